Source: an optimization exercise on an open RTL-to-GDS flow (aim: small area and a short achievable clock period). Production flows keep margins and buffers that such runs may drop.
RTL that was checked went through simulation tests only; none was proved equivalent to the original.
Order is by start time. A run may have started before the one above it ended, and the first run may already hold edits.
Not every run is shown, and edits may drop behaviour that the tests do not exercise.
The RTL of runs 2 to 9, 12, 13, 15, 18 to 20 and 28 was laid out without a check of its function.
Power is estimated from default activity; no workload was simulated.

File: design.v
module s_sat_13_12 #(
    parameter   WIN  = 13,
    parameter   WOUT = 12
)(
    input  signed     [WIN-1:0]  din,
    output reg signed [WOUT-1:0] dout
);
always  @(*) begin
    if ((din[WIN-1] == 1'b1) && (din[WIN-2:WOUT-1] != { {WIN-WOUT}{1'b1} })) begin
        dout = {1'b1,{{WOUT-1}{1'b0}}};
    end
    else if ((din[WIN-1] == 1'b0) && (din[WIN-2:WOUT-1] != { {WIN-WOUT}{1'b0} })) begin
        dout = {1'b0,{{WOUT-1}{1'b1}}};
    end
    else begin
        dout = din[WOUT-1:0];
    end
end
endmodule
module s_sat_22_12 #(
    parameter   WIN  = 22,
    parameter   WOUT = 12
)(
    input  signed     [WIN-1:0]  din,
    output reg signed [WOUT-1:0] dout
);
always  @(*) begin
    if ((din[WIN-1] == 1'b1) && (din[WIN-2:WIN-3] != { 2{1'b1} })) begin
        dout = {1'b1,{{WOUT-1}{1'b0}}};
    end
    else if ((din[WIN-1] == 1'b0) && (din[WIN-2:WIN-3] != { 2{1'b0} })) begin
        dout = {1'b0,{{WOUT-1}{1'b1}}};
    end
    else begin
        dout = din[19:8];
    end
end
endmodule
module butterfly #(
    parameter WD = 12
)(
    input  signed [WD-1:0] din_a_re,
    input  signed [WD-1:0] din_a_im,
    input  signed [WD-1:0] din_b_re,
    input  signed [WD-1:0] din_b_im,
    output signed [WD-1:0] dout_a_re,
    output signed [WD-1:0] dout_a_im,
    output signed [WD-1:0] dout_b_re,
    output signed [WD-1:0] dout_b_im
);
    wire signed [WD:0] add_re, add_im, sub_re, sub_im;
    assign add_re = din_a_re + din_b_re;
    assign add_im = din_a_im + din_b_im;
    assign sub_re = din_a_re - din_b_re;
    assign sub_im = din_a_im - din_b_im;
    s_sat_13_12 sa0 (
        .din(add_re),
        .dout(dout_a_re)
    );
    s_sat_13_12 sa1 (
        .din(add_im),
        .dout(dout_a_im)
    );
    s_sat_13_12 sa2 (
        .din(sub_re),
        .dout(dout_b_re)
    );
    s_sat_13_12 sa3 (
        .din(sub_im),
        .dout(dout_b_im)
    );
endmodule
module tf_multi #(
    parameter WD   = 12,
    parameter WNRD = 9
)(
    input  signed [WD-1:0]   din_re,
    input  signed [WD-1:0]   din_im,
    input  signed [WNRD-1:0] wnr_re,
    input  signed [WNRD-1:0] wnr_im,
    output signed [WD-1:0]   dout_re,
    output signed [WD-1:0]   dout_im
);
    wire signed [WD+WNRD-1:0] m0, m1, m2, m3;
    assign m0 = din_re * wnr_re;
    assign m1 = din_im * wnr_im;
    assign m2 = din_re * wnr_im;
    assign m3 = din_im * wnr_re;
    wire signed [WD+WNRD:0] s0, s1;
    assign s0 = m0 - m1;     
    assign s1 = m2 + m3;     
    s_sat_22_12 sat0
    (
        .din(s0),
        .dout(dout_re)
    );
    s_sat_22_12 sat1
    (
        .din(s1),
        .dout(dout_im)
    );
endmodule
module fft_16 #(
    parameter WD = 12,
    parameter WNRD = 9
)(
    input                  clk,
    input                  rst_n,
    input                  en,
    input  signed [WD-1:0] sin_re,
    input  signed [WD-1:0] sin_im,
    output signed [WD-1:0] sout_re,
    output signed [WD-1:0] sout_im
);
    localparam W16_1_RE = 9'b011101100;
    localparam W16_1_IM = 9'b110011110;
    localparam W16_2_RE = 9'b010110101;
    localparam W16_2_IM = 9'b101001010;
    localparam W16_3_RE = 9'b001100001;
    localparam W16_3_IM = 9'b100010011;
    localparam W16_4_RE = 9'b000000000;
    localparam W16_4_IM = 9'b100000000;
    localparam W16_5_RE = 9'b110011110;
    localparam W16_5_IM = 9'b100010011;
    localparam W16_6_RE = 9'b101001010;
    localparam W16_6_IM = 9'b101001010;
    localparam W16_7_RE = 9'b100010011;
    localparam W16_7_IM = 9'b110011110;
    reg [3:0] count;
    reg  signed [WNRD-1:0] w1_re, w1_im, w2_re, w2_im;
    wire signed [WNRD-1:0] w3_re, w3_im;
    reg  signed [WD-1:0] d1_re [0:7];
    reg  signed [WD-1:0] d1_im [0:7];
    wire signed [WD-1:0] bf1_a_re;
    wire signed [WD-1:0] bf1_a_im;
    wire signed [WD-1:0] bf1_b_re;
    wire signed [WD-1:0] bf1_b_im;
    wire signed [WD-1:0] mux1_a_re;
    wire signed [WD-1:0] mux1_a_im;
    wire signed [WD-1:0] mux1_b_re;
    wire signed [WD-1:0] mux1_b_im;
    wire signed [WD-1:0] tf1_re;
    wire signed [WD-1:0] tf1_im;
    wire signed [WD-1:0] mux1_out_re;
    wire signed [WD-1:0] mux1_out_im;
    reg signed  [WD-1:0] stage1_out_re;
    reg signed  [WD-1:0] stage1_out_im;
    reg  signed [WD-1:0] d2_re [0:3];
    reg  signed [WD-1:0] d2_im [0:3];
    wire signed [WD-1:0] bf2_a_re;
    wire signed [WD-1:0] bf2_a_im;
    wire signed [WD-1:0] bf2_b_re;
    wire signed [WD-1:0] bf2_b_im;
    wire signed [WD-1:0] mux2_a_re;
    wire signed [WD-1:0] mux2_a_im;
    wire signed [WD-1:0] mux2_b_re;
    wire signed [WD-1:0] mux2_b_im;
    wire signed [WD-1:0] tf2_re;
    wire signed [WD-1:0] tf2_im;
    wire signed [WD-1:0] mux2_out_re;
    wire signed [WD-1:0] mux2_out_im;
    reg signed  [WD-1:0] stage2_out_re;
    reg signed  [WD-1:0] stage2_out_im;
    reg  signed [WD-1:0] d3_re [0:1];
    reg  signed [WD-1:0] d3_im [0:1];
    wire signed [WD-1:0] bf3_a_re;
    wire signed [WD-1:0] bf3_a_im;
    wire signed [WD-1:0] bf3_b_re;
    wire signed [WD-1:0] bf3_b_im;
    wire signed [WD-1:0] mux3_a_re;
    wire signed [WD-1:0] mux3_a_im;
    wire signed [WD-1:0] mux3_b_re;
    wire signed [WD-1:0] mux3_b_im;
    wire signed [WD-1:0] tf3_re;
    wire signed [WD-1:0] tf3_im;
    wire signed [WD-1:0] mux3_out_re;
    wire signed [WD-1:0] mux3_out_im;
    reg signed  [WD-1:0] stage3_out_re;
    reg signed  [WD-1:0] stage3_out_im;
    reg  signed [WD-1:0] d4_re;
    reg  signed [WD-1:0] d4_im;
    wire signed [WD-1:0] bf4_a_re;
    wire signed [WD-1:0] bf4_a_im;
    wire signed [WD-1:0] bf4_b_re;
    wire signed [WD-1:0] bf4_b_im;
    wire signed [WD-1:0] mux4_a_re;
    wire signed [WD-1:0] mux4_a_im;
    wire signed [WD-1:0] mux4_b_re;
    wire signed [WD-1:0] mux4_b_im;
    reg signed  [WD-1:0] stage4_out_re;
    reg signed  [WD-1:0] stage4_out_im;
    always @(posedge clk) begin
        if (!rst_n)
            count <= 4'd0;
        else if (en)
            count <= count + 1'b1;
        else
            count <= 4'd0;
    end
    assign mux1_a_re = (count[3])? bf1_a_re : d1_re[7];
    assign mux1_a_im = (count[3])? bf1_a_im : d1_im[7];
    assign mux1_b_re = (count[3])? bf1_b_re : sin_re;
    assign mux1_b_im = (count[3])? bf1_b_im : sin_im;
    assign mux1_out_re = ((count > 4'd0) & (count < 4'd8))? tf1_re : mux1_a_re;      
    assign mux1_out_im = ((count > 4'd0) & (count < 4'd8))? tf1_im : mux1_a_im;
    always @(*) begin
        w1_re <= W16_1_RE;
        w1_im <= W16_1_IM;
        case(count)
            4'd2: begin
                w1_re <= W16_2_RE;
                w1_im <= W16_2_IM;
            end
            4'd3: begin
                w1_re <= W16_3_RE;
                w1_im <= W16_3_IM;
            end
            4'd4: begin
                w1_re <= W16_4_RE;
                w1_im <= W16_4_IM;
            end
            4'd5: begin
                w1_re <= W16_5_RE;
                w1_im <= W16_5_IM;
            end
            4'd6: begin
                w1_re <= W16_6_RE;
                w1_im <= W16_6_IM;
            end
            4'd7: begin
                w1_re <= W16_7_RE;
                w1_im <= W16_7_IM;
            end
            default: begin
                w1_re <= W16_1_RE;
                w1_im <= W16_1_IM;
            end
        endcase
    end
    assign mux2_a_re = ((count == 0) | (count > 12) | (count > 4 & count < 9))? bf2_a_re : d2_re[3];
    assign mux2_a_im = ((count == 0) | (count > 12) | (count > 4 & count < 9))? bf2_a_im : d2_im[3];
    assign mux2_b_re = ((count == 0) | (count > 12) | (count > 4 & count < 9))? bf2_b_re : stage1_out_re;
    assign mux2_b_im = ((count == 0) | (count > 12) | (count > 4 & count < 9))? bf2_b_im : stage1_out_im;
    assign mux2_out_re = ((count > 1 & count < 5) | (count > 9 & count < 13))? tf2_re : mux2_a_re;
    assign mux2_out_im = ((count > 1 & count < 5) | (count > 9 & count < 13))? tf2_im : mux2_a_im;
    always @(*) begin
        w2_re <= W16_2_RE;
        w2_im <= W16_2_IM;
        case(count)
            4'd3: begin
                w2_re <= W16_4_RE;
                w2_im <= W16_4_IM;
            end
            4'd4: begin
                w2_re <= W16_6_RE;
                w2_im <= W16_6_IM;
            end
            4'd11: begin
                w2_re <= W16_4_RE;
                w2_im <= W16_4_IM;
            end
            4'd12: begin
                w2_re <= W16_6_RE;
                w2_im <= W16_6_IM;
            end
            default: begin
                w2_re <= W16_2_RE;
                w2_im <= W16_2_IM;
            end
        endcase
    end
    assign mux3_a_re = (~count[1])?
                        bf3_a_re : d3_re[1];
    assign mux3_a_im = (~count[1])?
                        bf3_a_im : d3_im[1];
    assign mux3_b_re = (~count[1])?
                        bf3_b_re : stage2_out_re;
    assign mux3_b_im = (~count[1])?
                        bf3_b_im : stage2_out_im;
    assign mux3_out_re = ((count==3) | (count==7) | (count==11) | (count==15))? tf3_re : mux3_a_re;
    assign mux3_out_im = ((count==3) | (count==7) | (count==11) | (count==15))? tf3_im : mux3_a_im;
    assign w3_re = W16_4_RE;
    assign w3_im = W16_4_IM;
    assign mux4_a_re = (~count[0])? bf4_a_re : d4_re;
    assign mux4_a_im = (~count[0])? bf4_a_im : d4_im;
    assign mux4_b_re = (~count[0])? bf4_b_re : stage3_out_re;
    assign mux4_b_im = (~count[0])? bf4_b_im : stage3_out_im;
    always @(posedge clk) begin
        if (!rst_n) begin
            d1_re[0] <= 12'd0;
            d1_im[0] <= 12'd0;
            d1_re[1] <= 12'd0;
            d1_im[1] <= 12'd0;
            d1_re[2] <= 12'd0;
            d1_im[2] <= 12'd0;
            d1_re[3] <= 12'd0;
            d1_im[3] <= 12'd0;
            d1_re[4] <= 12'd0;
            d1_im[4] <= 12'd0;
            d1_re[5] <= 12'd0;
            d1_im[5] <= 12'd0;
            d1_re[6] <= 12'd0;
            d1_im[6] <= 12'd0;
            d1_re[7] <= 12'd0;
            d1_im[7] <= 12'd0;
        end
        else begin
            d1_re[0] <= mux1_b_re;
            d1_im[0] <= mux1_b_im;
            d1_re[1] <= d1_re[0];
            d1_im[1] <= d1_im[0];
            d1_re[2] <= d1_re[1];
            d1_im[2] <= d1_im[1];
            d1_re[3] <= d1_re[2];
            d1_im[3] <= d1_im[2];
            d1_re[4] <= d1_re[3];
            d1_im[4] <= d1_im[3];
            d1_re[5] <= d1_re[4];
            d1_im[5] <= d1_im[4];
            d1_re[6] <= d1_re[5];
            d1_im[6] <= d1_im[5];
            d1_re[7] <= d1_re[6];
            d1_im[7] <= d1_im[6];
        end
    end
    butterfly bf1
    (
    .din_a_re   (d1_re[7]),
    .din_a_im   (d1_im[7]),
    .din_b_re   (sin_re),
    .din_b_im   (sin_im),
    .dout_a_re  (bf1_a_re),
    .dout_a_im  (bf1_a_im),
    .dout_b_re  (bf1_b_re),
    .dout_b_im  (bf1_b_im)
    );
    tf_multi tf1
    (
    .din_re     (mux1_a_re),
    .din_im     (mux1_a_im),
    .wnr_re     (w1_re),
    .wnr_im     (w1_im),
    .dout_re    (tf1_re),
    .dout_im    (tf1_im)
    );
    always @(posedge clk) begin
        if (!rst_n) begin
            stage1_out_re <= 12'd0;
            stage1_out_im <= 12'd0;
        end
        else begin
            stage1_out_re <= mux1_out_re;
            stage1_out_im <= mux1_out_im;
        end
    end
    always @(posedge clk) begin
        if (!rst_n) begin
            d2_re[0] <= 12'd0;
            d2_im[0] <= 12'd0;
            d2_re[1] <= 12'd0;
            d2_im[1] <= 12'd0;
            d2_re[2] <= 12'd0;
            d2_im[2] <= 12'd0;
            d2_re[3] <= 12'd0;
            d2_im[3] <= 12'd0;
        end
        else begin
            d2_re[0] <= mux2_b_re;
            d2_im[0] <= mux2_b_im;
            d2_re[1] <= d2_re[0];
            d2_im[1] <= d2_im[0];
            d2_re[2] <= d2_re[1];
            d2_im[2] <= d2_im[1];
            d2_re[3] <= d2_re[2];
            d2_im[3] <= d2_im[2];
        end
    end
    butterfly bf2
    (
    .din_a_re   (d2_re[3]),
    .din_a_im   (d2_im[3]),
    .din_b_re   (stage1_out_re),
    .din_b_im   (stage1_out_im),
    .dout_a_re  (bf2_a_re),
    .dout_a_im  (bf2_a_im),
    .dout_b_re  (bf2_b_re),
    .dout_b_im  (bf2_b_im)
    );
    tf_multi tf2
    (
    .din_re     (mux2_a_re),
    .din_im     (mux2_a_im),
    .wnr_re     (w2_re),
    .wnr_im     (w2_im),
    .dout_re    (tf2_re),
    .dout_im    (tf2_im)
    );
    always @(posedge clk) begin
        if (!rst_n) begin
            stage2_out_re <= 12'd0;
            stage2_out_im <= 12'd0;
        end
        else begin
            stage2_out_re <= mux2_out_re;
            stage2_out_im <= mux2_out_im;
        end
    end
    always @(posedge clk) begin
        if (!rst_n) begin
            d3_re[0] <= 12'd0;
            d3_im[0] <= 12'd0;
            d3_re[1] <= 12'd0;
            d3_im[1] <= 12'd0;
        end
        else begin
            d3_re[0] <= mux3_b_re;
            d3_im[0] <= mux3_b_im;
            d3_re[1] <= d3_re[0];
            d3_im[1] <= d3_im[0];
        end
    end
    butterfly bf3
    (
    .din_a_re   (d3_re[1]),
    .din_a_im   (d3_im[1]),
    .din_b_re   (stage2_out_re),
    .din_b_im   (stage2_out_im),
    .dout_a_re  (bf3_a_re),
    .dout_a_im  (bf3_a_im),
    .dout_b_re  (bf3_b_re),
    .dout_b_im  (bf3_b_im)
    );
    tf_multi tf3
    (
    .din_re     (mux3_a_re),
    .din_im     (mux3_a_im),
    .wnr_re     (w3_re),
    .wnr_im     (w3_im),
    .dout_re    (tf3_re),
    .dout_im    (tf3_im)
    );
    always @(posedge clk) begin
        if (!rst_n) begin
            stage3_out_re <= 12'd0;
            stage3_out_im <= 12'd0;
        end
        else begin
            stage3_out_re <= mux3_out_re;
            stage3_out_im <= mux3_out_im;
        end
    end
    always @(posedge clk) begin
        if (!rst_n) begin
            d4_re <= 12'd0;
            d4_im <= 12'd0;
        end
        else begin
            d4_re <= mux4_b_re;
            d4_im <= mux4_b_im;
        end
    end
    butterfly bf4
    (
    .din_a_re   (d4_re),
    .din_a_im   (d4_im),
    .din_b_re   (stage3_out_re),
    .din_b_im   (stage3_out_im),
    .dout_a_re  (bf4_a_re),
    .dout_a_im  (bf4_a_im),
    .dout_b_re  (bf4_b_re),
    .dout_b_im  (bf4_b_im)
    );
    always @(posedge clk) begin
        if (!rst_n) begin
            stage4_out_re <= 12'd0;
            stage4_out_im <= 12'd0;
        end
        else begin
            stage4_out_re <= mux4_a_re;
            stage4_out_im <= mux4_a_im;
        end
    end
    assign sout_re = stage4_out_re;
    assign sout_im = stage4_out_im;
endmodule
File: run.sh
#!/bin/bash
# synth_recipe.tcl (not shown) runs the flow's synth.tcl, then flattens the netlist and writes it again
# the make line also repeats each setting of config.mk as NAME=value (left out here)
make -C /OpenROAD-flow-scripts/flow DESIGN_CONFIG=/design/flow/config.mk WORK_HOME=/design/flow/orfs CLKGATE_MAP_FILE= SYNTH_SCRIPT=/design/flow/synth_recipe.tcl finish
File: config.mk
export PLATFORM = sky130hd
export DESIGN_NAME = fft_16
export DESIGN_NICKNAME = fft_16
export VERILOG_FILES = /design/flow/design.v
export SDC_FILE = /design/flow/constraint.sdc
export NUM_CORES = 4
export LEC_CHECK = 0
export CAP_MARGIN = 20
export CORE_MARGIN = 2
export CORE_UTILIZATION = 40
export SLEW_MARGIN = 20
File: constraint.sdc
create_clock -name core_clock -period 11.0 [get_ports {clk}]
set_input_delay 2.2000 -clock core_clock [delete_from_list [all_inputs] [get_ports {clk}]]
set_output_delay 2.2000 -clock core_clock [all_outputs]
set_load 0.01 [all_outputs]
==> results.rst, run 1 <==
.. list-table::
   :header-rows: 1

   * - Metric
     - Value
   * - Total of warnings raised by yosys
     - 15
   * - Critical-path maximum fanout
     - 5
   * - Total Routing Usage GR
     - around 22%
   * - Layout overhead on the synthesized area
     - 14.3%
   * - Achievable frequency
     - about 0.093 GHz
   * - Least-Margin Pin Slew
     - between 1 and 1.5 ns
   * - Number of clock sinks
     - between 400 and 500
   * - Global placer's final weighted congestion
     - between 0.9 and 1
   * - Yosys top cell area share
     - between 20 and 30%
   * - Max capacitance violation total
     - 0
   * - Height of the chip
     - ~360 µm
   * - Stage delay of the slowest cell on the critical path
     - approximately 0.54 ns
   * - Share of the cycle needed by the critical path after routing
     - ~98%
   * - Global-route wire length before repair
     - approximately 230 mm
   * - Antenna violations before repair
     - 1
   * - Pin count of the biggest net entering global routing
     - between 90 and 100
   * - Worst max-slew margin expressed relative to the limit
     - about a quarter
   * - Critical Path AT
     - around 11 ns
   * - Initial standard-cell utilization of the core
     - 40.2%
   * - Synth area leader
     - sky130_fd_sc_hd__fa_1
   * - Fraction of final layout cells sized beyond drive strength 1
     - 11.5%
   * - Core Footprint
     - between 0.1 and 0.15 mm²
   * - Total Routed Length
     - around 140 mm
   * - Net count of the mapped netlist
     - about 7,100
   * - R2r worst-path depth
     - 36
   * - Worst reg-to-reg setup slack
     - roughly 0.56 ns
   * - CTS H-tree depth
     - 2
   * - Gr ovfl total
     - 0
   * - Netlist Area Pre-Place
     - about 0.052 mm²
   * - Total number of nets in the final design
     - 7,359
   * - Via count of the first global-routing pass
     - 41,100
   * - Most common cell after layout, fill and taps aside
     - sky130_fd_sc_hd__inv_1
   * - Final Hold Fails
     - 0
   * - Cell seen most often among critical-path stages
     - sky130_fd_sc_hd__fa_1
   * - Number of storage elements in the synthesis netlist
     - 460
   * - Number of vias in the routed layout
     - 39,500
   * - Period minus WS final
     - between 10 and 15 ns
   * - Cts bufs inserted
     - 55
   * - Post-synth EDFFs
     - 0
   * - DR DRC count
     - 0
   * - Post-Synthesis Cells
     - around 5,800
   * - Async set-or-reset flop fraction in the synthesized netlist
     - 0%
   * - Critical path depth in cells
     - 36
   * - Number of standard cells in the final layout excluding fillers
     - 7,830
   * - Critical Path End
     - stage1_out_re[5]
   * - Timing startpoint of the critical path
     - sin_re[5]
   * - Number of buffer and inverter instances along the worst setup path
     - 9
   * - Most frequently used flop master after synthesis
     - sky130_fd_sc_hd__dfxtp_1
   * - Average cell area after synthesis
     - around 9.0 µm²
   * - Total die area
     - 0.133 mm²
   * - Number of buffer cells added on primary ports
     - 50
   * - Setup crit end kind
     - flip-flop
   * - Delay-heaviest family, CP
     - adder cells
   * - Worst hold slack
     - about 0.42 ns
   * - CTS root buffer
     - sky130_fd_sc_hd__clkbuf_16
   * - Critical path startpoint category
     - primary input
   * - Routed via count divided by cell count
     - 5.05
   * - Iter 0 DRT Violations
     - 2,591
   * - CTS Hold Buffers Added
     - 0
   * - Total placed cells including tap cells
     - between 7,000 and 8,000
   * - Outcome
     - finished clean
   * - Site row count
     - 132
   * - Final-report setup violation count
     - 0
   * - Top post-synthesis cells by area
     - sky130_fd_sc_hd__fa_1 (28%), sky130_fd_sc_hd__dfxtp_1 (18%), sky130_fd_sc_hd__ha_1 (14%), sky130_fd_sc_hd__inv_1 (7.7%), sky130_fd_sc_hd__a21oi_1 (3.6%)
   * - Crit Path Category
     - primary input to flip-flop
   * - Die width
     - ~360 µm
   * - Distinct cell type count of the synthesized netlist
     - 110
   * - Maximum root-to-sink buffer count
     - 3
   * - Count of final max-slew check failures
     - 0
   * - Clock tree from TritonCTS
     - yes
   * - Most frequent cells in the layout
     - sky130_fd_sc_hd__inv_1 (1,055), sky130_fd_sc_hd__fa_1 (711), sky130_fd_sc_hd__ha_1 (563)
   * - Required time at the endpoint of the critical path
     - ~12 ns
   * - Reg clk slew, reported paths
     - about 0.06 ns
   * - Hold WC Path Type
     - flip-flop to flip-flop
   * - Sequential area share after synthesis
     - roughly 18%
   * - Detail Placement HPWL
     - 116 mm
   * - Highest-delay cell along the critical path
     - sky130_fd_sc_hd__fa_1
   * - Final routed wire length divided by cell count
     - around 18 µm
   * - Number of antenna-violating nets in the routed design
     - 0
   * - Latest clock arrival within the worst-skew pair
     - a little under 0.7 ns
   * - Top Ports
     - 51
   * - Detailed Routing Iterations Pass 1
     - 5
   * - Critical register-to-register path endpoint
     - stage2_out_re[5]
   * - Worst clock skew
     - between 0.05 and 0.06 ns
   * - Reg-to-Reg Start
     - d2_re[3][4]
## worst register-to-register path: cells and delay by family, from the launching register on
family,cells,cell delay [ns]
adder cells (fa/ha/maj),9,4.22
buffers and inverters,8,0.93
AND/OR/NAND/NOR,5,1.24
XOR/XNOR,1,0.22
flip-flops,1,0.50
AO/OA/AOI/OAI,13,3.25
## layer usage
layer	wire length [µm]	global-route usage [%]	share of wire, %
met5	8	0	0.0056
met4	3430	5.39	2.4
met3	7180	2.72	5.0
met2	66100	36.3	46
met1	66500	30.6	46
## kinds of logic after synthesis
kind of cell,share of synthesized area (%)
DFF,17.7
adders and majority gates,42.8
AOI/OAI and AO/OA,12.6
and+or+nand+nor,12.4
xor gates and xnor gates,4.27
muxes,0.640
buffers and inverters,9.54
## cell usage after synthesis, drive strengths merged, types with 38 or more instances
master and n:
xor2 71, nor3 48, fa 718, nand2b 86, nand3 38, dfxtp 460, nor2 390, and2 283
a21o 42, ha 575, nor2b 41, a21oi 377, a221oi 45, inv 1071, o21ai 281, maj3 69
nand2 295, clkbuf 216, xnor2 178, o21bai 46
## timing repair
| action | in CTS | in global routing |
|---|---|---|
| endpoints found under the setup margin | 24 | 35 |
| cloned | 1 | 2 |
| setup buffers | 9 | 15 |
| gates resized for setup | 38 | 102 |
| pin swaps | 27 | 66 |
## stage by stage
step	cell area, µm²	setup TNS (ns)	setup WS (ns)	util [%]
floorplan	52100	-0.221	-0.0368	-
global placement	56800	-20.67	-0.985	43.9
detailed placement	56800	-25.04	-1.15	43.9
CTS	58900	0	0.0112	45.6
global route	59500	-0.314	-0.0474	46.0
finish	59500	0	0.230	46.0
## flip-flops by register name, summed over array words and instances (netlist names)
signal	count
d1_re	96
stage4_out_im	12
d1_im	96
d2_re	48
d4_im	12
stage4_out_re	12
stage2_out_re	12
stage3_out_re	12
stage2_out_im	12
d3_re	24
d2_im	48
d4_re	12
count	4
stage3_out_im	12
stage1_out_im	12
stage1_out_re	12
d3_im	24
## layout make-up
| class | instances | area, µm² |
|---|---|---|
| antenna | 2 | 5.00 |
| inverter | 1079 | 4060 |
| timing repair buffer | 445 | 3540 |
| clock inverter | 38 | 475 |
| clock buffer | 66 | 1480 |
| sequential | 460 | 9220 |
| tap | 1742 | 2180 |
| fill | 12500 | 69900 |
| multi-input combinational | 3998 | 38500 |
## worst min path at each step
| stage | depth (start not counted) | to | startpoint | slack, ns |
|---|---|---|---|---|
| after floorplan | 1 | d1_im[1][0] | d1_im[0][0] | 0.41 |
| after global placement | 1 | d2_re[3][10] | d2_re[2][10] | 0.41 |
| after detailed placement | 1 | d2_re[1][0] | d2_re[0][0] | 0.42 |
| after CTS | 1 | d1_re[5][3] | d1_re[4][3] | 0.43 |
| after global routing | 1 | d1_re[7][7] | d1_re[6][7] | 0.43 |
| final | 1 | d1_re[5][3] | d1_re[4][3] | 0.42 |
Power of run 1 is left out: the tool's default activity adds up to more than one toggle a clock period on the data nets, which glitch-free logic cannot reach.
==> inputs of run 2 (changes only) <==
==> design.v (replaced) <==
module s_sat_13_12 (
    input  signed [12:0] din,
    output signed [11:0] dout
);
    assign dout = (din[12] ^ din[11]) ? {din[12], {11{~din[12]}}} : din[11:0];
endmodule
module s_sat_22_12 (
    input  signed [21:0] din,
    output signed [11:0] dout
);
    wire ovf = (din[21] != din[20]) || (din[21] != din[19]);
    assign dout = ovf ? {din[21], {11{~din[21]}}} : din[19:8];
endmodule
module butterfly (
    input  signed [11:0] din_a_re,
    input  signed [11:0] din_a_im,
    input  signed [11:0] din_b_re,
    input  signed [11:0] din_b_im,
    output signed [11:0] dout_a_re,
    output signed [11:0] dout_a_im,
    output signed [11:0] dout_b_re,
    output signed [11:0] dout_b_im
);
    wire signed [12:0] add_re = din_a_re + din_b_re;
    wire signed [12:0] add_im = din_a_im + din_b_im;
    wire signed [12:0] sub_re = din_a_re - din_b_re;
    wire signed [12:0] sub_im = din_a_im - din_b_im;
    s_sat_13_12 sa0 (.din(add_re), .dout(dout_a_re));
    s_sat_13_12 sa1 (.din(add_im), .dout(dout_a_im));
    s_sat_13_12 sa2 (.din(sub_re), .dout(dout_b_re));
    s_sat_13_12 sa3 (.din(sub_im), .dout(dout_b_im));
endmodule
module tf_multi (
    input  signed [11:0] din_re,
    input  signed [11:0] din_im,
    input         [2:0]  k,
    output signed [11:0] dout_re,
    output signed [11:0] dout_im
);
    wire signed [11:0] a = din_re;
    wire signed [11:0] b = din_im;
    wire signed [20:0] a5   = (a <<< 2) + a;
    wire signed [20:0] a3   = (a <<< 1) + a;
    wire signed [20:0] a97  = (a3 <<< 5) + a;
    wire signed [20:0] a236 = (a <<< 8) - (a5 <<< 2);
    wire signed [20:0] a181 = (a5 <<< 5) + (a5 <<< 2) + a;
    wire signed [20:0] a256 = a <<< 8;
    wire signed [20:0] b5   = (b <<< 2) + b;
    wire signed [20:0] b3   = (b <<< 1) + b;
    wire signed [20:0] b97  = (b3 <<< 5) + b;
    wire signed [20:0] b236 = (b <<< 8) - (b5 <<< 2);
    wire signed [20:0] b181 = (b5 <<< 5) + (b5 <<< 2) + b;
    wire signed [20:0] b256 = b <<< 8;
    reg signed [20:0] re_a, re_b, im_a, im_b;
    reg ra_n, ea_re, eb_re, ia_n, ib_n, ea_im, eb_im;
    always @(*) begin
        re_a = 21'sd0; re_b = 21'sd0; im_a = 21'sd0; im_b = 21'sd0;
        ra_n = 1'b0; ea_re = 1'b0; eb_re = 1'b0;
        ia_n = 1'b0; ib_n = 1'b0; ea_im = 1'b0; eb_im = 1'b0;
        case (k)
            3'd1: begin re_a = a236; re_b = b97;  eb_re = 1'b1;
                        im_a = a97;  im_b = b236; ia_n = 1'b1; ea_im = 1'b1; end
            3'd2: begin re_a = a181; re_b = b181; eb_re = 1'b1;
                        im_a = a181; im_b = b181; ia_n = 1'b1; ea_im = 1'b1; end
            3'd3: begin re_a = a97;  re_b = b236; eb_re = 1'b1;
                        im_a = a236; im_b = b97;  ia_n = 1'b1; ea_im = 1'b1; end
            3'd4: begin re_a = 21'sd0; re_b = b256;
                        im_a = a256; im_b = 21'sd0; ia_n = 1'b1; end
            3'd5: begin re_a = a97;  re_b = b236; ra_n = 1'b1; ea_re = 1'b1; eb_re = 1'b1;
                        im_a = a236; im_b = b97;  ia_n = 1'b1; ib_n = 1'b1; ea_im = 1'b1; eb_im = 1'b1; end
            3'd6: begin re_a = a181; re_b = b181; ra_n = 1'b1; ea_re = 1'b1; eb_re = 1'b1;
                        im_a = a181; im_b = b181; ia_n = 1'b1; ib_n = 1'b1; ea_im = 1'b1; eb_im = 1'b1; end
            default: begin re_a = a236; re_b = b97; ra_n = 1'b1; ea_re = 1'b1; eb_re = 1'b1;
                        im_a = a97;  im_b = b236; ia_n = 1'b1; ib_n = 1'b1; ea_im = 1'b1; eb_im = 1'b1; end
        endcase
    end
    wire signed [20:0] ea = {{9{a[11]}}, a};
    wire signed [20:0] eb = {{9{b[11]}}, b};
    wire signed [21:0] s_re = (ra_n ? -re_a : re_a) + re_b
                            + (ea_re ? -ea : 21'sd0) + (eb_re ? eb : 21'sd0);
    wire signed [21:0] s_im = -im_a + (ib_n ? -im_b : im_b)
                            + (ea_im ? -ea : 21'sd0) + (eb_im ? -eb : 21'sd0);
    s_sat_22_12 sat0 (.din(s_re), .dout(dout_re));
    s_sat_22_12 sat1 (.din(s_im), .dout(dout_im));
endmodule
module tf_multi2 (
    input  signed [11:0] din_re,
    input  signed [11:0] din_im,
    input         [1:0]  k,        
    output signed [11:0] dout_re,
    output signed [11:0] dout_im
);
    wire signed [11:0] a = din_re;
    wire signed [11:0] b = din_im;
    wire signed [12:0] u = a + b;
    wire signed [12:0] v = b - a;
    wire signed [21:0] u5 = (u <<< 2) + u;
    wire signed [21:0] v5 = (v <<< 2) + v;
    wire signed [21:0] u181 = (u5 <<< 5) + (u5 <<< 2) + u;
    wire signed [21:0] v181 = (v5 <<< 5) + (v5 <<< 2) + v;
    wire signed [21:0] a256 = a <<< 8;
    wire signed [21:0] b256 = b <<< 8;
    reg signed [21:0] s_re, s_im;
    always @(*) begin
        case (k)
            2'd2:    begin s_re = b256;      s_im = -a256; end
            2'd3:    begin s_re = v181 + v;  s_im = -(u181 + u); end
            default: begin s_re = u181 + b;  s_im = v181 - a; end
        endcase
    end
    s_sat_22_12 sat0 (.din(s_re), .dout(dout_re));
    s_sat_22_12 sat1 (.din(s_im), .dout(dout_im));
endmodule
module fft_16 (
    input                clk,
    input                rst_n,
    input                en,
    input  signed [11:0] sin_re,
    input  signed [11:0] sin_im,
    output signed [11:0] sout_re,
    output signed [11:0] sout_im
);
    reg [3:0] count;
    always @(posedge clk) begin
        if (!rst_n || !en) count <= 4'd0;
        else               count <= count + 4'd1;
    end
    reg signed [11:0] d1_re [0:7];
    reg signed [11:0] d1_im [0:7];
    reg signed [11:0] s1_re, s1_im;
    reg signed [11:0] m1_re, m1_im;
    wire signed [11:0] bf1_a_re, bf1_a_im, bf1_b_re, bf1_b_im;
    wire signed [11:0] tf1_re, tf1_im;
    butterfly bf1 (.din_a_re(d1_re[7]), .din_a_im(d1_im[7]),
                   .din_b_re(sin_re),   .din_b_im(sin_im),
                   .dout_a_re(bf1_a_re), .dout_a_im(bf1_a_im),
                   .dout_b_re(bf1_b_re), .dout_b_im(bf1_b_im));
    tf_multi tf1 (.din_re(d1_re[6]), .din_im(d1_im[6]), .k(count[2:0] + 3'd1),
                  .dout_re(tf1_re), .dout_im(tf1_im));
    integer i;
    always @(posedge clk) begin
        m1_re <= tf1_re;
        m1_im <= tf1_im;
        if (!rst_n) begin
            for (i = 0; i < 8; i = i + 1) begin
                d1_re[i] <= 12'd0;
                d1_im[i] <= 12'd0;
            end
            s1_re <= 12'd0;
            s1_im <= 12'd0;
        end else begin
            d1_re[0] <= count[3] ? bf1_b_re : sin_re;
            d1_im[0] <= count[3] ? bf1_b_im : sin_im;
            for (i = 1; i < 8; i = i + 1) begin
                d1_re[i] <= d1_re[i-1];
                d1_im[i] <= d1_im[i-1];
            end
            s1_re <= count[3] ? bf1_a_re : (count[2:0] == 3'd0) ? d1_re[7] : m1_re;
            s1_im <= count[3] ? bf1_a_im : (count[2:0] == 3'd0) ? d1_im[7] : m1_im;
        end
    end
    wire bfly2 = (count[2:0] == 3'd0) | (count[2] & (count[1] | count[0]));
    reg signed [11:0] d2_re [0:3];
    reg signed [11:0] d2_im [0:3];
    reg signed [11:0] s2_re, s2_im;
    reg signed [11:0] m2_re, m2_im;
    wire signed [11:0] bf2_a_re, bf2_a_im, bf2_b_re, bf2_b_im;
    wire signed [11:0] tf2_re, tf2_im;
    butterfly bf2 (.din_a_re(d2_re[3]), .din_a_im(d2_im[3]),
                   .din_b_re(s1_re),    .din_b_im(s1_im),
                   .dout_a_re(bf2_a_re), .dout_a_im(bf2_a_im),
                   .dout_b_re(bf2_b_re), .dout_b_im(bf2_b_im));
    tf_multi2 tf2 (.din_re(d2_re[2]), .din_im(d2_im[2]), .k(count[1:0]),
                   .dout_re(tf2_re), .dout_im(tf2_im));
    always @(posedge clk) begin
        m2_re <= tf2_re;
        m2_im <= tf2_im;
        if (!rst_n) begin
            for (i = 0; i < 4; i = i + 1) begin
                d2_re[i] <= 12'd0;
                d2_im[i] <= 12'd0;
            end
            s2_re <= 12'd0;
            s2_im <= 12'd0;
        end else begin
            d2_re[0] <= bfly2 ? bf2_b_re : s1_re;
            d2_im[0] <= bfly2 ? bf2_b_im : s1_im;
            for (i = 1; i < 4; i = i + 1) begin
                d2_re[i] <= d2_re[i-1];
                d2_im[i] <= d2_im[i-1];
            end
            s2_re <= bfly2 ? bf2_a_re : (count[1:0] == 2'd1) ? d2_re[3] : m2_re;
            s2_im <= bfly2 ? bf2_a_im : (count[1:0] == 2'd1) ? d2_im[3] : m2_im;
        end
    end
    reg signed [11:0] d3_re [0:1];
    reg signed [11:0] d3_im [0:1];
    reg signed [11:0] s3_re, s3_im;
    wire signed [11:0] bf3_a_re, bf3_a_im, bf3_b_re, bf3_b_im;
    wire signed [11:0] neg3_re = (d3_re[1] == 12'h800) ? 12'sd2047 : -d3_re[1];
    butterfly bf3 (.din_a_re(d3_re[1]), .din_a_im(d3_im[1]),
                   .din_b_re(s2_re),    .din_b_im(s2_im),
                   .dout_a_re(bf3_a_re), .dout_a_im(bf3_a_im),
                   .dout_b_re(bf3_b_re), .dout_b_im(bf3_b_im));
    always @(posedge clk) begin
        if (!rst_n) begin
            d3_re[0] <= 12'd0; d3_im[0] <= 12'd0;
            d3_re[1] <= 12'd0; d3_im[1] <= 12'd0;
            s3_re <= 12'd0;    s3_im <= 12'd0;
        end else begin
            d3_re[0] <= count[1] ? s2_re : bf3_b_re;
            d3_im[0] <= count[1] ? s2_im : bf3_b_im;
            d3_re[1] <= d3_re[0];
            d3_im[1] <= d3_im[0];
            s3_re <= ~count[1] ? bf3_a_re : count[0] ? d3_im[1] : d3_re[1];
            s3_im <= ~count[1] ? bf3_a_im : count[0] ? neg3_re  : d3_im[1];
        end
    end
    reg signed [11:0] d4_re, d4_im;
    reg signed [11:0] s4_re, s4_im;
    wire signed [11:0] bf4_a_re, bf4_a_im, bf4_b_re, bf4_b_im;
    butterfly bf4 (.din_a_re(d4_re), .din_a_im(d4_im),
                   .din_b_re(s3_re), .din_b_im(s3_im),
                   .dout_a_re(bf4_a_re), .dout_a_im(bf4_a_im),
                   .dout_b_re(bf4_b_re), .dout_b_im(bf4_b_im));
    always @(posedge clk) begin
        if (!rst_n) begin
            d4_re <= 12'd0; d4_im <= 12'd0;
            s4_re <= 12'd0; s4_im <= 12'd0;
        end else begin
            d4_re <= count[0] ? s3_re : bf4_b_re;
            d4_im <= count[0] ? s3_im : bf4_b_im;
            s4_re <= count[0] ? d4_re : bf4_a_re;
            s4_im <= count[0] ? d4_im : bf4_a_im;
        end
    end
    assign sout_re = s4_re;
    assign sout_im = s4_im;
endmodule
==> run 2 against run 1 <==
  * Still clean on timing, DRC and antenna
  * Sequential share of layout area is 5.0 points higher
  * Synthesized cell count down 4.1%
  * Register-to-register slack better by 0.83 ns
  * Design area shrank 16%
  * First-iteration DRC count up 10%
  * Area after synthesis shrank 12%
  * Via count down 3.2%
  * Critical endpoint is now m1_re[2]
  * Largest cell class unchanged
==> results.rst, run 2 <==
.. list-table::
   :header-rows: 1

   * - Metric
     - Value
   * - Final Hold Fails
     - 0 (unchanged)
   * - Average cell area after synthesis
     - 8.25 µm² (-8.6%)
   * - Least-Margin Pin Slew
     - 1.16 ns (+0.0242 ns)
   * - Top post-synthesis cells by area
     - sky130_fd_sc_hd__dfxtp_1 (22%), sky130_fd_sc_hd__ha_1 (16%), sky130_fd_sc_hd__fa_1 (6.9%), sky130_fd_sc_hd__xnor2_1 (6.2%), sky130_fd_sc_hd__a21oi_1 (5.9%)
   * - Worst max-slew margin expressed relative to the limit
     - 20.5% (-3.1 points)
   * - Most numerous cell types in the synthesized netlist
     - sky130_fd_sc_hd__inv_1 (593), sky130_fd_sc_hd__ha_1 (576), sky130_fd_sc_hd__a21oi_1 (542)
   * - Pin count of the biggest net entering global routing
     - 106 (+13%)
   * - Total number of nets in the final design
     - 6,254 (-15%)
   * - Crit Path Category
     - flip-flop to flip-flop
   * - Unrepaired setup endpoints after global routing
     - no
   * - Number of instances on the worst hold path
     - 1 (unchanged)
   * - Total Routing Usage GR
     - 22.5% (+0.51 points)
   * - Number of clock sinks
     - 508 (+10%)
   * - Worst Hold Path EP
     - d1_re[3][7]
   * - Number of standard cells in the final layout excluding fillers
     - 7,043 (-10%)
   * - Most common cell in the synthesized netlist
     - sky130_fd_sc_hd__inv_1
   * - Number of vias in the routed layout
     - 38,300 (-3.2%)
   * - Height of the chip
     - 342 µm (-6.3%)
   * - Share of the cycle needed by the critical path after routing
     - 87.3% (-11 points)
   * - Initial standard-cell utilization of the core
     - 40.4% (+0.20 points)
   * - Core Footprint
     - 0.113 mm² (-13%)
   * - Critical Path AT
     - 10.10 ns (-1.19 ns)
   * - Critical register-to-register path endpoint
     - m1_re[2]
   * - Global Route met3 Usage
     - 2.97% (+0.25 points)
   * - Filler cell count in the final layout
     - 11,200 (-11%)
   * - CTS Hold Buffers Added
     - 0 (unchanged)
   * - Registers with the most flip-flops
     - d1_im: 96 flops, d1_re: 96 flops
   * - Final-report setup violation count
     - 0 (unchanged)
   * - Number of cells upsized or downsized after cts
     - 0 (-100%)
   * - Setup_tns
     - 0 ns (unchanged)
   * - Fraction of final layout cells sized beyond drive strength 1
     - 4.88% (-6.6 points)
   * - Maximum root-to-sink buffer count
     - 3 (unchanged)
   * - Max capacitance violation total
     - 0 (unchanged)
   * - Yosys top cell area share
     - 22.3% (-5.3 points)
   * - Iter 0 DRT Violations
     - 2,854 (+10%)
   * - Required time at the endpoint of the critical path
     - 11.49 ns (-0.03 ns)
   * - Post-Synthesis Cells
     - 5,530 (-4.1%)
   * - Most common cell after layout, fill and taps aside
     - sky130_fd_sc_hd__inv_1
   * - Number of storage elements in the synthesis netlist
     - 508 (+10%)
   * - Clock tree from TritonCTS
     - yes
   * - Stage delay of the slowest cell on the critical path
     - 0.81 ns (+0.27 ns)
   * - Top Ports
     - 51 (unchanged)
   * - Most frequent cells in the layout
     - sky130_fd_sc_hd__inv_1 (593), sky130_fd_sc_hd__ha_1 (575), sky130_fd_sc_hd__a21oi_1 (542)
   * - Reg clk slew, reported paths
     - 0.06 ns (about the same)
   * - Net count of the mapped netlist
     - 6,290 (-11%)
   * - CTS root buffer
     - sky130_fd_sc_hd__clkbuf_16
   * - Distinct cell type count of the synthesized netlist
     - 96 (-13%)
   * - Hold WC Path Type
     - flip-flop to flip-flop
   * - DR DRC count
     - 0 (unchanged)
   * - Layout overhead on the synthesized area
     - 8.91%
   * - Gr ovfl total
     - 0 (unchanged)
   * - Count of final max-slew check failures
     - 0 (unchanged)
   * - Total of warnings raised by yosys
     - 15 (unchanged)
   * - Die width
     - 342 µm (-6.3%)
   * - Detail Placement HPWL
     - 105 mm (-10%)
   * - Number of antenna-violating nets in the routed design
     - 0 (unchanged)
   * - Synth area leader
     - sky130_fd_sc_hd__dfxtp_1
   * - Global-route wire length before repair
     - 209 mm (-9.0%)
   * - Critical-path maximum fanout
     - 18 (+13)
   * - Most frequently used flop master after synthesis
     - sky130_fd_sc_hd__dfxtp_1
   * - Antenna violations before repair
     - 6 (+5)
   * - Final routed wire length divided by cell count
     - 18.9 µm (+3.4%)
   * - Number of buffers inserted by post-CTS setup repair
     - 0 (-9)
   * - Critical path startpoint category
     - flip-flop
   * - Total placed cells including tap cells
     - 6,936 (-9.9%)
   * - Reg-to-Reg Start
     - d1_re[6][1]
   * - Setup crit end kind
     - flip-flop
   * - Most used routing layer
     - met2
   * - Period minus WS final
     - 9.61 ns (-1.16 ns)
   * - Highest-delay cell along the critical path
     - sky130_fd_sc_hd__dfxtp_1
   * - Achievable frequency
     - 0.104 GHz (+12%)
   * - Global placer's final weighted congestion
     - 0.952 (+3.8%)
   * - Worst clock skew
     - 0.0455 ns (-0.00915 ns)
   * - Latest clock arrival within the worst-skew pair
     - 0.69 ns (about the same)
   * - Met1 routing resource usage after global routing
     - 31.2% (+0.58 points)
   * - Total Routed Length
     - 133 mm (-7.0%)
   * - Routed via count divided by cell count
     - 5.43 (+7.6%)
   * - Post-synth EDFFs
     - 0 (unchanged)
   * - Outcome
     - finished clean
   * - Cts bufs inserted
     - 56 (+1.8%)
   * - Sequential area share after synthesis
     - 22.3% (+4.6 points)
   * - HP Start
     - d1_re[2][7]
   * - Via count of the first global-routing pass
     - 36,700 (-11%)
   * - Global-route track usage on met2
     - 36.7% (+0.41 points)
   * - CTS H-tree depth
     - 2 (unchanged)
   * - Detailed Routing Iterations Pass 1
     - 6 (+1)
   * - Worst reg-to-reg setup slack
     - 1.39 ns (+0.83 ns)
   * - Total die area
     - 0.117 mm² (-12%)
   * - Netlist Area Pre-Place
     - 0.0456 mm² (-12%)
   * - Async set-or-reset flop fraction in the synthesized netlist
     - 0% (unchanged)
   * - Number of buffer cells added on primary ports
     - 50 (unchanged)
   * - Site row count
     - 123 (-6.8%)
   * - R2r worst-path depth
     - 34 (-5.6%)
[run 2: area by class of cell]
class                           instances  area, µm²  share of cell area (%)
Multi-Input combinational cell       4224      32500                    65.4
Sequential cell                       508      10200                    20.5
Inverter                              597       2240                    4.51
Tap cell                             1500       1880                    3.78
Clock buffer                           68       1520                    3.05
Timing Repair Buffer                  107        933                    1.88
Clock inverter                         33        413                   0.831
Antenna cell                            6       15.0                  0.0302
[run 2: metal layers]
| metal | part of all wire, % | wire [µm] |
|---|---|---|
| met4 | 2.7 | 3590 |
| met1 | 46 | 61600 |
| met3 | 5.9 | 7920 |
| met5 | 0.0098 | 13 |
| met2 | 45 | 60200 |
[run 2: through the flow]
stage	util, %	setup slack, ns	hold WS [ns]	area (µm²)
global placement	42.3	1.66	0.412	47700
detailed placement	42.3	1.50	0.417	47700
CTS	44.0	1.45	0.396	49700
global route	44.0	0.618	0.412	49700
floorplan	-	2.64	0.412	45600
finish	44.0	1.39	0.407	49700
[run 2: worst max path at each step]
stage,start,to,slack [ns],cells after the start
floorplan,d1_re[6][11],m1_re[10],2.64,33
global placement,d1_re[6][1],m1_re[7],1.66,33
detailed placement,d1_re[6][1],m1_re[10],1.50,33
CTS,d1_re[6][1],m1_re[2],1.45,33
global route,d1_re[6][1],m1_re[2],0.62,34
finish,d1_re[6][1],m1_re[2],1.39,34
[run 2: kinds of logic after synthesis]
kind of cell / after synthesis / share of synthesized area, %
fa+ha+maj: 786 / 23.9
simple gates: 1312 / 14.8
buf+inv: 798 / 6.59
compound gates: 1613 / 22.2
mux: 78 / 1.82
flops: 508 / 22.3
xor+xnor: 435 / 8.45
[run 2: worst max-delay path, delay by kind of cell (launching register included)]
kind                       cells  cell delay [ns]
AOI/OAI and AO/OA             13             3.35
xor gates and xnor gates       3             0.79
adders and majority gates      6             2.55
buffers and inverters          3             0.18
DFF                            1             0.81
and+or+nand+nor                9             1.76
Power of run 2 is left out for the same reason.
==> inputs of run 3 (changes only) <==
--- a/config.mk
+++ b/config.mk
@@ -6,6 +6,8 @@
 export NUM_CORES = 4
 export LEC_CHECK = 0
+export ABC_CLOCK_PERIOD_IN_PS = 3000
 export CAP_MARGIN = 20
 export CORE_MARGIN = 2
 export CORE_UTILIZATION = 40
+export SETUP_SLACK_MARGIN = 5
 export SLEW_MARGIN = 20
==> run 3 against run 2 <==
  * Die area stayed put
  * Synthesized cell count unchanged
  * Still clean
  * Via count rose by 4.4%
==> results.rst, run 3 <==
.. list-table::
   :header-rows: 1

   * - Metric
     - Value
   * - Initial standard-cell utilization of the core
     - 40.4% (unchanged)
   * - Latest clock arrival within the worst-skew pair
     - 0.63 ns (-0.06 ns)
   * - Iter 0 DRT Violations
     - 3,370 (+18%)
   * - Total Routed Length
     - 140 mm (+5.2%)
   * - Net count of the mapped netlist
     - 6,290 (unchanged)
   * - CTS Hold Buffers Added
     - 0 (unchanged)
   * - Least-Margin Pin Slew
     - 1.06 ns (-0.102 ns)
   * - Final Hold Fails
     - 0 (unchanged)
   * - Worst Hold Path EP
     - d2_im[2][7]
   * - Number of buffer cells added on primary ports
     - 50 (unchanged)
   * - HP Start
     - d2_im[1][7]
   * - Total of warnings raised by yosys
     - 15 (unchanged)
   * - Async set-or-reset flop fraction in the synthesized netlist
     - 0% (unchanged)
   * - Fraction of final layout cells sized beyond drive strength 1
     - 17.8% (+13 points)
   * - Highest-delay cell along the critical path
     - sky130_fd_sc_hd__fa_1
   * - Achievable frequency
     - 0.122 GHz (+18%)
   * - Height of the chip
     - 342 µm (unchanged)
   * - Yosys top cell area share
     - 22.3% (unchanged)
   * - Distinct cell type count of the synthesized netlist
     - 96 (unchanged)
   * - Critical Path AT
     - 8.66 ns (-1.44 ns)
   * - Unrepaired setup endpoints after global routing
     - yes
   * - Stage delay of the slowest cell on the critical path
     - 0.56 ns (-0.25 ns)
   * - DR DRC count
     - 0 (unchanged)
   * - Filler cell count in the final layout
     - 10,500 (-6.0%)
   * - Layout overhead on the synthesized area
     - 22.1%
   * - Met2 layer wire length in the routed design
     - 64.4 mm (+7.0%)
   * - Worst reg-to-reg setup slack
     - 2.83 ns (+1.44 ns)
   * - Detail Route met3 WL
     - 7.36 mm (-7.1%)
   * - R2r worst-path depth
     - 35 (+2.9%)
   * - Synth area leader
     - sky130_fd_sc_hd__dfxtp_1
   * - Total Routing Usage GR
     - 23.1% (+0.59 points)
   * - Global-route wire length before repair
     - 217 mm (+3.4%)
   * - Via count of the first global-routing pass
     - 38,300 (+4.2%)
   * - Number of antenna-violating nets in the routed design
     - 0 (unchanged)
   * - Top post-synthesis cells by area
     - sky130_fd_sc_hd__dfxtp_1 (22%), sky130_fd_sc_hd__ha_1 (16%), sky130_fd_sc_hd__fa_1 (6.9%), sky130_fd_sc_hd__xnor2_1 (6.2%), sky130_fd_sc_hd__a21oi_1 (5.9%)
   * - Outcome
     - finished clean
   * - Most frequently used flop master after synthesis
     - sky130_fd_sc_hd__dfxtp_1
   * - Number of clock sinks
     - 508 (unchanged)
   * - Most common cell after layout, fill and taps aside
     - sky130_fd_sc_hd__inv_1
   * - Critical-path maximum fanout
     - 4 (-14)
   * - Critical register-to-register path endpoint
     - m1_re[4]
   * - Final-report setup violation count
     - 0 (unchanged)
   * - Cts bufs inserted
     - 51 (-8.9%)
   * - Antenna violations before repair
     - 2 (-4)
   * - Gr ovfl total
     - 0 (unchanged)
   * - Share of the cycle needed by the critical path after routing
     - 74.3% (-13 points)
   * - Netlist Area Pre-Place
     - 0.0456 mm² (unchanged)
   * - Worst clock skew
     - 0.0337 ns (-0.0118 ns)
   * - Crit Path Category
     - flip-flop to flip-flop
   * - Hold WC Path Type
     - flip-flop to flip-flop
   * - Most frequent cells in the layout
     - sky130_fd_sc_hd__inv_1 (561), sky130_fd_sc_hd__ha_1 (487), sky130_fd_sc_hd__dfxtp_1 (477)
   * - Total number of nets in the final design
     - 6,512 (+4.1%)
   * - Detail Placement HPWL
     - 101 mm (-3.1%)
   * - Post-Synthesis Cells
     - 5,530 (unchanged)
   * - Critical path startpoint category
     - flip-flop
   * - Required time at the endpoint of the critical path
     - 11.49 ns (about the same)
   * - Core Footprint
     - 0.113 mm² (unchanged)
   * - Max capacitance violation total
     - 0 (unchanged)
   * - CTS root buffer
     - sky130_fd_sc_hd__clkbuf_16
   * - Worst max-slew margin expressed relative to the limit
     - 28.8% (+8.3 points)
   * - Number of vias in the routed layout
     - 40,000 (+4.4%)
   * - Total die area
     - 0.117 mm² (unchanged)
   * - Reg-to-Reg Start
     - d1_re[6][3]
   * - Maximum root-to-sink buffer count
     - 3 (unchanged)
   * - Clock tree from TritonCTS
     - yes
   * - Site row count
     - 123 (unchanged)
   * - Pin count of the biggest net entering global routing
     - 128 (+21%)
   * - Most numerous cell types in the synthesized netlist
     - sky130_fd_sc_hd__inv_1 (593), sky130_fd_sc_hd__ha_1 (576), sky130_fd_sc_hd__a21oi_1 (542)
   * - Routed via count divided by cell count
     - 5.48 (+0.84%)
   * - Registers with the most flip-flops
     - d1_im: 96 flops, d1_re: 96 flops
   * - Final routed wire length divided by cell count
     - 19.2 µm (+1.5%)
   * - M1 wire length
     - 65.0 mm (+5.5%)
   * - Detailed Routing Iterations Pass 1
     - 7 (+1)
   * - Most common cell in the synthesized netlist
     - sky130_fd_sc_hd__inv_1
   * - Average cell area after synthesis
     - 8.25 µm² (unchanged)
   * - Sequential area share after synthesis
     - 22.3% (unchanged)
   * - Top Ports
     - 51 (unchanged)
   * - Setup_tns
     - 0 ns (unchanged)
   * - Number of storage elements in the synthesis netlist
     - 508 (unchanged)
   * - Setup crit end kind
     - flip-flop
   * - Die width
     - 342 µm (unchanged)
   * - CTS H-tree depth
     - 2 (unchanged)
   * - Reg clk slew, reported paths
     - 0.07 ns (about the same)
   * - Max layer used
     - met4
   * - Count of final max-slew check failures
     - 0 (unchanged)
   * - Number of instances on the worst hold path
     - 1 (unchanged)
   * - Post-synth EDFFs
     - 0 (unchanged)
   * - Period minus WS final
     - 8.17 ns (-1.44 ns)
   * - Global placer's final weighted congestion
     - 0.944 (-0.84%)
-- run 3: layer usage --
layer  up-vias  track usage (%)
met1     19100             32.5
met4         0             5.21
met2      1058             38.1
li1      19600                -
met3       207             2.33
met5         -                0
-- run 3: how the worst max path moves through the flow --
stage / startpoint / endpoint / cells after the start
2_1_floorplan: d1_re[6][3] / m1_re[2] / 34
3_3_place_gp: d1_re[6][6] / m1_re[6] / 27
3_5_place_dp: d1_re[6][6] / m1_re[4] / 27
4_1_cts: d1_re[6][3] / m1_re[9] / 37
5_1_grt: d1_re[6][8] / m1_re[4] / 34
6_report: d1_re[6][3] / m1_re[4] / 35
-- run 3: cells by family (layout without fill, tap and decap cells) --
family / Yosys count / in the layout / synth area share [%]
and+or+nand+nor: 1312 / 1312 / 14.8
other: 0 / 1 / 0
AOI/OAI and AO/OA: 1613 / 1618 / 22.2
buffers and inverters: 798 / 1057 / 6.59
adders and majority gates: 786 / 786 / 23.9
DFF: 508 / 508 / 22.3
muxes: 78 / 78 / 1.82
xor gates and xnor gates: 435 / 435 / 8.45
-- run 3: area by class of cell --
cell class | count | area, µm² | area share [%]
Multi-Input combinational cell | 4229 | 36200 | 65.1
Sequential cell | 508 | 10300 | 18.4
Timing Repair Buffer | 365 | 3270 | 5.87
Inverter | 597 | 2270 | 4.08
Tap cell | 1500 | 1880 | 3.37
Clock buffer | 73 | 1520 | 2.73
Clock inverter | 22 | 239 | 0.429
Antenna cell | 1 | 2.50 | 0.00449
-- run 3: worst max-delay path: cells and delay by family (launching register included) --
family / cells / cell delay, ns
compound gates: 12 / 2.83
xor+xnor: 3 / 0.56
fa+ha+maj: 6 / 2.34
buf+inv: 7 / 0.61
flops: 1 / 0.38
simple gates: 7 / 1.30
-- run 3: what timing repair did --
| item | 4_1_cts | 5_1_grt |
|---|---|---|
| resized for setup | 383 | 165 |
| setup endpoints to repair | 48 | 66 |
| setup buffers | 215 | 48 |
| endpoints found under the hold margin | 0 | 0 |
| pin swaps | 237 | 173 |
| gates cloned | 9 | 2 |
-- run 3: per-stage QoR --
step	util, %	hold slack (ns)	cell area, µm²	instances	worst slack, ns
5_1_grt	49.4	0.427	55700	7294	2.56
4_1_cts	48.2	0.398	54400	7243	3.19
3_3_place_gp	43.1	0.413	48700	6924	2.25
3_5_place_dp	43.2	0.417	48700	6924	2.12
6_report	49.4	0.406	55700	7295	2.83
2_1_floorplan	-	0.411	46700	5530	3.74
Power of run 3 is left out for the same reason.
==> inputs of run 4 (changes only) <==
==> design.v (replaced) <==
module tf_multi (
    input  signed [11:0] a,
    input  signed [11:0] b,
    input  signed [13:0] a3,       
    input  signed [13:0] b3,       
    input         [2:0]  k,
    output        [21:0] re_s,
    output        [21:0] re_c,
    output        [21:0] im_s,
    output        [21:0] im_c
);
    function [11:0] cdig(input [2:0] kk);
        case (kk)
            3'd1: cdig = {4'sd4, -4'sd2, -4'sd4};
            3'd2: cdig = {4'sd3, -4'sd1, -4'sd3};
            3'd3: cdig = {4'sd1,  4'sd4,  4'sd1};
            3'd5: cdig = {-4'sd1, -4'sd4, -4'sd2};
            3'd6: cdig = {-4'sd3, 4'sd1,  4'sd2};
            3'd7: cdig = {-4'sd4, 4'sd2,  4'sd3};
            default: cdig = 12'd0;
        endcase
    endfunction
    function [11:0] sdig(input [2:0] kk);
        case (kk)
            3'd1, 3'd7: sdig = {4'sd1, 4'sd4, 4'sd2};
            3'd2, 3'd6: sdig = {4'sd3, -4'sd1, -4'sd2};
            3'd3, 3'd5: sdig = {4'sd4, -4'sd2, -4'sd3};
            3'd4:       sdig = {4'sd4, 4'sd0, 4'sd0};
            default:    sdig = 12'd0;
        endcase
    endfunction
    function [11:0] negdig(input [11:0] d);
        negdig = {-d[11:8], -d[7:4], -d[3:0]};
    endfunction
    function [21:0] row(input signed [11:0] x, input signed [13:0] x3,
                        input [3:0] d, input integer p);
        reg [3:0] m;
        reg signed [21:0] mv;
        begin
            m = d[3] ? -d : d;
            case (m)
                4'd1: mv = x;
                4'd2: mv = x <<< 1;
                4'd3: mv = x3;
                4'd4: mv = x <<< 2;
                default: mv = 22'sd0;
            endcase
            row = d[3] ? (~mv) << p : mv << p;
        end
    endfunction
    function [21:0] corr(input [11:0] da, input [11:0] db);
        corr = (da[11] ? 22'd64 : 22'd0) + (da[7] ? 22'd8 : 22'd0) + (da[3] ? 22'd1 : 22'd0)
             + (db[11] ? 22'd64 : 22'd0) + (db[7] ? 22'd8 : 22'd0) + (db[3] ? 22'd1 : 22'd0);
    endfunction
    function [43:0] csa(input [21:0] x, input [21:0] y, input [21:0] z);
        csa = {x ^ y ^ z, ((x & y) | (x & z) | (y & z)) << 1};
    endfunction
    function [43:0] tree(input [21:0] r0, input [21:0] r1, input [21:0] r2,
                         input [21:0] r3, input [21:0] r4, input [21:0] r5,
                         input [21:0] kc);
        reg [43:0] l1a, l1b, l2, l3;
        begin
            l1a = csa(r0, r1, r2);
            l1b = csa(r3, r4, r5);
            l2  = csa(l1a[43:22], l1a[21:0], l1b[43:22]);
            l3  = csa(l2[43:22], l2[21:0], l1b[21:0]);
            tree = csa(l3[43:22], l3[21:0], kc);
        end
    endfunction
    wire [11:0] c_d  = cdig(k);
    wire [11:0] s_d  = sdig(k);
    wire [11:0] ns_d = negdig(s_d);
    wire [43:0] re_v = tree(row(a, a3, c_d[11:8], 6), row(a, a3, c_d[7:4], 3), row(a, a3, c_d[3:0], 0),
                            row(b, b3, s_d[11:8], 6), row(b, b3, s_d[7:4], 3), row(b, b3, s_d[3:0], 0),
                            corr(c_d, s_d));
    wire [43:0] im_v = tree(row(a, a3, ns_d[11:8], 6), row(a, a3, ns_d[7:4], 3), row(a, a3, ns_d[3:0], 0),
                            row(b, b3, c_d[11:8], 6), row(b, b3, c_d[7:4], 3), row(b, b3, c_d[3:0], 0),
                            corr(ns_d, c_d));
    assign re_s = re_v[43:22];
    assign re_c = re_v[21:0];
    assign im_s = im_v[43:22];
    assign im_c = im_v[21:0];
endmodule
module tf_multi2 (
    input  signed [11:0] a,
    input  signed [11:0] b,
    input  signed [12:0] u,
    input  signed [12:0] v,
    input         [1:0]  k,        
    output        [21:0] re_s,
    output        [21:0] re_c,
    output        [21:0] im_s,
    output        [21:0] im_c
);
    function [43:0] csa(input [21:0] x, input [21:0] y, input [21:0] z);
        csa = {x ^ y ^ z, ((x & y) | (x & z) | (y & z)) << 1};
    endfunction
    function [43:0] tree6(input [21:0] r0, input [21:0] r1, input [21:0] r2,
                          input [21:0] r3, input [21:0] r4, input [21:0] r5);
        reg [43:0] l1a, l1b, l2;
        begin
            l1a = csa(r0, r1, r2);
            l1b = csa(r3, r4, r5);
            l2  = csa(l1a[43:22], l1a[21:0], l1b[43:22]);
            tree6 = csa(l2[43:22], l2[21:0], l1b[21:0]);
        end
    endfunction
    wire w2 = (k == 2'd1);
    wire w4 = (k == 2'd2);
    wire w6 = (k == 2'd3);
    wire signed [21:0] xr = w6 ? v : w2 ? u : 22'sd0;
    wire signed [21:0] xi = w6 ? ~u : w2 ? v : 22'sd0;
    wire signed [21:0] nu = ~u;
    wire signed [21:0] na = ~a;
    wire signed [21:0] su = u;
    wire signed [21:0] sv = v;
    wire signed [21:0] sb = b;
    wire signed [21:0] re_r0 = w2 ? su : w6 ? (sv <<< 1) : 22'sd0;
    wire signed [21:0] re_r5 = w2 ? sb : w4 ? (sb <<< 8) : 22'sd0;
    wire signed [21:0] im_r0 = w2 ? sv : w6 ? (nu <<< 1) : 22'sd256;
    wire signed [21:0] im_r5 = w2 ? na : w4 ? (na <<< 8) : 22'sd182;
    wire [21:0] im_r2 = (xi <<< 2) | {21'd0, w2};
    wire [43:0] re_v = tree6(xr <<< 7, xr <<< 5, xr <<< 4, xr <<< 2, re_r0, re_r5);
    wire [43:0] im_v = tree6(xi <<< 7, xi <<< 5, xi <<< 4, im_r2, im_r0, im_r5);
    assign re_s = re_v[43:22];
    assign re_c = re_v[21:0];
    assign im_s = im_v[43:22];
    assign im_c = im_v[21:0];
endmodule
module fft_16 (
    input                clk,
    input                rst_n,
    input                en,
    input  signed [11:0] sin_re,
    input  signed [11:0] sin_im,
    output signed [11:0] sout_re,
    output signed [11:0] sout_im
);
    function signed [11:0] sat13(input signed [12:0] x);
        sat13 = (x[12] ^ x[11]) ? {x[12], {11{~x[12]}}} : x[11:0];
    endfunction
    function signed [11:0] sat14(input signed [13:0] x);
        sat14 = (x[13:11] == 3'b000 || x[13:11] == 3'b111) ? x[11:0]
                                                         : {x[13], {11{~x[13]}}};
    endfunction
    reg [3:0] count;
    always @(posedge clk) begin
        if (!rst_n || !en) count <= 4'd0;
        else               count <= count + 4'd1;
    end
    integer i;
    reg signed [12:0] d1r0_re, d1r0_im;           
    reg signed [11:0] d1_re [1:7];
    reg signed [11:0] d1_im [1:7];
    reg signed [13:0] s1_re, s1_im;               
    reg signed [13:0] p3_re, p3_im;               
    reg        [21:0] v1rs, v1rc, v1is, v1ic;      
    wire signed [11:0] a1_re = d1_re[7];
    wire signed [11:0] a1_im = d1_im[7];
    wire signed [12:0] add1_re = a1_re + sin_re;
    wire signed [12:0] add1_im = a1_im + sin_im;
    wire signed [12:0] sub1_re = a1_re - sin_re;
    wire signed [12:0] sub1_im = a1_im - sin_im;
    wire [21:0] t1rs, t1rc, t1is, t1ic;
    tf_multi tf1 (.a(d1_re[6]), .b(d1_im[6]), .a3(p3_re), .b3(p3_im),
                  .k(count[2:0] + 3'd1),
                  .re_s(t1rs), .re_c(t1rc), .im_s(t1is), .im_c(t1ic));
    wire [21:0] m1_re_full = v1rs + v1rc;
    wire [21:0] m1_im_full = v1is + v1ic;
    wire signed [13:0] m1_re = m1_re_full[21:8];
    wire signed [13:0] m1_im = m1_im_full[21:8];
    always @(posedge clk) begin
        v1rs <= t1rs; v1rc <= t1rc; v1is <= t1is; v1ic <= t1ic;
        if (!rst_n) begin
            d1r0_re <= 13'd0; d1r0_im <= 13'd0;
            for (i = 1; i < 8; i = i + 1) begin
                d1_re[i] <= 12'd0;
                d1_im[i] <= 12'd0;
            end
            s1_re <= 14'd0; s1_im <= 14'd0;
            p3_re <= 14'd0; p3_im <= 14'd0;
        end else begin
            d1r0_re <= count[3] ? sub1_re : {sin_re[11], sin_re};
            d1r0_im <= count[3] ? sub1_im : {sin_im[11], sin_im};
            d1_re[1] <= sat13(d1r0_re);
            d1_im[1] <= sat13(d1r0_im);
            for (i = 2; i < 8; i = i + 1) begin
                d1_re[i] <= d1_re[i-1];
                d1_im[i] <= d1_im[i-1];
            end
            p3_re <= (d1_re[5] <<< 1) + d1_re[5];
            p3_im <= (d1_im[5] <<< 1) + d1_im[5];
            s1_re <= count[3] ? add1_re : (count[2:0] == 3'd0) ? a1_re : m1_re;
            s1_im <= count[3] ? add1_im : (count[2:0] == 3'd0) ? a1_im : m1_im;
        end
    end
    wire bfly2 = (count[2:0] == 3'd0) | (count[2] & (count[1] | count[0]));
    wire signed [11:0] y1_re = sat14(s1_re);
    wire signed [11:0] y1_im = sat14(s1_im);
    reg signed [12:0] d2r0_re, d2r0_im;
    reg signed [11:0] d2_re [1:3];
    reg signed [11:0] d2_im [1:3];
    reg signed [13:0] s2_re, s2_im;
    reg signed [12:0] u2, v2;                     
    reg        [21:0] v2rs, v2rc, v2is, v2ic;
    wire signed [12:0] add2_re = d2_re[3] + y1_re;
    wire signed [12:0] add2_im = d2_im[3] + y1_im;
    wire signed [12:0] sub2_re = d2_re[3] - y1_re;
    wire signed [12:0] sub2_im = d2_im[3] - y1_im;
    wire [21:0] t2rs, t2rc, t2is, t2ic;
    tf_multi2 tf2 (.a(d2_re[2]), .b(d2_im[2]), .u(u2), .v(v2), .k(count[1:0]),
                   .re_s(t2rs), .re_c(t2rc), .im_s(t2is), .im_c(t2ic));
    wire [21:0] m2_re_full = v2rs + v2rc;
    wire [21:0] m2_im_full = v2is + v2ic;
    wire signed [13:0] m2_re = m2_re_full[21:8];
    wire signed [13:0] m2_im = m2_im_full[21:8];
    always @(posedge clk) begin
        v2rs <= t2rs; v2rc <= t2rc; v2is <= t2is; v2ic <= t2ic;
        if (!rst_n) begin
            d2r0_re <= 13'd0; d2r0_im <= 13'd0;
            for (i = 1; i < 4; i = i + 1) begin
                d2_re[i] <= 12'd0;
                d2_im[i] <= 12'd0;
            end
            s2_re <= 14'd0; s2_im <= 14'd0;
            u2 <= 13'd0; v2 <= 13'd0;
        end else begin
            d2r0_re <= bfly2 ? sub2_re : {y1_re[11], y1_re};
            d2r0_im <= bfly2 ? sub2_im : {y1_im[11], y1_im};
            d2_re[1] <= sat13(d2r0_re);
            d2_im[1] <= sat13(d2r0_im);
            d2_re[2] <= d2_re[1]; d2_im[2] <= d2_im[1];
            d2_re[3] <= d2_re[2]; d2_im[3] <= d2_im[2];
            u2 <= d2_re[1] + d2_im[1];
            v2 <= d2_im[1] - d2_re[1];
            s2_re <= bfly2 ? add2_re : (count[1:0] == 2'd1) ? d2_re[3] : m2_re;
            s2_im <= bfly2 ? add2_im : (count[1:0] == 2'd1) ? d2_im[3] : m2_im;
        end
    end
    wire signed [11:0] y2_re = sat14(s2_re);
    wire signed [11:0] y2_im = sat14(s2_im);
    reg signed [12:0] d3r0_re, d3r0_im;
    reg signed [11:0] d3_re, d3_im;
    reg signed [12:0] s3_re, s3_im;
    wire signed [12:0] add3_re = d3_re + y2_re;
    wire signed [12:0] add3_im = d3_im + y2_im;
    wire signed [12:0] sub3_re = d3_re - y2_re;
    wire signed [12:0] sub3_im = d3_im - y2_im;
    wire signed [12:0] neg3_re = -d3_re;
    always @(posedge clk) begin
        if (!rst_n) begin
            d3r0_re <= 13'd0; d3r0_im <= 13'd0;
            d3_re <= 12'd0;   d3_im <= 12'd0;
            s3_re <= 13'd0;   s3_im <= 13'd0;
        end else begin
            d3r0_re <= count[1] ? {y2_re[11], y2_re} : sub3_re;
            d3r0_im <= count[1] ? {y2_im[11], y2_im} : sub3_im;
            d3_re <= sat13(d3r0_re);
            d3_im <= sat13(d3r0_im);
            s3_re <= ~count[1] ? add3_re : count[0] ? {d3_im[11], d3_im} : {d3_re[11], d3_re};
            s3_im <= ~count[1] ? add3_im : count[0] ? neg3_re : {d3_im[11], d3_im};
        end
    end
    wire signed [11:0] y3_re = sat13(s3_re);
    wire signed [11:0] y3_im = sat13(s3_im);
    reg signed [12:0] d4r_re, d4r_im;
    reg signed [11:0] s4_re, s4_im;
    wire signed [11:0] a4_re = sat13(d4r_re);
    wire signed [11:0] a4_im = sat13(d4r_im);
    wire signed [12:0] add4_re = a4_re + y3_re;
    wire signed [12:0] add4_im = a4_im + y3_im;
    wire signed [12:0] sub4_re = a4_re - y3_re;
    wire signed [12:0] sub4_im = a4_im - y3_im;
    always @(posedge clk) begin
        if (!rst_n) begin
            d4r_re <= 13'd0; d4r_im <= 13'd0;
            s4_re <= 12'd0;  s4_im <= 12'd0;
        end else begin
            d4r_re <= count[0] ? {y3_re[11], y3_re} : sub4_re;
            d4r_im <= count[0] ? {y3_im[11], y3_im} : sub4_im;
            s4_re <= count[0] ? a4_re : sat13(add4_re);
            s4_im <= count[0] ? a4_im : sat13(add4_im);
        end
    end
    assign sout_re = s4_re;
    assign sout_im = s4_im;
endmodule
--- a/config.mk
+++ b/config.mk
@@ -6,5 +6,5 @@
 export NUM_CORES = 4
 export LEC_CHECK = 0
-export ABC_CLOCK_PERIOD_IN_PS = 3000
+export ABC_CLOCK_PERIOD_IN_PS = 2500
 export CAP_MARGIN = 20
 export CORE_MARGIN = 2
==> run 4 against run 3 <==
  * Still clean on timing, DRC and antenna
  * Sequential share of layout area grew 8.3 points
  * Critical path depth decreased by 14
  * Register-to-register slack better by 2.3 ns
  * Final cell count shrank 4.1%
  * Critical path type unchanged
  * Critical endpoint is now v1is[6]
==> results.rst, run 4 <==
.. list-table::
   :header-rows: 1

   * - Metric
     - Value
   * - Outcome
     - finished clean
   * - Worst Hold Path EP
     - d1_im[5][4]
   * - Final core occ
     - 44.5% (-4.9 points)
   * - Final-report setup violation count
     - 0 (unchanged)
   * - Total number of nets in the final design
     - 6,123 (-6.0%)
   * - HP Start
     - d1_im[4][4]
   * - Routed via count divided by cell count
     - 5.42 (-0.98%)
   * - Worst max-slew margin expressed relative to the limit
     - 22.7% (-6.1 points)
   * - Yosys top cell area share
     - 29.5% (+7.2 points)
   * - Detail Placement HPWL
     - 99.4 mm (-2.0%)
   * - Netlist Area Pre-Place
     - 0.0468 mm² (+2.6%)
   * - Most common cell after layout, fill and taps aside
     - sky130_fd_sc_hd__dfxtp_1
   * - Cells along the critical path
     - buf_12 -> ha_2 -> ha_4 -> nand2b_1 -> nand2_1 -> buf_6 -> nor2_4 -> buf_12 -> clkinvlp_4 -> ha_4 -> clkinvlp_4 -> a2111oi_4 -> buf_4 -> a222oi_1 -> nor2_1 -> xnor2_1 -> fa_1 -> fa_1 -> inv_1 -> fa_1 -> fa_1
   * - Latest clock arrival within the worst-skew pair
     - 0.68 ns (+0.05 ns)
   * - Number of buffer cells added on primary ports
     - 50 (unchanged)
   * - Total Routed Length
     - 137 mm (-2.3%)
   * - Final Power
     - approximately 13 mW
   * - R2r worst-path depth
     - 21 (-40%)
   * - Portion of netlist area occupied by mux cells
     - 1.12% (-0.69 points)
   * - Critical path startpoint category
     - flip-flop
   * - Sequential area share after synthesis
     - 29.5% (+7.2 points)
   * - Async set-or-reset flop fraction in the synthesized netlist
     - 0% (unchanged)
   * - Highest-delay cell along the critical path
     - sky130_fd_sc_hd__fa_1
   * - Most numerous cell types in the synthesized netlist
     - sky130_fd_sc_hd__dfxtp_1 (689), sky130_fd_sc_hd__a21oi_1 (544), sky130_fd_sc_hd__nor2_1 (529)
   * - Most frequently used flop master after synthesis
     - sky130_fd_sc_hd__dfxtp_1
   * - Required time at the endpoint of the critical path
     - 11.53 ns (+0.04 ns)
   * - Number of instances on the worst hold path
     - 1 (unchanged)
   * - Distinct cell type count of the synthesized netlist
     - 80 (-17%)
   * - Via count of the first global-routing pass
     - 36,300 (-5.1%)
   * - Net count of the mapped netlist
     - 6,279 (-0.17%)
   * - Global-route wire length before repair
     - 212 mm (-2.3%)
   * - Average cell area after synthesis
     - 8.41 µm² (+2.0%)
   * - DR DRC count
     - 0 (unchanged)
   * - Reg-to-Reg Start
     - count[1]
   * - CTS Hold Buffers Added
     - 0 (unchanged)
   * - Clock tree from TritonCTS
     - yes
   * - Number of antenna-violating nets in the routed design
     - 0 (unchanged)
   * - Most common cell in the synthesized netlist
     - sky130_fd_sc_hd__dfxtp_1
   * - Layout overhead on the synthesized area
     - 10.2%
   * - Count of final max-slew check failures
     - 0 (unchanged)
   * - Total die area
     - 0.120 mm² (+2.6%)
   * - Global placer's final weighted congestion
     - 0.923 (-2.2%)
   * - Registers with the most flip-flops
     - d1_im: 82 flops, d1_re: 82 flops
   * - Total of warnings raised by yosys
     - 11 (-4)
   * - Cell seen most often among critical-path stages
     - sky130_fd_sc_hd__fa_1
   * - Die width
     - 346 µm (+1.3%)
   * - Final routed wire length divided by cell count
     - 19.6 µm (+1.9%)
   * - Top post-synthesis cells by area
     - sky130_fd_sc_hd__dfxtp_1 (29%), sky130_fd_sc_hd__ha_1 (11%), sky130_fd_sc_hd__fa_1 (11%), sky130_fd_sc_hd__a21oi_1 (5.8%), sky130_fd_sc_hd__xnor2_1 (5.1%)
   * - Post-Synthesis Cells
     - 5,565 (+0.63%)
   * - Largest family of logic cells by synthesized area
     - adder cells
   * - Least-Margin Pin Slew
     - 1.15 ns (+0.0946 ns)
   * - Iter 0 DRT Violations
     - 3,782 (+12%)
   * - Setup_tns
     - 0 ns (unchanged)
   * - Synth area leader
     - sky130_fd_sc_hd__dfxtp_1
   * - Critical-path maximum fanout
     - 39 (+35)
   * - CTS root buffer
     - sky130_fd_sc_hd__clkbuf_16
   * - Period minus WS final
     - 5.83 ns (-2.34 ns)
   * - Detailed Routing Iterations Pass 1
     - 10 (+3)
   * - Height of the chip
     - 346 µm (+1.3%)
   * - Initial standard-cell utilization of the core
     - 40.3% (-0.10 points)
   * - Max capacitance violation total
     - 0 (unchanged)
   * - Hold WC Path Type
     - flip-flop to flip-flop
   * - Crit Path Category
     - flip-flop to flip-flop
   * - Most frequent cells in the layout
     - sky130_fd_sc_hd__dfxtp_1 (686), sky130_fd_sc_hd__a21oi_1 (543), sky130_fd_sc_hd__nor2_1 (526)
   * - Final Hold Fails
     - 0 (unchanged)
   * - Unrepaired setup endpoints after global routing
     - no
   * - Leakage power
     - 22.5 nW
   * - Post-synth EDFFs
     - 0 (unchanged)
   * - XOR/XNOR share of the synthesized area
     - 6.23% (-2.2 points)
   * - Area fraction in and, or, nand and nor cells after synthesis
     - 15.7% (+0.86 points)
   * - Area fraction in compound gates after synthesis
     - 17.9% (-4.3 points)
   * - Worst vdd rail ir drop
     - 0.141 mV
   * - Fraction of final layout cells sized beyond drive strength 1
     - 5.26% (-13 points)
   * - Share of the cycle needed by the critical path after routing
     - 53.0% (-21 points)
   * - CTS H-tree depth
     - 3 (+1)
   * - Pin count of the biggest net entering global routing
     - 125 (-2.3%)
   * - Number of buffer and inverter instances along the worst setup path
     - 7 (unchanged)
   * - Maximum root-to-sink buffer count
     - 3 (unchanged)
   * - Worst reg-to-reg setup slack
     - 5.17 ns (+2.34 ns)
   * - Achievable frequency
     - 0.172 GHz (+40%)
   * - Setup crit end kind
     - flip-flop
   * - Cell area power density
     - 258 mW/mm²
   * - Worst clock skew
     - 0.0316 ns (-0.00216 ns)
   * - Reg clk slew, reported paths
     - 0.06 ns (about the same)
   * - Gr ovfl total
     - 0 (unchanged)
   * - Core Footprint
     - 0.116 mm² (+2.9%)
   * - Critical register-to-register path endpoint
     - v1is[6]
   * - Stage delay of the slowest cell on the critical path
     - 0.49 ns (-0.07 ns)
   * - Number of clock sinks
     - 689 (+36%)
   * - Top Ports
     - 51 (unchanged)
   * - Critical Path AT
     - 6.36 ns (-2.30 ns)
   * - Antenna violations before repair
     - 12 (+10)
   * - Delay-heaviest family, CP
     - adder cells
   * - Total Routing Usage GR
     - 22.3% (-0.78 points)
   * - Site row count
     - 125 (+1.6%)
   * - Cts bufs inserted
     - 81 (+59%)
   * - Number of storage elements in the synthesis netlist
     - 689 (+36%)
   * - Number of vias in the routed layout
     - 38,000 (-5.0%)
   * - Adder-cell share of the synthesized area
     - 22.6% (-1.3 points)
## run 4: cells by family (layout without fill, tap and decap cells)
group / count (synthesis) / count (layout)
xor+xnor: 333 / 333
buf+inv: 868 / 775
fa+ha+maj: 689 / 689
simple gates: 1604 / 1604
mux: 51 / 51
compound gates: 1331 / 1332
flops: 689 / 689
other cells: 0 / 1
## run 4: worst max-delay path by stage
stage / startpoint / endpoint / slack, ns / cells after the start
floorplan: count[0] / v1is[16] / 5.07 / 25
global placement: count[1] / v1is[16] / 2.60 / 21
detailed placement: count[1] / v1is[16] / 2.54 / 21
CTS: count[1] / v1rs[20] / 4.97 / 18
global route: count[1] / v1is[6] / 4.97 / 18
finish: count[1] / v1is[6] / 5.17 / 21
## run 4: worst register-to-register path, cell delays in order, from the launching register on
cell	delay (ns)
sky130_fd_sc_hd__dfxtp_2	0.38
sky130_fd_sc_hd__buf_12	0.19
sky130_fd_sc_hd__ha_2	0.21
sky130_fd_sc_hd__ha_4	0.36
sky130_fd_sc_hd__nand2b_1	0.14
sky130_fd_sc_hd__nand2_1	0.08
sky130_fd_sc_hd__buf_6	0.21
sky130_fd_sc_hd__nor2_4	0.20
sky130_fd_sc_hd__buf_12	0.19
sky130_fd_sc_hd__clkinvlp_4	0.19
sky130_fd_sc_hd__ha_4	0.35
sky130_fd_sc_hd__clkinvlp_4	0.13
sky130_fd_sc_hd__a2111oi_4	0.43
sky130_fd_sc_hd__buf_4	0.22
sky130_fd_sc_hd__a222oi_1	0.10
sky130_fd_sc_hd__nor2_1	0.19
sky130_fd_sc_hd__xnor2_1	0.18
sky130_fd_sc_hd__fa_1	0.48
sky130_fd_sc_hd__fa_1	0.49
sky130_fd_sc_hd__inv_1	0.05
sky130_fd_sc_hd__fa_1	0.49
sky130_fd_sc_hd__fa_1	0.41
## run 4: report_power, final
group	internal (mW)	leakage (nW)	switching (mW)
combinational	2.87	15.5	4.04
clock	1.62	1.33	1.15
sequential	3.17	5.67	0.485
total	7.66	22.5	5.67
## run 4: cell type report
class | count | area (µm²)
Antenna cell | 1 | 2.50
Clock buffer | 106 | 2230
Clock inverter | 41 | 522
Fill cell | 11300 | 64400
Inverter | 510 | 1940
Multi-Input combinational cell | 4009 | 30000
Sequential cell | 689 | 13800
Tap cell | 1524 | 1910
Timing Repair Buffer | 118 | 1190
## run 4: what timing repair did
| action | CTS | global route |
|---|---|---|
| setup buffers | 10 | 7 |
| endpoints found under the setup margin | 76 | 55 |
| pin swaps | 5 | 6 |
| cloned | 0 | 4 |
| resized for setup | 34 | 26 |
## run 4: stage by stage
| stage | cells | setup slack (ns) | instance area [µm²] | hold WS (ns) |
|---|---|---|---|---|
| floorplan | 5565 | 5.07 | 46800 | 0.412 |
| CTS | 6986 | 4.97 | 51300 | 0.428 |
| global placement | 6829 | 2.60 | 48300 | 0.414 |
| global route | 6997 | 4.97 | 51600 | 0.436 |
| finish | 6998 | 5.17 | 51600 | 0.427 |
| detailed placement | 6829 | 2.54 | 48300 | 0.417 |
## run 4: metal layers
layer	share of wire (%)	track usage, %	wire length, µm
met1	45	30.6	61100
met2	45	35.6	61100
met3	7.3	3.52	9970
met4	3.6	7.98	4880
met5	0	0	0
==> inputs of run 5 (changes only) <==
--- a/config.mk
+++ b/config.mk
@@ -6,8 +6,6 @@
 export NUM_CORES = 4
 export LEC_CHECK = 0
-export ABC_CLOCK_PERIOD_IN_PS = 2500
 export CAP_MARGIN = 20
 export CORE_MARGIN = 2
 export CORE_UTILIZATION = 40
-export SETUP_SLACK_MARGIN = 5
 export SLEW_MARGIN = 20
==> run 5 against run 4 <==
  * Still clean
  * Area after synthesis unchanged
  * Synthesized cell count unchanged
  * Sequential power about the same
  * Die area unchanged
  * Total power increased by 0.62%
  * Sequential share of layout area is 0.18 points higher
  * First-iteration DRC count fell by 13%
  * Utilization shrank 0.30 points
  * Critical path type unchanged
==> results.rst, run 5 <==
.. list-table::
   :header-rows: 1

   * - Metric
     - Value
   * - Detailed Routing Iterations Pass 1
     - 13 (+3)
   * - HP Start
     - d1_im[4][2]
   * - Met2 layer wire length in the routed design
     - 60.7 mm (-0.72%)
   * - Height of the chip
     - 346 µm (unchanged)
   * - Number of instances on the worst hold path
     - 1 (unchanged)
   * - R2r worst-path depth
     - 20 (-4.8%)
   * - Net count of the mapped netlist
     - 6,279 (unchanged)
   * - Via count of the first global-routing pass
     - 36,200 (-0.36%)
   * - Fraction of final layout cells sized beyond drive strength 1
     - 4.66% (-0.60 points)
   * - M1 wire length
     - 60.3 mm (-1.3%)
   * - Stage delay of the slowest cell on the critical path
     - 1.06 ns (+0.57 ns)
   * - Total Routed Length
     - 135 mm (-1.8%)
   * - Most frequently used flop master after synthesis
     - sky130_fd_sc_hd__dfxtp_1
   * - Async set-or-reset flop fraction in the synthesized netlist
     - 0% (unchanged)
   * - Achievable frequency
     - 0.120 GHz (-30%)
   * - Outcome
     - finished clean
   * - Reg clk slew, reported paths
     - 0.07 ns (about the same)
   * - Iter 0 DRT Violations
     - 3,297 (-13%)
   * - Antenna violations before repair
     - 14 (+2)
   * - Worst max-slew margin expressed relative to the limit
     - 26.7% (+4.0 points)
   * - Maximum root-to-sink buffer count
     - 3 (unchanged)
   * - Reg-to-Reg Start
     - count[0]
   * - Number of cells upsized or downsized after cts
     - 0 (-100%)
   * - Yosys top cell area share
     - 29.5% (unchanged)
   * - Count of final max-slew check failures
     - 0 (unchanged)
   * - Die width
     - 346 µm (unchanged)
   * - Period minus WS final
     - 8.30 ns (+2.48 ns)
   * - Setup crit end kind
     - flip-flop
   * - CTS root buffer
     - sky130_fd_sc_hd__clkbuf_16
   * - Detail Placement HPWL
     - 100 mm (+0.99%)
   * - Total die area
     - 0.120 mm² (unchanged)
   * - Detail Route met3 WL
     - 9.25 mm (-7.3%)
   * - Unrepaired setup endpoints after global routing
     - no
   * - Number of antenna-violating nets in the routed design
     - 0 (unchanged)
   * - Most common cell in the synthesized netlist
     - sky130_fd_sc_hd__dfxtp_1
   * - Critical-path maximum fanout
     - 39 (unchanged)
   * - DR DRC count
     - 0 (unchanged)
   * - Leakage power
     - 22.4 nW (-0.35%)
   * - Total Routing Usage GR
     - 22.2% (-0.11 points)
   * - Post-synth EDFFs
     - 0 (unchanged)
   * - Distinct cell type count of the synthesized netlist
     - 80 (unchanged)
   * - CTS Hold Buffers Added
     - 0 (unchanged)
   * - Core Footprint
     - 0.116 mm² (unchanged)
   * - Number of buffers inserted by post-CTS setup repair
     - 0 (-10)
   * - Most numerous cell types in the synthesized netlist
     - sky130_fd_sc_hd__dfxtp_1 (689), sky130_fd_sc_hd__a21oi_1 (544), sky130_fd_sc_hd__nor2_1 (529)
   * - Critical Path AT
     - 8.85 ns (+2.49 ns)
   * - Latest clock arrival within the worst-skew pair
     - 0.68 ns (about the same)
   * - Share of the cycle needed by the critical path after routing
     - 75.5% (+23 points)
   * - Top Ports
     - 51 (unchanged)
   * - Most frequent cells in the layout
     - sky130_fd_sc_hd__dfxtp_1 (686), sky130_fd_sc_hd__a21oi_1 (543), sky130_fd_sc_hd__nor2_1 (526)
   * - Setup_tns
     - 0 ns (unchanged)
   * - Post-Synthesis Cells
     - 5,565 (unchanged)
   * - Worst hold slack
     - 0.430 ns (+0.00299 ns)
   * - Cell seen most often among critical-path stages
     - sky130_fd_sc_hd__inv_1
   * - Pin count of the biggest net entering global routing
     - 100 (-20%)
   * - Critical register-to-register path endpoint
     - v1is[16]
   * - Hold WC Path Type
     - flip-flop to flip-flop
   * - Average cell area after synthesis
     - 8.41 µm² (unchanged)
   * - Worst reg-to-reg setup slack
     - 2.70 ns (-2.48 ns)
   * - Sequential power share
     - 27.3% (about the same)
   * - Number of vias in the routed layout
     - 37,600 (-0.90%)
   * - Max capacitance violation total
     - 0 (unchanged)
   * - Initial standard-cell utilization of the core
     - 40.3% (unchanged)
   * - Site row count
     - 125 (unchanged)
   * - Cells along the critical path
     - clkinv_1 -> ha_1 -> nand2_1 -> nand2_1 -> buf_4 -> nor2_2 -> buf_4 -> inv_1 -> ha_1 -> inv_1 -> a2111oi_4 -> o21ai_1 -> xnor2_1 -> inv_2 -> fa_1 -> inv_1 -> fa_1 -> inv_1 -> fa_1 -> ha_1
   * - Cell area power density
     - 262 mW/mm² (+1.3%)
   * - Gr ovfl total
     - 0 (unchanged)
   * - Netlist Area Pre-Place
     - 0.0468 mm² (unchanged)
   * - Global-route wire length before repair
     - 210 mm (-0.61%)
   * - Number of standard cells in the final layout excluding fillers
     - 6,975 (-0.33%)
   * - Proportion of power drawn by the clock network
     - 21.7% (+1.0 points)
   * - Final Hold Fails
     - 0 (unchanged)
   * - Filler cell count in the final layout
     - 11,400 (+0.66%)
   * - Number of storage elements in the synthesis netlist
     - 689 (unchanged)
   * - Synth area leader
     - sky130_fd_sc_hd__dfxtp_1
   * - Top post-synthesis cells by area
     - sky130_fd_sc_hd__dfxtp_1 (29%), sky130_fd_sc_hd__ha_1 (11%), sky130_fd_sc_hd__fa_1 (11%), sky130_fd_sc_hd__a21oi_1 (5.8%), sky130_fd_sc_hd__xnor2_1 (5.1%)
   * - Routed via count divided by cell count
     - 5.39 (-0.57%)
   * - Sequential area share after synthesis
     - 29.5% (unchanged)
   * - Worst Hold Path EP
     - d1_im[5][2]
   * - Number of clock sinks
     - 689 (unchanged)
   * - Cts bufs inserted
     - 80 (-1.2%)
   * - Global placer's final weighted congestion
     - 0.926 (+0.29%)
   * - Least-Margin Pin Slew
     - 1.10 ns (-0.0553 ns)
   * - Final-report setup violation count
     - 0 (unchanged)
   * - Net switching component of the power
     - 5.62 mW (-0.85%)
   * - Number of buffer cells added on primary ports
     - 50 (unchanged)
   * - Pint
     - 7.79 mW (+1.7%)
   * - Required time at the endpoint of the critical path
     - 11.55 ns (+0.02 ns)
   * - Critical path startpoint category
     - flip-flop
   * - Logic gate share of total power
     - 50.9% (-0.9 points)
   * - Total of warnings raised by yosys
     - 11 (unchanged)
   * - Final routed wire length divided by cell count
     - 19.3 µm (-1.5%)
   * - Max layer used
     - met5
   * - CTS H-tree depth
     - 3 (unchanged)
   * - Registers with the most flip-flops
     - d1_im: 82 flops, d1_re: 82 flops
   * - Worst vdd rail ir drop
     - 0.156 mV (+10%)
   * - Switching part of the total power
     - 41.9% (-0.62 points)
   * - Total placed cells including tap cells
     - 6,830 (+0.015%)
   * - Crit Path Category
     - flip-flop to flip-flop
   * - Most common cell after layout, fill and taps aside
     - sky130_fd_sc_hd__dfxtp_1
   * - Layout overhead on the synthesized area
     - 9.51%
   * - Worst clock skew
     - 0.0520 ns (+0.0204 ns)
   * - Highest-delay cell along the critical path
     - sky130_fd_sc_hd__ha_1
   * - Total number of nets in the final design
     - 6,102 (-0.34%)
   * - Clock tree from TritonCTS
     - yes
[run 5: critical path: cells and delay by family, from the launching register on]
kind | cells | cell delay (ns)
flops | 1 | 0.35
xor+xnor | 1 | 0.47
fa+ha+maj | 6 | 3.46
buf+inv | 8 | 2.48
simple gates | 3 | 0.30
compound gates | 2 | 1.06
[run 5: cell type report]
type	instances	area [µm²]	share of cell area [%]
multi-input cells	4008	29800	58.2
flip-flops and latches	689	13800	26.9
clock buffers	104	2260	4.41
inverters	510	1930	3.76
well taps	1524	1910	3.72
repair buffers	99	870	1.70
clock inverters	39	653	1.27
diodes	2	5.00	0.00976
[run 5: cells by family (layout without fill, tap and decap cells)]
logic type / Yosys count / after routing / synth area share (%)
xor+xnor: 333 / 333 / 6.23
fa+ha+maj: 689 / 689 / 22.6
flops: 689 / 689 / 29.5
buf+inv: 868 / 752 / 7.02
other cells: 0 / 2 / 0
mux: 51 / 51 / 1.12
compound gates: 1331 / 1331 / 17.9
simple gates: 1604 / 1604 / 15.7
[run 5: power groups by stage]
stage          Sequential, mW  Clock, mW  Combinational, mW
6_report                 3.67       2.92               6.83
5_1_grt                  3.74       3.08               7.76
3_5_place_dp             3.72          0               6.76
3_3_place_gp             3.71          0               6.66
2_1_floorplan            3.48          0               5.32
4_1_cts                  3.67       2.98               6.82
[run 5: through the flow]
step | total power [mW] | utilization [%] | worst slack (ns) | cell area (µm²)
floorplan | 8.80 | - | 4.90 | 46800
global placement | 10.4 | 41.6 | 2.69 | 48300
detailed placement | 10.5 | 41.6 | 2.49 | 48300
CTS | 13.5 | 44.1 | 2.50 | 51200
global route | 14.6 | 44.2 | 2.38 | 51300
finish | 13.4 | 44.2 | 2.70 | 51300
[run 5: how the worst max path moves through the flow]
stage,from,to
2_1_floorplan,count[0],v1is[16]
3_5_place_dp,count[0],v1is[16]
3_3_place_gp,count[0],v1is[16]
4_1_cts,count[0],v1is[16]
6_report,count[0],v1is[16]
5_1_grt,count[0],v1is[16]
[run 5: layer usage]
layer / track usage (%) / up-vias
met5: 0 / -
met3: 3.81 / 288
met1: 30.1 / 17800
met4: 7.34 / 2
met2: 35.8 / 1226
li1: - / 18300
==> inputs of run 6 (changes only) <==
--- a/design.v
+++ b/design.v
@@ -4,5 +4,5 @@
     input  signed [13:0] a3,       
     input  signed [13:0] b3,       
-    input         [2:0]  k,
+    input         [47:0] sel,      
     output        [21:0] re_s,
     output        [21:0] re_c,
@@ -10,87 +10,20 @@
     output        [21:0] im_c
 );
-    function [11:0] cdig(input [2:0] kk);
-        case (kk)
-            3'd1: cdig = {4'sd4, -4'sd2, -4'sd4};
-            3'd2: cdig = {4'sd3, -4'sd1, -4'sd3};
-            3'd3: cdig = {4'sd1,  4'sd4,  4'sd1};
-            3'd5: cdig = {-4'sd1, -4'sd4, -4'sd2};
-            3'd6: cdig = {-4'sd3, 4'sd1,  4'sd2};
-            3'd7: cdig = {-4'sd4, 4'sd2,  4'sd3};
-            default: cdig = 12'd0;
-        endcase
-    endfunction
-    function [11:0] sdig(input [2:0] kk);
-        case (kk)
-            3'd1, 3'd7: sdig = {4'sd1, 4'sd4, 4'sd2};
-            3'd2, 3'd6: sdig = {4'sd3, -4'sd1, -4'sd2};
-            3'd3, 3'd5: sdig = {4'sd4, -4'sd2, -4'sd3};
-            3'd4:       sdig = {4'sd4, 4'sd0, 4'sd0};
-            default:    sdig = 12'd0;
-        endcase
-    endfunction
-    function [11:0] negdig(input [11:0] d);
-        negdig = {-d[11:8], -d[7:4], -d[3:0]};
-    endfunction
+    wire [4:0] c6 = sel[47:43], c3 = sel[42:38], c0 = sel[37:33];
+    wire [4:0] s6 = sel[32:28], s3 = sel[27:23], s0 = sel[22:18];
+    wire [2:0] ns = sel[17:15];
+    wire [2:0] k_ra6 = sel[14:12], k_rb6 = sel[11:9], k_ib6 = sel[8:6],
+               k_ia3 = sel[5:3],   k_ib3 = sel[2:0];
     function [21:0] row(input signed [11:0] x, input signed [13:0] x3,
-                        input [3:0] d, input integer p);
-        reg [3:0] m;
-        reg signed [21:0] mv;
+                        input [3:0] m, input neg, input integer p, input [2:0] kc);
+        reg signed [21:0] mv, xs, x3s;
         begin
-            m = d[3] ? -d : d;
-            case (m)
-                4'd1: mv = x;
-                4'd2: mv = x <<< 1;
-                4'd3: mv = x3;
-                4'd4: mv = x <<< 2;
-                default: mv = 22'sd0;
-            endcase
-            row = d[3] ? (~mv) << p : mv << p;
-        end
-    endfunction
-    function [21:0] corr(input [11:0] da, input [11:0] db);
-        corr = (da[11] ? 22'd64 : 22'd0) + (da[7] ? 22'd8 : 22'd0) + (da[3] ? 22'd1 : 22'd0)
-             + (db[11] ? 22'd64 : 22'd0) + (db[7] ? 22'd8 : 22'd0) + (db[3] ? 22'd1 : 22'd0);
-    endfunction
-    function [43:0] csa(input [21:0] x, input [21:0] y, input [21:0] z);
-        csa = {x ^ y ^ z, ((x & y) | (x & z) | (y & z)) << 1};
-    endfunction
-    function [43:0] tree(input [21:0] r0, input [21:0] r1, input [21:0] r2,
-                         input [21:0] r3, input [21:0] r4, input [21:0] r5,
-                         input [21:0] kc);
-        reg [43:0] l1a, l1b, l2, l3;
-        begin
-            l1a = csa(r0, r1, r2);
-            l1b = csa(r3, r4, r5);
-            l2  = csa(l1a[43:22], l1a[21:0], l1b[43:22]);
-            l3  = csa(l2[43:22], l2[21:0], l1b[21:0]);
-            tree = csa(l3[43:22], l3[21:0], kc);
-        end
-    endfunction
-    wire [11:0] c_d  = cdig(k);
-    wire [11:0] s_d  = sdig(k);
-    wire [11:0] ns_d = negdig(s_d);
-    wire [43:0] re_v = tree(row(a, a3, c_d[11:8], 6), row(a, a3, c_d[7:4], 3), row(a, a3, c_d[3:0], 0),
-                            row(b, b3, s_d[11:8], 6), row(b, b3, s_d[7:4], 3), row(b, b3, s_d[3:0], 0),
-                            corr(c_d, s_d));
-    wire [43:0] im_v = tree(row(a, a3, ns_d[11:8], 6), row(a, a3, ns_d[7:4], 3), row(a, a3, ns_d[3:0], 0),
-                            row(b, b3, c_d[11:8], 6), row(b, b3, c_d[7:4], 3), row(b, b3, c_d[3:0], 0),
-                            corr(ns_d, c_d));
-    assign re_s = re_v[43:22];
-    assign re_c = re_v[21:0];
-    assign im_s = im_v[43:22];
-    assign im_c = im_v[21:0];
-endmodule
-module tf_multi2 (
-    input  signed [11:0] a,
-    input  signed [11:0] b,
-    input  signed [12:0] u,
-    input  signed [12:0] v,
-    input         [1:0]  k,        
-    output        [21:0] re_s,
-    output        [21:0] re_c,
-    output        [21:0] im_s,
-    output        [21:0] im_c
-);
+            xs = x;
+            x3s = x3;
+            mv = ({22{m[0]}} & xs) | ({22{m[1]}} & (xs << 1))
+               | ({22{m[2]}} & x3s) | ({22{m[3]}} & (xs << 2));
+            row = neg ? ~(mv << p) : ((mv << p) | kc);
+        end
+    endfunction
     function [43:0] csa(input [21:0] x, input [21:0] y, input [21:0] z);
         csa = {x ^ y ^ z, ((x & y) | (x & z) | (y & z)) << 1};
@@ -106,7 +39,70 @@
         end
     endfunction
-    wire w2 = (k == 2'd1);
-    wire w4 = (k == 2'd2);
-    wire w6 = (k == 2'd3);
+    wire [43:0] re_v = tree6(row(a, a3, c6[3:0], c6[4], 6, k_ra6),
+                             row(a, a3, c3[3:0], c3[4], 3, 3'd0),
+                             row(a, a3, c0[3:0], c0[4], 0, 3'd0),
+                             row(b, b3, s6[3:0], s6[4], 6, k_rb6),
+                             row(b, b3, s3[3:0], s3[4], 3, 3'd0),
+                             row(b, b3, s0[3:0], s0[4], 0, 3'd0));
+    wire [43:0] im_v = tree6(row(a, a3, s6[3:0], ns[2], 6, 3'd0),
+                             row(a, a3, s3[3:0], ns[1], 3, k_ia3),
+                             row(a, a3, s0[3:0], ns[0], 0, 3'd0),
+                             row(b, b3, c6[3:0], c6[4], 6, k_ib6),
+                             row(b, b3, c3[3:0], c3[4], 3, k_ib3),
+                             row(b, b3, c0[3:0], c0[4], 0, 3'd0));
+    assign re_s = re_v[43:22];
+    assign re_c = re_v[21:0];
+    assign im_s = im_v[43:22];
+    assign im_c = im_v[21:0];
+endmodule
+module tf_dec (
+    input  [2:0]  k,
+    output [47:0] sel
+);
+    function [4:0] dg(input integer d);
+        dg = {d < 0, (d == 4 || d == -4), (d == 3 || d == -3),
+              (d == 2 || d == -2), (d == 1 || d == -1)};
+    endfunction
+    reg [47:0] t;
+    always @(*) begin
+        case (k)
+            3'd1: t = {dg( 4), dg(-2), dg(-4), dg(1), dg( 4), dg( 2), 3'b111, 3'd2, 3'd0, 3'd5, 3'd0, 3'd0};
+            3'd2: t = {dg( 3), dg(-1), dg(-3), dg(3), dg(-1), dg(-2), 3'b100, 3'd4, 3'd0, 3'd3, 3'd0, 3'd0};
+            3'd3: t = {dg( 1), dg( 4), dg( 1), dg(4), dg(-2), dg(-3), 3'b100, 3'd2, 3'd0, 3'd1, 3'd0, 3'd0};
+            3'd4: t = {dg( 0), dg( 0), dg( 0), dg(4), dg( 0), dg( 0), 3'b100, 3'd0, 3'd0, 3'd1, 3'd0, 3'd0};
+            3'd5: t = {dg(-1), dg(-4), dg(-2), dg(4), dg(-2), dg(-3), 3'b100, 3'd0, 3'd5, 3'd0, 3'd4, 3'd0};
+            3'd6: t = {dg(-3), dg( 1), dg( 2), dg(3), dg(-1), dg(-2), 3'b100, 3'd0, 3'd3, 3'd0, 3'd2, 3'd0};
+            3'd7: t = {dg(-4), dg( 2), dg( 3), dg(1), dg( 4), dg( 2), 3'b111, 3'd0, 3'd1, 3'd0, 3'd0, 3'd4};
+            default: t = 48'd0;
+        endcase
+    end
+    assign sel = t;
+endmodule
+module tf_multi2 (
+    input  signed [11:0] a,
+    input  signed [11:0] b,
+    input  signed [12:0] u,
+    input  signed [12:0] v,
+    input                w2,       
+    input                w4,
+    input                w6,
+    output        [21:0] re_s,
+    output        [21:0] re_c,
+    output        [21:0] im_s,
+    output        [21:0] im_c
+);
+    function [43:0] csa(input [21:0] x, input [21:0] y, input [21:0] z);
+        csa = {x ^ y ^ z, ((x & y) | (x & z) | (y & z)) << 1};
+    endfunction
+    function [43:0] tree6(input [21:0] r0, input [21:0] r1, input [21:0] r2,
+                          input [21:0] r3, input [21:0] r4, input [21:0] r5);
+        reg [43:0] l1a, l1b, l2;
+        begin
+            l1a = csa(r0, r1, r2);
+            l1b = csa(r3, r4, r5);
+            l2  = csa(l1a[43:22], l1a[21:0], l1b[43:22]);
+            tree6 = csa(l2[43:22], l2[21:0], l1b[21:0]);
+        end
+    endfunction
     wire signed [21:0] xr = w6 ? v : w2 ? u : 22'sd0;
     wire signed [21:0] xi = w6 ? ~u : w2 ? v : 22'sd0;
@@ -145,7 +141,15 @@
     endfunction
     reg [3:0] count;
-    always @(posedge clk) begin
-        if (!rst_n || !en) count <= 4'd0;
-        else               count <= count + 4'd1;
+    wire [3:0] count_n = (!rst_n || !en) ? 4'd0 : count + 4'd1;
+    always @(posedge clk) count <= count_n;
+    wire [47:0] sel1_n;
+    tf_dec dec1 (.k(count_n[2:0] + 3'd1), .sel(sel1_n));
+    reg [47:0] sel1;
+    reg w2r, w4r, w6r;
+    always @(posedge clk) begin
+        sel1 <= sel1_n;
+        w2r <= (count_n[1:0] == 2'd1);
+        w4r <= (count_n[1:0] == 2'd2);
+        w6r <= (count_n[1:0] == 2'd3);
     end
     integer i;
@@ -164,5 +168,5 @@
     wire [21:0] t1rs, t1rc, t1is, t1ic;
     tf_multi tf1 (.a(d1_re[6]), .b(d1_im[6]), .a3(p3_re), .b3(p3_im),
-                  .k(count[2:0] + 3'd1),
+                  .sel(sel1),
                   .re_s(t1rs), .re_c(t1rc), .im_s(t1is), .im_c(t1ic));
     wire [21:0] m1_re_full = v1rs + v1rc;
@@ -209,5 +213,6 @@
     wire signed [12:0] sub2_im = d2_im[3] - y1_im;
     wire [21:0] t2rs, t2rc, t2is, t2ic;
-    tf_multi2 tf2 (.a(d2_re[2]), .b(d2_im[2]), .u(u2), .v(v2), .k(count[1:0]),
+    tf_multi2 tf2 (.a(d2_re[2]), .b(d2_im[2]), .u(u2), .v(v2),
+                   .w2(w2r), .w4(w4r), .w6(w6r),
                    .re_s(t2rs), .re_c(t2rc), .im_s(t2is), .im_c(t2ic));
     wire [21:0] m2_re_full = v2rs + v2rc;
--- a/config.mk
+++ b/config.mk
@@ -6,6 +6,8 @@
 export NUM_CORES = 4
 export LEC_CHECK = 0
+export ABC_CLOCK_PERIOD_IN_PS = 2500
 export CAP_MARGIN = 20
 export CORE_MARGIN = 2
 export CORE_UTILIZATION = 40
+export SETUP_SLACK_MARGIN = 5
 export SLEW_MARGIN = 20
==> run 6 against run 5 <==
  * Non-clock buffer count fell by 15
  * Setup slack improved by 3.7 ns
  * Critical path depth fell by 8
  * Area after synthesis fell by 5.0%
  * Largest power group unchanged
==> results.rst, run 6 <==
.. list-table::
   :header-rows: 1

   * - Metric
     - Value
   * - Outcome
     - finished clean
   * - Antenna violations before repair
     - 2 (-12)
   * - Critical path startpoint category
     - primary input
   * - Layout overhead on the synthesized area
     - 9.62%
   * - Via count of the first global-routing pass
     - 33,000 (-8.8%)
   * - Number of buffer cells added on primary ports
     - 50 (unchanged)
   * - Reg-to-Reg Start
     - s1_im[13]
   * - Netlist Area Pre-Place
     - 0.0445 mm² (-5.0%)
   * - Crit Path Category
     - primary input to flip-flop
   * - CTS Hold Buffers Added
     - 0 (unchanged)
   * - Area fraction in and, or, nand and nor cells after synthesis
     - 12.8% (-2.8 points)
   * - Maximum root-to-sink buffer count
     - 3 (unchanged)
   * - Adder-cell share of the synthesized area
     - 22.4% (-0.17 points)
   * - Total of warnings raised by yosys
     - 12 (+1)
   * - Worst clock skew
     - 0.0231 ns (-0.0288 ns)
   * - Final routed wire length divided by cell count
     - 18.7 µm (-2.9%)
   * - Total Routed Length
     - 120 mm (-11%)
   * - Area fraction in compound gates after synthesis
     - 17.8% (-0.13 points)
   * - Fraction of final layout cells sized beyond drive strength 1
     - 4.46% (-0.20 points)
   * - Portion of netlist area occupied by mux cells
     - 1.34% (+0.22 points)
   * - Most frequent cells in the layout
     - sky130_fd_sc_hd__dfxtp_1 (698), sky130_fd_sc_hd__inv_1 (513), sky130_fd_sc_hd__a21oi_1 (385)
   * - Period minus WS final
     - 4.61 ns (-3.70 ns)
   * - Number of vias in the routed layout
     - 33,900 (-10%)
   * - Count of final max-slew check failures
     - 0 (unchanged)
   * - Unrepaired setup endpoints after global routing
     - no
   * - Top Ports
     - 51 (unchanged)
   * - HP Start
     - d1_re[4][9]
   * - Number of cells upsized or downsized after cts
     - 0 (unchanged)
   * - Yosys top cell area share
     - 31.8% (+2.3 points)
   * - Share of the cycle needed by the critical path after routing
     - 41.9% (-34 points)
   * - CTS root buffer
     - sky130_fd_sc_hd__clkbuf_16
   * - Core Footprint
     - 0.111 mm² (-4.8%)
   * - Detail Placement HPWL
     - 87.7 mm (-13%)
   * - Pin count of the biggest net entering global routing
     - 145 (+45%)
   * - CTS H-tree depth
     - 3 (unchanged)
   * - Clock tree from TritonCTS
     - yes
   * - Global-route wire length before repair
     - 188 mm (-11%)
   * - Initial standard-cell utilization of the core
     - 40.2% (-0.087 points)
   * - Site row count
     - 122 (-2.4%)
   * - Most common cell in the synthesized netlist
     - sky130_fd_sc_hd__dfxtp_1
   * - Achievable frequency
     - 0.217 GHz (+80%)
   * - Synth area leader
     - sky130_fd_sc_hd__dfxtp_1
   * - Global placer's final weighted congestion
     - 0.928 (+0.27%)
   * - Final Hold Fails
     - 0 (unchanged)
   * - Most numerous cell types in the synthesized netlist
     - sky130_fd_sc_hd__dfxtp_1 (706), sky130_fd_sc_hd__inv_1 (514), sky130_fd_sc_hd__a21oi_1 (385)
   * - Critical Path AT
     - 5.19 ns (-3.66 ns)
   * - Most common cell after layout, fill and taps aside
     - sky130_fd_sc_hd__dfxtp_1
   * - Critical register-to-register path endpoint
     - s2_im[10]
   * - Number of storage elements in the synthesis netlist
     - 706 (+2.5%)
   * - Distinct cell type count of the synthesized netlist
     - 82 (+2.5%)
   * - Height of the chip
     - 337 µm (-2.5%)
   * - Number of antenna-violating nets in the routed design
     - 0 (unchanged)
   * - Most frequently used flop master after synthesis
     - sky130_fd_sc_hd__dfxtp_1
   * - Cts bufs inserted
     - 77 (-3.8%)
   * - Iter 0 DRT Violations
     - 2,731 (-17%)
   * - Number of buffers inserted by post-CTS setup repair
     - 0 (unchanged)
   * - Latest clock arrival within the worst-skew pair
     - 0.66 ns (-0.02 ns)
   * - Final-report setup violation count
     - 0 (unchanged)
   * - Cell area power density
     - 284 mW/mm² (+8.5%)
   * - Number of standard cells in the final layout excluding fillers
     - 6,397 (-8.3%)
   * - Total placed cells including tap cells
     - 6,257 (-8.4%)
   * - Number of clock sinks
     - 706 (+2.5%)
   * - Gr ovfl total
     - 0 (unchanged)
   * - Worst Hold Path EP
     - d1_re[5][9]
   * - R2r worst-path depth
     - 17 (-15%)
   * - Top post-synthesis cells by area
     - sky130_fd_sc_hd__dfxtp_1 (32%), sky130_fd_sc_hd__fa_1 (12%), sky130_fd_sc_hd__ha_1 (10%), sky130_fd_sc_hd__xnor2_1 (4.8%), sky130_fd_sc_hd__inv_1 (4.3%)
   * - Detailed Routing Iterations Pass 1
     - 11 (-2)
   * - Post-Synthesis Cells
     - 4,968 (-11%)
   * - Net count of the mapped netlist
     - 5,625 (-10%)
   * - Leakage power
     - 21.4 nW (-4.4%)
   * - Max capacitance violation total
     - 0 (unchanged)
   * - Critical-path maximum fanout
     - 6 (-85%)
   * - Reg clk slew, reported paths
     - 0.06 ns (about the same)
   * - Setup crit end kind
     - flip-flop
   * - Routed via count divided by cell count
     - 5.29 (-1.8%)
   * - Largest family of logic cells by synthesized area
     - adder cells
   * - Total die area
     - 0.114 mm² (-4.9%)
   * - Registers with the most flip-flops
     - d1_im: 82 flops, d1_re: 82 flops
   * - Total number of nets in the final design
     - 5,505 (-9.8%)
   * - Total Routing Usage GR
     - 21.0% (-1.3 points)
   * - Setup_tns
     - 0 ns (unchanged)
   * - DR DRC count
     - 0 (unchanged)
   * - Average cell area after synthesis
     - 8.95 µm² (+6.4%)
   * - Die width
     - 337 µm (-2.5%)
   * - XOR/XNOR share of the synthesized area
     - 7.09% (+0.86 points)
   * - Worst reg-to-reg setup slack
     - 6.42 ns (+3.72 ns)
   * - Hold WC Path Type
     - flip-flop to flip-flop
   * - Worst max-slew margin expressed relative to the limit
     - 31.3% (+4.6 points)
   * - Worst vdd rail ir drop
     - 0.229 mV (+47%)
   * - Async set-or-reset flop fraction in the synthesized netlist
     - 0% (unchanged)
   * - Post-synth EDFFs
     - 0 (unchanged)
   * - Required time at the endpoint of the critical path
     - 11.58 ns (+0.03 ns)
   * - Sequential area share after synthesis
     - 31.8% (+2.3 points)
   * - Number of instances on the worst hold path
     - 1 (unchanged)
   * - Least-Margin Pin Slew
     - 1.02 ns (-0.0757 ns)
run 6: per-stage QoR:
stage               area, µm²  utilization [%]  total power, mW  setup WS, ns  hold WS, ns
finish                  48800             44.1             13.8          6.39        0.419
detailed placement      46100             41.7             11.1          5.73        0.417
global route            48800             44.1             15.0          6.00        0.438
floorplan               44500                -             9.25          6.58        0.412
global placement        46100             41.7             11.0          5.68        0.413
CTS                     48700             44.1             13.9          6.42        0.426
run 6: worst max-delay path, cell delays in order:
cell,delay (ns)
sky130_fd_sc_hd__clkdlybuf4s50_1,0.52
sky130_fd_sc_hd__inv_1,0.06
sky130_fd_sc_hd__ha_1,0.37
sky130_fd_sc_hd__nor2b_1,0.18
sky130_fd_sc_hd__o21ai_0,0.22
sky130_fd_sc_hd__a21oi_1,0.12
sky130_fd_sc_hd__o21ai_0,0.22
sky130_fd_sc_hd__a21oi_1,0.15
sky130_fd_sc_hd__o21ai_0,0.26
sky130_fd_sc_hd__a21oi_1,0.12
sky130_fd_sc_hd__or4b_2,0.61
sky130_fd_sc_hd__a31oi_1,0.17
run 6: logic make-up (layout without fill, tap and decap cells):
group	after synthesis	count (layout)
DFF	706	706
buffers and inverters	801	741
xor gates and xnor gates	360	360
AOI/OAI and AO/OA	1201	1201
and+or+nand+nor	1204	1204
adders and majority gates	638	638
other	0	1
muxes	58	58
run 6: worst max-delay path by stage:
| stage | slack (ns) | to | startpoint |
|---|---|---|---|
| after floorplan | 6.58 | d1r0_re[12] | sin_re[2] |
| after global placement | 5.68 | d1r0_re[12] | sin_re[2] |
| after detailed placement | 5.73 | d1r0_re[12] | sin_re[2] |
| after CTS | 6.42 | d1r0_re[12] | sin_re[2] |
| after global routing | 6.00 | s2_im[10] | s1_im[13] |
| final | 6.39 | d1r0_re[12] | sin_re[2] |
run 6: layer usage:
layer  wire length, µm  track usage, %  vias up  part of all wire [%]
met5                 0               0        -                     0
met4              3880            6.87        0                   3.2
met3              6190            2.92      214                   5.2
met2             54900            34.4      858                    46
met1             54800            28.4    16300                    46
li1                  -               -    16500                     -
run 6: cell type report:
type                    count  area [µm²]
well taps                1488        1860
repair buffers             84         772
flip-flops and latches    706       14200
multi-input cells        3461       27300
fillers                 10800       61800
clock buffers             102        2110
clock inverters            37         568
diodes                      1        2.50
inverters                 518        1950
run 6: report_power, final:
part,internal [mW],total [mW],switching [mW]
sequential,3.22,3.69,0.465
combinational,3.07,7.38,4.31
clock,1.65,2.77,1.13
total,7.94,13.8,5.91
==> inputs of run 7 (changes only) <==
==> flow/run.sh (new file) <==
#!/bin/bash
set -euo pipefail
export SETUP_SLACK_MARGIN=7
bash standard.sh > make_standard.log 2>&1
==> standard.sh (new file) <==
#!/bin/bash
# synth_recipe.tcl (not shown) runs the flow's synth.tcl, then flattens the netlist and writes it again
# the make line also repeats each setting of config.mk as NAME=value (left out here)
make -C /OpenROAD-flow-scripts/flow DESIGN_CONFIG=/design/flow/config.mk WORK_HOME=/design/flow/orfs CLKGATE_MAP_FILE= SYNTH_SCRIPT=/design/flow/synth_recipe.tcl "${@:-finish}"
--- a/config.mk
+++ b/config.mk
@@ -10,4 +10,3 @@
 export CORE_MARGIN = 2
 export CORE_UTILIZATION = 40
-export SETUP_SLACK_MARGIN = 5
 export SLEW_MARGIN = 20
removed: run.sh
==> run 7 against run 6 <==
  * Still clean on timing, DRC and antenna
  * Flip-flop and latch count unchanged
  * Clock power is 4% lower
  * Non-clock buffer count rose by 18
  * Utilization up 0.46 points
  * Sequential power is essentially flat
  * Register-to-register slack better by 0.72 ns
  * Critical path type unchanged
==> results.rst, run 7 <==
.. list-table::
   :header-rows: 1

   * - Metric
     - Value
   * - CTS H-tree depth
     - 3 (unchanged)
   * - Most frequently used flop master after synthesis
     - sky130_fd_sc_hd__dfxtp_1
   * - Async set-or-reset flop fraction in the synthesized netlist
     - 0% (unchanged)
   * - Worst clock skew
     - 0.0353 ns (+0.0121 ns)
   * - Height of the chip
     - 337 µm (unchanged)
   * - Max capacitance violation total
     - 0 (unchanged)
   * - Cts bufs inserted
     - 77 (unchanged)
   * - Final routed wire length divided by cell count
     - 18.9 µm (+0.95%)
   * - Number of storage elements in the synthesis netlist
     - 706 (unchanged)
   * - Global-route track usage on met2
     - 34.3% (-0.13 points)
   * - XOR/XNOR share of the synthesized area
     - 7.09% (unchanged)
   * - Final Hold Fails
     - 0 (unchanged)
   * - Count of final max-slew check failures
     - 0 (unchanged)
   * - Filler cell count in the final layout
     - 10,900 (+0.10%)
   * - Number of clock sinks
     - 706 (unchanged)
   * - Least-Margin Pin Slew
     - 0.947 ns (-0.0762 ns)
   * - Critical-path maximum fanout
     - 6 (unchanged)
   * - Most common cell in the synthesized netlist
     - sky130_fd_sc_hd__dfxtp_1
   * - Setup crit end kind
     - flip-flop
   * - Pin count of the biggest net entering global routing
     - 104 (-28%)
   * - Yosys top cell area share
     - 31.8% (unchanged)
   * - Global Route met3 Usage
     - 2.96% (+0.040 points)
   * - Detail Placement HPWL
     - 87.8 mm (+0.12%)
   * - Fraction of final layout cells sized beyond drive strength 1
     - 6.45% (+2.0 points)
   * - Global placer's final weighted congestion
     - 0.889 (-4.2%)
   * - Outcome
     - finished clean
   * - Sequential power share
     - 26.6% (about the same)
   * - Maximum root-to-sink buffer count
     - 3 (unchanged)
   * - DR DRC count
     - 0 (unchanged)
   * - Worst max-slew margin expressed relative to the limit
     - 36.8% (+5.6 points)
   * - Largest family of logic cells by synthesized area
     - adder cells
   * - Number of vias in the routed layout
     - 34,100 (+0.68%)
   * - Final Power
     - 13.9 mW (+0.56%)
   * - Gr ovfl total
     - 0 (unchanged)
   * - Latest clock arrival within the worst-skew pair
     - 0.66 ns (about the same)
   * - Post-Synthesis Cells
     - 4,968 (unchanged)
   * - Die width
     - 337 µm (unchanged)
   * - Clock tree from TritonCTS
     - yes
   * - Most used routing layer
     - met2
   * - Net count of the mapped netlist
     - 5,625 (unchanged)
   * - Worst reg-to-reg setup slack
     - 7.14 ns (+0.72 ns)
   * - Final-report setup violation count
     - 0 (unchanged)
   * - Netlist Area Pre-Place
     - 0.0445 mm² (unchanged)
   * - Required time at the endpoint of the critical path
     - 11.58 ns (about the same)
   * - Period minus WS final
     - 3.93 ns (-0.677 ns)
   * - Total number of nets in the final design
     - 5,525 (+0.36%)
   * - Routed via count divided by cell count
     - 5.31 (+0.37%)
   * - Adder-cell share of the synthesized area
     - 22.4% (unchanged)
   * - Core Footprint
     - 0.111 mm² (unchanged)
   * - Hold WC Path Type
     - flip-flop to flip-flop
   * - Crit Path Category
     - primary input to flip-flop
   * - Reg clk slew, reported paths
     - 0.06 ns (about the same)
   * - Top post-synthesis cells by area
     - sky130_fd_sc_hd__dfxtp_1 (32%), sky130_fd_sc_hd__fa_1 (12%), sky130_fd_sc_hd__ha_1 (10%), sky130_fd_sc_hd__xnor2_1 (4.8%), sky130_fd_sc_hd__inv_1 (4.3%)
   * - Most common cell after layout, fill and taps aside
     - sky130_fd_sc_hd__dfxtp_1
   * - Portion of netlist area occupied by mux cells
     - 1.34% (unchanged)
   * - Worst vdd rail ir drop
     - 0.181 mV (-21%)
   * - Most frequent cells in the layout
     - sky130_fd_sc_hd__dfxtp_1 (692), sky130_fd_sc_hd__inv_1 (510), sky130_fd_sc_hd__a21oi_1 (370)
   * - Total Routed Length
     - 121 mm (+1.3%)
   * - Most numerous cell types in the synthesized netlist
     - sky130_fd_sc_hd__dfxtp_1 (706), sky130_fd_sc_hd__inv_1 (514), sky130_fd_sc_hd__a21oi_1 (385)
   * - Iter 0 DRT Violations
     - 2,588 (-5.2%)
   * - Achievable frequency
     - 0.254 GHz (+17%)
   * - Top Ports
     - 51 (unchanged)
   * - Area fraction in and, or, nand and nor cells after synthesis
     - 12.8% (unchanged)
   * - Leakage power
     - 21.6 nW (+0.71%)
   * - R2r worst-path depth
     - 17 (unchanged)
   * - Critical Path AT
     - 4.51 ns (-0.68 ns)
   * - Post-synth EDFFs
     - 0 (unchanged)
   * - Proportion of power drawn by the clock network
     - 19.0% (-1.0 points)
   * - Switching part of the total power
     - 43.0% (+0.36 points)
   * - CTS root buffer
     - sky130_fd_sc_hd__clkbuf_16
   * - Average cell area after synthesis
     - 8.95 µm² (unchanged)
   * - Initial standard-cell utilization of the core
     - 40.2% (unchanged)
   * - Layout overhead on the synthesized area
     - 10.8%
   * - Net switching component of the power
     - 5.99 mW (+1.4%)
   * - PnR worst setup slack
     - 7.07 ns (+0.677 ns)
   * - Distinct cell type count of the synthesized netlist
     - 82 (unchanged)
   * - Number of antenna diodes
     - 0 (-1)
   * - Cell area power density
     - 283 mW/mm² (-0.48%)
   * - Area fraction in compound gates after synthesis
     - 17.8% (unchanged)
   * - Pint
     - 7.94 mW (about the same)
   * - Sequential area share after synthesis
     - 31.8% (unchanged)
   * - Via count of the first global-routing pass
     - 33,600 (+1.7%)
   * - Number of buffer cells added on primary ports
     - 50 (unchanged)
   * - Number of instances on the worst hold path
     - 1 (unchanged)
   * - Registers with the most flip-flops
     - d1_im: 82 flops, d1_re: 82 flops
   * - Total die area
     - 0.114 mm² (unchanged)
   * - Number of antenna-violating nets in the routed design
     - 0 (unchanged)
   * - Total Routing Usage GR
     - 21.2% (+0.18 points)
   * - Global-route wire length before repair
     - 190 mm (+1.2%)
   * - Critical path startpoint category
     - primary input
   * - Share of the cycle needed by the critical path after routing
     - 35.7% (-6.2 points)
   * - Setup_tns
     - 0 ns (unchanged)
   * - Detailed Routing Iterations Pass 1
     - 9 (-2)
   * - Synth area leader
     - sky130_fd_sc_hd__dfxtp_1
   * - Logic gate share of total power
     - 54.4% (+1.1 points)
   * - Total of warnings raised by yosys
     - 12 (unchanged)
   * - Unrepaired setup endpoints after global routing
     - yes
   * - Antenna violations before repair
     - 3 (+1)
   * - Site row count
     - 122 (unchanged)
   * - Setup Slack @ Placement
     - 6.05 ns (+0.315 ns)
   * - Met1 routing resource usage after global routing
     - 28.6% (+0.19 points)
==> run 7: cell counts after synthesis <==
Identical to the previous run, type by type.
==> run 7: timing repair <==
item | 4_1_cts | 5_1_grt
hold endpoints to repair | 0 | 0
resized for setup | 35 | 71
hold buffers | 0 | 0
pin swaps | 8 | 17
setup buffers | 6 | 11
cloned | 1 | 1
endpoints found under the setup margin | 98 | 128
==> run 7: path summary, 6_finish.rpt <==
path	start	endpoint
setup / recovery	sin_re[3]	d1r0_re[12]
hold / removal	d1_im[4][9]	d1_im[5][9]
setup reg to reg	s1_im[13]	s2_im[10]
hold reg to reg	d1_im[4][9]	d1_im[5][9]
==> run 7: per-layer routing <==
layer	vias to the layer above	share of wire, %
met2	917	45
li1	16600	-
met1	16400	46
met3	241	5.5
met5	-	0
met4	0	3.7
==> run 7: cells by family after synthesis <==
family	count (synthesis)
adder cells (fa/ha/maj)	638
AND/OR/NAND/NOR	1204
AO/OA/AOI/OAI	1201
flip-flops	706
multiplexers	58
XOR/XNOR	360
buffers and inverters	801
==> run 7: per-stage QoR <==
stage | cell area, µm² | std cells | util (%) | hold slack (ns)
after detailed placement | 46200 | 6258 | 41.8 | 0.417
final | 49300 | 6417 | 44.6 | 0.428
after global routing | 49300 | 6417 | 44.6 | 0.438
after floorplan | 44600 | 4968 | - | 0.412
after global placement | 46200 | 6257 | 41.8 | 0.414
after CTS | 48900 | 6405 | 44.2 | 0.427
==> run 7: area by class of cell <==
| cell class | instances | area (µm²) | share of cell area, % |
|---|---|---|---|
| multi-input combinational | 3463 | 27800 | 56.4 |
| clock buffer | 109 | 2240 | 4.55 |
| timing repair buffer | 102 | 923 | 1.87 |
| clock inverter | 31 | 345 | 0.701 |
| inverter | 518 | 1960 | 3.97 |
| tap | 1488 | 1860 | 3.78 |
| sequential | 706 | 14200 | 28.7 |
==> run 7: power groups by stage <==
stage / Clock (mW) / Sequential [mW] / Combinational, mW
2_1_floorplan: 0 / 3.53 / 5.73
3_3_place_gp: 0 / 3.73 / 7.24
3_5_place_dp: 0 / 3.74 / 7.33
4_1_cts: 2.71 / 3.69 / 7.46
5_1_grt: 2.81 / 3.76 / 8.55
6_report: 2.65 / 3.70 / 7.57
==> run 7: worst max-delay path, stage by stage <==
cell and delay (ns):
sky130_fd_sc_hd__clkdlybuf4s50_1 0.51, sky130_fd_sc_hd__inv_1 0.09, sky130_fd_sc_hd__ha_4 0.27, sky130_fd_sc_hd__o21ai_2 0.07, sky130_fd_sc_hd__a21oi_1 0.10, sky130_fd_sc_hd__o21ai_1 0.21, sky130_fd_sc_hd__a21oi_2 0.10, sky130_fd_sc_hd__o21ai_1 0.17
sky130_fd_sc_hd__a21oi_1 0.12, sky130_fd_sc_hd__or4b_4 0.48, sky130_fd_sc_hd__a31oi_1 0.17
==> inputs of run 8 (changes only) <==
--- a/design.v
+++ b/design.v
@@ -154,4 +154,11 @@
     end
     integer i;
+    reg [2:0] age;
+    always @(posedge clk) begin
+        if (!rst_n)          age <= 3'd0;
+        else if (age != 3'd6) age <= age + 3'd1;
+    end
+    wire ok1 = (age == 3'd6);      
+    wire ok2 = (age >= 3'd2);      
     reg signed [12:0] d1r0_re, d1r0_im;           
     reg signed [11:0] d1_re [1:7];
@@ -160,6 +167,6 @@
     reg signed [13:0] p3_re, p3_im;               
     reg        [21:0] v1rs, v1rc, v1is, v1ic;      
-    wire signed [11:0] a1_re = d1_re[7];
-    wire signed [11:0] a1_im = d1_im[7];
+    wire signed [11:0] a1_re = ok1 ? d1_re[7] : 12'sd0;
+    wire signed [11:0] a1_im = ok1 ? d1_im[7] : 12'sd0;
     wire signed [12:0] add1_re = a1_re + sin_re;
     wire signed [12:0] add1_im = a1_im + sin_im;
@@ -176,12 +183,14 @@
     always @(posedge clk) begin
         v1rs <= t1rs; v1rc <= t1rc; v1is <= t1is; v1ic <= t1ic;
+        for (i = 2; i < 8; i = i + 1) begin
+            d1_re[i] <= d1_re[i-1];
+            d1_im[i] <= d1_im[i-1];
+        end
+        p3_re <= (d1_re[5] <<< 1) + d1_re[5];
+        p3_im <= (d1_im[5] <<< 1) + d1_im[5];
         if (!rst_n) begin
             d1r0_re <= 13'd0; d1r0_im <= 13'd0;
-            for (i = 1; i < 8; i = i + 1) begin
-                d1_re[i] <= 12'd0;
-                d1_im[i] <= 12'd0;
-            end
+            d1_re[1] <= 12'd0; d1_im[1] <= 12'd0;
             s1_re <= 14'd0; s1_im <= 14'd0;
-            p3_re <= 14'd0; p3_im <= 14'd0;
         end else begin
             d1r0_re <= count[3] ? sub1_re : {sin_re[11], sin_re};
@@ -189,12 +198,6 @@
             d1_re[1] <= sat13(d1r0_re);
             d1_im[1] <= sat13(d1r0_im);
-            for (i = 2; i < 8; i = i + 1) begin
-                d1_re[i] <= d1_re[i-1];
-                d1_im[i] <= d1_im[i-1];
-            end
-            p3_re <= (d1_re[5] <<< 1) + d1_re[5];
-            p3_im <= (d1_im[5] <<< 1) + d1_im[5];
-            s1_re <= count[3] ? add1_re : (count[2:0] == 3'd0) ? a1_re : m1_re;
-            s1_im <= count[3] ? add1_im : (count[2:0] == 3'd0) ? a1_im : m1_im;
+            s1_re <= count[3] ? add1_re : (count[2:0] == 3'd0) ? a1_re : ok1 ? m1_re : 14'sd0;
+            s1_im <= count[3] ? add1_im : (count[2:0] == 3'd0) ? a1_im : ok1 ? m1_im : 14'sd0;
         end
     end
@@ -208,8 +211,10 @@
     reg signed [12:0] u2, v2;                     
     reg        [21:0] v2rs, v2rc, v2is, v2ic;
-    wire signed [12:0] add2_re = d2_re[3] + y1_re;
-    wire signed [12:0] add2_im = d2_im[3] + y1_im;
-    wire signed [12:0] sub2_re = d2_re[3] - y1_re;
-    wire signed [12:0] sub2_im = d2_im[3] - y1_im;
+    wire signed [11:0] a2_re = ok2 ? d2_re[3] : 12'sd0;
+    wire signed [11:0] a2_im = ok2 ? d2_im[3] : 12'sd0;
+    wire signed [12:0] add2_re = a2_re + y1_re;
+    wire signed [12:0] add2_im = a2_im + y1_im;
+    wire signed [12:0] sub2_re = a2_re - y1_re;
+    wire signed [12:0] sub2_im = a2_im - y1_im;
     wire [21:0] t2rs, t2rc, t2is, t2ic;
     tf_multi2 tf2 (.a(d2_re[2]), .b(d2_im[2]), .u(u2), .v(v2),
@@ -222,12 +227,12 @@
     always @(posedge clk) begin
         v2rs <= t2rs; v2rc <= t2rc; v2is <= t2is; v2ic <= t2ic;
+        d2_re[2] <= d2_re[1]; d2_im[2] <= d2_im[1];
+        d2_re[3] <= d2_re[2]; d2_im[3] <= d2_im[2];
+        u2 <= d2_re[1] + d2_im[1];
+        v2 <= d2_im[1] - d2_re[1];
         if (!rst_n) begin
             d2r0_re <= 13'd0; d2r0_im <= 13'd0;
-            for (i = 1; i < 4; i = i + 1) begin
-                d2_re[i] <= 12'd0;
-                d2_im[i] <= 12'd0;
-            end
+            d2_re[1] <= 12'd0; d2_im[1] <= 12'd0;
             s2_re <= 14'd0; s2_im <= 14'd0;
-            u2 <= 13'd0; v2 <= 13'd0;
         end else begin
             d2r0_re <= bfly2 ? sub2_re : {y1_re[11], y1_re};
@@ -235,10 +240,6 @@
             d2_re[1] <= sat13(d2r0_re);
             d2_im[1] <= sat13(d2r0_im);
-            d2_re[2] <= d2_re[1]; d2_im[2] <= d2_im[1];
-            d2_re[3] <= d2_re[2]; d2_im[3] <= d2_im[2];
-            u2 <= d2_re[1] + d2_im[1];
-            v2 <= d2_im[1] - d2_re[1];
-            s2_re <= bfly2 ? add2_re : (count[1:0] == 2'd1) ? d2_re[3] : m2_re;
-            s2_im <= bfly2 ? add2_im : (count[1:0] == 2'd1) ? d2_im[3] : m2_im;
+            s2_re <= bfly2 ? add2_re : (count[1:0] == 2'd1) ? a2_re : ok2 ? m2_re : 14'sd0;
+            s2_im <= bfly2 ? add2_im : (count[1:0] == 2'd1) ? a2_im : ok2 ? m2_im : 14'sd0;
         end
     end
==> flow/run.sh (replaced) <==
#!/bin/bash
set -euo pipefail
export SETUP_SLACK_MARGIN=7.5
bash standard.sh > make_standard.log 2>&1
==> run 8 against run 7 <==
  * Highest routed layer is now met5
  * Flip-flop and latch count is 3 higher
  * Sequential share of layout area is 0.82 points lower
  * Register-to-register slack better by 0.19 ns
  * Count of clock-buffer cells in the layout stayed put
  * Wire length is 5.5% higher
  * Area after synthesis is 0.28% lower
  * Total power is 3.5% lower
  * Still clean on timing, DRC and antenna
  * Design area is 3.5% higher
  * Die area is 0.28% lower
  * Critical path type unchanged
==> results.rst, run 8 <==
.. list-table::
   :header-rows: 1

   * - Metric
     - Value
   * - Critical-path maximum fanout
     - 5 (-1)
   * - Setup_tns
     - 0 ns (unchanged)
   * - Hold WC Path Type
     - flip-flop to flip-flop
   * - Least-Margin Pin Slew
     - 1.07 ns (+0.127 ns)
   * - Number of buffer cells added on primary ports
     - 50 (unchanged)
   * - Total die area
     - 0.114 mm² (-0.28%)
   * - Total Routed Length
     - 128 mm (+5.5%)
   * - Portion of netlist area occupied by mux cells
     - 1.34% (-0.0046 points)
   * - Post-synth EDFFs
     - 0 (unchanged)
   * - Crit Path Category
     - primary input to flip-flop
   * - Die width
     - 337 µm (-0.14%)
   * - Via count of the first global-routing pass
     - 34,000 (+1.2%)
   * - Final Power
     - 13.4 mW (-3.5%)
   * - Reg clk slew, reported paths
     - 0.07 ns (about the same)
   * - Most common cell after layout, fill and taps aside
     - sky130_fd_sc_hd__dfxtp_1
   * - Cell area power density
     - 263 mW/mm² (-6.8%)
   * - Site row count
     - 122 (unchanged)
   * - Final Hold Fails
     - 0 (unchanged)
   * - Top post-synthesis cells by area
     - sky130_fd_sc_hd__dfxtp_1 (32%), sky130_fd_sc_hd__fa_1 (12%), sky130_fd_sc_hd__ha_1 (9.9%), sky130_fd_sc_hd__xnor2_1 (5.3%), sky130_fd_sc_hd__inv_1 (4.3%)
   * - Top Ports
     - 51 (unchanged)
   * - Latest clock arrival within the worst-skew pair
     - 0.68 ns (+0.02 ns)
   * - Critical Path AT
     - 4.48 ns (-0.03 ns)
   * - Registers with the most flip-flops
     - d1_im: 83 flops, d1_re: 83 flops
   * - CTS root buffer
     - sky130_fd_sc_hd__clkbuf_16
   * - Iter 0 DRT Violations
     - 3,019 (+17%)
   * - Net count of the mapped netlist
     - 5,572 (-0.94%)
   * - Required time at the endpoint of the critical path
     - 11.61 ns (+0.03 ns)
   * - Number of buffer and inverter instances along the worst setup path
     - 2 (unchanged)
   * - Number of clock sinks
     - 709 (+0.42%)
   * - Share of the cycle needed by the critical path after routing
     - 35.1% (-0.62 points)
   * - Core Footprint
     - 0.110 mm² (-0.14%)
   * - Initial standard-cell utilization of the core
     - 40.2% (-0.059 points)
   * - Delay-heaviest family, CP
     - compound AO/OA/AOI/OAI gates
   * - Synth area leader
     - sky130_fd_sc_hd__dfxtp_1
   * - Met1 routing resource usage after global routing
     - 29.9% (+1.3 points)
   * - Most used routing layer
     - met2
   * - Count of final max-slew check failures
     - 0 (unchanged)
   * - Final routed wire length divided by cell count
     - 19.8 µm (+4.6%)
   * - Total number of nets in the final design
     - 5,562 (+0.67%)
   * - Clock tree from TritonCTS
     - yes
   * - Period minus WS final
     - 3.86 ns (-0.0679 ns)
   * - Layout overhead on the synthesized area
     - 15.0%
   * - Number of antenna-violating nets in the routed design
     - 0 (unchanged)
   * - Final-report setup violation count
     - 0 (unchanged)
   * - Outcome
     - finished clean
   * - Leakage power
     - 22.2 nW (+2.7%)
   * - DR DRC count
     - 0 (unchanged)
   * - Routed via count divided by cell count
     - 5.39 (+1.4%)
   * - Filler cell count in the final layout
     - 10,500 (-3.1%)
   * - Detail Placement HPWL
     - 93.0 mm (+5.9%)
   * - Distinct cell type count of the synthesized netlist
     - 105 (+28%)
   * - Fraction of final layout cells sized beyond drive strength 1
     - 11.8% (+5.3 points)
   * - Largest family of logic cells by synthesized area
     - adder cells
   * - Setup crit end kind
     - flip-flop
   * - Pin count of the biggest net entering global routing
     - 98 (-5.8%)
   * - Highest-delay cell along the critical path
     - sky130_fd_sc_hd__or4_1
   * - Cts bufs inserted
     - 81 (+5.2%)
   * - Area fraction in compound gates after synthesis
     - 18.5% (+0.71 points)
   * - Most numerous cell types in the synthesized netlist
     - sky130_fd_sc_hd__dfxtp_1 (709), sky130_fd_sc_hd__inv_1 (509), sky130_fd_sc_hd__nor2_1 (379)
   * - Gr ovfl total
     - 0 (unchanged)
   * - Maximum root-to-sink buffer count
     - 3 (unchanged)
   * - Average cell area after synthesis
     - 9.00 µm² (+0.50%)
   * - Global Route met3 Usage
     - 3.12% (+0.16 points)
   * - Most frequent cells in the layout
     - sky130_fd_sc_hd__dfxtp_1 (689), sky130_fd_sc_hd__inv_1 (487), sky130_fd_sc_hd__nor2_1 (369)
   * - Detailed Routing Iterations Pass 1
     - 10 (+1)
   * - Most common cell in the synthesized netlist
     - sky130_fd_sc_hd__dfxtp_1
   * - Area fraction in and, or, nand and nor cells after synthesis
     - 11.5% (-1.3 points)
   * - Worst max-slew margin expressed relative to the limit
     - 27.6% (-9.2 points)
   * - Adder-cell share of the synthesized area
     - 22.2% (-0.16 points)
   * - XOR/XNOR share of the synthesized area
     - 7.60% (+0.51 points)
   * - Achievable frequency
     - 0.259 GHz (+1.8%)
   * - Global placer's final weighted congestion
     - 0.930 (+4.6%)
   * - Global-route wire length before repair
     - 197 mm (+3.6%)
   * - Stage delay of the slowest cell on the critical path
     - 0.40 ns (-0.11 ns)
   * - Netlist Area Pre-Place
     - 0.0444 mm² (-0.28%)
   * - Worst vdd rail ir drop
     - 0.169 mV (-6.7%)
   * - CTS H-tree depth
     - 3 (unchanged)
   * - Max capacitance violation total
     - 0 (unchanged)
   * - Worst clock skew
     - 0.0259 ns (-0.00931 ns)
   * - Unrepaired setup endpoints after global routing
     - yes
   * - Sequential area share after synthesis
     - 32.0% (+0.23 points)
   * - Yosys top cell area share
     - 32.0% (+0.23 points)
   * - Cells along the critical path
     - buf_8 -> ha_4 -> inv_2 -> fa_2 -> a31oi_1 -> o22ai_1 -> a32oi_1 -> maj3_2 -> o21ai_4 -> a211oi_2 -> nor2_1 -> or4_1 -> o21ai_1
   * - Global-route track usage on met2
     - 36.0% (+1.7 points)
   * - Height of the chip
     - 337 µm (-0.14%)
   * - Most frequently used flop master after synthesis
     - sky130_fd_sc_hd__dfxtp_1
   * - Total of warnings raised by yosys
     - 12 (unchanged)
   * - Async set-or-reset flop fraction in the synthesized netlist
     - 0% (unchanged)
   * - Total Routing Usage GR
     - 22.2% (+1.1 points)
   * - Critical path startpoint category
     - primary input
   * - Post-Synthesis Cells
     - 4,929 (-0.79%)
   * - Number of storage elements in the synthesis netlist
     - 709 (+0.42%)
   * - Number of vias in the routed layout
     - 34,900 (+2.3%)
   * - Antenna violations before repair
     - 4 (+1)
[run 8: per-layer routing]
| metal | share of wire (%) | wire length [µm] | vias up |
|---|---|---|---|
| met5 | 0.010 | 13 | - |
| met1 | 44 | 56900 | 16800 |
| met2 | 46 | 58400 | 1099 |
| li1 | - | - | 16700 |
| met4 | 4.0 | 5120 | 2 |
| met3 | 5.8 | 7460 | 247 |
[run 8: path summary, 6_finish.rpt]
path / slack (ns) / to / cells past startpoint / startpoint
max: 7.14 / d1r0_re[12] / 13 / sin_re[0]
min: 0.32 / d1_re[5][10] / 0 / d1_re[4][10]
max reg2reg: 7.33 / d1r0_im[10] / 18 / age[0]
min reg2reg: 0.32 / d1_re[5][10] / 0 / d1_re[4][10]
[run 8: area by class of cell]
class	instances	area, µm²	share of cell area [%]
flip-flops and latches	709	14200	27.9
diodes	3	7.51	0.0147
clock inverters	36	522	1.02
multi-input cells	3429	28300	55.5
repair buffers	185	1790	3.51
inverters	513	1970	3.86
clock buffers	109	2310	4.53
well taps	1488	1860	3.65
[run 8: report_power, final]
part           leakage [nW]  switching [mW]  internal, mW  total [mW]
combinational          14.9            3.85          2.89        6.74
sequential             5.86           0.578          3.28        3.86
clock                  1.38            1.17          1.66        2.83
[run 8: cells by family after synthesis]
kind of cell | Yosys count
flip-flops | 709
adder cells (fa/ha/maj) | 631
multiplexers | 58
XOR/XNOR | 384
AO/OA/AOI/OAI | 1223
buffers and inverters | 792
AND/OR/NAND/NOR | 1132
[run 8: repair_timing]
action | 4_1_cts | 5_1_grt
setup endpoints to repair | 329 | 218
gates cloned | 4 | 0
gates resized for setup | 201 | 176
pin swaps | 79 | 78
hold buffers | 0 | 0
buffers inserted | 57 | 36
[run 8: stage by stage]
| step | std cells | hold slack (ns) | instance area (µm²) | setup WS, ns | util, % |
|---|---|---|---|---|---|
| after floorplan | 4929 | 0.310 | 44600 | 6.68 | - |
| after global placement | 6227 | 0.310 | 46200 | 5.81 | 41.8 |
| after detailed placement | 6227 | 0.312 | 46200 | 5.80 | 41.8 |
| after CTS | 6433 | 0.319 | 50000 | 7.22 | 45.3 |
| after global routing | 6470 | 0.325 | 51000 | 7.01 | 46.2 |
| final | 6472 | 0.317 | 51000 | 7.14 | 46.2 |
==> inputs of run 9 (changes only) <==
==> flow/run.sh (replaced) <==
#!/bin/bash
set -euo pipefail
export SETUP_SLACK_MARGIN=8.0
bash standard.sh > make_standard.log 2>&1
==> run 9 against run 8 <==
  * Still clean on timing, DRC and antenna
  * Register-to-register slack lost 0.02 ns
  * Synthesized cell count is the same
  * Non-clock buffer count grew 222
  * Clock power grew 5%
  * Fmax grew 0.38%
  * Critical path depth is the same
  * First-iteration DRC count grew 3.9%
  * Critical endpoint unchanged
  * Largest power group unchanged
  * Highest routed layer is now met4
==> results.rst, run 9 <==
.. list-table::
   :header-rows: 1

   * - Metric
     - Value
   * - Achievable frequency
     - 0.260 GHz (+0.38%)
   * - Detailed Routing Iterations Pass 1
     - 9 (-1)
   * - Gr ovfl total
     - 0 (unchanged)
   * - Post-Synthesis Cells
     - 4,929 (unchanged)
   * - Worst vdd rail ir drop
     - 0.172 mV (+1.9%)
   * - Global placer's final weighted congestion
     - 0.925 (-0.54%)
   * - Leakage power
     - 24.1 nW (+8.5%)
   * - Core Footprint
     - 0.110 mm² (unchanged)
   * - Net switching component of the power
     - 6.25 mW (+12%)
   * - Top Ports
     - 51 (unchanged)
   * - Clock tree from TritonCTS
     - yes
   * - Unrepaired setup endpoints after global routing
     - yes
   * - Switching part of the total power
     - 41.9% (+0.19 points)
   * - Pin count of the biggest net entering global routing
     - 83 (-15%)
   * - Setup_tns
     - 0 ns (unchanged)
   * - Critical-path maximum fanout
     - 5 (unchanged)
   * - Average cell area after synthesis
     - 9.00 µm² (unchanged)
   * - Yosys top cell area share
     - 32.0% (unchanged)
   * - Proportion of power drawn by the clock network
     - 19.8% (-1.3 points)
   * - Most common cell in the synthesized netlist
     - sky130_fd_sc_hd__dfxtp_1
   * - Pint
     - 8.68 mW (+11%)
   * - Most common cell after layout, fill and taps aside
     - sky130_fd_sc_hd__dfxtp_1
   * - Detail Placement HPWL
     - 93.2 mm (+0.20%)
   * - Synth area leader
     - sky130_fd_sc_hd__dfxtp_1
   * - Max capacitance violation total
     - 0 (unchanged)
   * - CTS H-tree depth
     - 3 (unchanged)
   * - Total Routed Length
     - 140 mm (+9.6%)
   * - Placement-stage cell area
     - 0.0465 mm² (+0.77%)
   * - Sequential power share
     - 26.1% (-2.6 points)
   * - Required time at the endpoint of the critical path
     - 11.62 ns (about the same)
   * - Cell area power density
     - 265 mW/mm² (+0.59%)
   * - Timing startpoint of the critical path
     - sin_re[0]
   * - Sequential area share after synthesis
     - 32.0% (unchanged)
   * - Number of antenna-violating nets in the routed design
     - 0 (unchanged)
   * - Total Routing Usage GR
     - 23.6% (+1.3 points)
   * - Height of the chip
     - 337 µm (unchanged)
   * - Reg-to-Reg Start
     - age[0]
   * - Least-Margin Pin Slew
     - 0.890 ns (-0.185 ns)
   * - Number of instances on the worst hold path
     - 0 (unchanged)
   * - Reg clk slew, reported paths
     - 0.06 ns (about the same)
   * - Most frequently used flop master after synthesis
     - sky130_fd_sc_hd__dfxtp_1
   * - Global-route wire length before repair
     - 208 mm (+5.8%)
   * - Fraction of final layout cells sized beyond drive strength 1
     - 25.0% (+13 points)
   * - Antenna violations before repair
     - 3 (-1)
   * - Critical path startpoint category
     - primary input
   * - Initial standard-cell utilization of the core
     - 40.2% (unchanged)
   * - Period minus WS final
     - 3.85 ns (-0.0145 ns)
   * - XOR/XNOR share of the synthesized area
     - 7.60% (unchanged)
   * - Total of warnings raised by yosys
     - 12 (unchanged)
   * - Routed via count divided by cell count
     - 5.49 (+1.8%)
   * - Site row count
     - 122 (unchanged)
   * - Critical Path AT
     - 4.47 ns (about the same)
   * - Registers with the most flip-flops
     - d1_im: 83 flops, d1_re: 83 flops
   * - Number of buffer cells added on primary ports
     - 50 (unchanged)
   * - Crit Path Category
     - primary input to flip-flop
   * - Maximum root-to-sink buffer count
     - 3 (unchanged)
   * - Largest family of logic cells by synthesized area
     - adder cells
   * - Net count of the mapped netlist
     - 5,572 (unchanged)
   * - Distinct cell type count of the synthesized netlist
     - 105 (unchanged)
   * - Post-synth EDFFs
     - 0 (unchanged)
   * - Share of the cycle needed by the critical path after routing
     - 35.0% (-0.13 points)
   * - Logic gate share of total power
     - 54.0% (+3.8 points)
   * - Die width
     - 337 µm (unchanged)
   * - Final Hold Fails
     - 0 (unchanged)
   * - Area fraction in compound gates after synthesis
     - 18.5% (unchanged)
   * - Adder-cell share of the synthesized area
     - 22.2% (unchanged)
   * - Async set-or-reset flop fraction in the synthesized netlist
     - 0% (unchanged)
   * - Final instance area
     - 0.0563 mm² (+10%)
   * - Latest clock arrival within the worst-skew pair
     - 0.69 ns (about the same)
   * - Stage delay of the slowest cell on the critical path
     - 0.40 ns (about the same)
   * - R2r worst-path depth
     - 20 (+2)
   * - Total die area
     - 0.114 mm² (unchanged)
   * - Worst max-slew margin expressed relative to the limit
     - 40.5% (+13 points)
   * - Final core occ
     - 51.1% (+4.8 points)
   * - Area fraction in and, or, nand and nor cells after synthesis
     - 11.5% (unchanged)
   * - Setup crit end kind
     - flip-flop
   * - DR DRC count
     - 0 (unchanged)
   * - HP Start
     - d1_im[4][11]
   * - Count of final max-slew check failures
     - 0 (unchanged)
   * - Number of storage elements in the synthesis netlist
     - 709 (unchanged)
   * - Via count of the first global-routing pass
     - 35,400 (+4.2%)
   * - Portion of netlist area occupied by mux cells
     - 1.34% (unchanged)
   * - Cells along the critical path
     - buf_8 -> ha_4 -> inv_2 -> fa_2 -> a31oi_1 -> o22ai_1 -> a32oi_1 -> maj3_2 -> o21ai_4 -> a211oi_2 -> nor2_1 -> or4_1 -> o21ai_1
   * - Hold WC Path Type
     - flip-flop to flip-flop
   * - CTS root buffer
     - sky130_fd_sc_hd__clkbuf_16
   * - Worst clock skew
     - 0.0363 ns (+0.0103 ns)
   * - Number of clock sinks
     - 709 (unchanged)
   * - Outcome
     - finished clean
   * - Most frequent cells in the layout
     - sky130_fd_sc_hd__dfxtp_1 (653), sky130_fd_sc_hd__inv_1 (438), sky130_fd_sc_hd__nor2_1 (354)
   * - Top post-synthesis cells by area
     - sky130_fd_sc_hd__dfxtp_1 (32%), sky130_fd_sc_hd__fa_1 (12%), sky130_fd_sc_hd__ha_1 (9.9%), sky130_fd_sc_hd__xnor2_1 (5.3%), sky130_fd_sc_hd__inv_1 (4.3%)
   * - Total number of nets in the final design
     - 5,786 (+4.0%)
   * - Final-report setup violation count
     - 0 (unchanged)
   * - Layout overhead on the synthesized area
     - 27.0%
   * - Highest-delay cell along the critical path
     - sky130_fd_sc_hd__or4_1
   * - Netlist Area Pre-Place
     - 0.0444 mm² (unchanged)
   * - Iter 0 DRT Violations
     - 3,137 (+3.9%)
   * - Number of vias in the routed layout
     - 36,700 (+5.3%)
   * - Final routed wire length divided by cell count
     - 20.9 µm (+5.9%)
   * - Cts bufs inserted
     - 80 (-1.2%)
   * - CTS Hold Buffers Added
     - 0 (unchanged)
   * - Most numerous cell types in the synthesized netlist
     - sky130_fd_sc_hd__dfxtp_1 (709), sky130_fd_sc_hd__inv_1 (509), sky130_fd_sc_hd__nor2_1 (379)
## run 9: cell counts after synthesis
No cell type changed its count.
## run 9: power groups by stage
stage                     registers [mW]  logic (mW)  clock network [mW]
after detailed placement            3.90        6.34                   0
after CTS                           3.86        7.23                3.02
after global placement              3.90        6.26                   0
after global routing                3.95        8.90                3.11
final                               3.90        8.07                2.96
after floorplan                     3.61        4.96                   0
## run 9: final timing paths
kind	end	slack [ns]
setup / recovery	d1r0_re[12]	7.15
hold reg to reg	d1_im[5][11]	0.32
setup reg to reg	s1_im[8]	7.31
hold / removal	d1_im[5][11]	0.32
## run 9: cells by family after synthesis
group / after synthesis
AOI/OAI and AO/OA: 1223
adders and majority gates: 631
and+or+nand+nor: 1132
DFF: 709
xor gates and xnor gates: 384
buffers and inverters: 792
muxes: 58
## run 9: area by class of cell
type | count | area (µm²)
fill | 9872 | 54000
multi-input combinational | 3432 | 31100
sequential | 709 | 14300
timing repair buffer | 407 | 4170
clock buffer | 94 | 2120
inverter | 513 | 2000
tap | 1488 | 1860
clock inverter | 51 | 806
antenna | 1 | 2.50
## run 9: worst max-delay path, delay by kind of cell
| kind | cells | cell delay [ns] |
|---|---|---|
| compound gates | 6 | 0.92 |
| fa+ha+maj | 3 | 0.79 |
| buf+inv | 2 | 0.12 |
| simple gates | 2 | 0.46 |
## run 9: repair_timing
action                     CTS  global route
gates resized for setup    647           457
pin swaps                  247           335
buffers inserted           179           127
gates cloned                12            12
setup endpoints to repair  427           285
## run 9: metrics by stage
step	worst slack, ns	power, mW	hold slack, ns	instances
3_3_place_gp	5.82	10.2	0.310	6219
2_1_floorplan	6.68	8.57	0.310	4929
3_5_place_dp	5.82	10.2	0.312	6219
5_1_grt	7.07	16.0	0.326	6694
4_1_cts	7.23	14.1	0.323	6555
6_report	7.15	14.9	0.320	6695
## run 9: layer usage
| layer | vias up | track usage [%] | routed length (µm) |
|---|---|---|---|
| li1 | 17200 | - | - |
| met1 | 17900 | 31.1 | 59900 |
| met2 | 1317 | 39.5 | 65700 |
| met3 | 328 | 3.41 | 9090 |
| met4 | 0 | 7.83 | 5440 |
| met5 | - | 0 | 0 |
==> inputs of run 10 (changes only) <==
==> design.v (replaced) <==
module tf_multi (
    input  signed [11:0] a,
    input  signed [11:0] b,
    input  signed [13:0] a3,       
    input  signed [13:0] b3,       
    input         [47:0] sel,      
    output        [12:0] re_s,     
    output        [12:0] re_c,
    output               re_c8,    
    output        [12:0] im_s,
    output        [12:0] im_c,
    output               im_c8
);
    wire [4:0] c6 = sel[47:43], c3 = sel[42:38], c0 = sel[37:33];
    wire [4:0] s6 = sel[32:28], s3 = sel[27:23], s0 = sel[22:18];
    wire [2:0] ns = sel[17:15];
    wire [2:0] k_ra6 = sel[14:12], k_rb6 = sel[11:9], k_ib6 = sel[8:6],
               k_ia3 = sel[5:3],   k_ib3 = sel[2:0];
    function [21:0] row(input signed [11:0] x, input signed [13:0] x3,
                        input [3:0] m, input neg, input integer p, input [2:0] kc);
        reg signed [21:0] mv, xs, x3s;
        begin
            xs = x;
            x3s = x3;
            mv = ({22{m[0]}} & xs) | ({22{m[1]}} & (xs << 1))
               | ({22{m[2]}} & x3s) | ({22{m[3]}} & (xs << 2));
            row = neg ? ~(mv << p) : ((mv << p) | kc);
        end
    endfunction
    function [43:0] csa(input [21:0] x, input [21:0] y, input [21:0] z);
        csa = {x ^ y ^ z, ((x & y) | (x & z) | (y & z)) << 1};
    endfunction
    function [43:0] tree6(input [21:0] r0, input [21:0] r1, input [21:0] r2,
                          input [21:0] r3, input [21:0] r4, input [21:0] r5);
        reg [43:0] l1a, l1b, l2;
        begin
            l1a = csa(r0, r1, r2);
            l1b = csa(r3, r4, r5);
            l2  = csa(l1a[43:22], l1a[21:0], l1b[43:22]);
            tree6 = csa(l2[43:22], l2[21:0], l1b[21:0]);
        end
    endfunction
    wire [43:0] re_v = tree6(row(a, a3, c6[3:0], c6[4], 6, k_ra6),
                             row(a, a3, c3[3:0], c3[4], 3, 3'd0),
                             row(a, a3, c0[3:0], c0[4], 0, 3'd0),
                             row(b, b3, s6[3:0], s6[4], 6, k_rb6),
                             row(b, b3, s3[3:0], s3[4], 3, 3'd0),
                             row(b, b3, s0[3:0], s0[4], 0, 3'd0));
    wire [43:0] im_v = tree6(row(a, a3, s6[3:0], ns[2], 6, 3'd0),
                             row(a, a3, s3[3:0], ns[1], 3, k_ia3),
                             row(a, a3, s0[3:0], ns[0], 0, 3'd0),
                             row(b, b3, c6[3:0], c6[4], 6, k_ib6),
                             row(b, b3, c3[3:0], c3[4], 3, k_ib3),
                             row(b, b3, c0[3:0], c0[4], 0, 3'd0));
    wire [8:0] re_lo = re_v[29:22] + re_v[7:0];
    wire [8:0] im_lo = im_v[29:22] + im_v[7:0];
    assign re_s  = re_v[42:30];
    assign re_c  = re_v[20:8];
    assign re_c8 = re_lo[8];
    assign im_s  = im_v[42:30];
    assign im_c  = im_v[20:8];
    assign im_c8 = im_lo[8];
endmodule
module tf_dec (
    input  [2:0]  k,
    output [47:0] sel
);
    function [4:0] dg(input integer d);
        dg = {d < 0, (d == 4 || d == -4), (d == 3 || d == -3),
              (d == 2 || d == -2), (d == 1 || d == -1)};
    endfunction
    reg [47:0] t;
    always @(*) begin
        case (k)
            3'd1: t = {dg( 4), dg(-2), dg(-4), dg(1), dg( 4), dg( 2), 3'b111, 3'd2, 3'd0, 3'd5, 3'd0, 3'd0};
            3'd2: t = {dg( 3), dg(-1), dg(-3), dg(3), dg(-1), dg(-2), 3'b100, 3'd4, 3'd0, 3'd3, 3'd0, 3'd0};
            3'd3: t = {dg( 1), dg( 4), dg( 1), dg(4), dg(-2), dg(-3), 3'b100, 3'd2, 3'd0, 3'd1, 3'd0, 3'd0};
            3'd4: t = {dg( 0), dg( 0), dg( 0), dg(4), dg( 0), dg( 0), 3'b100, 3'd0, 3'd0, 3'd1, 3'd0, 3'd0};
            3'd5: t = {dg(-1), dg(-4), dg(-2), dg(4), dg(-2), dg(-3), 3'b100, 3'd0, 3'd5, 3'd0, 3'd4, 3'd0};
            3'd6: t = {dg(-3), dg( 1), dg( 2), dg(3), dg(-1), dg(-2), 3'b100, 3'd0, 3'd3, 3'd0, 3'd2, 3'd0};
            3'd7: t = {dg(-4), dg( 2), dg( 3), dg(1), dg( 4), dg( 2), 3'b111, 3'd0, 3'd1, 3'd0, 3'd0, 3'd4};
            default: t = 48'd0;
        endcase
    end
    assign sel = t;
endmodule
module tf_multi2 (
    input  signed [11:0] a,
    input  signed [11:0] b,
    input  signed [12:0] u,
    input  signed [12:0] v,
    input                w2,       
    input                w4,
    input                w6,
    output        [12:0] re_s,     
    output        [12:0] re_c,
    output               re_c8,    
    output        [12:0] im_s,
    output        [12:0] im_c,
    output               im_c8
);
    function [43:0] csa(input [21:0] x, input [21:0] y, input [21:0] z);
        csa = {x ^ y ^ z, ((x & y) | (x & z) | (y & z)) << 1};
    endfunction
    function [43:0] tree6(input [21:0] r0, input [21:0] r1, input [21:0] r2,
                          input [21:0] r3, input [21:0] r4, input [21:0] r5);
        reg [43:0] l1a, l1b, l2;
        begin
            l1a = csa(r0, r1, r2);
            l1b = csa(r3, r4, r5);
            l2  = csa(l1a[43:22], l1a[21:0], l1b[43:22]);
            tree6 = csa(l2[43:22], l2[21:0], l1b[21:0]);
        end
    endfunction
    wire signed [21:0] xr = w6 ? v : w2 ? u : 22'sd0;
    wire signed [21:0] xi = w6 ? ~u : w2 ? v : 22'sd0;
    wire signed [21:0] nu = ~u;
    wire signed [21:0] na = ~a;
    wire signed [21:0] su = u;
    wire signed [21:0] sv = v;
    wire signed [21:0] sb = b;
    wire signed [21:0] re_r0 = w2 ? su : w6 ? (sv <<< 1) : 22'sd0;
    wire signed [21:0] re_r5 = w2 ? sb : w4 ? (sb <<< 8) : 22'sd0;
    wire signed [21:0] im_r0 = w2 ? sv : w6 ? (nu <<< 1) : 22'sd256;
    wire signed [21:0] im_r5 = w2 ? na : w4 ? (na <<< 8) : 22'sd182;
    wire [21:0] im_r2 = (xi <<< 2) | {21'd0, w2};
    wire [43:0] re_v = tree6(xr <<< 7, xr <<< 5, xr <<< 4, xr <<< 2, re_r0, re_r5);
    wire [43:0] im_v = tree6(xi <<< 7, xi <<< 5, xi <<< 4, im_r2, im_r0, im_r5);
    wire [8:0] re_lo = re_v[29:22] + re_v[7:0];
    wire [8:0] im_lo = im_v[29:22] + im_v[7:0];
    assign re_s  = re_v[42:30];
    assign re_c  = re_v[20:8];
    assign re_c8 = re_lo[8];
    assign im_s  = im_v[42:30];
    assign im_c  = im_v[20:8];
    assign im_c8 = im_lo[8];
endmodule
module fft_16 (
    input                clk,
    input                rst_n,
    input                en,
    input  signed [11:0] sin_re,
    input  signed [11:0] sin_im,
    output signed [11:0] sout_re,
    output signed [11:0] sout_im
);
    function signed [11:0] sat13(input signed [12:0] x);
        sat13 = (x[12] ^ x[11]) ? {x[12], {11{~x[12]}}} : x[11:0];
    endfunction
    function signed [12:0] sx(input signed [11:0] x);
        sx = x;
    endfunction
    reg [3:0] count;
    wire [3:0] count_n = (!rst_n || !en) ? 4'd0 : count + 4'd1;
    always @(posedge clk) count <= count_n;
    reg z1;             
    reg bf2;            
    reg p2;             
    reg [47:0] sel1;    
    reg w2r, w4r, w6r;  
    wire [47:0] sel1_n;
    tf_dec dec1 (.k(count_n[2:0] + 3'd1), .sel(sel1_n));
    always @(posedge clk) begin
        z1  <= (count_n[2:0] == 3'd0);
        bf2 <= (count_n[2:0] == 3'd0) | (count_n[2] & (count_n[1] | count_n[0]));
        p2  <= (count_n[1:0] == 2'd1) & ~count_n[2];
        sel1 <= sel1_n;
        w2r <= (count_n[1:0] == 2'd1);
        w4r <= (count_n[1:0] == 2'd2);
        w6r <= (count_n[1:0] == 2'd3);
    end
    reg [7:0] age;
    always @(posedge clk) age <= rst_n ? {age[6:0], 1'b1} : 8'd0;
    wire ok1 = age[7];      
    wire ok2 = age[3];      
    wire ok3 = age[1];      
    integer i;
    reg signed [12:0] d1r0_re, d1r0_im;           
    reg signed [11:0] d1_re [1:7];
    reg signed [11:0] d1_im [1:7];
    reg signed [12:0] s1_re, s1_im;               
    reg signed [13:0] p3_re, p3_im;               
    reg        [12:0] v1rs, v1rc, v1is, v1ic;     
    reg               v1r8, v1i8;
    wire signed [11:0] a1_re = ok1 ? d1_re[7] : 12'sd0;
    wire signed [11:0] a1_im = ok1 ? d1_im[7] : 12'sd0;
    wire [12:0] t1rs, t1rc, t1is, t1ic;
    wire        t1r8, t1i8;
    tf_multi tf1 (.a(d1_re[6]), .b(d1_im[6]), .a3(p3_re), .b3(p3_im),
                  .sel(sel1),
                  .re_s(t1rs), .re_c(t1rc), .re_c8(t1r8),
                  .im_s(t1is), .im_c(t1ic), .im_c8(t1i8));
    wire tw1 = ~count[3] & ~z1 & ok1;
    wire signed [12:0] s1a_re = (count[3] | z1) ? sx(a1_re) : tw1 ? v1rs : 13'sd0;
    wire signed [12:0] s1a_im = (count[3] | z1) ? sx(a1_im) : tw1 ? v1is : 13'sd0;
    wire signed [12:0] s1b_re = count[3] ? sx(sin_re) : tw1 ? v1rc : 13'sd0;
    wire signed [12:0] s1b_im = count[3] ? sx(sin_im) : tw1 ? v1ic : 13'sd0;
    wire signed [12:0] s1n_re = s1a_re + s1b_re + (tw1 & v1r8);
    wire signed [12:0] s1n_im = s1a_im + s1b_im + (tw1 & v1i8);
    wire signed [12:0] d1a_re = count[3] ? sx(a1_re) : 13'sd0;
    wire signed [12:0] d1a_im = count[3] ? sx(a1_im) : 13'sd0;
    wire signed [12:0] d1b_re = sx(sin_re) ^ {13{count[3]}};
    wire signed [12:0] d1b_im = sx(sin_im) ^ {13{count[3]}};
    wire signed [12:0] d1n_re = d1a_re + d1b_re + count[3];
    wire signed [12:0] d1n_im = d1a_im + d1b_im + count[3];
    always @(posedge clk) begin
        v1rs <= t1rs; v1rc <= t1rc; v1is <= t1is; v1ic <= t1ic;
        v1r8 <= t1r8; v1i8 <= t1i8;
        d1r0_re <= d1n_re;
        d1r0_im <= d1n_im;
        d1_re[1] <= sat13(d1r0_re);
        d1_im[1] <= sat13(d1r0_im);
        for (i = 2; i < 8; i = i + 1) begin
            d1_re[i] <= d1_re[i-1];
            d1_im[i] <= d1_im[i-1];
        end
        p3_re <= (d1_re[5] <<< 1) + d1_re[5];
        p3_im <= (d1_im[5] <<< 1) + d1_im[5];
        if (!rst_n) begin
            s1_re <= 13'd0; s1_im <= 13'd0;
        end else begin
            s1_re <= s1n_re;
            s1_im <= s1n_im;
        end
    end
    wire signed [11:0] y1_re = sat13(s1_re);
    wire signed [11:0] y1_im = sat13(s1_im);
    reg signed [12:0] d2r0_re, d2r0_im;
    reg signed [11:0] d2_re [1:3];
    reg signed [11:0] d2_im [1:3];
    reg signed [12:0] s2_re, s2_im;
    reg signed [12:0] u2, v2;                     
    reg        [12:0] v2rs, v2rc, v2is, v2ic;
    reg               v2r8, v2i8;
    wire signed [11:0] a2_re = ok2 ? d2_re[3] : 12'sd0;
    wire signed [11:0] a2_im = ok2 ? d2_im[3] : 12'sd0;
    wire [12:0] t2rs, t2rc, t2is, t2ic;
    wire        t2r8, t2i8;
    tf_multi2 tf2 (.a(d2_re[2]), .b(d2_im[2]), .u(u2), .v(v2),
                   .w2(w2r), .w4(w4r), .w6(w6r),
                   .re_s(t2rs), .re_c(t2rc), .re_c8(t2r8),
                   .im_s(t2is), .im_c(t2ic), .im_c8(t2i8));
    wire tw2 = ~bf2 & ~p2 & ok2;
    wire signed [12:0] s2a_re = (bf2 | p2) ? sx(a2_re) : tw2 ? v2rs : 13'sd0;
    wire signed [12:0] s2a_im = (bf2 | p2) ? sx(a2_im) : tw2 ? v2is : 13'sd0;
    wire signed [12:0] s2b_re = bf2 ? sx(y1_re) : tw2 ? v2rc : 13'sd0;
    wire signed [12:0] s2b_im = bf2 ? sx(y1_im) : tw2 ? v2ic : 13'sd0;
    wire signed [12:0] s2n_re = s2a_re + s2b_re + (tw2 & v2r8);
    wire signed [12:0] s2n_im = s2a_im + s2b_im + (tw2 & v2i8);
    wire signed [12:0] d2a_re = bf2 ? sx(a2_re) : 13'sd0;
    wire signed [12:0] d2a_im = bf2 ? sx(a2_im) : 13'sd0;
    wire signed [12:0] d2b_re = sx(y1_re) ^ {13{bf2}};
    wire signed [12:0] d2b_im = sx(y1_im) ^ {13{bf2}};
    wire signed [12:0] d2n_re = d2a_re + d2b_re + bf2;
    wire signed [12:0] d2n_im = d2a_im + d2b_im + bf2;
    always @(posedge clk) begin
        v2rs <= t2rs; v2rc <= t2rc; v2is <= t2is; v2ic <= t2ic;
        v2r8 <= t2r8; v2i8 <= t2i8;
        d2r0_re <= d2n_re;
        d2r0_im <= d2n_im;
        d2_re[1] <= sat13(d2r0_re);
        d2_im[1] <= sat13(d2r0_im);
        d2_re[2] <= d2_re[1]; d2_im[2] <= d2_im[1];
        d2_re[3] <= d2_re[2]; d2_im[3] <= d2_im[2];
        u2 <= d2_re[1] + d2_im[1];
        v2 <= d2_im[1] - d2_re[1];
        if (!rst_n) begin
            s2_re <= 13'd0; s2_im <= 13'd0;
        end else begin
            s2_re <= s2n_re;
            s2_im <= s2n_im;
        end
    end
    wire signed [11:0] y2_re = sat13(s2_re);
    wire signed [11:0] y2_im = sat13(s2_im);
    reg signed [12:0] d3r0_re, d3r0_im;
    reg signed [11:0] d3_re, d3_im;
    reg signed [12:0] s3_re, s3_im;
    wire signed [11:0] a3_re = ok3 ? d3_re : 12'sd0;
    wire signed [11:0] a3_im = ok3 ? d3_im : 12'sd0;
    wire c1 = count[1], c0 = count[0];
    wire nc1 = ~count[1], nc0 = ~count[0];
    wire signed [12:0] s3a_re = (c1 & c0) ? sx(a3_im) : sx(a3_re);
    wire signed [12:0] s3a_im = (c1 & c0) ? ~sx(a3_re) : sx(a3_im);
    wire signed [12:0] s3n_re = s3a_re + (c1 ? 13'sd0 : sx(y2_re));
    wire signed [12:0] s3n_im = s3a_im + (c1 ? 13'sd0 : sx(y2_im)) + (c1 & c0);
    wire signed [12:0] d3n_re = (c1 ? 13'sd0 : sx(a3_re)) + (sx(y2_re) ^ {13{nc1}}) + nc1;
    wire signed [12:0] d3n_im = (c1 ? 13'sd0 : sx(a3_im)) + (sx(y2_im) ^ {13{nc1}}) + nc1;
    always @(posedge clk) begin
        d3r0_re <= d3n_re;
        d3r0_im <= d3n_im;
        d3_re <= sat13(d3r0_re);
        d3_im <= sat13(d3r0_im);
        if (!rst_n) begin
            s3_re <= 13'd0; s3_im <= 13'd0;
        end else begin
            s3_re <= s3n_re;
            s3_im <= s3n_im;
        end
    end
    wire signed [11:0] y3_re = sat13(s3_re);
    wire signed [11:0] y3_im = sat13(s3_im);
    reg signed [12:0] d4r_re, d4r_im;
    reg signed [11:0] s4_re, s4_im;
    wire signed [11:0] a4_re = sat13(d4r_re);
    wire signed [11:0] a4_im = sat13(d4r_im);
    wire signed [12:0] s4n_re = sx(a4_re) + (c0 ? 13'sd0 : sx(y3_re));
    wire signed [12:0] s4n_im = sx(a4_im) + (c0 ? 13'sd0 : sx(y3_im));
    wire signed [12:0] d4n_re = (c0 ? 13'sd0 : sx(a4_re)) + (sx(y3_re) ^ {13{nc0}}) + nc0;
    wire signed [12:0] d4n_im = (c0 ? 13'sd0 : sx(a4_im)) + (sx(y3_im) ^ {13{nc0}}) + nc0;
    always @(posedge clk) begin
        if (!rst_n) begin
            d4r_re <= 13'd0; d4r_im <= 13'd0;
            s4_re <= 12'd0;  s4_im <= 12'd0;
        end else begin
            d4r_re <= d4n_re;
            d4r_im <= d4n_im;
            s4_re <= sat13(s4n_re);
            s4_im <= sat13(s4n_im);
        end
    end
    assign sout_re = s4_re;
    assign sout_im = s4_im;
endmodule
==> run 10 against run 9 <==
  * Sequential power down 2%
  * Combinational power decreased by about 30%
  * Die area shrank 9.2%
  * Non-clock buffer count increased by 12
  * Flip-flop and latch count is 46 lower
  * Register-to-register slack better by 0.16 ns
  * Worst hold slack got worse by 0.0069 ns
  * Critical path type unchanged
  * Critical endpoint is now s1_re[3]
  * Largest power group unchanged
==> results.rst, run 10 <==
.. list-table::
   :header-rows: 1

   * - Metric
     - Value
   * - Outcome
     - finished clean
   * - Worst vdd rail ir drop
     - 0.158 mV (-8.0%)
   * - Switching part of the total power
     - 38.7% (-3.2 points)
   * - Gr ovfl total
     - 0 (unchanged)
   * - Sequential power share
     - 31.7% (+5.6 points)
   * - Registers with the most flip-flops
     - d1_im: 83 flops, d1_re: 83 flops
   * - Critical path startpoint category
     - primary input
   * - Total Routing Usage GR
     - 22.6% (-0.96 points)
   * - Most used routing layer
     - met2
   * - Required time at the endpoint of the critical path
     - 11.58 ns (-0.04 ns)
   * - Post-synth EDFFs
     - 0 (unchanged)
   * - Final instance area
     - 0.0519 mm² (-7.8%)
   * - Setup crit end kind
     - flip-flop
   * - Most common cell after layout, fill and taps aside
     - sky130_fd_sc_hd__dfxtp_1
   * - R2r worst-path depth
     - 13 (-35%)
   * - Number of standard cells in the final layout excluding fillers
     - 5,862 (-12%)
   * - Number of storage elements in the synthesis netlist
     - 663 (-6.5%)
   * - Detail Placement HPWL
     - 78.5 mm (-16%)
   * - Yosys top cell area share
     - 33.0% (+0.98 points)
   * - Height of the chip
     - 321 µm (-4.7%)
   * - Most numerous cell types in the synthesized netlist
     - sky130_fd_sc_hd__dfxtp_1 (663), sky130_fd_sc_hd__nand2_1 (359), sky130_fd_sc_hd__inv_1 (341)
   * - Total area of multi-input combinational cells
     - 0.0282 mm² (-9.3%)
   * - Routed via count divided by cell count
     - 5.42 (-1.2%)
   * - Critical path depth in cells
     - 15 (+2)
   * - Period minus WS final
     - 3.73 ns (-0.117 ns)
   * - Count of final max-slew check failures
     - 0 (unchanged)
   * - Total number of nets in the final design
     - 5,144 (-11%)
   * - Number of clock sinks
     - 663 (-6.5%)
   * - Delay-heaviest family, CP
     - buffers and inverters
   * - Top Ports
     - 51 (unchanged)
   * - Clock tree from TritonCTS
     - yes
   * - Global-route wire length before repair
     - 181 mm (-13%)
   * - Setup_tns
     - 0 ns (unchanged)
   * - Global placer's final weighted congestion
     - 0.912 (-1.4%)
   * - Pint
     - 7.44 mW (-14%)
   * - Max capacitance violation total
     - 0 (unchanged)
   * - Global Route met3 Usage
     - 4.07% (+0.66 points)
   * - Top post-synthesis cells by area
     - sky130_fd_sc_hd__dfxtp_1 (33%), sky130_fd_sc_hd__fa_1 (14%), sky130_fd_sc_hd__ha_1 (10%), sky130_fd_sc_hd__xnor2_1 (6.0%), sky130_fd_sc_hd__nand2_1 (3.3%)
   * - Detailed Routing Iterations Pass 1
     - 9 (unchanged)
   * - Achievable frequency
     - 0.268 GHz (+3.1%)
   * - Site row count
     - 116 (-4.9%)
   * - Filler cell count in the final layout
     - 8,739 (-11%)
   * - Unrepaired setup endpoints after global routing
     - yes
   * - Global-route track usage on met2
     - 36.9% (-2.5 points)
   * - Worst max-slew margin expressed relative to the limit
     - 34.6% (-5.8 points)
   * - Die width
     - 321 µm (-4.7%)
   * - Net switching component of the power
     - 4.70 mW (-25%)
   * - Worst clock skew
     - 0.0317 ns (-0.00456 ns)
   * - Cell area power density
     - 234 mW/mm² (-12%)
   * - Leakage power
     - 23.3 nW (-3.1%)
   * - Net count of the mapped netlist
     - 4,851 (-13%)
   * - Core Footprint
     - 0.0999 mm² (-9.5%)
   * - Latest clock arrival within the worst-skew pair
     - 0.66 ns (-0.03 ns)
   * - Initial standard-cell utilization of the core
     - 40.3% (+0.11 points)
   * - Met1 routing resource usage after global routing
     - 30.2% (-0.91 points)
   * - Post-Synthesis Cells
     - 4,211 (-15%)
   * - Distinct cell type count of the synthesized netlist
     - 80 (-24%)
   * - Cell seen most often among critical-path stages
     - sky130_fd_sc_hd__buf_4
   * - CTS H-tree depth
     - 3 (unchanged)
   * - Number of antenna-violating nets in the routed design
     - 0 (unchanged)
   * - Hold WC Path Type
     - flip-flop to flip-flop
   * - Most frequent cells in the layout
     - sky130_fd_sc_hd__dfxtp_1 (606), sky130_fd_sc_hd__nand2_1 (325), sky130_fd_sc_hd__ha_1 (283)
   * - Crit Path Category
     - primary input to flip-flop
   * - Footprint of the flip-flops and latches
     - 0.0134 mm² (-6.3%)
   * - DR DRC count
     - 0 (unchanged)
   * - CTS root buffer
     - sky130_fd_sc_hd__clkbuf_16
   * - Layout overhead on the synthesized area
     - 29.1%
   * - Critical-path maximum fanout
     - 2 (-3)
   * - Cells along the critical path
     - buf_4 -> a22o_1 -> ha_1 -> a21o_1 -> a21oi_2 -> buf_4 -> buf_4 -> buf_4 -> buf_4 -> buf_4 -> buf_4 -> buf_4 -> buf_4 -> xnor2_2 -> nor2_2
   * - Total of warnings raised by yosys
     - 12 (unchanged)
   * - Synth area leader
     - sky130_fd_sc_hd__dfxtp_1
   * - Netlist Area Pre-Place
     - 0.0402 mm² (-9.3%)
   * - Proportion of power drawn by the clock network
     - 22.1% (+2.3 points)
   * - Reg clk slew, reported paths
     - 0.06 ns (about the same)
   * - Cts bufs inserted
     - 75 (-6.3%)
   * - Sequential area share after synthesis
     - 33.0% (+0.98 points)
   * - Least-Margin Pin Slew
     - 0.970 ns (+0.0805 ns)
   * - Async set-or-reset flop fraction in the synthesized netlist
     - 0% (unchanged)
   * - Average cell area after synthesis
     - 9.56 µm² (+6.2%)
   * - Final Hold Fails
     - 0 (unchanged)
   * - Total die area
     - 0.103 mm² (-9.2%)
   * - Highest-delay cell along the critical path
     - sky130_fd_sc_hd__ha_1
   * - Antenna violations before repair
     - 3 (unchanged)
   * - Via count of the first global-routing pass
     - 31,200 (-12%)
   * - Most common cell in the synthesized netlist
     - sky130_fd_sc_hd__dfxtp_1
   * - Maximum root-to-sink buffer count
     - 3 (unchanged)
   * - Iter 0 DRT Violations
     - 2,843 (-9.4%)
   * - Number of instances on the worst hold path
     - 0 (unchanged)
   * - Stage delay of the slowest cell on the critical path
     - 0.28 ns (-0.12 ns)
   * - Pin count of the biggest net entering global routing
     - 56 (-33%)
   * - Number of buffer cells added on primary ports
     - 50 (unchanged)
   * - Critical Path AT
     - 4.31 ns (-0.16 ns)
   * - Fraction of final layout cells sized beyond drive strength 1
     - 26.6% (+1.5 points)
   * - Total placed cells including tap cells
     - 5,377 (-14%)
   * - Share of the cycle needed by the critical path after routing
     - 33.9% (-1.1 points)
   * - Setup Slack @ Placement
     - 6.13 ns (+0.308 ns)
   * - Logic gate share of total power
     - 46.3% (-7.7 points)
   * - Number of vias in the routed layout
     - 31,800 (-13%)
   * - Final-report setup violation count
     - 0 (unchanged)
   * - Placement-stage cell area
     - 0.0427 mm² (-8.2%)
   * - Final routed wire length divided by cell count
     - 20.6 µm (-1.8%)
   * - Total Routed Length
     - 121 mm (-14%)
   * - Most frequently used flop master after synthesis
     - sky130_fd_sc_hd__dfxtp_1
   * - PnR worst setup slack
     - 7.27 ns (+0.117 ns)
   * - Number of buffer and inverter instances along the worst setup path
     - 9 (+7)
==> run 10: cell count changes after synthesis, moves of 44 or more <==
cell	before	now
sky130_fd_sc_hd__inv_1	509	341
sky130_fd_sc_hd__nor2_1	379	220
sky130_fd_sc_hd__a21oi_1	370	225
sky130_fd_sc_hd__a21o_1	45	152
sky130_fd_sc_hd__a211oi_1	55	7
sky130_fd_sc_hd__dfxtp_1	709	663
sky130_fd_sc_hd__o21ai_0	227	183
==> run 10: cell type report <==
class / instances / area share (%)
Antenna cell: 1 / 0.00482
Clock buffer: 98 / 4.05
Clock inverter: 38 / 1.07
Inverter: 346 / 2.68
Multi-Input combinational cell: 2996 / 54.3
Sequential cell: 663 / 25.8
Tap cell: 1298 / 3.13
Timing Repair Buffer: 419 / 8.94
Timing Repair inverter: 3 / 0.0434
==> run 10: metal layers <==
| layer | vias up | wire [µm] |
|---|---|---|
| met5 | - | 0 |
| met4 | 0 | 4330 |
| met3 | 278 | 8970 |
| met2 | 1101 | 55400 |
| met1 | 15500 | 51800 |
| li1 | 14900 | - |
==> run 10: path summary, 6_finish.rpt <==
kind              slack (ns)     endpoint         from
hold reg to reg         0.31  d1_re[4][5]  d1_re[3][5]
setup reg to reg        7.47         v1r8     sel1[46]
hold / removal          0.31  d1_re[4][5]  d1_re[3][5]
setup / recovery        7.27     s1_re[3]    sin_re[1]
==> run 10: kinds of logic (layout without fill, tap and decap cells) <==
logic type	after synthesis	after routing	share of synthesized area, %
buf+inv	557	904	5.22
xor+xnor	372	372	8.10
flops	663	663	33.0
other cells	0	1	0
fa+ha+maj	634	634	24.7
compound gates	973	975	16.6
mux	38	38	0.958
simple gates	974	977	11.4
==> run 10: worst reg2reg max path, delay by kind of cell (launching register included) <==
family	cells	cell delay, ns
AOI/OAI and AO/OA	2	0.12
xor gates and xnor gates	1	0.15
adders and majority gates	4	1.71
buffers and inverters	3	0.37
DFF	1	0.38
and+or+nand+nor	3	0.68
==> run 10: power groups by stage <==
stage	clock, mW	combinational [mW]	sequential [mW]
finish	2.68	5.61	3.84
global route	2.84	6.30	3.89
CTS	2.73	5.26	3.79
detailed placement	0	4.83	3.81
global placement	0	4.78	3.81
floorplan	0	3.84	3.47
==> run 10: what timing repair did <==
item                       4_1_cts  5_1_grt
buffers inserted               193      116
setup endpoints to repair      315      228
hold buffers                     0        0
pin swaps                      230      326
gates resized for setup        602      404
cloned                          32        7
==> run 10: stage by stage <==
stage | utilization (%) | power [mW] | hold slack [ns]
detailed placement | 42.7 | 8.64 | 0.312
finish | 52.0 | 12.1 | 0.313
global placement | 42.7 | 8.59 | 0.310
floorplan | - | 7.30 | 0.310
CTS | 49.4 | 11.8 | 0.316
global route | 52.0 | 13.0 | 0.312
==> inputs of run 11 (changes only) <==
==> flow/run.sh (replaced) <==
#!/bin/bash
set -euo pipefail
export SETUP_SLACK_MARGIN=7.5
bash standard.sh > make_standard.log 2>&1
==> run 11 against run 10 <==
  * Total power fell by 8.5%
  * Final cell count fell by 3.8%
  * Register-to-register slack barely moved
  * Via count fell by 4.8%
  * Clock power fell by 7.8%
  * First-iteration DRC count fell by 16%
  * Largest power group unchanged
  * Flip-flop and latch count did not move
  * Highest routed layer unchanged
  * Fmax rose by 0.43%
==> results.rst, run 11 <==
.. list-table::
   :header-rows: 1

   * - Metric
     - Value
   * - Final Hold Fails
     - 0 (unchanged)
   * - Critical path startpoint category
     - primary input
   * - Reg clk slew, reported paths
     - 0.06 ns (about the same)
   * - Synth area leader
     - sky130_fd_sc_hd__dfxtp_1
   * - Final routed wire length divided by cell count
     - 19.5 µm (-5.2%)
   * - Sequential area share after synthesis
     - 33.0% (unchanged)
   * - Unrepaired setup endpoints after global routing
     - yes
   * - Filler cell count in the final layout
     - 9,266 (+6.0%)
   * - Initial standard-cell utilization of the core
     - 40.3% (unchanged)
   * - Leakage power
     - 21.5 nW (-7.7%)
   * - R2r worst-path depth
     - 10 (-3)
   * - Height of the chip
     - 321 µm (unchanged)
   * - Worst reg-to-reg setup slack
     - 7.48 ns (about the same)
   * - Number of buffer and inverter instances along the worst setup path
     - 1 (-8)
   * - HP Start
     - d1_re[3][5]
   * - Setup_tns
     - 0 ns (unchanged)
   * - Distinct cell type count of the synthesized netlist
     - 80 (unchanged)
   * - Number of instances on the worst hold path
     - 0 (unchanged)
   * - Registers with the most flip-flops
     - d1_im: 83 flops, d1_re: 83 flops
   * - Critical-path maximum fanout
     - 3 (+1)
   * - Final Power
     - 11.1 mW (-8.5%)
   * - Outcome
     - finished clean
   * - Number of antenna-violating nets in the routed design
     - 0 (unchanged)
   * - Max capacitance violation total
     - 0 (unchanged)
   * - Critical Path AT
     - 4.22 ns (-0.09 ns)
   * - Antenna violations before repair
     - 2 (-1)
   * - Cell area power density
     - 237 mW/mm² (+1.4%)
   * - Netlist Area Pre-Place
     - 0.0402 mm² (unchanged)
   * - Cells along the critical path
     - buf_8 -> a22o_1 -> fa_2 -> a21o_1 -> a21oi_2 -> o21ai_1 -> a2111o_1 -> a31oi_1 -> xor2_1 -> nor2_1
   * - Number of standard cells in the final layout excluding fillers
     - 5,640 (-3.8%)
   * - Routed via count divided by cell count
     - 5.36 (-1.1%)
   * - Post-Synthesis Cells
     - 4,211 (unchanged)
   * - Clock tree from TritonCTS
     - yes
   * - Worst Hold Path EP
     - d1_re[4][5]
   * - Most frequent cells in the layout
     - sky130_fd_sc_hd__dfxtp_1 (626), sky130_fd_sc_hd__nand2_1 (352), sky130_fd_sc_hd__inv_1 (330)
   * - Yosys top cell area share
     - 33.0% (unchanged)
   * - Period minus WS final
     - 3.72 ns (-0.0161 ns)
   * - Worst vdd rail ir drop
     - 0.126 mV (-20%)
   * - Final-report setup violation count
     - 0 (unchanged)
   * - Final instance area
     - 0.0469 mm² (-9.8%)
   * - Top post-synthesis cells by area
     - sky130_fd_sc_hd__dfxtp_1 (33%), sky130_fd_sc_hd__fa_1 (14%), sky130_fd_sc_hd__ha_1 (10%), sky130_fd_sc_hd__xnor2_1 (6.0%), sky130_fd_sc_hd__nand2_1 (3.3%)
   * - CTS H-tree depth
     - 3 (unchanged)
   * - Crit Path Category
     - primary input to flip-flop
   * - Count of final max-slew check failures
     - 0 (unchanged)
   * - Cts bufs inserted
     - 74 (-1.3%)
   * - Die width
     - 321 µm (unchanged)
   * - Gr ovfl total
     - 0 (unchanged)
   * - Core Footprint
     - 0.0999 mm² (unchanged)
   * - Layout overhead on the synthesized area
     - 16.5%
   * - Number of vias in the routed layout
     - 30,300 (-4.8%)
   * - Global placer's final weighted congestion
     - 0.902 (-1.1%)
   * - Total Routed Length
     - 110 mm (-8.8%)
   * - Average cell area after synthesis
     - 9.56 µm² (unchanged)
   * - Detail Placement HPWL
     - 77.3 mm (-1.4%)
   * - Stage delay of the slowest cell on the critical path
     - 0.44 ns (+0.16 ns)
   * - Worst clock skew
     - 0.0256 ns (-0.00616 ns)
   * - Setup crit end kind
     - flip-flop
   * - Share of the cycle needed by the critical path after routing
     - 33.8% (-0.15 points)
   * - Top Ports
     - 51 (unchanged)
   * - Most common cell after layout, fill and taps aside
     - sky130_fd_sc_hd__dfxtp_1
   * - Achievable frequency
     - 0.269 GHz (+0.43%)
   * - Most numerous cell types in the synthesized netlist
     - sky130_fd_sc_hd__dfxtp_1 (663), sky130_fd_sc_hd__nand2_1 (359), sky130_fd_sc_hd__inv_1 (341)
   * - Detailed Routing Iterations Pass 1
     - 8 (-1)
   * - Hold WC Path Type
     - flip-flop to flip-flop
   * - Iter 0 DRT Violations
     - 2,382 (-16%)
   * - Maximum root-to-sink buffer count
     - 3 (unchanged)
   * - CTS root buffer
     - sky130_fd_sc_hd__clkbuf_16
   * - Via count of the first global-routing pass
     - 29,800 (-4.7%)
   * - Post-synth EDFFs
     - 0 (unchanged)
   * - Total of warnings raised by yosys
     - 12 (unchanged)
   * - Async set-or-reset flop fraction in the synthesized netlist
     - 0% (unchanged)
   * - Required time at the endpoint of the critical path
     - 11.50 ns (-0.08 ns)
   * - Reg-to-Reg Start
     - sel1[27]
   * - Total Routing Usage GR
     - 21.1% (-1.5 points)
   * - Site row count
     - 116 (unchanged)
   * - Placement-stage cell area
     - 0.0420 mm² (-1.6%)
   * - Final core occ
     - 46.9% (-5.1 points)
   * - Most frequently used flop master after synthesis
     - sky130_fd_sc_hd__dfxtp_1
   * - Number of clock sinks
     - 663 (unchanged)
   * - DR DRC count
     - 0 (unchanged)
   * - Fraction of final layout cells sized beyond drive strength 1
     - 12.7% (-14 points)
   * - Number of buffer cells added on primary ports
     - 50 (unchanged)
   * - Delay-heaviest family, CP
     - compound AO/OA/AOI/OAI gates
   * - Most common cell in the synthesized netlist
     - sky130_fd_sc_hd__dfxtp_1
   * - Global-route wire length before repair
     - 170 mm (-6.0%)
   * - Number of storage elements in the synthesis netlist
     - 663 (unchanged)
   * - Net count of the mapped netlist
     - 4,851 (unchanged)
   * - Least-Margin Pin Slew
     - 1.06 ns (+0.0875 ns)
   * - Worst max-slew margin expressed relative to the limit
     - 29.4% (-5.2 points)
   * - Latest clock arrival within the worst-skew pair
     - 0.64 ns (-0.02 ns)
   * - Highest-delay cell along the critical path
     - sky130_fd_sc_hd__a2111o_1
   * - Total die area
     - 0.103 mm² (unchanged)
   * - Critical register-to-register path endpoint
     - v1r8
   * - Pin count of the biggest net entering global routing
     - 77 (+38%)
   * - Total placed cells including tap cells
     - 5,379 (+0.037%)
   * - Total number of nets in the final design
     - 4,922 (-4.3%)
run 11: report_power, final:
| group | total, mW | switching (mW) | internal [mW] |
|---|---|---|---|
| registers | 3.80 | 0.643 | 3.16 |
| logic | 4.83 | 2.60 | 2.23 |
| clock network | 2.47 | 1.07 | 1.40 |
run 11: worst max-delay path by stage:
| stage | from | end | slack (ns) | cells after the start |
|---|---|---|---|---|
| after floorplan | sin_im[0] | s1_im[11] | 6.89 | 9 |
| after global placement | sin_im[0] | s1_im[12] | 6.18 | 12 |
| after detailed placement | sin_re[0] | d1r0_re[10] | 6.13 | 11 |
| after CTS | sin_im[0] | s1_im[11] | 7.28 | 10 |
| after global routing | sin_im[0] | s1_im[12] | 7.19 | 13 |
| final | sin_re[0] | s1_re[11] | 7.28 | 10 |
run 11: cell families after synthesis:
kind of cell | synth area share, %
compound gates | 16.6
xor+xnor | 8.10
fa+ha+maj | 24.7
buf+inv | 5.22
flops | 33.0
mux | 0.958
simple gates | 11.4
run 11: per-stage QoR:
step | hold slack (ns) | worst slack (ns)
3_5_place_dp | 0.312 | 6.13
4_1_cts | 0.312 | 7.28
6_report | 0.311 | 7.28
5_1_grt | 0.319 | 7.19
3_3_place_gp | 0.310 | 6.18
2_1_floorplan | 0.310 | 6.89
run 11: metal layers:
metal	up-vias	global-route usage [%]	routed length (µm)
met5	-	0	0
met4	0	7.23	3550
met3	222	3.60	7150
met2	961	33.9	49900
met1	14600	28.6	49400
li1	14500	-	-
run 11: timing repair:
item,4_1_cts,5_1_grt
endpoints found under the hold margin,0,0
pin swaps,80,84
hold buffers,0,0
setup endpoints to repair,246,103
buffers inserted,64,43
resized for setup,238,125
cloned,15,3
run 11: worst reg2reg max path, delay by kind of cell (launching register included):
| family | cells | cell delay, ns |
|---|---|---|
| adder cells (fa/ha/maj) | 4 | 1.84 |
| flip-flops | 1 | 0.53 |
| AND/OR/NAND/NOR | 1 | 0.34 |
| buffers and inverters | 2 | 0.33 |
| XOR/XNOR | 1 | 0.25 |
| AO/OA/AOI/OAI | 2 | 0.13 |
run 11: cell type report:
type,count,area [µm²],area share (%)
clock buffer,94,2080,4.44
timing repair inverter,2,12.5,0.0267
inverter,346,1340,2.86
sequential,663,13400,28.5
clock inverter,41,349,0.745
tap,1298,1620,3.47
antenna,1,2.50,0.00534
multi-input combinational,2993,25900,55.3
timing repair buffer,202,2180,4.66
==> inputs of run 12 (changes only) <==
--- a/design.v
+++ b/design.v
@@ -151,4 +151,16 @@
         sx = x;
     endfunction
+    function [13:0] addsplit(input [12:0] a, input [12:0] b, input cin);
+        reg [7:0] lo;
+        reg [5:0] hi;
+        begin
+            lo = a[6:0] + b[6:0] + cin;
+            hi = a[12:7] + b[12:7];
+            addsplit = {hi, lo[7], lo[6:0]};
+        end
+    endfunction
+    function signed [12:0] addjoin(input [13:0] p);
+        addjoin = {p[13:8] + p[7], p[6:0]};
+    endfunction
     reg [3:0] count;
     wire [3:0] count_n = (!rst_n || !en) ? 4'd0 : count + 4'd1;
@@ -176,8 +188,8 @@
     wire ok3 = age[1];      
     integer i;
-    reg signed [12:0] d1r0_re, d1r0_im;           
+    reg        [13:0] d1r0_re, d1r0_im;           
     reg signed [11:0] d1_re [1:7];
     reg signed [11:0] d1_im [1:7];
-    reg signed [12:0] s1_re, s1_im;               
+    reg        [13:0] s1_re, s1_im;               
     reg signed [13:0] p3_re, p3_im;               
     reg        [12:0] v1rs, v1rc, v1is, v1ic;     
@@ -196,12 +208,12 @@
     wire signed [12:0] s1b_re = count[3] ? sx(sin_re) : tw1 ? v1rc : 13'sd0;
     wire signed [12:0] s1b_im = count[3] ? sx(sin_im) : tw1 ? v1ic : 13'sd0;
-    wire signed [12:0] s1n_re = s1a_re + s1b_re + (tw1 & v1r8);
-    wire signed [12:0] s1n_im = s1a_im + s1b_im + (tw1 & v1i8);
+    wire [13:0] s1n_re = addsplit(s1a_re, s1b_re, tw1 & v1r8);
+    wire [13:0] s1n_im = addsplit(s1a_im, s1b_im, tw1 & v1i8);
     wire signed [12:0] d1a_re = count[3] ? sx(a1_re) : 13'sd0;
     wire signed [12:0] d1a_im = count[3] ? sx(a1_im) : 13'sd0;
     wire signed [12:0] d1b_re = sx(sin_re) ^ {13{count[3]}};
     wire signed [12:0] d1b_im = sx(sin_im) ^ {13{count[3]}};
-    wire signed [12:0] d1n_re = d1a_re + d1b_re + count[3];
-    wire signed [12:0] d1n_im = d1a_im + d1b_im + count[3];
+    wire [13:0] d1n_re = addsplit(d1a_re, d1b_re, count[3]);
+    wire [13:0] d1n_im = addsplit(d1a_im, d1b_im, count[3]);
     always @(posedge clk) begin
         v1rs <= t1rs; v1rc <= t1rc; v1is <= t1is; v1ic <= t1ic;
@@ -209,6 +221,6 @@
         d1r0_re <= d1n_re;
         d1r0_im <= d1n_im;
-        d1_re[1] <= sat13(d1r0_re);
-        d1_im[1] <= sat13(d1r0_im);
+        d1_re[1] <= sat13(addjoin(d1r0_re));
+        d1_im[1] <= sat13(addjoin(d1r0_im));
         for (i = 2; i < 8; i = i + 1) begin
             d1_re[i] <= d1_re[i-1];
@@ -218,5 +230,5 @@
         p3_im <= (d1_im[5] <<< 1) + d1_im[5];
         if (!rst_n) begin
-            s1_re <= 13'd0; s1_im <= 13'd0;
+            s1_re <= 14'd0; s1_im <= 14'd0;
         end else begin
             s1_re <= s1n_re;
@@ -224,6 +236,6 @@
         end
     end
-    wire signed [11:0] y1_re = sat13(s1_re);
-    wire signed [11:0] y1_im = sat13(s1_im);
+    wire signed [11:0] y1_re = sat13(addjoin(s1_re));
+    wire signed [11:0] y1_im = sat13(addjoin(s1_im));
     reg signed [12:0] d2r0_re, d2r0_im;
     reg signed [11:0] d2_re [1:3];
==> flow/run.sh (replaced) <==
#!/bin/bash
set -euo pipefail
export SETUP_SLACK_MARGIN=7.7
bash standard.sh > make_standard.log 2>&1
==> run 12 against run 11 <==
  * Count of clock-buffer cells in the layout increased by 6
  * Via count increased by 1.5%
  * Sequential power decreased by 2%
  * First-iteration DRC count increased by 8.9%
  * Setup slack got worse by 0.53 ns
  * Utilization increased by 0.67 points
  * Clock skew increased by 0.017 ns
  * Final cell count increased by 2.8%
  * Die area increased by 1.9%
  * Still clean
  * Highest routed layer is now met5
  * Non-clock buffer count increased by 46
==> results.rst, run 12 <==
.. list-table::
   :header-rows: 1

   * - Metric
     - Value
   * - Layout overhead on the synthesized area
     - 18.1%
   * - Unrepaired setup endpoints after global routing
     - yes
   * - Total area of multi-input combinational cells
     - 0.0270 mm² (+4.2%)
   * - CTS Hold Buffers Added
     - 0 (unchanged)
   * - Maximum root-to-sink buffer count
     - 3 (unchanged)
   * - Critical register-to-register path endpoint
     - s2_re[4]
   * - Total of warnings raised by yosys
     - 12 (unchanged)
   * - Met1 routing resource usage after global routing
     - 27.4% (-1.2 points)
   * - Die width
     - 324 µm (+0.96%)
   * - Registers with the most flip-flops
     - d1_im: 83 flops, d1_re: 83 flops
   * - Critical path startpoint category
     - flip-flop
   * - Worst reg-to-reg setup slack
     - 6.75 ns (-0.73 ns)
   * - CTS H-tree depth
     - 3 (unchanged)
   * - Distinct cell type count of the synthesized netlist
     - 94 (+18%)
   * - Total die area
     - 0.105 mm² (+1.9%)
   * - Total placed cells including tap cells
     - 5,488 (+2.0%)
   * - Top post-synthesis cells by area
     - sky130_fd_sc_hd__dfxtp_1 (33%), sky130_fd_sc_hd__fa_1 (14%), sky130_fd_sc_hd__ha_1 (10%), sky130_fd_sc_hd__xnor2_1 (5.1%), sky130_fd_sc_hd__nand2_1 (3.3%)
   * - Reg-to-Reg Start
     - s1_re[8]
   * - Most frequently used flop master after synthesis
     - sky130_fd_sc_hd__dfxtp_1
   * - Setup crit end kind
     - flip-flop
   * - Portion of netlist area occupied by mux cells
     - 0.894% (-0.064 points)
   * - Number of antenna-violating nets in the routed design
     - 0 (unchanged)
   * - Sequential power share
     - 33.5% (-0.7 points)
   * - Site row count
     - 117 (+0.86%)
   * - Post-Synthesis Cells
     - 4,267 (+1.3%)
   * - Core Footprint
     - 0.102 mm² (+1.9%)
   * - Number of vias in the routed layout
     - 30,700 (+1.5%)
   * - Global-route track usage on met2
     - 34.1% (+0.25 points)
   * - Leakage power
     - 22.1 nW (+2.5%)
   * - Total number of nets in the final design
     - 5,021 (+2.0%)
   * - Via count of the first global-routing pass
     - 30,100 (+1.2%)
   * - Detailed Routing Iterations Pass 1
     - 10 (+2)
   * - Top Ports
     - 51 (unchanged)
   * - PnR worst setup slack
     - 6.75 ns (-0.532 ns)
   * - Achievable frequency
     - 0.235 GHz (-13%)
   * - CTS root buffer
     - sky130_fd_sc_hd__clkbuf_16
   * - Setup Slack @ Placement
     - 6.37 ns (+0.236 ns)
   * - Least-Margin Pin Slew
     - 0.988 ns (-0.0704 ns)
   * - Total Routing Usage GR
     - 21.1% (+0.045 points)
   * - Detail Placement HPWL
     - 79.6 mm (+2.9%)
   * - Crit Path Category
     - flip-flop to flip-flop
   * - Most used routing layer
     - met2
   * - Global placer's final weighted congestion
     - 0.910 (+0.91%)
   * - Period minus WS final
     - 4.25 ns (+0.532 ns)
   * - Number of instances on the worst hold path
     - 0 (unchanged)
   * - Synth area leader
     - sky130_fd_sc_hd__dfxtp_1
   * - Number of clock sinks
     - 667 (+0.60%)
   * - Post-synth EDFFs
     - 0 (unchanged)
   * - Critical Path AT
     - 4.77 ns (+0.55 ns)
   * - Outcome
     - finished clean
   * - Most common cell in the synthesized netlist
     - sky130_fd_sc_hd__dfxtp_1
   * - Count of final max-slew check failures
     - 0 (unchanged)
   * - Adder-cell share of the synthesized area
     - 24.6% (-0.14 points)
   * - Most numerous cell types in the synthesized netlist
     - sky130_fd_sc_hd__dfxtp_1 (667), sky130_fd_sc_hd__nand2_1 (357), sky130_fd_sc_hd__inv_1 (348)
   * - Net count of the mapped netlist
     - 4,913 (+1.3%)
   * - Logic gate share of total power
     - 43.6% (about the same)
   * - Average cell area after synthesis
     - 9.61 µm² (+0.61%)
   * - Cts bufs inserted
     - 75 (+1.4%)
   * - Required time at the endpoint of the critical path
     - 11.52 ns (+0.02 ns)
   * - Cell area power density
     - 229 mW/mm² (-3.3%)
   * - Worst clock skew
     - 0.0422 ns (+0.0166 ns)
   * - Pin count of the biggest net entering global routing
     - 79 (+2.6%)
   * - Number of storage elements in the synthesis netlist
     - 667 (+0.60%)
   * - Worst max-slew margin expressed relative to the limit
     - 33.6% (+4.2 points)
   * - Worst vdd rail ir drop
     - 0.148 mV (+18%)
   * - Final routed wire length divided by cell count
     - 19.4 µm (-0.58%)
   * - Proportion of power drawn by the clock network
     - 22.9% (+0.6 points)
   * - Global Route met3 Usage
     - 4.81% (+1.2 points)
   * - Pint
     - 6.85 mW (+0.94%)
   * - Sequential area share after synthesis
     - 32.5% (-0.44 points)
   * - HP Start
     - d1_re[2][0]
   * - Netlist Area Pre-Place
     - 0.0410 mm² (+2.0%)
   * - Worst Hold Path EP
     - d1_re[3][0]
   * - Total Routed Length
     - 112 mm (+2.2%)
   * - Share of the cycle needed by the critical path after routing
     - 38.6% (+4.8 points)
   * - DR DRC count
     - 0 (unchanged)
   * - Final-report setup violation count
     - 0 (unchanged)
   * - Number of standard cells in the final layout excluding fillers
     - 5,797 (+2.8%)
   * - Routed via count divided by cell count
     - 5.29 (-1.3%)
   * - Antenna violations before repair
     - 3 (+1)
   * - Critical-path maximum fanout
     - 6 (+3)
   * - Iter 0 DRT Violations
     - 2,593 (+8.9%)
   * - Largest family of logic cells by synthesized area
     - adder cells
   * - Filler cell count in the final layout
     - 9,442 (+1.9%)
   * - Latest clock arrival within the worst-skew pair
     - 0.66 ns (+0.02 ns)
   * - Net switching component of the power
     - 4.25 mW (-1.6%)
   * - Most frequent cells in the layout
     - sky130_fd_sc_hd__dfxtp_1 (613), sky130_fd_sc_hd__nand2_1 (347), sky130_fd_sc_hd__inv_1 (330)
   * - Final core occ
     - 47.6% (+0.67 points)
   * - Async set-or-reset flop fraction in the synthesized netlist
     - 0% (unchanged)
   * - Height of the chip
     - 324 µm (+0.96%)
   * - Most common cell after layout, fill and taps aside
     - sky130_fd_sc_hd__dfxtp_1
   * - Final Hold Fails
     - 0 (unchanged)
   * - Footprint of the flip-flops and latches
     - 0.0135 mm² (+0.83%)
   * - Reg clk slew, reported paths
     - 0.06 ns (about the same)
   * - Yosys top cell area share
     - 32.5% (-0.44 points)
   * - XOR/XNOR share of the synthesized area
     - 8.11% (+0.013 points)
   * - Setup_tns
     - 0 ns (unchanged)
   * - Hold WC Path Type
     - flip-flop to flip-flop
   * - Switching part of the total power
     - 38.3% (-0.62 points)
   * - Gr ovfl total
     - 0 (unchanged)
   * - Clock tree from TritonCTS
     - yes
   * - Number of buffer cells added on primary ports
     - 50 (unchanged)
   * - Area fraction in and, or, nand and nor cells after synthesis
     - 11.9% (+0.52 points)
   * - R2r worst-path depth
     - 24 (+14)
   * - Final Power
     - 11.1 mW (about the same)
   * - Max capacitance violation total
     - 0 (unchanged)
   * - Global-route wire length before repair
     - 171 mm (+0.37%)
   * - Fraction of final layout cells sized beyond drive strength 1
     - 16.1% (+3.4 points)
   * - Area fraction in compound gates after synthesis
     - 16.6% (about the same)
   * - Initial standard-cell utilization of the core
     - 40.3% (about the same)
[run 12: stage by stage]
step	hold slack, ns	instance area (µm²)
finish	0.315	48400
global route	0.328	48400
CTS	0.321	47100
detailed placement	0.312	43000
global placement	0.310	43000
floorplan	0.310	41600
[run 12: kinds of logic (layout without fill, tap and decap cells)]
| family | after synthesis | after routing |
|---|---|---|
| simple gates | 997 | 1001 |
| compound gates | 970 | 971 |
| flops | 667 | 667 |
| fa+ha+maj | 643 | 643 |
| buf+inv | 575 | 729 |
| xor+xnor | 379 | 380 |
| mux | 36 | 36 |
| other cells | 0 | 2 |
[run 12: power groups by stage]
| stage | registers (mW) | clock network (mW) | logic (mW) |
|---|---|---|---|
| finish | 3.71 | 2.55 | 4.84 |
| global route | 3.75 | 2.70 | 5.46 |
| CTS | 3.67 | 2.60 | 4.64 |
| detailed placement | 3.71 | 0 | 4.38 |
| global placement | 3.71 | 0 | 4.30 |
| floorplan | 3.41 | 0 | 3.35 |
[run 12: repair_timing]
action | CTS | global route
setup endpoints to repair | 269 | 145
gates resized for setup | 356 | 189
cloned | 8 | 3
setup buffers | 93 | 74
pin swaps | 75 | 159
[run 12: layout make-up]
type / count / share of cell area [%]
clock inverter: 29 / 0.767
timing repair inverter: 1 / 0.0103
inverter: 351 / 2.80
sequential: 667 / 27.8
antenna: 2 / 0.0103
multi-input combinational: 3031 / 55.8
timing repair buffer: 248 / 4.96
clock buffer: 100 / 4.34
tap: 1368 / 3.53
[run 12: worst max path at each step]
stage	startpoint	endpoint	slack (ns)	cells past startpoint
after floorplan	s1_re[8]	s2_re[12]	6.85	19
after global placement	sin_re[0]	s1_re[6]	6.46	12
after detailed placement	sel1[45]	v2i8	6.37	11
after CTS	s1_re[8]	s2_re[12]	6.77	18
after global routing	s1_re[7]	s2_re[10]	6.55	18
final	s1_re[8]	s2_re[4]	6.75	24
[run 12: per-layer routing]
layer,share of wire [%],vias to the layer above
li1,-,14700
met1,43,14800
met2,46,958
met3,7.4,235
met4,3.9,4
met5,0.016,-
[run 12: critical path, stage by stage, from the launching register on]
cell and delay (ns):
sky130_fd_sc_hd__dfxtp_2 0.33, sky130_fd_sc_hd__ha_4 0.16, sky130_fd_sc_hd__and3_4 0.16, sky130_fd_sc_hd__and3_4 0.20, sky130_fd_sc_hd__xor2_4 0.16, sky130_fd_sc_hd__ha_4 0.35
sky130_fd_sc_hd__clkinv_8 0.07, sky130_fd_sc_hd__a221oi_4 0.41, sky130_fd_sc_hd__o21ai_2 0.13, sky130_fd_sc_hd__fa_2 0.42, sky130_fd_sc_hd__fa_2 0.40, sky130_fd_sc_hd__a21o_1 0.18
sky130_fd_sc_hd__a21oi_2 0.15, sky130_fd_sc_hd__buf_4 0.13, sky130_fd_sc_hd__buf_6 0.08, sky130_fd_sc_hd__buf_6 0.08, sky130_fd_sc_hd__buf_6 0.08, sky130_fd_sc_hd__buf_6 0.08
sky130_fd_sc_hd__buf_6 0.08, sky130_fd_sc_hd__buf_6 0.08, sky130_fd_sc_hd__buf_6 0.08, sky130_fd_sc_hd__buf_6 0.08, sky130_fd_sc_hd__buf_6 0.08, sky130_fd_sc_hd__xnor2_2 0.04
sky130_fd_sc_hd__and2_1 0.15
==> inputs of run 13 (changes only) <==
--- a/design.v
+++ b/design.v
@@ -151,16 +151,11 @@
         sx = x;
     endfunction
-    function [13:0] addsplit(input [12:0] a, input [12:0] b, input cin);
-        reg [7:0] lo;
-        reg [5:0] hi;
+    function signed [12:0] addc(input [12:0] a, input [12:0] b, input ci);
+        reg [13:0] t;
         begin
-            lo = a[6:0] + b[6:0] + cin;
-            hi = a[12:7] + b[12:7];
-            addsplit = {hi, lo[7], lo[6:0]};
+            t = {a, 1'b1} + {b, ci};
+            addc = t[13:1];
         end
     endfunction
-    function signed [12:0] addjoin(input [13:0] p);
-        addjoin = {p[13:8] + p[7], p[6:0]};
-    endfunction
     reg [3:0] count;
     wire [3:0] count_n = (!rst_n || !en) ? 4'd0 : count + 4'd1;
@@ -188,8 +183,8 @@
     wire ok3 = age[1];      
     integer i;
-    reg        [13:0] d1r0_re, d1r0_im;           
+    reg signed [12:0] d1r0_re, d1r0_im;           
     reg signed [11:0] d1_re [1:7];
     reg signed [11:0] d1_im [1:7];
-    reg        [13:0] s1_re, s1_im;               
+    reg signed [12:0] s1_re, s1_im;               
     reg signed [13:0] p3_re, p3_im;               
     reg        [12:0] v1rs, v1rc, v1is, v1ic;     
@@ -208,12 +203,12 @@
     wire signed [12:0] s1b_re = count[3] ? sx(sin_re) : tw1 ? v1rc : 13'sd0;
     wire signed [12:0] s1b_im = count[3] ? sx(sin_im) : tw1 ? v1ic : 13'sd0;
-    wire [13:0] s1n_re = addsplit(s1a_re, s1b_re, tw1 & v1r8);
-    wire [13:0] s1n_im = addsplit(s1a_im, s1b_im, tw1 & v1i8);
+    wire signed [12:0] s1n_re = addc(s1a_re, s1b_re, tw1 & v1r8);
+    wire signed [12:0] s1n_im = addc(s1a_im, s1b_im, tw1 & v1i8);
     wire signed [12:0] d1a_re = count[3] ? sx(a1_re) : 13'sd0;
     wire signed [12:0] d1a_im = count[3] ? sx(a1_im) : 13'sd0;
     wire signed [12:0] d1b_re = sx(sin_re) ^ {13{count[3]}};
     wire signed [12:0] d1b_im = sx(sin_im) ^ {13{count[3]}};
-    wire [13:0] d1n_re = addsplit(d1a_re, d1b_re, count[3]);
-    wire [13:0] d1n_im = addsplit(d1a_im, d1b_im, count[3]);
+    wire signed [12:0] d1n_re = addc(d1a_re, d1b_re, count[3]);
+    wire signed [12:0] d1n_im = addc(d1a_im, d1b_im, count[3]);
     always @(posedge clk) begin
         v1rs <= t1rs; v1rc <= t1rc; v1is <= t1is; v1ic <= t1ic;
@@ -221,6 +216,6 @@
         d1r0_re <= d1n_re;
         d1r0_im <= d1n_im;
-        d1_re[1] <= sat13(addjoin(d1r0_re));
-        d1_im[1] <= sat13(addjoin(d1r0_im));
+        d1_re[1] <= sat13(d1r0_re);
+        d1_im[1] <= sat13(d1r0_im);
         for (i = 2; i < 8; i = i + 1) begin
             d1_re[i] <= d1_re[i-1];
@@ -230,5 +225,5 @@
         p3_im <= (d1_im[5] <<< 1) + d1_im[5];
         if (!rst_n) begin
-            s1_re <= 14'd0; s1_im <= 14'd0;
+            s1_re <= 13'd0; s1_im <= 13'd0;
         end else begin
             s1_re <= s1n_re;
@@ -236,6 +231,6 @@
         end
     end
-    wire signed [11:0] y1_re = sat13(addjoin(s1_re));
-    wire signed [11:0] y1_im = sat13(addjoin(s1_im));
+    wire signed [11:0] y1_re = sat13(s1_re);
+    wire signed [11:0] y1_im = sat13(s1_im);
     reg signed [12:0] d2r0_re, d2r0_im;
     reg signed [11:0] d2_re [1:3];
@@ -258,12 +253,12 @@
     wire signed [12:0] s2b_re = bf2 ? sx(y1_re) : tw2 ? v2rc : 13'sd0;
     wire signed [12:0] s2b_im = bf2 ? sx(y1_im) : tw2 ? v2ic : 13'sd0;
-    wire signed [12:0] s2n_re = s2a_re + s2b_re + (tw2 & v2r8);
-    wire signed [12:0] s2n_im = s2a_im + s2b_im + (tw2 & v2i8);
+    wire signed [12:0] s2n_re = addc(s2a_re, s2b_re, tw2 & v2r8);
+    wire signed [12:0] s2n_im = addc(s2a_im, s2b_im, tw2 & v2i8);
     wire signed [12:0] d2a_re = bf2 ? sx(a2_re) : 13'sd0;
     wire signed [12:0] d2a_im = bf2 ? sx(a2_im) : 13'sd0;
     wire signed [12:0] d2b_re = sx(y1_re) ^ {13{bf2}};
     wire signed [12:0] d2b_im = sx(y1_im) ^ {13{bf2}};
-    wire signed [12:0] d2n_re = d2a_re + d2b_re + bf2;
-    wire signed [12:0] d2n_im = d2a_im + d2b_im + bf2;
+    wire signed [12:0] d2n_re = addc(d2a_re, d2b_re, bf2);
+    wire signed [12:0] d2n_im = addc(d2a_im, d2b_im, bf2);
     always @(posedge clk) begin
         v2rs <= t2rs; v2rc <= t2rc; v2is <= t2is; v2ic <= t2ic;
@@ -296,7 +291,7 @@
     wire signed [12:0] s3a_im = (c1 & c0) ? ~sx(a3_re) : sx(a3_im);
     wire signed [12:0] s3n_re = s3a_re + (c1 ? 13'sd0 : sx(y2_re));
-    wire signed [12:0] s3n_im = s3a_im + (c1 ? 13'sd0 : sx(y2_im)) + (c1 & c0);
-    wire signed [12:0] d3n_re = (c1 ? 13'sd0 : sx(a3_re)) + (sx(y2_re) ^ {13{nc1}}) + nc1;
-    wire signed [12:0] d3n_im = (c1 ? 13'sd0 : sx(a3_im)) + (sx(y2_im) ^ {13{nc1}}) + nc1;
+    wire signed [12:0] s3n_im = addc(s3a_im, c1 ? 13'sd0 : sx(y2_im), c1 & c0);
+    wire signed [12:0] d3n_re = addc(c1 ? 13'sd0 : sx(a3_re), sx(y2_re) ^ {13{nc1}}, nc1);
+    wire signed [12:0] d3n_im = addc(c1 ? 13'sd0 : sx(a3_im), sx(y2_im) ^ {13{nc1}}, nc1);
     always @(posedge clk) begin
         d3r0_re <= d3n_re;
@@ -319,6 +314,6 @@
     wire signed [12:0] s4n_re = sx(a4_re) + (c0 ? 13'sd0 : sx(y3_re));
     wire signed [12:0] s4n_im = sx(a4_im) + (c0 ? 13'sd0 : sx(y3_im));
-    wire signed [12:0] d4n_re = (c0 ? 13'sd0 : sx(a4_re)) + (sx(y3_re) ^ {13{nc0}}) + nc0;
-    wire signed [12:0] d4n_im = (c0 ? 13'sd0 : sx(a4_im)) + (sx(y3_im) ^ {13{nc0}}) + nc0;
+    wire signed [12:0] d4n_re = addc(c0 ? 13'sd0 : sx(a4_re), sx(y3_re) ^ {13{nc0}}, nc0);
+    wire signed [12:0] d4n_im = addc(c0 ? 13'sd0 : sx(a4_im), sx(y3_im) ^ {13{nc0}}, nc0);
     always @(posedge clk) begin
         if (!rst_n) begin
==> flow/run.sh (replaced) <==
#!/bin/bash
set -euo pipefail
export SETUP_SLACK_MARGIN=7.5
export SETUP_MOVE_SEQUENCE=unbuffer,sizeup,swap,clone,split
bash standard.sh > make_standard.log 2>&1
==> run 13 against run 12 <==
  * Clock skew fell by 0.017 ns
  * Die area barely moved
  * Setup slack improved by 0.17 ns
  * Highest routed layer is now met4
  * Sequential power rose by 3%
  * Non-clock buffer count fell by 135
  * Fmax rose by 4.1%
  * Combinational power rose by 2%
  * Critical path depth fell by 8
  * First-iteration DRC count fell by 0.54%
  * Register-to-register slack improved by 0.17 ns
  * Design area fell by 1.7%
  * Still clean
==> results.rst, run 13 <==
.. list-table::
   :header-rows: 1

   * - Metric
     - Value
   * - Routed via count divided by cell count
     - 5.36 (+1.2%)
   * - Worst vdd rail ir drop
     - 0.141 mV (-4.6%)
   * - Global placer's final weighted congestion
     - 0.910 (about the same)
   * - Iter 0 DRT Violations
     - 2,579 (-0.54%)
   * - Post-Synthesis Cells
     - 4,331 (+1.5%)
   * - CTS root buffer
     - sky130_fd_sc_hd__clkbuf_16
   * - Required time at the endpoint of the critical path
     - 11.53 ns (about the same)
   * - Most common cell in the synthesized netlist
     - sky130_fd_sc_hd__dfxtp_1
   * - Total Routed Length
     - 114 mm (+1.6%)
   * - Most used routing layer
     - met2
   * - Unrepaired setup endpoints after global routing
     - yes
   * - Reg clk slew, reported paths
     - 0.06 ns (about the same)
   * - Registers with the most flip-flops
     - d1_im: 83 flops, d1_re: 83 flops
   * - Pin count of the biggest net entering global routing
     - 64 (-19%)
   * - Die width
     - 324 µm (about the same)
   * - Sequential area share after synthesis
     - 32.4% (-0.17 points)
   * - Critical Path AT
     - 4.61 ns (-0.16 ns)
   * - Fraction of final layout cells sized beyond drive strength 1
     - 11.4% (-4.7 points)
   * - Number of buffer cells added on primary ports
     - 50 (unchanged)
   * - Total number of nets in the final design
     - 4,962 (-1.2%)
   * - Global Route met3 Usage
     - 3.61% (-1.2 points)
   * - Worst max-slew margin expressed relative to the limit
     - 32.5% (-1.0 points)
   * - Final routed wire length divided by cell count
     - 19.9 µm (+2.4%)
   * - Leakage power
     - 21.6 nW (-2.3%)
   * - Post-synth EDFFs
     - 0 (unchanged)
   * - Critical path startpoint category
     - flip-flop
   * - Setup_tns
     - 0 ns (unchanged)
   * - Setup crit end kind
     - flip-flop
   * - Number of antenna-violating nets in the routed design
     - 0 (unchanged)
   * - Top Ports
     - 51 (unchanged)
   * - Distinct cell type count of the synthesized netlist
     - 95 (+1.1%)
   * - Async set-or-reset flop fraction in the synthesized netlist
     - 0% (unchanged)
   * - CTS H-tree depth
     - 3 (unchanged)
   * - Net count of the mapped netlist
     - 4,971 (+1.2%)
   * - Average cell area after synthesis
     - 9.46 µm² (-1.6%)
   * - Height of the chip
     - 324 µm (about the same)
   * - Count of final max-slew check failures
     - 0 (unchanged)
   * - Number of vias in the routed layout
     - 30,800 (+0.38%)
   * - Number of storage elements in the synthesis netlist
     - 663 (-0.60%)
   * - Synth area leader
     - sky130_fd_sc_hd__dfxtp_1
   * - Via count of the first global-routing pass
     - 30,100 (-0.080%)
   * - Clock tree from TritonCTS
     - yes
   * - Cell area power density
     - 242 mW/mm² (+5.6%)
   * - Antenna violations before repair
     - 3 (unchanged)
   * - Number of clock sinks
     - 663 (-0.60%)
   * - Detailed Routing Iterations Pass 1
     - 9 (-1)
   * - Most frequent cells in the layout
     - sky130_fd_sc_hd__dfxtp_1 (635), sky130_fd_sc_hd__nand2_1 (335), sky130_fd_sc_hd__inv_1 (334)
   * - Met1 routing resource usage after global routing
     - 29.8% (+2.4 points)
   * - Global-route track usage on met2
     - 33.8% (-0.27 points)
   * - Cts bufs inserted
     - 76 (+1.3%)
   * - Core Footprint
     - 0.102 mm² (unchanged)
   * - Max capacitance violation total
     - 0 (unchanged)
   * - Initial standard-cell utilization of the core
     - 40.3% (about the same)
   * - Global-route wire length before repair
     - 174 mm (+1.9%)
   * - DR DRC count
     - 0 (unchanged)
   * - Most numerous cell types in the synthesized netlist
     - sky130_fd_sc_hd__dfxtp_1 (663), sky130_fd_sc_hd__ha_1 (350), sky130_fd_sc_hd__inv_1 (345)
   * - Most frequently used flop master after synthesis
     - sky130_fd_sc_hd__dfxtp_1
   * - Hold WC Path Type
     - flip-flop to flip-flop
   * - Final Hold Fails
     - 0 (unchanged)
   * - Placement-stage cell area
     - 0.0429 mm² (-0.17%)
   * - Total die area
     - 0.105 mm² (about the same)
   * - Period minus WS final
     - 4.08 ns (-0.166 ns)
   * - Number of antenna diodes
     - 0 (-2)
   * - Layout overhead on the synthesized area
     - 16.2%
   * - Achievable frequency
     - 0.245 GHz (+4.1%)
   * - Least-Margin Pin Slew
     - 1.01 ns (+0.0228 ns)
   * - Final-report setup violation count
     - 0 (unchanged)
   * - Outcome
     - finished clean
   * - Total Routing Usage GR
     - 21.4% (+0.29 points)
   * - Share of the cycle needed by the critical path after routing
     - 37.1% (-1.5 points)
   * - Site row count
     - 117 (unchanged)
   * - Latest clock arrival within the worst-skew pair
     - 0.67 ns (about the same)
   * - Total of warnings raised by yosys
     - 12 (unchanged)
   * - Netlist Area Pre-Place
     - 0.0410 mm² (about the same)
   * - Maximum root-to-sink buffer count
     - 3 (unchanged)
   * - Worst clock skew
     - 0.0253 ns (-0.0169 ns)
   * - Detail Placement HPWL
     - 81.1 mm (+1.9%)
   * - Worst hold slack
     - 0.308 ns (-0.00673 ns)
   * - Most common cell after layout, fill and taps aside
     - sky130_fd_sc_hd__dfxtp_1
   * - Yosys top cell area share
     - 32.4% (-0.17 points)
   * - Gr ovfl total
     - 0 (unchanged)
   * - Final instance area
     - 0.0476 mm² (-1.7%)
   * - Top post-synthesis cells by area
     - sky130_fd_sc_hd__dfxtp_1 (32%), sky130_fd_sc_hd__fa_1 (13%), sky130_fd_sc_hd__ha_1 (11%), sky130_fd_sc_hd__xnor2_1 (5.7%), sky130_fd_sc_hd__inv_1 (3.2%)
   * - Critical-path maximum fanout
     - 27 (+21)
   * - Crit Path Category
     - flip-flop to flip-flop
run 13: cell count changes after synthesis, moves of 26 or more:
| cell | previous run | this run |
|---|---|---|
| sky130_fd_sc_hd__nor2_1 | 151 | 236 |
| sky130_fd_sc_hd__and2_1 | 137 | 68 |
| sky130_fd_sc_hd__a21oi_1 | 170 | 234 |
| sky130_fd_sc_hd__o21a_1 | 56 | 24 |
| sky130_fd_sc_hd__xor2_1 | 141 | 109 |
| sky130_fd_sc_hd__xnor2_1 | 237 | 267 |
| sky130_fd_sc_hd__a21o_1 | 119 | 145 |
run 13: final cells by class:
type	instances	area (µm²)
clock buffers	101	2170
clock inverters	36	634
fillers	9536	54100
inverters	350	1360
multi-input cells	3114	26900
flip-flops and latches	663	13300
well taps	1368	1710
repair buffers	113	1440
repair inverters	4	22.5
run 13: final timing paths:
path | from | end | slack (ns) | cells past startpoint
worst min-delay path | d1_im[4][3] | d1_im[5][3] | 0.31 | 0
worst min register to register | d1_im[4][3] | d1_im[5][3] | 0.31 | 0
worst max register to register | sel1[35] | v1i8 | 6.92 | 16
worst max-delay path | sel1[35] | v1i8 | 6.92 | 16
run 13: timing repair:
action / CTS / global route
gates cloned: 15 / 15
endpoints found under the setup margin: 213 / 127
setup buffers: 6 / 5
hold buffers: 0 / 0
endpoints found under the hold margin: 0 / 0
resized for setup: 185 / 199
pin swaps: 35 / 82
run 13: critical path: stages, from the launching register on:
cell and delay [ns]:
sky130_fd_sc_hd__dfxtp_1 0.33, sky130_fd_sc_hd__buf_12 0.17, sky130_fd_sc_hd__a22o_1 0.22, sky130_fd_sc_hd__a221oi_2 0.20, sky130_fd_sc_hd__xnor2_1 0.13, sky130_fd_sc_hd__fa_1 0.51, sky130_fd_sc_hd__inv_1 0.05, sky130_fd_sc_hd__fa_1 0.45
sky130_fd_sc_hd__fa_1 0.51, sky130_fd_sc_hd__inv_1 0.04, sky130_fd_sc_hd__ha_1 0.27, sky130_fd_sc_hd__nor2b_4 0.13, sky130_fd_sc_hd__o2111a_1 0.11, sky130_fd_sc_hd__a311o_1 0.28, sky130_fd_sc_hd__a21o_1 0.20, sky130_fd_sc_hd__a2111oi_4 0.28
sky130_fd_sc_hd__a21oi_1 0.07
run 13: kinds of logic (layout without fill, tap and decap cells):
group,Yosys count,in the layout,synth area share (%)
AO/OA/AOI/OAI,987,989,16.5
XOR/XNOR,376,376,8.03
adder cells (fa/ha/maj),653,653,24.5
buffers and inverters,562,604,5.25
flip-flops,663,663,32.4
multiplexers,37,38,0.928
AND/OR/NAND/NOR,1053,1058,12.4
run 13: layer usage:
metal | part of all wire (%) | wire length (µm)
met1 | 45 | 51600
met2 | 45 | 51800
met3 | 6.5 | 7460
met4 | 2.9 | 3300
met5 | 0 | 0
run 13: report_power, final:
| group | switching [mW] | total (mW) | internal (mW) |
|---|---|---|---|
| clock | 1.11 | 2.78 | 1.67 |
| combinational | 2.70 | 4.92 | 2.22 |
| sequential | 0.663 | 3.82 | 3.16 |
run 13: stage by stage:
stage | setup slack [ns] | total power [mW] | cells | util (%)
after floorplan | 7.11 | 7.06 | 4331 | -
after global placement | 5.99 | 8.41 | 5570 | 42.2
after detailed placement | 5.99 | 8.46 | 5570 | 42.2
after CTS | 6.93 | 11.3 | 5728 | 45.8
after global routing | 6.75 | 12.4 | 5749 | 46.8
final | 6.92 | 11.5 | 5749 | 46.8
==> inputs of run 14 (changes only) <==
==> design.v: back to that of run 10 <==
==> run 14 against run 13 <==
  * Clock skew is 0.00092 ns lower
  * Wire length is 3.0% lower
  * Non-clock buffer count is 1 higher
  * Critical endpoint is now s1_re[9]
  * Critical path depth is 6 lower
  * First-iteration DRC count is 3.4% lower
  * Still clean on timing, DRC and antenna
==> results.rst, run 14 <==
.. list-table::
   :header-rows: 1

   * - Metric
     - Value
   * - DR DRC count
     - 0 (unchanged)
   * - Number of antenna diodes
     - 0 (unchanged)
   * - Routed via count divided by cell count
     - 5.42 (+1.1%)
   * - Netlist Area Pre-Place
     - 0.0402 mm² (-1.8%)
   * - Via count of the first global-routing pass
     - 29,700 (-1.4%)
   * - Worst vdd rail ir drop
     - 0.125 mV (-12%)
   * - Cts bufs inserted
     - 74 (-2.6%)
   * - Final-report setup violation count
     - 0 (unchanged)
   * - Final routed wire length divided by cell count
     - 19.9 µm (+0.21%)
   * - Fraction of final layout cells sized beyond drive strength 1
     - 11.1% (-0.25 points)
   * - Reg clk slew, reported paths
     - 0.06 ns (about the same)
   * - Count of final max-slew check failures
     - 0 (unchanged)
   * - Final Hold Fails
     - 0 (unchanged)
   * - Height of the chip
     - 321 µm (-0.91%)
   * - Critical path startpoint category
     - primary input
   * - Net count of the mapped netlist
     - 4,851 (-2.4%)
   * - Sequential power share
     - 34.3% (+1.2 points)
   * - Footprint of the flip-flops and latches
     - 0.0134 mm² (+0.18%)
   * - Stage delay of the slowest cell on the critical path
     - 0.42 ns (-0.09 ns)
   * - Detail Placement HPWL
     - 77.3 mm (-4.7%)
   * - Pin count of the biggest net entering global routing
     - 77 (+20%)
   * - Global placer's final weighted congestion
     - 0.902 (-0.87%)
   * - Number of vias in the routed layout
     - 30,100 (-2.2%)
   * - Least-Margin Pin Slew
     - 1.04 ns (+0.0301 ns)
   * - Hold WC Path Type
     - flip-flop to flip-flop
   * - Filler cell count in the final layout
     - 9,338 (-2.1%)
   * - Initial standard-cell utilization of the core
     - 40.3% (about the same)
   * - Setup_tns
     - 0 ns (unchanged)
   * - Largest family of logic cells by synthesized area
     - adder cells
   * - XOR/XNOR share of the synthesized area
     - 8.10% (+0.063 points)
   * - Registers with the most flip-flops
     - d1_im: 83 flops, d1_re: 83 flops
   * - Reg-to-Reg Start
     - sel1[45]
   * - Adder-cell share of the synthesized area
     - 24.7% (+0.23 points)
   * - Most common cell in the synthesized netlist
     - sky130_fd_sc_hd__dfxtp_1
   * - Most numerous cell types in the synthesized netlist
     - sky130_fd_sc_hd__dfxtp_1 (663), sky130_fd_sc_hd__nand2_1 (359), sky130_fd_sc_hd__inv_1 (341)
   * - Highest-delay cell along the critical path
     - sky130_fd_sc_hd__a2111o_1
   * - Most frequent cells in the layout
     - sky130_fd_sc_hd__dfxtp_1 (626), sky130_fd_sc_hd__nand2_1 (354), sky130_fd_sc_hd__inv_1 (326)
   * - Average cell area after synthesis
     - 9.56 µm² (+0.97%)
   * - CTS root buffer
     - sky130_fd_sc_hd__clkbuf_16
   * - Cell area power density
     - 240 mW/mm² (-0.86%)
   * - Area fraction in compound gates after synthesis
     - 16.6% (+0.13 points)
   * - Top post-synthesis cells by area
     - sky130_fd_sc_hd__dfxtp_1 (33%), sky130_fd_sc_hd__fa_1 (14%), sky130_fd_sc_hd__ha_1 (10%), sky130_fd_sc_hd__xnor2_1 (6.0%), sky130_fd_sc_hd__nand2_1 (3.3%)
   * - Sequential area share after synthesis
     - 33.0% (+0.60 points)
   * - Proportion of power drawn by the clock network
     - 22.3% (-1.8 points)
   * - Max capacitance violation total
     - 0 (unchanged)
   * - Critical register-to-register path endpoint
     - v2i8
   * - Detailed Routing Iterations Pass 1
     - 13 (+4)
   * - Number of standard cells in the final layout excluding fillers
     - 5,562 (-3.3%)
   * - Total Routed Length
     - 111 mm (-3.0%)
   * - Total Routing Usage GR
     - 21.1% (-0.26 points)
   * - Share of the cycle needed by the critical path after routing
     - 34.0% (-3.1 points)
   * - Layout overhead on the synthesized area
     - 15.0%
   * - Unrepaired setup endpoints after global routing
     - yes
   * - Placement-stage cell area
     - 0.0420 mm² (-2.1%)
   * - Site row count
     - 116 (-0.85%)
   * - Post-Synthesis Cells
     - 4,211 (-2.8%)
   * - Iter 0 DRT Violations
     - 2,492 (-3.4%)
   * - Outcome
     - finished clean
   * - R2r worst-path depth
     - 12 (-4)
   * - Latest clock arrival within the worst-skew pair
     - 0.64 ns (-0.03 ns)
   * - Setup crit end kind
     - flip-flop
   * - Core Footprint
     - 0.0999 mm² (-1.9%)
   * - Maximum root-to-sink buffer count
     - 3 (unchanged)
   * - Async set-or-reset flop fraction in the synthesized netlist
     - 0% (unchanged)
   * - Timing startpoint of the critical path
     - sin_re[0]
   * - Worst reg-to-reg setup slack
     - 7.44 ns (+0.52 ns)
   * - Achievable frequency
     - 0.268 GHz (+9.2%)
   * - Cells along the critical path
     - buf_8 -> a22o_1 -> fa_2 -> a21o_1 -> a21oi_2 -> o21ai_2 -> a2111o_1 -> a41oi_2 -> xor2_1 -> nor2_1
   * - Gr ovfl total
     - 0 (unchanged)
   * - Post-synth EDFFs
     - 0 (unchanged)
   * - Critical Path AT
     - 4.23 ns (-0.38 ns)
   * - Number of antenna-violating nets in the routed design
     - 0 (unchanged)
   * - Portion of netlist area occupied by mux cells
     - 0.958% (+0.030 points)
   * - Total number of nets in the final design
     - 4,845 (-2.4%)
   * - Crit Path Category
     - primary input to flip-flop
   * - Pint
     - 6.77 mW (-3.9%)
   * - Yosys top cell area share
     - 33.0% (+0.60 points)
   * - Logic gate share of total power
     - 43.5% (+0.8 points)
   * - Number of instances on the worst hold path
     - 0 (unchanged)
   * - Worst Hold Path EP
     - d1_re[4][5]
   * - Most frequently used flop master after synthesis
     - sky130_fd_sc_hd__dfxtp_1
   * - Worst clock skew
     - 0.0244 ns (-0.000922 ns)
   * - HP Start
     - d1_re[3][5]
   * - Total of warnings raised by yosys
     - 12 (unchanged)
   * - Area fraction in and, or, nand and nor cells after synthesis
     - 11.4% (-1.0 points)
   * - Net switching component of the power
     - 4.33 mW (-3.1%)
   * - Period minus WS final
     - 3.74 ns (-0.344 ns)
   * - Most common cell after layout, fill and taps aside
     - sky130_fd_sc_hd__dfxtp_1
   * - Number of clock sinks
     - 663 (unchanged)
   * - Required time at the endpoint of the critical path
     - 11.50 ns (-0.03 ns)
   * - CTS H-tree depth
     - 3 (unchanged)
   * - Leakage power
     - 21.2 nW (-2.0%)
   * - Top Ports
     - 51 (unchanged)
   * - Number of storage elements in the synthesis netlist
     - 663 (unchanged)
   * - Clock tree from TritonCTS
     - yes
   * - Total placed cells including tap cells
     - 5,379 (-3.4%)
   * - Distinct cell type count of the synthesized netlist
     - 80 (-16%)
   * - Antenna violations before repair
     - 4 (+1)
   * - Critical-path maximum fanout
     - 4 (-85%)
   * - Die width
     - 321 µm (-0.91%)
   * - Synth area leader
     - sky130_fd_sc_hd__dfxtp_1
   * - Total area of multi-input combinational cells
     - 0.0259 mm² (-3.7%)
   * - Final instance area
     - 0.0463 mm² (-2.8%)
   * - Worst max-slew margin expressed relative to the limit
     - 30.5% (-2.0 points)
   * - Number of buffer cells added on primary ports
     - 50 (unchanged)
   * - Global-route wire length before repair
     - 170 mm (-2.2%)
   * - Total die area
     - 0.103 mm² (-1.8%)
   * - Switching part of the total power
     - 39.0% (+0.19 points)
[run 14: cell count changes after synthesis, moves of 10 or more]
cell / before / now
sky130_fd_sc_hd__nand3_1: 73 / 49
sky130_fd_sc_hd__maj3_1: 40 / 21
sky130_fd_sc_hd__nor2_1: 236 / 220
sky130_fd_sc_hd__o21ai_0: 167 / 183
sky130_fd_sc_hd__nand2_1: 344 / 359
sky130_fd_sc_hd__a31oi_1: 31 / 17
sky130_fd_sc_hd__fa_1: 263 / 276
sky130_fd_sc_hd__ha_1: 350 / 337
sky130_fd_sc_hd__xor2_1: 109 / 97
sky130_fd_sc_hd__a211oi_1: 18 / 7
sky130_fd_sc_hd__nand4_1: 17 / 6
sky130_fd_sc_hd__buf_2: 12 / 2
sky130_fd_sc_hd__clkbuf_1: 171 / 181
[run 14: cell families (layout without fill, tap and decap cells)]
kind of cell	count (synthesis)	count (layout)
AOI/OAI and AO/OA	973	973
adders and majority gates	634	634
muxes	38	38
xor gates and xnor gates	372	372
DFF	663	663
buffers and inverters	557	602
and+or+nand+nor	974	982
[run 14: area by class of cell]
cell class                 count  share of cell area [%]
sequential                   663                    28.9
timing repair inverter         7                  0.0919
tap                         1298                    3.51
clock buffer                  94                    4.49
inverter                     346                    2.91
clock inverter                41                   0.754
timing repair buffer         114                    3.35
multi-input combinational   2999                    56.0
[run 14: timing repair]
item | CTS | global route
setup endpoints to repair | 246 | 90
cloned | 23 | 10
hold buffers | 0 | 0
setup buffers | 9 | 6
pin swaps | 66 | 90
resized for setup | 255 | 116
[run 14: layer usage]
layer  vias to the layer above  part of all wire [%]  wire length, µm  track usage, %
li1                      14400                     -                -               -
met5                         -                     0                0               0
met3                       248                   6.7             7420            3.49
met4                         0                   3.5             3880            7.58
met1                     14500                    44            48800            28.7
met2                       993                    46            50600            33.9
[run 14: through the flow]
stage	hold WS [ns]	setup WS (ns)	utilization (%)	power (mW)
3_3_place_gp	0.310	6.18	42.1	8.35
6_report	0.310	7.26	46.4	11.1
5_1_grt	0.319	7.16	46.4	12.0
2_1_floorplan	0.310	6.89	-	7.09
3_5_place_dp	0.312	6.13	42.1	8.38
4_1_cts	0.312	7.25	45.8	11.0
[run 14: worst max path at each step]
| stage | to | slack [ns] | cells after the start |
|---|---|---|---|
| after floorplan | s1_im[11] | 6.89 | 9 |
| after detailed placement | d1r0_re[10] | 6.13 | 11 |
| after global routing | s1_im[11] | 7.16 | 10 |
| after CTS | s1_im[11] | 7.25 | 10 |
| after global placement | s1_im[12] | 6.18 | 12 |
| final | s1_re[9] | 7.26 | 10 |
[run 14: critical path: cells and delay by family]
| family | cells | cell delay [ns] |
|---|---|---|
| AND/OR/NAND/NOR | 1 | 0.07 |
| adder cells (fa/ha/maj) | 1 | 0.37 |
| buffers and inverters | 1 | 0.10 |
| XOR/XNOR | 1 | 0.17 |
| AO/OA/AOI/OAI | 6 | 1.32 |
[run 14: power by group through the flow]
stage | registers (mW) | clock network (mW) | logic (mW)
floorplan | 3.46 | 0 | 3.63
global placement | 3.82 | 0 | 4.53
detailed placement | 3.81 | 0 | 4.57
CTS | 3.77 | 2.52 | 4.73
global route | 3.85 | 2.62 | 5.49
finish | 3.81 | 2.47 | 4.82
==> inputs of run 15 (changes only) <==
==> design.v: back to that of run 12 <==
==> run 15 against run 14 <==
  * Clock power is 14% higher
  * Final cell count rose by 2.0%
  * Critical path depth up 8
  * Via count barely moved
  * First-iteration DRC count is 0.72% lower
  * Global-route usage rose by 0.066 points
  * Fmax fell by 15%
  * Setup slack worse by 0.68 ns
  * Utilization about the same
  * Die area up 1.9%
  * Critical path type is now flip-flop to flip-flop
==> results.rst, run 15 <==
.. list-table::
   :header-rows: 1

   * - Metric
     - Value
   * - Global placer's final weighted congestion
     - 0.936 (+3.7%)
   * - Max capacitance violation total
     - 0 (unchanged)
   * - Net count of the mapped netlist
     - 4,913 (+1.3%)
   * - Height of the chip
     - 324 µm (+0.96%)
   * - Most numerous cell types in the synthesized netlist
     - sky130_fd_sc_hd__dfxtp_1 (667), sky130_fd_sc_hd__nand2_1 (357), sky130_fd_sc_hd__inv_1 (348)
   * - Maximum root-to-sink buffer count
     - 3 (unchanged)
   * - Top post-synthesis cells by area
     - sky130_fd_sc_hd__dfxtp_1 (33%), sky130_fd_sc_hd__fa_1 (14%), sky130_fd_sc_hd__ha_1 (10%), sky130_fd_sc_hd__xnor2_1 (5.1%), sky130_fd_sc_hd__nand2_1 (3.3%)
   * - PnR worst setup slack
     - 6.58 ns (-0.684 ns)
   * - Async set-or-reset flop fraction in the synthesized netlist
     - 0% (unchanged)
   * - Hold WC Path Type
     - flip-flop to flip-flop
   * - Total number of nets in the final design
     - 4,885 (+0.83%)
   * - Number of clock sinks
     - 667 (+0.60%)
   * - Most common cell after layout, fill and taps aside
     - sky130_fd_sc_hd__dfxtp_1
   * - Final Hold Fails
     - 0 (unchanged)
   * - Total area of multi-input combinational cells
     - 0.0265 mm² (+2.3%)
   * - Stage delay of the slowest cell on the critical path
     - 0.41 ns (about the same)
   * - Pin count of the biggest net entering global routing
     - 79 (+2.6%)
   * - Top Ports
     - 51 (unchanged)
   * - Required time at the endpoint of the critical path
     - 11.54 ns (+0.04 ns)
   * - Largest family of logic cells by synthesized area
     - adder cells
   * - Detailed Routing Iterations Pass 1
     - 7 (-6)
   * - XOR/XNOR share of the synthesized area
     - 8.11% (+0.013 points)
   * - Registers with the most flip-flops
     - d1_im: 83 flops, d1_re: 83 flops
   * - Detail Placement HPWL
     - 80.8 mm (+4.4%)
   * - Post-synth EDFFs
     - 0 (unchanged)
   * - Worst vdd rail ir drop
     - 0.162 mV (+29%)
   * - Distinct cell type count of the synthesized netlist
     - 94 (+18%)
   * - Gr ovfl total
     - 0 (unchanged)
   * - Iter 0 DRT Violations
     - 2,474 (-0.72%)
   * - Final routed wire length divided by cell count
     - 19.6 µm (-1.3%)
   * - Clock tree from TritonCTS
     - yes
   * - Number of buffer and inverter instances along the worst setup path
     - 0 (-1)
   * - Detail Route met3 WL
     - 7.13 mm (-3.9%)
   * - Outcome
     - finished clean
   * - Achievable frequency
     - 0.226 GHz (-15%)
   * - Crit Path Category
     - flip-flop to flip-flop
   * - Critical path startpoint category
     - flip-flop
   * - Met2 layer wire length in the routed design
     - 51.7 mm (+2.1%)
   * - Site row count
     - 117 (+0.86%)
   * - Core Footprint
     - 0.102 mm² (+1.9%)
   * - Area fraction in compound gates after synthesis
     - 16.6% (about the same)
   * - Total Routed Length
     - 111 mm (+0.69%)
   * - CTS H-tree depth
     - 3 (unchanged)
   * - Critical-path maximum fanout
     - 6 (+2)
   * - Worst clock skew
     - 0.0239 ns (-0.000478 ns)
   * - Latest clock arrival within the worst-skew pair
     - 0.66 ns (+0.02 ns)
   * - Final Power
     - 11.1 mW (about the same)
   * - Number of buffer cells added on primary ports
     - 50 (unchanged)
   * - Area fraction in and, or, nand and nor cells after synthesis
     - 11.9% (+0.52 points)
   * - M1 wire length
     - 48.8 mm (about the same)
   * - Max layer used
     - met4
   * - Most frequent cells in the layout
     - sky130_fd_sc_hd__dfxtp_1 (633), sky130_fd_sc_hd__nand2_1 (352), sky130_fd_sc_hd__inv_1 (334)
   * - Routed via count divided by cell count
     - 5.31 (-2.0%)
   * - Die width
     - 324 µm (+0.96%)
   * - Period minus WS final
     - 4.42 ns (+0.684 ns)
   * - Share of the cycle needed by the critical path after routing
     - 40.2% (+6.2 points)
   * - Cell area power density
     - 236 mW/mm² (-1.7%)
   * - Setup Slack @ Placement
     - 6.38 ns (+0.248 ns)
   * - Number of antenna-violating nets in the routed design
     - 0 (unchanged)
   * - Fraction of final layout cells sized beyond drive strength 1
     - 10.9% (-0.21 points)
   * - CTS root buffer
     - sky130_fd_sc_hd__clkbuf_16
   * - Total Routing Usage GR
     - 21.2% (+0.066 points)
   * - Number of storage elements in the synthesis netlist
     - 667 (+0.60%)
   * - Filler cell count in the final layout
     - 9,603 (+2.8%)
   * - DR DRC count
     - 0 (unchanged)
   * - Delay-heaviest family, CP
     - compound AO/OA/AOI/OAI gates
   * - Average cell area after synthesis
     - 9.61 µm² (+0.61%)
   * - Highest-delay cell along the critical path
     - sky130_fd_sc_hd__fa_2
   * - Most frequently used flop master after synthesis
     - sky130_fd_sc_hd__dfxtp_1
   * - Leakage power
     - 21.4 nW (+1.4%)
   * - Reg clk slew, reported paths
     - 0.06 ns (about the same)
   * - Least-Margin Pin Slew
     - 1.03 ns (-0.00904 ns)
   * - Count of final max-slew check failures
     - 0 (unchanged)
   * - Global-route wire length before repair
     - 171 mm (+0.47%)
   * - Setup_tns
     - 0 ns (unchanged)
   * - CTS Hold Buffers Added
     - 0 (unchanged)
   * - Unrepaired setup endpoints after global routing
     - yes
   * - Antenna violations before repair
     - 0 (-4)
   * - Critical Path AT
     - 4.97 ns (+0.74 ns)
   * - Cts bufs inserted
     - 77 (+4.1%)
   * - Total of warnings raised by yosys
     - 12 (unchanged)
   * - Footprint of the flip-flops and latches
     - 0.0134 mm² (+0.46%)
   * - Worst hold slack
     - 0.318 ns (+0.00763 ns)
   * - Setup crit end kind
     - flip-flop
   * - Worst max-slew margin expressed relative to the limit
     - 31.0% (+0.44 points)
   * - Synth area leader
     - sky130_fd_sc_hd__dfxtp_1
   * - Portion of netlist area occupied by mux cells
     - 0.894% (-0.064 points)
   * - Most common cell in the synthesized netlist
     - sky130_fd_sc_hd__dfxtp_1
   * - Yosys top cell area share
     - 32.5% (-0.44 points)
   * - Layout overhead on the synthesized area
     - 14.9%
   * - Via count of the first global-routing pass
     - 29,700 (+0.22%)
   * - Sequential area share after synthesis
     - 32.5% (-0.44 points)
   * - Adder-cell share of the synthesized area
     - 24.6% (-0.14 points)
   * - Post-Synthesis Cells
     - 4,267 (+1.3%)
   * - Netlist Area Pre-Place
     - 0.0410 mm² (+2.0%)
   * - Initial standard-cell utilization of the core
     - 40.3% (about the same)
   * - Cells along the critical path
     - ha_4 -> and3_4 -> and3_4 -> xor2_4 -> ha_4 -> and2_4 -> a221oi_4 -> o21ai_2 -> fa_2 -> fa_2 -> a21o_1 -> a21oi_2 -> o21bai_1 -> a2111o_1 -> a41oi_2 -> o21ai_1 -> xor2_1 -> and2_1
   * - Number of vias in the routed layout
     - 30,100 (-0.046%)
   * - Total die area
     - 0.105 mm² (+1.9%)
   * - Final-report setup violation count
     - 0 (unchanged)
==> run 15: cell count changes after synthesis, sizes merged, moves of 11 or more <==
cell	before	now
and2	68	139
nor2	220	152
a21oi	227	177
xor2	97	141
xnor2	275	238
a21o	153	119
o21a	25	56
a21boi	57	83
nor2b	60	73
o31ai	16	4
buf	29	40
nand2b	28	39
o21ai	185	196
==> run 15: final cells by class <==
type	instances	area share, %
Timing Repair inverter	6	0.0637
Antenna cell	2	0.0106
Inverter	351	2.86
Tap cell	1368	3.63
Clock buffer	92	4.36
Clock inverter	50	1.57
Timing Repair Buffer	102	2.72
Sequential cell	667	28.5
Multi-Input combinational cell	3034	56.3
==> run 15: metal layers <==
metal	GRT usage [%]	up-vias
li1	-	14400
met1	28.1	14600
met2	34.8	915
met3	3.71	197
met4	7.39	0
met5	0	-
==> run 15: cells by family after synthesis <==
family	count (synthesis)
simple gates	997
compound gates	970
flops	667
fa+ha+maj	643
buf+inv	575
xor+xnor	379
mux	36
==> run 15: repair_timing <==
item / in CTS / in global routing
buffers inserted: 6 / 2
pin swaps: 52 / 80
setup endpoints to repair: 225 / 129
cloned: 18 / 7
resized for setup: 207 / 112
==> run 15: power by group <==
part / switching, mW / internal [mW]
logic: 2.55 / 2.05
registers: 0.581 / 3.12
clock network: 1.11 / 1.70
==> run 15: path summary, 6_finish.rpt <==
check                    from          end  slack (ns)  depth (start not counted)
setup reg to reg     s1_re[8]    s2_re[12]        6.58                         18
hold reg to reg   d1_im[4][6]  d1_im[5][6]        0.32                          0
setup / recovery     s1_re[8]    s2_re[12]        6.58                         18
hold / removal    d1_im[4][6]  d1_im[5][6]        0.32                          0
==> run 15: metrics by stage <==
stage / utilization (%) / instance area (µm²) / instances
3_3_place_gp: 42.1 / 42800 / 5495
6_report: 46.3 / 47100 / 5672
2_1_floorplan: - / 41300 / 4267
3_5_place_dp: 42.1 / 42800 / 5495
5_1_grt: 46.3 / 47100 / 5670
4_1_cts: 45.8 / 46600 / 5661
==> inputs of run 16 (changes only) <==
==> design.v: back to that of run 10 <==
==> flow/run.sh (replaced) <==
#!/bin/bash
set -euo pipefail
export SETUP_SLACK_MARGIN=7.25
export SETUP_MOVE_SEQUENCE=unbuffer,sizeup,swap,clone,split
bash standard.sh > make_standard.log 2>&1
--- a/config.mk
+++ b/config.mk
@@ -9,4 +9,5 @@
 export CAP_MARGIN = 20
 export CORE_MARGIN = 2
-export CORE_UTILIZATION = 40
+export CORE_UTILIZATION = 65
+export PLACE_DENSITY = 0.75
 export SLEW_MARGIN = 20
==> run 16 against run 15 <==
  * Still clean
  * Utilization up 26 points
  * Flip-flop and latch count shrank 4
  * Count of clock-buffer cells in the layout is 10 lower
  * Critical endpoint is now s1_im[11]
  * Largest power group unchanged
==> results.rst, run 16 <==
.. list-table::
   :header-rows: 1

   * - Metric
     - Value
   * - Worst hold slack
     - 0.323 ns (+0.00485 ns)
   * - Number of clock sinks
     - 663 (-0.60%)
   * - Height of the chip
     - 253 µm (-22%)
   * - Total of warnings raised by yosys
     - 12 (unchanged)
   * - Total die area
     - 0.0639 mm² (-39%)
   * - Clock tree from TritonCTS
     - yes
   * - Filler cell count in the final layout
     - 4,565 (-52%)
   * - Latest clock arrival within the worst-skew pair
     - 0.64 ns (-0.02 ns)
   * - Count of final max-slew check failures
     - 0 (unchanged)
   * - Netlist Area Pre-Place
     - 0.0402 mm² (-1.9%)
   * - Most frequent cells in the layout
     - sky130_fd_sc_hd__dfxtp_1 (646), sky130_fd_sc_hd__nand2_1 (359), sky130_fd_sc_hd__inv_1 (335)
   * - Hold WC Path Type
     - flip-flop to flip-flop
   * - Synth area leader
     - sky130_fd_sc_hd__dfxtp_1
   * - Final routed wire length divided by cell count
     - 20.9 µm (+6.2%)
   * - Layout overhead on the synthesized area
     - 11.1%
   * - Worst vdd rail ir drop
     - 0.168 mV (+3.6%)
   * - Number of storage elements in the synthesis netlist
     - 663 (-0.60%)
   * - Global-route track usage on met2
     - 50.8% (+16 points)
   * - Number of vias in the routed layout
     - 30,500 (+1.3%)
   * - Most numerous cell types in the synthesized netlist
     - sky130_fd_sc_hd__dfxtp_1 (663), sky130_fd_sc_hd__nand2_1 (359), sky130_fd_sc_hd__inv_1 (341)
   * - Setup_tns
     - 0 ns (unchanged)
   * - Site row count
     - 91 (-22%)
   * - Post-synth EDFFs
     - 0 (unchanged)
   * - Max capacitance violation total
     - 0 (unchanged)
   * - Final Hold Fails
     - 0 (unchanged)
   * - Number of standard cells in the final layout excluding fillers
     - 5,015 (-12%)
   * - Cell area power density
     - 246 mW/mm² (+4.5%)
   * - Total number of nets in the final design
     - 4,815 (-1.4%)
   * - Registers with the most flip-flops
     - d1_im: 83 flops, d1_re: 83 flops
   * - Total placed cells including tap cells
     - 4,871 (-11%)
   * - Number of buffer cells added on primary ports
     - 50 (unchanged)
   * - Top post-synthesis cells by area
     - sky130_fd_sc_hd__dfxtp_1 (33%), sky130_fd_sc_hd__fa_1 (14%), sky130_fd_sc_hd__ha_1 (10%), sky130_fd_sc_hd__xnor2_1 (6.0%), sky130_fd_sc_hd__nand2_1 (3.3%)
   * - Footprint of the flip-flops and latches
     - 0.0133 mm² (-0.87%)
   * - Cts bufs inserted
     - 71 (-7.8%)
   * - Post-Synthesis Cells
     - 4,211 (-1.3%)
   * - Net count of the mapped netlist
     - 4,851 (-1.3%)
   * - Async set-or-reset flop fraction in the synthesized netlist
     - 0% (unchanged)
   * - Global Route met3 Usage
     - 7.25% (+3.5 points)
   * - Leakage power
     - 20.7 nW (-3.5%)
   * - CTS H-tree depth
     - 3 (unchanged)
   * - Routed via count divided by cell count
     - 6.08 (+15%)
   * - Detail Placement HPWL
     - 75.1 mm (-7.0%)
   * - Pin count of the biggest net entering global routing
     - 92 (+16%)
   * - Fraction of final layout cells sized beyond drive strength 1
     - 8.33% (-2.6 points)
   * - Global-route wire length before repair
     - 161 mm (-6.1%)
   * - Critical-path maximum fanout
     - 4 (-2)
   * - Via count of the first global-routing pass
     - 29,500 (-0.80%)
   * - Antenna violations before repair
     - 2 (+2)
   * - Initial standard-cell utilization of the core
     - 65.4% (+25 points)
   * - Distinct cell type count of the synthesized netlist
     - 80 (-15%)
   * - Number of antenna diodes
     - 0 (-2)
   * - Die width
     - 253 µm (-22%)
   * - Detailed Routing Iterations Pass 1
     - 9 (+2)
   * - Period minus WS final
     - 3.79 ns (-0.636 ns)
   * - Critical path startpoint category
     - primary input
   * - Final-report setup violation count
     - 0 (unchanged)
   * - Required time at the endpoint of the critical path
     - 11.51 ns (-0.03 ns)
   * - Number of antenna-violating nets in the routed design
     - 0 (unchanged)
   * - Most used routing layer
     - met2
   * - Worst max-slew margin expressed relative to the limit
     - 31.5% (+0.49 points)
   * - Worst clock skew
     - 0.0265 ns (+0.00260 ns)
   * - DR DRC count
     - 0 (unchanged)
   * - Sequential area share after synthesis
     - 33.0% (+0.44 points)
   * - Reg clk slew, reported paths
     - 0.06 ns (about the same)
   * - Maximum root-to-sink buffer count
     - 3 (unchanged)
   * - Setup crit end kind
     - flip-flop
   * - Average cell area after synthesis
     - 9.56 µm² (-0.61%)
   * - Total Routing Usage GR
     - 32.4% (+11 points)
   * - Total area of multi-input combinational cells
     - 0.0256 mm² (-3.6%)
   * - CTS root buffer
     - sky130_fd_sc_hd__clkbuf_16
   * - Gr ovfl total
     - 0 (unchanged)
   * - Core Footprint
     - 0.0615 mm² (-40%)
   * - Global placer's final weighted congestion
     - 0.961 (+2.7%)
   * - Most frequently used flop master after synthesis
     - sky130_fd_sc_hd__dfxtp_1
   * - Share of the cycle needed by the critical path after routing
     - 34.4% (-5.8 points)
   * - Outcome
     - finished clean
   * - Least-Margin Pin Slew
     - 1.03 ns (-0.00495 ns)
   * - Most common cell after layout, fill and taps aside
     - sky130_fd_sc_hd__dfxtp_1
   * - Placement-stage cell area
     - 0.0413 mm² (-3.6%)
   * - Yosys top cell area share
     - 33.0% (+0.44 points)
   * - Critical Path AT
     - 4.30 ns (-0.67 ns)
   * - Final instance area
     - 0.0447 mm² (-5.1%)
   * - Top Ports
     - 51 (unchanged)
   * - Most common cell in the synthesized netlist
     - sky130_fd_sc_hd__dfxtp_1
   * - Unrepaired setup endpoints after global routing
     - yes
   * - Met1 routing resource usage after global routing
     - 43.8% (+16 points)
   * - Achievable frequency
     - 0.264 GHz (+17%)
   * - Iter 0 DRT Violations
     - 3,074 (+24%)
   * - Total Routed Length
     - 105 mm (-6.1%)
   * - Crit Path Category
     - primary input to flip-flop
[run 16: final timing paths]
kind                from           to  slack [ns]  cells after the start
max            sin_im[0]    s1_im[11]        7.21                     10
min          d1_re[2][6]  d1_re[3][6]        0.32                      0
max reg2reg     sel1[27]         v1r8        7.25                     10
min reg2reg  d1_re[2][6]  d1_re[3][6]        0.32                      0
[run 16: kinds of logic after synthesis]
family / synth area share (%)
muxes: 0.958
and+or+nand+nor: 11.4
AOI/OAI and AO/OA: 16.6
adders and majority gates: 24.7
DFF: 33.0
xor gates and xnor gates: 8.10
buffers and inverters: 5.22
[run 16: where the power goes]
group / internal, mW / total, mW / switching (mW) / leakage (nW)
clock: 1.46 / 2.50 / 1.04 / 1.19
combinational: 2.13 / 4.71 / 2.58 / 14.0
sequential: 3.15 / 3.80 / 0.644 / 5.54
total: 6.75 / 11.0 / 4.26 / 20.7
[run 16: critical path, stage by stage]
cell	delay (ns)
sky130_fd_sc_hd__buf_8	0.10
sky130_fd_sc_hd__a22o_4	0.24
sky130_fd_sc_hd__fa_2	0.40
sky130_fd_sc_hd__a21o_1	0.20
sky130_fd_sc_hd__a21oi_2	0.20
sky130_fd_sc_hd__o21ai_2	0.09
sky130_fd_sc_hd__a2111o_1	0.49
sky130_fd_sc_hd__a31oi_2	0.17
sky130_fd_sc_hd__xor2_1	0.16
sky130_fd_sc_hd__nor2_1	0.05
[run 16: area by class of cell]
cell class                      instances  share of cell area [%]
Clock inverter                         41                    1.31
Clock buffer                           82                    4.20
Tap cell                              790                    2.21
Inverter                              346                    2.96
Multi-Input combinational cell       2997                    57.2
Sequential cell                       663                    29.8
Timing Repair inverter                  3                  0.0336
Timing Repair Buffer                   93                    2.35
[run 16: per-layer routing]
layer  vias to the layer above  share of wire (%)
met5                         -                  0
met4                         0                3.6
met3                       237                9.2
met2                      1239                 45
met1                     14800                 42
li1                      14300                  -
[run 16: stage by stage]
| step | setup slack (ns) | total power [mW] | util (%) |
|---|---|---|---|
| final | 7.21 | 11.0 | 72.7 |
| after detailed placement | 6.10 | 8.37 | 67.1 |
| after CTS | 7.13 | 10.9 | 71.8 |
| after global placement | 6.16 | 8.24 | 67.1 |
| after floorplan | 6.89 | 7.06 | - |
| after global routing | 7.10 | 11.8 | 72.7 |
[run 16: repair_timing]
item                       CTS  global route
hold endpoints to repair     0             0
hold buffers                 0             0
setup buffers                4             4
setup endpoints to repair  168            99
gates resized for setup    114            97
gates cloned                 3            10
pin swaps                   19            40
==> inputs of run 17 (changes only) <==
--- a/config.mk
+++ b/config.mk
@@ -9,5 +9,4 @@
 export CAP_MARGIN = 20
 export CORE_MARGIN = 2
-export CORE_UTILIZATION = 65
-export PLACE_DENSITY = 0.75
+export CORE_UTILIZATION = 40
 export SLEW_MARGIN = 20
==> run 17 against run 16 <==
  * Still clean
  * Fmax grew 1.1%
  * Wire length grew 3.0%
  * Worst hold slack is essentially flat
  * Setup slack gained 0.040 ns
  * Register-to-register slack gained 0.08 ns
  * Via count shrank 2.6%
  * Final cell count grew 10%
  * Flip-flop and latch count is the same
  * Synthesized cell count is the same
  * Area after synthesis is the same
  * Utilization shrank 27 points
  * Critical path type unchanged
  * Critical endpoint unchanged
==> results.rst, run 17 <==
.. list-table::
   :header-rows: 1

   * - Metric
     - Value
   * - CTS root buffer
     - sky130_fd_sc_hd__clkbuf_16
   * - Worst reg-to-reg setup slack
     - 7.33 ns (+0.08 ns)
   * - Initial standard-cell utilization of the core
     - 40.3% (-25 points)
   * - Global placer's final weighted congestion
     - 0.948 (-1.3%)
   * - Area fraction in and, or, nand and nor cells after synthesis
     - 11.4% (unchanged)
   * - Top post-synthesis cells by area
     - sky130_fd_sc_hd__dfxtp_1 (33%), sky130_fd_sc_hd__fa_1 (14%), sky130_fd_sc_hd__ha_1 (10%), sky130_fd_sc_hd__xnor2_1 (6.0%), sky130_fd_sc_hd__nand2_1 (3.3%)
   * - Total number of nets in the final design
     - 4,818 (+0.062%)
   * - Antenna violations before repair
     - 5 (+3)
   * - Number of buffer cells added on primary ports
     - 50 (unchanged)
   * - Total Routing Usage GR
     - 20.9% (-12 points)
   * - Period minus WS final
     - 3.75 ns (-0.0400 ns)
   * - Latest clock arrival within the worst-skew pair
     - 0.68 ns (+0.04 ns)
   * - Final routed wire length divided by cell count
     - 19.5 µm (-6.7%)
   * - Net count of the mapped netlist
     - 4,851 (unchanged)
   * - Fraction of final layout cells sized beyond drive strength 1
     - 8.49% (+0.16 points)
   * - Count of final max-slew check failures
     - 0 (unchanged)
   * - Number of antenna-violating nets in the routed design
     - 0 (unchanged)
   * - Synth area leader
     - sky130_fd_sc_hd__dfxtp_1
   * - Critical path startpoint category
     - primary input
   * - Clock tree from TritonCTS
     - yes
   * - Most common cell in the synthesized netlist
     - sky130_fd_sc_hd__dfxtp_1
   * - CTS Hold Buffers Added
     - 0 (unchanged)
   * - Adder-cell share of the synthesized area
     - 24.7% (unchanged)
   * - Number of vias in the routed layout
     - 29,700 (-2.6%)
   * - Number of storage elements in the synthesis netlist
     - 663 (unchanged)
   * - Routed via count divided by cell count
     - 5.36 (-12%)
   * - Total of warnings raised by yosys
     - 12 (unchanged)
   * - Via count of the first global-routing pass
     - 29,200 (-0.98%)
   * - Worst Hold Path EP
     - d1_im[2][3]
   * - Core Footprint
     - 0.0999 mm² (+62%)
   * - Top Ports
     - 51 (unchanged)
   * - Most frequently used flop master after synthesis
     - sky130_fd_sc_hd__dfxtp_1
   * - Critical register-to-register path endpoint
     - s2_im[12]
   * - Total Routed Length
     - 108 mm (+3.0%)
   * - Global-route wire length before repair
     - 168 mm (+4.7%)
   * - Gr ovfl total
     - 0 (unchanged)
   * - R2r worst-path depth
     - 14 (+4)
   * - Post-Synthesis Cells
     - 4,211 (unchanged)
   * - Reg clk slew, reported paths
     - 0.06 ns (about the same)
   * - Unrepaired setup endpoints after global routing
     - yes
   * - Global Route met3 Usage
     - 3.40% (-3.8 points)
   * - Site row count
     - 116 (+27%)
   * - Area fraction in compound gates after synthesis
     - 16.6% (unchanged)
   * - Average cell area after synthesis
     - 9.56 µm² (unchanged)
   * - Die width
     - 321 µm (+27%)
   * - Filler cell count in the final layout
     - 9,549 (+110%)
   * - Achievable frequency
     - 0.267 GHz (+1.1%)
   * - Final Hold Fails
     - 0 (unchanged)
   * - XOR/XNOR share of the synthesized area
     - 8.10% (unchanged)
   * - Most common cell after layout, fill and taps aside
     - sky130_fd_sc_hd__dfxtp_1
   * - Iter 0 DRT Violations
     - 2,548 (-17%)
   * - Final-report setup violation count
     - 0 (unchanged)
   * - Detail Placement HPWL
     - 78.7 mm (+4.7%)
   * - Hold WC Path Type
     - flip-flop to flip-flop
   * - Largest family of logic cells by synthesized area
     - adder cells
   * - Distinct cell type count of the synthesized netlist
     - 80 (unchanged)
   * - Met1 routing resource usage after global routing
     - 28.9% (-15 points)
   * - Worst clock skew
     - 0.0555 ns (+0.0289 ns)
   * - CTS H-tree depth
     - 3 (unchanged)
   * - Share of the cycle needed by the critical path after routing
     - 34.0% (-0.36 points)
   * - Setup crit end kind
     - flip-flop
   * - Cts bufs inserted
     - 77 (+8.5%)
   * - Least-Margin Pin Slew
     - 1.04 ns (+0.0122 ns)
   * - Leakage power
     - 20.8 nW (+0.48%)
   * - Critical-path maximum fanout
     - 4 (unchanged)
   * - Reg-to-Reg Start
     - s1_im[11]
   * - Final Power
     - 11.2 mW (+1.5%)
   * - Worst max-slew margin expressed relative to the limit
     - 30.0% (-1.5 points)
   * - Post-synth EDFFs
     - 0 (unchanged)
   * - DR DRC count
     - 0 (unchanged)
   * - Cell area power density
     - 245 mW/mm² (-0.38%)
   * - HP Start
     - d1_im[1][3]
   * - Critical Path AT
     - 4.26 ns (-0.04 ns)
   * - Total die area
     - 0.103 mm² (+61%)
   * - Most used routing layer
     - met2
   * - Height of the chip
     - 321 µm (+27%)
   * - Required time at the endpoint of the critical path
     - 11.52 ns (about the same)
   * - Crit Path Category
     - primary input to flip-flop
   * - Outcome
     - finished clean
   * - Async set-or-reset flop fraction in the synthesized netlist
     - 0% (unchanged)
   * - Maximum root-to-sink buffer count
     - 3 (unchanged)
   * - Detailed Routing Iterations Pass 1
     - 10 (+1)
   * - Worst vdd rail ir drop
     - 0.166 mV (-0.92%)
   * - Setup_tns
     - 0 ns (unchanged)
   * - Portion of netlist area occupied by mux cells
     - 0.958% (unchanged)
   * - Pin count of the biggest net entering global routing
     - 88 (-4.3%)
   * - Netlist Area Pre-Place
     - 0.0402 mm² (unchanged)
   * - Most numerous cell types in the synthesized netlist
     - sky130_fd_sc_hd__dfxtp_1 (663), sky130_fd_sc_hd__nand2_1 (359), sky130_fd_sc_hd__inv_1 (341)
   * - Number of clock sinks
     - 663 (unchanged)
   * - Number of antenna diodes
     - 0 (unchanged)
   * - Most frequent cells in the layout
     - sky130_fd_sc_hd__dfxtp_1 (642), sky130_fd_sc_hd__nand2_1 (359), sky130_fd_sc_hd__inv_1 (337)
   * - Yosys top cell area share
     - 33.0% (unchanged)
   * - Layout overhead on the synthesized area
     - 13.2%
   * - Number of instances on the worst hold path
     - 0 (unchanged)
   * - Sequential area share after synthesis
     - 33.0% (unchanged)
   * - Global-route track usage on met2
     - 32.6% (-18 points)
   * - Registers with the most flip-flops
     - d1_im: 83 flops, d1_re: 83 flops
   * - Max capacitance violation total
     - 0 (unchanged)
[run 17: worst max path at each step]
stage	cells past startpoint	to	from	slack, ns
final	10	s1_im[11]	sin_im[0]	7.25
after global routing	12	s2_im[12]	bf2	7.14
after CTS	14	s2_im[12]	s1_im[11]	7.14
after detailed placement	12	s1_re[12]	sin_re[0]	6.15
after global placement	12	s1_re[12]	sin_re[0]	6.16
after floorplan	9	s1_im[11]	sin_im[0]	6.89
[run 17: stage by stage]
step                      setup WS (ns)  instance area, µm²  utilization, %  cells  hold WS (ns)
final                              7.25               45600            45.6   5537         0.323
after global routing               7.14               45600            45.6   5537         0.323
after CTS                          7.14               45100            45.2   5529         0.318
after detailed placement           6.15               41900            42.0   5378         0.312
after global placement             6.16               41900            42.0   5378         0.310
after floorplan                    6.89               40300               -   4211         0.310
[run 17: cells by family (layout without fill, tap and decap cells)]
kind of cell	count (synthesis)	after routing
AND/OR/NAND/NOR	974	978
AO/OA/AOI/OAI	973	973
flip-flops	663	663
adder cells (fa/ha/maj)	634	634
buffers and inverters	557	581
XOR/XNOR	372	372
multiplexers	38	38
[run 17: repair_timing]
action                                 4_1_cts  5_1_grt
buffers inserted                             4        3
cloned                                       7        5
resized for setup                          105       99
pin swaps                                   17       32
endpoints found under the hold margin        0        0
setup endpoints to repair                  149       79
[run 17: layout make-up]
cell class,instances,area (µm²),share of cell area (%)
multi-input combinational,2995,25500,56.0
sequential,663,13300,29.2
clock buffer,99,2140,4.70
tap,1298,1620,3.56
inverter,346,1330,2.91
timing repair buffer,92,1080,2.38
clock inverter,41,562,1.23
timing repair inverter,3,15.0,0.0330
[run 17: power breakdown]
part	switching (mW)	total, mW	internal (mW)
combinational	2.56	4.70	2.15
sequential	0.634	3.79	3.16
clock	1.12	2.69	1.57
total	4.31	11.2	6.87
[run 17: critical path, cell delays in order]
cell	delay, ns
sky130_fd_sc_hd__buf_8	0.10
sky130_fd_sc_hd__a22o_1	0.24
sky130_fd_sc_hd__fa_2	0.37
sky130_fd_sc_hd__a21o_1	0.17
sky130_fd_sc_hd__a21oi_2	0.20
sky130_fd_sc_hd__o21ai_2	0.10
sky130_fd_sc_hd__a2111o_1	0.43
sky130_fd_sc_hd__a31oi_1	0.24
sky130_fd_sc_hd__xor2_1	0.17
sky130_fd_sc_hd__nor2_1	0.05
[run 17: routing by layer]
| metal | vias to the layer above | wire length (µm) |
|---|---|---|
| met1 | 14300 | 49400 |
| met4 | 2 | 4200 |
| met2 | 940 | 47300 |
| li1 | 14300 | - |
| met3 | 187 | 6950 |
| met5 | - | 12 |
==> inputs of run 18 (changes only) <==
--- a/design.v
+++ b/design.v
@@ -192,16 +192,19 @@
                   .im_s(t1is), .im_c(t1ic), .im_c8(t1i8));
     wire tw1 = ~count[3] & ~z1 & ok1;
-    wire signed [12:0] s1a_re = (count[3] | z1) ? sx(a1_re) : tw1 ? v1rs : 13'sd0;
-    wire signed [12:0] s1a_im = (count[3] | z1) ? sx(a1_im) : tw1 ? v1is : 13'sd0;
-    wire signed [12:0] s1b_re = count[3] ? sx(sin_re) : tw1 ? v1rc : 13'sd0;
-    wire signed [12:0] s1b_im = count[3] ? sx(sin_im) : tw1 ? v1ic : 13'sd0;
-    wire signed [12:0] s1n_re = s1a_re + s1b_re + (tw1 & v1r8);
-    wire signed [12:0] s1n_im = s1a_im + s1b_im + (tw1 & v1i8);
-    wire signed [12:0] d1a_re = count[3] ? sx(a1_re) : 13'sd0;
-    wire signed [12:0] d1a_im = count[3] ? sx(a1_im) : 13'sd0;
-    wire signed [12:0] d1b_re = sx(sin_re) ^ {13{count[3]}};
-    wire signed [12:0] d1b_im = sx(sin_im) ^ {13{count[3]}};
-    wire signed [12:0] d1n_re = d1a_re + d1b_re + count[3];
-    wire signed [12:0] d1n_im = d1a_im + d1b_im + count[3];
+    wire signed [12:0] add1_re = sx(a1_re) + sx(sin_re);
+    wire signed [12:0] add1_im = sx(a1_im) + sx(sin_im);
+    wire signed [12:0] s1a_re = z1 ? sx(a1_re) : tw1 ? v1rs : 13'sd0;
+    wire signed [12:0] s1a_im = z1 ? sx(a1_im) : tw1 ? v1is : 13'sd0;
+    wire signed [12:0] s1b_re = tw1 ? v1rc : 13'sd0;
+    wire signed [12:0] s1b_im = tw1 ? v1ic : 13'sd0;
+    wire signed [12:0] m1_re = s1a_re + s1b_re + (tw1 & v1r8);
+    wire signed [12:0] m1_im = s1a_im + s1b_im + (tw1 & v1i8);
+    wire signed [12:0] s1n_re = count[3] ? add1_re : m1_re;
+    wire signed [12:0] s1n_im = count[3] ? add1_im : m1_im;
+    wire signed [12:0] d1a_re = count[3] ? ~sx(a1_re) : 13'sd0;
+    wire signed [12:0] d1a_im = count[3] ? ~sx(a1_im) : 13'sd0;
+    wire signed [12:0] d1n_re = d1a_re + sx(sin_re);
+    wire signed [12:0] d1n_im = d1a_im + sx(sin_im);
+    reg d1c;
     always @(posedge clk) begin
         v1rs <= t1rs; v1rc <= t1rc; v1is <= t1is; v1ic <= t1ic;
@@ -209,6 +212,7 @@
         d1r0_re <= d1n_re;
         d1r0_im <= d1n_im;
-        d1_re[1] <= sat13(d1r0_re);
-        d1_im[1] <= sat13(d1r0_im);
+        d1c <= count[3];
+        d1_re[1] <= sat13(d1r0_re ^ {13{d1c}});
+        d1_im[1] <= sat13(d1r0_im ^ {13{d1c}});
         for (i = 2; i < 8; i = i + 1) begin
             d1_re[i] <= d1_re[i-1];
==> run 18 against run 17 <==
  * Wire length up 6.8%
  * Sequential share of layout area is 0.76 points lower
  * Final cell count up 3.7%
  * Combinational power decreased by 4.3%
  * Sequential power is 3% lower
  * Count of clock-buffer cells in the layout decreased by 9
  * Setup slack gained 0.058 ns
  * Largest cell class unchanged
  * Largest power group unchanged
  * Highest routed layer unchanged
==> results.rst, run 18 <==
.. list-table::
   :header-rows: 1

   * - Metric
     - Value
   * - Total of warnings raised by yosys
     - 12 (unchanged)
   * - Most frequent cells in the layout
     - sky130_fd_sc_hd__dfxtp_1 (648), sky130_fd_sc_hd__inv_1 (343), sky130_fd_sc_hd__ha_1 (340)
   * - Share of the cycle needed by the critical path after routing
     - 33.5% (-0.53 points)
   * - Global placer's final weighted congestion
     - 0.893 (-5.8%)
   * - Critical Path AT
     - 1.49 ns (-2.77 ns)
   * - Number of clock sinks
     - 664 (+0.15%)
   * - Netlist Area Pre-Place
     - 0.0414 mm² (+2.8%)
   * - Number of antenna-violating nets in the routed design
     - 0 (unchanged)
   * - Final routed wire length divided by cell count
     - 20.1 µm (+3.0%)
   * - Via count of the first global-routing pass
     - 30,200 (+3.3%)
   * - Total die area
     - 0.106 mm² (+2.8%)
   * - Achievable frequency
     - 0.271 GHz (+1.6%)
   * - Setup_tns
     - 0 ns (unchanged)
   * - Required time at the endpoint of the critical path
     - 8.80 ns (-2.72 ns)
   * - Initial standard-cell utilization of the core
     - 40.5% (+0.20 points)
   * - Total Routed Length
     - 115 mm (+6.8%)
   * - Most frequently used flop master after synthesis
     - sky130_fd_sc_hd__dfxtp_1
   * - Post-synth EDFFs
     - 0 (unchanged)
   * - Yosys top cell area share
     - 32.1% (-0.86 points)
   * - Number of standard cells in the final layout excluding fillers
     - 5,740 (+3.7%)
   * - Gr ovfl total
     - 0 (unchanged)
   * - Critical-path maximum fanout
     - 1 (-3)
   * - Net count of the mapped netlist
     - 5,005 (+3.2%)
   * - Detailed Routing Iterations Pass 1
     - 13 (+3)
   * - Latest clock arrival within the worst-skew pair
     - 0.66 ns (-0.02 ns)
   * - Count of final max-slew check failures
     - 0 (unchanged)
   * - CTS Hold Buffers Added
     - 0 (unchanged)
   * - Iter 0 DRT Violations
     - 2,464 (-3.3%)
   * - Top Ports
     - 51 (unchanged)
   * - Unrepaired setup endpoints after global routing
     - no
   * - Leakage power
     - 21.1 nW (+1.3%)
   * - Distinct cell type count of the synthesized netlist
     - 80 (unchanged)
   * - Number of vias in the routed layout
     - 31,000 (+4.3%)
   * - Post-Synthesis Cells
     - 4,341 (+3.1%)
   * - Stage delay of the slowest cell on the critical path
     - 0.53 ns (+0.10 ns)
   * - Cells along the critical path
     - clkdlybuf4s50_1
   * - Delay-heaviest family, CP
     - buffers and inverters
   * - Core Footprint
     - 0.102 mm² (+2.3%)
   * - Detail Placement HPWL
     - 84.5 mm (+7.4%)
   * - Maximum root-to-sink buffer count
     - 3 (unchanged)
   * - Hold WC Path Type
     - flip-flop to flip-flop
   * - Average cell area after synthesis
     - 9.53 µm² (-0.24%)
   * - Cts bufs inserted
     - 72 (-6.5%)
   * - Pin count of the biggest net entering global routing
     - 89 (+1.1%)
   * - Period minus WS final
     - 3.69 ns (-0.0580 ns)
   * - Global Route met3 Usage
     - 2.82% (-0.58 points)
   * - Fraction of final layout cells sized beyond drive strength 1
     - 7.96% (-0.53 points)
   * - Met1 routing resource usage after global routing
     - 26.9% (-2.0 points)
   * - Total placed cells including tap cells
     - 5,583 (+3.8%)
   * - CTS H-tree depth
     - 3 (unchanged)
   * - Highest-delay cell along the critical path
     - sky130_fd_sc_hd__clkdlybuf4s50_1
   * - Most used routing layer
     - met2
   * - Most numerous cell types in the synthesized netlist
     - sky130_fd_sc_hd__dfxtp_1 (664), sky130_fd_sc_hd__ha_1 (359), sky130_fd_sc_hd__inv_1 (350)
   * - Least-Margin Pin Slew
     - 1.02 ns (-0.0147 ns)
   * - Total number of nets in the final design
     - 4,977 (+3.3%)
   * - Registers with the most flip-flops
     - d1_im: 83 flops, d1_re: 83 flops
   * - Routed via count divided by cell count
     - 5.39 (+0.58%)
   * - Final core occ
     - 45.8% (+0.20 points)
   * - Layout overhead on the synthesized area
     - 13.2% (about the same)
   * - Outcome
     - finished clean
   * - Clock tree from TritonCTS
     - yes
   * - Synth area leader
     - sky130_fd_sc_hd__dfxtp_1
   * - Final Hold Fails
     - 0 (unchanged)
   * - Setup crit end kind
     - output port
   * - Site row count
     - 117 (+0.86%)
   * - Sequential area share after synthesis
     - 32.1% (-0.86 points)
   * - Worst clock skew
     - 0.0388 ns (-0.0167 ns)
   * - CTS root buffer
     - sky130_fd_sc_hd__clkbuf_16
   * - Crit Path Category
     - flip-flop to output port
   * - Worst max-slew margin expressed relative to the limit
     - 31.6% (+1.6 points)
   * - Global-route track usage on met2
     - 35.5% (+2.9 points)
   * - Antenna violations before repair
     - 11 (+6)
   * - Top post-synthesis cells by area
     - sky130_fd_sc_hd__dfxtp_1 (32%), sky130_fd_sc_hd__fa_1 (13%), sky130_fd_sc_hd__ha_1 (11%), sky130_fd_sc_hd__xnor2_1 (5.9%), sky130_fd_sc_hd__inv_1 (3.2%)
   * - Number of buffer and inverter instances along the worst setup path
     - 1 (unchanged)
   * - Final-report setup violation count
     - 0 (unchanged)
   * - Most common cell after layout, fill and taps aside
     - sky130_fd_sc_hd__dfxtp_1
   * - Async set-or-reset flop fraction in the synthesized netlist
     - 0% (unchanged)
   * - Reg clk slew, reported paths
     - 0.06 ns (about the same)
   * - Most common cell in the synthesized netlist
     - sky130_fd_sc_hd__dfxtp_1
   * - Total Routing Usage GR
     - 20.9% (+0.053 points)
   * - Global-route wire length before repair
     - 174 mm (+3.2%)
   * - Number of storage elements in the synthesis netlist
     - 664 (+0.15%)
   * - Cell area power density
     - 229 mW/mm² (-6.5%)
   * - Worst vdd rail ir drop
     - 0.185 mV (+11%)
   * - Die width
     - 326 µm (+1.4%)
   * - DR DRC count
     - 0 (unchanged)
   * - Height of the chip
     - 326 µm (+1.4%)
   * - Max capacitance violation total
     - 0 (unchanged)
   * - Critical path startpoint category
     - flip-flop
   * - Number of buffer cells added on primary ports
     - 50 (unchanged)
## run 18: cell count changes in the layout (fill, tap and decap cells not counted), sizes merged, moves of 18 or more
cell,before,now
a21boi,57,38
ha,337,359
and3,65,44
nor2b,60,78
a21oi,227,209
and2,70,126
nand2,359,294
a21o,153,117
nor2,220,261
## run 18: timing repair
action | 4_1_cts | 5_1_grt
buffers inserted | 3 | 5
resized for setup | 64 | 117
pin swaps | 10 | 23
cloned | 4 | 12
setup endpoints to repair | 119 | 91
## run 18: where the power goes
group,leakage [nW],total [mW],internal [mW],switching (mW)
combinational,14.3,4.50,2.03,2.46
sequential,5.55,3.68,3.11,0.565
clock,1.22,2.57,1.47,1.10
total,21.1,10.7,6.62,4.12
## run 18: path summary, 6_finish.rpt
check	from	depth (start not counted)	slack (ns)	endpoint
hold / removal	d1_re[2][3]	0	0.33	d1_re[3][3]
setup / recovery	s4_re[6]	1	7.31	sout_re[6]
setup reg to reg	d1_re[6][4]	11	7.35	v1r8
hold reg to reg	d1_re[2][3]	0	0.33	d1_re[3][3]
## run 18: cell type report
class / count / area (µm²)
Clock inverter: 42 / 599
Antenna cell: 1 / 2.50
Timing Repair inverter: 3 / 15.0
Sequential cell: 664 / 13300
Tap cell: 1368 / 1710
Multi-Input combinational cell: 3114 / 26600
Clock buffer: 90 / 1930
Fill cell: 9861 / 55300
Timing Repair Buffer: 103 / 1250
Inverter: 355 / 1350
## run 18: routing by layer
metal	up-vias	wire, µm
li1	14800	-
met1	14900	48300
met2	1003	54700
met3	227	7280
met4	4	4800
met5	-	23
## run 18: cell families after synthesis
| logic type | after synthesis | synth area share [%] |
|---|---|---|
| compound gates | 982 | 16.4 |
| xor+xnor | 386 | 8.17 |
| fa+ha+maj | 671 | 25.1 |
| buf+inv | 567 | 5.16 |
| flops | 664 | 32.1 |
| mux | 42 | 1.03 |
| simple gates | 1029 | 12.0 |
## run 18: per-stage QoR
step	hold WS (ns)	cell area [µm²]	setup slack, ns	power, mW
global route	0.331	46800	7.24	11.6
finish	0.326	46800	7.31	10.7
floorplan	0.310	41500	7.14	6.75
CTS	0.327	46000	7.15	10.7
detailed placement	0.312	43200	6.32	8.11
global placement	0.310	43200	6.32	8.05
==> inputs of run 19 (changes only) <==
--- a/config.mk
+++ b/config.mk
@@ -10,3 +10,4 @@
 export CORE_MARGIN = 2
 export CORE_UTILIZATION = 40
+export CTS_BUF_LIST = sky130_fd_sc_hd__clkbuf_4 sky130_fd_sc_hd__clkbuf_8
 export SLEW_MARGIN = 20
==> run 19 against run 18 <==
  * Largest power group unchanged
  * First-iteration DRC count down 5.0%
  * Register-to-register slack better by 0.06 ns
  * Clock power about the same
  * Synthesized cell count unchanged
  * Final cell count up 1.3%
  * Clock skew up 0.024 ns
  * Critical endpoint is now s1_im[11]
  * Total power down 0.42%
  * Largest cell class unchanged
  * Fmax up 0.18%
==> results.rst, run 19 <==
.. list-table::
   :header-rows: 1

   * - Metric
     - Value
   * - Outcome
     - finished clean
   * - Max capacitance violation total
     - 0 (unchanged)
   * - Cells along the critical path
     - clkdlybuf4s50_1 -> ha_1 -> nand2_1 -> o211ai_1 -> a2111oi_4 -> o41ai_2 -> nor2_1 -> a21oi_1 -> o31ai_1
   * - Initial standard-cell utilization of the core
     - 40.5% (unchanged)
   * - Worst clock skew
     - 0.0627 ns (+0.0239 ns)
   * - Most numerous cell types in the synthesized netlist
     - sky130_fd_sc_hd__dfxtp_1 (664), sky130_fd_sc_hd__ha_1 (359), sky130_fd_sc_hd__inv_1 (350)
   * - Critical-path maximum fanout
     - 4 (+3)
   * - Filler cell count in the final layout
     - 9,932 (+0.72%)
   * - Number of standard cells in the final layout excluding fillers
     - 5,812 (+1.3%)
   * - Latest clock arrival within the worst-skew pair
     - 0.83 ns (+0.17 ns)
   * - Hold WC Path Type
     - flip-flop to flip-flop
   * - Critical path startpoint category
     - primary input
   * - Global-route wire length before repair
     - 175 mm (+0.81%)
   * - Core Footprint
     - 0.102 mm² (unchanged)
   * - Worst hold slack
     - 0.323 ns (-0.00294 ns)
   * - Synth area leader
     - sky130_fd_sc_hd__dfxtp_1
   * - Total Routed Length
     - 115 mm (about the same)
   * - Setup crit end kind
     - flip-flop
   * - Global Route met3 Usage
     - 3.67% (+0.85 points)
   * - Height of the chip
     - 326 µm (unchanged)
   * - Final Power
     - 10.7 mW (-0.42%)
   * - Number of buffer cells added on primary ports
     - 50 (unchanged)
   * - Top post-synthesis cells by area
     - sky130_fd_sc_hd__dfxtp_1 (32%), sky130_fd_sc_hd__fa_1 (13%), sky130_fd_sc_hd__ha_1 (11%), sky130_fd_sc_hd__xnor2_1 (5.9%), sky130_fd_sc_hd__inv_1 (3.2%)
   * - Least-Margin Pin Slew
     - 0.960 ns (-0.0646 ns)
   * - Unrepaired setup endpoints after global routing
     - yes
   * - Global-route track usage on met2
     - 35.6% (+0.11 points)
   * - Total area of multi-input combinational cells
     - 0.0266 mm² (-0.35%)
   * - CTS Hold Buffers Added
     - 0 (unchanged)
   * - Leakage power
     - 21.2 nW (+0.66%)
   * - Critical Path AT
     - 4.35 ns (+2.86 ns)
   * - Die width
     - 326 µm (unchanged)
   * - Total Routing Usage GR
     - 21.1% (+0.21 points)
   * - Number of clock sinks
     - 664 (unchanged)
   * - Registers with the most flip-flops
     - d1_im: 83 flops, d1_re: 83 flops
   * - Most common cell in the synthesized netlist
     - sky130_fd_sc_hd__dfxtp_1
   * - Worst max-slew margin expressed relative to the limit
     - 35.4% (+3.7 points)
   * - Layout overhead on the synthesized area
     - 12.9%
   * - Placement-stage cell area
     - 0.0432 mm² (unchanged)
   * - Post-synth EDFFs
     - 0 (unchanged)
   * - Average cell area after synthesis
     - 9.53 µm² (unchanged)
   * - Footprint of the flip-flops and latches
     - 0.0133 mm² (about the same)
   * - CTS H-tree depth
     - 3 (unchanged)
   * - Detail Placement HPWL
     - 84.5 mm (unchanged)
   * - Required time at the endpoint of the critical path
     - 11.67 ns (+2.87 ns)
   * - Cts bufs inserted
     - 111 (+54%)
   * - Highest-delay cell along the critical path
     - sky130_fd_sc_hd__clkdlybuf4s50_1
   * - Gr ovfl total
     - 0 (unchanged)
   * - Worst vdd rail ir drop
     - 0.164 mV (-12%)
   * - Setup_tns
     - 0 ns (unchanged)
   * - Pin count of the biggest net entering global routing
     - 89 (unchanged)
   * - Count of final max-slew check failures
     - 0 (unchanged)
   * - Share of the cycle needed by the critical path after routing
     - 33.5% (-0.061 points)
   * - Yosys top cell area share
     - 32.1% (unchanged)
   * - Netlist Area Pre-Place
     - 0.0414 mm² (unchanged)
   * - Site row count
     - 117 (unchanged)
   * - Delay-heaviest family, CP
     - compound AO/OA/AOI/OAI gates
   * - Number of storage elements in the synthesis netlist
     - 664 (unchanged)
   * - CTS root buffer
     - sky130_fd_sc_hd__clkbuf_8
   * - Number of vias in the routed layout
     - 31,000 (+0.31%)
   * - Number of buffer and inverter instances along the worst setup path
     - 1 (unchanged)
   * - Total number of nets in the final design
     - 5,012 (+0.70%)
   * - Cell area power density
     - 229 mW/mm² (-0.20%)
   * - Post-Synthesis Cells
     - 4,341 (unchanged)
   * - DR DRC count
     - 0 (unchanged)
   * - Async set-or-reset flop fraction in the synthesized netlist
     - 0% (unchanged)
   * - Final-report setup violation count
     - 0 (unchanged)
   * - Proportion of power drawn by the clock network
     - 23.9% (about the same)
   * - Crit Path Category
     - primary input to flip-flop
   * - Top Ports
     - 51 (unchanged)
   * - Total placed cells including tap cells
     - 5,583 (unchanged)
   * - Final Hold Fails
     - 0 (unchanged)
   * - Fraction of final layout cells sized beyond drive strength 1
     - 9.39% (+1.4 points)
   * - Met1 routing resource usage after global routing
     - 26.9% (-0.059 points)
   * - Total die area
     - 0.106 mm² (unchanged)
   * - Most used routing layer
     - met2
   * - Reg clk slew, reported paths
     - 0.06 ns (about the same)
   * - Iter 0 DRT Violations
     - 2,341 (-5.0%)
   * - HP Start
     - d1_im[2][9]
   * - Switching part of the total power
     - 38.6% (+0.24 points)
   * - Logic gate share of total power
     - 41.7% (-0.2 points)
   * - Detailed Routing Iterations Pass 1
     - 11 (-2)
   * - Number of antenna-violating nets in the routed design
     - 0 (unchanged)
   * - Clock tree from TritonCTS
     - yes
   * - Net switching component of the power
     - 4.13 mW (+0.21%)
   * - Antenna violations before repair
     - 11 (unchanged)
   * - Sequential area share after synthesis
     - 32.1% (unchanged)
   * - Most frequently used flop master after synthesis
     - sky130_fd_sc_hd__dfxtp_1
   * - Most frequent cells in the layout
     - sky130_fd_sc_hd__dfxtp_1 (648), sky130_fd_sc_hd__ha_1 (346), sky130_fd_sc_hd__inv_1 (343)
   * - Via count of the first global-routing pass
     - 30,600 (+1.3%)
   * - Achievable frequency
     - 0.272 GHz (+0.18%)
   * - Timing startpoint of the critical path
     - sin_im[2]
   * - Distinct cell type count of the synthesized netlist
     - 80 (unchanged)
   * - Sequential power share
     - 34.3% (about the same)
   * - Final instance area
     - 0.0467 mm² (-0.22%)
   * - Period minus WS final
     - 3.68 ns (-0.00675 ns)
   * - Most common cell after layout, fill and taps aside
     - sky130_fd_sc_hd__dfxtp_1
   * - Maximum root-to-sink buffer count
     - 3 (unchanged)
   * - Final core occ
     - 45.7% (-0.10 points)
   * - PnR worst setup slack
     - 7.32 ns (+0.00675 ns)
   * - Net count of the mapped netlist
     - 5,005 (unchanged)
   * - Setup Slack @ Placement
     - 6.32 ns (unchanged)
   * - Final routed wire length divided by cell count
     - 19.8 µm (-1.2%)
   * - Reg-to-Reg Start
     - s1_im[11]
   * - Stage delay of the slowest cell on the critical path
     - 0.49 ns (-0.04 ns)
   * - Routed via count divided by cell count
     - 5.34 (-0.93%)
   * - Total of warnings raised by yosys
     - 12 (unchanged)
   * - Global placer's final weighted congestion
     - 0.893 (unchanged)
   * - Pint
     - 6.57 mW (-0.82%)
==> run 19: timing repair <==
item / in CTS / in global routing
cloned: 5 / 7
resized for setup: 82 / 91
pin swaps: 6 / 11
setup buffers: 3 / 5
endpoints found under the setup margin: 127 / 79
==> run 19: area by class of cell <==
class / instances / area share, %
inverters: 355 / 2.88
diodes: 3 / 0.0161
multi-input cells: 3114 / 56.8
clock buffers: 162 / 4.50
clock inverters: 44 / 1.18
flip-flops and latches: 664 / 28.5
well taps: 1368 / 3.66
repair buffers: 99 / 2.39
repair inverters: 3 / 0.0321
==> run 19: cells by family (layout without fill, tap and decap cells) <==
group	after synthesis	in the layout	share of synthesized area, %
AND/OR/NAND/NOR	1029	1032	12.0
other	0	3	0
flip-flops	664	664	32.1
AO/OA/AOI/OAI	982	983	16.4
adder cells (fa/ha/maj)	671	671	25.1
XOR/XNOR	386	386	8.17
multiplexers	42	42	1.03
buffers and inverters	567	663	5.16
==> run 19: path summary, 6_finish.rpt <==
| path | to | slack [ns] | cells past startpoint |
|---|---|---|---|
| worst max-delay path | s1_im[11] | 7.32 | 9 |
| worst min-delay path | d1_im[3][9] | 0.32 | 0 |
| worst max register to register | s2_im[12] | 7.41 | 14 |
| worst min register to register | d1_im[3][9] | 0.32 | 0 |
==> run 19: metal layers <==
layer / share of wire (%) / vias to the layer above / routed length (µm)
li1: - / 14900 / -
met5: 0.011 / - / 13
met3: 6.1 / 240 / 6970
met4: 4.0 / 2 / 4650
met1: 42 / 14900 / 48900
met2: 47 / 946 / 54600
==> run 19: power by group through the flow <==
stage          Combinational (mW)  Sequential, mW  Clock (mW)
3_3_place_gp                 4.34            3.71           0
3_5_place_dp                 4.40            3.71           0
4_1_cts                      4.44            3.66        2.62
6_report                     4.47            3.67        2.56
5_1_grt                      5.09            3.72        2.73
2_1_floorplan                3.35            3.39           0
==> inputs of run 20 (changes only) <==
==> flow/run.sh (replaced) <==
#!/bin/bash
set -euo pipefail
export SETUP_SLACK_MARGIN=7.5
export SETUP_MOVE_SEQUENCE=unbuffer,sizeup,swap,clone,split
bash standard.sh > make_standard.log 2>&1
--- a/config.mk
+++ b/config.mk
@@ -10,4 +10,3 @@
 export CORE_MARGIN = 2
 export CORE_UTILIZATION = 40
-export CTS_BUF_LIST = sky130_fd_sc_hd__clkbuf_4 sky130_fd_sc_hd__clkbuf_8
 export SLEW_MARGIN = 20
==> run 20 against run 19 <==
  * Count of clock-buffer cells in the layout fell by 65
  * Clock power rose by 8.2%
  * Critical path type is now flip-flop to flip-flop
  * Still clean on timing, DRC and antenna
  * Total power rose by 3.4%
  * First-iteration DRC count rose by 13%
==> results.rst, run 20 <==
.. list-table::
   :header-rows: 1

   * - Metric
     - Value
   * - Outcome
     - finished clean
   * - Critical path startpoint category
     - flip-flop
   * - Largest family of logic cells by synthesized area
     - adder cells
   * - Total Routed Length
     - 114 mm (-1.1%)
   * - Worst reg-to-reg setup slack
     - 7.42 ns (about the same)
   * - Setup crit end kind
     - flip-flop
   * - Total area of multi-input combinational cells
     - 0.0274 mm² (+3.0%)
   * - Net count of the mapped netlist
     - 5,005 (unchanged)
   * - Final Hold Fails
     - 0 (unchanged)
   * - Unrepaired setup endpoints after global routing
     - yes
   * - Reg clk slew, reported paths
     - 0.06 ns (about the same)
   * - Critical-path maximum fanout
     - 7 (+3)
   * - Number of storage elements in the synthesis netlist
     - 664 (unchanged)
   * - Timing startpoint of the critical path
     - sel1[45]
   * - Period minus WS final
     - 3.58 ns (-0.0995 ns)
   * - Final-report setup violation count
     - 0 (unchanged)
   * - Yosys top cell area share
     - 32.1% (unchanged)
   * - Top Ports
     - 51 (unchanged)
   * - Filler cell count in the final layout
     - 9,708 (-2.3%)
   * - Area fraction in compound gates after synthesis
     - 16.4% (unchanged)
   * - Achievable frequency
     - 0.279 GHz (+2.8%)
   * - Footprint of the flip-flops and latches
     - 0.0133 mm² (+0.22%)
   * - CTS Hold Buffers Added
     - 0 (unchanged)
   * - Leakage power
     - 21.6 nW (+1.8%)
   * - Most frequent cells in the layout
     - sky130_fd_sc_hd__dfxtp_1 (637), sky130_fd_sc_hd__inv_1 (332), sky130_fd_sc_hd__ha_1 (316)
   * - Number of antenna-violating nets in the routed design
     - 0 (unchanged)
   * - Die width
     - 326 µm (unchanged)
   * - Iter 0 DRT Violations
     - 2,650 (+13%)
   * - Initial standard-cell utilization of the core
     - 40.5% (unchanged)
   * - Portion of netlist area occupied by mux cells
     - 1.03% (unchanged)
   * - Number of instances on the worst hold path
     - 0 (unchanged)
   * - Crit Path Category
     - flip-flop to flip-flop
   * - Total of warnings raised by yosys
     - 12 (unchanged)
   * - Total die area
     - 0.106 mm² (unchanged)
   * - Synth area leader
     - sky130_fd_sc_hd__dfxtp_1
   * - Number of buffer cells added on primary ports
     - 50 (unchanged)
   * - Most frequently used flop master after synthesis
     - sky130_fd_sc_hd__dfxtp_1
   * - Pin count of the biggest net entering global routing
     - 57 (-36%)
   * - Clock tree from TritonCTS
     - yes
   * - Layout overhead on the synthesized area
     - 16.6%
   * - DR DRC count
     - 0 (unchanged)
   * - Count of final max-slew check failures
     - 0 (unchanged)
   * - Required time at the endpoint of the critical path
     - 11.53 ns (-0.14 ns)
   * - Distinct cell type count of the synthesized netlist
     - 80 (unchanged)
   * - Via count of the first global-routing pass
     - 30,800 (+0.85%)
   * - Detailed Routing Iterations Pass 1
     - 12 (+1)
   * - Reg-to-Reg Start
     - sel1[45]
   * - Final instance area
     - 0.0482 mm² (+3.2%)
   * - Registers with the most flip-flops
     - d1_im: 83 flops, d1_re: 83 flops
   * - Share of the cycle needed by the critical path after routing
     - 32.6% (-0.90 points)
   * - Height of the chip
     - 326 µm (unchanged)
   * - PnR worst setup slack
     - 7.42 ns (+0.0995 ns)
   * - Global placer's final weighted congestion
     - 0.910 (+1.9%)
   * - Most common cell after layout, fill and taps aside
     - sky130_fd_sc_hd__dfxtp_1
   * - Routed via count divided by cell count
     - 5.38 (+0.79%)
   * - Detail Placement HPWL
     - 81.0 mm (-4.1%)
   * - CTS H-tree depth
     - 3 (unchanged)
   * - Worst vdd rail ir drop
     - 0.137 mV (-16%)
   * - Antenna violations before repair
     - 5 (-6)
   * - Cts bufs inserted
     - 77 (-31%)
   * - Site row count
     - 117 (unchanged)
   * - Core Footprint
     - 0.102 mm² (unchanged)
   * - Adder-cell share of the synthesized area
     - 25.1% (unchanged)
   * - XOR/XNOR share of the synthesized area
     - 8.17% (unchanged)
   * - Max capacitance violation total
     - 0 (unchanged)
   * - Sequential area share after synthesis
     - 32.1% (unchanged)
   * - Critical Path AT
     - 4.11 ns (-0.24 ns)
   * - Global-route wire length before repair
     - 175 mm (-0.13%)
   * - Setup Slack @ Placement
     - 6.28 ns (-0.0405 ns)
   * - Most numerous cell types in the synthesized netlist
     - sky130_fd_sc_hd__dfxtp_1 (664), sky130_fd_sc_hd__ha_1 (359), sky130_fd_sc_hd__inv_1 (350)
   * - Total number of nets in the final design
     - 5,009 (-0.060%)
   * - Setup_tns
     - 0 ns (unchanged)
   * - Post-synth EDFFs
     - 0 (unchanged)
   * - Area fraction in and, or, nand and nor cells after synthesis
     - 12.0% (unchanged)
   * - Final routed wire length divided by cell count
     - 19.7 µm (-0.45%)
   * - Most common cell in the synthesized netlist
     - sky130_fd_sc_hd__dfxtp_1
   * - Post-Synthesis Cells
     - 4,341 (unchanged)
   * - Worst clock skew
     - 0.0370 ns (-0.0257 ns)
   * - Total Routing Usage GR
     - 20.8% (-0.28 points)
   * - Gr ovfl total
     - 0 (unchanged)
   * - Worst max-slew margin expressed relative to the limit
     - 31.9% (-3.4 points)
   * - Top post-synthesis cells by area
     - sky130_fd_sc_hd__dfxtp_1 (32%), sky130_fd_sc_hd__fa_1 (13%), sky130_fd_sc_hd__ha_1 (11%), sky130_fd_sc_hd__xnor2_1 (5.9%), sky130_fd_sc_hd__inv_1 (3.2%)
   * - Maximum root-to-sink buffer count
     - 3 (unchanged)
   * - R2r worst-path depth
     - 13 (-1)
   * - Fraction of final layout cells sized beyond drive strength 1
     - 11.3% (+1.9 points)
   * - HP Start
     - d1_re[1][8]
   * - Placement-stage cell area
     - 0.0434 mm² (+0.37%)
   * - Number of vias in the routed layout
     - 31,100 (+0.17%)
   * - Async set-or-reset flop fraction in the synthesized netlist
     - 0% (unchanged)
   * - Number of clock sinks
     - 664 (unchanged)
   * - Netlist Area Pre-Place
     - 0.0414 mm² (unchanged)
   * - Average cell area after synthesis
     - 9.53 µm² (unchanged)
   * - Latest clock arrival within the worst-skew pair
     - 0.66 ns (-0.17 ns)
   * - CTS root buffer
     - sky130_fd_sc_hd__clkbuf_16
   * - Hold WC Path Type
     - flip-flop to flip-flop
   * - Least-Margin Pin Slew
     - 1.01 ns (+0.0512 ns)
   * - Cell area power density
     - 229 mW/mm² (+0.17%)
[run 20: cell count changes in the layout (fill, tap and decap cells not counted), sizes merged, moves of 6 or more]
cell,previous run,this run
clkinv,27,21
buf,45,60
clkinvlp,10,16
clkbuf,166,110
clkdlybuf4s50,21,7
bufbuf,1,12
[run 20: where the power goes]
group	switching, mW	internal (mW)
Clock	1.10	1.67
Sequential	0.538	3.11
Combinational	2.54	2.10
Total	4.18	6.88
[run 20: cell families after synthesis]
group,Yosys count
fa+ha+maj,671
simple gates,1029
compound gates,982
flops,664
buf+inv,567
mux,42
xor+xnor,386
[run 20: path summary, 6_finish.rpt]
path	endpoint
setup / recovery	v2i8
hold / removal	d1_re[2][8]
setup reg to reg	v2i8
hold reg to reg	d1_re[2][8]
[run 20: worst max-delay path, cell delays in order (launching register included)]
cell and delay, ns:
sky130_fd_sc_hd__dfxtp_4 0.51, sky130_fd_sc_hd__buf_12 0.19, sky130_fd_sc_hd__clkinvlp_4 0.18, sky130_fd_sc_hd__nor2_4 0.21, sky130_fd_sc_hd__buf_6 0.17, sky130_fd_sc_hd__nand2_4 0.06, sky130_fd_sc_hd__o21ai_4 0.10, sky130_fd_sc_hd__inv_2 0.08
sky130_fd_sc_hd__fa_1 0.53, sky130_fd_sc_hd__inv_1 0.05, sky130_fd_sc_hd__fa_1 0.49, sky130_fd_sc_hd__fa_1 0.42, sky130_fd_sc_hd__ha_1 0.30, sky130_fd_sc_hd__a21o_1 0.18
[run 20: final cells by class]
| cell class | instances | share of cell area (%) |
|---|---|---|
| Antenna cell | 3 | 0.0156 |
| Clock buffer | 97 | 4.40 |
| Clock inverter | 42 | 1.29 |
| Inverter | 355 | 2.85 |
| Multi-Input combinational cell | 3116 | 56.7 |
| Sequential cell | 664 | 27.7 |
| Tap cell | 1368 | 3.55 |
| Timing Repair Buffer | 125 | 3.45 |
| Timing Repair inverter | 6 | 0.0623 |
[run 20: through the flow]
| step | utilization (%) | cells | hold slack, ns | power (mW) |
|---|---|---|---|---|
| after global placement | 42.5 | 5584 | 0.310 | 8.00 |
| after CTS | 46.3 | 5754 | 0.310 | 11.0 |
| after floorplan | - | 4341 | 0.310 | 6.77 |
| final | 47.2 | 5776 | 0.312 | 11.1 |
| after detailed placement | 42.5 | 5584 | 0.312 | 8.05 |
| after global routing | 47.2 | 5773 | 0.320 | 11.9 |
[run 20: per-layer routing]
layer	up-vias	routed length [µm]	part of all wire, %	global-route usage (%)
met5	-	13	0.011	0
met4	2	4250	3.7	7.21
met3	225	8100	7.1	4.26
met2	966	53300	47	34.7
met1	15000	48300	42	26.8
li1	14900	-	-	-
[run 20: repair_timing]
action,4_1_cts,5_1_grt
pin swaps,35,105
resized for setup,215,181
setup buffers,11,5
cloned,20,14
endpoints found under the setup margin,215,102
hold endpoints to repair,0,0
==> inputs of run 21 (changes only) <==
--- a/design.v
+++ b/design.v
@@ -7,8 +7,8 @@
     output        [12:0] re_s,     
     output        [12:0] re_c,
-    output               re_c8,    
+    output        [8:0]  re_l,     
     output        [12:0] im_s,
     output        [12:0] im_c,
-    output               im_c8
+    output        [8:0]  im_l
 );
     wire [4:0] c6 = sel[47:43], c3 = sel[42:38], c0 = sel[37:33];
@@ -53,12 +53,12 @@
                              row(b, b3, c3[3:0], c3[4], 3, k_ib3),
                              row(b, b3, c0[3:0], c0[4], 0, 3'd0));
-    wire [8:0] re_lo = re_v[29:22] + re_v[7:0];
-    wire [8:0] im_lo = im_v[29:22] + im_v[7:0];
-    assign re_s  = re_v[42:30];
-    assign re_c  = re_v[20:8];
-    assign re_c8 = re_lo[8];
-    assign im_s  = im_v[42:30];
-    assign im_c  = im_v[20:8];
-    assign im_c8 = im_lo[8];
+    wire [4:0] re_lo = re_v[25:22] + re_v[3:0];
+    wire [4:0] im_lo = im_v[25:22] + im_v[3:0];
+    assign re_s = re_v[42:30];
+    assign re_c = re_v[20:8];
+    assign re_l = {re_v[29:26], re_v[7:4], re_lo[4]};
+    assign im_s = im_v[42:30];
+    assign im_c = im_v[20:8];
+    assign im_l = {im_v[29:26], im_v[7:4], im_lo[4]};
 endmodule
 module tf_dec (
@@ -95,8 +95,8 @@
     output        [12:0] re_s,     
     output        [12:0] re_c,
-    output               re_c8,    
+    output        [8:0]  re_l,     
     output        [12:0] im_s,
     output        [12:0] im_c,
-    output               im_c8
+    output        [8:0]  im_l
 );
     function [43:0] csa(input [21:0] x, input [21:0] y, input [21:0] z);
@@ -127,12 +127,12 @@
     wire [43:0] re_v = tree6(xr <<< 7, xr <<< 5, xr <<< 4, xr <<< 2, re_r0, re_r5);
     wire [43:0] im_v = tree6(xi <<< 7, xi <<< 5, xi <<< 4, im_r2, im_r0, im_r5);
-    wire [8:0] re_lo = re_v[29:22] + re_v[7:0];
-    wire [8:0] im_lo = im_v[29:22] + im_v[7:0];
-    assign re_s  = re_v[42:30];
-    assign re_c  = re_v[20:8];
-    assign re_c8 = re_lo[8];
-    assign im_s  = im_v[42:30];
-    assign im_c  = im_v[20:8];
-    assign im_c8 = im_lo[8];
+    wire [4:0] re_lo = re_v[25:22] + re_v[3:0];
+    wire [4:0] im_lo = im_v[25:22] + im_v[3:0];
+    assign re_s = re_v[42:30];
+    assign re_c = re_v[20:8];
+    assign re_l = {re_v[29:26], re_v[7:4], re_lo[4]};
+    assign im_s = im_v[42:30];
+    assign im_c = im_v[20:8];
+    assign im_l = {im_v[29:26], im_v[7:4], im_lo[4]};
 endmodule
 module fft_16 (
@@ -182,13 +182,16 @@
     reg signed [13:0] p3_re, p3_im;               
     reg        [12:0] v1rs, v1rc, v1is, v1ic;     
-    reg               v1r8, v1i8;
+    reg        [8:0]  v1rl, v1il;     
+    wire [4:0] c1r = v1rl[8:5] + v1rl[4:1] + v1rl[0];
+    wire [4:0] c1i = v1il[8:5] + v1il[4:1] + v1il[0];
+    wire v1r8 = c1r[4], v1i8 = c1i[4];
     wire signed [11:0] a1_re = ok1 ? d1_re[7] : 12'sd0;
     wire signed [11:0] a1_im = ok1 ? d1_im[7] : 12'sd0;
     wire [12:0] t1rs, t1rc, t1is, t1ic;
-    wire        t1r8, t1i8;
+    wire [8:0]  t1rl, t1il;
     tf_multi tf1 (.a(d1_re[6]), .b(d1_im[6]), .a3(p3_re), .b3(p3_im),
                   .sel(sel1),
-                  .re_s(t1rs), .re_c(t1rc), .re_c8(t1r8),
-                  .im_s(t1is), .im_c(t1ic), .im_c8(t1i8));
+                  .re_s(t1rs), .re_c(t1rc), .re_l(t1rl),
+                  .im_s(t1is), .im_c(t1ic), .im_l(t1il));
     wire tw1 = ~count[3] & ~z1 & ok1;
     wire signed [12:0] add1_re = sx(a1_re) + sx(sin_re);
@@ -209,5 +212,5 @@
     always @(posedge clk) begin
         v1rs <= t1rs; v1rc <= t1rc; v1is <= t1is; v1ic <= t1ic;
-        v1r8 <= t1r8; v1i8 <= t1i8;
+        v1rl <= t1rl; v1il <= t1il;
         d1r0_re <= d1n_re;
         d1r0_im <= d1n_im;
@@ -236,13 +239,16 @@
     reg signed [12:0] u2, v2;                     
     reg        [12:0] v2rs, v2rc, v2is, v2ic;
-    reg               v2r8, v2i8;
+    reg        [8:0]  v2rl, v2il;     
+    wire [4:0] c2r = v2rl[8:5] + v2rl[4:1] + v2rl[0];
+    wire [4:0] c2i = v2il[8:5] + v2il[4:1] + v2il[0];
+    wire v2r8 = c2r[4], v2i8 = c2i[4];
     wire signed [11:0] a2_re = ok2 ? d2_re[3] : 12'sd0;
     wire signed [11:0] a2_im = ok2 ? d2_im[3] : 12'sd0;
     wire [12:0] t2rs, t2rc, t2is, t2ic;
-    wire        t2r8, t2i8;
+    wire [8:0]  t2rl, t2il;
     tf_multi2 tf2 (.a(d2_re[2]), .b(d2_im[2]), .u(u2), .v(v2),
                    .w2(w2r), .w4(w4r), .w6(w6r),
-                   .re_s(t2rs), .re_c(t2rc), .re_c8(t2r8),
-                   .im_s(t2is), .im_c(t2ic), .im_c8(t2i8));
+                   .re_s(t2rs), .re_c(t2rc), .re_l(t2rl),
+                   .im_s(t2is), .im_c(t2ic), .im_l(t2il));
     wire tw2 = ~bf2 & ~p2 & ok2;
     wire signed [12:0] s2a_re = (bf2 | p2) ? sx(a2_re) : tw2 ? v2rs : 13'sd0;
@@ -260,5 +266,5 @@
     always @(posedge clk) begin
         v2rs <= t2rs; v2rc <= t2rc; v2is <= t2is; v2ic <= t2ic;
-        v2r8 <= t2r8; v2i8 <= t2i8;
+        v2rl <= t2rl; v2il <= t2il;
         d2r0_re <= d2n_re;
         d2r0_im <= d2n_im;
==> run 21 against run 20 <==
  * Worst hold slack improved by 0.0060 ns
  * Critical endpoint is now s1_re[10]
  * Largest power group unchanged
  * Clock skew down 0.0063 ns
  * Setup slack improved by 0.084 ns
  * Die area up 1.7%
  * Still clean on timing, DRC and antenna
  * Final cell count up 0.92%
  * Flip-flop and latch count up 32
  * Critical path type is now primary input to flip-flop
  * Register-to-register slack improved by 0.15 ns
  * Utilization shrank 0.68 points
==> results.rst, run 21 <==
.. list-table::
   :header-rows: 1

   * - Metric
     - Value
   * - Most frequent cells in the layout
     - sky130_fd_sc_hd__dfxtp_1 (671), sky130_fd_sc_hd__inv_1 (343), sky130_fd_sc_hd__ha_1 (325)
   * - Sequential area share after synthesis
     - 33.1% (+0.99 points)
   * - Pin count of the biggest net entering global routing
     - 86 (+51%)
   * - Maximum root-to-sink buffer count
     - 3 (unchanged)
   * - Unrepaired setup endpoints after global routing
     - yes
   * - Average cell area after synthesis
     - 9.57 µm² (+0.41%)
   * - Number of buffer cells added on primary ports
     - 50 (unchanged)
   * - Global placer's final weighted congestion
     - 0.891 (-2.1%)
   * - Die width
     - 328 µm (+0.83%)
   * - Reg-to-Reg Start
     - d4r_re[11]
   * - Initial standard-cell utilization of the core
     - 40.5% (about the same)
   * - DR DRC count
     - 0 (unchanged)
   * - Detail Placement HPWL
     - 82.7 mm (+2.0%)
   * - Post-synth EDFFs
     - 0 (unchanged)
   * - Share of the cycle needed by the critical path after routing
     - 31.8% (-0.76 points)
   * - Total of warnings raised by yosys
     - 12 (unchanged)
   * - Top post-synthesis cells by area
     - sky130_fd_sc_hd__dfxtp_1 (33%), sky130_fd_sc_hd__fa_1 (13%), sky130_fd_sc_hd__ha_1 (11%), sky130_fd_sc_hd__xnor2_1 (5.1%), sky130_fd_sc_hd__inv_1 (3.2%)
   * - Most numerous cell types in the synthesized netlist
     - sky130_fd_sc_hd__dfxtp_1 (696), sky130_fd_sc_hd__ha_1 (359), sky130_fd_sc_hd__inv_1 (358)
   * - Total number of nets in the final design
     - 5,043 (+0.68%)
   * - Leakage power
     - 21.4 nW (-0.93%)
   * - Least-Margin Pin Slew
     - 1.02 ns (+0.00963 ns)
   * - Core Footprint
     - 0.104 mm² (+1.7%)
   * - Final Hold Fails
     - 0 (unchanged)
   * - Filler cell count in the final layout
     - 9,843 (+1.4%)
   * - Net count of the mapped netlist
     - 5,060 (+1.1%)
   * - Setup crit end kind
     - flip-flop
   * - Period minus WS final
     - 3.50 ns (-0.0838 ns)
   * - Async set-or-reset flop fraction in the synthesized netlist
     - 0% (unchanged)
   * - Max capacitance violation total
     - 0 (unchanged)
   * - Critical Path AT
     - 4.04 ns (-0.07 ns)
   * - Clock tree from TritonCTS
     - yes
   * - Final routed wire length divided by cell count
     - 19.3 µm (-1.9%)
   * - Final instance area
     - 0.0484 mm² (+0.26%)
   * - Placement-stage cell area
     - 0.0442 mm² (+1.8%)
   * - Registers with the most flip-flops
     - d1_im: 83 flops, d1_re: 83 flops
   * - Yosys top cell area share
     - 33.1% (+0.99 points)
   * - Top Ports
     - 51 (unchanged)
   * - Achievable frequency
     - 0.286 GHz (+2.4%)
   * - Netlist Area Pre-Place
     - 0.0421 mm² (+1.7%)
   * - Number of clock sinks
     - 696 (+4.8%)
   * - Synth area leader
     - sky130_fd_sc_hd__dfxtp_1
   * - Number of standard cells in the final layout excluding fillers
     - 5,829 (+0.92%)
   * - Setup_tns
     - 0 ns (unchanged)
   * - Cts bufs inserted
     - 80 (+3.9%)
   * - Hold WC Path Type
     - flip-flop to flip-flop
   * - Count of final max-slew check failures
     - 0 (unchanged)
   * - Gr ovfl total
     - 0 (unchanged)
   * - Critical-path maximum fanout
     - 3 (-4)
   * - Site row count
     - 118 (+0.85%)
   * - Final Power
     - 11.2 mW (+1.3%)
   * - Total placed cells including tap cells
     - 5,651 (+1.2%)
   * - Height of the chip
     - 328 µm (+0.83%)
   * - Cell area power density
     - 232 mW/mm² (+1.0%)
   * - Switching part of the total power
     - 37.3% (-0.48 points)
   * - Most frequently used flop master after synthesis
     - sky130_fd_sc_hd__dfxtp_1
   * - Number of antenna-violating nets in the routed design
     - 0 (unchanged)
   * - HP Start
     - d1_re[3][4]
   * - Worst max-slew margin expressed relative to the limit
     - 31.9% (about the same)
   * - Fraction of final layout cells sized beyond drive strength 1
     - 10.6% (-0.67 points)
   * - Worst clock skew
     - 0.0307 ns (-0.00626 ns)
   * - Total die area
     - 0.108 mm² (+1.7%)
   * - Latest clock arrival within the worst-skew pair
     - 0.66 ns (about the same)
   * - Distinct cell type count of the synthesized netlist
     - 80 (unchanged)
   * - Final-report setup violation count
     - 0 (unchanged)
   * - Antenna violations before repair
     - 4 (-1)
   * - Critical path startpoint category
     - primary input
   * - Number of vias in the routed layout
     - 31,100 (+0.15%)
   * - Worst vdd rail ir drop
     - 0.128 mV (-6.7%)
   * - Most common cell in the synthesized netlist
     - sky130_fd_sc_hd__dfxtp_1
   * - Pint
     - 7.02 mW (+2.1%)
   * - Routed via count divided by cell count
     - 5.34 (-0.76%)
   * - Logic gate share of total power
     - 39.6% (-2.4 points)
   * - CTS H-tree depth
     - 3 (unchanged)
   * - Net switching component of the power
     - 4.18 mW (about the same)
   * - CTS root buffer
     - sky130_fd_sc_hd__clkbuf_16
   * - Via count of the first global-routing pass
     - 30,500 (-1.0%)
   * - Most common cell after layout, fill and taps aside
     - sky130_fd_sc_hd__dfxtp_1
   * - Timing startpoint of the critical path
     - sin_re[0]
   * - Number of storage elements in the synthesis netlist
     - 696 (+4.8%)
   * - Iter 0 DRT Violations
     - 2,578 (-2.7%)
   * - CTS Hold Buffers Added
     - 0 (unchanged)
   * - Required time at the endpoint of the critical path
     - 11.55 ns (+0.02 ns)
   * - Layout overhead on the synthesized area
     - 14.9%
   * - Sequential power share
     - 34.3% (+1.3 points)
   * - Crit Path Category
     - primary input to flip-flop
   * - Global-route wire length before repair
     - 173 mm (-1.1%)
   * - Total Routed Length
     - 113 mm (-1.0%)
   * - Reg clk slew, reported paths
     - 0.06 ns (about the same)
   * - Detailed Routing Iterations Pass 1
     - 10 (-2)
   * - Total Routing Usage GR
     - 20.6% (-0.26 points)
   * - Outcome
     - finished clean
   * - Post-Synthesis Cells
     - 4,396 (+1.3%)
   * - Proportion of power drawn by the clock network
     - 26.1% (+1.1 points)
==> run 21: final timing paths <==
path                                     to  slack [ns]  cells past startpoint
worst max-delay path              s1_re[10]        7.50                     11
worst min-delay path            d1_re[4][4]        0.32                      0
worst max register to register     s4_re[1]        7.57                     14
worst min register to register  d1_re[4][4]        0.32                      0
==> run 21: power groups by stage <==
stage	combinational, mW	clock, mW	sequential, mW
final	4.43	2.93	3.84
after detailed placement	4.25	0	3.87
after global routing	5.06	3.11	3.90
after CTS	4.33	3.00	3.83
after global placement	4.20	0	3.87
after floorplan	3.24	0	3.58
==> run 21: metal layers <==
metal | share of wire, % | vias to the layer above | global-route usage [%]
li1 | - | 15000 | -
met1 | 45 | 15000 | 28.0
met2 | 45 | 1000 | 32.7
met3 | 7.3 | 170 | 4.10
met4 | 2.8 | 4 | 6.92
met5 | 0.021 | - | 0
==> run 21: repair_timing <==
| item | in CTS | in global routing |
|---|---|---|
| hold endpoints to repair | 0 | 0 |
| resized for setup | 166 | 158 |
| gates cloned | 12 | 8 |
| buffers inserted | 3 | 3 |
| pin swaps | 22 | 67 |
| endpoints found under the setup margin | 215 | 144 |
==> run 21: layout make-up <==
type	instances	area [µm²]	share of cell area, %
multi-input cells	3136	27200	56.3
flip-flops and latches	696	14000	28.9
clock buffers	99	2180	4.51
well taps	1380	1730	3.57
inverters	361	1380	2.85
repair buffers	97	1060	2.19
clock inverters	50	772	1.60
repair inverters	7	40.0	0.0828
diodes	3	7.51	0.0155
==> run 21: logic make-up after synthesis <==
logic type,after synthesis,share of synthesized area [%]
and+or+nand+nor,1037,12.0
AOI/OAI and AO/OA,1000,16.2
DFF,696,33.1
adders and majority gates,657,24.4
buffers and inverters,575,5.16
xor gates and xnor gates,383,7.97
muxes,48,1.19
==> run 21: through the flow <==
step	hold WS [ns]	utilization, %	setup WS [ns]
after floorplan	0.310	-	7.20
after global placement	0.312	42.5	6.29
after detailed placement	0.312	42.5	6.30
after CTS	0.322	45.8	7.37
after global routing	0.327	46.5	7.42
final	0.318	46.5	7.50
==> run 21: worst max-delay path, stage by stage <==
cell	delay, ns
sky130_fd_sc_hd__buf_6	0.09
sky130_fd_sc_hd__ha_4	0.14
sky130_fd_sc_hd__inv_2	0.04
sky130_fd_sc_hd__fa_2	0.40
sky130_fd_sc_hd__nor2b_2	0.14
sky130_fd_sc_hd__o21ai_2	0.08
sky130_fd_sc_hd__a21oi_2	0.21
sky130_fd_sc_hd__o31a_1	0.27
sky130_fd_sc_hd__a31oi_4	0.12
sky130_fd_sc_hd__xnor2_1	0.15
sky130_fd_sc_hd__a31o_2	0.23
==> inputs of run 22 (changes only) <==
==> flow/run.sh (replaced) <==
#!/bin/bash
set -euo pipefail
export SETUP_SLACK_MARGIN=7.7
export SETUP_MOVE_SEQUENCE=unbuffer,sizeup,swap,clone,split
bash standard.sh > make_standard.log 2>&1
==> run 22 against run 21 <==
  * Still clean
  * Global-route usage rose by 0.89 points
  * Final cell count grew 0.14%
  * Via count grew 0.98%
  * Total power up 1.0%
  * Clock power is 2% lower
==> results.rst, run 22 <==
.. list-table::
   :header-rows: 1

   * - Metric
     - Value
   * - Number of storage elements in the synthesis netlist
     - 696 (unchanged)
   * - Number of buffer cells added on primary ports
     - 50 (unchanged)
   * - Gr ovfl total
     - 0 (unchanged)
   * - Synth area leader
     - sky130_fd_sc_hd__dfxtp_1
   * - Number of clock sinks
     - 696 (unchanged)
   * - Share of the cycle needed by the critical path after routing
     - 31.1% (-0.68 points)
   * - Cts bufs inserted
     - 78 (-2.5%)
   * - Reg clk slew, reported paths
     - 0.06 ns (about the same)
   * - Routed via count divided by cell count
     - 5.39 (+0.84%)
   * - Number of vias in the routed layout
     - 31,500 (+0.98%)
   * - Final Hold Fails
     - 0 (unchanged)
   * - Worst reg-to-reg setup slack
     - 7.58 ns (about the same)
   * - Required time at the endpoint of the critical path
     - 11.57 ns (+0.02 ns)
   * - CTS Hold Buffers Added
     - 0 (unchanged)
   * - Average cell area after synthesis
     - 9.57 µm² (unchanged)
   * - Final core occ
     - 47.4% (+0.91 points)
   * - Total Routing Usage GR
     - 21.5% (+0.89 points)
   * - Net count of the mapped netlist
     - 5,060 (unchanged)
   * - Height of the chip
     - 328 µm (unchanged)
   * - Netlist Area Pre-Place
     - 0.0421 mm² (unchanged)
   * - Yosys top cell area share
     - 33.1% (unchanged)
   * - Cell area power density
     - 230 mW/mm² (-0.91%)
   * - Most numerous cell types in the synthesized netlist
     - sky130_fd_sc_hd__dfxtp_1 (696), sky130_fd_sc_hd__ha_1 (359), sky130_fd_sc_hd__inv_1 (358)
   * - Registers with the most flip-flops
     - d1_im: 83 flops, d1_re: 83 flops
   * - Critical path startpoint category
     - flip-flop
   * - Iter 0 DRT Violations
     - 2,830 (+9.8%)
   * - Global-route wire length before repair
     - 180 mm (+3.8%)
   * - Max capacitance violation total
     - 0 (unchanged)
   * - CTS H-tree depth
     - 3 (unchanged)
   * - Count of final max-slew check failures
     - 0 (unchanged)
   * - Distinct cell type count of the synthesized netlist
     - 80 (unchanged)
   * - Final Power
     - 11.3 mW (+1.0%)
   * - Post-synth EDFFs
     - 0 (unchanged)
   * - Setup crit end kind
     - flip-flop
   * - Die width
     - 328 µm (unchanged)
   * - Final-report setup violation count
     - 0 (unchanged)
   * - Leakage power
     - 21.6 nW (+1.1%)
   * - Most common cell in the synthesized netlist
     - sky130_fd_sc_hd__dfxtp_1
   * - Hold WC Path Type
     - flip-flop to flip-flop
   * - Via count of the first global-routing pass
     - 31,000 (+1.6%)
   * - Total Routed Length
     - 118 mm (+5.1%)
   * - Site row count
     - 118 (unchanged)
   * - Fraction of final layout cells sized beyond drive strength 1
     - 13.2% (+2.6 points)
   * - Top post-synthesis cells by area
     - sky130_fd_sc_hd__dfxtp_1 (33%), sky130_fd_sc_hd__fa_1 (13%), sky130_fd_sc_hd__ha_1 (11%), sky130_fd_sc_hd__xnor2_1 (5.1%), sky130_fd_sc_hd__inv_1 (3.2%)
   * - Crit Path Category
     - flip-flop to flip-flop
   * - Final routed wire length divided by cell count
     - 20.3 µm (+4.9%)
   * - Unrepaired setup endpoints after global routing
     - yes
   * - Async set-or-reset flop fraction in the synthesized netlist
     - 0% (unchanged)
   * - Pin count of the biggest net entering global routing
     - 81 (-5.8%)
   * - Clock tree from TritonCTS
     - yes
   * - Total die area
     - 0.108 mm² (unchanged)
   * - Total number of nets in the final design
     - 5,058 (+0.30%)
   * - Least-Margin Pin Slew
     - 0.858 ns (-0.162 ns)
   * - Layout overhead on the synthesized area
     - 17.2%
   * - Detail Placement HPWL
     - 84.5 mm (+2.2%)
   * - Period minus WS final
     - 3.42 ns (-0.0750 ns)
   * - Critical Path AT
     - 3.99 ns (-0.05 ns)
   * - Setup_tns
     - 0 ns (unchanged)
   * - Most frequent cells in the layout
     - sky130_fd_sc_hd__dfxtp_1 (655), sky130_fd_sc_hd__inv_1 (334), sky130_fd_sc_hd__nand2_1 (316), sky130_fd_sc_hd__ha_1 (316), sky130_fd_sc_hd__fa_1 (263)
   * - Worst clock skew
     - 0.0483 ns (+0.0176 ns)
   * - Worst max-slew margin expressed relative to the limit
     - 42.6% (+11 points)
   * - Most common cell after layout, fill and taps aside
     - sky130_fd_sc_hd__dfxtp_1
   * - CTS root buffer
     - sky130_fd_sc_hd__clkbuf_16
   * - Outcome
     - finished clean
   * - Initial standard-cell utilization of the core
     - 40.5% (unchanged)
   * - Number of antenna-violating nets in the routed design
     - 0 (unchanged)
   * - Top Ports
     - 51 (unchanged)
   * - Core Footprint
     - 0.104 mm² (unchanged)
   * - Most frequently used flop master after synthesis
     - sky130_fd_sc_hd__dfxtp_1
   * - Detailed Routing Iterations Pass 1
     - 10 (unchanged)
   * - Antenna violations before repair
     - 6 (+2)
   * - Total of warnings raised by yosys
     - 12 (unchanged)
   * - Global placer's final weighted congestion
     - 0.891 (about the same)
   * - DR DRC count
     - 0 (unchanged)
   * - Post-Synthesis Cells
     - 4,396 (unchanged)
   * - Critical-path maximum fanout
     - 7 (+4)
   * - Achievable frequency
     - 0.292 GHz (+2.2%)
   * - Worst vdd rail ir drop
     - 0.214 mV (+67%)
   * - Sequential area share after synthesis
     - 33.1% (unchanged)
   * - Latest clock arrival within the worst-skew pair
     - 0.68 ns (+0.02 ns)
   * - Maximum root-to-sink buffer count
     - 3 (unchanged)
==> run 22: cell counts after synthesis <==
Identical to the previous run, type by type.
==> run 22: worst max-delay path, stage by stage (launching register included) <==
cell and delay, ns:
sky130_fd_sc_hd__dfxtp_4 0.40, sky130_fd_sc_hd__buf_12 0.14, sky130_fd_sc_hd__nor3b_4 0.42, sky130_fd_sc_hd__buf_12 0.17
sky130_fd_sc_hd__nor2b_4 0.14, sky130_fd_sc_hd__fa_2 0.25, sky130_fd_sc_hd__inv_2 0.05, sky130_fd_sc_hd__fa_2 0.42
sky130_fd_sc_hd__nor2b_4 0.13, sky130_fd_sc_hd__o21ai_2 0.08, sky130_fd_sc_hd__a21oi_2 0.26, sky130_fd_sc_hd__nor3_4 0.09
sky130_fd_sc_hd__o31ai_2 0.23, sky130_fd_sc_hd__mux2_4 0.33, sky130_fd_sc_hd__a31o_2 0.21
==> run 22: cell families (layout without fill, tap and decap cells) <==
group / count (synthesis) / in the layout / synth area share, %
and+or+nand+nor: 1037 / 1048 / 12.0
AOI/OAI and AO/OA: 1000 / 1001 / 16.2
DFF: 696 / 696 / 33.1
adders and majority gates: 657 / 657 / 24.4
buffers and inverters: 575 / 621 / 5.16
xor gates and xnor gates: 383 / 384 / 7.97
muxes: 48 / 48 / 1.19
other: 0 / 2 / 0
==> run 22: where the power goes <==
part / internal, mW / leakage [nW] / total [mW] / switching, mW
sequential: 3.28 / 5.82 / 3.88 / 0.595
combinational: 2.01 / 14.4 / 4.58 / 2.58
clock: 1.71 / 1.39 / 2.86 / 1.15
==> run 22: area by class of cell <==
type	count	area, µm²
tap	1380	1730
clock buffer	100	2200
fill	9715	54600
antenna	2	5.00
timing repair buffer	111	1530
timing repair inverter	8	47.5
inverter	361	1390
multi-input combinational	3138	27700
clock inverter	41	682
sequential	696	14000
==> run 22: per-stage QoR <==
stage                     cells  hold WS, ns  cell area (µm²)  worst slack, ns
final                      5837        0.308            49300             7.58
after global routing       5836        0.317            49300             7.48
after CTS                  5821        0.304            48400             7.46
after detailed placement   5643        0.312            44200             6.16
after global placement     5643        0.311            44200             6.27
after floorplan            4396        0.310            42600             7.20
==> run 22: routing by layer <==
layer,global-route usage (%),wire [µm],share of wire (%),up-vias
met4,7.44,4140,3.5,2
met3,4.18,7920,6.7,217
met1,29.0,52400,44,15300
li1,-,-,-,15000
met2,34.3,54000,46,937
met5,0,13,0.011,-
==> run 22: final timing paths <==
| kind | startpoint | endpoint | cells after the start |
|---|---|---|---|
| max reg2reg | age[7] | s1_re[10] | 14 |
| min reg2reg | d1_im[3][8] | d1_im[4][8] | 0 |
| max | age[7] | s1_re[10] | 14 |
| min | d1_im[3][8] | d1_im[4][8] | 0 |
==> run 22: repair_timing <==
action | 4_1_cts | 5_1_grt
setup endpoints to repair | 282 | 166
resized for setup | 368 | 170
setup buffers | 7 | 3
gates cloned | 30 | 11
pin swaps | 70 | 116
==> inputs of run 23 (changes only) <==
--- a/config.mk
+++ b/config.mk
@@ -10,3 +10,5 @@
 export CORE_MARGIN = 2
 export CORE_UTILIZATION = 40
+export CTS_CLUSTER_DIAMETER = 100
+export CTS_CLUSTER_SIZE = 30
 export SLEW_MARGIN = 20
==> run 23 against run 22 <==
  * Via count down 0.86%
  * Combinational power increased by 1%
  * Critical endpoint is now v1rl[0]
  * Flip-flop and latch count is the same
==> results.rst, run 23 <==
.. list-table::
   :header-rows: 1

   * - Metric
     - Value
   * - Sequential area share after synthesis
     - 33.1% (unchanged)
   * - Total Routed Length
     - 118 mm (-0.65%)
   * - Number of antenna diodes
     - 0 (-2)
   * - Net count of the mapped netlist
     - 5,060 (unchanged)
   * - R2r worst-path depth
     - 11 (-3)
   * - Total die area
     - 0.108 mm² (unchanged)
   * - Setup_tns
     - 0 ns (unchanged)
   * - Top post-synthesis cells by area
     - sky130_fd_sc_hd__dfxtp_1 (33%), sky130_fd_sc_hd__fa_1 (13%), sky130_fd_sc_hd__ha_1 (11%), sky130_fd_sc_hd__xnor2_1 (5.1%), sky130_fd_sc_hd__inv_1 (3.2%)
   * - Number of clock sinks
     - 696 (unchanged)
   * - Top Ports
     - 51 (unchanged)
   * - Reg clk slew, reported paths
     - 0.11 ns (+0.05 ns)
   * - Post-Synthesis Cells
     - 4,396 (unchanged)
   * - Critical path startpoint category
     - flip-flop
   * - Synth area leader
     - sky130_fd_sc_hd__dfxtp_1
   * - Count of final max-slew check failures
     - 0 (unchanged)
   * - Yosys top cell area share
     - 33.1% (unchanged)
   * - Most frequently used flop master after synthesis
     - sky130_fd_sc_hd__dfxtp_1
   * - Average cell area after synthesis
     - 9.57 µm² (unchanged)
   * - Maximum root-to-sink buffer count
     - 3 (unchanged)
   * - Routed via count divided by cell count
     - 5.42 (+0.64%)
   * - Number of storage elements in the synthesis netlist
     - 696 (unchanged)
   * - Most frequent cells in the layout
     - sky130_fd_sc_hd__dfxtp_1 (652), sky130_fd_sc_hd__inv_1 (327), sky130_fd_sc_hd__ha_1 (315)
   * - Detail Placement HPWL
     - 84.5 mm (unchanged)
   * - Latest clock arrival within the worst-skew pair
     - 0.71 ns (+0.03 ns)
   * - Fraction of final layout cells sized beyond drive strength 1
     - 12.3% (-0.84 points)
   * - Hold WC Path Type
     - flip-flop to flip-flop
   * - Achievable frequency
     - 0.292 GHz (about the same)
   * - Gr ovfl total
     - 0 (unchanged)
   * - Least-Margin Pin Slew
     - 0.893 ns (+0.0343 ns)
   * - Most common cell after layout, fill and taps aside
     - sky130_fd_sc_hd__dfxtp_1
   * - Period minus WS final
     - 3.42 ns (-0.00228 ns)
   * - Number of instances on the worst hold path
     - 0 (unchanged)
   * - HP Start
     - d1_re[2][5]
   * - Total of warnings raised by yosys
     - 12 (unchanged)
   * - Worst clock skew
     - 0.0560 ns (+0.00768 ns)
   * - Worst Hold Path EP
     - d1_re[3][5]
   * - Unrepaired setup endpoints after global routing
     - yes
   * - Antenna violations before repair
     - 4 (-2)
   * - Worst max-slew margin expressed relative to the limit
     - 40.3% (-2.3 points)
   * - Detailed Routing Iterations Pass 1
     - 11 (+1)
   * - Core Footprint
     - 0.104 mm² (unchanged)
   * - Global-route track usage on met2
     - 34.3% (about the same)
   * - Reg-to-Reg Start
     - sel1[36]
   * - Most common cell in the synthesized netlist
     - sky130_fd_sc_hd__dfxtp_1
   * - Final-report setup violation count
     - 0 (unchanged)
   * - Number of vias in the routed layout
     - 31,200 (-0.86%)
   * - Via count of the first global-routing pass
     - 30,300 (-2.2%)
   * - Clock tree from TritonCTS
     - yes
   * - DR DRC count
     - 0 (unchanged)
   * - Required time at the endpoint of the critical path
     - 11.56 ns (about the same)
   * - Cts bufs inserted
     - 31 (-60%)
   * - Netlist Area Pre-Place
     - 0.0421 mm² (unchanged)
   * - Number of buffer cells added on primary ports
     - 50 (unchanged)
   * - Critical register-to-register path endpoint
     - v1rl[0]
   * - Most numerous cell types in the synthesized netlist
     - sky130_fd_sc_hd__dfxtp_1 (696), sky130_fd_sc_hd__ha_1 (359), sky130_fd_sc_hd__inv_1 (358)
   * - Setup crit end kind
     - flip-flop
   * - Die width
     - 328 µm (unchanged)
   * - Share of the cycle needed by the critical path after routing
     - 31.1% (about the same)
   * - Layout overhead on the synthesized area
     - 13.4%
   * - Global placer's final weighted congestion
     - 0.891 (unchanged)
   * - Worst reg-to-reg setup slack
     - 7.58 ns (about the same)
   * - Worst vdd rail ir drop
     - 0.131 mV (-39%)
   * - Most used routing layer
     - met2
   * - Critical-path maximum fanout
     - 6 (-1)
   * - Critical Path AT
     - 3.98 ns (about the same)
   * - Cell area power density
     - 210 mW/mm² (-8.4%)
   * - Max capacitance violation total
     - 0 (unchanged)
   * - Global Route met3 Usage
     - 3.90% (-0.28 points)
   * - CTS root buffer
     - sky130_fd_sc_hd__clkbuf_16
   * - Leakage power
     - 20.8 nW (-3.9%)
   * - Post-synth EDFFs
     - 0 (unchanged)
   * - Async set-or-reset flop fraction in the synthesized netlist
     - 0% (unchanged)
   * - Total Routing Usage GR
     - 21.1% (-0.39 points)
   * - Pin count of the biggest net entering global routing
     - 81 (unchanged)
   * - Initial standard-cell utilization of the core
     - 40.5% (unchanged)
   * - Number of antenna-violating nets in the routed design
     - 0 (unchanged)
   * - Distinct cell type count of the synthesized netlist
     - 80 (unchanged)
   * - Global-route wire length before repair
     - 177 mm (-1.3%)
   * - Final routed wire length divided by cell count
     - 20.5 µm (+0.86%)
   * - Outcome
     - finished clean
   * - Crit Path Category
     - flip-flop to flip-flop
   * - Registers with the most flip-flops
     - d1_im: 83 flops, d1_re: 83 flops
   * - Final Hold Fails
     - 0 (unchanged)
   * - Site row count
     - 118 (unchanged)
   * - Final Power
     - 10.0 mW (-11%)
   * - Met1 routing resource usage after global routing
     - 28.5% (-0.42 points)
   * - Total number of nets in the final design
     - 5,018 (-0.79%)
   * - CTS H-tree depth
     - 1 (-2)
   * - Iter 0 DRT Violations
     - 2,895 (+2.3%)
   * - Height of the chip
     - 328 µm (unchanged)
run 23: timing repair:
| item | in CTS | in global routing |
|---|---|---|
| gates cloned | 28 | 20 |
| pin swaps | 62 | 123 |
| gates resized for setup | 350 | 229 |
| hold buffers | 0 | 0 |
| buffers inserted | 8 | 2 |
| setup endpoints to repair | 280 | 161 |
run 23: layer usage:
metal | share of wire, % | wire length [µm]
met5 | 0.027 | 32
met4 | 3.2 | 3720
met3 | 7.0 | 8260
met2 | 46 | 53900
met1 | 44 | 51700
run 23: cells by family after synthesis:
| group | count (synthesis) | share of synthesized area [%] |
|---|---|---|
| buffers and inverters | 575 | 5.16 |
| DFF | 696 | 33.1 |
| xor gates and xnor gates | 383 | 7.97 |
| AOI/OAI and AO/OA | 1000 | 16.2 |
| adders and majority gates | 657 | 24.4 |
| muxes | 48 | 1.19 |
| and+or+nand+nor | 1037 | 12.0 |
run 23: through the flow:
step                      instances  hold WS, ns  util [%]  setup slack (ns)  cell area [µm²]
after floorplan                4396        0.310         -              7.20            42600
after global placement         5643        0.311      42.5              6.27            44200
after detailed placement       5643        0.312      42.5              6.16            44200
after CTS                      5728        0.319      44.7              7.49            46500
after global routing           5750        0.321      45.9              7.47            47700
final                          5750        0.322      45.9              7.58            47700
run 23: cell type report:
class	count	area, µm²
tap	1380	1730
timing repair buffer	115	1570
clock buffer	34	787
timing repair inverter	9	52.6
sequential	696	14000
fill	9854	56200
clock inverter	15	270
multi-input combinational	3140	27900
inverter	361	1400
run 23: worst max-delay path, cell delays in order (launching register included):
cell and delay [ns]:
sky130_fd_sc_hd__dfxtp_4 0.40, sky130_fd_sc_hd__buf_12 0.15, sky130_fd_sc_hd__a22o_1 0.21, sky130_fd_sc_hd__a221oi_2 0.19
sky130_fd_sc_hd__xor2_1 0.22, sky130_fd_sc_hd__fa_1 0.47, sky130_fd_sc_hd__inv_2 0.07, sky130_fd_sc_hd__fa_1 0.45
sky130_fd_sc_hd__fa_1 0.57, sky130_fd_sc_hd__ha_4 0.21, sky130_fd_sc_hd__nor4b_4 0.12, sky130_fd_sc_hd__or2_4 0.23
run 23: how the worst max path moves through the flow:
| stage | from | to | slack (ns) | depth (start not counted) |
|---|---|---|---|---|
| 2_1_floorplan | sin_re[0] | d1r0_re[12] | 7.20 | 10 |
| 3_3_place_gp | bf2 | s2_re[12] | 6.27 | 13 |
| 3_5_place_dp | bf2 | s2_re[12] | 6.16 | 13 |
| 4_1_cts | s1_re[11] | s2_re[12] | 7.49 | 15 |
| 5_1_grt | sel1[36] | v1rl[0] | 7.47 | 11 |
| 6_report | sel1[36] | v1rl[0] | 7.58 | 11 |
run 23: report_power, final:
| group | total [mW] | switching (mW) | internal, mW |
|---|---|---|---|
| Clock | 1.51 | 0.888 | 0.619 |
| Combinational | 4.64 | 2.61 | 2.04 |
| Sequential | 3.88 | 0.604 | 3.27 |
==> inputs of run 24 (changes only) <==
--- a/config.mk
+++ b/config.mk
@@ -10,5 +10,5 @@
 export CORE_MARGIN = 2
 export CORE_UTILIZATION = 40
-export CTS_CLUSTER_DIAMETER = 100
-export CTS_CLUSTER_SIZE = 30
+export CTS_CLUSTER_DIAMETER = 80
+export CTS_CLUSTER_SIZE = 25
 export SLEW_MARGIN = 20
==> run 24 against run 23 <==
  * Wire length is 0.43% lower
  * Highest routed layer unchanged
  * Register-to-register slack better by 0.02 ns
  * Worst hold slack got worse by 0.0095 ns
  * Critical endpoint unchanged
  * Area after synthesis stayed put
  * Final cell count is 0.31% higher
==> results.rst, run 24 <==
.. list-table::
   :header-rows: 1

   * - Metric
     - Value
   * - Area fraction in compound gates after synthesis
     - 16.2% (unchanged)
   * - Outcome
     - finished clean
   * - Global-route wire length before repair
     - 178 mm (+0.47%)
   * - Fraction of final layout cells sized beyond drive strength 1
     - 12.6% (+0.31 points)
   * - Yosys top cell area share
     - 33.1% (unchanged)
   * - Final Power
     - 10.3 mW (+2.7%)
   * - Most common cell in the synthesized netlist
     - sky130_fd_sc_hd__dfxtp_1
   * - Die width
     - 328 µm (unchanged)
   * - Final-report setup violation count
     - 0 (unchanged)
   * - Sequential area share after synthesis
     - 33.1% (unchanged)
   * - Site row count
     - 118 (unchanged)
   * - Worst vdd rail ir drop
     - 0.152 mV (+16%)
   * - CTS root buffer
     - sky130_fd_sc_hd__clkbuf_16
   * - Cell area power density
     - 215 mW/mm² (+2.1%)
   * - Gr ovfl total
     - 0 (unchanged)
   * - Max capacitance violation total
     - 0 (unchanged)
   * - Portion of netlist area occupied by mux cells
     - 1.19% (unchanged)
   * - Layout overhead on the synthesized area
     - 14.1%
   * - Via count of the first global-routing pass
     - 30,600 (+0.85%)
   * - Total Routed Length
     - 117 mm (-0.43%)
   * - Post-synth EDFFs
     - 0 (unchanged)
   * - Distinct cell type count of the synthesized netlist
     - 80 (unchanged)
   * - DR DRC count
     - 0 (unchanged)
   * - Pin count of the biggest net entering global routing
     - 81 (unchanged)
   * - Synth area leader
     - sky130_fd_sc_hd__dfxtp_1
   * - Number of buffer and inverter instances along the worst setup path
     - 2 (unchanged)
   * - Average cell area after synthesis
     - 9.57 µm² (unchanged)
   * - Number of buffer cells added on primary ports
     - 50 (unchanged)
   * - Setup_tns
     - 0 ns (unchanged)
   * - Maximum root-to-sink buffer count
     - 3 (unchanged)
   * - Final instance area
     - 0.0480 mm² (+0.58%)
   * - Worst max-slew margin expressed relative to the limit
     - 42.1% (+1.8 points)
   * - Iter 0 DRT Violations
     - 2,779 (-4.0%)
   * - Least-Margin Pin Slew
     - 0.865 ns (-0.0276 ns)
   * - Number of vias in the routed layout
     - 31,200 (+0.14%)
   * - Number of standard cells in the final layout excluding fillers
     - 5,768 (+0.31%)
   * - Number of storage elements in the synthesis netlist
     - 696 (unchanged)
   * - Placement-stage cell area
     - 0.0442 mm² (unchanged)
   * - Height of the chip
     - 328 µm (unchanged)
   * - Top Ports
     - 51 (unchanged)
   * - Count of final max-slew check failures
     - 0 (unchanged)
   * - Most frequent cells in the layout
     - sky130_fd_sc_hd__dfxtp_1 (653), sky130_fd_sc_hd__inv_1 (329), sky130_fd_sc_hd__ha_1 (318)
   * - Total of warnings raised by yosys
     - 12 (unchanged)
   * - Routed via count divided by cell count
     - 5.41 (-0.17%)
   * - Net count of the mapped netlist
     - 5,060 (unchanged)
   * - Netlist Area Pre-Place
     - 0.0421 mm² (unchanged)
   * - Async set-or-reset flop fraction in the synthesized netlist
     - 0% (unchanged)
   * - Number of clock sinks
     - 696 (unchanged)
   * - Hold WC Path Type
     - flip-flop to flip-flop
   * - Most common cell after layout, fill and taps aside
     - sky130_fd_sc_hd__dfxtp_1
   * - Cell seen most often among critical-path stages
     - sky130_fd_sc_hd__fa_1
   * - Latest clock arrival within the worst-skew pair
     - 0.67 ns (-0.04 ns)
   * - Registers with the most flip-flops
     - d1_im: 83 flops, d1_re: 83 flops
   * - Most numerous cell types in the synthesized netlist
     - sky130_fd_sc_hd__dfxtp_1 (696), sky130_fd_sc_hd__ha_1 (359), sky130_fd_sc_hd__inv_1 (358)
   * - Total die area
     - 0.108 mm² (unchanged)
   * - Share of the cycle needed by the critical path after routing
     - 30.9% (-0.15 points)
   * - Core Footprint
     - 0.104 mm² (unchanged)
   * - Crit Path Category
     - flip-flop to flip-flop
   * - Delay-heaviest family, CP
     - adder cells
   * - Detailed Routing Iterations Pass 1
     - 10 (-1)
   * - Filler cell count in the final layout
     - 9,854 (unchanged)
   * - Detail Placement HPWL
     - 84.5 mm (unchanged)
   * - Critical-path maximum fanout
     - 6 (unchanged)
   * - Antenna violations before repair
     - 5 (+1)
   * - Area fraction in and, or, nand and nor cells after synthesis
     - 12.0% (unchanged)
   * - Setup crit end kind
     - flip-flop
   * - Largest family of logic cells by synthesized area
     - adder cells
   * - Worst clock skew
     - 0.0390 ns (-0.0170 ns)
   * - Number of antenna-violating nets in the routed design
     - 0 (unchanged)
   * - Cts bufs inserted
     - 42 (+35%)
   * - Final Hold Fails
     - 0 (unchanged)
   * - Number of antenna diodes
     - 0 (unchanged)
   * - Top post-synthesis cells by area
     - sky130_fd_sc_hd__dfxtp_1 (33%), sky130_fd_sc_hd__fa_1 (13%), sky130_fd_sc_hd__ha_1 (11%), sky130_fd_sc_hd__xnor2_1 (5.1%), sky130_fd_sc_hd__inv_1 (3.2%)
   * - Achievable frequency
     - 0.294 GHz (+0.49%)
   * - Required time at the endpoint of the critical path
     - 11.55 ns (about the same)
   * - Unrepaired setup endpoints after global routing
     - yes
   * - CTS Hold Buffers Added
     - 0 (unchanged)
   * - Stage delay of the slowest cell on the critical path
     - 0.57 ns (about the same)
   * - Most frequently used flop master after synthesis
     - sky130_fd_sc_hd__dfxtp_1
   * - Reg clk slew, reported paths
     - 0.10 ns (about the same)
   * - Post-Synthesis Cells
     - 4,396 (unchanged)
   * - Total Routing Usage GR
     - 21.3% (+0.20 points)
   * - Adder-cell share of the synthesized area
     - 24.4% (unchanged)
   * - Total number of nets in the final design
     - 5,023 (+0.10%)
   * - Period minus WS final
     - 3.40 ns (-0.0166 ns)
   * - Global placer's final weighted congestion
     - 0.891 (unchanged)
   * - Cells along the critical path
     - buf_12 -> a22o_1 -> a221oi_2 -> xor2_1 -> fa_1 -> inv_2 -> fa_1 -> fa_1 -> ha_4 -> nor4b_4 -> or2_4
   * - Initial standard-cell utilization of the core
     - 40.5% (unchanged)
   * - CTS H-tree depth
     - 2 (+1)
   * - Highest-delay cell along the critical path
     - sky130_fd_sc_hd__fa_1
   * - Critical Path AT
     - 3.95 ns (-0.03 ns)
   * - Critical path startpoint category
     - flip-flop
   * - Final routed wire length divided by cell count
     - 20.3 µm (-0.74%)
   * - Total placed cells including tap cells
     - 5,643 (unchanged)
   * - XOR/XNOR share of the synthesized area
     - 7.97% (unchanged)
   * - Leakage power
     - 20.9 nW (+0.75%)
   * - Clock tree from TritonCTS
     - yes
   * - Worst hold slack
     - 0.312 ns (-0.00952 ns)
-- run 24: worst paths after layout --
kind	start	endpoint	slack, ns	depth (start not counted)
max	sel1[36]	v1rl[0]	7.60	11
min	d1_im[3][2]	d1_im[4][2]	0.31	0
max reg2reg	sel1[36]	v1rl[0]	7.60	11
min reg2reg	d1_im[3][2]	d1_im[4][2]	0.31	0
-- run 24: where the power goes --
part	switching [mW]	internal [mW]
registers	0.601	3.27
logic	2.59	2.02
clock network	0.990	0.821
-- run 24: routing by layer --
metal | track usage, % | vias to the layer above | wire [µm] | share of wire (%)
li1 | - | 14900 | - | -
met1 | 28.7 | 15200 | 51500 | 44
met2 | 34.3 | 971 | 53500 | 46
met3 | 4.35 | 182 | 8380 | 7.2
met4 | 6.55 | 4 | 3770 | 3.2
met5 | 0 | - | 32 | 0.027
-- run 24: cells by family (layout without fill, tap and decap cells) --
family	Yosys count	after routing
AOI/OAI and AO/OA	1000	1001
xor gates and xnor gates	383	384
adders and majority gates	657	657
buffers and inverters	575	552
DFF	696	696
muxes	48	48
and+or+nand+nor	1037	1050
-- run 24: what timing repair did --
action	in CTS	in global routing
setup buffers	7	3
pin swaps	80	108
gates resized for setup	379	212
gates cloned	29	13
setup endpoints to repair	287	152
-- run 24: area by class of cell --
type                    count  area (µm²)  share of cell area (%)
clock inverters            25         368                   0.766
clock buffers              48        1100                    2.30
multi-input cells        3140       27800                    58.0
well taps                1380        1730                    3.60
flip-flops and latches    696       14000                    29.2
repair inverters            8        50.0                   0.104
repair buffers            110        1490                    3.11
inverters                 361        1390                    2.90
-- run 24: metrics by stage --
stage	utilization [%]	setup slack [ns]
final	46.2	7.60
after global routing	46.2	7.48
after CTS	45.2	7.52
after detailed placement	42.5	6.16
after global placement	42.5	6.27
after floorplan	-	7.20
==> inputs of run 25 (changes only) <==
==> flow/run.sh (replaced) <==
#!/bin/bash
set -euo pipefail
export SETUP_SLACK_MARGIN=7.5
export SETUP_MOVE_SEQUENCE=unbuffer,sizeup,swap,clone,split
bash standard.sh > make_standard.log 2>&1
==> run 25 against run 24 <==
  * Count of clock-buffer cells in the layout down 1
  * Largest power group unchanged
  * Critical path depth down 2
  * Highest routed layer unchanged
  * Final cell count down 0.31%
  * Synthesized cell count unchanged
  * Flip-flop and latch count unchanged
  * Utilization down 1.1 points
  * Sequential share of layout area up 0.63 points
  * Register-to-register slack worse by 0.06 ns
  * Via count down 1.3%
==> results.rst, run 25 <==
.. list-table::
   :header-rows: 1

   * - Metric
     - Value
   * - Most common cell in the synthesized netlist
     - sky130_fd_sc_hd__dfxtp_1
   * - Critical register-to-register path endpoint
     - s4_re[0]
   * - Unrepaired setup endpoints after global routing
     - yes
   * - Cell area power density
     - 215 mW/mm² (about the same)
   * - Gr ovfl total
     - 0 (unchanged)
   * - Post-synth EDFFs
     - 0 (unchanged)
   * - Initial standard-cell utilization of the core
     - 40.5% (unchanged)
   * - Netlist Area Pre-Place
     - 0.0421 mm² (unchanged)
   * - Share of the cycle needed by the critical path after routing
     - 32.0% (+1.0 points)
   * - Total die area
     - 0.108 mm² (unchanged)
   * - CTS root buffer
     - sky130_fd_sc_hd__clkbuf_16
   * - Final core occ
     - 45.0% (-1.1 points)
   * - Worst clock skew
     - 0.0449 ns (+0.00590 ns)
   * - Antenna violations before repair
     - 3 (-2)
   * - Via count of the first global-routing pass
     - 30,000 (-2.0%)
   * - Iter 0 DRT Violations
     - 2,823 (+1.6%)
   * - Sequential area share after synthesis
     - 33.1% (unchanged)
   * - Placement-stage cell area
     - 0.0442 mm² (about the same)
   * - Clock tree from TritonCTS
     - yes
   * - Period minus WS final
     - 3.52 ns (+0.112 ns)
   * - Maximum root-to-sink buffer count
     - 3 (unchanged)
   * - Number of clock sinks
     - 696 (unchanged)
   * - Worst reg-to-reg setup slack
     - 7.54 ns (-0.06 ns)
   * - Critical-path maximum fanout
     - 4 (-2)
   * - Latest clock arrival within the worst-skew pair
     - 0.66 ns (about the same)
   * - Achievable frequency
     - 0.284 GHz (-3.2%)
   * - Detail Placement HPWL
     - 82.7 mm (-2.1%)
   * - Average cell area after synthesis
     - 9.57 µm² (unchanged)
   * - Outcome
     - finished clean
   * - Setup crit end kind
     - flip-flop
   * - Top Ports
     - 51 (unchanged)
   * - Die width
     - 328 µm (unchanged)
   * - Setup_tns
     - 0 ns (unchanged)
   * - Post-Synthesis Cells
     - 4,396 (unchanged)
   * - Critical Path AT
     - 4.07 ns (+0.12 ns)
   * - Max capacitance violation total
     - 0 (unchanged)
   * - Critical path startpoint category
     - primary input
   * - Final routed wire length divided by cell count
     - 19.5 µm (-4.2%)
   * - Worst vdd rail ir drop
     - 0.122 mV (-20%)
   * - Crit Path Category
     - primary input to flip-flop
   * - Worst Hold Path EP
     - d1_re[4][4]
   * - Height of the chip
     - 328 µm (unchanged)
   * - Timing startpoint of the critical path
     - sin_re[2]
   * - Most numerous cell types in the synthesized netlist
     - sky130_fd_sc_hd__dfxtp_1 (696), sky130_fd_sc_hd__ha_1 (359), sky130_fd_sc_hd__inv_1 (358)
   * - Reg clk slew, reported paths
     - 0.09 ns (about the same)
   * - HP Start
     - d1_re[3][4]
   * - Cts bufs inserted
     - 42 (unchanged)
   * - Most common cell after layout, fill and taps aside
     - sky130_fd_sc_hd__dfxtp_1
   * - Yosys top cell area share
     - 33.1% (unchanged)
   * - Net switching component of the power
     - 4.01 mW (-4.1%)
   * - Met1 routing resource usage after global routing
     - 28.3% (-0.40 points)
   * - Worst max-slew margin expressed relative to the limit
     - 27.9% (-14 points)
   * - Total Routed Length
     - 112 mm (-4.5%)
   * - Least-Margin Pin Slew
     - 1.08 ns (+0.214 ns)
   * - Most used routing layer
     - met2
   * - Number of vias in the routed layout
     - 30,800 (-1.3%)
   * - Total Routing Usage GR
     - 20.3% (-1.0 points)
   * - Routed via count divided by cell count
     - 5.36 (-0.98%)
   * - Reg-to-Reg Start
     - d4r_re[11]
   * - Pin count of the biggest net entering global routing
     - 86 (+6.2%)
   * - Global-route wire length before repair
     - 171 mm (-3.7%)
   * - Top post-synthesis cells by area
     - sky130_fd_sc_hd__dfxtp_1 (33%), sky130_fd_sc_hd__fa_1 (13%), sky130_fd_sc_hd__ha_1 (11%), sky130_fd_sc_hd__xnor2_1 (5.1%), sky130_fd_sc_hd__inv_1 (3.2%)
   * - Layout overhead on the synthesized area
     - 11.3%
   * - Final Hold Fails
     - 0 (unchanged)
   * - Synth area leader
     - sky130_fd_sc_hd__dfxtp_1
   * - Global-route track usage on met2
     - 32.9% (-1.4 points)
   * - Switching part of the total power
     - 39.9% (-0.69 points)
   * - Number of antenna-violating nets in the routed design
     - 0 (unchanged)
   * - Fraction of final layout cells sized beyond drive strength 1
     - 8.95% (-3.7 points)
   * - Global placer's final weighted congestion
     - 0.891 (about the same)
   * - Hold WC Path Type
     - flip-flop to flip-flop
   * - R2r worst-path depth
     - 14 (+3)
   * - Site row count
     - 118 (unchanged)
   * - Proportion of power drawn by the clock network
     - 17.7% (about the same)
   * - Most frequent cells in the layout
     - sky130_fd_sc_hd__dfxtp_1 (673), sky130_fd_sc_hd__inv_1 (343), sky130_fd_sc_hd__ha_1 (325)
   * - Detailed Routing Iterations Pass 1
     - 10 (unchanged)
   * - CTS H-tree depth
     - 2 (unchanged)
   * - Number of buffer cells added on primary ports
     - 50 (unchanged)
   * - Distinct cell type count of the synthesized netlist
     - 80 (unchanged)
   * - Registers with the most flip-flops
     - d1_im: 83 flops, d1_re: 83 flops
   * - Net count of the mapped netlist
     - 5,060 (unchanged)
   * - Leakage power
     - 20.7 nW (-1.3%)
   * - Total of warnings raised by yosys
     - 12 (unchanged)
   * - Required time at the endpoint of the critical path
     - 11.55 ns (about the same)
   * - Number of storage elements in the synthesis netlist
     - 696 (unchanged)
   * - Most frequently used flop master after synthesis
     - sky130_fd_sc_hd__dfxtp_1
   * - Total number of nets in the final design
     - 5,005 (-0.36%)
   * - DR DRC count
     - 0 (unchanged)
   * - Core Footprint
     - 0.104 mm² (unchanged)
   * - Async set-or-reset flop fraction in the synthesized netlist
     - 0% (unchanged)
   * - Final instance area
     - 0.0468 mm² (-2.5%)
   * - Number of instances on the worst hold path
     - 0 (unchanged)
   * - Sequential power share
     - 38.2% (+0.6 points)
   * - Global Route met3 Usage
     - 3.06% (-1.3 points)
   * - Final-report setup violation count
     - 0 (unchanged)
   * - Pint
     - 6.04 mW (-1.3%)
   * - Count of final max-slew check failures
     - 0 (unchanged)
   * - Logic gate share of total power
     - 44.1% (-0.7 points)
## run 25: cell types whose count changed in the layout (fill, tap and decap cells not counted), sizes merged, moves of 4 or more
cell	previous run	this run
clkbuf	57	53
bufbuf	11	0
inv	361	370
clkinv	13	8
buf	77	47
dlymetal6s2s	1	7
clkdlybuf4s15	1	11
clkinvlp	18	13
dlygate4sd2	5	19
## run 25: metrics by stage
step | setup WS, ns | hold WS, ns | power [mW] | cells
after floorplan | 7.20 | 0.310 | 6.82 | 4396
after global placement | 6.29 | 0.312 | 8.07 | 5650
after detailed placement | 6.30 | 0.312 | 8.12 | 5651
after CTS | 7.33 | 0.301 | 10.0 | 5735
after global routing | 7.38 | 0.316 | 10.9 | 5749
final | 7.48 | 0.308 | 10.1 | 5750
## run 25: layer usage
| metal | wire (µm) | part of all wire [%] | up-vias |
|---|---|---|---|
| met5 | 15 | 0.013 | - |
| met4 | 2560 | 2.3 | 2 |
| met3 | 6960 | 6.2 | 149 |
| met2 | 51100 | 46 | 890 |
| met1 | 51300 | 46 | 14900 |
| li1 | - | - | 14900 |
## run 25: cell type report
type / instances / area [µm²]
Sequential cell: 696 / 14000
Antenna cell: 1 / 2.50
Timing Repair Buffer: 97 / 1050
Inverter: 361 / 1380
Fill cell: 9991 / 57100
Timing Repair inverter: 6 / 32.5
Tap cell: 1380 / 1730
Clock inverter: 25 / 329
Clock buffer: 47 / 1100
Multi-Input combinational cell: 3137 / 27200
## run 25: what timing repair did
action / 4_1_cts / 5_1_grt
gates resized for setup: 168 / 141
setup endpoints to repair: 213 / 145
hold buffers: 0 / 0
pin swaps: 20 / 56
gates cloned: 9 / 12
buffers inserted: 3 / 2
## run 25: kinds of logic after synthesis
group / Yosys count / synth area share, %
and+or+nand+nor: 1037 / 12.0
AOI/OAI and AO/OA: 1000 / 16.2
DFF: 696 / 33.1
adders and majority gates: 657 / 24.4
buffers and inverters: 575 / 5.16
xor gates and xnor gates: 383 / 7.97
muxes: 48 / 1.19
## run 25: how the worst max path moves through the flow
stage,endpoint,cells past startpoint,slack [ns]
global placement,s2_re[12],13,6.29
detailed placement,s2_re[12],13,6.30
CTS,s2_re[12],14,7.33
floorplan,d1r0_re[12],10,7.20
global route,s2_re[12],15,7.38
finish,s1_re[10],9,7.48
## run 25: power groups by stage
| stage | clock (mW) | sequential, mW | combinational [mW] |
|---|---|---|---|
| floorplan | 0 | 3.58 | 3.24 |
| global placement | 0 | 3.87 | 4.20 |
| detailed placement | 0 | 3.87 | 4.25 |
| finish | 1.78 | 3.84 | 4.44 |
| CTS | 1.84 | 3.82 | 4.34 |
| global route | 1.93 | 3.89 | 5.06 |
## run 25: critical path, cell delays in order
cell,delay [ns]
sky130_fd_sc_hd__clkdlybuf4s15_1,0.26
sky130_fd_sc_hd__ha_4,0.30
sky130_fd_sc_hd__nor2b_1,0.13
sky130_fd_sc_hd__o21ai_2,0.16
sky130_fd_sc_hd__a21oi_2,0.11
sky130_fd_sc_hd__o31a_1,0.34
sky130_fd_sc_hd__a31oi_2,0.24
sky130_fd_sc_hd__xnor2_1,0.11
sky130_fd_sc_hd__a31o_2,0.23
==> inputs of run 26 (changes only) <==
==> flow/run.sh (replaced) <==
#!/bin/bash
set -euo pipefail
export SETUP_SLACK_MARGIN=7.9
export SETUP_MOVE_SEQUENCE=unbuffer,sizeup,swap,clone,split
bash standard.sh > make_standard.log 2>&1
==> run 26 against run 25 <==
  * Combinational power rose by 7.4%
  * Global-route usage rose by 1.3 points
  * Synthesized cell count did not move
  * Wire length rose by 7.6%
  * Largest cell class unchanged
  * Via count rose by 2.1%
  * Sequential share of layout area fell by 1.2 points
  * First-iteration DRC count fell by 2.9%
  * Count of clock-buffer cells in the layout fell by 2
  * Die area did not move
  * Still clean
==> results.rst, run 26 <==
.. list-table::
   :header-rows: 1

   * - Metric
     - Value
   * - Share of the cycle needed by the critical path after routing
     - 31.2% (-0.76 points)
   * - Unrepaired setup endpoints after global routing
     - yes
   * - Worst max-slew margin expressed relative to the limit
     - 36.7% (+8.8 points)
   * - Netlist Area Pre-Place
     - 0.0421 mm² (unchanged)
   * - Total number of nets in the final design
     - 5,043 (+0.76%)
   * - CTS Hold Buffers Added
     - 0 (unchanged)
   * - Detail Placement HPWL
     - 83.6 mm (+1.1%)
   * - Reg clk slew, reported paths
     - 0.11 ns (+0.02 ns)
   * - Total die area
     - 0.108 mm² (unchanged)
   * - Least-Margin Pin Slew
     - 0.946 ns (-0.133 ns)
   * - Layout overhead on the synthesized area
     - 16.3%
   * - CTS H-tree depth
     - 2 (unchanged)
   * - Site row count
     - 118 (unchanged)
   * - Global placer's final weighted congestion
     - 0.904 (+1.5%)
   * - Total Routing Usage GR
     - 21.6% (+1.3 points)
   * - Net count of the mapped netlist
     - 5,060 (unchanged)
   * - Top Ports
     - 51 (unchanged)
   * - Sequential area share after synthesis
     - 33.1% (unchanged)
   * - Cts bufs inserted
     - 43 (+2.4%)
   * - Pin count of the biggest net entering global routing
     - 74 (-14%)
   * - Gr ovfl total
     - 0 (unchanged)
   * - Max capacitance violation total
     - 0 (unchanged)
   * - Maximum root-to-sink buffer count
     - 3 (unchanged)
   * - Setup crit end kind
     - flip-flop
   * - Yosys top cell area share
     - 33.1% (unchanged)
   * - Number of buffer cells added on primary ports
     - 50 (unchanged)
   * - Height of the chip
     - 328 µm (unchanged)
   * - Number of storage elements in the synthesis netlist
     - 696 (unchanged)
   * - Final Hold Fails
     - 0 (unchanged)
   * - Hold WC Path Type
     - flip-flop to flip-flop
   * - Number of clock sinks
     - 696 (unchanged)
   * - Required time at the endpoint of the critical path
     - 11.54 ns (about the same)
   * - Crit Path Category
     - flip-flop to flip-flop
   * - Cell area power density
     - 214 mW/mm² (-0.11%)
   * - Die width
     - 328 µm (unchanged)
   * - Core Footprint
     - 0.104 mm² (unchanged)
   * - Worst hold slack
     - 0.330 ns (+0.0224 ns)
   * - Synth area leader
     - sky130_fd_sc_hd__dfxtp_1
   * - Most numerous cell types in the synthesized netlist
     - sky130_fd_sc_hd__dfxtp_1 (696), sky130_fd_sc_hd__ha_1 (359), sky130_fd_sc_hd__inv_1 (358)
   * - Async set-or-reset flop fraction in the synthesized netlist
     - 0% (unchanged)
   * - Latest clock arrival within the worst-skew pair
     - 0.67 ns (about the same)
   * - Fraction of final layout cells sized beyond drive strength 1
     - 16.3% (+7.3 points)
   * - Most common cell after layout, fill and taps aside
     - sky130_fd_sc_hd__dfxtp_1
   * - Setup_tns
     - 0 ns (unchanged)
   * - Critical path startpoint category
     - flip-flop
   * - Average cell area after synthesis
     - 9.57 µm² (unchanged)
   * - PnR worst setup slack
     - 7.57 ns (+0.0832 ns)
   * - Most frequent cells in the layout
     - sky130_fd_sc_hd__dfxtp_1 (640), sky130_fd_sc_hd__inv_1 (312), sky130_fd_sc_hd__nand2_1 (308)
   * - Top post-synthesis cells by area
     - sky130_fd_sc_hd__dfxtp_1 (33%), sky130_fd_sc_hd__fa_1 (13%), sky130_fd_sc_hd__ha_1 (11%), sky130_fd_sc_hd__xnor2_1 (5.1%), sky130_fd_sc_hd__inv_1 (3.2%)
   * - Antenna violations before repair
     - 2 (-1)
   * - Critical Path AT
     - 3.98 ns (-0.09 ns)
   * - Final routed wire length divided by cell count
     - 20.8 µm (+6.9%)
   * - Final-report setup violation count
     - 0 (unchanged)
   * - Routed via count divided by cell count
     - 5.44 (+1.4%)
   * - Most frequently used flop master after synthesis
     - sky130_fd_sc_hd__dfxtp_1
   * - Critical-path maximum fanout
     - 8 (+4)
   * - Detailed Routing Iterations Pass 1
     - 10 (unchanged)
   * - Filler cell count in the final layout
     - 9,721 (-2.7%)
   * - DR DRC count
     - 0 (unchanged)
   * - Post-Synthesis Cells
     - 4,396 (unchanged)
   * - Number of antenna-violating nets in the routed design
     - 0 (unchanged)
   * - Worst clock skew
     - 0.0404 ns (-0.00451 ns)
   * - Initial standard-cell utilization of the core
     - 40.5% (unchanged)
   * - Clock tree from TritonCTS
     - yes
   * - Worst vdd rail ir drop
     - 0.165 mV (+35%)
   * - Distinct cell type count of the synthesized netlist
     - 80 (unchanged)
   * - Total Routed Length
     - 120 mm (+7.6%)
   * - Period minus WS final
     - 3.43 ns (-0.0832 ns)
   * - Global-route wire length before repair
     - 180 mm (+5.2%)
   * - Registers with the most flip-flops
     - d1_im: 83 flops, d1_re: 83 flops
   * - Outcome
     - finished clean
   * - Post-synth EDFFs
     - 0 (unchanged)
   * - Leakage power
     - 21.1 nW (+2.3%)
   * - Most common cell in the synthesized netlist
     - sky130_fd_sc_hd__dfxtp_1
   * - Count of final max-slew check failures
     - 0 (unchanged)
   * - Iter 0 DRT Violations
     - 2,740 (-2.9%)
   * - CTS root buffer
     - sky130_fd_sc_hd__clkbuf_16
   * - Achievable frequency
     - 0.291 GHz (+2.4%)
   * - Setup Slack @ Placement
     - 6.30 ns (+0.00648 ns)
   * - Total of warnings raised by yosys
     - 12 (unchanged)
   * - Via count of the first global-routing pass
     - 30,700 (+2.5%)
   * - Number of vias in the routed layout
     - 31,500 (+2.1%)
## run 26: cell count changes in the layout (fill, tap and decap cells not counted), sizes merged, moves of 2 or more
cell / change
buf: +42
bufbuf: +13
clkbuf: +4
clkdlybuf4s15: -10
clkinv: +5
clkinvlp: +3
dlygate4sd2: -17
dlymetal6s2s: -7
inv: -2
nor2: +2
or2: +4
## run 26: repair_timing
action | CTS | global route
endpoints found under the hold margin | 0 | 0
gates resized for setup | 474 | 265
setup buffers | 15 | 9
pin swaps | 146 | 152
setup endpoints to repair | 334 | 226
gates cloned | 40 | 11
## run 26: worst paths after layout
kind / startpoint / end / slack [ns] / cells after the start
worst max-delay path: sel1[45] / v2is[7] / 7.57 / 10
worst min register to register: d1_re[1][10] / d1_re[2][10] / 0.33 / 0
worst min-delay path: d1_re[1][10] / d1_re[2][10] / 0.33 / 0
worst max register to register: sel1[45] / v2is[7] / 7.57 / 10
## run 26: worst max-delay path: stages, from the launching register on
cell                         delay (ns)
sky130_fd_sc_hd__dfxtp_4           0.51
sky130_fd_sc_hd__clkinvlp_4        0.33
sky130_fd_sc_hd__nor2_4            0.40
sky130_fd_sc_hd__buf_8             0.20
sky130_fd_sc_hd__nand2_4           0.06
sky130_fd_sc_hd__o21ai_4           0.15
sky130_fd_sc_hd__inv_2             0.08
sky130_fd_sc_hd__fa_2              0.59
sky130_fd_sc_hd__inv_2             0.04
sky130_fd_sc_hd__fa_2              0.52
sky130_fd_sc_hd__fa_2              0.43
## run 26: cell type report
cell class,count,area [µm²],area share [%]
Antenna cell,1,2.50,0.00511
Clock buffer,45,1080,2.21
Timing Repair Buffer,124,1750,3.57
Timing Repair inverter,9,55.1,0.112
Multi-Input combinational cell,3144,28500,58.2
Tap cell,1380,1730,3.53
Inverter,361,1390,2.85
Sequential cell,696,14100,28.7
Clock inverter,29,397,0.810
## run 26: power by group
part,internal [mW],switching (mW)
sequential,3.28,0.613
combinational,2.12,2.65
clock,0.822,1.01
## run 26: through the flow
step | power [mW] | util, % | instance area (µm²) | instances
floorplan | 6.89 | - | 43000 | 4396
global placement | 8.20 | 42.8 | 44400 | 5639
detailed placement | 8.26 | 42.8 | 44400 | 5639
CTS | 10.3 | 45.9 | 47700 | 5768
global route | 11.3 | 47.1 | 48900 | 5788
finish | 10.5 | 47.1 | 48900 | 5789
## run 26: kinds of logic after synthesis
logic type	count (synthesis)	synth area share [%]
AND/OR/NAND/NOR	1037	12.0
AO/OA/AOI/OAI	1000	16.2
flip-flops	696	33.1
adder cells (fa/ha/maj)	657	24.4
buffers and inverters	575	5.16
XOR/XNOR	383	7.97
multiplexers	48	1.19
## run 26: metal layers
| metal | track usage [%] | wire length [µm] | vias to the layer above |
|---|---|---|---|
| met1 | 29.0 | 52600 | 15200 |
| met4 | 8.08 | 4550 | 4 |
| met2 | 33.8 | 53800 | 1084 |
| li1 | - | - | 15000 |
| met5 | 0.355 | 61 | - |
| met3 | 4.92 | 9410 | 228 |
==> inputs of run 27 (changes only) <==
==> flow/run.sh (replaced) <==
#!/bin/bash
set -euo pipefail
export SETUP_SLACK_MARGIN=7.7
export SETUP_MOVE_SEQUENCE=unbuffer,sizeup,swap,clone,split
bash standard.sh > make_standard.log 2>&1
--- a/config.mk
+++ b/config.mk
@@ -12,3 +12,4 @@
 export CTS_CLUSTER_DIAMETER = 80
 export CTS_CLUSTER_SIZE = 25
+export PLACE_DENSITY = 0.7
 export SLEW_MARGIN = 20
==> run 27 against run 26 <==
  * First-iteration DRC count rose by 25%
  * Highest routed layer unchanged
  * Die area stayed put
  * Still clean
  * Area after synthesis did not move
  * Register-to-register slack gained 0.04 ns
  * Clock power down 4%
==> results.rst, run 27 <==
.. list-table::
   :header-rows: 1

   * - Metric
     - Value
   * - Outcome
     - finished clean
   * - DR DRC count
     - 0 (unchanged)
   * - Total number of nets in the final design
     - 5,025 (-0.36%)
   * - Filler cell count in the final layout
     - 9,723 (+0.021%)
   * - R2r worst-path depth
     - 11 (+1)
   * - Netlist Area Pre-Place
     - 0.0421 mm² (unchanged)
   * - Share of the cycle needed by the critical path after routing
     - 30.9% (-0.33 points)
   * - Worst max-slew margin expressed relative to the limit
     - 32.1% (-4.6 points)
   * - Unrepaired setup endpoints after global routing
     - yes
   * - Clock tree from TritonCTS
     - yes
   * - Total Routed Length
     - 113 mm (-5.8%)
   * - XOR/XNOR share of the synthesized area
     - 7.97% (unchanged)
   * - Number of antenna-violating nets in the routed design
     - 0 (unchanged)
   * - Total of warnings raised by yosys
     - 12 (unchanged)
   * - Detail Placement HPWL
     - 80.7 mm (-3.5%)
   * - Top Ports
     - 51 (unchanged)
   * - Largest family of logic cells by synthesized area
     - adder cells
   * - Layout overhead on the synthesized area
     - 13.2%
   * - Post-synth EDFFs
     - 0 (unchanged)
   * - Cells along the critical path
     - buf_12 -> a22o_1 -> a221oi_2 -> xor2_1 -> fa_1 -> inv_2 -> fa_1 -> fa_1 -> ha_1 -> nor4b_4 -> or2_4
   * - Pin count of the biggest net entering global routing
     - 72 (-2.7%)
   * - Critical path startpoint category
     - flip-flop
   * - Height of the chip
     - 328 µm (unchanged)
   * - Proportion of power drawn by the clock network
     - 17.4% (about the same)
   * - Most frequent cells in the layout
     - sky130_fd_sc_hd__dfxtp_1 (648), sky130_fd_sc_hd__inv_1 (335), sky130_fd_sc_hd__ha_1 (319)
   * - Final instance area
     - 0.0476 mm² (-2.7%)
   * - Number of buffer cells added on primary ports
     - 50 (unchanged)
   * - Number of buffer and inverter instances along the worst setup path
     - 2 (-2)
   * - Max capacitance violation total
     - 0 (unchanged)
   * - Area fraction in and, or, nand and nor cells after synthesis
     - 12.0% (unchanged)
   * - Critical Path AT
     - 3.92 ns (-0.06 ns)
   * - Cell seen most often among critical-path stages
     - sky130_fd_sc_hd__fa_1
   * - Critical path depth in cells
     - 11 (+1)
   * - Worst vdd rail ir drop
     - 0.165 mV (about the same)
   * - Global placer's final weighted congestion
     - 0.926 (+2.5%)
   * - Detailed Routing Iterations Pass 1
     - 15 (+5)
   * - Site row count
     - 118 (unchanged)
   * - CTS root buffer
     - sky130_fd_sc_hd__clkbuf_16
   * - Yosys top cell area share
     - 33.1% (unchanged)
   * - Most numerous cell types in the synthesized netlist
     - sky130_fd_sc_hd__dfxtp_1 (696), sky130_fd_sc_hd__ha_1 (359), sky130_fd_sc_hd__inv_1 (358)
   * - Async set-or-reset flop fraction in the synthesized netlist
     - 0% (unchanged)
   * - Period minus WS final
     - 3.40 ns (-0.0362 ns)
   * - Iter 0 DRT Violations
     - 3,424 (+25%)
   * - Setup crit end kind
     - flip-flop
   * - Number of clock sinks
     - 696 (unchanged)
   * - Reg clk slew, reported paths
     - 0.09 ns (-0.02 ns)
   * - Stage delay of the slowest cell on the critical path
     - 0.47 ns (-0.12 ns)
   * - Average cell area after synthesis
     - 9.57 µm² (unchanged)
   * - Least-Margin Pin Slew
     - 1.01 ns (+0.0684 ns)
   * - Cell area power density
     - 213 mW/mm² (-0.58%)
   * - Sequential area share after synthesis
     - 33.1% (unchanged)
   * - Adder-cell share of the synthesized area
     - 24.4% (unchanged)
   * - Portion of netlist area occupied by mux cells
     - 1.19% (unchanged)
   * - Delay-heaviest family, CP
     - adder cells
   * - Synth area leader
     - sky130_fd_sc_hd__dfxtp_1
   * - Cts bufs inserted
     - 41 (-4.7%)
   * - Required time at the endpoint of the critical path
     - 11.52 ns (-0.02 ns)
   * - Final routed wire length divided by cell count
     - 19.7 µm (-5.5%)
   * - Number of vias in the routed layout
     - 31,700 (+0.90%)
   * - Maximum root-to-sink buffer count
     - 3 (unchanged)
   * - Highest-delay cell along the critical path
     - sky130_fd_sc_hd__fa_1
   * - Registers with the most flip-flops
     - d1_im: 83 flops, d1_re: 83 flops
   * - Area fraction in compound gates after synthesis
     - 16.2% (unchanged)
   * - Global-route wire length before repair
     - 173 mm (-3.8%)
   * - Sequential power share
     - 37.9% (+0.9 points)
   * - CTS Hold Buffers Added
     - 0 (unchanged)
   * - Placement-stage cell area
     - 0.0442 mm² (-0.64%)
   * - Fraction of final layout cells sized beyond drive strength 1
     - 11.9% (-4.4 points)
   * - Switching part of the total power
     - 40.1% (-0.68 points)
   * - Most frequently used flop master after synthesis
     - sky130_fd_sc_hd__dfxtp_1
   * - Net switching component of the power
     - 4.07 mW (-4.8%)
   * - Via count of the first global-routing pass
     - 31,100 (+1.3%)
   * - Logic gate share of total power
     - 44.7% (-0.8 points)
   * - Number of instances on the worst hold path
     - 0 (unchanged)
   * - Top post-synthesis cells by area
     - sky130_fd_sc_hd__dfxtp_1 (33%), sky130_fd_sc_hd__fa_1 (13%), sky130_fd_sc_hd__ha_1 (11%), sky130_fd_sc_hd__xnor2_1 (5.1%), sky130_fd_sc_hd__inv_1 (3.2%)
   * - Critical-path maximum fanout
     - 6 (-2)
   * - Routed via count divided by cell count
     - 5.50 (+1.3%)
   * - Most common cell in the synthesized netlist
     - sky130_fd_sc_hd__dfxtp_1
   * - Number of antenna diodes
     - 0 (-1)
   * - CTS H-tree depth
     - 2 (unchanged)
   * - Gr ovfl total
     - 0 (unchanged)
   * - Final-report setup violation count
     - 0 (unchanged)
   * - Most common cell after layout, fill and taps aside
     - sky130_fd_sc_hd__dfxtp_1
   * - Pint
     - 6.09 mW (-2.1%)
   * - Core Footprint
     - 0.104 mm² (unchanged)
   * - Hold WC Path Type
     - flip-flop to flip-flop
   * - Count of final max-slew check failures
     - 0 (unchanged)
   * - Number of storage elements in the synthesis netlist
     - 696 (unchanged)
   * - Distinct cell type count of the synthesized netlist
     - 80 (unchanged)
   * - Crit Path Category
     - flip-flop to flip-flop
   * - Total placed cells including tap cells
     - 5,639 (unchanged)
   * - Number of standard cells in the final layout excluding fillers
     - 5,767 (-0.38%)
   * - Final Hold Fails
     - 0 (unchanged)
   * - Net count of the mapped netlist
     - 5,060 (unchanged)
   * - Leakage power
     - 20.9 nW (-1.1%)
   * - Latest clock arrival within the worst-skew pair
     - 0.64 ns (-0.03 ns)
   * - Setup_tns
     - 0 ns (unchanged)
   * - Initial standard-cell utilization of the core
     - 40.5% (unchanged)
   * - Worst clock skew
     - 0.0537 ns (+0.0133 ns)
   * - Achievable frequency
     - 0.294 GHz (+1.1%)
   * - Total Routing Usage GR
     - 20.4% (-1.2 points)
   * - Post-Synthesis Cells
     - 4,396 (unchanged)
   * - Die width
     - 328 µm (unchanged)
   * - Antenna violations before repair
     - 2 (unchanged)
   * - Total die area
     - 0.108 mm² (unchanged)
==> run 27: cell families after synthesis <==
group                    count (synthesis)
XOR/XNOR                               383
AND/OR/NAND/NOR                       1037
flip-flops                             696
adder cells (fa/ha/maj)                657
multiplexers                            48
AO/OA/AOI/OAI                         1000
buffers and inverters                  575
==> run 27: path summary, 6_finish.rpt <==
path | end | startpoint | slack (ns)
setup / recovery | v1rl[0] | sel1[36] | 7.60
hold / removal | d1_im[4][1] | d1_im[3][1] | 0.30
setup reg to reg | v1rl[0] | sel1[36] | 7.60
hold reg to reg | d1_im[4][1] | d1_im[3][1] | 0.30
==> run 27: layer usage <==
layer	share of wire, %	track usage (%)	vias up
met5	0.0079	0	-
met4	4.4	8.52	2
met3	7.4	2.98	289
met2	46	33.6	1190
met1	42	26.7	15300
li1	-	-	14900
==> run 27: layout make-up <==
cell class / count / area [µm²] / area share [%]
Clock inverter: 23 / 312 / 0.654
Tap cell: 1380 / 1730 / 3.62
Sequential cell: 696 / 14000 / 29.5
Timing Repair inverter: 8 / 45.0 / 0.0945
Inverter: 361 / 1390 / 2.91
Timing Repair Buffer: 111 / 1440 / 3.03
Multi-Input combinational cell: 3142 / 27600 / 57.9
Clock buffer: 46 / 1100 / 2.30
==> run 27: what timing repair did <==
action                                 CTS  global route
setup endpoints to repair              293           150
pin swaps                               72           120
endpoints found under the hold margin    0             0
gates cloned                            26            15
setup buffers                           13             5
gates resized for setup                350           184
==> run 27: power groups by stage <==
| stage | Combinational [mW] | Clock (mW) | Sequential [mW] |
|---|---|---|---|
| floorplan | 3.26 | 0 | 3.58 |
| global placement | 4.16 | 0 | 3.86 |
| global route | 5.10 | 1.90 | 3.89 |
| CTS | 4.40 | 1.81 | 3.81 |
| detailed placement | 4.29 | 0 | 3.87 |
| finish | 4.54 | 1.77 | 3.85 |
==> run 27: per-stage QoR <==
stage | worst slack, ns | power, mW | util (%) | hold WS, ns
finish | 7.60 | 10.2 | 45.8 | 0.305
global route | 7.46 | 10.9 | 45.8 | 0.318
CTS | 7.49 | 10.0 | 45.0 | 0.306
detailed placement | 6.28 | 8.16 | 42.5 | 0.312
global placement | 6.34 | 8.02 | 42.5 | 0.311
floorplan | 7.20 | 6.84 | - | 0.310
==> inputs of run 28 (changes only) <==
--- a/design.v
+++ b/design.v
@@ -284,5 +284,5 @@
     wire signed [11:0] y2_re = sat13(s2_re);
     wire signed [11:0] y2_im = sat13(s2_im);
-    reg signed [12:0] d3r0_re, d3r0_im;
+    reg signed [11:0] d3r0_re, d3r0_im;
     reg signed [11:0] d3_re, d3_im;
     reg signed [12:0] s3_re, s3_im;
@@ -298,8 +298,8 @@
     wire signed [12:0] d3n_im = (c1 ? 13'sd0 : sx(a3_im)) + (sx(y2_im) ^ {13{nc1}}) + nc1;
     always @(posedge clk) begin
-        d3r0_re <= d3n_re;
-        d3r0_im <= d3n_im;
-        d3_re <= sat13(d3r0_re);
-        d3_im <= sat13(d3r0_im);
+        d3r0_re <= sat13(d3n_re);
+        d3r0_im <= sat13(d3n_im);
+        d3_re <= d3r0_re;
+        d3_im <= d3r0_im;
         if (!rst_n) begin
             s3_re <= 13'd0; s3_im <= 13'd0;
@@ -311,8 +311,8 @@
     wire signed [11:0] y3_re = sat13(s3_re);
     wire signed [11:0] y3_im = sat13(s3_im);
-    reg signed [12:0] d4r_re, d4r_im;
+    reg signed [11:0] d4r_re, d4r_im;
     reg signed [11:0] s4_re, s4_im;
-    wire signed [11:0] a4_re = sat13(d4r_re);
-    wire signed [11:0] a4_im = sat13(d4r_im);
+    wire signed [11:0] a4_re = d4r_re;
+    wire signed [11:0] a4_im = d4r_im;
     wire signed [12:0] s4n_re = sx(a4_re) + (c0 ? 13'sd0 : sx(y3_re));
     wire signed [12:0] s4n_im = sx(a4_im) + (c0 ? 13'sd0 : sx(y3_im));
@@ -321,9 +321,9 @@
     always @(posedge clk) begin
         if (!rst_n) begin
-            d4r_re <= 13'd0; d4r_im <= 13'd0;
+            d4r_re <= 12'd0; d4r_im <= 12'd0;
             s4_re <= 12'd0;  s4_im <= 12'd0;
         end else begin
-            d4r_re <= d4n_re;
-            d4r_im <= d4n_im;
+            d4r_re <= sat13(d4n_re);
+            d4r_im <= sat13(d4n_im);
             s4_re <= sat13(s4n_re);
             s4_im <= sat13(s4n_im);
==> run 28 against run 27 <==
  * Count of clock-buffer cells in the layout grew 2
  * Flip-flop and latch count shrank 4
  * Utilization grew 0.43 points
==> results.rst, run 28 <==
.. list-table::
   :header-rows: 1

   * - Metric
     - Value
   * - Sequential area share after synthesis
     - 32.9% (-0.20 points)
   * - Core Footprint
     - 0.104 mm² (unchanged)
   * - Reg-to-Reg Start
     - count[1]
   * - Distinct cell type count of the synthesized netlist
     - 90 (+13%)
   * - Critical-path maximum fanout
     - 57 (+51)
   * - Latest clock arrival within the worst-skew pair
     - 0.62 ns (-0.02 ns)
   * - R2r worst-path depth
     - 10 (-1)
   * - Registers with the most flip-flops
     - d1_im: 83 flops, d1_re: 83 flops
   * - Total placed cells including tap cells
     - 5,629 (-0.18%)
   * - Stage delay of the slowest cell on the critical path
     - 0.45 ns (-0.02 ns)
   * - Reg clk slew, reported paths
     - 0.09 ns (about the same)
   * - Height of the chip
     - 328 µm (about the same)
   * - Final-report setup violation count
     - 0 (unchanged)
   * - Total die area
     - 0.108 mm² (about the same)
   * - Most common cell in the synthesized netlist
     - sky130_fd_sc_hd__dfxtp_1
   * - Number of standard cells in the final layout excluding fillers
     - 5,758 (-0.16%)
   * - Layout overhead on the synthesized area
     - 14.3%
   * - Worst reg-to-reg setup slack
     - 7.65 ns (+0.05 ns)
   * - Final routed wire length divided by cell count
     - 19.7 µm (about the same)
   * - Pin count of the biggest net entering global routing
     - 59 (-18%)
   * - Max capacitance violation total
     - 0 (unchanged)
   * - Total Routing Usage GR
     - 20.2% (-0.16 points)
   * - Cell area power density
     - 208 mW/mm² (-2.5%)
   * - Share of the cycle needed by the critical path after routing
     - 31.1% (+0.21 points)
   * - Final Hold Fails
     - 0 (unchanged)
   * - Cells along the critical path
     - buf_2 -> buf_12 -> clkinv_8 -> buf_8 -> nor4b_1 -> nor2b_1 -> a221o_1
   * - Site row count
     - 118 (unchanged)
   * - Top Ports
     - 51 (unchanged)
   * - Least-Margin Pin Slew
     - 0.969 ns (-0.0459 ns)
   * - Highest-delay cell along the critical path
     - sky130_fd_sc_hd__nor4b_1
   * - Setup crit end kind
     - flip-flop
   * - Worst Hold Path EP
     - d1_re[5][9]
   * - Cts bufs inserted
     - 42 (+2.4%)
   * - Net count of the mapped netlist
     - 5,037 (-0.45%)
   * - Detailed Routing Iterations Pass 1
     - 12 (-3)
   * - Number of buffer cells added on primary ports
     - 50 (unchanged)
   * - Global-route wire length before repair
     - 173 mm (-0.25%)
   * - Yosys top cell area share
     - 32.9% (-0.20 points)
   * - Period minus WS final
     - 3.42 ns (+0.0235 ns)
   * - Most frequently used flop master after synthesis
     - sky130_fd_sc_hd__dfxtp_1
   * - Number of storage elements in the synthesis netlist
     - 692 (-0.57%)
   * - Die width
     - 328 µm (about the same)
   * - Top post-synthesis cells by area
     - sky130_fd_sc_hd__dfxtp_1 (33%), sky130_fd_sc_hd__fa_1 (13%), sky130_fd_sc_hd__ha_1 (10%), sky130_fd_sc_hd__xnor2_1 (4.9%), sky130_fd_sc_hd__inv_1 (3.1%)
   * - CTS root buffer
     - sky130_fd_sc_hd__clkbuf_16
   * - Number of clock sinks
     - 692 (-0.57%)
   * - Fraction of final layout cells sized beyond drive strength 1
     - 13.3% (+1.4 points)
   * - Placement-stage cell area
     - 0.0443 mm² (+0.36%)
   * - Critical Path AT
     - 3.97 ns (+0.05 ns)
   * - Worst max-slew margin expressed relative to the limit
     - 35.3% (+3.2 points)
   * - Setup_tns
     - 0 ns (unchanged)
   * - Final instance area
     - 0.0481 mm² (+0.95%)
   * - Outcome
     - finished clean
   * - DR DRC count
     - 0 (unchanged)
   * - Worst vdd rail ir drop
     - 0.155 mV (-5.8%)
   * - Number of instances on the worst hold path
     - 0 (unchanged)
   * - Total number of nets in the final design
     - 5,001 (-0.48%)
   * - Antenna violations before repair
     - 4 (+2)
   * - Routed via count divided by cell count
     - 5.52 (+0.36%)
   * - Average cell area after synthesis
     - 9.61 µm² (+0.38%)
   * - Via count of the first global-routing pass
     - 31,000 (-0.31%)
   * - Post-Synthesis Cells
     - 4,381 (-0.34%)
   * - Number of vias in the routed layout
     - 31,800 (+0.20%)
   * - Maximum root-to-sink buffer count
     - 3 (unchanged)
   * - Number of antenna-violating nets in the routed design
     - 0 (unchanged)
   * - Async set-or-reset flop fraction in the synthesized netlist
     - 0% (unchanged)
   * - Netlist Area Pre-Place
     - 0.0421 mm² (about the same)
   * - Synth area leader
     - sky130_fd_sc_hd__dfxtp_1
   * - Iter 0 DRT Violations
     - 3,002 (-12%)
   * - Initial standard-cell utilization of the core
     - 40.5% (about the same)
   * - Critical path startpoint category
     - primary input
   * - Count of final max-slew check failures
     - 0 (unchanged)
   * - Detail Placement HPWL
     - 77.8 mm (-3.6%)
   * - Worst clock skew
     - 0.0286 ns (-0.0251 ns)
   * - Most frequent cells in the layout
     - sky130_fd_sc_hd__dfxtp_1 (645), sky130_fd_sc_hd__inv_1 (323), sky130_fd_sc_hd__ha_1 (284)
   * - Most common cell after layout, fill and taps aside
     - sky130_fd_sc_hd__dfxtp_1
   * - Clock tree from TritonCTS
     - yes
   * - Most numerous cell types in the synthesized netlist
     - sky130_fd_sc_hd__dfxtp_1 (692), sky130_fd_sc_hd__ha_1 (351), sky130_fd_sc_hd__inv_1 (343)
   * - Unrepaired setup endpoints after global routing
     - yes
   * - Total of warnings raised by yosys
     - 12 (unchanged)
   * - Achievable frequency
     - 0.292 GHz (-0.69%)
   * - Hold WC Path Type
     - flip-flop to flip-flop
   * - CTS H-tree depth
     - 2 (unchanged)
   * - Leakage power
     - 20.7 nW (-1.2%)
   * - Final core occ
     - 46.3% (+0.43 points)
   * - HP Start
     - d1_re[4][9]
   * - Required time at the endpoint of the critical path
     - 11.55 ns (+0.03 ns)
   * - Final Power
     - 10.0 mW (-1.6%)
   * - Total Routed Length
     - 113 mm (-0.18%)
   * - Global placer's final weighted congestion
     - 0.908 (-1.9%)
   * - Critical register-to-register path endpoint
     - d3r0_im[6]
   * - Crit Path Category
     - primary input to flip-flop
   * - Gr ovfl total
     - 0 (unchanged)
   * - Post-synth EDFFs
     - 0 (unchanged)
-- run 28: layout make-up --
| class | instances | area, µm² |
|---|---|---|
| clock inverter | 26 | 365 |
| fill | 9614 | 55800 |
| clock buffer | 48 | 1090 |
| timing repair inverter | 9 | 60.1 |
| tap | 1380 | 1730 |
| multi-input combinational | 3144 | 28200 |
| inverter | 348 | 1350 |
| antenna | 3 | 7.51 |
| timing repair buffer | 108 | 1340 |
| sequential | 692 | 14000 |
-- run 28: worst max path at each step --
stage | from | end | slack, ns | depth (start not counted)
after floorplan | sin_re[0] | d1r0_re[12] | 7.20 | 10
after global placement | rst_n | s3_im[12] | 6.03 | 7
after detailed placement | rst_n | s3_im[12] | 6.06 | 7
after CTS | s1_re[11] | s2_re[12] | 7.51 | 14
after global routing | sin_im[0] | s1_im[12] | 7.50 | 11
final | rst_n | s3_im[12] | 7.58 | 7
-- run 28: through the flow --
step | hold WS [ns] | setup WS (ns)
6_report | 0.319 | 7.58
5_1_grt | 0.335 | 7.50
3_5_place_dp | 0.312 | 6.06
4_1_cts | 0.324 | 7.51
2_1_floorplan | 0.310 | 7.20
3_3_place_gp | 0.310 | 6.03
-- run 28: critical path, delay by kind of cell --
| family | cells | cell delay (ns) |
|---|---|---|
| buffers and inverters | 4 | 0.91 |
| AND/OR/NAND/NOR | 2 | 0.65 |
| AO/OA/AOI/OAI | 1 | 0.11 |
-- run 28: repair_timing --
item / CTS / global route
cloned: 27 / 5
setup endpoints to repair: 323 / 152
pin swaps: 94 / 152
gates resized for setup: 377 / 207
hold buffers: 0 / 0
endpoints found under the hold margin: 0 / 0
setup buffers: 14 / 6
-- run 28: power by group --
part | switching, mW | internal, mW
Sequential | 0.612 | 3.26
Clock | 0.968 | 0.817
Combinational | 2.41 | 1.93
Total | 3.99 | 6.01
-- run 28: per-layer routing --
metal | share of wire (%) | global-route usage, % | up-vias
met5 | 0.0097 | 0 | -
met4 | 3.6 | 6.96 | 2
met3 | 8.0 | 3.17 | 267
met2 | 44 | 31.8 | 1227
met1 | 44 | 28.3 | 15300
li1 | - | - | 15000
-- run 28: cell families after synthesis --
| group | count (synthesis) | share of synthesized area [%] |
|---|---|---|
| flip-flops | 692 | 32.9 |
| AO/OA/AOI/OAI | 1035 | 16.8 |
| buffers and inverters | 558 | 5.00 |
| multiplexers | 45 | 1.10 |
| XOR/XNOR | 374 | 7.78 |
| adder cells (fa/ha/maj) | 672 | 24.7 |
| AND/OR/NAND/NOR | 1005 | 11.7 |
==> inputs of run 29 (changes only) <==
--- a/design.v
+++ b/design.v
@@ -284,5 +284,5 @@
     wire signed [11:0] y2_re = sat13(s2_re);
     wire signed [11:0] y2_im = sat13(s2_im);
-    reg signed [11:0] d3r0_re, d3r0_im;
+    reg signed [12:0] d3r0_re, d3r0_im;
     reg signed [11:0] d3_re, d3_im;
     reg signed [12:0] s3_re, s3_im;
@@ -298,8 +298,8 @@
     wire signed [12:0] d3n_im = (c1 ? 13'sd0 : sx(a3_im)) + (sx(y2_im) ^ {13{nc1}}) + nc1;
     always @(posedge clk) begin
-        d3r0_re <= sat13(d3n_re);
-        d3r0_im <= sat13(d3n_im);
-        d3_re <= d3r0_re;
-        d3_im <= d3r0_im;
+        d3r0_re <= d3n_re;
+        d3r0_im <= d3n_im;
+        d3_re <= sat13(d3r0_re);
+        d3_im <= sat13(d3r0_im);
         if (!rst_n) begin
             s3_re <= 13'd0; s3_im <= 13'd0;
@@ -311,8 +311,8 @@
     wire signed [11:0] y3_re = sat13(s3_re);
     wire signed [11:0] y3_im = sat13(s3_im);
-    reg signed [11:0] d4r_re, d4r_im;
+    reg signed [12:0] d4r_re, d4r_im;
     reg signed [11:0] s4_re, s4_im;
-    wire signed [11:0] a4_re = d4r_re;
-    wire signed [11:0] a4_im = d4r_im;
+    wire signed [11:0] a4_re = sat13(d4r_re);
+    wire signed [11:0] a4_im = sat13(d4r_im);
     wire signed [12:0] s4n_re = sx(a4_re) + (c0 ? 13'sd0 : sx(y3_re));
     wire signed [12:0] s4n_im = sx(a4_im) + (c0 ? 13'sd0 : sx(y3_im));
@@ -321,9 +321,9 @@
     always @(posedge clk) begin
         if (!rst_n) begin
-            d4r_re <= 12'd0; d4r_im <= 12'd0;
+            d4r_re <= 13'd0; d4r_im <= 13'd0;
             s4_re <= 12'd0;  s4_im <= 12'd0;
         end else begin
-            d4r_re <= sat13(d4n_re);
-            d4r_im <= sat13(d4n_im);
+            d4r_re <= d4n_re;
+            d4r_im <= d4n_im;
             s4_re <= sat13(s4n_re);
             s4_im <= sat13(s4n_im);
--- a/config.mk
+++ b/config.mk
@@ -10,6 +10,6 @@
 export CORE_MARGIN = 2
 export CORE_UTILIZATION = 40
-export CTS_CLUSTER_DIAMETER = 80
-export CTS_CLUSTER_SIZE = 25
+export CTS_CLUSTER_DIAMETER = 60
+export CTS_CLUSTER_SIZE = 20
 export PLACE_DENSITY = 0.7
 export SLEW_MARGIN = 20
==> run 29 against run 28 <==
  * Critical path depth grew 6
  * Total power rose by 9.8%
  * First-iteration DRC count rose by 18%
  * Non-clock buffer count grew 1
  * Via count grew 1.0%
  * Wire length up 1.6%
  * Worst hold slack worse by 0.010 ns
  * Utilization rose by 0.64 points
  * Design area grew 1.4%
  * Global-route usage up 0.48 points
  * Synthesized cell count is 0.34% higher
  * Fmax down 0.22%
  * Largest cell class unchanged
  * Largest power group unchanged
==> results.rst, run 29 <==
.. list-table::
   :header-rows: 1

   * - Metric
     - Value
   * - Site row count
     - 118 (unchanged)
   * - Average cell area after synthesis
     - 9.57 µm² (-0.38%)
   * - Height of the chip
     - 328 µm (about the same)
   * - Via count of the first global-routing pass
     - 31,400 (+1.2%)
   * - Post-Synthesis Cells
     - 4,396 (+0.34%)
   * - Antenna violations before repair
     - 1 (-3)
   * - Required time at the endpoint of the critical path
     - 11.57 ns (+0.02 ns)
   * - Total Routed Length
     - 115 mm (+1.6%)
   * - Net count of the mapped netlist
     - 5,060 (+0.46%)
   * - Clock tree from TritonCTS
     - yes
   * - HP Start
     - d1_im[3][4]
   * - Critical path startpoint category
     - flip-flop
   * - Initial standard-cell utilization of the core
     - 40.5% (about the same)
   * - Delay-heaviest family, CP
     - compound AO/OA/AOI/OAI gates
   * - Final instance area
     - 0.0488 mm² (+1.4%)
   * - Leakage power
     - 21.4 nW (+3.4%)
   * - Number of vias in the routed layout
     - 32,100 (+1.0%)
   * - Hold WC Path Type
     - flip-flop to flip-flop
   * - Final Hold Fails
     - 0 (unchanged)
   * - CTS Hold Buffers Added
     - 0 (unchanged)
   * - Post-synth EDFFs
     - 0 (unchanged)
   * - Detail Placement HPWL
     - 80.7 mm (+3.8%)
   * - Final-report setup violation count
     - 0 (unchanged)
   * - R2r worst-path depth
     - 13 (+3)
   * - Registers with the most flip-flops
     - d1_im: 83 flops, d1_re: 83 flops
   * - Setup_tns
     - 0 ns (unchanged)
   * - Pin count of the biggest net entering global routing
     - 72 (+22%)
   * - Number of instances on the worst hold path
     - 0 (unchanged)
   * - Worst Hold Path EP
     - d1_im[4][4]
   * - Final core occ
     - 46.9% (+0.64 points)
   * - Detailed Routing Iterations Pass 1
     - 14 (+2)
   * - Iter 0 DRT Violations
     - 3,544 (+18%)
   * - Total Routing Usage GR
     - 20.7% (+0.48 points)
   * - Reg-to-Reg Start
     - age[7]
   * - Unrepaired setup endpoints after global routing
     - yes
   * - Most frequently used flop master after synthesis
     - sky130_fd_sc_hd__dfxtp_1
   * - Top Ports
     - 51 (unchanged)
   * - Highest-delay cell along the critical path
     - sky130_fd_sc_hd__nor3b_4
   * - Final Power
     - 11.0 mW (+9.8%)
   * - Stage delay of the slowest cell on the critical path
     - 0.52 ns (+0.07 ns)
   * - Critical-path maximum fanout
     - 8 (-86%)
   * - Fraction of final layout cells sized beyond drive strength 1
     - 13.5% (+0.16 points)
   * - Achievable frequency
     - 0.292 GHz (-0.22%)
   * - Worst vdd rail ir drop
     - 0.168 mV (+8.2%)
   * - Latest clock arrival within the worst-skew pair
     - 0.67 ns (+0.05 ns)
   * - DR DRC count
     - 0 (unchanged)
   * - PnR worst setup slack
     - 7.57 ns (-0.00738 ns)
   * - Top post-synthesis cells by area
     - sky130_fd_sc_hd__dfxtp_1 (33%), sky130_fd_sc_hd__fa_1 (13%), sky130_fd_sc_hd__ha_1 (11%), sky130_fd_sc_hd__xnor2_1 (5.1%), sky130_fd_sc_hd__inv_1 (3.2%)
   * - Worst reg-to-reg setup slack
     - 7.57 ns (-0.08 ns)
   * - Layout overhead on the synthesized area
     - 15.9%
   * - Core Footprint
     - 0.104 mm² (unchanged)
   * - Cts bufs inserted
     - 69 (+64%)
   * - Crit Path Category
     - flip-flop to flip-flop
   * - Setup crit end kind
     - flip-flop
   * - Final routed wire length divided by cell count
     - 19.7 µm (+0.46%)
   * - Sequential area share after synthesis
     - 33.1% (+0.20 points)
   * - Worst clock skew
     - 0.0472 ns (+0.0186 ns)
   * - Placement-stage cell area
     - 0.0442 mm² (-0.36%)
   * - Distinct cell type count of the synthesized netlist
     - 80 (-11%)
   * - Period minus WS final
     - 3.43 ns (+0.00738 ns)
   * - Total of warnings raised by yosys
     - 12 (unchanged)
   * - Number of clock sinks
     - 696 (+0.58%)
   * - Netlist Area Pre-Place
     - 0.0421 mm² (about the same)
   * - Total number of nets in the final design
     - 5,052 (+1.0%)
   * - Number of buffer cells added on primary ports
     - 50 (unchanged)
   * - Maximum root-to-sink buffer count
     - 3 (unchanged)
   * - Number of storage elements in the synthesis netlist
     - 696 (+0.58%)
   * - Worst hold slack
     - 0.309 ns (-0.00998 ns)
   * - Total die area
     - 0.108 mm² (about the same)
   * - Worst max-slew margin expressed relative to the limit
     - 34.9% (-0.45 points)
   * - Cells along the critical path
     - nor3b_4 -> buf_12 -> a22o_1 -> fa_2 -> inv_1 -> fa_2 -> nor2b_4 -> o21ai_2 -> a21oi_2 -> nor3_4 -> o31ai_2 -> mux2_2 -> a31o_2
   * - CTS root buffer
     - sky130_fd_sc_hd__clkbuf_16
   * - Outcome
     - finished clean
   * - Critical Path AT
     - 3.99 ns (+0.02 ns)
   * - Cell seen most often among critical-path stages
     - sky130_fd_sc_hd__fa_2
   * - Reg clk slew, reported paths
     - 0.08 ns (about the same)
   * - Number of antenna-violating nets in the routed design
     - 0 (unchanged)
   * - Count of final max-slew check failures
     - 0 (unchanged)
   * - Yosys top cell area share
     - 33.1% (+0.20 points)
   * - Total placed cells including tap cells
     - 5,639 (+0.18%)
   * - Number of buffer and inverter instances along the worst setup path
     - 2 (-2)
   * - Global placer's final weighted congestion
     - 0.926 (+2.0%)
   * - Setup Slack @ Placement
     - 6.28 ns (+0.222 ns)
   * - Most frequent cells in the layout
     - sky130_fd_sc_hd__dfxtp_1 (647), sky130_fd_sc_hd__inv_1 (335), sky130_fd_sc_hd__ha_1 (317)
   * - Global-route wire length before repair
     - 175 mm (+1.4%)
   * - Gr ovfl total
     - 0 (unchanged)
   * - Most common cell after layout, fill and taps aside
     - sky130_fd_sc_hd__dfxtp_1
   * - Async set-or-reset flop fraction in the synthesized netlist
     - 0% (unchanged)
   * - Max capacitance violation total
     - 0 (unchanged)
   * - Most numerous cell types in the synthesized netlist
     - sky130_fd_sc_hd__dfxtp_1 (696), sky130_fd_sc_hd__ha_1 (359), sky130_fd_sc_hd__inv_1 (358)
   * - Critical register-to-register path endpoint
     - s1_re[10]
   * - Most common cell in the synthesized netlist
     - sky130_fd_sc_hd__dfxtp_1
   * - CTS H-tree depth
     - 3 (+1)
   * - Share of the cycle needed by the critical path after routing
     - 31.2% (+0.067 points)
   * - Cell area power density
     - 225 mW/mm² (+8.3%)
   * - Least-Margin Pin Slew
     - 0.973 ns (+0.00451 ns)
   * - Die width
     - 328 µm (about the same)
   * - Synth area leader
     - sky130_fd_sc_hd__dfxtp_1
   * - Routed via count divided by cell count
     - 5.52 (-0.11%)
   * - Number of standard cells in the final layout excluding fillers
     - 5,823 (+1.1%)
## run 29: final cells by class
| cell class | instances | area, µm² |
|---|---|---|
| timing repair buffer | 109 | 1410 |
| clock buffer | 75 | 1800 |
| sequential | 696 | 14000 |
| timing repair inverter | 9 | 52.6 |
| multi-input combinational | 3142 | 27700 |
| fill | 9585 | 55200 |
| antenna | 2 | 5.00 |
| clock inverter | 49 | 648 |
| inverter | 361 | 1390 |
| tap | 1380 | 1730 |
## run 29: repair_timing
item	in CTS	in global routing
gates resized for setup	346	209
pin swaps	72	137
cloned	22	19
setup buffers	12	5
setup endpoints to repair	288	173
## run 29: worst max path at each step
| stage | end | slack (ns) | cells after the start | from |
|---|---|---|---|---|
| floorplan | d1r0_re[12] | 7.20 | 10 | sin_re[0] |
| global placement | s2_re[12] | 6.34 | 13 | bf2 |
| detailed placement | s2_re[12] | 6.28 | 13 | bf2 |
| CTS | s2_re[12] | 7.45 | 14 | s1_re[12] |
| global route | v1rl[0] | 7.44 | 11 | sel1[36] |
| finish | s1_re[10] | 7.57 | 13 | age[7] |
## run 29: report_power, final
part | internal (mW) | total [mW] | switching (mW)
clock network | 1.32 | 2.55 | 1.22
logic | 2.02 | 4.58 | 2.55
registers | 3.28 | 3.85 | 0.575
total | 6.63 | 11.0 | 4.35
## run 29: cells by family (layout without fill, tap and decap cells)
kind of cell	after synthesis	after routing	synth area share (%)
AOI/OAI and AO/OA	1000	1001	16.2
adders and majority gates	657	657	24.4
other	0	2	0
muxes	48	48	1.19
and+or+nand+nor	1037	1052	12.0
buffers and inverters	575	603	5.16
xor gates and xnor gates	383	384	7.97
DFF	696	696	33.1
## run 29: routing by layer
metal | up-vias | track usage, % | share of wire (%)
met5 | - | 0 | 0
li1 | 15000 | - | -
met2 | 1318 | 33.8 | 46
met1 | 15500 | 26.9 | 41
met3 | 333 | 3.63 | 7.9
met4 | 0 | 8.88 | 4.7
==> inputs of run 30 (changes only) <==
==> flow/run.sh (replaced) <==
#!/bin/bash
set -euo pipefail
export SETUP_SLACK_MARGIN=7.6
export SETUP_MOVE_SEQUENCE=unbuffer,sizeup,swap,clone,split
bash standard.sh > make_standard.log 2>&1
--- a/config.mk
+++ b/config.mk
@@ -10,6 +10,6 @@
 export CORE_MARGIN = 2
 export CORE_UTILIZATION = 40
-export CTS_CLUSTER_DIAMETER = 60
-export CTS_CLUSTER_SIZE = 20
+export CTS_CLUSTER_DIAMETER = 80
+export CTS_CLUSTER_SIZE = 25
 export PLACE_DENSITY = 0.7
 export SLEW_MARGIN = 20
==> run 30 against run 29 <==
  * Still clean
  * Clock power is 33% lower
  * Worst hold slack better by 0.010 ns
  * Register-to-register slack worse by 0.09 ns
  * Sequential share of layout area is 0.85 points higher
  * Count of clock-buffer cells in the layout is 29 lower
  * Synthesized cell count stayed put
  * Area after synthesis stayed put
  * Combinational power is 3% lower
  * Design area is 3.0% lower
  * Highest routed layer is now met5
==> results.rst, run 30 <==
.. list-table::
   :header-rows: 1

   * - Metric
     - Value
   * - Clock tree from TritonCTS
     - yes
   * - CTS Hold Buffers Added
     - 0 (unchanged)
   * - Critical-path maximum fanout
     - 7 (-1)
   * - Final routed wire length divided by cell count
     - 19.7 µm (-0.35%)
   * - Cts bufs inserted
     - 41 (-41%)
   * - Registers with the most flip-flops
     - d1_im: 83 flops, d1_re: 83 flops
   * - Synth area leader
     - sky130_fd_sc_hd__dfxtp_1
   * - Gr ovfl total
     - 0 (unchanged)
   * - Number of antenna-violating nets in the routed design
     - 0 (unchanged)
   * - Total die area
     - 0.108 mm² (unchanged)
   * - Final Power
     - 9.99 mW (-9.0%)
   * - Achievable frequency
     - 0.284 GHz (-2.7%)
   * - Detailed Routing Iterations Pass 1
     - 9 (-5)
   * - Top Ports
     - 51 (unchanged)
   * - Most numerous cell types in the synthesized netlist
     - sky130_fd_sc_hd__dfxtp_1 (696), sky130_fd_sc_hd__ha_1 (359), sky130_fd_sc_hd__inv_1 (358)
   * - Most common cell after layout, fill and taps aside
     - sky130_fd_sc_hd__dfxtp_1
   * - Total area of multi-input combinational cells
     - 0.0274 mm² (-1.2%)
   * - Global-route wire length before repair
     - 173 mm (-1.5%)
   * - Final instance area
     - 0.0473 mm² (-3.0%)
   * - Max capacitance violation total
     - 0 (unchanged)
   * - Setup_tns
     - 0 ns (unchanged)
   * - Number of vias in the routed layout
     - 31,700 (-1.3%)
   * - Top post-synthesis cells by area
     - sky130_fd_sc_hd__dfxtp_1 (33%), sky130_fd_sc_hd__fa_1 (13%), sky130_fd_sc_hd__ha_1 (11%), sky130_fd_sc_hd__xnor2_1 (5.1%), sky130_fd_sc_hd__inv_1 (3.2%)
   * - Cell area power density
     - 211 mW/mm² (-6.2%)
   * - Most frequently used flop master after synthesis
     - sky130_fd_sc_hd__dfxtp_1
   * - Total Routing Usage GR
     - 20.3% (-0.37 points)
   * - Most common cell in the synthesized netlist
     - sky130_fd_sc_hd__dfxtp_1
   * - Setup crit end kind
     - flip-flop
   * - Post-synth EDFFs
     - 0 (unchanged)
   * - Yosys top cell area share
     - 33.1% (unchanged)
   * - Unrepaired setup endpoints after global routing
     - yes
   * - Worst max-slew margin expressed relative to the limit
     - 31.8% (-3.1 points)
   * - Layout overhead on the synthesized area
     - 12.4%
   * - Footprint of the flip-flops and latches
     - 0.0140 mm² (-0.17%)
   * - Core Footprint
     - 0.104 mm² (unchanged)
   * - Reg clk slew, reported paths
     - 0.10 ns (+0.02 ns)
   * - CTS root buffer
     - sky130_fd_sc_hd__clkbuf_16
   * - Pin count of the biggest net entering global routing
     - 92 (+28%)
   * - Number of storage elements in the synthesis netlist
     - 696 (unchanged)
   * - DR DRC count
     - 0 (unchanged)
   * - Site row count
     - 118 (unchanged)
   * - Initial standard-cell utilization of the core
     - 40.5% (unchanged)
   * - Final-report setup violation count
     - 0 (unchanged)
   * - Sequential area share after synthesis
     - 33.1% (unchanged)
   * - Filler cell count in the final layout
     - 9,727 (+1.5%)
   * - Count of final max-slew check failures
     - 0 (unchanged)
   * - Total Routed Length
     - 113 mm (-1.5%)
   * - Number of clock sinks
     - 696 (unchanged)
   * - Critical path startpoint category
     - flip-flop
   * - Global placer's final weighted congestion
     - 0.921 (-0.58%)
   * - Die width
     - 328 µm (unchanged)
   * - Leakage power
     - 20.8 nW (-2.6%)
   * - Distinct cell type count of the synthesized netlist
     - 80 (unchanged)
   * - Period minus WS final
     - 3.52 ns (+0.0947 ns)
   * - Worst clock skew
     - 0.0420 ns (-0.00519 ns)
   * - Antenna violations before repair
     - 4 (+3)
   * - Total of warnings raised by yosys
     - 12 (unchanged)
   * - Fraction of final layout cells sized beyond drive strength 1
     - 10.3% (-3.2 points)
   * - Placement-stage cell area
     - 0.0442 mm² (about the same)
   * - Netlist Area Pre-Place
     - 0.0421 mm² (unchanged)
   * - Net count of the mapped netlist
     - 5,060 (unchanged)
   * - Worst vdd rail ir drop
     - 0.136 mV (-19%)
   * - Required time at the endpoint of the critical path
     - 11.53 ns (-0.04 ns)
   * - Worst reg-to-reg setup slack
     - 7.48 ns (-0.09 ns)
   * - Via count of the first global-routing pass
     - 31,500 (+0.19%)
   * - Crit Path Category
     - flip-flop to flip-flop
   * - Share of the cycle needed by the critical path after routing
     - 32.0% (+0.86 points)
   * - CTS H-tree depth
     - 2 (-1)
   * - Least-Margin Pin Slew
     - 1.01 ns (+0.0390 ns)
   * - Async set-or-reset flop fraction in the synthesized netlist
     - 0% (unchanged)
   * - Outcome
     - finished clean
   * - Critical Path AT
     - 4.05 ns (+0.06 ns)
   * - Detail Placement HPWL
     - 81.3 mm (+0.75%)
   * - Iter 0 DRT Violations
     - 3,091 (-13%)
   * - Average cell area after synthesis
     - 9.57 µm² (unchanged)
   * - Height of the chip
     - 328 µm (unchanged)
   * - Post-Synthesis Cells
     - 4,396 (unchanged)
   * - Final core occ
     - 45.5% (-1.4 points)
   * - Final Hold Fails
     - 0 (unchanged)
   * - Most frequent cells in the layout
     - sky130_fd_sc_hd__dfxtp_1 (668), sky130_fd_sc_hd__inv_1 (338), sky130_fd_sc_hd__ha_1 (322)
   * - Latest clock arrival within the worst-skew pair
     - 0.62 ns (-0.05 ns)
   * - Maximum root-to-sink buffer count
     - 3 (unchanged)
   * - Total number of nets in the final design
     - 5,016 (-0.71%)
   * - Number of buffer cells added on primary ports
     - 50 (unchanged)
   * - Hold WC Path Type
     - flip-flop to flip-flop
   * - Routed via count divided by cell count
     - 5.51 (-0.14%)
-- run 30: cell count changes in the layout (fill, tap and decap cells not counted), sizes merged, moves of 2 or more --
| cell | delta |
|---|---|
| inv | -16 |
| clkinvlp | -9 |
| clkbuf | -11 |
| clkinv | -4 |
| buf | -27 |
| or2 | -2 |
| clkdlybuf4s15 | +8 |
| bufinv | -2 |
-- run 30: final cells by class --
type	count	share of cell area (%)
Sequential cell	696	29.6
Inverter	361	2.92
Clock inverter	21	0.519
Timing Repair inverter	6	0.0741
Tap cell	1380	3.65
Timing Repair Buffer	109	3.00
Clock buffer	46	2.34
Multi-Input combinational cell	3137	57.8
Antenna cell	1	0.00529
-- run 30: critical path: stages (launching register included) --
cell and delay [ns]:
sky130_fd_sc_hd__dfxtp_4 0.42, sky130_fd_sc_hd__buf_12 0.17, sky130_fd_sc_hd__nor3b_4 0.51, sky130_fd_sc_hd__buf_12 0.19, sky130_fd_sc_hd__nor2b_4 0.15, sky130_fd_sc_hd__fa_2 0.23, sky130_fd_sc_hd__inv_2 0.05, sky130_fd_sc_hd__fa_2 0.41
sky130_fd_sc_hd__nor2b_4 0.13, sky130_fd_sc_hd__o21ai_2 0.08, sky130_fd_sc_hd__a21oi_2 0.26, sky130_fd_sc_hd__nor3_4 0.08, sky130_fd_sc_hd__o31ai_2 0.23, sky130_fd_sc_hd__mux2_4 0.33, sky130_fd_sc_hd__a31o_4 0.20
-- run 30: where the power goes --
part	total [mW]	switching, mW	internal, mW
clock	1.70	0.934	0.766
combinational	4.44	2.48	1.95
sequential	3.85	0.579	3.27
-- run 30: layer usage --
layer,up-vias,GRT usage [%],wire length (µm)
met5,-,0,23
met3,289,4.05,9430
met1,15300,26.0,46300
met4,4,8.27,5190
li1,14900,-,-
met2,1195,33.6,52300
-- run 30: worst paths after layout --
kind,startpoint,endpoint,cells after the start
max,count[3],s1_re[10],14
min,d1_im[3][5],d1_im[4][5],0
max reg2reg,count[3],s1_re[10],14
min reg2reg,d1_im[3][5],d1_im[4][5],0
-- run 30: metrics by stage --
stage,instances,hold slack (ns),setup slack [ns]
2_1_floorplan,4396,0.310,7.20
5_1_grt,5756,0.321,7.44
4_1_cts,5735,0.319,7.39
6_report,5757,0.319,7.48
3_3_place_gp,5644,0.311,6.41
3_5_place_dp,5644,0.312,6.33
-- run 30: logic make-up after synthesis --
| logic type | synth area share, % |
|---|---|
| AO/OA/AOI/OAI | 16.2 |
| XOR/XNOR | 7.97 |
| AND/OR/NAND/NOR | 12.0 |
| buffers and inverters | 5.16 |
| flip-flops | 33.1 |
| multiplexers | 1.19 |
| adder cells (fa/ha/maj) | 24.4 |
-- run 30: repair_timing --
item,in CTS,in global routing
resized for setup,257,150
hold endpoints to repair,0,0
cloned,21,15
pin swaps,42,93
buffers inserted,3,6
setup endpoints to repair,287,166

## static timing again, ports no longer ideal
No port has a modelled driver above. Below, the same layouts with a new extraction and two added sets of constraints.
Step 1: set_driving_cell puts a clkbuf_16 on clk and a buf_2 on each other input, an assumption about the parent block.
Step 2 adds t to the input delays and takes it off the output delays; t is the mean of the earliest and latest rising clock arrival at the registers after step 1. Input paths then give back, and output paths get back, about the clock's delay inside the block.
a / b / c = ideal / step 1 / step 2; a / b = the first two.
run | shift t [ns] | setup slack, ns | hold WS [ns] | worst slew at a driven data input, ns
run 1 | 0.728 | 0.230 / 0.269 / -0.458 | 0.424 / 0.424 / 0.424 | 0.07
run 2 | 0.738 | 1.393 / 1.393 / 1.393 | 0.407 / 0.407 / 0.407 | 0.24
run 3 | 0.683 | 2.829 / 2.829 / 2.829 | 0.406 / 0.406 / 0.406 | 0.15
run 4 | 0.739 | 5.171 / 5.171 / 5.171 | 0.427 / 0.427 / 0.427 | 0.21
run 5 | 0.726 | 2.696 / 2.696 / 2.696 | 0.430 / 0.430 / 0.430 | 0.19
run 6 | 0.724 | 6.391 / 6.423 / 5.716 | 0.419 / 0.419 / 0.419 | 0.13
run 7 | 0.716 | 7.068 / 7.094 / 6.378 | 0.428 / 0.428 / 0.428 | 0.16
run 8 | 0.736 | 7.136 / 7.063 / 6.328 | 0.317 / 0.317 / 0.317 | 0.15
run 9 | 0.738 | 7.151 / 7.159 / 6.421 | 0.320 / 0.320 / 0.320 | 0.20
run 10 | 0.716 | 7.268 / 7.313 / 6.596 | 0.313 / 0.313 / 0.313 | 0.10
run 11 | 0.702 | 7.284 / 7.317 / 6.616 | 0.311 / 0.311 / 0.311 | 0.13
run 12 | 0.707 | 6.752 / 6.752 / 6.752 | 0.315 / 0.315 / 0.315 | 0.19
run 13 | 0.723 | 6.919 / 6.919 / 6.821 | 0.308 / 0.308 / 0.308 | 0.11
run 14 | 0.697 | 7.262 / 7.297 / 6.600 | 0.310 / 0.310 / 0.310 | 0.12
run 15 | 0.718 | 6.578 / 6.578 / 6.578 | 0.318 / 0.318 / 0.318 | 0.22
run 16 | 0.690 | 7.215 / 7.212 / 6.522 | 0.323 / 0.323 / 0.323 | 0.09
run 17 | 0.724 | 7.255 / 7.251 / 6.562 | 0.323 / 0.323 / 0.323 | 0.11
run 18 | 0.708 | 7.313 / 7.244 / 6.697 | 0.326 / 0.326 / 0.326 | 0.13
run 19 | 0.861 | 7.319 / 7.331 / 6.497 | 0.323 / 0.323 / 0.323 | 0.14
run 20 | 0.715 | 7.419 / 7.419 / 6.798 | 0.312 / 0.312 / 0.312 | 0.15
run 21 | 0.721 | 7.503 / 7.489 / 6.818 | 0.318 / 0.318 / 0.318 | 0.13
run 22 | 0.725 | 7.578 / 7.578 / 6.959 | 0.308 / 0.308 / 0.308 | 0.10
run 23 | 0.746 | 7.580 / 7.580 / 6.974 | 0.322 / 0.322 / 0.322 | 0.10
run 24 | 0.712 | 7.597 / 7.597 / 6.988 | 0.312 / 0.312 / 0.312 | 0.11
run 25 | 0.702 | 7.484 / 7.494 / 6.824 | 0.308 / 0.308 / 0.308 | 0.14
run 26 | 0.712 | 7.568 / 7.568 / 6.967 | 0.330 / 0.330 / 0.330 | 0.11
run 27 | 0.679 | 7.604 / 7.604 / 6.962 | 0.305 / 0.305 / 0.305 | 0.13
run 28 | 0.682 | 7.580 / 7.625 / 6.943 | 0.319 / 0.319 / 0.319 | 0.12
run 29 | 0.718 | 7.573 / 7.573 / 6.983 | 0.309 / 0.309 / 0.309 | 0.14
run 30 | 0.666 | 7.478 / 7.478 / 6.939 | 0.319 / 0.319 / 0.319 | 0.27
Met with ideal ports but missed after step 2: setup timing in run 1. The setup slack of run 19, which loses most, moves by +0.012 ns with the drivers and by -0.822 ns with both steps.
